Context: an optimization exercise on an open-source flow, tuned for small area and a short achievable clock period. The choices shown serve that exercise and are no tape-out recipe.
RTL that was checked went through simulation tests only; none was proved equivalent to the original.
Order is by start time. A run may have started before the one above it ended, and the first run may already hold edits.
The series may have gaps, and a smaller design here may also do less where the tests do not look.
Function not checked in runs 1 to 12, 14 to 19, 21, 24, 26 and 29 to 31: the RTL went through the layout flow alone.
Power is estimated from default activity; no workload was simulated.

--- flow/run.sh ---
#!/bin/bash
# synth_recipe.tcl (not shown) runs the flow's synth.tcl, then flattens the netlist and writes it again
# the make line also repeats each setting of config.mk as NAME=value (left out here)
make -C /OpenROAD-flow-scripts/flow DESIGN_CONFIG=/design/flow/config.mk WORK_HOME=/design/flow/orfs CLKGATE_MAP_FILE= SYNTH_SCRIPT=/design/flow/synth_recipe.tcl finish
--- flow/config.mk ---
export PLATFORM = sky130hd
export DESIGN_NAME = dsp_27x27u
export DESIGN_NICKNAME = dsp_27x27u
export VERILOG_FILES = /design/flow/design.v
export SDC_FILE = /design/flow/constraint.sdc
export NUM_CORES = 4
export LEC_CHECK = 0
export CAP_MARGIN = 20
export CORE_MARGIN = 2
export CORE_UTILIZATION = 40
export SLEW_MARGIN = 20
--- flow/constraint.sdc ---
create_clock -name core_clock -period 8.5 [get_ports {clock}]
set_input_delay 1.7000 -clock core_clock [delete_from_list [all_inputs] [get_ports {clock}]]
set_output_delay 1.7000 -clock core_clock [all_outputs]
set_load 0.01 [all_outputs]
--- flow/design.v ---
module dsp_27x27u #(
    parameter LATENCY = 2,
    parameter AX_WIDTH = 27,
    parameter AY_WIDTH = 27,
    parameter RESULT_A_WIDTH = 54
) (
    input   clock,
    input   resetn,
    input   ivalid,
    input   iready,
    output  ovalid,
    output  oready,
    input [AX_WIDTH-1:0] ax,
    input [AY_WIDTH-1:0] ay,
    output [RESULT_A_WIDTH-1:0] resulta
);
    reg [RESULT_A_WIDTH-1:0] resulta_r[0:LATENCY-1];
    integer i;
    always @(posedge clock) begin
        resulta_r[0] <= ax * ay;
        for (i = 1; i < LATENCY; i=i+1) begin
            resulta_r[i] <= resulta_r[i-1];
        end
    end
    assign resulta = resulta_r[LATENCY-1];
    assign  ovalid = 1'b1;
    assign  oready = 1'b1;
endmodule
==> reports/qor.csv, run 1 <==
stage;metric;value;unit
run_status;status;complete, no violations;
synthesis;FFs w/ async S/R, synth;0;%
clock_network;Longest Clk Path Bufs;2;
route;post-DR vias/cell;4.77;
cells_and_area;FF+latch area;2160;um2
route;iteration count of the initial detailed-routing pass;7;
cells_and_area;fillcell total;6267;
timing;Final period util;97.0;%
place;Final GP Congestion;0.907;
synthesis;top-count cell post-synth;inv_1;
place;HPWL after DPL;58000;um
floorplan;num ports;114;
timing;max-slew violations;0;
cells_and_area;share of cells above drive strength 1;9.82;%
cells_and_area;area of the multi-input gates;20600;um2
synthesis;post-synthesis simple-gate area fraction;15.5;%
cells_and_area;Most flops, register;resulta_r;
timing;post-layout min period;8.25;ns
synthesis;Gate Count Post-Synth;2921;
route;antenna viol nets, final;0;
synthesis;post-synthesis compound-gate area fraction;4.22;%
timing;worst-margin pin slew;0.519;ns
critical_path;critical path's slowest cell;fa_1;
floorplan;Initial Utilization;40.5;%
grt;routing usage on met2;38.0;%
place;Port Buf Inserts;108;
synthesis;Adder-Cell Fraction of Synth Area;57.1;%
run;Max-Cap Viols;0;
synthesis;most frequent cells after synthesis;742 x inv_1, 624 x fa_1, 506 x nand2_1;
route;Routed WL;64900;um
floorplan;Die ar.;67300;um2
clock_network;Clock Pin Slew Worst Setup and Hold Paths;0.07;ns
clock_network;clock root buffer;clkbuf_16;
synthesis;Synth Register Bits;108;
place;pre-CTS setup slack;-0.387;ns
synthesis;Synth area leader;fa_1;
clock_network;Worst-Skew Late Latency;0.36;ns
synthesis;Synth top area share;47.9;%
cells_and_area;number of flip-flops in the largest register;108;
cells_and_area;largest registers;resulta_r: 108 flops;
synthesis;Netlist cell types;49;
critical_path;CP Max Fanout;9;
critical_path;Worst Setup Start Kind;input pin;
timing;Fmax achieved;0.121;GHz
synthesis;sequential share of the synthesized area;8.29;%
critical_path;CP required;8.79;ns
floorplan;Placeable Area;64500;um2
synthesis;number of synthesized flops with an enable pin;0;
grt;first-pass GRT wire length;106000;um
route;routed via count;19100;
cells_and_area;number of diodes;0;
timing;final setup margin;0.252;ns
synthesis;number of synthesis warnings;2;
clock_network;clock buffer count from CTS;9;
critical_path;Bufs and invs on worst path;11;
synthesis;Post-Synthesis Cell Area;26100;um2
grt;All-Layer GR Usage;20.3;%
timing;Final Hold Vio Count;0;
route;DR DRC count;0;
min_path;Hold Startpoint;resulta_r[0][16]$_DFF_P_;
cells_and_area;Nets;4016;
synthesis;XOR/XNOR Fraction of Synth Area;1.68;%
min_path;Hold WC Path Type;reg2reg;
cells_and_area;area grow syn2layout;16.5;%
grt;total grt overflow;0;
synthesis;post-synthesis mux area share;0;%
synthesis;synthesized area per cell;8.93;um2
grt;grt peak-use layer;met2;
grt;largest net degree at the start of global routing;28;
critical_path;CP dominant cell by count;fa_1;
floorplan;# rows;93;
synthesis;dominant cells by area after synthesis;fa_1 48%, inv_1 11%, ha_1 9.3%, dfxtp_1 8.3%, nand2_1 7.3%;
timing;Slew HR;65.1;%
critical_path;worst setup path startpoint;ay[3];
grt;number of global-route vias before repair;20500;
floorplan;DIE WIDTH;259;um
timing;hold_ws;0.327;ns
timing;Worst Clk Skew;0.00447;ns
critical_path;CP Class;in2reg;
route;per-cell routed wire length;16.2;um
synthesis;largest family of logic cells by synthesized area;adder cells;
clock_network;CTS tree;yes;
grt;met3 Use GR;2.27;%
critical_path;crit end category;register;
clock_network;clock sink count;108;
grt;met1 global-route usage;24.0;%
synthesis;dominant synthesized flop cell;dfxtp_1;
critical_path;slowest stage delay, CP;0.56;ns
critical_path;Data arrival, critical path;8.53;ns
clock_network;# H-tree levels;3;
critical_path;reg2reg start;resulta_r[0][11]$_DFF_P_;
timing;Final Setup Violations;0;
grt;initial antenna violation count;1;
clock_network;hold-fix buffers at CTS;0;
floorplan;die height;259;um
route;First DRT Iteration DRCs;855;
critical_path;Crit path max-delay family;adder cells;
[worst paths after layout]
check,end,slack (ns),cells past startpoint
hold / removal,resulta_r[1][16]$_DFF_P_,0.33,0
setup / recovery,resulta_r[0][49]$_DFF_P_,0.25,27
hold reg to reg,resulta_r[1][16]$_DFF_P_,0.33,0
setup reg to reg,resulta_r[1][11]$_DFF_P_,8.09,0
[timing repair]
item / in CTS / in global routing
endpoints found under the setup margin: 1 / 18
gates resized for setup: 1 / 30
pin swaps: 1 / 7
buffers inserted: 0 / 0
[cell usage in the layout, fill, tap and decap left out, types with 3 or more instances in the layout]
cell             Yosys  routed
ha_4                 0       3
nand3_1             12      12
fa_1               624     623
clkbuf_8             0       3
a21o_1              37      37
nand4_1             18      18
and2_1             273     273
nor2b_1              4       4
inv_1              742     742
a21oi_1             63      60
nor3_1               6       6
o21ai_1              1       7
nand2b_1             5       5
o21ai_0             25      18
a31oi_1              7       7
xor2_1              19      19
o211ai_1             3       3
xnor2_1             31      31
nor2_1              28      25
nand2_1            506     505
buf_4                2     236
o21bai_1            16      16
nor2_2               0       3
ha_1               193     189
buf_6                0       4
a21oi_2              0       3
dfxtp_1            108     108
buf_12               0      29
clkdlybuf4s50_1      0     108
clkbuf_16            0       9
[per-stage QoR]
| stage | setup TNS, ns | utilization, % | area (um2) | std cells |
|---|---|---|---|---|
| CTS | 0 | 47.0 | 30300 | 4001 |
| floorplan | 0 | - | 26100 | 2922 |
| global placement | -3.13 | 46.5 | 30000 | 3985 |
| detailed placement | -3.34 | 46.5 | 30000 | 3985 |
| global route | -0.0489 | 47.2 | 30400 | 4001 |
| finish | 0 | 47.2 | 30400 | 4001 |
[layer usage]
layer,vias up,routed length (um),part of all wire [%]
met2,368,35300,54
met4,2,2510,3.9
met3,110,1960,3.0
met1,9820,25100,39
met5,-,13,0.020
li1,8789,-,-
[layout make-up]
| cell class | count | share of cell area [%] |
|---|---|---|
| multi-input combinational | 1903 | 67.7 |
| tap | 855 | 3.52 |
| inverter | 742 | 9.16 |
| clock inverter | 4 | 0.173 |
| timing repair buffer | 377 | 11.4 |
| clock buffer | 12 | 0.877 |
| sequential | 108 | 7.11 |
[logic make-up (layout without fill, tap and decap cells)]
kind of cell / count (synthesis) / in the layout
XOR/XNOR: 50 / 50
AO/OA/AOI/OAI: 173 / 173
adder cells (fa/ha/maj): 817 / 817
AND/OR/NAND/NOR: 861 / 861
buffers and inverters: 911 / 1135
flip-flops: 108 / 108
other: 1 / 2
Power of run 1 is left out: the tool's default activity adds up to more than one toggle a clock period on the data nets, which glitch-free logic cannot reach.
==> run 2, diff against run 1 <==
==> flow/design.v (replaced) <==
module dsp_27x27u #(
    parameter LATENCY = 2,
    parameter AX_WIDTH = 27,
    parameter AY_WIDTH = 27,
    parameter RESULT_A_WIDTH = 54
) (
    input   clock,
    input   resetn,
    input   ivalid,
    input   iready,
    output  ovalid,
    output  oready,
    input [AX_WIDTH-1:0] ax,
    input [AY_WIDTH-1:0] ay,
    output [RESULT_A_WIDTH-1:0] resulta
);
    reg [26:0] xr;
    reg [13:0] negr;
    reg [13:0] oner;
    reg [13:0] twor;
    reg cs0_0;
    reg cs0_1;
    reg cs1_0;
    reg cs2_0;
    reg cs2_1;
    reg cs3_0;
    reg cs3_1;
    reg cs4_0;
    reg cs4_1;
    reg cs5_0;
    reg cs5_1;
    reg cs6_0;
    reg cs6_1;
    reg cs7_0;
    reg cs7_1;
    reg cs8_0;
    reg cs8_1;
    reg cs9_0;
    reg cs9_1;
    reg cs10_0;
    reg cs10_1;
    reg cs11_0;
    reg cs11_1;
    reg cs12_0;
    reg cs12_1;
    reg cs13_0;
    reg cs13_1;
    reg cs14_0;
    reg cs14_1;
    reg cs15_0;
    reg cs15_1;
    reg cs16_0;
    reg cs16_1;
    reg cs17_0;
    reg cs17_1;
    reg cs18_0;
    reg cs18_1;
    reg cs19_0;
    reg cs19_1;
    reg cs20_0;
    reg cs20_1;
    reg cs21_0;
    reg cs21_1;
    reg cs22_0;
    reg cs22_1;
    reg cs23_0;
    reg cs23_1;
    reg cs24_0;
    reg cs24_1;
    reg cs25_0;
    reg cs25_1;
    reg cs26_0;
    reg cs26_1;
    reg cs27_0;
    reg cs27_1;
    reg cs28_0;
    reg cs28_1;
    reg cs29_0;
    reg cs29_1;
    reg cs30_0;
    reg cs30_1;
    reg cs31_0;
    reg cs31_1;
    reg cs32_0;
    reg cs32_1;
    reg cs33_0;
    reg cs33_1;
    reg cs34_0;
    reg cs34_1;
    reg cs35_0;
    reg cs35_1;
    reg cs36_0;
    reg cs36_1;
    reg cs37_0;
    reg cs37_1;
    reg cs38_0;
    reg cs38_1;
    reg cs39_0;
    reg cs39_1;
    reg cs40_0;
    reg cs40_1;
    reg cs41_0;
    reg cs41_1;
    reg cs42_0;
    reg cs42_1;
    reg cs43_0;
    reg cs43_1;
    reg cs44_0;
    reg cs44_1;
    reg cs45_0;
    reg cs45_1;
    reg cs46_0;
    reg cs46_1;
    reg cs47_0;
    reg cs47_1;
    reg cs48_0;
    reg cs48_1;
    reg cs49_0;
    reg cs49_1;
    reg cs50_0;
    reg cs50_1;
    reg cs51_0;
    reg cs51_1;
    reg cs52_0;
    reg cs52_1;
    reg cs53_0;
    reg cs53_1;
    wire pp1;
    wire pp2;
    wire pp3;
    wire pp4;
    wire pp5;
    wire pp6;
    wire pp7;
    wire pp8;
    wire pp9;
    wire pp10;
    wire pp11;
    wire pp12;
    wire pp13;
    wire pp14;
    wire pp15;
    wire pp16;
    wire pp17;
    wire pp18;
    wire pp19;
    wire pp20;
    wire pp21;
    wire pp22;
    wire pp23;
    wire pp24;
    wire pp25;
    wire pp26;
    wire pp27;
    wire pp28;
    wire pp29;
    wire pp30;
    wire pp31;
    wire pp32;
    wire pp33;
    wire pp34;
    wire pp35;
    wire pp36;
    wire pp37;
    wire pp38;
    wire pp39;
    wire pp40;
    wire pp41;
    wire pp42;
    wire pp43;
    wire pp44;
    wire pp45;
    wire pp46;
    wire pp47;
    wire pp48;
    wire pp49;
    wire pp50;
    wire pp51;
    wire pp52;
    wire pp53;
    wire pp54;
    wire pp55;
    wire pp56;
    wire pp57;
    wire pp58;
    wire pp59;
    wire pp60;
    wire pp61;
    wire pp62;
    wire pp63;
    wire pp64;
    wire pp65;
    wire pp66;
    wire pp67;
    wire pp68;
    wire pp69;
    wire pp70;
    wire pp71;
    wire pp72;
    wire pp73;
    wire pp74;
    wire pp75;
    wire pp76;
    wire pp77;
    wire pp78;
    wire pp79;
    wire pp80;
    wire pp81;
    wire pp82;
    wire pp83;
    wire pp84;
    wire pp85;
    wire pp86;
    wire pp87;
    wire pp88;
    wire pp89;
    wire pp90;
    wire pp91;
    wire pp92;
    wire pp93;
    wire pp94;
    wire pp95;
    wire pp96;
    wire pp97;
    wire pp98;
    wire pp99;
    wire pp100;
    wire pp101;
    wire pp102;
    wire pp103;
    wire pp104;
    wire pp105;
    wire pp106;
    wire pp107;
    wire pp108;
    wire pp109;
    wire pp110;
    wire pp111;
    wire pp112;
    wire pp113;
    wire pp114;
    wire pp115;
    wire pp116;
    wire pp117;
    wire pp118;
    wire pp119;
    wire pp120;
    wire pp121;
    wire pp122;
    wire pp123;
    wire pp124;
    wire pp125;
    wire pp126;
    wire pp127;
    wire pp128;
    wire pp129;
    wire pp130;
    wire pp131;
    wire pp132;
    wire pp133;
    wire pp134;
    wire pp135;
    wire pp136;
    wire pp137;
    wire pp138;
    wire pp139;
    wire pp140;
    wire pp141;
    wire pp142;
    wire pp143;
    wire pp144;
    wire pp145;
    wire pp146;
    wire pp147;
    wire pp148;
    wire pp149;
    wire pp150;
    wire pp151;
    wire pp152;
    wire pp153;
    wire pp154;
    wire pp155;
    wire pp156;
    wire pp157;
    wire pp158;
    wire pp159;
    wire pp160;
    wire pp161;
    wire pp162;
    wire pp163;
    wire pp164;
    wire pp165;
    wire pp166;
    wire pp167;
    wire pp168;
    wire pp169;
    wire pp170;
    wire pp171;
    wire pp172;
    wire pp173;
    wire pp174;
    wire pp175;
    wire pp176;
    wire pp177;
    wire pp178;
    wire pp179;
    wire pp180;
    wire pp181;
    wire pp182;
    wire pp183;
    wire pp184;
    wire pp185;
    wire pp186;
    wire pp187;
    wire pp188;
    wire pp189;
    wire pp190;
    wire pp191;
    wire pp192;
    wire pp193;
    wire pp194;
    wire pp195;
    wire pp196;
    wire pp197;
    wire pp198;
    wire pp199;
    wire pp200;
    wire pp201;
    wire pp202;
    wire pp203;
    wire pp204;
    wire pp205;
    wire pp206;
    wire pp207;
    wire pp208;
    wire pp209;
    wire pp210;
    wire pp211;
    wire pp212;
    wire pp213;
    wire pp214;
    wire pp215;
    wire pp216;
    wire pp217;
    wire pp218;
    wire pp219;
    wire pp220;
    wire pp221;
    wire pp222;
    wire pp223;
    wire pp224;
    wire pp225;
    wire pp226;
    wire pp227;
    wire pp228;
    wire pp229;
    wire pp230;
    wire pp231;
    wire pp232;
    wire pp233;
    wire pp234;
    wire pp235;
    wire pp236;
    wire pp237;
    wire pp238;
    wire pp239;
    wire pp240;
    wire pp241;
    wire pp242;
    wire pp243;
    wire pp244;
    wire pp245;
    wire pp246;
    wire pp247;
    wire pp248;
    wire pp249;
    wire pp250;
    wire pp251;
    wire pp252;
    wire pp253;
    wire pp254;
    wire pp255;
    wire pp256;
    wire pp257;
    wire pp258;
    wire pp259;
    wire pp260;
    wire pp261;
    wire pp262;
    wire pp263;
    wire pp264;
    wire pp265;
    wire pp266;
    wire pp267;
    wire pp268;
    wire pp269;
    wire pp270;
    wire pp271;
    wire pp272;
    wire pp273;
    wire pp274;
    wire pp275;
    wire pp276;
    wire pp277;
    wire pp278;
    wire pp279;
    wire pp280;
    wire pp281;
    wire pp282;
    wire pp283;
    wire pp284;
    wire pp285;
    wire pp286;
    wire pp287;
    wire pp288;
    wire pp289;
    wire pp290;
    wire pp291;
    wire pp292;
    wire pp293;
    wire pp294;
    wire pp295;
    wire pp296;
    wire pp297;
    wire pp298;
    wire pp299;
    wire pp300;
    wire pp301;
    wire pp302;
    wire pp303;
    wire pp304;
    wire pp305;
    wire pp306;
    wire pp307;
    wire pp308;
    wire pp309;
    wire pp310;
    wire pp311;
    wire pp312;
    wire pp313;
    wire pp314;
    wire pp315;
    wire pp316;
    wire pp317;
    wire pp318;
    wire pp319;
    wire pp320;
    wire pp321;
    wire pp322;
    wire pp323;
    wire pp324;
    wire pp325;
    wire pp326;
    wire pp327;
    wire pp328;
    wire pp329;
    wire pp330;
    wire pp331;
    wire pp332;
    wire pp333;
    wire pp334;
    wire pp335;
    wire pp336;
    wire pp337;
    wire pp338;
    wire pp339;
    wire pp340;
    wire pp341;
    wire pp342;
    wire pp343;
    wire pp344;
    wire pp345;
    wire pp346;
    wire pp347;
    wire pp348;
    wire pp349;
    wire pp350;
    wire pp351;
    wire pp352;
    wire pp353;
    wire pp354;
    wire pp355;
    wire pp356;
    wire pp357;
    wire pp358;
    wire pp359;
    wire pp360;
    wire pp361;
    wire pp362;
    wire pp363;
    wire pp364;
    wire pp365;
    wire pp366;
    wire pp367;
    wire pp368;
    wire pp369;
    wire pp370;
    wire pp371;
    wire pp372;
    wire pp373;
    wire pp374;
    wire pp375;
    wire pp376;
    wire pp377;
    wire pp378;
    wire pp379;
    wire pp380;
    wire pp381;
    wire pp382;
    wire pp383;
    wire pp384;
    wire pp385;
    wire pp386;
    wire pp387;
    wire pp388;
    wire pp389;
    wire pp390;
    wire pp391;
    wire pp392;
    wire s393;
    wire c394;
    wire s395;
    wire c396;
    wire s397;
    wire c398;
    wire s399;
    wire c400;
    wire s401;
    wire c402;
    wire s403;
    wire c404;
    wire s405;
    wire c406;
    wire s407;
    wire c408;
    wire s409;
    wire c410;
    wire s411;
    wire c412;
    wire s413;
    wire c414;
    wire s415;
    wire c416;
    wire s417;
    wire c418;
    wire s419;
    wire c420;
    wire s421;
    wire c422;
    wire s423;
    wire c424;
    wire s425;
    wire c426;
    wire s427;
    wire c428;
    wire s429;
    wire c430;
    wire s431;
    wire c432;
    wire s433;
    wire c434;
    wire s435;
    wire c436;
    wire s437;
    wire c438;
    wire s439;
    wire c440;
    wire s441;
    wire c442;
    wire s443;
    wire c444;
    wire s445;
    wire c446;
    wire s447;
    wire c448;
    wire s449;
    wire c450;
    wire s451;
    wire c452;
    wire s453;
    wire c454;
    wire s455;
    wire c456;
    wire s457;
    wire c458;
    wire s459;
    wire c460;
    wire s461;
    wire c462;
    wire s463;
    wire c464;
    wire s465;
    wire c466;
    wire s467;
    wire c468;
    wire s469;
    wire c470;
    wire s471;
    wire c472;
    wire s473;
    wire c474;
    wire s475;
    wire c476;
    wire s477;
    wire c478;
    wire s479;
    wire c480;
    wire s481;
    wire c482;
    wire s483;
    wire c484;
    wire s485;
    wire c486;
    wire s487;
    wire c488;
    wire s489;
    wire c490;
    wire s491;
    wire c492;
    wire s493;
    wire c494;
    wire s495;
    wire c496;
    wire s497;
    wire c498;
    wire s499;
    wire c500;
    wire s501;
    wire c502;
    wire s503;
    wire c504;
    wire s505;
    wire c506;
    wire s507;
    wire c508;
    wire s509;
    wire c510;
    wire s511;
    wire c512;
    wire s513;
    wire c514;
    wire s515;
    wire c516;
    wire s517;
    wire c518;
    wire s519;
    wire c520;
    wire s521;
    wire c522;
    wire s523;
    wire c524;
    wire s525;
    wire c526;
    wire s527;
    wire c528;
    wire s529;
    wire c530;
    wire s531;
    wire c532;
    wire s533;
    wire c534;
    wire s535;
    wire c536;
    wire s537;
    wire c538;
    wire s539;
    wire c540;
    wire s541;
    wire c542;
    wire s543;
    wire c544;
    wire s545;
    wire c546;
    wire s547;
    wire c548;
    wire s549;
    wire c550;
    wire s551;
    wire c552;
    wire s553;
    wire c554;
    wire s555;
    wire c556;
    wire s557;
    wire c558;
    wire s559;
    wire c560;
    wire s561;
    wire c562;
    wire s563;
    wire c564;
    wire s565;
    wire c566;
    wire s567;
    wire c568;
    wire s569;
    wire c570;
    wire s571;
    wire c572;
    wire s573;
    wire c574;
    wire s575;
    wire c576;
    wire s577;
    wire c578;
    wire s579;
    wire c580;
    wire s581;
    wire c582;
    wire s583;
    wire c584;
    wire s585;
    wire c586;
    wire s587;
    wire c588;
    wire s589;
    wire c590;
    wire s591;
    wire c592;
    wire s593;
    wire c594;
    wire s595;
    wire c596;
    wire s597;
    wire c598;
    wire s599;
    wire c600;
    wire s601;
    wire c602;
    wire s603;
    wire c604;
    wire s605;
    wire c606;
    wire s607;
    wire c608;
    wire s609;
    wire c610;
    wire s611;
    wire c612;
    wire s613;
    wire c614;
    wire s615;
    wire c616;
    wire s617;
    wire c618;
    wire s619;
    wire c620;
    wire s621;
    wire c622;
    wire s623;
    wire c624;
    wire s625;
    wire c626;
    wire s627;
    wire c628;
    wire s629;
    wire c630;
    wire s631;
    wire c632;
    wire s633;
    wire c634;
    wire s635;
    wire c636;
    wire s637;
    wire c638;
    wire s639;
    wire c640;
    wire s641;
    wire c642;
    wire s643;
    wire c644;
    wire s645;
    wire c646;
    wire s647;
    wire c648;
    wire s649;
    wire c650;
    wire s651;
    wire c652;
    wire s653;
    wire c654;
    wire s655;
    wire c656;
    wire s657;
    wire c658;
    wire s659;
    wire c660;
    wire s661;
    wire c662;
    wire s663;
    wire c664;
    wire s665;
    wire c666;
    wire s667;
    wire c668;
    wire s669;
    wire c670;
    wire s671;
    wire c672;
    wire s673;
    wire c674;
    wire s675;
    wire c676;
    wire s677;
    wire c678;
    wire s679;
    wire c680;
    wire s681;
    wire c682;
    wire s683;
    wire c684;
    wire s685;
    wire c686;
    wire s687;
    wire c688;
    wire s689;
    wire c690;
    wire s691;
    wire c692;
    wire s693;
    wire c694;
    wire s695;
    wire c696;
    wire s697;
    wire c698;
    wire s699;
    wire c700;
    wire s701;
    wire c702;
    wire s703;
    wire c704;
    wire s705;
    wire c706;
    wire s707;
    wire c708;
    wire s709;
    wire c710;
    wire s711;
    wire c712;
    wire s713;
    wire c714;
    wire s715;
    wire c716;
    wire s717;
    wire c718;
    wire s719;
    wire c720;
    wire s721;
    wire c722;
    wire s723;
    wire c724;
    wire s725;
    wire c726;
    wire s727;
    wire c728;
    wire s729;
    wire c730;
    wire s731;
    wire c732;
    wire s733;
    wire c734;
    wire s735;
    wire c736;
    wire s737;
    wire c738;
    wire s739;
    wire c740;
    wire s741;
    wire c742;
    wire s743;
    wire c744;
    wire s745;
    wire c746;
    wire s747;
    wire c748;
    wire s749;
    wire c750;
    wire s751;
    wire c752;
    wire s753;
    wire c754;
    wire s755;
    wire c756;
    wire s757;
    wire c758;
    wire s759;
    wire c760;
    wire s761;
    wire c762;
    wire s763;
    wire c764;
    wire s765;
    wire c766;
    wire s767;
    wire c768;
    wire s769;
    wire c770;
    wire s771;
    wire c772;
    wire s773;
    wire c774;
    wire s775;
    wire c776;
    wire s777;
    wire c778;
    wire s779;
    wire c780;
    wire s781;
    wire c782;
    wire s783;
    wire c784;
    wire s785;
    wire c786;
    wire s787;
    wire c788;
    wire s789;
    wire c790;
    wire s791;
    wire c792;
    wire s793;
    wire c794;
    wire s795;
    wire c796;
    wire s797;
    wire c798;
    wire s799;
    wire c800;
    wire s801;
    wire c802;
    wire s803;
    wire c804;
    wire s805;
    wire c806;
    wire s807;
    wire c808;
    wire s809;
    wire c810;
    wire s811;
    wire c812;
    wire s813;
    wire c814;
    wire s815;
    wire c816;
    wire s817;
    wire c818;
    wire s819;
    wire c820;
    wire s821;
    wire c822;
    wire s823;
    wire c824;
    wire s825;
    wire c826;
    wire s827;
    wire c828;
    wire s829;
    wire c830;
    wire s831;
    wire c832;
    wire s833;
    wire c834;
    wire s835;
    wire c836;
    wire s837;
    wire c838;
    wire s839;
    wire c840;
    wire s841;
    wire c842;
    wire s843;
    wire c844;
    wire s845;
    wire c846;
    wire s847;
    wire c848;
    wire s849;
    wire c850;
    wire s851;
    wire c852;
    wire s853;
    wire c854;
    wire s855;
    wire c856;
    wire s857;
    wire c858;
    wire s859;
    wire c860;
    wire s861;
    wire c862;
    wire s863;
    wire c864;
    wire s865;
    wire c866;
    wire s867;
    wire c868;
    wire s869;
    wire c870;
    wire s871;
    wire c872;
    wire s873;
    wire c874;
    wire s875;
    wire c876;
    wire s877;
    wire c878;
    wire s879;
    wire c880;
    wire s881;
    wire c882;
    wire s883;
    wire c884;
    wire s885;
    wire c886;
    wire s887;
    wire c888;
    wire s889;
    wire c890;
    wire s891;
    wire c892;
    wire s893;
    wire c894;
    wire s895;
    wire c896;
    wire s897;
    wire c898;
    wire s899;
    wire c900;
    wire s901;
    wire c902;
    wire s903;
    wire c904;
    wire s905;
    wire c906;
    wire s907;
    wire c908;
    wire s909;
    wire c910;
    wire s911;
    wire c912;
    wire s913;
    wire c914;
    wire s915;
    wire c916;
    wire s917;
    wire c918;
    wire s919;
    wire c920;
    wire s921;
    wire c922;
    wire s923;
    wire c924;
    wire s925;
    wire c926;
    wire s927;
    wire c928;
    wire s929;
    wire c930;
    wire s931;
    wire c932;
    wire s933;
    wire c934;
    wire s935;
    wire c936;
    wire s937;
    wire c938;
    wire s939;
    wire c940;
    wire s941;
    wire c942;
    wire s943;
    wire c944;
    wire s945;
    wire c946;
    wire s947;
    wire c948;
    wire s949;
    wire c950;
    wire s951;
    wire c952;
    wire s953;
    wire c954;
    wire s955;
    wire c956;
    wire s957;
    wire c958;
    wire s959;
    wire c960;
    wire s961;
    wire c962;
    wire s963;
    wire c964;
    wire s965;
    wire c966;
    wire s967;
    wire c968;
    wire s969;
    wire c970;
    wire s971;
    wire c972;
    wire s973;
    wire c974;
    wire s975;
    wire c976;
    wire s977;
    wire c978;
    wire s979;
    wire c980;
    wire s981;
    wire c982;
    wire s983;
    wire c984;
    wire s985;
    wire c986;
    wire s987;
    wire c988;
    wire s989;
    wire c990;
    wire s991;
    wire c992;
    wire s993;
    wire c994;
    wire s995;
    wire c996;
    wire s997;
    wire c998;
    wire s999;
    wire c1000;
    wire s1001;
    wire c1002;
    wire s1003;
    wire c1004;
    wire s1005;
    wire c1006;
    wire s1007;
    wire c1008;
    wire s1009;
    wire c1010;
    wire s1011;
    wire c1012;
    wire s1013;
    wire c1014;
    wire s1015;
    wire c1016;
    wire s1017;
    wire c1018;
    wire s1019;
    wire c1020;
    wire s1021;
    wire c1022;
    wire s1023;
    wire c1024;
    wire s1025;
    wire c1026;
    wire s1027;
    wire c1028;
    wire s1029;
    wire c1030;
    wire s1031;
    wire c1032;
    wire s1033;
    wire c1034;
    wire s1035;
    wire c1036;
    wire s1037;
    wire c1038;
    wire s1039;
    wire c1040;
    wire s1041;
    wire c1042;
    wire s1043;
    wire c1044;
    wire s1045;
    wire c1046;
    wire s1047;
    wire c1048;
    wire s1049;
    wire c1050;
    wire s1051;
    wire c1052;
    wire s1053;
    wire c1054;
    wire s1055;
    wire c1056;
    wire s1057;
    wire c1058;
    wire s1059;
    wire c1060;
    wire s1061;
    wire c1062;
    wire s1063;
    wire c1064;
    wire s1065;
    wire c1066;
    wire s1067;
    wire c1068;
    wire s1069;
    wire c1070;
    wire s1071;
    wire c1072;
    wire s1073;
    wire c1074;
    wire s1075;
    wire c1076;
    wire s1077;
    wire c1078;
    wire s1079;
    wire c1080;
    wire s1081;
    wire c1082;
    wire s1083;
    wire c1084;
    wire s1085;
    wire c1086;
    wire s1087;
    wire c1088;
    wire s1089;
    wire c1090;
    wire s1091;
    wire c1092;
    wire s1093;
    wire c1094;
    wire s1095;
    wire c1096;
    wire s1097;
    wire c1098;
    wire s1099;
    wire c1100;
    wire s1101;
    wire c1102;
    wire s1103;
    wire c1104;
    wire s1105;
    wire c1106;
    wire s1107;
    wire c1108;
    wire s1109;
    wire c1110;
    wire s1111;
    wire c1112;
    wire s1113;
    wire c1114;
    wire s1115;
    wire c1116;
    wire [28:0] yz = {1'b0, ay, 1'b0};
    wire [13:0] neg_d, one_d, two_d;
    genvar gj;
    generate for (gj = 0; gj < 14; gj = gj + 1) begin : enc
        wire b0 = yz[2*gj], b1 = yz[2*gj+1], b2 = yz[2*gj+2];
        assign neg_d[gj] = b2;
        assign one_d[gj] = b1 ^ b0;
        assign two_d[gj] = (b2 & ~b1 & ~b0) | (~b2 & b1 & b0);
    end endgenerate
    assign pp1 = ((oner[0] & xr[0])) ^ negr[0];
    assign pp2 = ((oner[0] & xr[1]) | (twor[0] & xr[0])) ^ negr[0];
    assign pp3 = ((oner[0] & xr[2]) | (twor[0] & xr[1])) ^ negr[0];
    assign pp4 = ((oner[0] & xr[3]) | (twor[0] & xr[2])) ^ negr[0];
    assign pp5 = ((oner[0] & xr[4]) | (twor[0] & xr[3])) ^ negr[0];
    assign pp6 = ((oner[0] & xr[5]) | (twor[0] & xr[4])) ^ negr[0];
    assign pp7 = ((oner[0] & xr[6]) | (twor[0] & xr[5])) ^ negr[0];
    assign pp8 = ((oner[0] & xr[7]) | (twor[0] & xr[6])) ^ negr[0];
    assign pp9 = ((oner[0] & xr[8]) | (twor[0] & xr[7])) ^ negr[0];
    assign pp10 = ((oner[0] & xr[9]) | (twor[0] & xr[8])) ^ negr[0];
    assign pp11 = ((oner[0] & xr[10]) | (twor[0] & xr[9])) ^ negr[0];
    assign pp12 = ((oner[0] & xr[11]) | (twor[0] & xr[10])) ^ negr[0];
    assign pp13 = ((oner[0] & xr[12]) | (twor[0] & xr[11])) ^ negr[0];
    assign pp14 = ((oner[0] & xr[13]) | (twor[0] & xr[12])) ^ negr[0];
    assign pp15 = ((oner[0] & xr[14]) | (twor[0] & xr[13])) ^ negr[0];
    assign pp16 = ((oner[0] & xr[15]) | (twor[0] & xr[14])) ^ negr[0];
    assign pp17 = ((oner[0] & xr[16]) | (twor[0] & xr[15])) ^ negr[0];
    assign pp18 = ((oner[0] & xr[17]) | (twor[0] & xr[16])) ^ negr[0];
    assign pp19 = ((oner[0] & xr[18]) | (twor[0] & xr[17])) ^ negr[0];
    assign pp20 = ((oner[0] & xr[19]) | (twor[0] & xr[18])) ^ negr[0];
    assign pp21 = ((oner[0] & xr[20]) | (twor[0] & xr[19])) ^ negr[0];
    assign pp22 = ((oner[0] & xr[21]) | (twor[0] & xr[20])) ^ negr[0];
    assign pp23 = ((oner[0] & xr[22]) | (twor[0] & xr[21])) ^ negr[0];
    assign pp24 = ((oner[0] & xr[23]) | (twor[0] & xr[22])) ^ negr[0];
    assign pp25 = ((oner[0] & xr[24]) | (twor[0] & xr[23])) ^ negr[0];
    assign pp26 = ((oner[0] & xr[25]) | (twor[0] & xr[24])) ^ negr[0];
    assign pp27 = ((oner[0] & xr[26]) | (twor[0] & xr[25])) ^ negr[0];
    assign pp28 = ((twor[0] & xr[26])) ^ negr[0];
    assign pp29 = ((oner[1] & xr[0])) ^ negr[1];
    assign pp30 = ((oner[1] & xr[1]) | (twor[1] & xr[0])) ^ negr[1];
    assign pp31 = ((oner[1] & xr[2]) | (twor[1] & xr[1])) ^ negr[1];
    assign pp32 = ((oner[1] & xr[3]) | (twor[1] & xr[2])) ^ negr[1];
    assign pp33 = ((oner[1] & xr[4]) | (twor[1] & xr[3])) ^ negr[1];
    assign pp34 = ((oner[1] & xr[5]) | (twor[1] & xr[4])) ^ negr[1];
    assign pp35 = ((oner[1] & xr[6]) | (twor[1] & xr[5])) ^ negr[1];
    assign pp36 = ((oner[1] & xr[7]) | (twor[1] & xr[6])) ^ negr[1];
    assign pp37 = ((oner[1] & xr[8]) | (twor[1] & xr[7])) ^ negr[1];
    assign pp38 = ((oner[1] & xr[9]) | (twor[1] & xr[8])) ^ negr[1];
    assign pp39 = ((oner[1] & xr[10]) | (twor[1] & xr[9])) ^ negr[1];
    assign pp40 = ((oner[1] & xr[11]) | (twor[1] & xr[10])) ^ negr[1];
    assign pp41 = ((oner[1] & xr[12]) | (twor[1] & xr[11])) ^ negr[1];
    assign pp42 = ((oner[1] & xr[13]) | (twor[1] & xr[12])) ^ negr[1];
    assign pp43 = ((oner[1] & xr[14]) | (twor[1] & xr[13])) ^ negr[1];
    assign pp44 = ((oner[1] & xr[15]) | (twor[1] & xr[14])) ^ negr[1];
    assign pp45 = ((oner[1] & xr[16]) | (twor[1] & xr[15])) ^ negr[1];
    assign pp46 = ((oner[1] & xr[17]) | (twor[1] & xr[16])) ^ negr[1];
    assign pp47 = ((oner[1] & xr[18]) | (twor[1] & xr[17])) ^ negr[1];
    assign pp48 = ((oner[1] & xr[19]) | (twor[1] & xr[18])) ^ negr[1];
    assign pp49 = ((oner[1] & xr[20]) | (twor[1] & xr[19])) ^ negr[1];
    assign pp50 = ((oner[1] & xr[21]) | (twor[1] & xr[20])) ^ negr[1];
    assign pp51 = ((oner[1] & xr[22]) | (twor[1] & xr[21])) ^ negr[1];
    assign pp52 = ((oner[1] & xr[23]) | (twor[1] & xr[22])) ^ negr[1];
    assign pp53 = ((oner[1] & xr[24]) | (twor[1] & xr[23])) ^ negr[1];
    assign pp54 = ((oner[1] & xr[25]) | (twor[1] & xr[24])) ^ negr[1];
    assign pp55 = ((oner[1] & xr[26]) | (twor[1] & xr[25])) ^ negr[1];
    assign pp56 = ((twor[1] & xr[26])) ^ negr[1];
    assign pp57 = ((oner[2] & xr[0])) ^ negr[2];
    assign pp58 = ((oner[2] & xr[1]) | (twor[2] & xr[0])) ^ negr[2];
    assign pp59 = ((oner[2] & xr[2]) | (twor[2] & xr[1])) ^ negr[2];
    assign pp60 = ((oner[2] & xr[3]) | (twor[2] & xr[2])) ^ negr[2];
    assign pp61 = ((oner[2] & xr[4]) | (twor[2] & xr[3])) ^ negr[2];
    assign pp62 = ((oner[2] & xr[5]) | (twor[2] & xr[4])) ^ negr[2];
    assign pp63 = ((oner[2] & xr[6]) | (twor[2] & xr[5])) ^ negr[2];
    assign pp64 = ((oner[2] & xr[7]) | (twor[2] & xr[6])) ^ negr[2];
    assign pp65 = ((oner[2] & xr[8]) | (twor[2] & xr[7])) ^ negr[2];
    assign pp66 = ((oner[2] & xr[9]) | (twor[2] & xr[8])) ^ negr[2];
    assign pp67 = ((oner[2] & xr[10]) | (twor[2] & xr[9])) ^ negr[2];
    assign pp68 = ((oner[2] & xr[11]) | (twor[2] & xr[10])) ^ negr[2];
    assign pp69 = ((oner[2] & xr[12]) | (twor[2] & xr[11])) ^ negr[2];
    assign pp70 = ((oner[2] & xr[13]) | (twor[2] & xr[12])) ^ negr[2];
    assign pp71 = ((oner[2] & xr[14]) | (twor[2] & xr[13])) ^ negr[2];
    assign pp72 = ((oner[2] & xr[15]) | (twor[2] & xr[14])) ^ negr[2];
    assign pp73 = ((oner[2] & xr[16]) | (twor[2] & xr[15])) ^ negr[2];
    assign pp74 = ((oner[2] & xr[17]) | (twor[2] & xr[16])) ^ negr[2];
    assign pp75 = ((oner[2] & xr[18]) | (twor[2] & xr[17])) ^ negr[2];
    assign pp76 = ((oner[2] & xr[19]) | (twor[2] & xr[18])) ^ negr[2];
    assign pp77 = ((oner[2] & xr[20]) | (twor[2] & xr[19])) ^ negr[2];
    assign pp78 = ((oner[2] & xr[21]) | (twor[2] & xr[20])) ^ negr[2];
    assign pp79 = ((oner[2] & xr[22]) | (twor[2] & xr[21])) ^ negr[2];
    assign pp80 = ((oner[2] & xr[23]) | (twor[2] & xr[22])) ^ negr[2];
    assign pp81 = ((oner[2] & xr[24]) | (twor[2] & xr[23])) ^ negr[2];
    assign pp82 = ((oner[2] & xr[25]) | (twor[2] & xr[24])) ^ negr[2];
    assign pp83 = ((oner[2] & xr[26]) | (twor[2] & xr[25])) ^ negr[2];
    assign pp84 = ((twor[2] & xr[26])) ^ negr[2];
    assign pp85 = ((oner[3] & xr[0])) ^ negr[3];
    assign pp86 = ((oner[3] & xr[1]) | (twor[3] & xr[0])) ^ negr[3];
    assign pp87 = ((oner[3] & xr[2]) | (twor[3] & xr[1])) ^ negr[3];
    assign pp88 = ((oner[3] & xr[3]) | (twor[3] & xr[2])) ^ negr[3];
    assign pp89 = ((oner[3] & xr[4]) | (twor[3] & xr[3])) ^ negr[3];
    assign pp90 = ((oner[3] & xr[5]) | (twor[3] & xr[4])) ^ negr[3];
    assign pp91 = ((oner[3] & xr[6]) | (twor[3] & xr[5])) ^ negr[3];
    assign pp92 = ((oner[3] & xr[7]) | (twor[3] & xr[6])) ^ negr[3];
    assign pp93 = ((oner[3] & xr[8]) | (twor[3] & xr[7])) ^ negr[3];
    assign pp94 = ((oner[3] & xr[9]) | (twor[3] & xr[8])) ^ negr[3];
    assign pp95 = ((oner[3] & xr[10]) | (twor[3] & xr[9])) ^ negr[3];
    assign pp96 = ((oner[3] & xr[11]) | (twor[3] & xr[10])) ^ negr[3];
    assign pp97 = ((oner[3] & xr[12]) | (twor[3] & xr[11])) ^ negr[3];
    assign pp98 = ((oner[3] & xr[13]) | (twor[3] & xr[12])) ^ negr[3];
    assign pp99 = ((oner[3] & xr[14]) | (twor[3] & xr[13])) ^ negr[3];
    assign pp100 = ((oner[3] & xr[15]) | (twor[3] & xr[14])) ^ negr[3];
    assign pp101 = ((oner[3] & xr[16]) | (twor[3] & xr[15])) ^ negr[3];
    assign pp102 = ((oner[3] & xr[17]) | (twor[3] & xr[16])) ^ negr[3];
    assign pp103 = ((oner[3] & xr[18]) | (twor[3] & xr[17])) ^ negr[3];
    assign pp104 = ((oner[3] & xr[19]) | (twor[3] & xr[18])) ^ negr[3];
    assign pp105 = ((oner[3] & xr[20]) | (twor[3] & xr[19])) ^ negr[3];
    assign pp106 = ((oner[3] & xr[21]) | (twor[3] & xr[20])) ^ negr[3];
    assign pp107 = ((oner[3] & xr[22]) | (twor[3] & xr[21])) ^ negr[3];
    assign pp108 = ((oner[3] & xr[23]) | (twor[3] & xr[22])) ^ negr[3];
    assign pp109 = ((oner[3] & xr[24]) | (twor[3] & xr[23])) ^ negr[3];
    assign pp110 = ((oner[3] & xr[25]) | (twor[3] & xr[24])) ^ negr[3];
    assign pp111 = ((oner[3] & xr[26]) | (twor[3] & xr[25])) ^ negr[3];
    assign pp112 = ((twor[3] & xr[26])) ^ negr[3];
    assign pp113 = ((oner[4] & xr[0])) ^ negr[4];
    assign pp114 = ((oner[4] & xr[1]) | (twor[4] & xr[0])) ^ negr[4];
    assign pp115 = ((oner[4] & xr[2]) | (twor[4] & xr[1])) ^ negr[4];
    assign pp116 = ((oner[4] & xr[3]) | (twor[4] & xr[2])) ^ negr[4];
    assign pp117 = ((oner[4] & xr[4]) | (twor[4] & xr[3])) ^ negr[4];
    assign pp118 = ((oner[4] & xr[5]) | (twor[4] & xr[4])) ^ negr[4];
    assign pp119 = ((oner[4] & xr[6]) | (twor[4] & xr[5])) ^ negr[4];
    assign pp120 = ((oner[4] & xr[7]) | (twor[4] & xr[6])) ^ negr[4];
    assign pp121 = ((oner[4] & xr[8]) | (twor[4] & xr[7])) ^ negr[4];
    assign pp122 = ((oner[4] & xr[9]) | (twor[4] & xr[8])) ^ negr[4];
    assign pp123 = ((oner[4] & xr[10]) | (twor[4] & xr[9])) ^ negr[4];
    assign pp124 = ((oner[4] & xr[11]) | (twor[4] & xr[10])) ^ negr[4];
    assign pp125 = ((oner[4] & xr[12]) | (twor[4] & xr[11])) ^ negr[4];
    assign pp126 = ((oner[4] & xr[13]) | (twor[4] & xr[12])) ^ negr[4];
    assign pp127 = ((oner[4] & xr[14]) | (twor[4] & xr[13])) ^ negr[4];
    assign pp128 = ((oner[4] & xr[15]) | (twor[4] & xr[14])) ^ negr[4];
    assign pp129 = ((oner[4] & xr[16]) | (twor[4] & xr[15])) ^ negr[4];
    assign pp130 = ((oner[4] & xr[17]) | (twor[4] & xr[16])) ^ negr[4];
    assign pp131 = ((oner[4] & xr[18]) | (twor[4] & xr[17])) ^ negr[4];
    assign pp132 = ((oner[4] & xr[19]) | (twor[4] & xr[18])) ^ negr[4];
    assign pp133 = ((oner[4] & xr[20]) | (twor[4] & xr[19])) ^ negr[4];
    assign pp134 = ((oner[4] & xr[21]) | (twor[4] & xr[20])) ^ negr[4];
    assign pp135 = ((oner[4] & xr[22]) | (twor[4] & xr[21])) ^ negr[4];
    assign pp136 = ((oner[4] & xr[23]) | (twor[4] & xr[22])) ^ negr[4];
    assign pp137 = ((oner[4] & xr[24]) | (twor[4] & xr[23])) ^ negr[4];
    assign pp138 = ((oner[4] & xr[25]) | (twor[4] & xr[24])) ^ negr[4];
    assign pp139 = ((oner[4] & xr[26]) | (twor[4] & xr[25])) ^ negr[4];
    assign pp140 = ((twor[4] & xr[26])) ^ negr[4];
    assign pp141 = ((oner[5] & xr[0])) ^ negr[5];
    assign pp142 = ((oner[5] & xr[1]) | (twor[5] & xr[0])) ^ negr[5];
    assign pp143 = ((oner[5] & xr[2]) | (twor[5] & xr[1])) ^ negr[5];
    assign pp144 = ((oner[5] & xr[3]) | (twor[5] & xr[2])) ^ negr[5];
    assign pp145 = ((oner[5] & xr[4]) | (twor[5] & xr[3])) ^ negr[5];
    assign pp146 = ((oner[5] & xr[5]) | (twor[5] & xr[4])) ^ negr[5];
    assign pp147 = ((oner[5] & xr[6]) | (twor[5] & xr[5])) ^ negr[5];
    assign pp148 = ((oner[5] & xr[7]) | (twor[5] & xr[6])) ^ negr[5];
    assign pp149 = ((oner[5] & xr[8]) | (twor[5] & xr[7])) ^ negr[5];
    assign pp150 = ((oner[5] & xr[9]) | (twor[5] & xr[8])) ^ negr[5];
    assign pp151 = ((oner[5] & xr[10]) | (twor[5] & xr[9])) ^ negr[5];
    assign pp152 = ((oner[5] & xr[11]) | (twor[5] & xr[10])) ^ negr[5];
    assign pp153 = ((oner[5] & xr[12]) | (twor[5] & xr[11])) ^ negr[5];
    assign pp154 = ((oner[5] & xr[13]) | (twor[5] & xr[12])) ^ negr[5];
    assign pp155 = ((oner[5] & xr[14]) | (twor[5] & xr[13])) ^ negr[5];
    assign pp156 = ((oner[5] & xr[15]) | (twor[5] & xr[14])) ^ negr[5];
    assign pp157 = ((oner[5] & xr[16]) | (twor[5] & xr[15])) ^ negr[5];
    assign pp158 = ((oner[5] & xr[17]) | (twor[5] & xr[16])) ^ negr[5];
    assign pp159 = ((oner[5] & xr[18]) | (twor[5] & xr[17])) ^ negr[5];
    assign pp160 = ((oner[5] & xr[19]) | (twor[5] & xr[18])) ^ negr[5];
    assign pp161 = ((oner[5] & xr[20]) | (twor[5] & xr[19])) ^ negr[5];
    assign pp162 = ((oner[5] & xr[21]) | (twor[5] & xr[20])) ^ negr[5];
    assign pp163 = ((oner[5] & xr[22]) | (twor[5] & xr[21])) ^ negr[5];
    assign pp164 = ((oner[5] & xr[23]) | (twor[5] & xr[22])) ^ negr[5];
    assign pp165 = ((oner[5] & xr[24]) | (twor[5] & xr[23])) ^ negr[5];
    assign pp166 = ((oner[5] & xr[25]) | (twor[5] & xr[24])) ^ negr[5];
    assign pp167 = ((oner[5] & xr[26]) | (twor[5] & xr[25])) ^ negr[5];
    assign pp168 = ((twor[5] & xr[26])) ^ negr[5];
    assign pp169 = ((oner[6] & xr[0])) ^ negr[6];
    assign pp170 = ((oner[6] & xr[1]) | (twor[6] & xr[0])) ^ negr[6];
    assign pp171 = ((oner[6] & xr[2]) | (twor[6] & xr[1])) ^ negr[6];
    assign pp172 = ((oner[6] & xr[3]) | (twor[6] & xr[2])) ^ negr[6];
    assign pp173 = ((oner[6] & xr[4]) | (twor[6] & xr[3])) ^ negr[6];
    assign pp174 = ((oner[6] & xr[5]) | (twor[6] & xr[4])) ^ negr[6];
    assign pp175 = ((oner[6] & xr[6]) | (twor[6] & xr[5])) ^ negr[6];
    assign pp176 = ((oner[6] & xr[7]) | (twor[6] & xr[6])) ^ negr[6];
    assign pp177 = ((oner[6] & xr[8]) | (twor[6] & xr[7])) ^ negr[6];
    assign pp178 = ((oner[6] & xr[9]) | (twor[6] & xr[8])) ^ negr[6];
    assign pp179 = ((oner[6] & xr[10]) | (twor[6] & xr[9])) ^ negr[6];
    assign pp180 = ((oner[6] & xr[11]) | (twor[6] & xr[10])) ^ negr[6];
    assign pp181 = ((oner[6] & xr[12]) | (twor[6] & xr[11])) ^ negr[6];
    assign pp182 = ((oner[6] & xr[13]) | (twor[6] & xr[12])) ^ negr[6];
    assign pp183 = ((oner[6] & xr[14]) | (twor[6] & xr[13])) ^ negr[6];
    assign pp184 = ((oner[6] & xr[15]) | (twor[6] & xr[14])) ^ negr[6];
    assign pp185 = ((oner[6] & xr[16]) | (twor[6] & xr[15])) ^ negr[6];
    assign pp186 = ((oner[6] & xr[17]) | (twor[6] & xr[16])) ^ negr[6];
    assign pp187 = ((oner[6] & xr[18]) | (twor[6] & xr[17])) ^ negr[6];
    assign pp188 = ((oner[6] & xr[19]) | (twor[6] & xr[18])) ^ negr[6];
    assign pp189 = ((oner[6] & xr[20]) | (twor[6] & xr[19])) ^ negr[6];
    assign pp190 = ((oner[6] & xr[21]) | (twor[6] & xr[20])) ^ negr[6];
    assign pp191 = ((oner[6] & xr[22]) | (twor[6] & xr[21])) ^ negr[6];
    assign pp192 = ((oner[6] & xr[23]) | (twor[6] & xr[22])) ^ negr[6];
    assign pp193 = ((oner[6] & xr[24]) | (twor[6] & xr[23])) ^ negr[6];
    assign pp194 = ((oner[6] & xr[25]) | (twor[6] & xr[24])) ^ negr[6];
    assign pp195 = ((oner[6] & xr[26]) | (twor[6] & xr[25])) ^ negr[6];
    assign pp196 = ((twor[6] & xr[26])) ^ negr[6];
    assign pp197 = ((oner[7] & xr[0])) ^ negr[7];
    assign pp198 = ((oner[7] & xr[1]) | (twor[7] & xr[0])) ^ negr[7];
    assign pp199 = ((oner[7] & xr[2]) | (twor[7] & xr[1])) ^ negr[7];
    assign pp200 = ((oner[7] & xr[3]) | (twor[7] & xr[2])) ^ negr[7];
    assign pp201 = ((oner[7] & xr[4]) | (twor[7] & xr[3])) ^ negr[7];
    assign pp202 = ((oner[7] & xr[5]) | (twor[7] & xr[4])) ^ negr[7];
    assign pp203 = ((oner[7] & xr[6]) | (twor[7] & xr[5])) ^ negr[7];
    assign pp204 = ((oner[7] & xr[7]) | (twor[7] & xr[6])) ^ negr[7];
    assign pp205 = ((oner[7] & xr[8]) | (twor[7] & xr[7])) ^ negr[7];
    assign pp206 = ((oner[7] & xr[9]) | (twor[7] & xr[8])) ^ negr[7];
    assign pp207 = ((oner[7] & xr[10]) | (twor[7] & xr[9])) ^ negr[7];
    assign pp208 = ((oner[7] & xr[11]) | (twor[7] & xr[10])) ^ negr[7];
    assign pp209 = ((oner[7] & xr[12]) | (twor[7] & xr[11])) ^ negr[7];
    assign pp210 = ((oner[7] & xr[13]) | (twor[7] & xr[12])) ^ negr[7];
    assign pp211 = ((oner[7] & xr[14]) | (twor[7] & xr[13])) ^ negr[7];
    assign pp212 = ((oner[7] & xr[15]) | (twor[7] & xr[14])) ^ negr[7];
    assign pp213 = ((oner[7] & xr[16]) | (twor[7] & xr[15])) ^ negr[7];
    assign pp214 = ((oner[7] & xr[17]) | (twor[7] & xr[16])) ^ negr[7];
    assign pp215 = ((oner[7] & xr[18]) | (twor[7] & xr[17])) ^ negr[7];
    assign pp216 = ((oner[7] & xr[19]) | (twor[7] & xr[18])) ^ negr[7];
    assign pp217 = ((oner[7] & xr[20]) | (twor[7] & xr[19])) ^ negr[7];
    assign pp218 = ((oner[7] & xr[21]) | (twor[7] & xr[20])) ^ negr[7];
    assign pp219 = ((oner[7] & xr[22]) | (twor[7] & xr[21])) ^ negr[7];
    assign pp220 = ((oner[7] & xr[23]) | (twor[7] & xr[22])) ^ negr[7];
    assign pp221 = ((oner[7] & xr[24]) | (twor[7] & xr[23])) ^ negr[7];
    assign pp222 = ((oner[7] & xr[25]) | (twor[7] & xr[24])) ^ negr[7];
    assign pp223 = ((oner[7] & xr[26]) | (twor[7] & xr[25])) ^ negr[7];
    assign pp224 = ((twor[7] & xr[26])) ^ negr[7];
    assign pp225 = ((oner[8] & xr[0])) ^ negr[8];
    assign pp226 = ((oner[8] & xr[1]) | (twor[8] & xr[0])) ^ negr[8];
    assign pp227 = ((oner[8] & xr[2]) | (twor[8] & xr[1])) ^ negr[8];
    assign pp228 = ((oner[8] & xr[3]) | (twor[8] & xr[2])) ^ negr[8];
    assign pp229 = ((oner[8] & xr[4]) | (twor[8] & xr[3])) ^ negr[8];
    assign pp230 = ((oner[8] & xr[5]) | (twor[8] & xr[4])) ^ negr[8];
    assign pp231 = ((oner[8] & xr[6]) | (twor[8] & xr[5])) ^ negr[8];
    assign pp232 = ((oner[8] & xr[7]) | (twor[8] & xr[6])) ^ negr[8];
    assign pp233 = ((oner[8] & xr[8]) | (twor[8] & xr[7])) ^ negr[8];
    assign pp234 = ((oner[8] & xr[9]) | (twor[8] & xr[8])) ^ negr[8];
    assign pp235 = ((oner[8] & xr[10]) | (twor[8] & xr[9])) ^ negr[8];
    assign pp236 = ((oner[8] & xr[11]) | (twor[8] & xr[10])) ^ negr[8];
    assign pp237 = ((oner[8] & xr[12]) | (twor[8] & xr[11])) ^ negr[8];
    assign pp238 = ((oner[8] & xr[13]) | (twor[8] & xr[12])) ^ negr[8];
    assign pp239 = ((oner[8] & xr[14]) | (twor[8] & xr[13])) ^ negr[8];
    assign pp240 = ((oner[8] & xr[15]) | (twor[8] & xr[14])) ^ negr[8];
    assign pp241 = ((oner[8] & xr[16]) | (twor[8] & xr[15])) ^ negr[8];
    assign pp242 = ((oner[8] & xr[17]) | (twor[8] & xr[16])) ^ negr[8];
    assign pp243 = ((oner[8] & xr[18]) | (twor[8] & xr[17])) ^ negr[8];
    assign pp244 = ((oner[8] & xr[19]) | (twor[8] & xr[18])) ^ negr[8];
    assign pp245 = ((oner[8] & xr[20]) | (twor[8] & xr[19])) ^ negr[8];
    assign pp246 = ((oner[8] & xr[21]) | (twor[8] & xr[20])) ^ negr[8];
    assign pp247 = ((oner[8] & xr[22]) | (twor[8] & xr[21])) ^ negr[8];
    assign pp248 = ((oner[8] & xr[23]) | (twor[8] & xr[22])) ^ negr[8];
    assign pp249 = ((oner[8] & xr[24]) | (twor[8] & xr[23])) ^ negr[8];
    assign pp250 = ((oner[8] & xr[25]) | (twor[8] & xr[24])) ^ negr[8];
    assign pp251 = ((oner[8] & xr[26]) | (twor[8] & xr[25])) ^ negr[8];
    assign pp252 = ((twor[8] & xr[26])) ^ negr[8];
    assign pp253 = ((oner[9] & xr[0])) ^ negr[9];
    assign pp254 = ((oner[9] & xr[1]) | (twor[9] & xr[0])) ^ negr[9];
    assign pp255 = ((oner[9] & xr[2]) | (twor[9] & xr[1])) ^ negr[9];
    assign pp256 = ((oner[9] & xr[3]) | (twor[9] & xr[2])) ^ negr[9];
    assign pp257 = ((oner[9] & xr[4]) | (twor[9] & xr[3])) ^ negr[9];
    assign pp258 = ((oner[9] & xr[5]) | (twor[9] & xr[4])) ^ negr[9];
    assign pp259 = ((oner[9] & xr[6]) | (twor[9] & xr[5])) ^ negr[9];
    assign pp260 = ((oner[9] & xr[7]) | (twor[9] & xr[6])) ^ negr[9];
    assign pp261 = ((oner[9] & xr[8]) | (twor[9] & xr[7])) ^ negr[9];
    assign pp262 = ((oner[9] & xr[9]) | (twor[9] & xr[8])) ^ negr[9];
    assign pp263 = ((oner[9] & xr[10]) | (twor[9] & xr[9])) ^ negr[9];
    assign pp264 = ((oner[9] & xr[11]) | (twor[9] & xr[10])) ^ negr[9];
    assign pp265 = ((oner[9] & xr[12]) | (twor[9] & xr[11])) ^ negr[9];
    assign pp266 = ((oner[9] & xr[13]) | (twor[9] & xr[12])) ^ negr[9];
    assign pp267 = ((oner[9] & xr[14]) | (twor[9] & xr[13])) ^ negr[9];
    assign pp268 = ((oner[9] & xr[15]) | (twor[9] & xr[14])) ^ negr[9];
    assign pp269 = ((oner[9] & xr[16]) | (twor[9] & xr[15])) ^ negr[9];
    assign pp270 = ((oner[9] & xr[17]) | (twor[9] & xr[16])) ^ negr[9];
    assign pp271 = ((oner[9] & xr[18]) | (twor[9] & xr[17])) ^ negr[9];
    assign pp272 = ((oner[9] & xr[19]) | (twor[9] & xr[18])) ^ negr[9];
    assign pp273 = ((oner[9] & xr[20]) | (twor[9] & xr[19])) ^ negr[9];
    assign pp274 = ((oner[9] & xr[21]) | (twor[9] & xr[20])) ^ negr[9];
    assign pp275 = ((oner[9] & xr[22]) | (twor[9] & xr[21])) ^ negr[9];
    assign pp276 = ((oner[9] & xr[23]) | (twor[9] & xr[22])) ^ negr[9];
    assign pp277 = ((oner[9] & xr[24]) | (twor[9] & xr[23])) ^ negr[9];
    assign pp278 = ((oner[9] & xr[25]) | (twor[9] & xr[24])) ^ negr[9];
    assign pp279 = ((oner[9] & xr[26]) | (twor[9] & xr[25])) ^ negr[9];
    assign pp280 = ((twor[9] & xr[26])) ^ negr[9];
    assign pp281 = ((oner[10] & xr[0])) ^ negr[10];
    assign pp282 = ((oner[10] & xr[1]) | (twor[10] & xr[0])) ^ negr[10];
    assign pp283 = ((oner[10] & xr[2]) | (twor[10] & xr[1])) ^ negr[10];
    assign pp284 = ((oner[10] & xr[3]) | (twor[10] & xr[2])) ^ negr[10];
    assign pp285 = ((oner[10] & xr[4]) | (twor[10] & xr[3])) ^ negr[10];
    assign pp286 = ((oner[10] & xr[5]) | (twor[10] & xr[4])) ^ negr[10];
    assign pp287 = ((oner[10] & xr[6]) | (twor[10] & xr[5])) ^ negr[10];
    assign pp288 = ((oner[10] & xr[7]) | (twor[10] & xr[6])) ^ negr[10];
    assign pp289 = ((oner[10] & xr[8]) | (twor[10] & xr[7])) ^ negr[10];
    assign pp290 = ((oner[10] & xr[9]) | (twor[10] & xr[8])) ^ negr[10];
    assign pp291 = ((oner[10] & xr[10]) | (twor[10] & xr[9])) ^ negr[10];
    assign pp292 = ((oner[10] & xr[11]) | (twor[10] & xr[10])) ^ negr[10];
    assign pp293 = ((oner[10] & xr[12]) | (twor[10] & xr[11])) ^ negr[10];
    assign pp294 = ((oner[10] & xr[13]) | (twor[10] & xr[12])) ^ negr[10];
    assign pp295 = ((oner[10] & xr[14]) | (twor[10] & xr[13])) ^ negr[10];
    assign pp296 = ((oner[10] & xr[15]) | (twor[10] & xr[14])) ^ negr[10];
    assign pp297 = ((oner[10] & xr[16]) | (twor[10] & xr[15])) ^ negr[10];
    assign pp298 = ((oner[10] & xr[17]) | (twor[10] & xr[16])) ^ negr[10];
    assign pp299 = ((oner[10] & xr[18]) | (twor[10] & xr[17])) ^ negr[10];
    assign pp300 = ((oner[10] & xr[19]) | (twor[10] & xr[18])) ^ negr[10];
    assign pp301 = ((oner[10] & xr[20]) | (twor[10] & xr[19])) ^ negr[10];
    assign pp302 = ((oner[10] & xr[21]) | (twor[10] & xr[20])) ^ negr[10];
    assign pp303 = ((oner[10] & xr[22]) | (twor[10] & xr[21])) ^ negr[10];
    assign pp304 = ((oner[10] & xr[23]) | (twor[10] & xr[22])) ^ negr[10];
    assign pp305 = ((oner[10] & xr[24]) | (twor[10] & xr[23])) ^ negr[10];
    assign pp306 = ((oner[10] & xr[25]) | (twor[10] & xr[24])) ^ negr[10];
    assign pp307 = ((oner[10] & xr[26]) | (twor[10] & xr[25])) ^ negr[10];
    assign pp308 = ((twor[10] & xr[26])) ^ negr[10];
    assign pp309 = ((oner[11] & xr[0])) ^ negr[11];
    assign pp310 = ((oner[11] & xr[1]) | (twor[11] & xr[0])) ^ negr[11];
    assign pp311 = ((oner[11] & xr[2]) | (twor[11] & xr[1])) ^ negr[11];
    assign pp312 = ((oner[11] & xr[3]) | (twor[11] & xr[2])) ^ negr[11];
    assign pp313 = ((oner[11] & xr[4]) | (twor[11] & xr[3])) ^ negr[11];
    assign pp314 = ((oner[11] & xr[5]) | (twor[11] & xr[4])) ^ negr[11];
    assign pp315 = ((oner[11] & xr[6]) | (twor[11] & xr[5])) ^ negr[11];
    assign pp316 = ((oner[11] & xr[7]) | (twor[11] & xr[6])) ^ negr[11];
    assign pp317 = ((oner[11] & xr[8]) | (twor[11] & xr[7])) ^ negr[11];
    assign pp318 = ((oner[11] & xr[9]) | (twor[11] & xr[8])) ^ negr[11];
    assign pp319 = ((oner[11] & xr[10]) | (twor[11] & xr[9])) ^ negr[11];
    assign pp320 = ((oner[11] & xr[11]) | (twor[11] & xr[10])) ^ negr[11];
    assign pp321 = ((oner[11] & xr[12]) | (twor[11] & xr[11])) ^ negr[11];
    assign pp322 = ((oner[11] & xr[13]) | (twor[11] & xr[12])) ^ negr[11];
    assign pp323 = ((oner[11] & xr[14]) | (twor[11] & xr[13])) ^ negr[11];
    assign pp324 = ((oner[11] & xr[15]) | (twor[11] & xr[14])) ^ negr[11];
    assign pp325 = ((oner[11] & xr[16]) | (twor[11] & xr[15])) ^ negr[11];
    assign pp326 = ((oner[11] & xr[17]) | (twor[11] & xr[16])) ^ negr[11];
    assign pp327 = ((oner[11] & xr[18]) | (twor[11] & xr[17])) ^ negr[11];
    assign pp328 = ((oner[11] & xr[19]) | (twor[11] & xr[18])) ^ negr[11];
    assign pp329 = ((oner[11] & xr[20]) | (twor[11] & xr[19])) ^ negr[11];
    assign pp330 = ((oner[11] & xr[21]) | (twor[11] & xr[20])) ^ negr[11];
    assign pp331 = ((oner[11] & xr[22]) | (twor[11] & xr[21])) ^ negr[11];
    assign pp332 = ((oner[11] & xr[23]) | (twor[11] & xr[22])) ^ negr[11];
    assign pp333 = ((oner[11] & xr[24]) | (twor[11] & xr[23])) ^ negr[11];
    assign pp334 = ((oner[11] & xr[25]) | (twor[11] & xr[24])) ^ negr[11];
    assign pp335 = ((oner[11] & xr[26]) | (twor[11] & xr[25])) ^ negr[11];
    assign pp336 = ((twor[11] & xr[26])) ^ negr[11];
    assign pp337 = ((oner[12] & xr[0])) ^ negr[12];
    assign pp338 = ((oner[12] & xr[1]) | (twor[12] & xr[0])) ^ negr[12];
    assign pp339 = ((oner[12] & xr[2]) | (twor[12] & xr[1])) ^ negr[12];
    assign pp340 = ((oner[12] & xr[3]) | (twor[12] & xr[2])) ^ negr[12];
    assign pp341 = ((oner[12] & xr[4]) | (twor[12] & xr[3])) ^ negr[12];
    assign pp342 = ((oner[12] & xr[5]) | (twor[12] & xr[4])) ^ negr[12];
    assign pp343 = ((oner[12] & xr[6]) | (twor[12] & xr[5])) ^ negr[12];
    assign pp344 = ((oner[12] & xr[7]) | (twor[12] & xr[6])) ^ negr[12];
    assign pp345 = ((oner[12] & xr[8]) | (twor[12] & xr[7])) ^ negr[12];
    assign pp346 = ((oner[12] & xr[9]) | (twor[12] & xr[8])) ^ negr[12];
    assign pp347 = ((oner[12] & xr[10]) | (twor[12] & xr[9])) ^ negr[12];
    assign pp348 = ((oner[12] & xr[11]) | (twor[12] & xr[10])) ^ negr[12];
    assign pp349 = ((oner[12] & xr[12]) | (twor[12] & xr[11])) ^ negr[12];
    assign pp350 = ((oner[12] & xr[13]) | (twor[12] & xr[12])) ^ negr[12];
    assign pp351 = ((oner[12] & xr[14]) | (twor[12] & xr[13])) ^ negr[12];
    assign pp352 = ((oner[12] & xr[15]) | (twor[12] & xr[14])) ^ negr[12];
    assign pp353 = ((oner[12] & xr[16]) | (twor[12] & xr[15])) ^ negr[12];
    assign pp354 = ((oner[12] & xr[17]) | (twor[12] & xr[16])) ^ negr[12];
    assign pp355 = ((oner[12] & xr[18]) | (twor[12] & xr[17])) ^ negr[12];
    assign pp356 = ((oner[12] & xr[19]) | (twor[12] & xr[18])) ^ negr[12];
    assign pp357 = ((oner[12] & xr[20]) | (twor[12] & xr[19])) ^ negr[12];
    assign pp358 = ((oner[12] & xr[21]) | (twor[12] & xr[20])) ^ negr[12];
    assign pp359 = ((oner[12] & xr[22]) | (twor[12] & xr[21])) ^ negr[12];
    assign pp360 = ((oner[12] & xr[23]) | (twor[12] & xr[22])) ^ negr[12];
    assign pp361 = ((oner[12] & xr[24]) | (twor[12] & xr[23])) ^ negr[12];
    assign pp362 = ((oner[12] & xr[25]) | (twor[12] & xr[24])) ^ negr[12];
    assign pp363 = ((oner[12] & xr[26]) | (twor[12] & xr[25])) ^ negr[12];
    assign pp364 = ((twor[12] & xr[26])) ^ negr[12];
    assign pp365 = (oner[13] & xr[0]);
    assign pp366 = (oner[13] & xr[1]) | (twor[13] & xr[0]);
    assign pp367 = (oner[13] & xr[2]) | (twor[13] & xr[1]);
    assign pp368 = (oner[13] & xr[3]) | (twor[13] & xr[2]);
    assign pp369 = (oner[13] & xr[4]) | (twor[13] & xr[3]);
    assign pp370 = (oner[13] & xr[5]) | (twor[13] & xr[4]);
    assign pp371 = (oner[13] & xr[6]) | (twor[13] & xr[5]);
    assign pp372 = (oner[13] & xr[7]) | (twor[13] & xr[6]);
    assign pp373 = (oner[13] & xr[8]) | (twor[13] & xr[7]);
    assign pp374 = (oner[13] & xr[9]) | (twor[13] & xr[8]);
    assign pp375 = (oner[13] & xr[10]) | (twor[13] & xr[9]);
    assign pp376 = (oner[13] & xr[11]) | (twor[13] & xr[10]);
    assign pp377 = (oner[13] & xr[12]) | (twor[13] & xr[11]);
    assign pp378 = (oner[13] & xr[13]) | (twor[13] & xr[12]);
    assign pp379 = (oner[13] & xr[14]) | (twor[13] & xr[13]);
    assign pp380 = (oner[13] & xr[15]) | (twor[13] & xr[14]);
    assign pp381 = (oner[13] & xr[16]) | (twor[13] & xr[15]);
    assign pp382 = (oner[13] & xr[17]) | (twor[13] & xr[16]);
    assign pp383 = (oner[13] & xr[18]) | (twor[13] & xr[17]);
    assign pp384 = (oner[13] & xr[19]) | (twor[13] & xr[18]);
    assign pp385 = (oner[13] & xr[20]) | (twor[13] & xr[19]);
    assign pp386 = (oner[13] & xr[21]) | (twor[13] & xr[20]);
    assign pp387 = (oner[13] & xr[22]) | (twor[13] & xr[21]);
    assign pp388 = (oner[13] & xr[23]) | (twor[13] & xr[22]);
    assign pp389 = (oner[13] & xr[24]) | (twor[13] & xr[23]);
    assign pp390 = (oner[13] & xr[25]) | (twor[13] & xr[24]);
    assign pp391 = (oner[13] & xr[26]) | (twor[13] & xr[25]);
    assign pp392 = (twor[13] & xr[26]);
    assign s393 = pp25 ^ pp51;
    assign c394 = pp25 & pp51;
    assign s395 = pp26 ^ pp52;
    assign c396 = pp26 & pp52;
    mul_fa u_s397 (.a(pp27), .b(pp53), .c(pp79), .s(s397), .co(c398));
    mul_fa u_s399 (.a(pp28), .b(pp54), .c(pp80), .s(s399), .co(c400));
    mul_fa u_s401 (.a(pp55), .b(pp81), .c(pp107), .s(s401), .co(c402));
    assign s403 = pp133 ^ pp159;
    assign c404 = pp133 & pp159;
    mul_fa u_s405 (.a(pp56), .b(pp82), .c(pp108), .s(s405), .co(c406));
    assign s407 = pp134 ^ pp160;
    assign c408 = pp134 & pp160;
    mul_fa u_s409 (.a(pp83), .b(pp109), .c(pp135), .s(s409), .co(c410));
    assign s411 = pp84 ^ pp110;
    assign c412 = pp84 & pp110;
    assign s413 = pp17 ^ pp43;
    assign c414 = pp17 & pp43;
    assign s415 = pp18 ^ pp44;
    assign c416 = pp18 & pp44;
    mul_fa u_s417 (.a(pp19), .b(pp45), .c(pp71), .s(s417), .co(c418));
    assign s419 = pp97 ^ pp123;
    assign c420 = pp97 & pp123;
    mul_fa u_s421 (.a(pp20), .b(pp46), .c(pp72), .s(s421), .co(c422));
    assign s423 = pp98 ^ pp124;
    assign c424 = pp98 & pp124;
    mul_fa u_s425 (.a(pp21), .b(pp47), .c(pp73), .s(s425), .co(c426));
    mul_fa u_s427 (.a(pp99), .b(pp125), .c(pp151), .s(s427), .co(c428));
    assign s429 = pp177 ^ pp203;
    assign c430 = pp177 & pp203;
    mul_fa u_s431 (.a(pp22), .b(pp48), .c(pp74), .s(s431), .co(c432));
    mul_fa u_s433 (.a(pp100), .b(pp126), .c(pp152), .s(s433), .co(c434));
    assign s435 = pp178 ^ pp204;
    assign c436 = pp178 & pp204;
    mul_fa u_s437 (.a(pp23), .b(pp49), .c(pp75), .s(s437), .co(c438));
    mul_fa u_s439 (.a(pp101), .b(pp127), .c(pp153), .s(s439), .co(c440));
    mul_fa u_s441 (.a(pp179), .b(pp205), .c(pp231), .s(s441), .co(c442));
    assign s443 = pp257 ^ pp283;
    assign c444 = pp257 & pp283;
    mul_fa u_s445 (.a(pp24), .b(pp50), .c(pp76), .s(s445), .co(c446));
    mul_fa u_s447 (.a(pp102), .b(pp128), .c(pp154), .s(s447), .co(c448));
    mul_fa u_s449 (.a(pp180), .b(pp206), .c(pp232), .s(s449), .co(c450));
    assign s451 = pp258 ^ pp284;
    assign c452 = pp258 & pp284;
    mul_fa u_s453 (.a(s393), .b(pp77), .c(pp103), .s(s453), .co(c454));
    mul_fa u_s455 (.a(pp129), .b(pp155), .c(pp181), .s(s455), .co(c456));
    mul_fa u_s457 (.a(pp207), .b(pp233), .c(pp259), .s(s457), .co(c458));
    mul_fa u_s459 (.a(pp285), .b(pp311), .c(pp337), .s(s459), .co(c460));
    mul_fa u_s461 (.a(c394), .b(s395), .c(pp78), .s(s461), .co(c462));
    mul_fa u_s463 (.a(pp104), .b(pp130), .c(pp156), .s(s463), .co(c464));
    mul_fa u_s465 (.a(pp182), .b(pp208), .c(pp234), .s(s465), .co(c466));
    mul_fa u_s467 (.a(pp260), .b(pp286), .c(pp312), .s(s467), .co(c468));
    mul_fa u_s469 (.a(c396), .b(s397), .c(pp105), .s(s469), .co(c470));
    mul_fa u_s471 (.a(pp131), .b(pp157), .c(pp183), .s(s471), .co(c472));
    mul_fa u_s473 (.a(pp209), .b(pp235), .c(pp261), .s(s473), .co(c474));
    mul_fa u_s475 (.a(pp287), .b(pp313), .c(pp339), .s(s475), .co(c476));
    mul_fa u_s477 (.a(c398), .b(s399), .c(pp106), .s(s477), .co(c478));
    mul_fa u_s479 (.a(pp132), .b(pp158), .c(pp184), .s(s479), .co(c480));
    mul_fa u_s481 (.a(pp210), .b(pp236), .c(pp262), .s(s481), .co(c482));
    mul_fa u_s483 (.a(pp288), .b(pp314), .c(pp340), .s(s483), .co(c484));
    mul_fa u_s485 (.a(c400), .b(s401), .c(s403), .s(s485), .co(c486));
    mul_fa u_s487 (.a(pp185), .b(pp211), .c(pp237), .s(s487), .co(c488));
    mul_fa u_s489 (.a(pp263), .b(pp289), .c(pp315), .s(s489), .co(c490));
    mul_fa u_s491 (.a(pp341), .b(pp367), .c(~negr[0]), .s(s491), .co(c492));
    mul_fa u_s493 (.a(c402), .b(c404), .c(s405), .s(s493), .co(c494));
    mul_fa u_s495 (.a(s407), .b(pp186), .c(pp212), .s(s495), .co(c496));
    mul_fa u_s497 (.a(pp238), .b(pp264), .c(pp290), .s(s497), .co(c498));
    mul_fa u_s499 (.a(pp316), .b(pp342), .c(pp368), .s(s499), .co(c500));
    mul_fa u_s501 (.a(c406), .b(c408), .c(s409), .s(s501), .co(c502));
    mul_fa u_s503 (.a(pp161), .b(pp187), .c(pp213), .s(s503), .co(c504));
    mul_fa u_s505 (.a(pp239), .b(pp265), .c(pp291), .s(s505), .co(c506));
    mul_fa u_s507 (.a(pp317), .b(pp343), .c(pp369), .s(s507), .co(c508));
    mul_fa u_s509 (.a(c410), .b(s411), .c(pp136), .s(s509), .co(c510));
    mul_fa u_s511 (.a(pp162), .b(pp188), .c(pp214), .s(s511), .co(c512));
    mul_fa u_s513 (.a(pp240), .b(pp266), .c(pp292), .s(s513), .co(c514));
    mul_fa u_s515 (.a(pp318), .b(pp344), .c(pp370), .s(s515), .co(c516));
    mul_fa u_s517 (.a(c412), .b(pp111), .c(pp137), .s(s517), .co(c518));
    mul_fa u_s519 (.a(pp163), .b(pp189), .c(pp215), .s(s519), .co(c520));
    mul_fa u_s521 (.a(pp241), .b(pp267), .c(pp293), .s(s521), .co(c522));
    mul_fa u_s523 (.a(pp319), .b(pp345), .c(pp371), .s(s523), .co(c524));
    mul_fa u_s525 (.a(pp112), .b(pp138), .c(pp164), .s(s525), .co(c526));
    mul_fa u_s527 (.a(pp190), .b(pp216), .c(pp242), .s(s527), .co(c528));
    mul_fa u_s529 (.a(pp268), .b(pp294), .c(pp320), .s(s529), .co(c530));
    assign s531 = pp346 ^ pp372;
    assign c532 = pp346 & pp372;
    mul_fa u_s533 (.a(pp139), .b(pp165), .c(pp191), .s(s533), .co(c534));
    mul_fa u_s535 (.a(pp217), .b(pp243), .c(pp269), .s(s535), .co(c536));
    mul_fa u_s537 (.a(pp295), .b(pp321), .c(pp347), .s(s537), .co(c538));
    mul_fa u_s539 (.a(pp140), .b(pp166), .c(pp192), .s(s539), .co(c540));
    mul_fa u_s541 (.a(pp218), .b(pp244), .c(pp270), .s(s541), .co(c542));
    assign s543 = pp296 ^ pp322;
    assign c544 = pp296 & pp322;
    mul_fa u_s545 (.a(pp167), .b(pp193), .c(pp219), .s(s545), .co(c546));
    mul_fa u_s547 (.a(pp245), .b(pp271), .c(pp297), .s(s547), .co(c548));
    mul_fa u_s549 (.a(pp168), .b(pp194), .c(pp220), .s(s549), .co(c550));
    assign s551 = pp246 ^ pp272;
    assign c552 = pp246 & pp272;
    mul_fa u_s553 (.a(pp195), .b(pp221), .c(pp247), .s(s553), .co(c554));
    assign s555 = pp196 ^ pp222;
    assign c556 = pp196 & pp222;
    assign s557 = pp11 ^ pp37;
    assign c558 = pp11 & pp37;
    assign s559 = pp12 ^ pp38;
    assign c560 = pp12 & pp38;
    mul_fa u_s561 (.a(pp13), .b(pp39), .c(pp65), .s(s561), .co(c562));
    assign s563 = pp91 ^ pp117;
    assign c564 = pp91 & pp117;
    mul_fa u_s565 (.a(pp14), .b(pp40), .c(pp66), .s(s565), .co(c566));
    assign s567 = pp92 ^ pp118;
    assign c568 = pp92 & pp118;
    mul_fa u_s569 (.a(pp15), .b(pp41), .c(pp67), .s(s569), .co(c570));
    mul_fa u_s571 (.a(pp93), .b(pp119), .c(pp145), .s(s571), .co(c572));
    assign s573 = pp171 ^ pp197;
    assign c574 = pp171 & pp197;
    mul_fa u_s575 (.a(pp16), .b(pp42), .c(pp68), .s(s575), .co(c576));
    mul_fa u_s577 (.a(pp94), .b(pp120), .c(pp146), .s(s577), .co(c578));
    assign s579 = pp172 ^ pp198;
    assign c580 = pp172 & pp198;
    mul_fa u_s581 (.a(s413), .b(pp69), .c(pp95), .s(s581), .co(c582));
    mul_fa u_s583 (.a(pp121), .b(pp147), .c(pp173), .s(s583), .co(c584));
    mul_fa u_s585 (.a(pp199), .b(pp225), .c(negr[8]), .s(s585), .co(c586));
    mul_fa u_s587 (.a(c414), .b(s415), .c(pp70), .s(s587), .co(c588));
    mul_fa u_s589 (.a(pp96), .b(pp122), .c(pp148), .s(s589), .co(c590));
    mul_fa u_s591 (.a(pp174), .b(pp200), .c(pp226), .s(s591), .co(c592));
    mul_fa u_s593 (.a(c416), .b(s417), .c(s419), .s(s593), .co(c594));
    mul_fa u_s595 (.a(pp149), .b(pp175), .c(pp201), .s(s595), .co(c596));
    mul_fa u_s597 (.a(pp227), .b(pp253), .c(negr[9]), .s(s597), .co(c598));
    mul_fa u_s599 (.a(c418), .b(c420), .c(s421), .s(s599), .co(c600));
    mul_fa u_s601 (.a(s423), .b(pp150), .c(pp176), .s(s601), .co(c602));
    mul_fa u_s603 (.a(pp202), .b(pp228), .c(pp254), .s(s603), .co(c604));
    mul_fa u_s605 (.a(c422), .b(c424), .c(s425), .s(s605), .co(c606));
    mul_fa u_s607 (.a(s427), .b(s429), .c(pp229), .s(s607), .co(c608));
    mul_fa u_s609 (.a(pp255), .b(pp281), .c(negr[10]), .s(s609), .co(c610));
    mul_fa u_s611 (.a(c426), .b(c428), .c(c430), .s(s611), .co(c612));
    mul_fa u_s613 (.a(s431), .b(s433), .c(s435), .s(s613), .co(c614));
    mul_fa u_s615 (.a(pp230), .b(pp256), .c(pp282), .s(s615), .co(c616));
    mul_fa u_s617 (.a(c432), .b(c434), .c(c436), .s(s617), .co(c618));
    mul_fa u_s619 (.a(s437), .b(s439), .c(s441), .s(s619), .co(c620));
    mul_fa u_s621 (.a(s443), .b(pp309), .c(negr[11]), .s(s621), .co(c622));
    mul_fa u_s623 (.a(c438), .b(c440), .c(c442), .s(s623), .co(c624));
    mul_fa u_s625 (.a(c444), .b(s445), .c(s447), .s(s625), .co(c626));
    mul_fa u_s627 (.a(s449), .b(s451), .c(pp310), .s(s627), .co(c628));
    mul_fa u_s629 (.a(c446), .b(c448), .c(c450), .s(s629), .co(c630));
    mul_fa u_s631 (.a(c452), .b(s453), .c(s455), .s(s631), .co(c632));
    mul_fa u_s633 (.a(s457), .b(s459), .c(negr[12]), .s(s633), .co(c634));
    mul_fa u_s635 (.a(c454), .b(c456), .c(c458), .s(s635), .co(c636));
    mul_fa u_s637 (.a(c460), .b(s461), .c(s463), .s(s637), .co(c638));
    mul_fa u_s639 (.a(s465), .b(s467), .c(pp338), .s(s639), .co(c640));
    mul_fa u_s641 (.a(c462), .b(c464), .c(c466), .s(s641), .co(c642));
    mul_fa u_s643 (.a(c468), .b(s469), .c(s471), .s(s643), .co(c644));
    mul_fa u_s645 (.a(s473), .b(s475), .c(pp365), .s(s645), .co(c646));
    mul_fa u_s647 (.a(c470), .b(c472), .c(c474), .s(s647), .co(c648));
    mul_fa u_s649 (.a(c476), .b(s477), .c(s479), .s(s649), .co(c650));
    mul_fa u_s651 (.a(s481), .b(s483), .c(pp366), .s(s651), .co(c652));
    mul_fa u_s653 (.a(c478), .b(c480), .c(c482), .s(s653), .co(c654));
    mul_fa u_s655 (.a(c484), .b(s485), .c(s487), .s(s655), .co(c656));
    assign s657 = ~(s489 ^ s491);
    assign c658 = s489 | s491;
    mul_fa u_s659 (.a(c486), .b(c488), .c(c490), .s(s659), .co(c660));
    mul_fa u_s661 (.a(c492), .b(s493), .c(s495), .s(s661), .co(c662));
    assign s663 = ~(s497 ^ s499);
    assign c664 = s497 | s499;
    mul_fa u_s665 (.a(c494), .b(c496), .c(c498), .s(s665), .co(c666));
    mul_fa u_s667 (.a(c500), .b(s501), .c(s503), .s(s667), .co(c668));
    mul_fa u_s669 (.a(s505), .b(s507), .c(~negr[1]), .s(s669), .co(c670));
    mul_fa u_s671 (.a(c502), .b(c504), .c(c506), .s(s671), .co(c672));
    mul_fa u_s673 (.a(c508), .b(s509), .c(s511), .s(s673), .co(c674));
    assign s675 = ~(s513 ^ s515);
    assign c676 = s513 | s515;
    mul_fa u_s677 (.a(c510), .b(c512), .c(c514), .s(s677), .co(c678));
    mul_fa u_s679 (.a(c516), .b(s517), .c(s519), .s(s679), .co(c680));
    mul_fa u_s681 (.a(s521), .b(s523), .c(~negr[2]), .s(s681), .co(c682));
    mul_fa u_s683 (.a(c518), .b(c520), .c(c522), .s(s683), .co(c684));
    mul_fa u_s685 (.a(c524), .b(s525), .c(s527), .s(s685), .co(c686));
    assign s687 = ~(s529 ^ s531);
    assign c688 = s529 | s531;
    mul_fa u_s689 (.a(c526), .b(c528), .c(c530), .s(s689), .co(c690));
    mul_fa u_s691 (.a(c532), .b(s533), .c(s535), .s(s691), .co(c692));
    mul_fa u_s693 (.a(s537), .b(pp373), .c(~negr[3]), .s(s693), .co(c694));
    mul_fa u_s695 (.a(c534), .b(c536), .c(c538), .s(s695), .co(c696));
    mul_fa u_s697 (.a(s539), .b(s541), .c(s543), .s(s697), .co(c698));
    assign s699 = ~(pp348 ^ pp374);
    assign c700 = pp348 | pp374;
    mul_fa u_s701 (.a(c540), .b(c542), .c(c544), .s(s701), .co(c702));
    mul_fa u_s703 (.a(s545), .b(s547), .c(pp323), .s(s703), .co(c704));
    mul_fa u_s705 (.a(pp349), .b(pp375), .c(~negr[4]), .s(s705), .co(c706));
    mul_fa u_s707 (.a(c546), .b(c548), .c(s549), .s(s707), .co(c708));
    mul_fa u_s709 (.a(s551), .b(pp298), .c(pp324), .s(s709), .co(c710));
    assign s711 = ~(pp350 ^ pp376);
    assign c712 = pp350 | pp376;
    mul_fa u_s713 (.a(c550), .b(c552), .c(s553), .s(s713), .co(c714));
    mul_fa u_s715 (.a(pp273), .b(pp299), .c(pp325), .s(s715), .co(c716));
    mul_fa u_s717 (.a(pp351), .b(pp377), .c(~negr[5]), .s(s717), .co(c718));
    mul_fa u_s719 (.a(c554), .b(s555), .c(pp248), .s(s719), .co(c720));
    mul_fa u_s721 (.a(pp274), .b(pp300), .c(pp326), .s(s721), .co(c722));
    assign s723 = ~(pp352 ^ pp378);
    assign c724 = pp352 | pp378;
    mul_fa u_s725 (.a(c556), .b(pp223), .c(pp249), .s(s725), .co(c726));
    mul_fa u_s727 (.a(pp275), .b(pp301), .c(pp327), .s(s727), .co(c728));
    mul_fa u_s729 (.a(pp353), .b(pp379), .c(~negr[6]), .s(s729), .co(c730));
    mul_fa u_s731 (.a(pp224), .b(pp250), .c(pp276), .s(s731), .co(c732));
    mul_fa u_s733 (.a(pp302), .b(pp328), .c(pp354), .s(s733), .co(c734));
    mul_fa u_s737 (.a(pp251), .b(pp277), .c(pp303), .s(s737), .co(c738));
    mul_fa u_s739 (.a(pp329), .b(pp355), .c(pp381), .s(s739), .co(c740));
    mul_fa u_s741 (.a(pp252), .b(pp278), .c(pp304), .s(s741), .co(c742));
    assign s743 = pp330 ^ pp356;
    assign c744 = pp330 & pp356;
    mul_fa u_s745 (.a(pp279), .b(pp305), .c(pp331), .s(s745), .co(c746));
    assign s747 = pp280 ^ pp306;
    assign c748 = pp280 & pp306;
    assign s749 = pp7 ^ pp33;
    assign c750 = pp7 & pp33;
    assign s751 = pp8 ^ pp34;
    assign c752 = pp8 & pp34;
    mul_fa u_s753 (.a(pp9), .b(pp35), .c(pp61), .s(s753), .co(c754));
    assign s755 = pp87 ^ pp113;
    assign c756 = pp87 & pp113;
    mul_fa u_s757 (.a(pp10), .b(pp36), .c(pp62), .s(s757), .co(c758));
    assign s759 = pp88 ^ pp114;
    assign c760 = pp88 & pp114;
    mul_fa u_s761 (.a(s557), .b(pp63), .c(pp89), .s(s761), .co(c762));
    mul_fa u_s763 (.a(pp115), .b(pp141), .c(negr[5]), .s(s763), .co(c764));
    mul_fa u_s765 (.a(c558), .b(s559), .c(pp64), .s(s765), .co(c766));
    mul_fa u_s767 (.a(pp90), .b(pp116), .c(pp142), .s(s767), .co(c768));
    mul_fa u_s769 (.a(c560), .b(s561), .c(s563), .s(s769), .co(c770));
    mul_fa u_s771 (.a(pp143), .b(pp169), .c(negr[6]), .s(s771), .co(c772));
    mul_fa u_s773 (.a(c562), .b(c564), .c(s565), .s(s773), .co(c774));
    mul_fa u_s775 (.a(s567), .b(pp144), .c(pp170), .s(s775), .co(c776));
    mul_fa u_s777 (.a(c566), .b(c568), .c(s569), .s(s777), .co(c778));
    mul_fa u_s779 (.a(s571), .b(s573), .c(negr[7]), .s(s779), .co(c780));
    mul_fa u_s781 (.a(c570), .b(c572), .c(c574), .s(s781), .co(c782));
    mul_fa u_s783 (.a(s575), .b(s577), .c(s579), .s(s783), .co(c784));
    mul_fa u_s785 (.a(c576), .b(c578), .c(c580), .s(s785), .co(c786));
    mul_fa u_s787 (.a(s581), .b(s583), .c(s585), .s(s787), .co(c788));
    mul_fa u_s789 (.a(c582), .b(c584), .c(c586), .s(s789), .co(c790));
    mul_fa u_s791 (.a(s587), .b(s589), .c(s591), .s(s791), .co(c792));
    mul_fa u_s793 (.a(c588), .b(c590), .c(c592), .s(s793), .co(c794));
    mul_fa u_s795 (.a(s593), .b(s595), .c(s597), .s(s795), .co(c796));
    mul_fa u_s797 (.a(c594), .b(c596), .c(c598), .s(s797), .co(c798));
    mul_fa u_s799 (.a(s599), .b(s601), .c(s603), .s(s799), .co(c800));
    mul_fa u_s801 (.a(c600), .b(c602), .c(c604), .s(s801), .co(c802));
    mul_fa u_s803 (.a(s605), .b(s607), .c(s609), .s(s803), .co(c804));
    mul_fa u_s805 (.a(c606), .b(c608), .c(c610), .s(s805), .co(c806));
    mul_fa u_s807 (.a(s611), .b(s613), .c(s615), .s(s807), .co(c808));
    mul_fa u_s809 (.a(c612), .b(c614), .c(c616), .s(s809), .co(c810));
    mul_fa u_s811 (.a(s617), .b(s619), .c(s621), .s(s811), .co(c812));
    mul_fa u_s813 (.a(c618), .b(c620), .c(c622), .s(s813), .co(c814));
    mul_fa u_s815 (.a(s623), .b(s625), .c(s627), .s(s815), .co(c816));
    mul_fa u_s817 (.a(c624), .b(c626), .c(c628), .s(s817), .co(c818));
    mul_fa u_s819 (.a(s629), .b(s631), .c(s633), .s(s819), .co(c820));
    mul_fa u_s821 (.a(c630), .b(c632), .c(c634), .s(s821), .co(c822));
    mul_fa u_s823 (.a(s635), .b(s637), .c(s639), .s(s823), .co(c824));
    mul_fa u_s825 (.a(c636), .b(c638), .c(c640), .s(s825), .co(c826));
    mul_fa u_s827 (.a(s641), .b(s643), .c(s645), .s(s827), .co(c828));
    mul_fa u_s829 (.a(c642), .b(c644), .c(c646), .s(s829), .co(c830));
    mul_fa u_s831 (.a(s647), .b(s649), .c(s651), .s(s831), .co(c832));
    mul_fa u_s833 (.a(c648), .b(c650), .c(c652), .s(s833), .co(c834));
    mul_fa u_s835 (.a(s653), .b(s655), .c(s657), .s(s835), .co(c836));
    mul_fa u_s837 (.a(c654), .b(c656), .c(c658), .s(s837), .co(c838));
    mul_fa u_s839 (.a(s659), .b(s661), .c(s663), .s(s839), .co(c840));
    mul_fa u_s841 (.a(c660), .b(c662), .c(c664), .s(s841), .co(c842));
    mul_fa u_s843 (.a(s665), .b(s667), .c(s669), .s(s843), .co(c844));
    mul_fa u_s845 (.a(c666), .b(c668), .c(c670), .s(s845), .co(c846));
    mul_fa u_s847 (.a(s671), .b(s673), .c(s675), .s(s847), .co(c848));
    mul_fa u_s849 (.a(c672), .b(c674), .c(c676), .s(s849), .co(c850));
    mul_fa u_s851 (.a(s677), .b(s679), .c(s681), .s(s851), .co(c852));
    mul_fa u_s853 (.a(c678), .b(c680), .c(c682), .s(s853), .co(c854));
    mul_fa u_s855 (.a(s683), .b(s685), .c(s687), .s(s855), .co(c856));
    mul_fa u_s857 (.a(c684), .b(c686), .c(c688), .s(s857), .co(c858));
    mul_fa u_s859 (.a(s689), .b(s691), .c(s693), .s(s859), .co(c860));
    mul_fa u_s861 (.a(c690), .b(c692), .c(c694), .s(s861), .co(c862));
    mul_fa u_s863 (.a(s695), .b(s697), .c(s699), .s(s863), .co(c864));
    mul_fa u_s865 (.a(c696), .b(c698), .c(c700), .s(s865), .co(c866));
    mul_fa u_s867 (.a(s701), .b(s703), .c(s705), .s(s867), .co(c868));
    mul_fa u_s869 (.a(c702), .b(c704), .c(c706), .s(s869), .co(c870));
    mul_fa u_s871 (.a(s707), .b(s709), .c(s711), .s(s871), .co(c872));
    mul_fa u_s873 (.a(c708), .b(c710), .c(c712), .s(s873), .co(c874));
    mul_fa u_s875 (.a(s713), .b(s715), .c(s717), .s(s875), .co(c876));
    mul_fa u_s877 (.a(c714), .b(c716), .c(c718), .s(s877), .co(c878));
    mul_fa u_s879 (.a(s719), .b(s721), .c(s723), .s(s879), .co(c880));
    mul_fa u_s881 (.a(c720), .b(c722), .c(c724), .s(s881), .co(c882));
    mul_fa u_s883 (.a(s725), .b(s727), .c(s729), .s(s883), .co(c884));
    mul_fa u_s885 (.a(c726), .b(c728), .c(c730), .s(s885), .co(c886));
    mul_fa u_s887 (.a(s731), .b(s733), .c(~pp380), .s(s887), .co(c888));
    mul_fa u_s889 (.a(c732), .b(c734), .c(pp380), .s(s889), .co(c890));
    mul_fa u_s891 (.a(s737), .b(s739), .c(~negr[7]), .s(s891), .co(c892));
    mul_fa u_s893 (.a(c738), .b(c740), .c(s741), .s(s893), .co(c894));
    assign s895 = ~(s743 ^ pp382);
    assign c896 = s743 | pp382;
    mul_fa u_s897 (.a(c742), .b(c744), .c(s745), .s(s897), .co(c898));
    mul_fa u_s899 (.a(pp357), .b(pp383), .c(~negr[8]), .s(s899), .co(c900));
    mul_fa u_s901 (.a(c746), .b(s747), .c(pp332), .s(s901), .co(c902));
    assign s903 = ~(pp358 ^ pp384);
    assign c904 = pp358 | pp384;
    mul_fa u_s905 (.a(c748), .b(pp307), .c(pp333), .s(s905), .co(c906));
    mul_fa u_s907 (.a(pp359), .b(pp385), .c(~negr[9]), .s(s907), .co(c908));
    mul_fa u_s909 (.a(pp308), .b(pp334), .c(pp360), .s(s909), .co(c910));
    mul_fa u_s913 (.a(pp335), .b(pp361), .c(pp387), .s(s913), .co(c914));
    assign s915 = pp336 ^ pp362;
    assign c916 = pp336 & pp362;
    assign s917 = pp5 ^ pp31;
    assign c918 = pp5 & pp31;
    assign s919 = pp6 ^ pp32;
    assign c920 = pp6 & pp32;
    mul_fa u_s921 (.a(s749), .b(pp59), .c(pp85), .s(s921), .co(c922));
    mul_fa u_s923 (.a(c750), .b(s751), .c(pp60), .s(s923), .co(c924));
    mul_fa u_s925 (.a(c752), .b(s753), .c(s755), .s(s925), .co(c926));
    mul_fa u_s927 (.a(c754), .b(c756), .c(s757), .s(s927), .co(c928));
    mul_fa u_s929 (.a(c758), .b(c760), .c(s761), .s(s929), .co(c930));
    mul_fa u_s931 (.a(c762), .b(c764), .c(s765), .s(s931), .co(c932));
    mul_fa u_s933 (.a(c766), .b(c768), .c(s769), .s(s933), .co(c934));
    mul_fa u_s935 (.a(c770), .b(c772), .c(s773), .s(s935), .co(c936));
    mul_fa u_s937 (.a(c774), .b(c776), .c(s777), .s(s937), .co(c938));
    mul_fa u_s939 (.a(c778), .b(c780), .c(s781), .s(s939), .co(c940));
    mul_fa u_s941 (.a(c782), .b(c784), .c(s785), .s(s941), .co(c942));
    mul_fa u_s943 (.a(c786), .b(c788), .c(s789), .s(s943), .co(c944));
    mul_fa u_s945 (.a(c790), .b(c792), .c(s793), .s(s945), .co(c946));
    mul_fa u_s947 (.a(c794), .b(c796), .c(s797), .s(s947), .co(c948));
    mul_fa u_s949 (.a(c798), .b(c800), .c(s801), .s(s949), .co(c950));
    mul_fa u_s951 (.a(c802), .b(c804), .c(s805), .s(s951), .co(c952));
    mul_fa u_s953 (.a(c806), .b(c808), .c(s809), .s(s953), .co(c954));
    mul_fa u_s955 (.a(c810), .b(c812), .c(s813), .s(s955), .co(c956));
    mul_fa u_s957 (.a(c814), .b(c816), .c(s817), .s(s957), .co(c958));
    mul_fa u_s959 (.a(c818), .b(c820), .c(s821), .s(s959), .co(c960));
    mul_fa u_s961 (.a(c822), .b(c824), .c(s825), .s(s961), .co(c962));
    mul_fa u_s963 (.a(c826), .b(c828), .c(s829), .s(s963), .co(c964));
    mul_fa u_s965 (.a(c830), .b(c832), .c(s833), .s(s965), .co(c966));
    mul_fa u_s967 (.a(c834), .b(c836), .c(s837), .s(s967), .co(c968));
    mul_fa u_s969 (.a(c838), .b(c840), .c(s841), .s(s969), .co(c970));
    mul_fa u_s971 (.a(c842), .b(c844), .c(s845), .s(s971), .co(c972));
    mul_fa u_s973 (.a(c846), .b(c848), .c(s849), .s(s973), .co(c974));
    mul_fa u_s975 (.a(c850), .b(c852), .c(s853), .s(s975), .co(c976));
    mul_fa u_s977 (.a(c854), .b(c856), .c(s857), .s(s977), .co(c978));
    mul_fa u_s979 (.a(c858), .b(c860), .c(s861), .s(s979), .co(c980));
    mul_fa u_s981 (.a(c862), .b(c864), .c(s865), .s(s981), .co(c982));
    mul_fa u_s983 (.a(c866), .b(c868), .c(s869), .s(s983), .co(c984));
    mul_fa u_s985 (.a(c870), .b(c872), .c(s873), .s(s985), .co(c986));
    mul_fa u_s987 (.a(c874), .b(c876), .c(s877), .s(s987), .co(c988));
    mul_fa u_s989 (.a(c878), .b(c880), .c(s881), .s(s989), .co(c990));
    mul_fa u_s991 (.a(c882), .b(c884), .c(s885), .s(s991), .co(c992));
    mul_fa u_s993 (.a(c886), .b(c888), .c(s889), .s(s993), .co(c994));
    mul_fa u_s995 (.a(c890), .b(c892), .c(s893), .s(s995), .co(c996));
    mul_fa u_s997 (.a(c894), .b(c896), .c(s897), .s(s997), .co(c998));
    mul_fa u_s999 (.a(c898), .b(c900), .c(s901), .s(s999), .co(c1000));
    mul_fa u_s1001 (.a(c902), .b(c904), .c(s905), .s(s1001), .co(c1002));
    mul_fa u_s1003 (.a(c906), .b(c908), .c(s909), .s(s1003), .co(c1004));
    mul_fa u_s1005 (.a(c910), .b(pp386), .c(s913), .s(s1005), .co(c1006));
    mul_fa u_s1007 (.a(c914), .b(s915), .c(pp388), .s(s1007), .co(c1008));
    mul_fa u_s1009 (.a(c916), .b(pp363), .c(pp389), .s(s1009), .co(c1010));
    assign s1011 = pp364 ^ pp390;
    assign c1012 = pp364 & pp390;
    assign s1013 = pp3 ^ pp29;
    assign c1014 = pp3 & pp29;
    assign s1015 = pp4 ^ pp30;
    assign c1016 = pp4 & pp30;
    mul_fa u_s1017 (.a(s917), .b(pp57), .c(negr[2]), .s(s1017), .co(c1018));
    mul_fa u_s1019 (.a(c918), .b(s919), .c(pp58), .s(s1019), .co(c1020));
    mul_fa u_s1021 (.a(c920), .b(s921), .c(negr[3]), .s(s1021), .co(c1022));
    mul_fa u_s1023 (.a(c922), .b(s923), .c(pp86), .s(s1023), .co(c1024));
    mul_fa u_s1025 (.a(c924), .b(s925), .c(negr[4]), .s(s1025), .co(c1026));
    mul_fa u_s1027 (.a(c926), .b(s927), .c(s759), .s(s1027), .co(c1028));
    mul_fa u_s1029 (.a(c928), .b(s929), .c(s763), .s(s1029), .co(c1030));
    mul_fa u_s1031 (.a(c930), .b(s931), .c(s767), .s(s1031), .co(c1032));
    mul_fa u_s1033 (.a(c932), .b(s933), .c(s771), .s(s1033), .co(c1034));
    mul_fa u_s1035 (.a(c934), .b(s935), .c(s775), .s(s1035), .co(c1036));
    mul_fa u_s1037 (.a(c936), .b(s937), .c(s779), .s(s1037), .co(c1038));
    mul_fa u_s1039 (.a(c938), .b(s939), .c(s783), .s(s1039), .co(c1040));
    mul_fa u_s1041 (.a(c940), .b(s941), .c(s787), .s(s1041), .co(c1042));
    mul_fa u_s1043 (.a(c942), .b(s943), .c(s791), .s(s1043), .co(c1044));
    mul_fa u_s1045 (.a(c944), .b(s945), .c(s795), .s(s1045), .co(c1046));
    mul_fa u_s1047 (.a(c946), .b(s947), .c(s799), .s(s1047), .co(c1048));
    mul_fa u_s1049 (.a(c948), .b(s949), .c(s803), .s(s1049), .co(c1050));
    mul_fa u_s1051 (.a(c950), .b(s951), .c(s807), .s(s1051), .co(c1052));
    mul_fa u_s1053 (.a(c952), .b(s953), .c(s811), .s(s1053), .co(c1054));
    mul_fa u_s1055 (.a(c954), .b(s955), .c(s815), .s(s1055), .co(c1056));
    mul_fa u_s1057 (.a(c956), .b(s957), .c(s819), .s(s1057), .co(c1058));
    mul_fa u_s1059 (.a(c958), .b(s959), .c(s823), .s(s1059), .co(c1060));
    mul_fa u_s1061 (.a(c960), .b(s961), .c(s827), .s(s1061), .co(c1062));
    mul_fa u_s1063 (.a(c962), .b(s963), .c(s831), .s(s1063), .co(c1064));
    mul_fa u_s1065 (.a(c964), .b(s965), .c(s835), .s(s1065), .co(c1066));
    mul_fa u_s1067 (.a(c966), .b(s967), .c(s839), .s(s1067), .co(c1068));
    mul_fa u_s1069 (.a(c968), .b(s969), .c(s843), .s(s1069), .co(c1070));
    mul_fa u_s1071 (.a(c970), .b(s971), .c(s847), .s(s1071), .co(c1072));
    mul_fa u_s1073 (.a(c972), .b(s973), .c(s851), .s(s1073), .co(c1074));
    mul_fa u_s1075 (.a(c974), .b(s975), .c(s855), .s(s1075), .co(c1076));
    mul_fa u_s1077 (.a(c976), .b(s977), .c(s859), .s(s1077), .co(c1078));
    mul_fa u_s1079 (.a(c978), .b(s979), .c(s863), .s(s1079), .co(c1080));
    mul_fa u_s1081 (.a(c980), .b(s981), .c(s867), .s(s1081), .co(c1082));
    mul_fa u_s1083 (.a(c982), .b(s983), .c(s871), .s(s1083), .co(c1084));
    mul_fa u_s1085 (.a(c984), .b(s985), .c(s875), .s(s1085), .co(c1086));
    mul_fa u_s1087 (.a(c986), .b(s987), .c(s879), .s(s1087), .co(c1088));
    mul_fa u_s1089 (.a(c988), .b(s989), .c(s883), .s(s1089), .co(c1090));
    mul_fa u_s1091 (.a(c990), .b(s991), .c(s887), .s(s1091), .co(c1092));
    mul_fa u_s1093 (.a(c992), .b(s993), .c(s891), .s(s1093), .co(c1094));
    mul_fa u_s1095 (.a(c994), .b(s995), .c(s895), .s(s1095), .co(c1096));
    mul_fa u_s1097 (.a(c996), .b(s997), .c(s899), .s(s1097), .co(c1098));
    mul_fa u_s1099 (.a(c998), .b(s999), .c(s903), .s(s1099), .co(c1100));
    mul_fa u_s1101 (.a(c1000), .b(s1001), .c(s907), .s(s1101), .co(c1102));
    mul_fa u_s1103 (.a(c1002), .b(s1003), .c(~pp386), .s(s1103), .co(c1104));
    mul_fa u_s1105 (.a(c1004), .b(s1005), .c(~negr[10]), .s(s1105), .co(c1106));
    assign s1107 = ~(c1006 ^ s1007);
    assign c1108 = c1006 | s1007;
    mul_fa u_s1109 (.a(c1008), .b(s1009), .c(~negr[11]), .s(s1109), .co(c1110));
    assign s1111 = ~(c1010 ^ s1011);
    assign c1112 = c1010 | s1011;
    mul_fa u_s1113 (.a(c1012), .b(pp391), .c(~negr[12]), .s(s1113), .co(c1114));
    wire [53:0] hi = {cs53_0, cs52_0, cs51_0, cs50_0, cs49_0, cs48_0, cs47_0, cs46_0, cs45_0, cs44_0, cs43_0, cs42_0, cs41_0, cs40_0, cs39_0, cs38_0, cs37_0, cs36_0, cs35_0, cs34_0, cs33_0, cs32_0, cs31_0, cs30_0, cs29_0, cs28_0, cs27_0, cs26_0, cs25_0, cs24_0, cs23_0, cs22_0, cs21_0, cs20_0, cs19_0, cs18_0, cs17_0, cs16_0, cs15_0, cs14_0, cs13_0, cs12_0, cs11_0, cs10_0, cs9_0, cs8_0, cs7_0, cs6_0, cs5_0, cs4_0, cs3_0, cs2_0, cs1_0, cs0_0} + {cs53_1, cs52_1, cs51_1, cs50_1, cs49_1, cs48_1, cs47_1, cs46_1, cs45_1, cs44_1, cs43_1, cs42_1, cs41_1, cs40_1, cs39_1, cs38_1, cs37_1, cs36_1, cs35_1, cs34_1, cs33_1, cs32_1, cs31_1, cs30_1, cs29_1, cs28_1, cs27_1, cs26_1, cs25_1, cs24_1, cs23_1, cs22_1, cs21_1, cs20_1, cs19_1, cs18_1, cs17_1, cs16_1, cs15_1, cs14_1, cs13_1, cs12_1, cs11_1, cs10_1, cs9_1, cs8_1, cs7_1, cs6_1, cs5_1, cs4_1, cs3_1, cs2_1, 1'b0, cs0_1};
    assign resulta = hi;
    always @(posedge clock) begin
        xr <= ax;
        negr <= neg_d;
        oner <= one_d;
        twor <= two_d;
        cs0_0 <= pp1;
        cs0_1 <= negr[0];
        cs1_0 <= pp2;
        cs2_0 <= s1013;
        cs2_1 <= negr[1];
        cs3_0 <= c1014;
        cs3_1 <= s1015;
        cs4_0 <= c1016;
        cs4_1 <= s1017;
        cs5_0 <= c1018;
        cs5_1 <= s1019;
        cs6_0 <= c1020;
        cs6_1 <= s1021;
        cs7_0 <= c1022;
        cs7_1 <= s1023;
        cs8_0 <= c1024;
        cs8_1 <= s1025;
        cs9_0 <= c1026;
        cs9_1 <= s1027;
        cs10_0 <= c1028;
        cs10_1 <= s1029;
        cs11_0 <= c1030;
        cs11_1 <= s1031;
        cs12_0 <= c1032;
        cs12_1 <= s1033;
        cs13_0 <= c1034;
        cs13_1 <= s1035;
        cs14_0 <= c1036;
        cs14_1 <= s1037;
        cs15_0 <= c1038;
        cs15_1 <= s1039;
        cs16_0 <= c1040;
        cs16_1 <= s1041;
        cs17_0 <= c1042;
        cs17_1 <= s1043;
        cs18_0 <= c1044;
        cs18_1 <= s1045;
        cs19_0 <= c1046;
        cs19_1 <= s1047;
        cs20_0 <= c1048;
        cs20_1 <= s1049;
        cs21_0 <= c1050;
        cs21_1 <= s1051;
        cs22_0 <= c1052;
        cs22_1 <= s1053;
        cs23_0 <= c1054;
        cs23_1 <= s1055;
        cs24_0 <= c1056;
        cs24_1 <= s1057;
        cs25_0 <= c1058;
        cs25_1 <= s1059;
        cs26_0 <= c1060;
        cs26_1 <= s1061;
        cs27_0 <= c1062;
        cs27_1 <= s1063;
        cs28_0 <= c1064;
        cs28_1 <= s1065;
        cs29_0 <= c1066;
        cs29_1 <= s1067;
        cs30_0 <= c1068;
        cs30_1 <= s1069;
        cs31_0 <= c1070;
        cs31_1 <= s1071;
        cs32_0 <= c1072;
        cs32_1 <= s1073;
        cs33_0 <= c1074;
        cs33_1 <= s1075;
        cs34_0 <= c1076;
        cs34_1 <= s1077;
        cs35_0 <= c1078;
        cs35_1 <= s1079;
        cs36_0 <= c1080;
        cs36_1 <= s1081;
        cs37_0 <= c1082;
        cs37_1 <= s1083;
        cs38_0 <= c1084;
        cs38_1 <= s1085;
        cs39_0 <= c1086;
        cs39_1 <= s1087;
        cs40_0 <= c1088;
        cs40_1 <= s1089;
        cs41_0 <= c1090;
        cs41_1 <= s1091;
        cs42_0 <= c1092;
        cs42_1 <= s1093;
        cs43_0 <= c1094;
        cs43_1 <= s1095;
        cs44_0 <= c1096;
        cs44_1 <= s1097;
        cs45_0 <= c1098;
        cs45_1 <= s1099;
        cs46_0 <= c1100;
        cs46_1 <= s1101;
        cs47_0 <= c1102;
        cs47_1 <= s1103;
        cs48_0 <= c1104;
        cs48_1 <= s1105;
        cs49_0 <= c1106;
        cs49_1 <= s1107;
        cs50_0 <= c1108;
        cs50_1 <= s1109;
        cs51_0 <= c1110;
        cs51_1 <= s1111;
        cs52_0 <= c1112;
        cs52_1 <= s1113;
        cs53_0 <= c1114;
        cs53_1 <= ~pp392;
    end
    assign  ovalid = 1'b1;
    assign  oready = 1'b1;
endmodule
module mul_fa (
    input a,
    input b,
    input c,
    output s,
    output co
);
    assign s = a ^ b ^ c;
    assign co = (a & b) | (a & c) | (b & c);
endmodule
--- a/flow/config.mk
+++ b/flow/config.mk
@@ -11 +11,3 @@
 export SLEW_MARGIN = 20
+export SYNTH_HIERARCHICAL = 1
+export SYNTH_MINIMUM_KEEP_SIZE = 0
==> reports/qor.csv, run 2 <==
stage;metric;value;unit
run_status;status;complete, no violations;
timing;Slew HR;25.6;%
cells_and_area;share of cells above drive strength 1;5.51;%
critical_path;crit end category;output port;
route;antenna viol nets, final;0;
synthesis;Post-Synthesis Cell Area;20900;um2
place;Final GP Congestion;0.905;
clock_network;Worst-Skew Late Latency;0.48;ns
synthesis;sequential share of the synthesized area;16.8;%
critical_path;Data arrival, critical path;4.57;ns
critical_path;Crit path max-delay family;compound AO/OA/AOI/OAI gates;
route;DR DRC count;0;
clock_network;# H-tree levels;4;
floorplan;Die ar.;54000;um2
route;Routed WL;67900;um
cells_and_area;FF+latch area;3510;um2
cells_and_area;fillcell total;4862;
cells_and_area;Post-Layout Cell Count;2732;
timing;post-layout min period;6.27;ns
synthesis;most frequent cells after synthesis;398 x xnor2_1, 344 x a22oi_1, 313 x fa_1;
critical_path;critical path's slowest cell;nor4_1;
synthesis;number of synthesized flops with an enable pin;0;
clock_network;CTS tree;yes;
floorplan;Placeable Area;51400;um2
synthesis;Synth Register Bits;175;
synthesis;number of synthesis warnings;7;
place;pre-CTS setup slack;2.87;ns
critical_path;Worst Setup Start Kind;register;
synthesis;Synth top area share;30.0;%
clock_network;clock buffer count from CTS;17;
critical_path;ordered cell list for the critical path;ha_1 > ha_1 > a21oi_1 > nor2_1 > nor4_1 > nor4_1 > buf_4 > o21a_1 > o211ai_1 > a21oi_1 > a311oi_1 > clkdlybuf4s50_1;
grt;All-Layer GR Usage;25.3;%
cells_and_area;design area;23100;um2
place;Port Buf Inserts;108;
grt;largest net degree at the start of global routing;31;
clock_network;hold-fix buffers at CTS;0;
cells_and_area;Nets;2510;
timing;Final period util;73.8;%
timing;Worst Clk Skew;0.0174;ns
critical_path;Bufs and invs on worst path;2;
cells_and_area;area of the multi-input gates;16300;um2
critical_path;slowest stage delay, CP;0.93;ns
clock_network;Longest Clk Path Bufs;2;
route;post-DR vias/cell;6.07;
timing;setup TNS;0;ns
grt;number of global-route vias before repair;17300;
floorplan;num ports;114;
floorplan;die height;232;um
min_path;Hold WC Path Type;reg2reg;
cells_and_area;most common cell after layout, fill and taps aside;xnor2_1;
clock_network;Setup Buffers After CTS;0;
floorplan;# rows;83;
synthesis;FFs w/ async S/R, synth;0;%
clock_network;CTS resizes;0;
critical_path;CP Max Fanout;5;
timing;Fmax achieved;0.159;GHz
cells_and_area;commonest non-fill, non-tap cells in the layout;398 x xnor2_1, 344 x a22oi_1, 313 x fa_1, 172 x dfxtp_1, 108 x clkdlybuf4s50_1;
synthesis;top-count cell post-synth;xnor2_1;
place;placed inst area;22500;um2
route;per-cell routed wire length;24.9;um
synthesis;Gate Count Post-Synth;2062;
place;HPWL after DPL;44900;um
timing;RSZ-0062 raised after global routing;no;
timing;Final Setup Violations;0;
timing;worst-margin pin slew;1.11;ns
clock_network;clock sink count;175;
route;First DRT Iteration DRCs;1826;
synthesis;synthesized area per cell;10.1;um2
run;Max-Cap Viols;0;
clock_network;clock root buffer;clkbuf_16;
cells_and_area;number of flip-flops in the largest register;27;
synthesis;Synth area leader;fa_1;
grt;total grt overflow;0;
cells_and_area;number of diodes;0;
synthesis;Netlist cell types;56;
floorplan;Initial Utilization;40.6;%
synthesis;dominant cells by area after synthesis;fa_1 30%, dfxtp_1 17%, xnor2_1 17%, a22oi_1 12%, ha_1 6.0%;
synthesis;dominant synthesized flop cell;dfxtp_1;
floorplan;DIE WIDTH;232;um
cells_and_area;Most flops, register;xr;
clock_network;Clock Pin Slew Worst Setup and Hold Paths;0.07;ns
route;iteration count of the initial detailed-routing pass;6;
cells_and_area;largest registers;xr: 27 flops, oner: 14 flops, twor: 14 flops;
timing;Final Hold Vio Count;0;
route;routed via count;16600;
critical_path;CP Class;reg2out;
critical_path;CP required;6.80;ns
grt;first-pass GRT wire length;103000;um
timing;max-slew violations;0;
place;dpl cells;2700;
grt;initial antenna violation count;0;
cells_and_area;area grow syn2layout;10.7;%
timing;final setup margin;2.23;ns
## run 2: changes by cell type after synthesis, sizes merged, moves of 266 or more
cell   change
inv      -686
nand2    -435
xnor2    +367
a22oi    +344
fa       -311
and2     -266
## run 2: cell type report
class	count	share of cell area [%]
inverter	57	0.927
clock inverter	15	0.813
clock buffer	17	1.84
timing repair buffer	174	6.83
sequential	175	15.2
tap	680	3.69
multi-input combinational	1614	70.7
## run 2: stage by stage
| step | hold WS [ns] | utilization, % |
|---|---|---|
| floorplan | 0.347 | - |
| global placement | 0.667 | 43.7 |
| detailed placement | 0.674 | 43.7 |
| CTS | 0.693 | 44.9 |
| global route | 0.719 | 44.9 |
| finish | 0.703 | 44.9 |
## run 2: worst paths after layout
path             startpoint              to  slack (ns)  cells past startpoint
max reg2reg  xr[17]$_DFF_P_  cs29_1$_DFF_P_        4.14                      8
min reg2reg  xr[26]$_DFF_P_  cs53_1$_DFF_P_        0.70                      2
max           cs0_0$_DFF_P_     resulta[46]        2.23                     12
min          xr[26]$_DFF_P_  cs53_1$_DFF_P_        0.70                      2
## run 2: kinds of logic after synthesis
kind of cell | Yosys count | share of synthesized area (%)
XOR/XNOR | 428 | 18.0
flip-flops | 175 | 16.8
other | 1 | 0.0180
adder cells (fa/ha/maj) | 413 | 36.0
AO/OA/AOI/OAI | 559 | 19.2
buffers and inverters | 274 | 4.98
AND/OR/NAND/NOR | 212 | 5.03
## run 2: per-layer routing
| metal | track usage (%) | wire [um] |
|---|---|---|
| met5 | 0 | 0 |
| met4 | 9.84 | 2200 |
| met3 | 8.53 | 8240 |
| met2 | 38.8 | 30500 |
| met1 | 32.8 | 27000 |
## run 2: tightest hold or removal path: stages, from the launching register on
cell and delay (ns):
dfxtp_1 0.30, buf_4 0.24, nand2_1 0.10
## run 2: modules after synthesis (local to each module, per instance)
| module | cells inside | cell area (um2) | flops+latches |
|---|---|---|---|
| mul_fa | 1 | 20.0 | 0 |
| dsp_27x27u | 1749 | 14600 | 175 |
Power of run 2 is not shown: the default activity estimate is doubtful for this run.
==> run 3, diff against run 2 <==
--- a/flow/config.mk
+++ b/flow/config.mk
@@ -7,2 +7,3 @@
 export LEC_CHECK = 0
+export ABC_CLOCK_PERIOD_IN_PS = 4000
 export CAP_MARGIN = 20
@@ -10,2 +11,3 @@
 export CORE_UTILIZATION = 40
+export SETUP_SLACK_MARGIN = 5
 export SLEW_MARGIN = 20
==> reports/qor.csv, run 3 <==
stage;metric;value;unit
run_status;status;complete, no violations;
place;Port Buf Inserts;108;
timing;final setup margin;3.59;ns
route;First DRT Iteration DRCs;2004;
timing;Final Setup Violations;0;
clock_network;hold-fix buffers at CTS;0;
grt;number of global-route vias before repair;18500;
synthesis;Synth Register Bits;175;
min_path;Hold WC Path Type;reg2reg;
timing;post-layout min period;4.91;ns
synthesis;number of synthesis warnings;7;
clock_network;CTS tree;yes;
cells_and_area;number of diodes;0;
floorplan;die height;232;um
clock_network;clock root buffer;clkbuf_16;
cells_and_area;fillcell total;4328;
cells_and_area;commonest non-fill, non-tap cells in the layout;357 x xnor2_1, 282 x a22oi_1, 172 x fa_1, 141 x fa_2, 134 x dfxtp_1;
critical_path;critical path's slowest cell;o41a_1;
synthesis;Gate Count Post-Synth;2062;
route;post-DR vias/cell;6.15;
timing;Slew HR;66.5;%
synthesis;Post-Synthesis Cell Area;20900;um2
cells_and_area;area of the multi-input gates;18200;um2
grt;largest net degree at the start of global routing;31;
cells_and_area;largest registers;xr: 27 flops, oner: 14 flops, twor: 14 flops;
clock_network;Worst-Skew Late Latency;0.48;ns
critical_path;slowest stage delay, CP;0.40;ns
place;Final GP Congestion;0.864;
clock_network;Clock Pin Slew Worst Setup and Hold Paths;0.07;ns
synthesis;top-count cell post-synth;xnor2_1;
critical_path;Reg2Reg Depth;10;
cells_and_area;area grow syn2layout;31.5;%
critical_path;CP Class;reg2out;
clock_network;clock buffer count from CTS;17;
critical_path;Worst Setup Start Kind;register;
grt;first-pass GRT wire length;114000;um
timing;Fmax achieved;0.204;GHz
timing;max-slew violations;0;
grt;All-Layer GR Usage;28.1;%
run;Max-Cap Viols;0;
floorplan;Initial Utilization;40.6;%
critical_path;reg2reg start;xr[24]$_DFF_P_;
synthesis;synthesized area per cell;10.1;um2
route;iteration count of the initial detailed-routing pass;6;
clock_network;Longest Clk Path Bufs;2;
timing;hold_ws;0.634;ns
timing;Final Hold Vio Count;0;
place;HPWL after DPL;44500;um
synthesis;sequential share of the synthesized area;16.8;%
cells_and_area;share of cells above drive strength 1;32.3;%
route;antenna viol nets, final;0;
cells_and_area;Nets;2668;
floorplan;Die ar.;54000;um2
synthesis;dominant synthesized flop cell;dfxtp_1;
cells_and_area;FF+latch area;3610;um2
min_path;Hold Startpoint;negr[1]$_DFF_P_;
timing;Worst Clk Skew;0.0149;ns
critical_path;crit end category;output port;
grt;routing usage on met2;43.7;%
grt;met1 global-route usage;36.2;%
floorplan;# rows;83;
synthesis;FFs w/ async S/R, synth;0;%
clock_network;# H-tree levels;4;
synthesis;number of synthesized flops with an enable pin;0;
route;routed via count;17800;
grt;initial antenna violation count;0;
grt;met3 Use GR;8.21;%
critical_path;Data arrival, critical path;3.21;ns
grt;grt peak-use layer;met2;
cells_and_area;most common cell after layout, fill and taps aside;xnor2_1;
critical_path;ordered cell list for the critical path;ha_4 > or3_4 > o221a_4 > a311oi_4 > buf_6 > a21oi_4 > o21ai_4 > o211ai_1 > o41a_1 > xor2_2 > buf_2;
clock_network;clock sink count;175;
synthesis;Synth area leader;fa_1;
synthesis;dominant cells by area after synthesis;fa_1 30%, dfxtp_1 17%, xnor2_1 17%, a22oi_1 12%, ha_1 6.0%;
timing;RSZ-0062 raised after global routing;yes;
min_path;hold path cells;1;
route;per-cell routed wire length;26.5;um
grt;total grt overflow;0;
floorplan;num ports;114;
timing;Final period util;57.7;%
place;pre-CTS setup slack;3.02;ns
critical_path;R2R Setup Slk;4.52;ns
route;Routed WL;76600;um
timing;worst-margin pin slew;0.503;ns
route;DR DRC count;0;
critical_path;CP required;6.80;ns
timing;setup TNS;0;ns
critical_path;FF-to-FF End;cs29_1$_DFF_P_;
floorplan;Placeable Area;51400;um2
cells_and_area;Most flops, register;xr;
floorplan;DIE WIDTH;232;um
cells_and_area;number of flip-flops in the largest register;27;
synthesis;most frequent cells after synthesis;398 x xnor2_1, 344 x a22oi_1, 313 x fa_1;
min_path;Hold EP;cs2_1$_DFF_P_;
critical_path;CP Max Fanout;3;
synthesis;Netlist cell types;56;
synthesis;Synth top area share;30.0;%
[run 3: per-layer routing]
layer	part of all wire (%)	vias up	wire, um
met5	0	-	0
met1	39	8953	30000
met2	46	1167	35000
met4	4.3	0	3300
li1	-	7399	-
met3	11	253	8270
[run 3: worst max path at each step]
stage	cells past startpoint	slack, ns	startpoint	end
6_report	11	3.59	cs3_0$_DFF_P_	resulta[51]
5_1_grt	11	3.52	cs3_0$_DFF_P_	resulta[51]
4_1_cts	11	3.42	cs3_0$_DFF_P_	resulta[51]
3_5_place_dp	10	3.02	cs6_0$_DFF_P_	resulta[41]
3_3_place_gp	10	3.02	cs6_0$_DFF_P_	resulta[41]
2_1_floorplan	9	4.49	cs4_0$_DFF_P_	resulta[51]
[run 3: worst max-delay path, delay by kind of cell, from the launching register on]
family	cells	cell delay, ns
AOI/OAI and AO/OA	6	1.38
buffers and inverters	2	0.32
adders and majority gates	1	0.15
and+or+nand+nor	1	0.38
xor gates and xnor gates	1	0.15
DFF	1	0.33
[run 3: area by class of cell]
| cell class | count | area share (%) |
|---|---|---|
| multi-input combinational | 1614 | 66.1 |
| tap | 680 | 3.10 |
| clock inverter | 14 | 0.688 |
| sequential | 175 | 13.2 |
| timing repair buffer | 332 | 14.5 |
| clock buffer | 18 | 1.60 |
| inverter | 57 | 0.780 |
[run 3: cells by family (layout without fill, tap and decap cells)]
group / Yosys count / after routing / share of synthesized area [%]
compound gates: 559 / 559 / 19.2
xor+xnor: 428 / 428 / 18.0
fa+ha+maj: 413 / 413 / 36.0
buf+inv: 274 / 421 / 4.98
simple gates: 212 / 212 / 5.03
flops: 175 / 175 / 16.8
other cells: 1 / 2 / 0.0180
[run 3: Yosys stat by module (local to each module, per instance)]
module | area (um2) | cells inside | copies in the design
dsp_27x27u | 14600 | 1749 | 1
mul_fa | 20.0 | 1 | 313
[run 3: what timing repair did]
action,in CTS,in global routing
pin swaps,202,114
gates resized for setup,622,151
gates cloned,21,2
setup endpoints to repair,115,103
setup buffers,79,59
endpoints found under the hold margin,0,0
[run 3: through the flow]
stage	instance area, um2	utilization [%]	cells
4_1_cts	26300	51.2	2829
6_report	27400	53.4	2890
5_1_grt	27400	53.4	2890
3_5_place_dp	22900	44.6	2697
3_3_place_gp	22900	44.6	2697
2_1_floorplan	21700	-	2063
Power of run 3 is not shown: the default activity estimate is doubtful for this run.
==> run 4, diff against run 3 <==
--- a/flow/config.mk
+++ b/flow/config.mk
@@ -11,3 +11,3 @@
 export CORE_UTILIZATION = 40
-export SETUP_SLACK_MARGIN = 5
+export SETUP_SLACK_MARGIN = 4
 export SLEW_MARGIN = 20
==> reports/qor.csv, run 4 <==
stage;metric;value;unit
synthesis;number of synthesized flops with an enable pin;0;
cells_and_area;area of the multi-input gates;17100;um2
clock_network;clock sink count;175;
synthesis;Synth area leader;fa_1;
synthesis;Netlist cell types;56;
timing;RSZ-0062 raised after global routing;yes;
grt;first-pass GRT wire length;106000;um
timing;post-layout min period;4.98;ns
grt;number of global-route vias before repair;17800;
clock_network;CTS tree;yes;
timing;Final Hold Vio Count;0;
timing;Slew HR;36.7;%
floorplan;num ports;114;
floorplan;Placeable Area;51400;um2
place;Port Buf Inserts;108;
timing;worst-margin pin slew;0.949;ns
cells_and_area;area grow syn2layout;15.7;%
route;First DRT Iteration DRCs;1879;
floorplan;# rows;83;
critical_path;reg2reg start;xr[17]$_DFF_P_;
synthesis;synthesized area per cell;10.1;um2
timing;Final period util;58.6;%
timing;hold_ws;0.706;ns
critical_path;Worst Setup Start Kind;register;
cells_and_area;most common cell after layout, fill and taps aside;xnor2_1;
floorplan;Initial Utilization;40.6;%
route;iteration count of the initial detailed-routing pass;8;
synthesis;Synth top area share;30.0;%
synthesis;sequential share of the synthesized area;16.8;%
critical_path;Data arrival, critical path;3.28;ns
route;antenna viol nets, final;0;
timing;Fmax achieved;0.201;GHz
place;HPWL after DPL;44900;um
clock_network;hold-fix buffers at CTS;0;
grt;total grt overflow;0;
cells_and_area;Nets;2560;
clock_network;# H-tree levels;4;
cells_and_area;commonest non-fill, non-tap cells in the layout;388 x xnor2_1, 343 x a22oi_1, 313 x fa_1, 161 x dfxtp_1, 99 x buf_4;
min_path;Hold EP;cs53_1$_DFF_P_;
timing;setup TNS;0;ns
synthesis;number of synthesis warnings;7;
floorplan;die height;232;um
timing;Worst Clk Skew;0.0187;ns
synthesis;Post-Synthesis Cell Area;20900;um2
synthesis;Synth Register Bits;175;
grt;All-Layer GR Usage;25.7;%
timing;max-slew violations;0;
min_path;Hold Startpoint;xr[26]$_DFF_P_;
route;Routed WL;69300;um
min_path;hold path cells;2;
clock_network;Worst-Skew Late Latency;0.48;ns
run;Max-Cap Viols;0;
synthesis;most frequent cells after synthesis;398 x xnor2_1, 344 x a22oi_1, 313 x fa_1;
clock_network;clock buffer count from CTS;17;
grt;initial antenna violation count;0;
floorplan;Die ar.;54000;um2
synthesis;dominant synthesized flop cell;dfxtp_1;
place;Final GP Congestion;0.905;
route;post-DR vias/cell;6.06;
cells_and_area;share of cells above drive strength 1;14.6;%
timing;Final Setup Violations;0;
cells_and_area;fillcell total;4784;
critical_path;CP Class;reg2out;
floorplan;DIE WIDTH;232;um
route;DR DRC count;0;
critical_path;CP Max Fanout;3;
cells_and_area;number of diodes;0;
route;per-cell routed wire length;24.9;um
synthesis;Gate Count Post-Synth;2062;
route;routed via count;16900;
clock_network;clock root buffer;clkbuf_16;
critical_path;crit end category;output port;
grt;largest net degree at the start of global routing;31;
critical_path;CP required;6.80;ns
synthesis;top-count cell post-synth;xnor2_1;
synthesis;FFs w/ async S/R, synth;0;%
clock_network;Clock Pin Slew Worst Setup and Hold Paths;0.08;ns
critical_path;R2R Setup Slk;4.14;ns
min_path;Hold WC Path Type;reg2reg;
cells_and_area;Most flops, register;xr;
critical_path;FF-to-FF End;cs29_1$_DFF_P_;
clock_network;Longest Clk Path Bufs;2;
cells_and_area;largest registers;xr: 27 flops, oner: 14 flops, twor: 14 flops;
run_status;status;complete, no violations;
critical_path;Reg2Reg Depth;8;
synthesis;dominant cells by area after synthesis;fa_1 30%, dfxtp_1 17%, xnor2_1 17%, a22oi_1 12%, ha_1 6.0%;
cells_and_area;number of flip-flops in the largest register;27;
cells_and_area;FF+latch area;3520;um2
-- run 4: cell counts after synthesis --
Identical to the previous run, type by type.
-- run 4: cell type report --
type                            count  share of cell area (%)
Multi-Input combinational cell   1614                    70.9
Clock inverter                     15                   0.777
Tap cell                          680                    3.52
Inverter                           57                   0.886
Timing Repair Buffer              224                    7.59
Sequential cell                   175                    14.6
Clock buffer                       17                    1.76
-- run 4: worst max-delay path, cell delays in order (launching register included) --
cell,delay [ns]
dfxtp_2,0.34
ha_4,0.24
a21o_1,0.23
nor4_4,0.30
buf_6,0.16
nor4_2,0.05
buf_4,0.17
o21a_4,0.20
o211ai_1,0.28
buf_4,0.17
buf_4,0.09
a21oi_1,0.08
a311oi_2,0.31
buf_2,0.19
-- run 4: what timing repair did --
item / in CTS / in global routing
setup buffers: 33 / 17
endpoints found under the setup margin: 46 / 40
gates cloned: 0 / 0
pin swaps: 62 / 40
gates resized for setup: 266 / 68
-- run 4: metrics by stage --
stage / instance area [um2] / util (%) / std cells / worst slack (ns)
finish: 24100 / 47.0 / 2782 / 3.52
global route: 24100 / 47.0 / 2782 / 3.42
CTS: 23800 / 46.3 / 2765 / 3.40
detailed placement: 22500 / 43.7 / 2700 / 2.87
global placement: 22500 / 43.7 / 2700 / 2.88
floorplan: 20900 / - / 2063 / 4.34
-- run 4: worst max-delay path by stage --
stage | to | from | cells after the start | slack [ns]
floorplan | cs30_1$_DFF_P_ | negr[4]$_DFF_P_ | 9 | 4.34
global placement | resulta[46] | cs0_0$_DFF_P_ | 12 | 2.88
detailed placement | resulta[46] | cs0_0$_DFF_P_ | 12 | 2.87
CTS | resulta[51] | cs3_1$_DFF_P_ | 11 | 3.40
global route | resulta[53] | cs39_0$_DFF_P_ | 10 | 3.42
finish | resulta[46] | cs9_1$_DFF_P_ | 13 | 3.52
-- run 4: modules after synthesis, one instance, submodules excluded --
module,area (um2),cells inside,flops+latches,copies in the design
dsp_27x27u,14600,1749,175,1
mul_fa,20.0,1,0,313
-- run 4: cell families (layout without fill, tap and decap cells) --
logic type,Yosys count,in the layout,synth area share (%)
AOI/OAI and AO/OA,559,559,19.2
xor gates and xnor gates,428,428,18.0
adders and majority gates,413,413,36.0
buffers and inverters,274,313,4.98
DFF,175,175,16.8
other,1,2,0.0180
and+or+nand+nor,212,212,5.03
-- run 4: per-layer routing --
| layer | global-route usage (%) | up-vias | part of all wire [%] | routed length [um] |
|---|---|---|---|---|
| li1 | - | 7148 | - | - |
| met3 | 8.44 | 199 | 12 | 8160 |
| met1 | 32.9 | 8445 | 39 | 27300 |
| met2 | 40.1 | 1080 | 46 | 31600 |
| met5 | 0 | - | 0 | 0 |
| met4 | 10.0 | 0 | 3.3 | 2260 |
Power of run 4 is not shown: the default activity estimate is doubtful for this run.
--- run 5: outline of the changes from run 4 ---
flow/design.v: 2177 -> 2114 lines; modules unchanged: 1
  dsp_27x27u: edited, 2167 -> 2104 lines, shown in part
==> module dsp_27x27u as of run 5, first 63 of 2104 lines <==
module dsp_27x27u #(
    parameter LATENCY = 2,
    parameter AX_WIDTH = 27,
    parameter AY_WIDTH = 27,
    parameter RESULT_A_WIDTH = 54
) (
    input   clock,
    input   resetn,
    input   ivalid,
    input   iready,
    output  ovalid,
    output  oready,
    input [AX_WIDTH-1:0] ax,
    input [AY_WIDTH-1:0] ay,
    output [RESULT_A_WIDTH-1:0] resulta
);
    reg [26:0] xr;
    reg [13:0] negr;
    reg [13:0] oner;
    reg [13:0] twor;
    reg [18:0] lowr;
    reg cs18_0;
    reg cs18_1;
    reg cs19_0;
    reg cs19_1;
    reg cs20_0;
    reg cs20_1;
    reg cs21_0;
    reg cs21_1;
    reg cs22_0;
    reg cs22_1;
    reg cs23_0;
    reg cs23_1;
    reg cs24_0;
    reg cs24_1;
    reg cs25_0;
    reg cs25_1;
    reg cs26_0;
    reg cs26_1;
    reg cs27_0;
    reg cs27_1;
    reg cs28_0;
    reg cs28_1;
    reg cs29_0;
    reg cs29_1;
    reg cs30_0;
    reg cs30_1;
    reg cs31_0;
    reg cs31_1;
    reg cs32_0;
    reg cs32_1;
    reg cs33_0;
    reg cs33_1;
    reg cs34_0;
    reg cs34_1;
    reg cs35_0;
    reg cs35_1;
    reg cs36_0;
    reg cs36_1;
    reg cs37_0;
    reg cs37_1;
    reg cs38_0;
    reg cs38_1;
--- a/flow/config.mk
+++ b/flow/config.mk
@@ -7,3 +7,3 @@
 export LEC_CHECK = 0
-export ABC_CLOCK_PERIOD_IN_PS = 4000
+export ABC_CLOCK_PERIOD_IN_PS = 1200
 export CAP_MARGIN = 20
==> reports/qor.csv, run 5 <==
stage;metric;value;unit
run_status;status;complete, no violations;
clock_network;hold-fix buffers at CTS;0;
critical_path;Bufs and invs on worst path;4;
cells_and_area;area grow syn2layout;15.8;%
critical_path;CP required;6.80;ns
floorplan;num ports;114;
critical_path;CP Class;reg2out;
route;First DRT Iteration DRCs;1599;
critical_path;CP Max Fanout;3;
floorplan;die height;228;um
synthesis;number of synthesized flops with an enable pin;0;
floorplan;# rows;82;
run;Max-Cap Viols;0;
clock_network;clock sink count;159;
synthesis;FFs w/ async S/R, synth;0;%
route;post-DR vias/cell;6.01;
floorplan;Initial Utilization;40.3;%
grt;first-pass GRT wire length;97700;um
clock_network;Clock Pin Slew Worst Setup and Hold Paths;0.07;ns
timing;Worst Clk Skew;0.0180;ns
grt;initial antenna violation count;0;
floorplan;Placeable Area;49800;um2
timing;worst-margin pin slew;0.765;ns
clock_network;CTS tree;yes;
cells_and_area;Nets;2415;
cells_and_area;Post-Route Utilization;46.6;%
synthesis;Synth area leader;fa_1;
cells_and_area;commonest non-fill, non-tap cells in the layout;389 x xnor2_1, 327 x a22oi_1, 310 x fa_1, 141 x dfxtp_1, 95 x ha_1;
route;routed via count;15800;
synthesis;most frequent cells after synthesis;393 x xnor2_1, 338 x a22oi_1, 313 x fa_1;
synthesis;Netlist cell types;50;
critical_path;Crit path max-delay family;compound AO/OA/AOI/OAI gates;
critical_path;critical path's slowest cell;fa_2;
route;DR DRC count;0;
cells_and_area;Most flops, register;xr;
synthesis;Gate Count Post-Synth;1931;
route;iteration count of the initial detailed-routing pass;6;
synthesis;Post-Synthesis Cell Area;20000;um2
synthesis;Synth top area share;31.3;%
timing;max-slew violations;0;
timing;hold_ws;0.660;ns
synthesis;dominant cells by area after synthesis;fa_1 31%, xnor2_1 17%, dfxtp_1 16%, a22oi_1 13%, ha_1 6.5%;
route;Routed WL;64800;um
route;antenna viol nets, final;0;
clock_network;Longest Clk Path Bufs;2;
route;per-cell routed wire length;24.7;um
floorplan;Die ar.;51900;um2
critical_path;Worst Setup Start Kind;register;
cells_and_area;fillcell total;4587;
clock_network;Worst-Skew Late Latency;0.49;ns
timing;Final period util;59.5;%
timing;Final Hold Vio Count;0;
timing;setup TNS;0;ns
cells_and_area;number of diodes;0;
grt;largest net degree at the start of global routing;31;
synthesis;sequential share of the synthesized area;15.9;%
cells_and_area;share of cells above drive strength 1;12.7;%
place;pre-CTS setup slack;3.12;ns
grt;All-Layer GR Usage;24.5;%
critical_path;slowest stage delay, CP;0.39;ns
min_path;Hold WC Path Type;reg2reg;
floorplan;DIE WIDTH;228;um
timing;Slew HR;48.5;%
clock_network;# H-tree levels;4;
synthesis;dominant synthesized flop cell;dfxtp_1;
place;Final GP Congestion;0.856;
synthesis;Synth Register Bits;159;
cells_and_area;largest registers;xr: 27 flops, lowr: 19 flops;
grt;number of global-route vias before repair;16700;
clock_network;clock buffer count from CTS;17;
timing;Fmax achieved;0.198;GHz
timing;final setup margin;3.44;ns
synthesis;number of synthesis warnings;7;
place;Port Buf Inserts;108;
cells_and_area;most common cell after layout, fill and taps aside;xnor2_1;
critical_path;crit end category;output port;
grt;total grt overflow;0;
synthesis;top-count cell post-synth;xnor2_1;
critical_path;ordered cell list for the critical path;inv_2 > fa_2 > inv_2 > fa_2 > a21oi_2 > o211ai_1 > a31oi_4 > o21ai_4 > buf_12 > nor3_2 > o21ai_2 > nand4_1 > a31oi_1 > xor2_1 > buf_2;
clock_network;clock root buffer;clkbuf_16;
timing;post-layout min period;5.06;ns
timing;Final Setup Violations;0;
place;HPWL after DPL;39600;um
cells_and_area;number of flip-flops in the largest register;27;
critical_path;Data arrival, critical path;3.36;ns
synthesis;synthesized area per cell;10.4;um2
timing;RSZ-0062 raised after global routing;yes;
==> run 5: cell types whose count changed after synthesis, sizes merged, moves of 7 or more <==
cell,before,now
o21a,12,4
dfxtp,175,159
a21oi,61,45
inv,56,49
clkbuf,118,132
nand2,71,54
nor2,36,17
and3,11,3
==> run 5: kinds of logic (layout without fill, tap and decap cells) <==
group	Yosys count	in the layout	share of synthesized area [%]
other	1	2	0.0187
AND/OR/NAND/NOR	146	146	3.68
flip-flops	159	159	15.9
AO/OA/AOI/OAI	509	509	18.5
adder cells (fa/ha/maj)	417	417	37.8
XOR/XNOR	424	424	18.5
buffers and inverters	275	296	5.62
==> run 5: through the flow <==
step,instances,cell area [um2]
after detailed placement,2554,21500
final,2625,23200
after global routing,2625,23200
after global placement,2554,21500
after floorplan,1932,20100
after CTS,2611,22600
==> run 5: modules after synthesis (local to each module, per instance) <==
module	times used	area (um2)	flops+latches
dsp_27x27u	1	13800	159
mul_fa	311	20.0	0
==> run 5: repair_timing <==
item | CTS | global route
resized for setup | 214 | 79
setup endpoints to repair | 36 | 33
cloned | 3 | 7
pin swaps | 37 | 28
buffers inserted | 22 | 7
==> run 5: cell type report <==
type                            count  area (um2)  area share, %
Sequential cell                   159        3230           13.9
Tap cell                          672         841           3.63
Clock buffer                       20         457           1.97
Inverter                           49         184          0.793
Clock inverter                     12         100          0.432
Timing Repair Buffer              215        2320           10.0
Multi-Input combinational cell   1498       16100           69.2
==> run 5: layer usage <==
layer,vias up,track usage (%),routed length (um)
li1,6632,-,-
met1,7965,30.7,25400
met2,951,39.1,29700
met3,227,6.69,6690
met4,4,11.5,2930
met5,-,0,117
==> run 5: final timing paths <==
| path | from | end | slack [ns] | cells after the start |
|---|---|---|---|---|
| worst max-delay path | lowr[18]$_DFF_P_ | resulta[50] | 3.44 | 15 |
| worst min-delay path | xr[26]$_DFF_P_ | cs53_1$_DFF_P_ | 0.66 | 2 |
| worst max register to register | xr[5]$_DFF_P_ | lowr[17]$_DFF_P_ | 4.12 | 17 |
| worst min register to register | xr[26]$_DFF_P_ | cs53_1$_DFF_P_ | 0.66 | 2 |
==> run 5: worst register-to-register path: cells and delay by family, from the launching register on <==
| kind | cells | cell delay (ns) |
|---|---|---|
| AND/OR/NAND/NOR | 4 | 0.61 |
| AO/OA/AOI/OAI | 5 | 0.76 |
| XOR/XNOR | 2 | 0.32 |
| adder cells (fa/ha/maj) | 5 | 2.09 |
| flip-flops | 1 | 0.38 |
| buffers and inverters | 1 | 0.16 |
Power of run 5 is not shown: the default activity estimate is doubtful for this run.
==> run 6, diff against run 5 <==
==> flow/design.v: back to that of run 2 <==
==> reports/qor.csv, run 6 <==
stage;metric;value;unit
synthesis;Netlist cell types;56;
timing;worst-margin pin slew;0.949;ns
timing;Worst Clk Skew;0.0187;ns
floorplan;die height;232;um
timing;max-slew violations;0;
critical_path;Worst Setup Start Kind;register;
timing;Final period util;58.6;%
floorplan;Initial Utilization;40.6;%
floorplan;num ports;114;
min_path;Hold WC Path Type;reg2reg;
cells_and_area;share of cells above drive strength 1;14.6;%
route;post-DR vias/cell;6.06;
timing;Final Setup Violations;0;
run_status;status;complete, no violations;
synthesis;Synth Register Bits;175;
synthesis;most frequent cells after synthesis;398 x xnor2_1, 344 x a22oi_1, 313 x fa_1;
timing;Slew HR;36.7;%
synthesis;dominant synthesized flop cell;dfxtp_1;
route;Routed WL;69300;um
grt;total grt overflow;0;
critical_path;R2R Setup Slk;4.14;ns
route;per-cell routed wire length;24.9;um
clock_network;CTS tree;yes;
cells_and_area;Most flops, register;xr;
cells_and_area;area grow syn2layout;15.7;%
grt;largest net degree at the start of global routing;31;
floorplan;# rows;83;
clock_network;clock buffer count from CTS;17;
critical_path;Data arrival, critical path;3.28;ns
synthesis;Post-Synthesis Cell Area;20900;um2
synthesis;top-count cell post-synth;xnor2_1;
cells_and_area;most common cell after layout, fill and taps aside;xnor2_1;
timing;Final Hold Vio Count;0;
route;First DRT Iteration DRCs;1879;
place;Final GP Congestion;0.905;
clock_network;hold-fix buffers at CTS;0;
grt;number of global-route vias before repair;17800;
clock_network;# H-tree levels;4;
place;Port Buf Inserts;108;
route;antenna viol nets, final;0;
cells_and_area;number of flip-flops in the largest register;27;
timing;post-layout min period;4.98;ns
synthesis;Synth area leader;fa_1;
clock_network;clock root buffer;clkbuf_16;
clock_network;Clock Pin Slew Worst Setup and Hold Paths;0.08;ns
clock_network;Worst-Skew Late Latency;0.48;ns
floorplan;Die ar.;54000;um2
synthesis;number of synthesis warnings;7;
timing;setup TNS;0;ns
place;HPWL after DPL;44900;um
grt;first-pass GRT wire length;106000;um
cells_and_area;Post-Layout Cell Count;2782;
synthesis;synthesized area per cell;10.1;um2
critical_path;CP Class;reg2out;
cells_and_area;largest registers;xr: 27 flops, oner: 14 flops, twor: 14 flops;
route;iteration count of the initial detailed-routing pass;8;
cells_and_area;Nets;2560;
cells_and_area;number of diodes;0;
synthesis;Gate Count Post-Synth;2062;
timing;RSZ-0062 raised after global routing;yes;
clock_network;clock sink count;175;
synthesis;sequential share of the synthesized area;16.8;%
synthesis;FFs w/ async S/R, synth;0;%
cells_and_area;fillcell total;4784;
cells_and_area;commonest non-fill, non-tap cells in the layout;388 x xnor2_1, 343 x a22oi_1, 313 x fa_1, 161 x dfxtp_1, 99 x buf_4;
synthesis;dominant cells by area after synthesis;fa_1 30%, dfxtp_1 17%, xnor2_1 17%, a22oi_1 12%, ha_1 6.0%;
synthesis;Synth top area share;30.0;%
critical_path;CP Max Fanout;3;
clock_network;Longest Clk Path Bufs;2;
synthesis;number of synthesized flops with an enable pin;0;
grt;initial antenna violation count;0;
critical_path;CP required;6.80;ns
floorplan;DIE WIDTH;232;um
floorplan;Placeable Area;51400;um2
place;dpl cells;2700;
run;Max-Cap Viols;0;
route;routed via count;16900;
critical_path;crit end category;output port;
timing;Fmax achieved;0.201;GHz
route;DR DRC count;0;
grt;All-Layer GR Usage;25.7;%
-- run 6: timing repair --
item,in CTS,in global routing
resized for setup,266,68
gates cloned,0,0
endpoints found under the setup margin,46,40
pin swaps,62,40
buffers inserted,33,17
-- run 6: critical path: stages, from the launching register on --
cell	delay, ns
dfxtp_2	0.34
ha_4	0.24
a21o_1	0.23
nor4_4	0.30
buf_6	0.16
nor4_2	0.05
buf_4	0.17
o21a_4	0.20
o211ai_1	0.28
buf_4	0.17
buf_4	0.09
a21oi_1	0.08
a311oi_2	0.31
buf_2	0.19
-- run 6: cells by family after synthesis --
family | synth area share (%)
adders and majority gates | 36.0
other | 0.0180
buffers and inverters | 4.98
DFF | 16.8
AOI/OAI and AO/OA | 19.2
xor gates and xnor gates | 18.0
and+or+nand+nor | 5.03
-- run 6: cell type report --
cell class,count,area (um2),area share [%]
repair buffers,224,1830,7.59
multi-input cells,1614,17100,70.9
clock buffers,17,425,1.76
inverters,57,214,0.886
well taps,680,851,3.52
flip-flops and latches,175,3520,14.6
clock inverters,15,188,0.777
-- run 6: worst paths after layout --
check | cells after the start | from | endpoint
setup / recovery | 13 | cs9_1$_DFF_P_ | resulta[46]
setup reg to reg | 8 | xr[17]$_DFF_P_ | cs29_1$_DFF_P_
hold reg to reg | 2 | xr[26]$_DFF_P_ | cs53_1$_DFF_P_
hold / removal | 2 | xr[26]$_DFF_P_ | cs53_1$_DFF_P_
-- run 6: through the flow --
step                      util (%)  hold slack, ns  cell area [um2]  setup WS [ns]
after global routing          47.0           0.718            24100           3.42
final                         47.0           0.706            24100           3.52
after floorplan                  -           0.347            20900           4.34
after detailed placement      43.7           0.674            22500           2.87
after global placement        43.7           0.667            22500           2.88
after CTS                     46.3           0.693            23800           3.40
-- run 6: layer usage --
layer  wire length, um  track usage [%]  up-vias  share of wire [%]
met4              2260             10.0        0                3.3
met5                 0                0        -                  0
met2             31600             40.1     1080                 46
li1                  -                -     7148                  -
met1             27300             32.9     8445                 39
met3              8160             8.44      199                 12
-- run 6: modules after synthesis (local to each module, per instance) --
module	times used	area, um2	cells
mul_fa	313	20.0	1
dsp_27x27u	1	14600	1749
Power of run 6 is not shown: the default activity estimate is doubtful for this run.
==> run 7: too many edits to list; what changed since run 6 <==
flow/design.v: 2177 -> 2683 lines; modules unchanged: 1
  dsp_27x27u: edited, 2167 -> 2673 lines, shown in part
==> module dsp_27x27u, changes in run 7, first 60 of 1610 lines <==
@@ -20,37 +20,3 @@
     reg [13:0] twor;
-    reg cs0_0;
-    reg cs0_1;
-    reg cs1_0;
-    reg cs2_0;
-    reg cs2_1;
-    reg cs3_0;
-    reg cs3_1;
-    reg cs4_0;
-    reg cs4_1;
-    reg cs5_0;
-    reg cs5_1;
-    reg cs6_0;
-    reg cs6_1;
-    reg cs7_0;
-    reg cs7_1;
-    reg cs8_0;
-    reg cs8_1;
-    reg cs9_0;
-    reg cs9_1;
-    reg cs10_0;
-    reg cs10_1;
-    reg cs11_0;
-    reg cs11_1;
-    reg cs12_0;
-    reg cs12_1;
-    reg cs13_0;
-    reg cs13_1;
-    reg cs14_0;
-    reg cs14_1;
-    reg cs15_0;
-    reg cs15_1;
-    reg cs16_0;
-    reg cs16_1;
-    reg cs17_0;
-    reg cs17_1;
+    reg [18:0] lowr;
     reg cs18_0;
@@ -1241,4 +1207,284 @@
     wire c1114;
-    wire s1115;
-    wire c1116;
+    wire pg1115;
+    wire pg1116;
+    wire pp1117;
+    wire pg1118;
+    wire pp1119;
+    wire pg1120;
+    wire pp1121;
+    wire pg1122;
+    wire pp1123;
+    wire pg1124;
+    wire pp1125;
+    wire pg1126;
+    wire pp1127;
+    wire pg1128;
+    wire pp1129;
+    wire pg1130;
+    wire pp1131;
--- a/flow/config.mk
+++ b/flow/config.mk
@@ -7,3 +7,2 @@
 export LEC_CHECK = 0
-export ABC_CLOCK_PERIOD_IN_PS = 1200
 export CAP_MARGIN = 20
@@ -11,3 +10,3 @@
 export CORE_UTILIZATION = 40
-export SETUP_SLACK_MARGIN = 4
+export SETUP_SLACK_MARGIN = 4.5
 export SLEW_MARGIN = 20
==> reports/qor.csv, run 7 <==
stage;metric;value;unit
cells_and_area;most common cell after layout, fill and taps aside;xnor2_1;
timing;setup TNS;0;ns
critical_path;Worst Setup Start Kind;register;
critical_path;slowest stage delay, CP;0.41;ns
critical_path;FF-to-FF End;lowr[18]$_DFF_P_;
cells_and_area;fillcell total;4372;
route;DR DRC count;0;
min_path;hold path cells;2;
timing;Final Setup Violations;0;
grt;All-Layer GR Usage;26.2;%
cells_and_area;area grow syn2layout;25.1;%
route;antenna viol nets, final;0;
cells_and_area;commonest non-fill, non-tap cells in the layout;378 x xnor2_1, 301 x a22oi_1, 267 x fa_1, 127 x dfxtp_1, 79 x ha_1;
cells_and_area;Nets;2511;
route;First DRT Iteration DRCs;1769;
synthesis;largest family of logic cells by synthesized area;adder cells;
route;DRT met1 WL;26400;um
critical_path;ordered cell list for the critical path;inv_2 > fa_2 > nor2b_4 > o31a_1 > o2111ai_2 > o211ai_4 > buf_4 > a21boi_4 > o311ai_4 > buf_12 > a31oi_1 > xnor2_1 > buf_2;
synthesis;most frequent cells after synthesis;396 x xnor2_1, 338 x a22oi_1, 312 x fa_1;
synthesis;Synth Register Bits;159;
timing;Fmax achieved;0.206;GHz
synthesis;post-synthesis compound-gate area fraction;19.5;%
synthesis;post-synthesis mux area share;0.0558;%
floorplan;die height;229;um
cells_and_area;largest registers;xr: 27 flops, lowr: 19 flops;
synthesis;Post-Synthesis Cell Area;20200;um2
min_path;Hold EP;cs53_1$_DFF_P_;
route;iteration count of the initial detailed-routing pass;7;
grt;total grt overflow;0;
route;per-cell routed wire length;25.4;um
cells_and_area;area of the multi-input gates;17100;um2
floorplan;Placeable Area;50000;um2
synthesis;top-count cell post-synth;xnor2_1;
floorplan;Initial Utilization;40.4;%
synthesis;dominant synthesized flop cell;dfxtp_1;
synthesis;Gate Count Post-Synth;1951;
synthesis;Adder-Cell Fraction of Synth Area;37.4;%
critical_path;CP required;6.80;ns
route;post-DR vias/cell;6.13;
critical_path;R2R Setup Slk;4.20;ns
timing;RSZ-0062 raised after global routing;yes;
route;Routed WL;69100;um
grt;first-pass GRT wire length;105000;um
floorplan;DIE WIDTH;229;um
min_path;Hold Startpoint;xr[26]$_DFF_P_;
synthesis;post-synthesis simple-gate area fraction;3.86;%
synthesis;dominant cells by area after synthesis;fa_1 31%, xnor2_1 17%, dfxtp_1 16%, a22oi_1 13%, ha_1 6.4%;
critical_path;CP Class;reg2out;
timing;Slew HR;63.5;%
critical_path;reg2reg start;xr[9]$_DFF_P_;
place;HPWL after DPL;41200;um
synthesis;synthesized area per cell;10.3;um2
synthesis;XOR/XNOR Fraction of Synth Area;18.4;%
critical_path;Data arrival, critical path;3.15;ns
floorplan;Die ar.;52300;um2
route;DR WL met3;7520;um
synthesis;Synth top area share;30.9;%
run_status;status;complete, no violations;
synthesis;Netlist cell types;66;
grt;largest net degree at the start of global routing;29;
place;Port Buf Inserts;108;
floorplan;num ports;114;
clock_network;Worst-Skew Late Latency;0.48;ns
route;routed via count;16700;
synthesis;sequential share of the synthesized area;15.8;%
min_path;Hold WC Path Type;reg2reg;
timing;post-layout min period;4.85;ns
timing;Worst Clk Skew;0.0108;ns
route;Highest Signal Layer;met4;
grt;number of global-route vias before repair;17500;
place;Final GP Congestion;0.928;
clock_network;# H-tree levels;4;
critical_path;Bufs and invs on worst path;4;
run;Max-Cap Viols;0;
clock_network;clock root buffer;clkbuf_16;
critical_path;critical path's slowest cell;fa_2;
clock_network;Longest Clk Path Bufs;2;
cells_and_area;share of cells above drive strength 1;22.7;%
floorplan;# rows;82;
critical_path;Crit path max-delay family;compound AO/OA/AOI/OAI gates;
synthesis;Synth area leader;fa_1;
clock_network;CTS tree;yes;
grt;initial antenna violation count;0;
clock_network;Clock Pin Slew Worst Setup and Hold Paths;0.07;ns
cells_and_area;FF+latch area;3260;um2
clock_network;hold-fix buffers at CTS;0;
critical_path;CP Max Fanout;4;
timing;max-slew violations;0;
cells_and_area;Most flops, register;xr;
cells_and_area;number of flip-flops in the largest register;27;
synthesis;FFs w/ async S/R, synth;0;%
critical_path;crit end category;output port;
cells_and_area;number of diodes;0;
clock_network;clock buffer count from CTS;17;
critical_path;worst setup path startpoint;lowr[18]$_DFF_P_;
timing;Final period util;57.1;%
clock_network;clock sink count;159;
synthesis;number of synthesis warnings;7;
route;met2 wire len;31700;um
timing;Final Hold Vio Count;0;
critical_path;Reg2Reg Depth;14;
synthesis;number of synthesized flops with an enable pin;0;
timing;worst-margin pin slew;0.541;ns
run 7: worst max path at each step:
stage	cells after the start	end	slack, ns
floorplan	14	lowr[17]$_DFF_P_	4.42
global placement	11	resulta[47]	3.45
detailed placement	11	resulta[47]	3.46
CTS	13	resulta[53]	3.61
global route	15	resulta[50]	3.52
finish	13	resulta[47]	3.65
run 7: cell type report:
cell class,instances,area share (%)
multi-input combinational,1524,67.7
sequential,159,12.9
timing repair buffer,282,13.0
clock inverter,14,0.590
tap,672,3.33
inverter,53,0.788
clock buffer,18,1.74
run 7: per-layer routing:
metal | global-route usage, % | vias to the layer above
li1 | - | 6920
met1 | 32.7 | 8444
met2 | 41.8 | 1057
met3 | 7.57 | 258
met4 | 12.3 | 0
met5 | 0 | -
run 7: worst reg2reg max path, cell delays in order (launching register included):
cell and delay, ns:
dfxtp_4 0.39, buf_12 0.16, a22oi_2 0.19, xnor2_1 0.16
fa_1 0.49, fa_1 0.53, fa_1 0.47, ha_4 0.28
ha_4 0.17, or3_4 0.38, o2111ai_4 0.09, a21oi_2 0.10
o21a_2 0.25, o41ai_4 0.34, o21ai_2 0.16
run 7: kinds of logic (layout without fill, tap and decap cells):
kind of cell,count (synthesis),after routing
compound gates,527,527
xor+xnor,423,423
fa+ha+maj,416,416
buf+inv,269,367
flops,159,159
simple gates,155,155
other cells,1,2
mux,1,1
run 7: what timing repair did:
| item | in CTS | in global routing |
|---|---|---|
| resized for setup | 377 | 174 |
| setup endpoints to repair | 80 | 54 |
| gates cloned | 13 | 0 |
| pin swaps | 102 | 80 |
| buffers inserted | 69 | 24 |
run 7: Yosys stat by module (local to each module, per instance):
module	flops+latches	copies in the design	cell area, um2
mul_fa	0	311	20.0
dsp_27x27u	159	1	14000
run 7: per-stage QoR:
stage / utilization [%] / setup WS (ns) / hold slack [ns] / area [um2] / std cells
finish: 50.5 / 3.65 / 0.587 / 25200 / 2722
global placement: 43.7 / 3.45 / 0.628 / 21900 / 2584
floorplan: - / 4.42 / 0.628 / 20500 / 1952
global route: 50.5 / 3.52 / 0.632 / 25200 / 2722
CTS: 48.8 / 3.61 / 0.649 / 24400 / 2698
detailed placement: 43.7 / 3.46 / 0.630 / 21900 / 2584
Power of run 7 is not shown: the default activity estimate is doubtful for this run.
==> run 8: too many edits to list; what changed since run 7 <==
flow/design.v: 2683 -> 2181 lines; modules unchanged: 1
  dsp_27x27u: edited, 2673 -> 2171 lines, shown in part
==> module dsp_27x27u, changes in run 8, first 75 of 3252 lines <==
@@ -17,5 +17,9 @@
     reg [26:0] xr;
-    reg [13:0] negr;
-    reg [13:0] oner;
-    reg [13:0] twor;
+    reg [28:0] x3r;
+    reg [8:0] negr;
+    reg [8:0] oner;
+    reg [8:0] twor;
+    reg [8:0] thrr;
+    reg [8:0] fourr;
+    reg ytop;
     reg [18:0] lowr;
@@ -381,106 +385,106 @@
     wire pp288;
-    wire pp289;
-    wire pp290;
-    wire pp291;
-    wire pp292;
-    wire pp293;
-    wire pp294;
-    wire pp295;
-    wire pp296;
-    wire pp297;
-    wire pp298;
-    wire pp299;
-    wire pp300;
-    wire pp301;
-    wire pp302;
-    wire pp303;
-    wire pp304;
-    wire pp305;
-    wire pp306;
-    wire pp307;
-    wire pp308;
-    wire pp309;
-    wire pp310;
-    wire pp311;
-    wire pp312;
-    wire pp313;
-    wire pp314;
-    wire pp315;
-    wire pp316;
-    wire pp317;
-    wire pp318;
-    wire pp319;
-    wire pp320;
-    wire pp321;
-    wire pp322;
-    wire pp323;
-    wire pp324;
-    wire pp325;
-    wire pp326;
-    wire pp327;
-    wire pp328;
-    wire pp329;
-    wire pp330;
-    wire pp331;
-    wire pp332;
-    wire pp333;
-    wire pp334;
-    wire pp335;
-    wire pp336;
-    wire pp337;
-    wire pp338;
-    wire pp339;
-    wire pp340;
-    wire pp341;
-    wire pp342;
-    wire pp343;
-    wire pp344;
-    wire pp345;
-    wire pp346;
-    wire pp347;
-    wire pp348;
==> reports/qor.csv, run 8 <==
stage;metric;value;unit
synthesis;Gate Count Post-Synth;2222;
timing;Fmax achieved;0.213;GHz
synthesis;most frequent cells after synthesis;309 x xnor2_1, 224 x a221oi_1, 224 x a22o_1;
clock_network;CTS tree;yes;
route;post-DR vias/cell;6.39;
critical_path;Data arrival, critical path;2.99;ns
synthesis;number of synthesis warnings;8;
synthesis;dominant synthesized flop cell;dfxtp_1;
grt;largest net degree at the start of global routing;57;
floorplan;Initial Utilization;40.5;%
critical_path;CP Class;reg2out;
timing;Final Setup Violations;0;
cells_and_area;commonest non-fill, non-tap cells in the layout;302 x xnor2_1, 224 x a22o_1, 206 x a221oi_1, 198 x fa_1, 156 x dfxtp_1;
power;Leak Pwr;9.66;nW
place;placed inst area;22700;um2
timing;post-layout min period;4.69;ns
critical_path;crit end category;output port;
cells_and_area;number of diodes;0;
floorplan;die height;235;um
timing;Slew HR;47.9;%
min_path;Hold WC Path Type;reg2reg;
timing;hold_ws;0.802;ns
grt;initial antenna violation count;0;
clock_network;clock root buffer;clkbuf_16;
place;dpl cells;2809;
critical_path;CP Max Fanout;4;
synthesis;synthesized area per cell;9.60;um2
place;Final GP Congestion;0.905;
grt;total grt overflow;0;
route;per-cell routed wire length;24.3;um
place;pre-CTS setup slack;3.53;ns
timing;RSZ-0062 raised after global routing;yes;
critical_path;Worst Setup Start Kind;register;
power;IR drop worst, VDD;346;uV
clock_network;Longest Clk Path Bufs;2;
clock_network;hold-fix buffers at CTS;0;
grt;first-pass GRT wire length;108000;um
synthesis;dominant cells by area after synthesis;fa_1 19%, dfxtp_1 18%, xnor2_1 13%, ha_1 10%, a221oi_1 9.2%;
floorplan;DIE WIDTH;235;um
grt;number of global-route vias before repair;18400;
timing;Worst Clk Skew;0.00944;ns
power;Power Density;410;nW/um2
cells_and_area;area grow syn2layout;15.1;%
run_status;status;complete, no violations;
timing;worst-margin pin slew;0.782;ns
synthesis;Post-Synthesis Cell Area;21300;um2
route;antenna viol nets, final;0;
clock_network;Worst-Skew Late Latency;0.47;ns
timing;Final period util;55.2;%
synthesis;Netlist cell types;62;
cells_and_area;design area;24600;um2
cells_and_area;number of flip-flops in the largest register;29;
floorplan;num ports;114;
critical_path;CP required;6.80;ns
floorplan;# rows;84;
synthesis;Synth Register Bits;191;
place;Port Buf Inserts;108;
floorplan;Die ar.;55200;um2
route;DR DRC count;0;
clock_network;clock sink count;191;
synthesis;Synth area leader;fa_1;
synthesis;top-count cell post-synth;xnor2_1;
synthesis;FFs w/ async S/R, synth;0;%
route;iteration count of the initial detailed-routing pass;10;
run;Max-Cap Viols;0;
cells_and_area;Most flops, register;x3r;
synthesis;Synth top area share;18.9;%
route;First DRT Iteration DRCs;1940;
clock_network;# H-tree levels;4;
clock_network;Clock Pin Slew Worst Setup and Hold Paths;0.07;ns
floorplan;Placeable Area;52700;um2
grt;All-Layer GR Usage;24.5;%
cells_and_area;Nets;2618;
route;routed via count;18500;
timing;max-slew violations;0;
synthesis;sequential share of the synthesized area;17.9;%
cells_and_area;Post-Layout Cell Count;2889;
cells_and_area;largest registers;x3r: 29 flops, xr: 26 flops, lowr: 19 flops;
clock_network;clock buffer count from CTS;17;
cells_and_area;most common cell after layout, fill and taps aside;xnor2_1;
cells_and_area;share of cells above drive strength 1;15.9;%
timing;Final Hold Vio Count;0;
timing;final setup margin;3.81;ns
timing;setup TNS;0;ns
route;Routed WL;70200;um
place;HPWL after DPL;45900;um
synthesis;number of synthesized flops with an enable pin;0;
[run 8: what timing repair did]
action                     in CTS  in global routing
setup endpoints to repair      56                 44
hold endpoints to repair        0                  0
pin swaps                      44                 51
setup buffers                  27                 20
cloned                          0                  1
gates resized for setup       252                111
[run 8: layer usage]
| metal | global-route usage (%) | wire length (um) | vias to the layer above | share of wire [%] |
|---|---|---|---|---|
| met3 | 6.36 | 7730 | 236 | 11 |
| met1 | 32.9 | 29100 | 8972 | 41 |
| li1 | - | - | 8078 | - |
| met4 | 11.3 | 2980 | 0 | 4.2 |
| met5 | 0 | 0 | - | 0 |
| met2 | 36.8 | 30400 | 1170 | 43 |
[run 8: power breakdown]
part	internal [W]	switching [W]	leakage, nW
combinational	0.00368	0.00402	7.77
sequential	0.00131	0.000281	1.61
clock	0.000418	0.000356	0.277
total	0.00540	0.00466	9.66
[run 8: Yosys stat by module, one instance, submodules excluded]
module      cells inside  times used
dsp_27x27u          2023           1
mul_fa                 1         199
[run 8: cell type report]
class	count	area, um2
timing repair buffer	217	1940
clock inverter	12	124
sequential	191	3900
inverter	97	367
tap	688	861
multi-input combinational	1664	16900
clock buffer	20	447
fill	4888	28100
[run 8: worst max-delay path, cell delays in order, from the launching register on]
cell,delay [ns]
dfxtp_2,0.33
ha_4,0.24
nor2b_4,0.13
o211ai_1,0.28
a31oi_2,0.18
a21o_4,0.27
o311ai_4,0.31
a21oi_4,0.10
buf_6,0.13
or3b_1,0.35
nand3_2,0.09
buf_6,0.10
[run 8: cells by family (layout without fill, tap and decap cells)]
group	count (synthesis)	in the layout	synth area share, %
XOR/XNOR	328	328	13.5
multiplexers	13	13	0.663
buffers and inverters	368	346	6.62
AO/OA/AOI/OAI	709	709	26.8
adder cells (fa/ha/maj)	372	372	28.9
flip-flops	191	191	17.9
AND/OR/NAND/NOR	240	240	5.57
other	1	2	0.0176
[run 8: final timing paths]
| check | depth (start not counted) | slack [ns] | from | endpoint |
|---|---|---|---|---|
| max | 11 | 3.81 | cs19_1$_DFF_P_ | resulta[53] |
| max reg2reg | 9 | 4.59 | x3r[27]$_DFF_P_ | cs32_1$_DFF_P_ |
| min reg2reg | 1 | 0.80 | negr[0]$_DFF_P_ | lowr[0]$_DFF_P_ |
| min | 1 | 0.80 | negr[0]$_DFF_P_ | lowr[0]$_DFF_P_ |
[run 8: metrics by stage]
stage                     total power [W]  util (%)
final                              0.0101      46.6
after global routing               0.0111      46.6
after CTS                         0.00970      45.4
after detailed placement          0.00861      43.1
after global placement            0.00846      43.1
after floorplan                   0.00626         -
## Run 9: large edit since run 8, in outline
flow/design.v: 2181 -> 2729 lines; modules unchanged: 1
  dsp_27x27u: edited, 2171 -> 2673 lines, shown in part
  mul_g0001: new, 8 lines, not shown
  mul_g0010: new, 8 lines
  mul_g1100: new, 8 lines
  mul_g1110: new, 8 lines, not shown
  mul_p001: new, 7 lines
  mul_p110: new, 7 lines
==> module dsp_27x27u as of run 9, first 23 of 2673 lines <==
module dsp_27x27u #(
    parameter LATENCY = 2,
    parameter AX_WIDTH = 27,
    parameter AY_WIDTH = 27,
    parameter RESULT_A_WIDTH = 54
) (
    input   clock,
    input   resetn,
    input   ivalid,
    input   iready,
    output  ovalid,
    output  oready,
    input [AX_WIDTH-1:0] ax,
    input [AY_WIDTH-1:0] ay,
    output [RESULT_A_WIDTH-1:0] resulta
);
    reg [26:0] xr;
    reg [13:0] negr;
    reg [13:0] oner;
    reg [13:0] twor;
    reg [18:0] lowr;
    reg cs18_0;
    reg cs18_1;
==> module mul_g0010 as of run 9 <==
module mul_g0010 (
    input gh,
    input ph,
    input gl,
    output go
);
    assign go = gh | (ph & ~gl);
endmodule
==> module mul_g1100 as of run 9 <==
module mul_g1100 (
    input gh,
    input ph,
    input gl,
    output go
);
    assign go = ~gh | (~ph & gl);
endmodule
==> module mul_p001 as of run 9 <==
module mul_p001 (
    input ph,
    input pl,
    output po
);
    assign po = ~(ph & pl);
endmodule
==> module mul_p110 as of run 9 <==
module mul_p110 (
    input ph,
    input pl,
    output po
);
    assign po = ~ph & ~pl;
endmodule
--- a/flow/config.mk
+++ b/flow/config.mk
@@ -10,3 +10,3 @@
 export CORE_UTILIZATION = 40
-export SETUP_SLACK_MARGIN = 4.5
+export SETUP_SLACK_MARGIN = 4
 export SLEW_MARGIN = 20
==> reports/qor.csv, run 9 <==
stage;metric;value;unit
cells_and_area;share of cells above drive strength 1;15.0;%
critical_path;Worst Setup Start Kind;register;
route;DRT met1 WL;27800;um
cells_and_area;Most flops, register;xr;
synthesis;dominant cells by area after synthesis;fa_1 30%, xnor2_1 17%, dfxtp_1 15%, a22oi_1 12%, ha_1 6.4%;
place;Port Buf Inserts;108;
synthesis;dominant synthesized flop cell;dfxtp_1;
route;iteration count of the initial detailed-routing pass;6;
synthesis;number of synthesis warnings;7;
synthesis;Post-Synthesis Cell Area;20600;um2
route;antenna viol nets, final;0;
grt;largest net degree at the start of global routing;33;
clock_network;clock sink count;159;
floorplan;Die ar.;53400;um2
timing;Worst Clk Skew;0.0216;ns
cells_and_area;most common cell after layout, fill and taps aside;xnor2_1;
critical_path;R2R Setup Slk;4.03;ns
place;Final GP Congestion;0.936;
floorplan;Initial Utilization;40.3;%
critical_path;critical path's slowest cell;fa_1;
critical_path;worst setup path startpoint;twor[4]$_DFF_P_;
critical_path;CP required;8.91;ns
clock_network;clock buffer count from CTS;17;
timing;Final period util;52.6;%
clock_network;Longest Clk Path Bufs;2;
run_status;status;complete, no violations;
floorplan;DIE WIDTH;231;um
synthesis;number of synthesized flops with an enable pin;0;
floorplan;die height;231;um
floorplan;# rows;83;
grt;All-Layer GR Usage;25.4;%
synthesis;synthesized area per cell;10.1;um2
timing;hold_ws;0.709;ns
grt;initial antenna violation count;0;
timing;post-layout min period;4.47;ns
synthesis;Netlist cell types;47;
critical_path;CP Class;reg2reg;
grt;total grt overflow;0;
cells_and_area;Nets;2515;
cells_and_area;number of diodes;0;
synthesis;Gate Count Post-Synth;2036;
synthesis;FFs w/ async S/R, synth;0;%
cells_and_area;largest registers;xr: 27 flops, lowr: 19 flops;
route;met2 wire len;31000;um
critical_path;CP endpoint;lowr[17]$_DFF_P_;
grt;number of global-route vias before repair;17300;
timing;RSZ-0062 raised after global routing;yes;
critical_path;crit end category;register;
clock_network;CTS tree;yes;
timing;setup TNS;0;ns
critical_path;slowest stage delay, CP;0.53;ns
cells_and_area;number of flip-flops in the largest register;27;
route;DR DRC count;0;
critical_path;Data arrival, critical path;4.88;ns
clock_network;Worst-Skew Late Latency;0.48;ns
critical_path;FF-to-FF End;lowr[17]$_DFF_P_;
synthesis;Synth area leader;fa_1;
floorplan;Placeable Area;51100;um2
grt;first-pass GRT wire length;103000;um
route;post-DR vias/cell;6.06;
route;Routed WL;69700;um
critical_path;ordered cell list for the critical path;clkbuf_8 > a22oi_1 > xnor2_1 > fa_1 > fa_1 > fa_1 > fa_1 > ha_1 > ha_4 > nand2_1 > a2111o_1 > a2111o_1 > nand3_1;
timing;Slew HR;44.4;%
cells_and_area;commonest non-fill, non-tap cells in the layout;394 x xnor2_1, 336 x a22oi_1, 310 x fa_1, 146 x dfxtp_1, 96 x clkdlybuf4s50_1;
floorplan;num ports;114;
clock_network;Clock Pin Slew Worst Setup and Hold Paths;0.07;ns
timing;max-slew violations;0;
run;Max-Cap Viols;0;
cells_and_area;area grow syn2layout;15.8;%
synthesis;sequential share of the synthesized area;15.4;%
synthesis;most frequent cells after synthesis;394 x xnor2_1, 338 x a22oi_1, 311 x fa_1;
critical_path;CP dominant cell by count;fa_1;
critical_path;CP Max Fanout;27;
place;HPWL after DPL;43800;um
critical_path;reg2reg start;twor[4]$_DFF_P_;
synthesis;top-count cell post-synth;xnor2_1;
synthesis;Synth Register Bits;159;
route;Highest Signal Layer;met4;
timing;Fmax achieved;0.224;GHz
timing;worst-margin pin slew;0.834;ns
min_path;Hold WC Path Type;reg2reg;
clock_network;clock root buffer;clkbuf_16;
route;First DRT Iteration DRCs;1747;
clock_network;hold-fix buffers at CTS;0;
synthesis;Synth top area share;30.2;%
route;DR WL met3;8110;um
timing;Final Setup Violations;0;
route;routed via count;16600;
timing;Final Hold Vio Count;0;
critical_path;Reg2Reg Depth;13;
clock_network;# H-tree levels;4;
route;per-cell routed wire length;25.5;um
[run 9: worst min-delay path by stage]
| stage | cells past startpoint | slack (ns) | from | endpoint |
|---|---|---|---|---|
| 6_report | 2 | 0.71 | xr[26]$_DFF_P_ | cs53_1$_DFF_P_ |
| 5_1_grt | 2 | 0.75 | xr[26]$_DFF_P_ | cs53_1$_DFF_P_ |
| 4_1_cts | 2 | 0.70 | twor[13]$_DFF_P_ | cs53_1$_DFF_P_ |
| 3_5_place_dp | 2 | 0.68 | twor[13]$_DFF_P_ | cs53_1$_DFF_P_ |
| 3_3_place_gp | 2 | 0.68 | twor[13]$_DFF_P_ | cs53_1$_DFF_P_ |
| 2_1_floorplan | 2 | 0.61 | negr[0]$_DFF_P_ | lowr[0]$_DFF_P_ |
[run 9: per-stage QoR]
step	utilization (%)	setup WS, ns	cell area, um2	std cells
6_report	46.7	4.03	23900	2734
4_1_cts	45.4	3.80	23200	2720
3_5_place_dp	43.5	3.24	22200	2682
3_3_place_gp	43.5	3.27	22200	2682
5_1_grt	46.7	3.92	23900	2734
2_1_floorplan	-	3.99	20600	2037
[run 9: final cells by class]
type,count,area (um2)
multi-input cells,1612,16800
repair buffers,191,2130
clock inverters,14,204
fillers,4791,27200
inverters,60,225
clock buffers,18,429
well taps,680,851
flip-flops and latches,159,3220
[run 9: Yosys stat by module (local to each module, per instance)]
module / cells inside / flops+latches / times used / cell area, um2
dsp_27x27u: 1441 / 159 / 1 / 12800
mul_fa: 1 / 0 / 311 / 20.0
mul_g1100: 2 / 0 / 8 / 12.5
mul_g0010: 2 / 0 / 5 / 11.3
mul_g0001: 1 / 0 / 82 / 8.76
mul_g1110: 1 / 0 / 58 / 5.00
mul_p001: 1 / 0 / 66 / 3.75
mul_p110: 1 / 0 / 52 / 3.75
[run 9: kinds of logic after synthesis]
kind of cell    count (synthesis)  share of synthesized area [%]
xor+xnor                      428                           18.2
other cells                     1                         0.0182
buf+inv                       266                           4.97
flops                         159                           15.4
simple gates                  200                           4.24
mux                             1                          0.109
fa+ha+maj                     416                           36.6
compound gates                565                           20.5
[run 9: timing repair]
action,in CTS,in global routing
endpoints found under the setup margin,31,21
cloned,0,6
hold endpoints to repair,0,0
setup buffers,6,8
gates resized for setup,90,125
pin swaps,11,13
[run 9: layer usage]
metal	up-vias	global-route usage (%)
met3	192	5.87
li1	7000	-
met2	1111	39.2
met4	0	11.1
met1	8269	34.1
met5	-	0
[run 9: worst max-delay path: cells and delay by family, from the launching register on]
| family | cells | cell delay (ns) |
|---|---|---|
| XOR/XNOR | 1 | 0.16 |
| AND/OR/NAND/NOR | 2 | 0.13 |
| adder cells (fa/ha/maj) | 6 | 2.42 |
| flip-flops | 1 | 0.33 |
| buffers and inverters | 1 | 0.31 |
| AO/OA/AOI/OAI | 3 | 1.03 |
Power of run 9 is not shown: the default activity estimate is doubtful for this run.
--- run 10: outline of the changes from run 9 ---
flow/design.v: 2729 -> 2686 lines; modules unchanged: 7
  dsp_27x27u: edited, 2673 -> 2600 lines, not shown
  mul_g0100: new, 8 lines
  mul_g1000: new, 8 lines
  mul_p010: new, 7 lines
  mul_p100: new, 7 lines
==> module mul_g0100 as of run 10 <==
module mul_g0100 (
    input gh,
    input ph,
    input gl,
    output go
);
    assign go = gh | (~ph & gl);
endmodule
==> module mul_g1000 as of run 10 <==
module mul_g1000 (
    input gh,
    input ph,
    input gl,
    output go
);
    assign go = ~gh | (ph & gl);
endmodule
==> module mul_p010 as of run 10 <==
module mul_p010 (
    input ph,
    input pl,
    output po
);
    assign po = ph & ~pl;
endmodule
==> module mul_p100 as of run 10 <==
module mul_p100 (
    input ph,
    input pl,
    output po
);
    assign po = ~ph & pl;
endmodule
--- a/flow/config.mk
+++ b/flow/config.mk
@@ -9,4 +9,4 @@
 export CORE_MARGIN = 2
-export CORE_UTILIZATION = 40
-export SETUP_SLACK_MARGIN = 4
+export CORE_UTILIZATION = 55
+export SETUP_SLACK_MARGIN = 4.7
 export SLEW_MARGIN = 20
==> reports/qor.csv, run 10 <==
stage;metric;value;unit
synthesis;most frequent cells after synthesis;297 x xnor2_1, 225 x a221oi_1, 225 x a22o_1;
route;met2 wire len;33700;um
critical_path;Worst Setup Start Kind;register;
route;per-cell routed wire length;27.8;um
cells_and_area;most common cell after layout, fill and taps aside;xnor2_1;
synthesis;dominant cells by area after synthesis;fa_1 18%, dfxtp_1 17%, xnor2_1 12%, ha_1 9.7%, a221oi_1 9.0%;
floorplan;Placeable Area;39600;um2
critical_path;CP required;8.89;ns
synthesis;FFs w/ async S/R, synth;0;%
grt;All-Layer GR Usage;37.8;%
cells_and_area;number of diodes;0;
timing;Final Setup Violations;0;
synthesis;Synth Register Bits;190;
grt;largest net degree at the start of global routing;57;
critical_path;slowest stage delay, CP;0.63;ns
critical_path;Data arrival, critical path;4.57;ns
route;routed via count;20100;
synthesis;synthesized area per cell;9.43;um2
place;Final GP Congestion;0.939;
grt;total grt overflow;0;
grt;initial antenna violation count;0;
clock_network;# H-tree levels;4;
clock_network;Clock Pin Slew Worst Setup and Hold Paths;0.08;ns
clock_network;Longest Clk Path Bufs;2;
timing;worst-margin pin slew;0.677;ns
route;Highest Signal Layer;met5;
critical_path;CP Max Fanout;6;
timing;Final period util;49.1;%
min_path;Hold WC Path Type;reg2reg;
critical_path;crit end category;register;
timing;post-layout min period;4.18;ns
cells_and_area;share of cells above drive strength 1;32.5;%
floorplan;DIE WIDTH;204;um
run;Max-Cap Viols;0;
cells_and_area;commonest non-fill, non-tap cells in the layout;289 x xnor2_1, 225 x a22o_1, 140 x ha_1, 129 x fa_1, 127 x a221oi_1;
synthesis;dominant synthesized flop cell;dfxtp_1;
critical_path;critical path depth in cells;15;
route;First DRT Iteration DRCs;2466;
synthesis;top-count cell post-synth;xnor2_1;
timing;Worst Clk Skew;0.0105;ns
synthesis;number of synthesized flops with an enable pin;0;
critical_path;CP Class;reg2reg;
synthesis;Post-Synthesis Cell Area;22000;um2
critical_path;ordered cell list for the critical path;buf_12 > a22o_1 > a221oi_2 > xnor2_2 > fa_1 > fa_2 > fa_1 > ha_4 > ha_4 > nand2_4 > nor2_4 > nand2_2 > nor2_2 > a21oi_2 > xnor2_1;
cells_and_area;Most flops, register;x3r;
synthesis;Netlist cell types;57;
critical_path;Bufs and invs on worst path;1;
timing;Final Hold Vio Count;0;
critical_path;Crit path max-delay family;adder cells;
cells_and_area;Nets;2792;
run_status;status;complete, no violations;
synthesis;Synth top area share;18.2;%
floorplan;num ports;114;
clock_network;CTS tree;yes;
grt;first-pass GRT wire length;120000;um
floorplan;die height;204;um
synthesis;Synth area leader;fa_1;
timing;Slew HR;54.9;%
place;Port Buf Inserts;108;
floorplan;# rows;73;
timing;max-slew violations;0;
critical_path;Reg2Reg Depth;15;
clock_network;clock buffer count from CTS;17;
critical_path;critical path's slowest cell;fa_1;
synthesis;number of synthesis warnings;8;
clock_network;clock root buffer;clkbuf_16;
timing;RSZ-0062 raised after global routing;yes;
route;antenna viol nets, final;0;
route;DR DRC count;0;
timing;setup TNS;0;ns
floorplan;Die ar.;41600;um2
route;Routed WL;80700;um
cells_and_area;area grow syn2layout;24.0;%
synthesis;Gate Count Post-Synth;2333;
critical_path;R2R Setup Slk;4.32;ns
cells_and_area;number of flip-flops in the largest register;29;
place;HPWL after DPL;50600;um
floorplan;Initial Utilization;55.5;%
min_path;hold path cells;1;
route;post-DR vias/cell;6.92;
timing;Fmax achieved;0.239;GHz
grt;number of global-route vias before repair;20200;
route;DR WL met3;11300;um
clock_network;clock sink count;190;
synthesis;sequential share of the synthesized area;17.3;%
cells_and_area;largest registers;x3r: 29 flops, xr: 26 flops, lowr: 19 flops;
route;DRT met1 WL;31300;um
clock_network;hold-fix buffers at CTS;0;
route;iteration count of the initial detailed-routing pass;8;
clock_network;Worst-Skew Late Latency;0.47;ns
-- run 10: changes by cell type after synthesis, sizes merged, moves of 30 or more --
cell / delta
a21oi: +54
a221oi: +225
a22o: +200
a22oi: -330
dfxtp: +31
fa: -111
ha: +66
inv: +43
nand2: +30
o21ai: +32
xnor2: -97
-- run 10: modules after synthesis, one instance, submodules excluded, excerpt --
module | copies in the design | cells inside
mul_fa | 199 | 1
mul_g1110 | 74 | 1
mul_p001 | 90 | 1
mul_g0001 | 110 | 1
mul_p100 | 1 | 1
mul_g0010 | 7 | 2
mul_g1000 | 1 | 1
mul_g0100 | 1 | 2
mul_g1100 | 14 | 2
dsp_27x27u | 1 | 1748
-- run 10: layout make-up --
class                           count  area [um2]
Sequential cell                   190        3970
Inverter                          103         387
Clock inverter                     13         166
Timing Repair Buffer              267        2810
Fill cell                        3132       12400
Clock buffer                       19         453
Tap cell                          525         657
Multi-Input combinational cell   1784       18800
-- run 10: kinds of logic after synthesis --
family | count (synthesis) | share of synthesized area (%)
AOI/OAI and AO/OA | 788 | 29.1
adders and majority gates | 371 | 27.9
buffers and inverters | 360 | 6.25
xor gates and xnor gates | 334 | 13.3
and+or+nand+nor | 280 | 5.65
DFF | 190 | 17.3
muxes | 9 | 0.455
other | 1 | 0.0170
-- run 10: worst paths after layout --
kind / startpoint / endpoint
worst min register to register: negr[0]$_DFF_P_ / lowr[0]$_DFF_P_
worst max-delay path: fourr[1]$_DFF_P_ / lowr[17]$_DFF_P_
worst min-delay path: negr[0]$_DFF_P_ / lowr[0]$_DFF_P_
worst max register to register: fourr[1]$_DFF_P_ / lowr[17]$_DFF_P_
-- run 10: per-layer routing --
layer / track usage (%) / up-vias
met5: 0.714 / -
met2: 56.6 / 1455
li1: - / 8554
met3: 14.1 / 393
met1: 48.5 / 9682
met4: 17.4 / 4
-- run 10: per-stage QoR --
| step | hold slack (ns) | utilization (%) | worst slack [ns] | cell area (um2) | std cells |
|---|---|---|---|---|---|
| floorplan | 0.616 | - | 4.69 | 22400 | 2334 |
| global placement | 0.846 | 59.4 | 3.96 | 23500 | 2780 |
| detailed placement | 0.876 | 59.4 | 3.93 | 23500 | 2780 |
| CTS | 0.782 | 66.0 | 4.47 | 26200 | 2864 |
| global route | 0.803 | 68.8 | 4.21 | 27300 | 2901 |
| finish | 0.791 | 68.8 | 4.32 | 27300 | 2901 |
-- run 10: repair_timing --
item | 4_1_cts | 5_1_grt
gates cloned | 6 | 4
endpoints found under the setup margin | 94 | 84
pin swaps | 105 | 146
gates resized for setup | 459 | 198
buffers inserted | 46 | 33
Power of run 10 is not shown: the default activity estimate is doubtful for this run.
--- run 11: outline of the changes from run 10 ---
flow/design.v: 2686 -> 2638 lines; modules unchanged: 9
  dsp_27x27u: edited, 2600 -> 2568 lines, shown in part
  removed: mul_g0100, mul_g1000
==> module dsp_27x27u as of run 11, first 81 of 2568 lines <==
module dsp_27x27u #(
    parameter LATENCY = 2,
    parameter AX_WIDTH = 27,
    parameter AY_WIDTH = 27,
    parameter RESULT_A_WIDTH = 54
) (
    input   clock,
    input   resetn,
    input   ivalid,
    input   iready,
    output  ovalid,
    output  oready,
    input [AX_WIDTH-1:0] ax,
    input [AY_WIDTH-1:0] ay,
    output [RESULT_A_WIDTH-1:0] resulta
);
    reg [26:0] xr;
    reg [28:0] x3r;
    reg [8:0] negr;
    reg [8:0] oner;
    reg [8:0] twor;
    reg [8:0] thrr;
    reg [8:0] fourr;
    reg ytop;
    reg [18:0] lowr;
    reg pr18;
    reg gr18;
    reg pr19;
    reg gr19;
    reg pr20;
    reg gr20;
    reg pr21;
    reg gr21;
    reg pr22;
    reg gr22;
    reg pr23;
    reg gr23;
    reg pr24;
    reg gr24;
    reg pr25;
    reg gr25;
    reg pr26;
    reg gr26;
    reg pr27;
    reg gr27;
    reg pr28;
    reg gr28;
    reg pr29;
    reg gr29;
    reg pr30;
    reg gr30;
    reg pr31;
    reg gr31;
    reg pr32;
    reg gr32;
    reg pr33;
    reg gr33;
    reg pr34;
    reg gr34;
    reg pr35;
    reg gr35;
    reg pr36;
    reg gr36;
    reg pr37;
    reg gr37;
    reg pr38;
    reg gr38;
    reg pr39;
    reg gr39;
    reg pr40;
    reg gr40;
    reg pr41;
    reg gr41;
    reg pr42;
    reg gr42;
    reg pr43;
    reg gr43;
    reg pr44;
    reg gr44;
    reg pr45;
    reg gr45;
==> reports/qor.csv, run 11 <==
stage;metric;value;unit
min_path;Hold EP;lowr[0]$_DFF_P_;
timing;Fmax achieved;0.236;GHz
grt;number of global-route vias before repair;18200;
critical_path;slowest stage delay, CP;0.67;ns
critical_path;Reg2Reg Depth;11;
grt;largest net degree at the start of global routing;57;
route;post-DR vias/cell;6.71;
cells_and_area;Most flops, register;x3r;
synthesis;most frequent cells after synthesis;295 x xnor2_1, 224 x a221oi_1, 224 x a22o_1;
clock_network;CTS tree;yes;
synthesis;number of synthesis warnings;8;
clock_network;# H-tree levels;4;
clock_network;Worst-Skew Late Latency;0.48;ns
power;Power Density;455;nW/um2
power;IR drop worst, VDD;458;uV
floorplan;DIE WIDTH;201;um
timing;Slew HR;47.6;%
clock_network;clock sink count;190;
critical_path;CP Max Fanout;14;
critical_path;ordered cell list for the critical path;buf_12 > a222oi_1 > xnor2_1 > ha_1 > inv_1 > fa_1 > fa_2 > fa_2 > fa_2 > fa_1 > ha_2;
route;antenna viol nets, final;0;
timing;RSZ-0062 raised after global routing;yes;
critical_path;CP required;8.87;ns
synthesis;sequential share of the synthesized area;17.9;%
critical_path;R2R Setup Slk;4.26;ns
route;First DRT Iteration DRCs;2203;
min_path;Hold Startpoint;negr[0]$_DFF_P_;
floorplan;num ports;114;
synthesis;Synth Register Bits;190;
route;per-cell routed wire length;26.1;um
synthesis;Gate Count Post-Synth;2135;
synthesis;Synth top area share;18.8;%
cells_and_area;number of diodes;0;
grt;total grt overflow;0;
place;Port Buf Inserts;108;
floorplan;die height;201;um
cells_and_area;area grow syn2layout;22.4;%
route;routed via count;18100;
run_status;status;complete, no violations;
run;Max-Cap Viols;0;
critical_path;crit end category;register;
synthesis;Post-Synthesis Cell Area;21200;um2
synthesis;synthesized area per cell;9.95;um2
place;HPWL after DPL;43100;um
cells_and_area;commonest non-fill, non-tap cells in the layout;284 x xnor2_1, 224 x a22o_1, 154 x a221oi_1, 129 x ha_1, 125 x dfxtp_1;
clock_network;clock root buffer;clkbuf_16;
timing;Final Hold Vio Count;0;
floorplan;Placeable Area;37800;um2
clock_network;Longest Clk Path Bufs;2;
cells_and_area;number of flip-flops in the largest register;29;
cells_and_area;largest registers;x3r: 29 flops, xr: 26 flops, lowr: 19 flops;
floorplan;Die ar.;40200;um2
synthesis;Synth area leader;fa_1;
timing;final setup margin;4.26;ns
timing;Worst Clk Skew;0.0170;ns
route;iteration count of the initial detailed-routing pass;9;
place;Final GP Congestion;0.923;
clock_network;Clock Pin Slew Worst Setup and Hold Paths;0.08;ns
timing;Final period util;49.9;%
grt;first-pass GRT wire length;108000;um
synthesis;dominant cells by area after synthesis;fa_1 19%, dfxtp_1 18%, xnor2_1 12%, ha_1 10%, a221oi_1 9.2%;
synthesis;Netlist cell types;32;
clock_network;clock buffer count from CTS;17;
floorplan;# rows;71;
timing;worst-margin pin slew;0.786;ns
route;Routed WL;70200;um
timing;max-slew violations;0;
critical_path;FF-to-FF End;pr32$_DFF_P_;
critical_path;Worst Setup Start Kind;register;
place;pre-CTS setup slack;3.78;ns
cells_and_area;share of cells above drive strength 1;31.9;%
timing;Final Setup Violations;0;
timing;post-layout min period;4.24;ns
min_path;Hold WC Path Type;reg2reg;
synthesis;FFs w/ async S/R, synth;0;%
timing;setup TNS;0;ns
critical_path;CP Class;reg2reg;
critical_path;reg2reg start;xr[25]$_DFF_P_;
grt;All-Layer GR Usage;34.2;%
cells_and_area;most common cell after layout, fill and taps aside;xnor2_1;
grt;initial antenna violation count;0;
critical_path;CP dominant cell by count;fa_2;
power;Leak Pwr;10.3;nW
critical_path;critical path's slowest cell;a222oi_1;
cells_and_area;Nets;2595;
min_path;hold path cells;1;
synthesis;top-count cell post-synth;xnor2_1;
critical_path;Data arrival, critical path;4.61;ns
clock_network;hold-fix buffers at CTS;0;
synthesis;dominant synthesized flop cell;dfxtp_1;
synthesis;number of synthesized flops with an enable pin;0;
floorplan;Initial Utilization;56.1;%
route;DR DRC count;0;
[run 11: changes by cell type in the layout (fill, tap and decap cells not counted), sizes merged, moves of 29 or more]
| cell | delta |
|---|---|
| nor2 | -58 |
| nand2 | -56 |
| a21oi | -55 |
| o21ai | -50 |
| a21o | +29 |
| inv | +29 |
[run 11: worst max-delay path, delay by kind of cell (launching register included)]
family                     cells  cell delay, ns
AOI/OAI and AO/OA              1            0.67
DFF                            1            0.36
buffers and inverters          2            0.22
xor gates and xnor gates       1            0.17
adders and majority gates      7            2.69
[run 11: power breakdown]
part           total (W)  internal [W]  switching, W
combinational    0.00927       0.00479       0.00449
clock           0.000844      0.000409      0.000434
sequential       0.00172       0.00135      0.000368
total             0.0118       0.00655       0.00529
[run 11: repair_timing]
action | in CTS | in global routing
setup buffers | 52 | 31
pin swaps | 130 | 119
gates cloned | 7 | 2
gates resized for setup | 435 | 154
setup endpoints to repair | 102 | 82
[run 11: how the worst max path moves through the flow]
| stage | start | to | slack, ns | depth (start not counted) |
|---|---|---|---|---|
| floorplan | fourr[5]$_DFF_P_ | pr27$_DFF_P_ | 4.64 | 11 |
| global placement | pr18$_DFF_P_ | resulta[52] | 3.83 | 9 |
| detailed placement | pr18$_DFF_P_ | resulta[51] | 3.78 | 8 |
| CTS | lowr[18]$_DFF_P_ | resulta[53] | 4.38 | 10 |
| global route | xr[26]$_DFF_P_ | pr32$_DFF_P_ | 4.18 | 11 |
| finish | xr[25]$_DFF_P_ | pr32$_DFF_P_ | 4.26 | 11 |
[run 11: layout make-up]
type,instances,area [um2]
inverter,132,495
timing repair buffer,263,2830
tap,511,639
multi-input combinational,1565,17500
sequential,190,3940
clock inverter,14,176
clock buffer,18,439
fill,2956,11800
[run 11: routing by layer]
| layer | GRT usage (%) | routed length (um) | up-vias |
|---|---|---|---|
| li1 | - | - | 7751 |
| met1 | 45.5 | 28200 | 8852 |
| met3 | 12.6 | 8810 | 259 |
| met4 | 13.7 | 3230 | 2 |
| met5 | 0 | 98 | - |
| met2 | 50.3 | 29800 | 1217 |
[run 11: cells by family (layout without fill, tap and decap cells)]
group / after synthesis / in the layout / synth area share, %
flops: 190 / 190 / 17.9
other cells: 1 / 2 / 0.0176
xor+xnor: 340 / 340 / 14.0
simple gates: 167 / 167 / 4.93
buf+inv: 381 / 427 / 6.91
mux: 8 / 8 / 0.424
fa+ha+maj: 368 / 368 / 28.7
compound gates: 680 / 680 / 27.1
[run 11: stage by stage]
step	instances	util (%)	hold slack, ns	total power, W	cell area [um2]
finish	2693	68.7	0.788	0.0118	26000
detailed placement	2569	59.8	0.884	0.00871	22600
global route	2693	68.7	0.833	0.0132	26000
global placement	2569	59.8	0.902	0.00850	22600
CTS	2660	66.1	0.786	0.0106	25000
floorplan	2136	-	0.618	0.00660	21500
[run 11: modules after synthesis, one instance, submodules excluded]
module	times used	area, um2	cells inside
mul_p100	6	13.8	1
mul_g0010	41	11.3	2
mul_p001	54	3.75	1
mul_g1100	21	12.5	2
mul_g0001	89	8.76	1
dsp_27x27u	1	14900	1582
mul_p110	22	3.75	1
mul_fa	199	20.0	1
mul_p010	26	13.8	1
mul_g1110	33	5.00	1
==> run 12: too many edits to list; what changed since run 11 <==
flow/design.v: 2638 -> 2771 lines; modules unchanged: 9
  dsp_27x27u: edited, 2568 -> 2685 lines, shown in part
  mul_x3: new, 8 lines
  mul_mj: new, 8 lines
==> module dsp_27x27u, changes in run 12, first 48 of 1460 lines <==
@@ -24,3 +24,15 @@
     reg ytop;
-    reg [18:0] lowr;
+    reg [12:0] lowr;
+    reg pr12;
+    reg gr12;
+    reg pr13;
+    reg gr13;
+    reg pr14;
+    reg gr14;
+    reg pr15;
+    reg gr15;
+    reg pr16;
+    reg gr16;
+    reg pr17;
+    reg gr17;
     reg pr18;
@@ -1074,14 +1086,14 @@
     wire lg977;
-    wire lp978;
-    wire lg979;
-    wire lp980;
-    wire lg981;
-    wire lp982;
-    wire lg983;
-    wire lp984;
-    wire lg985;
-    wire lp986;
-    wire lg987;
-    wire lp988;
-    wire lg989;
+    wire pp978;
+    wire pg979;
+    wire pp980;
+    wire pg981;
+    wire pp982;
+    wire pg983;
+    wire pp984;
+    wire pg985;
+    wire pp986;
+    wire pg987;
+    wire pg988;
+    wire pg989;
     wire pp990;
@@ -1094,5 +1106,5 @@
     wire pg997;
-    wire pp998;
+    wire pg998;
==> module mul_x3 as of run 12 <==
module mul_x3 (
    input a,
    input b,
    input c,
    output s
);
    assign s = a ^ b ^ c;
endmodule
==> module mul_mj as of run 12 <==
module mul_mj (
    input a,
    input b,
    input c,
    output co
);
    assign co = (a & b) | (a & c) | (b & c);
endmodule
--- a/flow/config.mk
+++ b/flow/config.mk
@@ -9,4 +9,4 @@
 export CORE_MARGIN = 2
-export CORE_UTILIZATION = 55
-export SETUP_SLACK_MARGIN = 4.7
+export CORE_UTILIZATION = 45
+export SETUP_SLACK_MARGIN = 4.6
 export SLEW_MARGIN = 20
==> reports/qor.csv, run 12 <==
stage;metric;value;unit
run_status;status;complete, no violations;
clock_network;Clock Pin Slew Worst Setup and Hold Paths;0.07;ns
grt;All-Layer GR Usage;26.0;%
route;iteration count of the initial detailed-routing pass;10;
cells_and_area;share of cells above drive strength 1;22.0;%
place;HPWL after DPL;45200;um
clock_network;clock buffer count from CTS;17;
grt;total grt overflow;0;
clock_network;CTS tree;yes;
timing;hold_ws;0.764;ns
floorplan;Die ar.;52200;um2
clock_network;Worst-Skew Late Latency;0.50;ns
place;placed inst area;24200;um2
cells_and_area;Nets;2554;
critical_path;CP required;6.80;ns
cells_and_area;largest registers;x3r: 29 flops, xr: 26 flops, lowr: 13 flops;
run;Max-Cap Viols;0;
route;DR DRC count;0;
cells_and_area;most common cell after layout, fill and taps aside;xnor2_1;
route;antenna viol nets, final;0;
cells_and_area;design area;25500;um2
timing;setup TNS;0;ns
min_path;Hold EP;lowr[0]$_DFF_P_;
floorplan;Placeable Area;50000;um2
floorplan;# rows;82;
route;routed via count;18400;
cells_and_area;number of flip-flops in the largest register;29;
synthesis;most frequent cells after synthesis;294 x xnor2_1, 224 x a221oi_1, 224 x a22o_1;
synthesis;FFs w/ async S/R, synth;0;%
place;Final GP Congestion;0.880;
grt;initial antenna violation count;0;
cells_and_area;commonest non-fill, non-tap cells in the layout;289 x xnor2_1, 224 x a22o_1, 219 x a221oi_1, 169 x ha_1, 169 x dfxtp_1;
timing;post-layout min period;4.16;ns
timing;Slew HR;45.5;%
clock_network;# H-tree levels;4;
grt;largest net degree at the start of global routing;39;
power;Leak Pwr;10.8;nW
route;First DRT Iteration DRCs;2222;
clock_network;hold-fix buffers at CTS;0;
critical_path;Worst Setup Start Kind;register;
synthesis;top-count cell post-synth;xnor2_1;
clock_network;clock root buffer;clkbuf_16;
critical_path;CP Class;reg2out;
min_path;Hold Startpoint;negr[0]$_DFF_P_;
timing;worst-margin pin slew;0.816;ns
route;Routed WL;69000;um
synthesis;dominant synthesized flop cell;dfxtp_1;
timing;RSZ-0062 raised after global routing;yes;
timing;Worst Clk Skew;0.0123;ns
critical_path;critical path's slowest cell;dfxtp_2;
clock_network;Longest Clk Path Bufs;2;
critical_path;reg2reg start;x3r[23]$_DFF_P_;
grt;number of global-route vias before repair;18300;
timing;Fmax achieved;0.240;GHz
synthesis;Synth top area share;17.3;%
route;post-DR vias/cell;6.34;
synthesis;Netlist cell types;34;
critical_path;R2R Setup Slk;4.63;ns
critical_path;Reg2Reg Depth;9;
critical_path;slowest stage delay, CP;0.34;ns
cells_and_area;area grow syn2layout;12.3;%
critical_path;Data arrival, critical path;2.46;ns
synthesis;Gate Count Post-Synth;2232;
critical_path;FF-to-FF End;pr33$_DFF_P_;
power;Power Density;438;nW/um2
timing;Final period util;48.9;%
floorplan;die height;229;um
min_path;hold path cells;1;
route;per-cell routed wire length;23.8;um
synthesis;sequential share of the synthesized area;17.3;%
critical_path;ordered cell list for the critical path;a21oi_4 > o21ai_4 > a21oi_4 > o21ai_4 > buf_12 > buf_4 > buf_4 > buf_6 > a21oi_2 > xnor2_1 > buf_2;
critical_path;crit end category;output port;
floorplan;DIE WIDTH;229;um
synthesis;Post-Synthesis Cell Area;22700;um2
floorplan;num ports;114;
clock_network;clock sink count;196;
power;IR drop worst, VDD;310;uV
timing;Final Hold Vio Count;0;
cells_and_area;number of diodes;0;
synthesis;synthesized area per cell;10.2;um2
synthesis;Synth area leader;dfxtp_1;
grt;first-pass GRT wire length;107000;um
timing;max-slew violations;0;
synthesis;Synth Register Bits;196;
cells_and_area;Most flops, register;x3r;
critical_path;CP Max Fanout;4;
cells_and_area;Post-Route Utilization;51.0;%
floorplan;Initial Utilization;45.4;%
synthesis;number of synthesized flops with an enable pin;0;
min_path;Hold WC Path Type;reg2reg;
timing;Final Setup Violations;0;
synthesis;dominant cells by area after synthesis;dfxtp_1 17%, xnor2_1 11%, fa_1 9.9%, ha_1 9.3%, xor3_1 9.1%;
synthesis;number of synthesis warnings;8;
place;Port Buf Inserts;108;
[run 12: cell families after synthesis]
family | count (synthesis) | synth area share (%)
flops | 196 | 17.3
xor+xnor | 427 | 22.2
other cells | 1 | 0.0165
fa+ha+maj | 368 | 23.5
buf+inv | 381 | 6.47
mux | 8 | 0.397
simple gates | 169 | 4.65
compound gates | 682 | 25.4
[run 12: cell type report]
type / instances / area, um2
inverters: 132 / 498
clock buffers: 18 / 429
well taps: 672 / 841
multi-input cells: 1656 / 17700
repair buffers: 212 / 1930
clock inverters: 13 / 155
fillers: 4521 / 24500
flip-flops and latches: 196 / 3980
[run 12: worst max path at each step]
stage	start	to	slack, ns	depth (start not counted)
floorplan	pr12$_DFF_P_	resulta[46]	4.65	8
global route	pr12$_DFF_P_	resulta[44]	4.23	11
finish	pr12$_DFF_P_	resulta[31]	4.34	11
global placement	pr12$_DFF_P_	resulta[53]	3.62	10
CTS	lowr[12]$_DFF_P_	resulta[49]	4.30	11
detailed placement	pr12$_DFF_P_	resulta[49]	3.54	10
[run 12: worst max-delay path, delay by kind of cell (launching register included)]
family / cells / cell delay, ns
AOI/OAI and AO/OA: 5 / 0.78
buffers and inverters: 5 / 0.69
DFF: 1 / 0.34
xor gates and xnor gates: 1 / 0.14
[run 12: what timing repair did]
item,4_1_cts,5_1_grt
setup buffers,26,8
pin swaps,32,22
resized for setup,206,69
setup endpoints to repair,78,57
cloned,1,2
[run 12: stage by stage]
stage          instances  setup WS, ns  total power (W)
2_1_floorplan       2233          4.65          0.00807
3_3_place_gp        2831          3.62           0.0101
3_5_place_dp        2831          3.54           0.0102
4_1_cts             2889          4.30           0.0112
5_1_grt             2899          4.23           0.0123
6_report            2899          4.34           0.0112
[run 12: report_power, final]
group / switching (W) / internal, W
logic: 0.00374 / 0.00485
clock network: 0.000398 / 0.000417
registers: 0.000372 / 0.00138
total: 0.00451 / 0.00664
[run 12: routing by layer]
metal	GRT usage [%]	share of wire (%)
met1	34.3	42
met2	39.5	43
met3	9.03	11
met4	9.29	3.1
met5	0	0
[run 12: modules after synthesis, one instance, submodules excluded, excerpt]
module / cell area (um2) / times used / cells
mul_g1110: 5.00 / 35 / 1
mul_p110: 3.75 / 23 / 1
mul_g0010: 11.3 / 43 / 2
mul_p010: 13.8 / 26 / 1
mul_mj: 11.3 / 87 / 1
mul_p001: 3.75 / 55 / 1
mul_x3: 23.8 / 87 / 1
dsp_27x27u: 15000 / 1 / 1587
==> run 13: too many edits to list; what changed since run 12 <==
flow/design.v: 2771 -> 2227 lines; modules unchanged: 7
  dsp_27x27u: edited, 2685 -> 2171 lines, shown in part
  removed: mul_p010, mul_p100, mul_x3, mul_mj
==> module dsp_27x27u, changes in run 13, first 72 of 3614 lines <==
@@ -24,87 +24,75 @@
     reg ytop;
-    reg [12:0] lowr;
-    reg pr12;
-    reg gr12;
-    reg pr13;
-    reg gr13;
-    reg pr14;
-    reg gr14;
-    reg pr15;
-    reg gr15;
-    reg pr16;
-    reg gr16;
-    reg pr17;
-    reg gr17;
-    reg pr18;
-    reg gr18;
-    reg pr19;
-    reg gr19;
-    reg pr20;
-    reg gr20;
-    reg pr21;
-    reg gr21;
-    reg pr22;
-    reg gr22;
-    reg pr23;
-    reg gr23;
-    reg pr24;
-    reg gr24;
-    reg pr25;
-    reg gr25;
-    reg pr26;
-    reg gr26;
-    reg pr27;
-    reg gr27;
-    reg pr28;
-    reg gr28;
-    reg pr29;
-    reg gr29;
-    reg pr30;
-    reg gr30;
-    reg pr31;
-    reg gr31;
-    reg pr32;
-    reg gr32;
-    reg pr33;
-    reg gr33;
-    reg pr34;
-    reg gr34;
-    reg pr35;
-    reg gr35;
-    reg pr36;
-    reg gr36;
-    reg pr37;
-    reg gr37;
-    reg pr38;
-    reg gr38;
-    reg pr39;
-    reg gr39;
-    reg pr40;
-    reg gr40;
-    reg pr41;
-    reg gr41;
-    reg pr42;
-    reg gr42;
-    reg pr43;
-    reg gr43;
-    reg pr44;
-    reg gr44;
-    reg pr45;
-    reg gr45;
-    reg pr46;
--- a/flow/config.mk
+++ b/flow/config.mk
@@ -9,4 +9,4 @@
 export CORE_MARGIN = 2
-export CORE_UTILIZATION = 45
-export SETUP_SLACK_MARGIN = 4.6
+export CORE_UTILIZATION = 40
+export SETUP_SLACK_MARGIN = 4.5
 export SLEW_MARGIN = 20
==> reports/qor.csv, run 13 <==
stage;metric;value;unit
run;Max-Cap Viols;0;
grt;routing usage on met2;41.1;%
clock_network;clock sink count;191;
critical_path;CP endpoint;resulta[53];
cells_and_area;number of diodes;0;
synthesis;Gate Count Post-Synth;2284;
place;pre-CTS setup slack;3.85;ns
cells_and_area;most common cell after layout, fill and taps aside;xnor2_1;
grt;grt peak-use layer;met2;
timing;Fmax achieved;0.246;GHz
critical_path;critical path's slowest cell;dfxtp_2;
timing;Worst Clk Skew;0.0106;ns
floorplan;Die ar.;56200;um2
synthesis;number of synthesis warnings;8;
route;post-DR vias/cell;6.44;
synthesis;Synth Register Bits;191;
critical_path;CP Max Fanout;4;
grt;met1 global-route usage;35.9;%
route;Routed WL;78800;um
place;Final GP Congestion;0.933;
run_status;status;complete, no violations;
clock_network;CTS tree;yes;
route;DR DRC count;0;
cells_and_area;fillcell total;4859;
grt;first-pass GRT wire length;117000;um
min_path;Hold WC Path Type;reg2reg;
clock_network;Longest Clk Path Bufs;2;
synthesis;Synth area leader;fa_1;
cells_and_area;area grow syn2layout;21.6;%
place;HPWL after DPL;50300;um
timing;max-slew violations;0;
clock_network;clock root buffer;clkbuf_16;
critical_path;Worst Setup Start Kind;register;
critical_path;R2R Setup Slk;4.55;ns
cells_and_area;Nets;2739;
critical_path;CP Class;reg2out;
grt;initial antenna violation count;0;
cells_and_area;Most flops, register;x3r;
clock_network;hold-fix buffers at CTS;0;
grt;All-Layer GR Usage;27.1;%
synthesis;top-count cell post-synth;xnor2_1;
synthesis;Synth top area share;18.4;%
floorplan;# rows;85;
grt;met3 Use GR;7.30;%
timing;Slew HR;49.1;%
critical_path;slowest stage delay, CP;0.34;ns
critical_path;CP dominant cell by count;o21ai_4;
route;First DRT Iteration DRCs;2275;
timing;worst-margin pin slew;0.763;ns
grt;number of global-route vias before repair;19500;
synthesis;FFs w/ async S/R, synth;0;%
synthesis;Post-Synthesis Cell Area;21700;um2
timing;post-layout min period;4.06;ns
critical_path;CP required;6.80;ns
synthesis;Netlist cell types;54;
floorplan;DIE WIDTH;237;um
cells_and_area;commonest non-fill, non-tap cells in the layout;297 x xnor2_1, 224 x a22o_1, 202 x a221oi_1, 195 x fa_1, 146 x dfxtp_1;
timing;final setup margin;4.44;ns
floorplan;num ports;114;
clock_network;Clock Pin Slew Worst Setup and Hold Paths;0.07;ns
synthesis;number of synthesized flops with an enable pin;0;
critical_path;worst setup path startpoint;cs34_1$_DFF_P_;
synthesis;synthesized area per cell;9.51;um2
grt;largest net degree at the start of global routing;57;
timing;Final period util;47.8;%
clock_network;clock buffer count from CTS;17;
cells_and_area;number of flip-flops in the largest register;29;
synthesis;dominant synthesized flop cell;dfxtp_1;
timing;Final Setup Violations;0;
floorplan;die height;237;um
critical_path;Crit path max-delay family;compound AO/OA/AOI/OAI gates;
place;Port Buf Inserts;108;
grt;total grt overflow;0;
clock_network;Worst-Skew Late Latency;0.47;ns
cells_and_area;largest registers;x3r: 29 flops, xr: 26 flops, lowr: 19 flops;
synthesis;dominant cells by area after synthesis;fa_1 18%, dfxtp_1 18%, xnor2_1 12%, ha_1 9.9%, a221oi_1 9.2%;
route;antenna viol nets, final;0;
critical_path;FF-to-FF End;lowr[18]$_DFF_P_;
critical_path;ordered cell list for the critical path;ha_4 > a21oi_4 > o21ai_4 > a21oi_4 > o21ai_4 > a21oi_2 > o21ai_4 > xnor2_2 > xnor2_1 > buf_2;
synthesis;most frequent cells after synthesis;300 x xnor2_1, 227 x a221oi_1, 224 x a22o_1;
cells_and_area;share of cells above drive strength 1;24.7;%
timing;Final Hold Vio Count;0;
synthesis;sequential share of the synthesized area;17.6;%
timing;setup TNS;0;ns
critical_path;reg2reg start;fourr[0]$_DFF_P_;
floorplan;Placeable Area;53700;um2
floorplan;Initial Utilization;40.4;%
clock_network;# H-tree levels;4;
critical_path;crit end category;output port;
timing;RSZ-0062 raised after global routing;yes;
route;routed via count;19500;
critical_path;critical path depth in cells;10;
critical_path;Reg2Reg Depth;14;
route;iteration count of the initial detailed-routing pass;9;
critical_path;Bufs and invs on worst path;1;
route;per-cell routed wire length;26.1;um
critical_path;Data arrival, critical path;2.36;ns
run 13: modules after synthesis (local to each module, per instance):
module      area [um2]  cells  flops+latches  times used
dsp_27x27u       16100   1801            191           1
mul_fa            20.0      1              0         199
mul_g0001         8.76      1              0          82
mul_g0010         11.3      2              0           5
mul_g1100         12.5      2              0           8
mul_g1110         5.00      1              0          58
mul_p001          3.75      1              0          66
mul_p110          3.75      1              0          52
run 13: metal layers:
metal | wire [um] | vias to the layer above
met4 | 3530 | 2
met3 | 8740 | 262
met5 | 58 | -
met2 | 34400 | 1279
li1 | - | 8396
met1 | 32100 | 9517
run 13: worst min-delay path by stage:
stage	startpoint	endpoint	slack [ns]	cells past startpoint
global placement	x3r[0]$_DFF_P_	lowr[0]$_DFF_P_	0.91	4
floorplan	negr[0]$_DFF_P_	lowr[0]$_DFF_P_	0.58	2
global route	negr[0]$_DFF_P_	lowr[0]$_DFF_P_	0.82	1
finish	negr[0]$_DFF_P_	lowr[0]$_DFF_P_	0.77	1
detailed placement	x3r[0]$_DFF_P_	lowr[0]$_DFF_P_	0.90	4
CTS	negr[0]$_DFF_P_	lowr[0]$_DFF_P_	0.77	1
run 13: cells by family after synthesis:
group	synth area share [%]
compound gates	28.4
xor+xnor	13.6
fa+ha+maj	28.3
buf+inv	6.13
flops	17.6
mux	0.415
other cells	0.0173
simple gates	5.52
run 13: through the flow:
step / util [%] / hold WS [ns] / instance area (um2) / std cells
after floorplan: - / 0.577 / 21700 / 2285
after global placement: 43.3 / 0.906 / 23200 / 2907
after global routing: 49.2 / 0.821 / 26400 / 3019
after CTS: 47.4 / 0.773 / 25400 / 2975
final: 49.2 / 0.770 / 26400 / 3019
after detailed placement: 43.3 / 0.896 / 23200 / 2907
run 13: what timing repair did:
| item | 4_1_cts | 5_1_grt |
|---|---|---|
| buffers inserted | 36 | 40 |
| gates cloned | 0 | 4 |
| gates resized for setup | 370 | 163 |
| pin swaps | 82 | 88 |
| endpoints found under the setup margin | 61 | 44 |
run 13: layout make-up:
class | instances | area (um2) | share of cell area [%]
timing repair buffer | 259 | 2330 | 8.82
sequential | 191 | 3890 | 14.7
multi-input combinational | 1746 | 18300 | 69.4
inverter | 95 | 357 | 1.35
clock inverter | 14 | 194 | 0.734
clock buffer | 18 | 429 | 1.63
tap | 696 | 871 | 3.30
run 13: worst register-to-register path, stage by stage (launching register included):
cell      delay, ns
dfxtp_4        0.35
buf_12         0.13
a22o_1         0.23
a221oi_2       0.24
xnor2_2        0.18
fa_1           0.47
fa_1           0.49
fa_1           0.57
ha_4           0.22
ha_4           0.26
a21o_1         0.19
a21oi_2        0.10
o21ai_1        0.08
a21oi_2        0.18
o41ai_4        0.11
Power of run 13 is not shown: the default activity estimate is doubtful for this run.
## Run 14: large edit since run 13, in outline
flow/design.v: 2227 -> 3185 lines; modules unchanged: 7
  dsp_27x27u: edited, 2171 -> 3083 lines, not shown
  mul_g0100: new, 8 lines
  mul_g1000: new, 8 lines, not shown
  mul_p010: new, 7 lines
  mul_p100: new, 7 lines
  mul_x3: new, 8 lines
  mul_mj: new, 8 lines, not shown
==> module mul_g0100 as of run 14 <==
module mul_g0100 (
    input gh,
    input ph,
    input gl,
    output go
);
    assign go = gh | (~ph & gl);
endmodule
==> module mul_p010 as of run 14 <==
module mul_p010 (
    input ph,
    input pl,
    output po
);
    assign po = ph & ~pl;
endmodule
==> module mul_p100 as of run 14 <==
module mul_p100 (
    input ph,
    input pl,
    output po
);
    assign po = ~ph & pl;
endmodule
==> module mul_x3 as of run 14 <==
module mul_x3 (
    input a,
    input b,
    input c,
    output s
);
    assign s = a ^ b ^ c;
endmodule
--- a/flow/config.mk
+++ b/flow/config.mk
@@ -9,4 +9,4 @@
 export CORE_MARGIN = 2
-export CORE_UTILIZATION = 40
-export SETUP_SLACK_MARGIN = 4.5
+export CORE_UTILIZATION = 45
+export SETUP_SLACK_MARGIN = 4.7
 export SLEW_MARGIN = 20
==> reports/qor.csv, run 14 <==
stage;metric;value;unit
synthesis;XOR/XNOR Fraction of Synth Area;21.5;%
clock_network;hold-fix buffers at CTS;0;
critical_path;CP Max Fanout;4;
timing;RSZ-0062 raised after global routing;yes;
synthesis;dominant synthesized flop cell;dfxtp_1;
synthesis;number of synthesized flops with an enable pin;0;
synthesis;largest family of logic cells by synthesized area;compound AO/OA/AOI/OAI gates;
power;switching power;0.00558;W
cells_and_area;area grow syn2layout;18.8;%
synthesis;Post-Synthesis Cell Area;23500;um2
route;Routed WL;80600;um
critical_path;R2R Setup Slk;4.71;ns
power;IR drop worst, VDD;395;uV
route;per-cell routed wire length;25.8;um
synthesis;dominant cells by area after synthesis;dfxtp_1 17%, xnor2_1 11%, fa_1 9.5%, ha_1 9.0%, xor3_1 8.8%;
clock_network;clock sink count;196;
synthesis;synthesized area per cell;9.76;um2
place;Port Buf Inserts;108;
synthesis;post-synthesis simple-gate area fraction;5.25;%
clock_network;Clock Pin Slew Worst Setup and Hold Paths;0.07;ns
floorplan;Placeable Area;51500;um2
floorplan;Initial Utilization;45.6;%
clock_network;CTS tree;yes;
synthesis;most frequent cells after synthesis;293 x xnor2_1, 224 x a221oi_1, 224 x a22o_1;
clock_network;Worst-Skew Late Latency;0.47;ns
floorplan;Die ar.;54100;um2
route;post-DR vias/cell;6.39;
cells_and_area;Most flops, register;x3r;
synthesis;Synth Register Bits;196;
power;Internal;0.00724;W
timing;Final period util;45.4;%
run_status;status;complete, no violations;
place;Final GP Congestion;0.940;
timing;worst-margin pin slew;0.691;ns
cells_and_area;share of cells above drive strength 1;31.9;%
place;placed inst area;24900;um2
grt;total grt overflow;0;
cells_and_area;FF+latch area;4120;um2
synthesis;post-synthesis mux area share;0.383;%
clock_network;Longest Clk Path Bufs;2;
synthesis;post-synthesis compound-gate area fraction;27.3;%
cells_and_area;largest registers;x3r: 29 flops, xr: 26 flops, lowr: 13 flops;
floorplan;DIE WIDTH;232;um
critical_path;Worst Setup Start Kind;register;
grt;largest net degree at the start of global routing;57;
critical_path;worst setup path startpoint;pr15$_DFF_P_;
route;First DRT Iteration DRCs;2205;
critical_path;CP Class;reg2out;
critical_path;crit end category;output port;
timing;Slew HR;53.9;%
grt;number of global-route vias before repair;20000;
route;DR DRC count;0;
synthesis;Netlist cell types;34;
synthesis;Adder-Cell Fraction of Synth Area;22.7;%
critical_path;FF-to-FF End;pr31$_DFF_P_;
cells_and_area;fillcell total;4561;
place;HPWL after DPL;54800;um
floorplan;die height;232;um
cells_and_area;number of flip-flops in the largest register;29;
cells_and_area;area of the multi-input gates;19600;um2
synthesis;FFs w/ async S/R, synth;0;%
grt;initial antenna violation count;0;
synthesis;Synth area leader;dfxtp_1;
critical_path;CP required;6.80;ns
cells_and_area;design area;27900;um2
power;Sw Ratio;43.5;%
cells_and_area;number of diodes;0;
synthesis;Synth top area share;16.7;%
power;Flop pwr share;15.1;%
grt;All-Layer GR Usage;29.7;%
synthesis;Gate Count Post-Synth;2406;
clock_network;clock root buffer;clkbuf_16;
cells_and_area;most common cell after layout, fill and taps aside;xnor2_1;
synthesis;top-count cell post-synth;xnor2_1;
floorplan;# rows;83;
timing;Final Hold Vio Count;0;
route;routed via count;19900;
critical_path;Reg2Reg Depth;9;
timing;Worst Clk Skew;0.0173;ns
synthesis;number of synthesis warnings;8;
floorplan;num ports;114;
timing;setup TNS;0;ns
timing;Final Setup Violations;0;
timing;post-layout min period;3.86;ns
critical_path;Data arrival, critical path;2.16;ns
power;Leak Pwr;11.2;nW
synthesis;sequential share of the synthesized area;16.7;%
critical_path;CP endpoint;resulta[44];
cells_and_area;commonest non-fill, non-tap cells in the layout;290 x xnor2_1, 224 x a22o_1, 191 x a221oi_1, 169 x ha_1, 121 x dfxtp_1;
route;iteration count of the initial detailed-routing pass;6;
critical_path;reg2reg start;x3r[16]$_DFF_P_;
route;antenna viol nets, final;0;
run;Max-Cap Viols;0;
grt;first-pass GRT wire length;123000;um
cells_and_area;Nets;2769;
min_path;Hold WC Path Type;reg2reg;
power;clock power share;7.1;%
clock_network;# H-tree levels;4;
clock_network;clock buffer count from CTS;17;
power;Gate power share;77.8;%
timing;Fmax achieved;0.259;GHz
power;Power Density;459;nW/um2
timing;max-slew violations;0;
[run 14: cell count changes in the layout (fill, tap and decap cells not counted), sizes merged, moves of 8 or more]
cell	previous run	this run
fa	200	112
maj3	0	87
xor3	0	87
a21oi	115	146
nand2	107	132
o21ai	98	122
inv	102	116
nor2b	11	23
nand3	10	0
o21a	10	0
xor2	37	47
a31oi	8	0
[run 14: worst min path at each step]
stage | startpoint | to | slack, ns | cells past startpoint
after floorplan | negr[0]$_DFF_P_ | lowr[2]$_DFF_P_ | 0.63 | 2
after global routing | negr[0]$_DFF_P_ | lowr[0]$_DFF_P_ | 0.91 | 2
final | negr[0]$_DFF_P_ | lowr[0]$_DFF_P_ | 0.85 | 2
after detailed placement | negr[0]$_DFF_P_ | lowr[0]$_DFF_P_ | 0.86 | 2
after global placement | negr[0]$_DFF_P_ | lowr[0]$_DFF_P_ | 0.86 | 2
after CTS | negr[0]$_DFF_P_ | lowr[0]$_DFF_P_ | 0.87 | 2
[run 14: Yosys stat by module (local to each module, per instance), a selection]
module	cells	flip-flops and latches	times used
mul_fa	1	0	112
mul_g0001	1	0	146
mul_g1000	1	0	1
mul_g1110	1	0	88
mul_p010	1	0	10
mul_p100	1	0	3
[run 14: critical path, cell delays in order (launching register included)]
cell,delay [ns]
dfxtp_4,0.38
a21oi_4,0.22
o21ai_4,0.11
a21oi_2,0.17
buf_4,0.14
o21ai_4,0.06
a21oi_2,0.18
o21ai_4,0.10
xor2_1,0.17
buf_2,0.15
[run 14: layer usage]
metal	wire length [um]	vias up	part of all wire, %	global-route usage [%]
met5	0	-	0	0
met4	3140	0	3.9	12.2
met3	9680	240	12	9.39
met2	33900	1213	42	43.4
met1	33900	9642	42	40.2
li1	-	8833	-	-
[run 14: power groups by stage]
stage	registers [W]	logic [W]	clock network (W)
after floorplan	0.00157	0.00675	0
after global placement	0.00178	0.00903	0
after detailed placement	0.00178	0.00912	0
after CTS	0.00189	0.00974	0.000933
after global routing	0.00196	0.0109	0.000969
final	0.00194	0.00997	0.000911
[run 14: logic make-up (layout without fill, tap and decap cells)]
| family | Yosys count | count (layout) |
|---|---|---|
| and+or+nand+nor | 266 | 266 |
| AOI/OAI and AO/OA | 776 | 776 |
| muxes | 8 | 8 |
| buffers and inverters | 364 | 397 |
| other | 1 | 2 |
| DFF | 196 | 196 |
| xor gates and xnor gates | 427 | 427 |
| adders and majority gates | 368 | 368 |
[run 14: metrics by stage]
| stage | instances | worst slack (ns) | util, % | total power [W] | hold slack, ns |
|---|---|---|---|---|---|
| finish | 3120 | 4.64 | 54.2 | 0.0128 | 0.848 |
| global route | 3120 | 4.51 | 54.2 | 0.0139 | 0.906 |
| CTS | 3097 | 4.57 | 52.7 | 0.0126 | 0.874 |
| detailed placement | 3012 | 3.89 | 48.4 | 0.0109 | 0.855 |
| global placement | 3012 | 3.93 | 48.4 | 0.0108 | 0.857 |
| floorplan | 2407 | 4.89 | - | 0.00833 | 0.631 |
[run 14: layout make-up]
type / instances / share of cell area, %
multi-input combinational: 1847 / 70.3
tap: 680 / 3.05
sequential: 196 / 14.8
inverter: 115 / 1.55
timing repair buffer: 253 / 7.97
clock buffer: 21 / 1.69
clock inverter: 8 / 0.708
[run 14: repair_timing]
action,CTS,global route
buffers inserted,56,23
resized for setup,457,166
pin swaps,100,86
setup endpoints to repair,95,60
## Run 15: large edit since run 14, in outline
flow/design.v: 3185 -> 3297 lines; modules unchanged: 13
  dsp_27x27u: edited, 3083 -> 3195 lines, shown in part
==> module dsp_27x27u, changes in run 15, first 23 of 705 lines <==
@@ -2063,21 +2063,28 @@
     assign c449 = pp6 & pp32;
-    mul_fa u_s450 (.a(negr[2]), .b(pp7), .c(pp33), .s(s450), .co(c451));
+    mul_x3 ux_s450 (.a(negr[2]), .b(pp7), .c(pp33), .s(s450));
+    mul_mj um_s450 (.a(negr[2]), .b(pp7), .c(pp33), .co(c451));
     assign s452 = pp59 ^ c449;
     assign c453 = pp59 & c449;
-    mul_fa u_s454 (.a(pp8), .b(pp34), .c(pp60), .s(s454), .co(c455));
-    assign s456 = c451 ^ c453;
-    assign c457 = c451 & c453;
-    mul_fa u_s458 (.a(pp9), .b(pp35), .c(pp61), .s(s458), .co(c459));
+    mul_x3 ux_s454 (.a(pp8), .b(pp34), .c(pp60), .s(s454));
+    mul_mj um_s454 (.a(pp8), .b(pp34), .c(pp60), .co(c455));
+    assign s456 = c451 ^ s454;
+    assign c457 = c451 & s454;
+    mul_x3 ux_s458 (.a(pp9), .b(pp35), .c(pp61), .s(s458));
+    mul_mj um_s458 (.a(pp9), .b(pp35), .c(pp61), .co(c459));
     assign s460 = c455 ^ s458;
     assign c461 = c455 & s458;
-    mul_fa u_s462 (.a(negr[3]), .b(pp10), .c(pp36), .s(s462), .co(c463));
-    mul_fa u_s464 (.a(pp62), .b(pp88), .c(c459), .s(s464), .co(c465));
-    assign s466 = s462 ^ c461;
-    assign c467 = s462 & c461;
--- a/flow/config.mk
+++ b/flow/config.mk
@@ -10,3 +10,3 @@
 export CORE_UTILIZATION = 45
-export SETUP_SLACK_MARGIN = 4.7
+export SETUP_SLACK_MARGIN = 4.8
 export SLEW_MARGIN = 20
==> reports/qor.csv, run 15 <==
stage;metric;value;unit
run_status;status;complete, no violations;
grt;number of global-route vias before repair;21700;
synthesis;number of synthesized flops with an enable pin;0;
critical_path;CP Max Fanout;4;
synthesis;top-count cell post-synth;xnor2_1;
critical_path;slowest stage delay, CP;0.38;ns
clock_network;Longest Clk Path Bufs;2;
cells_and_area;commonest non-fill, non-tap cells in the layout;288 x xnor2_1, 224 x a22o_1, 208 x a221oi_1, 198 x maj3_2, 196 x xor3_1;
power;Sw Ratio;44.8;%
synthesis;dominant cells by area after synthesis;xor3_1 19%, dfxtp_1 16%, xnor2_1 10%, maj3_2 8.9%, ha_1 8.4%;
grt;All-Layer GR Usage;32.7;%
critical_path;critical path's slowest cell;dfxtp_4;
power;switching power;0.00616;W
clock_network;clock root buffer;clkbuf_16;
power;Gate power share;79.5;%
route;post-DR vias/cell;6.63;
critical_path;CP required;6.80;ns
power;IR drop worst, VDD;429;uV
route;iteration count of the initial detailed-routing pass;9;
critical_path;crit end category;output port;
cells_and_area;Nets;2775;
synthesis;synthesized area per cell;9.99;um2
floorplan;DIE WIDTH;240;um
critical_path;Worst Setup Start Kind;register;
cells_and_area;most common cell after layout, fill and taps aside;xnor2_1;
critical_path;Bufs and invs on worst path;2;
place;Final GP Congestion;0.938;
floorplan;die height;240;um
synthesis;most frequent cells after synthesis;293 x xnor2_1, 224 x a221oi_1, 224 x a22o_1;
timing;Fmax achieved;0.256;GHz
power;Leak Pwr;12.4;nW
power;Flop pwr share;14.5;%
cells_and_area;share of cells above drive strength 1;34.9;%
grt;largest net degree at the start of global routing;58;
floorplan;Initial Utilization;45.5;%
grt;initial antenna violation count;2;
critical_path;Data arrival, critical path;2.21;ns
route;per-cell routed wire length;29.2;um
clock_network;clock buffer count from CTS;17;
timing;Final Hold Vio Count;0;
floorplan;Placeable Area;55200;um2
critical_path;Crit path max-delay family;compound AO/OA/AOI/OAI gates;
synthesis;FFs w/ async S/R, synth;0;%
timing;Final period util;46.0;%
timing;worst-margin pin slew;0.802;ns
cells_and_area;largest registers;x3r: 29 flops, xr: 26 flops, lowr: 13 flops;
min_path;Hold WC Path Type;reg2reg;
grt;first-pass GRT wire length;139000;um
timing;max-slew violations;0;
floorplan;num ports;114;
power;Power Density;463;nW/um2
timing;post-layout min period;3.91;ns
run;Max-Cap Viols;0;
grt;total grt overflow;0;
cells_and_area;area grow syn2layout;17.9;%
cells_and_area;Most flops, register;x3r;
synthesis;Synth area leader;xor3_1;
synthesis;Netlist cell types;33;
clock_network;hold-fix buffers at CTS;0;
power;clock power share;5.9;%
synthesis;number of synthesis warnings;8;
critical_path;CP dominant cell by count;a21oi_4;
route;First DRT Iteration DRCs;2469;
synthesis;Gate Count Post-Synth;2517;
place;HPWL after DPL;60800;um
synthesis;Synth Register Bits;196;
synthesis;dominant synthesized flop cell;dfxtp_1;
critical_path;ordered cell list for the critical path;a21oi_4 > o21ai_4 > buf_6 > a21oi_4 > o21ai_2 > a21oi_2 > xnor2_1 > buf_2;
clock_network;clock sink count;196;
route;DR DRC count;0;
timing;Worst Clk Skew;0.0138;ns
timing;RSZ-0062 raised after global routing;yes;
timing;Final Setup Violations;0;
floorplan;Die ar.;57800;um2
clock_network;Worst-Skew Late Latency;0.49;ns
floorplan;# rows;86;
place;placed inst area;26700;um2
cells_and_area;number of flip-flops in the largest register;29;
synthesis;Synth top area share;18.8;%
synthesis;Post-Synthesis Cell Area;25100;um2
critical_path;CP Class;reg2out;
route;routed via count;22000;
cells_and_area;design area;29700;um2
clock_network;Clock Pin Slew Worst Setup and Hold Paths;0.08;ns
clock_network;# H-tree levels;4;
power;Final Power;0.0137;W
place;Port Buf Inserts;108;
route;antenna viol nets, final;0;
power;Internal;0.00758;W
timing;setup TNS;0;ns
timing;Slew HR;46.5;%
synthesis;sequential share of the synthesized area;15.6;%
route;Routed WL;96700;um
clock_network;CTS tree;yes;
## run 15: cell types whose count changed after synthesis, sizes merged
cell,delta
clkbuf,+27
maj3,+111
buf,-27
fa,-112
xor3,+112
## run 15: what timing repair did
action                                  in CTS  in global routing
setup buffers                               51                 37
endpoints found under the setup margin      84                 64
pin swaps                                  104                 73
endpoints found under the hold margin        0                  0
cloned                                       0                  1
gates resized for setup                    486                118
## run 15: layout make-up
type	count	area, um2
fillers	4944	25500
multi-input cells	1958	21100
flip-flops and latches	196	4160
repair buffers	260	2380
well taps	748	936
inverters	115	432
clock buffers	17	425
clock inverters	15	185
diodes	1	2.50
## run 15: Yosys stat by module (local to each module, per instance)
module	flops+latches	times used	area (um2)	cells
dsp_27x27u	196	1	15000	1591
mul_g1000	0	1	10.0	1
mul_p110	0	77	3.75	1
mul_g0001	0	146	8.76	1
mul_p100	0	3	13.8	1
mul_p001	0	114	3.75	1
mul_g1100	0	24	12.5	2
mul_g0100	0	1	11.3	2
mul_g0010	0	20	11.3	2
mul_p010	0	10	13.8	1
mul_x3	0	199	23.8	1
mul_g1110	0	88	5.00	1
mul_mj	0	198	11.3	1
## run 15: worst paths after layout
check                   from              end  slack [ns]  cells past startpoint
max             pr17$_DFF_P_      resulta[42]        4.59                      8
min          negr[0]$_DFF_P_  lowr[0]$_DFF_P_        0.93                      2
max reg2reg   x3r[4]$_DFF_P_     pr27$_DFF_P_        4.82                      9
min reg2reg  negr[0]$_DFF_P_  lowr[0]$_DFF_P_        0.93                      2
## run 15: layer usage
layer	routed length, um	track usage [%]	vias up	part of all wire (%)
met2	42000	50.3	1343	43
met1	37800	40.0	10800	39
met3	10900	10.7	369	11
met4	5970	18.6	2	6.2
li1	-	-	9432	-
met5	57	0	-	0.059
## run 15: kinds of logic (layout without fill, tap and decap cells)
logic type | count (synthesis) | count (layout) | synth area share [%]
muxes | 8 | 8 | 0.358
adders and majority gates | 367 | 367 | 17.3
xor gates and xnor gates | 539 | 539 | 30.7
other | 1 | 3 | 0.0149
and+or+nand+nor | 266 | 266 | 4.91
buffers and inverters | 364 | 407 | 5.66
DFF | 196 | 196 | 15.6
AOI/OAI and AO/OA | 776 | 776 | 25.5
## run 15: worst min-delay path: cells and delay by family (launching register included)
family / cells / cell delay, ns
flip-flops: 1 / 0.31
buffers and inverters: 1 / 0.32
XOR/XNOR: 1 / 0.22
## run 15: per-stage QoR
stage / hold WS, ns / instances / util (%) / setup slack [ns]
floorplan: 0.631 / 2518 / - / 4.93
global placement: 0.889 / 3188 / 48.3 / 3.97
detailed placement: 0.892 / 3188 / 48.3 / 3.92
CTS: 0.916 / 3271 / 52.0 / 4.62
global route: 0.951 / 3309 / 53.7 / 4.50
finish: 0.933 / 3310 / 53.7 / 4.59
## run 15: power groups by stage
stage / logic [W] / clock network (W) / registers (W)
after global routing: 0.0117 / 0.000873 / 0.00200
after global placement: 0.00986 / 0 / 0.00184
after detailed placement: 0.00997 / 0 / 0.00184
after floorplan: 0.00709 / 0 / 0.00157
final: 0.0109 / 0.000818 / 0.00200
after CTS: 0.0103 / 0.000843 / 0.00195
==> run 16: too many edits to list; what changed since run 15 <==
flow/design.v: 3297 -> 2821 lines; modules unchanged: 13
  dsp_27x27u: edited, 3195 -> 2719 lines, shown in part
==> module dsp_27x27u, changes in run 16, first 65 of 2318 lines <==
@@ -1086,57 +1086,57 @@
     wire lg977;
-    wire pg978;
-    wire pp979;
+    wire pp978;
+    wire pg979;
     wire pp980;
-    wire pp981;
-    wire pg982;
-    wire pp983;
-    wire pg984;
-    wire pp985;
-    wire pg986;
-    wire pp987;
-    wire pg988;
-    wire pp989;
-    wire pg990;
-    wire pp991;
-    wire pg992;
-    wire pp993;
-    wire pg994;
-    wire pp995;
+    wire pg981;
+    wire pp982;
+    wire pg983;
+    wire pp984;
+    wire pg985;
+    wire pp986;
+    wire pg987;
+    wire pp988;
+    wire pg989;
+    wire pp990;
+    wire pg991;
+    wire pp992;
+    wire pg993;
+    wire pp994;
+    wire pg995;
     wire pg996;
-    wire pp997;
-    wire pg998;
+    wire pg997;
+    wire pp998;
     wire pg999;
     wire pp1000;
-    wire pp1001;
+    wire pg1001;
     wire pg1002;
-    wire pp1003;
+    wire pg1003;
     wire pg1004;
-    wire pp1005;
+    wire pg1005;
     wire pg1006;
-    wire pp1007;
+    wire pg1007;
     wire pg1008;
-    wire pp1009;
-    wire pg1010;
-    wire pp1011;
-    wire pg1012;
-    wire pp1013;
-    wire pg1014;
-    wire pp1015;
-    wire pg1016;
-    wire pg1017;
--- a/flow/config.mk
+++ b/flow/config.mk
@@ -10,3 +10,3 @@
 export CORE_UTILIZATION = 45
-export SETUP_SLACK_MARGIN = 4.8
+export SETUP_SLACK_MARGIN = 4.6
 export SLEW_MARGIN = 20
==> reports/qor.csv, run 16 <==
stage;metric;value;unit
synthesis;sequential share of the synthesized area;17.4;%
floorplan;die height;228;um
cells_and_area;Nets;2574;
synthesis;Synth Register Bits;196;
clock_network;Worst-Skew Late Latency;0.48;ns
timing;setup TNS;0;ns
grt;first-pass GRT wire length;111000;um
min_path;Hold WC Path Type;reg2reg;
timing;worst-margin pin slew;0.857;ns
cells_and_area;share of cells above drive strength 1;26.2;%
power;Leak Pwr;10.7;nW
timing;Slew HR;42.8;%
cells_and_area;number of diodes;0;
timing;max-slew violations;0;
clock_network;# H-tree levels;4;
cells_and_area;number of flip-flops in the largest register;29;
synthesis;Gate Count Post-Synth;2236;
grt;largest net degree at the start of global routing;57;
timing;Final Setup Violations;0;
power;switching power;0.00495;W
cells_and_area;area grow syn2layout;15.1;%
critical_path;CP Class;reg2out;
critical_path;CP Max Fanout;3;
cells_and_area;largest registers;x3r: 29 flops, xr: 26 flops, lowr: 13 flops;
cells_and_area;Post-Route Utilization;52.1;%
place;dpl cells;2830;
synthesis;FFs w/ async S/R, synth;0;%
power;clock power share;7.1;%
synthesis;top-count cell post-synth;xnor2_1;
critical_path;Worst Setup Start Kind;register;
timing;post-layout min period;4.06;ns
cells_and_area;area of the multi-input gates;18000;um2
route;antenna viol nets, final;0;
power;Internal;0.00679;W
synthesis;number of synthesized flops with an enable pin;0;
clock_network;clock buffer count from CTS;17;
cells_and_area;fillcell total;4484;
synthesis;dominant synthesized flop cell;dfxtp_1;
route;iteration count of the initial detailed-routing pass;6;
synthesis;most frequent cells after synthesis;300 x xnor2_1, 224 x a221oi_1, 224 x a22o_1;
critical_path;CP required;6.80;ns
cells_and_area;most common cell after layout, fill and taps aside;xnor2_1;
power;Flop pwr share;15.5;%
route;routed via count;18400;
critical_path;ordered cell list for the critical path;a21oi_4 > o21ai_4 > a21oi_4 > o21ai_2 > a21oi_2 > o21ai_4 > buf_4 > a21oi_2 > xnor2_1 > clkdlybuf4s15_1;
critical_path;slowest stage delay, CP;0.38;ns
synthesis;Post-Synthesis Cell Area;22500;um2
clock_network;Clock Pin Slew Worst Setup and Hold Paths;0.08;ns
run;Max-Cap Viols;0;
synthesis;Netlist cell types;34;
grt;number of global-route vias before repair;18300;
timing;Final Hold Vio Count;0;
clock_network;Longest Clk Path Bufs;2;
synthesis;dominant cells by area after synthesis;dfxtp_1 17%, xnor2_1 12%, fa_1 10%, ha_1 9.4%, xor3_1 9.2%;
critical_path;crit end category;output port;
cells_and_area;FF+latch area;4040;um2
floorplan;Placeable Area;49800;um2
floorplan;# rows;82;
floorplan;num ports;114;
grt;initial antenna violation count;0;
timing;Final period util;47.8;%
power;Power Density;453;nW/um2
timing;Fmax achieved;0.246;GHz
power;Sw Ratio;42.2;%
place;Final GP Congestion;0.906;
synthesis;number of synthesis warnings;8;
floorplan;Initial Utilization;45.3;%
cells_and_area;commonest non-fill, non-tap cells in the layout;298 x xnor2_1, 224 x a22o_1, 213 x a221oi_1, 168 x ha_1, 133 x dfxtp_1;
route;DR DRC count;0;
route;Routed WL;74600;um
run_status;status;complete, no violations;
grt;All-Layer GR Usage;27.6;%
route;post-DR vias/cell;6.32;
critical_path;Data arrival, critical path;2.36;ns
synthesis;Synth top area share;17.4;%
floorplan;Die ar.;51900;um2
grt;total grt overflow;0;
cells_and_area;Most flops, register;x3r;
power;IR drop worst, VDD;269;uV
route;First DRT Iteration DRCs;1889;
clock_network;clock sink count;196;
power;Gate power share;77.4;%
route;per-cell routed wire length;25.5;um
timing;Worst Clk Skew;0.0157;ns
floorplan;DIE WIDTH;228;um
synthesis;synthesized area per cell;10.1;um2
synthesis;Synth area leader;dfxtp_1;
critical_path;critical path's slowest cell;dfxtp_4;
clock_network;clock root buffer;clkbuf_16;
timing;RSZ-0062 raised after global routing;yes;
cells_and_area;Post-Layout Cell Count;2920;
place;HPWL after DPL;48900;um
clock_network;CTS tree;yes;
place;Port Buf Inserts;108;
run 16: per-module statistics from Yosys (local to each module, per instance), excerpt:
module | times used | cell area, um2
dsp_27x27u | 1 | 15000
mul_fa | 112 | 20.0
mul_g0001 | 104 | 8.76
mul_g0010 | 26 | 11.3
mul_g1000 | 1 | 10.0
mul_g1110 | 48 | 5.00
mul_p001 | 66 | 3.75
mul_p010 | 10 | 13.8
mul_p100 | 2 | 13.8
mul_p110 | 42 | 3.75
mul_x3 | 87 | 23.8
run 16: kinds of logic (layout without fill, tap and decap cells):
group	after synthesis	after routing	share of synthesized area [%]
compound gates	692	692	25.8
flops	196	196	17.4
mux	8	8	0.400
simple gates	181	181	4.00
buf+inv	363	374	6.25
fa+ha+maj	368	368	23.7
xor+xnor	427	427	22.4
other cells	1	2	0.0166
run 16: routing by layer:
| metal | GRT usage, % | vias up | part of all wire, % |
|---|---|---|---|
| met2 | 41.0 | 1141 | 42 |
| met5 | 0 | - | 0 |
| met1 | 37.3 | 8901 | 42 |
| met4 | 12.4 | 0 | 4.1 |
| li1 | - | 8170 | - |
| met3 | 7.58 | 229 | 11 |
run 16: area by class of cell:
type / instances / share of cell area, %
Multi-Input combinational cell: 1678 / 69.3
Sequential cell: 196 / 15.6
Timing Repair Buffer: 228 / 7.78
Tap cell: 672 / 3.24
Clock buffer: 18 / 1.69
Inverter: 114 / 1.66
Clock inverter: 14 / 0.752
run 16: final timing paths:
kind / cells after the start / from / to / slack, ns
worst min-delay path: 2 / negr[0]$_DFF_P_ / lowr[0]$_DFF_P_ / 0.89
worst max register to register: 9 / x3r[11]$_DFF_P_ / pr28$_DFF_P_ / 4.62
worst max-delay path: 10 / pr22$_DFF_P_ / resulta[52] / 4.44
worst min register to register: 2 / negr[0]$_DFF_P_ / lowr[0]$_DFF_P_ / 0.89
run 16: power groups by stage:
stage               clock (W)  sequential, W  combinational [W]
global route         0.000896        0.00183             0.0100
floorplan                   0        0.00154            0.00647
detailed placement          0        0.00173            0.00852
finish               0.000835        0.00181            0.00909
global placement            0        0.00172            0.00852
CTS                  0.000861        0.00175            0.00887
run 16: worst max-delay path: cells and delay by family (launching register included):
family	cells	cell delay [ns]
xor gates and xnor gates	1	0.12
DFF	1	0.38
AOI/OAI and AO/OA	7	1.00
buffers and inverters	2	0.39
run 16: timing repair:
action,4_1_cts,5_1_grt
gates resized for setup,246,166
pin swaps,37,80
setup endpoints to repair,75,59
hold buffers,0,0
gates cloned,0,2
buffers inserted,25,31
run 16: through the flow:
stage | hold slack, ns | total power, W | setup WS (ns) | area, um2
global placement | 0.896 | 0.0102 | 3.48 | 23900
finish | 0.892 | 0.0117 | 4.44 | 25900
CTS | 0.916 | 0.0115 | 4.35 | 25200
global route | 0.937 | 0.0127 | 4.32 | 25900
detailed placement | 0.904 | 0.0102 | 3.48 | 23900
floorplan | 0.614 | 0.00801 | 4.86 | 22500
==> run 17, diff against run 16 <==
--- a/flow/config.mk
+++ b/flow/config.mk
@@ -10,3 +10,3 @@
 export CORE_UTILIZATION = 45
-export SETUP_SLACK_MARGIN = 4.6
+export SETUP_SLACK_MARGIN = 4.2
 export SLEW_MARGIN = 20
==> reports/qor.csv, run 17 <==
stage;metric;value;unit
run_status;status;complete, no violations;
grt;number of global-route vias before repair;18200;
power;Flop pwr share;15.4;%
clock_network;clock buffer count from CTS;17;
synthesis;dominant synthesized flop cell;dfxtp_1;
timing;Final period util;51.1;%
power;switching power;0.00480;W
synthesis;Gate Count Post-Synth;2236;
timing;Slew HR;29.7;%
synthesis;FFs w/ async S/R, synth;0;%
clock_network;Clock Pin Slew Worst Setup and Hold Paths;0.08;ns
floorplan;# rows;82;
critical_path;critical path depth in cells;9;
route;Routed WL;73100;um
critical_path;CP endpoint;resulta[52];
floorplan;Initial Utilization;45.3;%
grt;total grt overflow;0;
clock_network;Worst-Skew Late Latency;0.48;ns
clock_network;hold-fix buffers at CTS;0;
cells_and_area;fillcell total;4520;
cells_and_area;largest registers;x3r: 29 flops, xr: 26 flops, lowr: 13 flops;
run;Max-Cap Viols;0;
timing;Worst Clk Skew;0.0159;ns
critical_path;R2R Setup Slk;4.37;ns
critical_path;slowest stage delay, CP;0.55;ns
cells_and_area;area grow syn2layout;12.1;%
clock_network;CTS tree;yes;
synthesis;most frequent cells after synthesis;300 x xnor2_1, 224 x a221oi_1, 224 x a22o_1;
route;routed via count;18200;
clock_network;clock root buffer;clkbuf_16;
synthesis;Synth top area share;17.4;%
place;Final GP Congestion;0.906;
critical_path;Worst Setup Start Kind;register;
cells_and_area;number of flip-flops in the largest register;29;
grt;largest net degree at the start of global routing;57;
critical_path;crit end category;output port;
synthesis;dominant cells by area after synthesis;dfxtp_1 17%, xnor2_1 12%, fa_1 10%, ha_1 9.4%, xor3_1 9.2%;
floorplan;Die ar.;51900;um2
timing;RSZ-0062 raised after global routing;yes;
timing;worst-margin pin slew;1.05;ns
critical_path;ordered cell list for the critical path;a21oi_4 > o21ai_4 > a21oi_4 > buf_4 > buf_6 > o21ai_4 > a21oi_2 > xnor2_1 > clkdlybuf4s50_1;
grt;initial antenna violation count;0;
critical_path;FF-to-FF End;pr27$_DFF_P_;
power;Sw Ratio;41.8;%
critical_path;Crit path max-delay family;compound AO/OA/AOI/OAI gates;
synthesis;number of synthesized flops with an enable pin;0;
route;DR DRC count;0;
place;HPWL after DPL;48900;um
synthesis;synthesized area per cell;10.1;um2
route;antenna viol nets, final;0;
power;Power Density;455;nW/um2
route;per-cell routed wire length;25.4;um
clock_network;clock sink count;196;
cells_and_area;share of cells above drive strength 1;20.8;%
timing;Final Hold Vio Count;0;
timing;post-layout min period;4.34;ns
place;Port Buf Inserts;108;
cells_and_area;number of diodes;0;
synthesis;Post-Synthesis Cell Area;22500;um2
route;iteration count of the initial detailed-routing pass;9;
timing;Final Setup Violations;0;
cells_and_area;Nets;2533;
timing;hold_ws;0.892;ns
critical_path;CP required;6.80;ns
min_path;Hold WC Path Type;reg2reg;
synthesis;Synth area leader;dfxtp_1;
critical_path;CP Class;reg2out;
power;Leak Pwr;10.4;nW
grt;All-Layer GR Usage;27.5;%
critical_path;worst setup path startpoint;pr14$_DFF_P_;
route;post-DR vias/cell;6.32;
cells_and_area;most common cell after layout, fill and taps aside;xnor2_1;
route;First DRT Iteration DRCs;1822;
grt;first-pass GRT wire length;111000;um
clock_network;Longest Clk Path Bufs;2;
floorplan;Placeable Area;49800;um2
critical_path;Reg2Reg Depth;8;
critical_path;Data arrival, critical path;2.64;ns
power;IR drop worst, VDD;260;uV
synthesis;Netlist cell types;34;
critical_path;Bufs and invs on worst path;3;
cells_and_area;commonest non-fill, non-tap cells in the layout;300 x xnor2_1, 224 x a22o_1, 224 x a221oi_1, 169 x ha_1, 154 x dfxtp_1;
critical_path;reg2reg start;oner[0]$_DFF_P_;
timing;max-slew violations;0;
min_path;hold path cells;2;
floorplan;die height;228;um
clock_network;# H-tree levels;4;
critical_path;CP Max Fanout;4;
cells_and_area;Most flops, register;x3r;
power;Internal;0.00669;W
floorplan;num ports;114;
synthesis;number of synthesis warnings;8;
synthesis;Synth Register Bits;196;
timing;Fmax achieved;0.230;GHz
timing;setup TNS;0;ns
synthesis;sequential share of the synthesized area;17.4;%
power;clock power share;7.3;%
critical_path;critical path's slowest cell;clkdlybuf4s50_1;
floorplan;DIE WIDTH;228;um
power;Gate power share;77.3;%
synthesis;top-count cell post-synth;xnor2_1;
[run 17: metal layers]
layer / vias to the layer above / global-route usage [%] / routed length (um)
li1: 8077 / - / -
met1: 8820 / 37.2 / 31300
met2: 1107 / 41.0 / 30800
met3: 201 / 7.59 / 8100
met4: 0 / 12.1 / 2840
met5: - / 0 / 0
[run 17: area by class of cell]
class | instances | area [um2] | area share, %
tap | 672 | 841 | 3.33
inverter | 114 | 428 | 1.69
clock inverter | 14 | 195 | 0.773
clock buffer | 18 | 439 | 1.74
timing repair buffer | 187 | 1710 | 6.76
multi-input combinational | 1678 | 17700 | 70.0
sequential | 196 | 3980 | 15.7
[run 17: power by group through the flow]
| stage | registers [W] | clock network [W] | logic [W] |
|---|---|---|---|
| 6_report | 0.00177 | 0.000836 | 0.00888 |
| 5_1_grt | 0.00179 | 0.000897 | 0.00979 |
| 4_1_cts | 0.00172 | 0.000861 | 0.00886 |
| 3_5_place_dp | 0.00173 | 0 | 0.00852 |
| 3_3_place_gp | 0.00172 | 0 | 0.00852 |
| 2_1_floorplan | 0.00154 | 0 | 0.00647 |
[run 17: metrics by stage]
| step | std cells | utilization (%) | power (W) | area [um2] | setup slack, ns |
|---|---|---|---|---|---|
| 2_1_floorplan | 2237 | - | 0.00801 | 22500 | 4.86 |
| 3_3_place_gp | 2830 | 48.1 | 0.0102 | 23900 | 3.48 |
| 3_5_place_dp | 2830 | 48.1 | 0.0102 | 23900 | 3.48 |
| 4_1_cts | 2874 | 50.0 | 0.0114 | 24900 | 3.98 |
| 5_1_grt | 2879 | 50.8 | 0.0125 | 25300 | 4.04 |
| 6_report | 2879 | 50.8 | 0.0115 | 25300 | 4.16 |
[run 17: logic make-up (layout without fill, tap and decap cells)]
group	after synthesis	after routing	synth area share, %
AOI/OAI and AO/OA	692	692	25.8
xor gates and xnor gates	427	427	22.4
adders and majority gates	368	368	23.7
buffers and inverters	363	333	6.25
DFF	196	196	17.4
muxes	8	8	0.400
other	1	2	0.0166
and+or+nand+nor	181	181	4.00
[run 17: timing repair]
action	CTS	global route
gates resized for setup	61	112
endpoints found under the setup margin	38	30
pin swaps	8	16
buffers inserted	12	5
[run 17: worst register-to-register path, stage by stage, from the launching register on]
cell,delay (ns)
dfxtp_1,1.02
a221oi_1,0.24
xnor2_1,0.21
fa_1,0.57
fa_1,0.51
xor3_1,0.43
xor3_1,0.27
xor3_1,0.44
ha_1,0.32
[run 17: how the worst min path moves through the flow]
stage / start / slack, ns / endpoint
detailed placement: negr[0]$_DFF_P_ / 0.90 / lowr[0]$_DFF_P_
global route: negr[0]$_DFF_P_ / 0.94 / lowr[0]$_DFF_P_
CTS: negr[0]$_DFF_P_ / 0.92 / lowr[0]$_DFF_P_
finish: negr[0]$_DFF_P_ / 0.89 / lowr[0]$_DFF_P_
floorplan: negr[0]$_DFF_P_ / 0.61 / lowr[2]$_DFF_P_
global placement: negr[0]$_DFF_P_ / 0.90 / lowr[0]$_DFF_P_
[run 17: Yosys stat by module (local to each module, per instance), excerpt]
| module | copies in the design | area [um2] | cells |
|---|---|---|---|
| mul_p100 | 2 | 13.8 | 1 |
| mul_mj | 87 | 11.3 | 1 |
| mul_g1000 | 1 | 10.0 | 1 |
| mul_g1110 | 48 | 5.00 | 1 |
| mul_p110 | 42 | 3.75 | 1 |
| mul_g0001 | 104 | 8.76 | 1 |
| mul_p001 | 66 | 3.75 | 1 |
| mul_fa | 112 | 20.0 | 1 |
| mul_p010 | 10 | 13.8 | 1 |
==> run 18, diff against run 17 <==
--- a/flow/design.v
+++ b/flow/design.v
@@ -1895,29 +1895,24 @@
     mul_fa u_s468 (.a(pp11), .b(pp37), .c(pp63), .s(s468), .co(c469));
-    mul_x3 ux_s470 (.a(pp89), .b(c463), .c(s468), .s(s470));
-    mul_mj um_s470 (.a(pp89), .b(c463), .c(s468), .co(c471));
-    assign s472 = s470 ^ c465;
-    assign c473 = s470 & c465;
+    mul_fa u_s470 (.a(pp89), .b(c463), .c(s468), .s(s470), .co(c471));
+    assign s472 = c465 ^ c467;
+    assign c473 = c465 & c467;
     mul_fa u_s474 (.a(pp12), .b(pp38), .c(pp64), .s(s474), .co(c475));
-    mul_x3 ux_s476 (.a(pp90), .b(c469), .c(s474), .s(s476));
-    mul_mj um_s476 (.a(pp90), .b(c469), .c(s474), .co(c477));
-    assign s478 = s476 ^ c471;
-    assign c479 = s476 & c471;
+    mul_fa u_s476 (.a(pp90), .b(c469), .c(s474), .s(s476), .co(c477));
+    assign s478 = c471 ^ s476;
+    assign c479 = c471 & s476;
     mul_fa u_s480 (.a(negr[4]), .b(pp13), .c(pp39), .s(s480), .co(c481));
     mul_fa u_s482 (.a(pp65), .b(pp91), .c(pp117), .s(s482), .co(c483));
-    mul_x3 ux_s484 (.a(c475), .b(s480), .c(s482), .s(s484));
-    mul_mj um_s484 (.a(c475), .b(s480), .c(s482), .co(c485));
-    assign s486 = s484 ^ c477;
-    assign c487 = s484 & c477;
+    mul_fa u_s484 (.a(c475), .b(s480), .c(s482), .s(s484), .co(c485));
+    assign s486 = c477 ^ s484;
+    assign c487 = c477 & s484;
     mul_fa u_s488 (.a(pp14), .b(pp40), .c(pp66), .s(s488), .co(c489));
     mul_fa u_s490 (.a(pp92), .b(pp118), .c(c481), .s(s490), .co(c491));
-    mul_x3 ux_s492 (.a(c483), .b(s488), .c(s490), .s(s492));
-    mul_mj um_s492 (.a(c483), .b(s488), .c(s490), .co(c493));
-    assign s494 = c485 ^ s492;
-    assign c495 = c485 & s492;
+    mul_fa u_s492 (.a(c483), .b(s488), .c(s490), .s(s492), .co(c493));
+    assign s494 = c485 ^ c487;
+    assign c495 = c485 & c487;
     mul_fa u_s496 (.a(pp15), .b(pp41), .c(pp67), .s(s496), .co(c497));
     mul_fa u_s498 (.a(pp93), .b(pp119), .c(c489), .s(s498), .co(c499));
-    mul_x3 ux_s500 (.a(s496), .b(c491), .c(s498), .s(s500));
-    mul_mj um_s500 (.a(s496), .b(c491), .c(s498), .co(c501));
-    assign s502 = s500 ^ c493;
-    assign c503 = s500 & c493;
+    mul_fa u_s500 (.a(s496), .b(c491), .c(s498), .s(s500), .co(c501));
+    assign s502 = c493 ^ s500;
+    assign c503 = c493 & s500;
     mul_fa u_s504 (.a(negr[5]), .b(pp16), .c(pp42), .s(s504), .co(c505));
@@ -1925,3 +1920,3 @@
     mul_fa u_s508 (.a(pp146), .b(c497), .c(s504), .s(s508), .co(c509));
-    mul_x3 ux_s510 (.a(s506), .b(c499), .c(s508), .s(s510));
+    mul_x3 ux_s510 (.a(c499), .b(s506), .c(s508), .s(s510));
     mul_mj um_s510 (.a(s506), .b(c499), .c(s508), .co(c511));
@@ -1931,6 +1926,5 @@
     mul_fa u_s516 (.a(pp95), .b(pp121), .c(pp147), .s(s516), .co(c517));
-    mul_x3 ux_s518 (.a(c505), .b(c507), .c(s514), .s(s518));
-    mul_mj um_s518 (.a(c505), .b(c507), .c(s514), .co(c519));
-    mul_x3 ux_s520 (.a(s516), .b(s518), .c(c509), .s(s520));
-    mul_mj um_s520 (.a(s516), .b(s518), .c(c509), .co(c521));
+    mul_fa u_s518 (.a(c505), .b(c507), .c(s514), .s(s518), .co(c519));
+    mul_x3 ux_s520 (.a(c509), .b(s516), .c(s518), .s(s520));
+    mul_mj um_s520 (.a(s516), .b(c509), .c(s518), .co(c521));
     assign s522 = s520 ^ c511;
@@ -1939,6 +1933,5 @@
     mul_fa u_s526 (.a(pp96), .b(pp122), .c(pp148), .s(s526), .co(c527));
-    mul_x3 ux_s528 (.a(c515), .b(c517), .c(s524), .s(s528));
-    mul_mj um_s528 (.a(c515), .b(c517), .c(s524), .co(c529));
-    mul_x3 ux_s530 (.a(s526), .b(s528), .c(c519), .s(s530));
-    mul_mj um_s530 (.a(s526), .b(s528), .c(c519), .co(c531));
+    mul_fa u_s528 (.a(c515), .b(c517), .c(s524), .s(s528), .co(c529));
+    mul_x3 ux_s530 (.a(c519), .b(s526), .c(s528), .s(s530));
+    mul_mj um_s530 (.a(s526), .b(c519), .c(s528), .co(c531));
     assign s532 = s530 ^ c521;
@@ -1948,8 +1941,7 @@
     mul_fa u_s538 (.a(pp149), .b(pp175), .c(c525), .s(s538), .co(c539));
-    mul_x3 ux_s540 (.a(c527), .b(s534), .c(s536), .s(s540));
-    mul_mj um_s540 (.a(c527), .b(s534), .c(s536), .co(c541));
-    mul_x3 ux_s542 (.a(s540), .b(s538), .c(c529), .s(s542));
-    mul_mj um_s542 (.a(s540), .b(s538), .c(c529), .co(c543));
-    assign s544 = s542 ^ c531;
-    assign c545 = s542 & c531;
+    mul_fa u_s540 (.a(c527), .b(s534), .c(s536), .s(s540), .co(c541));
+    mul_x3 ux_s542 (.a(c529), .b(s538), .c(s540), .s(s542));
+    mul_mj um_s542 (.a(s538), .b(c529), .c(s540), .co(c543));
+    assign s544 = c531 ^ s542;
+    assign c545 = c531 & s542;
     mul_fa u_s546 (.a(pp20), .b(pp46), .c(pp72), .s(s546), .co(c547));
@@ -1957,8 +1949,7 @@
     mul_fa u_s550 (.a(pp176), .b(c535), .c(c537), .s(s550), .co(c551));
-    mul_x3 ux_s552 (.a(s546), .b(s548), .c(c539), .s(s552));
-    mul_mj um_s552 (.a(s546), .b(s548), .c(c539), .co(c553));
-    mul_x3 ux_s554 (.a(c541), .b(s550), .c(s552), .s(s554));
+    mul_fa u_s552 (.a(s546), .b(s548), .c(c539), .s(s552), .co(c553));
+    mul_x3 ux_s554 (.a(s550), .b(c541), .c(s552), .s(s554));
     mul_mj um_s554 (.a(c541), .b(s550), .c(s552), .co(c555));
-    assign s556 = c543 ^ s554;
-    assign c557 = c543 & s554;
+    assign s556 = c543 ^ c545;
+    assign c557 = c543 & c545;
     mul_fa u_s558 (.a(pp21), .b(pp47), .c(pp73), .s(s558), .co(c559));
@@ -1966,8 +1957,7 @@
     mul_fa u_s562 (.a(pp177), .b(c547), .c(c549), .s(s562), .co(c563));
-    mul_x3 ux_s564 (.a(s558), .b(s560), .c(c551), .s(s564));
-    mul_mj um_s564 (.a(s558), .b(s560), .c(c551), .co(c565));
-    mul_x3 ux_s566 (.a(s562), .b(s564), .c(c553), .s(s566));
-    mul_mj um_s566 (.a(s562), .b(s564), .c(c553), .co(c567));
-    assign s568 = c555 ^ s566;
-    assign c569 = c555 & s566;
+    mul_fa u_s564 (.a(s558), .b(s560), .c(c551), .s(s564), .co(c565));
+    mul_x3 ux_s566 (.a(c553), .b(s562), .c(s564), .s(s566));
+    mul_mj um_s566 (.a(s562), .b(c553), .c(s564), .co(c567));
+    assign s568 = s566 ^ c555;
+    assign c569 = s566 & c555;
     mul_fa u_s570 (.a(negr[7]), .b(pp22), .c(pp48), .s(s570), .co(c571));
@@ -1976,6 +1966,5 @@
     mul_fa u_s576 (.a(c559), .b(c561), .c(s570), .s(s576), .co(c577));
-    mul_x3 ux_s578 (.a(s572), .b(s574), .c(c563), .s(s578));
-    mul_mj um_s578 (.a(s572), .b(s574), .c(c563), .co(c579));
-    mul_x3 ux_s580 (.a(s576), .b(s578), .c(c565), .s(s580));
-    mul_mj um_s580 (.a(s576), .b(s578), .c(c565), .co(c581));
+    mul_fa u_s578 (.a(s572), .b(s574), .c(c563), .s(s578), .co(c579));
+    mul_x3 ux_s580 (.a(c565), .b(s576), .c(s578), .s(s580));
+    mul_mj um_s580 (.a(s576), .b(c565), .c(s578), .co(c581));
     assign s582 = s580 ^ c567;
@@ -1985,10 +1974,8 @@
     mul_fa u_s588 (.a(pp179), .b(pp205), .c(c571), .s(s588), .co(c589));
-    mul_x3 ux_s590 (.a(c573), .b(c575), .c(s584), .s(s590));
-    mul_mj um_s590 (.a(c573), .b(c575), .c(s584), .co(c591));
-    mul_x3 ux_s592 (.a(s586), .b(s590), .c(s588), .s(s592));
-    mul_mj um_s592 (.a(s586), .b(s590), .c(s588), .co(c593));
-    mul_x3 ux_s594 (.a(c577), .b(s592), .c(c579), .s(s594));
-    mul_mj um_s594 (.a(c577), .b(s592), .c(c579), .co(c595));
-    assign s596 = c581 ^ s594;
-    assign c597 = c581 & s594;
+    mul_fa u_s590 (.a(c573), .b(c575), .c(s584), .s(s590), .co(c591));
+    mul_fa u_s592 (.a(s586), .b(s588), .c(c577), .s(s592), .co(c593));
+    mul_x3 ux_s594 (.a(c579), .b(s590), .c(s592), .s(s594));
+    mul_mj um_s594 (.a(s590), .b(c579), .c(s592), .co(c595));
+    assign s596 = s594 ^ c581;
+    assign c597 = s594 & c581;
     mul_fa u_s598 (.a(pp24), .b(pp50), .c(pp76), .s(s598), .co(c599));
@@ -1996,10 +1983,8 @@
     mul_fa u_s602 (.a(pp180), .b(pp206), .c(c585), .s(s602), .co(c603));
-    mul_x3 ux_s604 (.a(c587), .b(s598), .c(s600), .s(s604));
-    mul_mj um_s604 (.a(c587), .b(s598), .c(s600), .co(c605));
-    mul_x3 ux_s606 (.a(c589), .b(s602), .c(c591), .s(s606));
-    mul_mj um_s606 (.a(c589), .b(s602), .c(c591), .co(c607));
-    mul_x3 ux_s608 (.a(s604), .b(c593), .c(s606), .s(s608));
+    mul_fa u_s604 (.a(c587), .b(s598), .c(s600), .s(s604), .co(c605));
+    mul_fa u_s606 (.a(c589), .b(s602), .c(c591), .s(s606), .co(c607));
+    mul_x3 ux_s608 (.a(c593), .b(s604), .c(s606), .s(s608));
     mul_mj um_s608 (.a(s604), .b(c593), .c(s606), .co(c609));
-    assign s610 = c595 ^ s608;
-    assign c611 = c595 & s608;
+    assign s610 = s608 ^ c595;
+    assign c611 = s608 & c595;
     mul_fa u_s612 (.a(negr[8]), .b(pp25), .c(pp51), .s(s612), .co(c613));
@@ -2008,10 +1993,9 @@
     mul_fa u_s618 (.a(pp233), .b(c599), .c(c601), .s(s618), .co(c619));
-    mul_x3 ux_s620 (.a(s612), .b(s614), .c(s616), .s(s620));
-    mul_mj um_s620 (.a(s612), .b(s614), .c(s616), .co(c621));
-    mul_x3 ux_s622 (.a(c603), .b(c605), .c(s620), .s(s622));
-    mul_mj um_s622 (.a(c603), .b(c605), .c(s620), .co(c623));
-    mul_x3 ux_s624 (.a(s618), .b(c607), .c(s622), .s(s624));
-    mul_mj um_s624 (.a(s618), .b(c607), .c(s622), .co(c625));
-    assign s626 = c609 ^ s624;
-    assign c627 = c609 & s624;
+    mul_fa u_s620 (.a(s612), .b(s614), .c(s616), .s(s620), .co(c621));
+    mul_x3 ux_s622 (.a(s618), .b(c603), .c(c605), .s(s622));
+    mul_mj um_s622 (.a(c603), .b(s618), .c(c605), .co(c623));
+    mul_x3 ux_s624 (.a(s622), .b(s620), .c(c607), .s(s624));
+    mul_mj um_s624 (.a(s620), .b(s622), .c(c607), .co(c625));
+    assign s626 = s624 ^ c609;
+    assign c627 = s624 & c609;
     mul_fa u_s628 (.a(pp26), .b(pp52), .c(pp78), .s(s628), .co(c629));
@@ -2020,10 +2004,9 @@
     mul_fa u_s634 (.a(c613), .b(c615), .c(c617), .s(s634), .co(c635));
-    mul_x3 ux_s636 (.a(s628), .b(s630), .c(s632), .s(s636));
-    mul_mj um_s636 (.a(s628), .b(s630), .c(s632), .co(c637));
-    mul_x3 ux_s638 (.a(c619), .b(c621), .c(s636), .s(s638));
-    mul_mj um_s638 (.a(c619), .b(c621), .c(s636), .co(c639));
-    mul_x3 ux_s640 (.a(s634), .b(c623), .c(s638), .s(s640));
-    mul_mj um_s640 (.a(s634), .b(c623), .c(s638), .co(c641));
-    assign s642 = c625 ^ s640;
-    assign c643 = c625 & s640;
+    mul_fa u_s636 (.a(s628), .b(s630), .c(s632), .s(s636), .co(c637));
+    mul_x3 ux_s638 (.a(c621), .b(c619), .c(s634), .s(s638));
+    mul_mj um_s638 (.a(c619), .b(c621), .c(s634), .co(c639));
+    mul_x3 ux_s640 (.a(c623), .b(s636), .c(s638), .s(s640));
+    mul_mj um_s640 (.a(s636), .b(c623), .c(s638), .co(c641));
+    assign s642 = s640 ^ c625;
+    assign c643 = s640 & c625;
     mul_fa u_s644 (.a(pp27), .b(pp53), .c(pp79), .s(s644), .co(c645));
@@ -2032,8 +2015,7 @@
     mul_fa u_s650 (.a(c629), .b(c631), .c(c633), .s(s650), .co(c651));
-    mul_x3 ux_s652 (.a(s644), .b(s646), .c(s648), .s(s652));
-    mul_mj um_s652 (.a(s644), .b(s646), .c(s648), .co(c653));
-    mul_x3 ux_s654 (.a(c635), .b(c637), .c(s652), .s(s654));
-    mul_mj um_s654 (.a(c635), .b(c637), .c(s652), .co(c655));
-    mul_x3 ux_s656 (.a(s650), .b(s654), .c(c639), .s(s656));
-    mul_mj um_s656 (.a(s650), .b(s654), .c(c639), .co(c657));
+    mul_fa u_s652 (.a(s644), .b(s646), .c(s648), .s(s652), .co(c653));
+    mul_x3 ux_s654 (.a(c637), .b(c635), .c(s650), .s(s654));
+    mul_mj um_s654 (.a(c635), .b(c637), .c(s650), .co(c655));
+    mul_x3 ux_s656 (.a(c639), .b(s652), .c(s654), .s(s656));
+    mul_mj um_s656 (.a(s652), .b(c639), .c(s654), .co(c657));
     assign s658 = c641 ^ s656;
@@ -2044,9 +2026,8 @@
     mul_fa u_s666 (.a(pp236), .b(c645), .c(c647), .s(s666), .co(c667));
-    mul_x3 ux_s668 (.a(c649), .b(s660), .c(s662), .s(s668));
-    mul_mj um_s668 (.a(c649), .b(s660), .c(s662), .co(c669));
-    mul_x3 ux_s670 (.a(s664), .b(c651), .c(s668), .s(s670));
-    mul_mj um_s670 (.a(s664), .b(c651), .c(s668), .co(c671));
-    mul_x3 ux_s672 (.a(c653), .b(s666), .c(s670), .s(s672));
-    mul_mj um_s672 (.a(c653), .b(s666), .c(s670), .co(c673));
-    mul_x3 ux_s674 (.a(c655), .b(s672), .c(c657), .s(s674));
+    mul_fa u_s668 (.a(c649), .b(s660), .c(s662), .s(s668), .co(c669));
+    mul_x3 ux_s670 (.a(c651), .b(s664), .c(s666), .s(s670));
+    mul_mj um_s670 (.a(s664), .b(c651), .c(s666), .co(c671));
+    mul_x3 ux_s672 (.a(s668), .b(c653), .c(s670), .s(s672));
+    mul_mj um_s672 (.a(c653), .b(s668), .c(s670), .co(c673));
+    mul_x3 ux_s674 (.a(s672), .b(c655), .c(c657), .s(s674));
     mul_mj um_s674 (.a(c655), .b(s672), .c(c657), .co(c675));
@@ -2056,9 +2037,8 @@
     mul_fa u_s682 (.a(pp237), .b(c661), .c(c663), .s(s682), .co(c683));
-    mul_x3 ux_s684 (.a(c665), .b(s676), .c(s678), .s(s684));
-    mul_mj um_s684 (.a(c665), .b(s676), .c(s678), .co(c685));
-    mul_x3 ux_s686 (.a(s680), .b(c667), .c(s684), .s(s686));
-    mul_mj um_s686 (.a(s680), .b(c667), .c(s684), .co(c687));
-    mul_x3 ux_s688 (.a(c669), .b(s682), .c(s686), .s(s688));
-    mul_mj um_s688 (.a(c669), .b(s682), .c(s686), .co(c689));
-    mul_x3 ux_s690 (.a(c671), .b(s688), .c(c673), .s(s690));
+    mul_fa u_s684 (.a(c665), .b(s676), .c(s678), .s(s684), .co(c685));
+    mul_x3 ux_s686 (.a(c667), .b(s680), .c(c669), .s(s686));
+    mul_mj um_s686 (.a(s680), .b(c667), .c(c669), .co(c687));
+    mul_x3 ux_s688 (.a(s684), .b(s682), .c(s686), .s(s688));
+    mul_mj um_s688 (.a(s682), .b(s684), .c(s686), .co(c689));
+    mul_x3 ux_s690 (.a(s688), .b(c671), .c(c673), .s(s690));
     mul_mj um_s690 (.a(c671), .b(s688), .c(c673), .co(c691));
@@ -2070,8 +2050,7 @@
     mul_fa u_s700 (.a(c677), .b(c679), .c(c681), .s(s700), .co(c701));
-    mul_x3 ux_s702 (.a(s694), .b(s696), .c(s698), .s(s702));
-    mul_mj um_s702 (.a(s694), .b(s696), .c(s698), .co(c703));
-    mul_x3 ux_s704 (.a(c683), .b(c685), .c(s702), .s(s704));
-    mul_mj um_s704 (.a(c683), .b(c685), .c(s702), .co(c705));
-    mul_x3 ux_s706 (.a(s700), .b(c687), .c(s704), .s(s706));
-    mul_mj um_s706 (.a(s700), .b(c687), .c(s704), .co(c707));
+    mul_fa u_s702 (.a(s694), .b(s696), .c(s698), .s(s702), .co(c703));
+    mul_x3 ux_s704 (.a(c685), .b(c683), .c(s700), .s(s704));
+    mul_mj um_s704 (.a(c683), .b(c685), .c(s700), .co(c705));
+    mul_x3 ux_s706 (.a(c687), .b(s702), .c(s704), .s(s706));
+    mul_mj um_s706 (.a(s702), .b(c687), .c(s704), .co(c707));
     assign s708 = c689 ^ s706;
@@ -2084,8 +2063,7 @@
     mul_fa u_s718 (.a(c695), .b(c697), .c(c699), .s(s718), .co(c719));
-    mul_x3 ux_s720 (.a(s712), .b(s714), .c(s716), .s(s720));
-    mul_mj um_s720 (.a(s712), .b(s714), .c(s716), .co(c721));
-    mul_x3 ux_s722 (.a(c701), .b(c703), .c(s720), .s(s722));
-    mul_mj um_s722 (.a(c701), .b(c703), .c(s720), .co(c723));
-    mul_x3 ux_s724 (.a(s718), .b(s722), .c(c705), .s(s724));
-    mul_mj um_s724 (.a(s718), .b(s722), .c(c705), .co(c725));
+    mul_fa u_s720 (.a(s712), .b(s714), .c(s716), .s(s720), .co(c721));
+    mul_x3 ux_s722 (.a(c703), .b(c701), .c(s718), .s(s722));
+    mul_mj um_s722 (.a(c701), .b(c703), .c(s718), .co(c723));
+    mul_x3 ux_s724 (.a(c705), .b(s720), .c(s722), .s(s724));
+    mul_mj um_s724 (.a(s720), .b(c705), .c(s722), .co(c725));
     assign s726 = c707 ^ s724;
@@ -2097,12 +2075,10 @@
     mul_fa u_s734 (.a(pp240), .b(c711), .c(s728), .s(s734), .co(c735));
-    mul_x3 ux_s736 (.a(c713), .b(c715), .c(s730), .s(s736));
-    mul_mj um_s736 (.a(c713), .b(c715), .c(s730), .co(c737));
-    mul_x3 ux_s738 (.a(s732), .b(c717), .c(s734), .s(s738));
-    mul_mj um_s738 (.a(s732), .b(c717), .c(s734), .co(c739));
-    mul_x3 ux_s740 (.a(s736), .b(c719), .c(s738), .s(s740));
-    mul_mj um_s740 (.a(s736), .b(c719), .c(s738), .co(c741));
-    mul_x3 ux_s742 (.a(c721), .b(s740), .c(c723), .s(s742));
-    mul_mj um_s742 (.a(c721), .b(s740), .c(c723), .co(c743));
-    assign s744 = s742 ^ c725;
-    assign c745 = s742 & c725;
+    mul_fa u_s736 (.a(c713), .b(c715), .c(s730), .s(s736), .co(c737));
+    mul_fa u_s738 (.a(s732), .b(c717), .c(s734), .s(s738), .co(c739));
+    mul_x3 ux_s740 (.a(s736), .b(c719), .c(c721), .s(s740));
+    mul_mj um_s740 (.a(c719), .b(s736), .c(c721), .co(c741));
+    mul_x3 ux_s742 (.a(c723), .b(s738), .c(s740), .s(s742));
+    mul_mj um_s742 (.a(s738), .b(c723), .c(s740), .co(c743));
+    assign s744 = c725 ^ s742;
+    assign c745 = c725 & s742;
     mul_fa u_s746 (.a(pp267), .b(~negr[1]), .c(pp85), .s(s746), .co(c747));
@@ -2111,9 +2087,8 @@
     mul_fa u_s752 (.a(c729), .b(c731), .c(c733), .s(s752), .co(c753));
-    mul_x3 ux_s754 (.a(s746), .b(s748), .c(s750), .s(s754));
-    mul_mj um_s754 (.a(s746), .b(s748), .c(s750), .co(c755));
-    mul_x3 ux_s756 (.a(c735), .b(c737), .c(s754), .s(s756));
-    mul_mj um_s756 (.a(c735), .b(c737), .c(s754), .co(c757));
-    mul_x3 ux_s758 (.a(s752), .b(c739), .c(s756), .s(s758));
-    mul_mj um_s758 (.a(s752), .b(c739), .c(s756), .co(c759));
-    mul_x3 ux_s760 (.a(c741), .b(s758), .c(c743), .s(s760));
+    mul_fa u_s754 (.a(s746), .b(s748), .c(s750), .s(s754), .co(c755));
+    mul_x3 ux_s756 (.a(c737), .b(c735), .c(s752), .s(s756));
+    mul_mj um_s756 (.a(c735), .b(c737), .c(s752), .co(c757));
+    mul_x3 ux_s758 (.a(c739), .b(s754), .c(s756), .s(s758));
+    mul_mj um_s758 (.a(s754), .b(c739), .c(s756), .co(c759));
+    mul_x3 ux_s760 (.a(s758), .b(c741), .c(c743), .s(s760));
     mul_mj um_s760 (.a(c741), .b(s758), .c(c743), .co(c761));
@@ -2124,10 +2099,9 @@
     mul_fa u_s768 (.a(s762), .b(c747), .c(c749), .s(s768), .co(c769));
-    mul_x3 ux_s770 (.a(c751), .b(s764), .c(s766), .s(s770));
-    mul_mj um_s770 (.a(c751), .b(s764), .c(s766), .co(c771));
-    mul_x3 ux_s772 (.a(c753), .b(s768), .c(c755), .s(s772));
+    mul_fa u_s770 (.a(c751), .b(s764), .c(s766), .s(s770), .co(c771));
+    mul_x3 ux_s772 (.a(s768), .b(c753), .c(c755), .s(s772));
     mul_mj um_s772 (.a(c753), .b(s768), .c(c755), .co(c773));
-    mul_x3 ux_s774 (.a(s770), .b(s772), .c(c757), .s(s774));
-    mul_mj um_s774 (.a(s770), .b(s772), .c(c757), .co(c775));
-    assign s776 = s774 ^ c759;
-    assign c777 = s774 & c759;
+    mul_x3 ux_s774 (.a(c757), .b(s770), .c(s772), .s(s774));
+    mul_mj um_s774 (.a(s770), .b(c757), .c(s772), .co(c775));
+    assign s776 = c759 ^ s774;
+    assign c777 = c759 & s774;
     assign s778 = ~(pp269 ^ pp87);
@@ -2137,10 +2111,9 @@
     mul_fa u_s784 (.a(c763), .b(s778), .c(c765), .s(s784), .co(c785));
-    mul_x3 ux_s786 (.a(c767), .b(s780), .c(s782), .s(s786));
-    mul_mj um_s786 (.a(c767), .b(s780), .c(s782), .co(c787));
-    mul_x3 ux_s788 (.a(c769), .b(s784), .c(c771), .s(s788));
+    mul_fa u_s786 (.a(c767), .b(s780), .c(s782), .s(s786), .co(c787));
+    mul_x3 ux_s788 (.a(s784), .b(c769), .c(c771), .s(s788));
     mul_mj um_s788 (.a(c769), .b(s784), .c(c771), .co(c789));
-    mul_x3 ux_s790 (.a(s786), .b(s788), .c(c773), .s(s790));
+    mul_x3 ux_s790 (.a(s788), .b(s786), .c(c773), .s(s790));
     mul_mj um_s790 (.a(s786), .b(s788), .c(c773), .co(c791));
-    assign s792 = s790 ^ c775;
-    assign c793 = s790 & c775;
+    assign s792 = c775 ^ s790;
+    assign c793 = c775 & s790;
     mul_fa u_s794 (.a(pp270), .b(~negr[2]), .c(pp114), .s(s794), .co(c795));
@@ -2149,8 +2122,7 @@
     mul_fa u_s800 (.a(c781), .b(c783), .c(s794), .s(s800), .co(c801));
-    mul_x3 ux_s802 (.a(s796), .b(s798), .c(c785), .s(s802));
-    mul_mj um_s802 (.a(s796), .b(s798), .c(c785), .co(c803));
-    mul_x3 ux_s804 (.a(c787), .b(s800), .c(s802), .s(s804));
-    mul_mj um_s804 (.a(c787), .b(s800), .c(s802), .co(c805));
-    mul_x3 ux_s806 (.a(c789), .b(s804), .c(c791), .s(s806));
-    mul_mj um_s806 (.a(c789), .b(s804), .c(c791), .co(c807));
+    mul_fa u_s802 (.a(s796), .b(s798), .c(c785), .s(s802), .co(c803));
+    mul_x3 ux_s804 (.a(s800), .b(c787), .c(c789), .s(s804));
+    mul_mj um_s804 (.a(c787), .b(s800), .c(c789), .co(c805));
+    mul_x3 ux_s806 (.a(s804), .b(s802), .c(c791), .s(s806));
+    mul_mj um_s806 (.a(s802), .b(s804), .c(c791), .co(c807));
     assign s808 = ~(pp271 ^ pp115);
@@ -2159,8 +2131,6 @@
     mul_fa u_s812 (.a(pp219), .b(pp245), .c(s808), .s(s812), .co(c813));
-    mul_x3 ux_s814 (.a(c795), .b(c797), .c(s810), .s(s814));
-    mul_mj um_s814 (.a(c795), .b(c797), .c(s810), .co(c815));
-    mul_x3 ux_s816 (.a(c799), .b(s812), .c(s814), .s(s816));
-    mul_mj um_s816 (.a(c799), .b(s812), .c(s814), .co(c817));
-    mul_x3 ux_s818 (.a(c801), .b(s816), .c(c803), .s(s818));
-    mul_mj um_s818 (.a(c801), .b(s816), .c(c803), .co(c819));
+    mul_fa u_s814 (.a(c795), .b(c797), .c(s810), .s(s814), .co(c815));
+    mul_fa u_s816 (.a(c799), .b(s812), .c(c801), .s(s816), .co(c817));
+    mul_x3 ux_s818 (.a(c803), .b(s814), .c(s816), .s(s818));
+    mul_mj um_s818 (.a(s814), .b(c803), .c(s816), .co(c819));
     assign s820 = c805 ^ s818;
@@ -2171,8 +2141,6 @@
     mul_fa u_s826 (.a(pp220), .b(pp246), .c(c809), .s(s826), .co(c827));
-    mul_x3 ux_s828 (.a(s822), .b(c811), .c(s824), .s(s828));
-    mul_mj um_s828 (.a(s822), .b(c811), .c(s824), .co(c829));
-    mul_x3 ux_s830 (.a(c813), .b(s826), .c(s828), .s(s830));
-    mul_mj um_s830 (.a(c813), .b(s826), .c(s828), .co(c831));
-    mul_x3 ux_s832 (.a(c815), .b(s830), .c(c817), .s(s832));
-    mul_mj um_s832 (.a(c815), .b(s830), .c(c817), .co(c833));
+    mul_fa u_s828 (.a(s822), .b(c811), .c(s824), .s(s828), .co(c829));
+    mul_fa u_s830 (.a(c813), .b(s826), .c(c815), .s(s830), .co(c831));
+    mul_x3 ux_s832 (.a(c817), .b(s828), .c(s830), .s(s832));
+    mul_mj um_s832 (.a(s828), .b(c817), .c(s830), .co(c833));
     assign s834 = s832 ^ c819;
@@ -2182,8 +2150,7 @@
     mul_fa u_s840 (.a(pp247), .b(c823), .c(c825), .s(s840), .co(c841));
-    mul_x3 ux_s842 (.a(s836), .b(s838), .c(c827), .s(s842));
-    mul_mj um_s842 (.a(s836), .b(s838), .c(c827), .co(c843));
-    mul_x3 ux_s844 (.a(s840), .b(c829), .c(s842), .s(s844));
+    mul_fa u_s842 (.a(s836), .b(s838), .c(c827), .s(s842), .co(c843));
+    mul_x3 ux_s844 (.a(c829), .b(s840), .c(s842), .s(s844));
     mul_mj um_s844 (.a(s840), .b(c829), .c(s842), .co(c845));
     mul_x3 ux_s846 (.a(c831), .b(s844), .c(c833), .s(s846));
-    mul_mj um_s846 (.a(c831), .b(s844), .c(c833), .co(c847));
+    mul_mj um_s846 (.a(s844), .b(c831), .c(c833), .co(c847));
     assign s848 = ~(pp274 ^ pp144);
@@ -2192,5 +2159,4 @@
     mul_fa u_s852 (.a(pp248), .b(s848), .c(c837), .s(s852), .co(c853));
-    mul_x3 ux_s854 (.a(c839), .b(s850), .c(c841), .s(s854));
-    mul_mj um_s854 (.a(c839), .b(s850), .c(c841), .co(c855));
-    mul_x3 ux_s856 (.a(s852), .b(c843), .c(s854), .s(s856));
+    mul_fa u_s854 (.a(c839), .b(s850), .c(c841), .s(s854), .co(c855));
+    mul_x3 ux_s856 (.a(c843), .b(s852), .c(s854), .s(s856));
     mul_mj um_s856 (.a(s852), .b(c843), .c(s854), .co(c857));
@@ -2202,8 +2168,7 @@
     mul_fa u_s864 (.a(pp249), .b(c849), .c(s860), .s(s864), .co(c865));
-    mul_x3 ux_s866 (.a(c851), .b(s862), .c(s864), .s(s866));
-    mul_mj um_s866 (.a(c851), .b(s862), .c(s864), .co(c867));
-    mul_x3 ux_s868 (.a(c853), .b(s866), .c(c855), .s(s868));
+    mul_fa u_s866 (.a(c851), .b(s862), .c(s864), .s(s866), .co(c867));
+    mul_x3 ux_s868 (.a(s866), .b(c853), .c(c855), .s(s868));
     mul_mj um_s868 (.a(c853), .b(s866), .c(c855), .co(c869));
-    assign s870 = c857 ^ s868;
-    assign c871 = c857 & s868;
+    assign s870 = s868 ^ c857;
+    assign c871 = s868 & c857;
     mul_fa u_s872 (.a(pp276), .b(~negr[4]), .c(pp172), .s(s872), .co(c873));
@@ -2211,5 +2176,5 @@
     mul_fa u_s876 (.a(c861), .b(c863), .c(s872), .s(s876), .co(c877));
-    mul_x3 ux_s878 (.a(s874), .b(c865), .c(s876), .s(s878));
+    mul_x3 ux_s878 (.a(c865), .b(s874), .c(s876), .s(s878));
     mul_mj um_s878 (.a(s874), .b(c865), .c(s876), .co(c879));
-    mul_x3 ux_s880 (.a(c867), .b(s878), .c(c869), .s(s880));
+    mul_x3 ux_s880 (.a(s878), .b(c867), .c(c869), .s(s880));
     mul_mj um_s880 (.a(c867), .b(s878), .c(c869), .co(c881));
@@ -2219,6 +2184,5 @@
     mul_fa u_s886 (.a(s882), .b(c873), .c(c875), .s(s886), .co(c887));
-    mul_x3 ux_s888 (.a(s884), .b(c877), .c(s886), .s(s888));
-    mul_mj um_s888 (.a(s884), .b(c877), .c(s886), .co(c889));
-    assign s890 = s888 ^ c879;
-    assign c891 = s888 & c879;
+    mul_fa u_s888 (.a(s884), .b(c877), .c(s886), .s(s888), .co(c889));
+    assign s890 = c879 ^ s888;
+    assign c891 = c879 & s888;
     assign s892 = ~(pp278 ^ pp174);
@@ -2227,11 +2191,9 @@
     mul_fa u_s896 (.a(c883), .b(s892), .c(c885), .s(s896), .co(c897));
-    mul_x3 ux_s898 (.a(s894), .b(c887), .c(s896), .s(s898));
-    mul_mj um_s898 (.a(s894), .b(c887), .c(s896), .co(c899));
-    assign s900 = s898 ^ c889;
-    assign c901 = s898 & c889;
+    mul_fa u_s898 (.a(s894), .b(c887), .c(s896), .s(s898), .co(c899));
+    assign s900 = c889 ^ s898;
+    assign c901 = c889 & s898;
     mul_fa u_s902 (.a(pp279), .b(~negr[5]), .c(pp201), .s(s902), .co(c903));
     mul_fa u_s904 (.a(pp227), .b(pp253), .c(c893), .s(s904), .co(c905));
-    mul_x3 ux_s906 (.a(c895), .b(s902), .c(s904), .s(s906));
-    mul_mj um_s906 (.a(c895), .b(s902), .c(s904), .co(c907));
-    mul_x3 ux_s908 (.a(c897), .b(s906), .c(c899), .s(s908));
+    mul_fa u_s906 (.a(c895), .b(s902), .c(s904), .s(s906), .co(c907));
+    mul_x3 ux_s908 (.a(s906), .b(c897), .c(c899), .s(s908));
     mul_mj um_s908 (.a(c897), .b(s906), .c(c899), .co(c909));
@@ -2240,6 +2202,5 @@
     mul_fa u_s912 (.a(pp228), .b(pp254), .c(s910), .s(s912), .co(c913));
-    mul_x3 ux_s914 (.a(c903), .b(c905), .c(s912), .s(s914));
-    mul_mj um_s914 (.a(c903), .b(c905), .c(s912), .co(c915));
-    assign s916 = s914 ^ c907;
-    assign c917 = s914 & c907;
+    mul_fa u_s914 (.a(c903), .b(c905), .c(s912), .s(s914), .co(c915));
+    assign s916 = c907 ^ s914;
+    assign c917 = c907 & s914;
     assign s918 = ~(pp281 ^ pp203);
@@ -2247,9 +2208,8 @@
     mul_fa u_s920 (.a(pp229), .b(pp255), .c(c911), .s(s920), .co(c921));
-    mul_x3 ux_s922 (.a(s918), .b(c913), .c(s920), .s(s922));
-    mul_mj um_s922 (.a(s918), .b(c913), .c(s920), .co(c923));
-    assign s924 = s922 ^ c915;
-    assign c925 = s922 & c915;
+    mul_fa u_s922 (.a(s918), .b(c913), .c(s920), .s(s922), .co(c923));
+    assign s924 = c915 ^ s922;
+    assign c925 = c915 & s922;
     mul_fa u_s926 (.a(pp282), .b(~negr[6]), .c(pp230), .s(s926), .co(c927));
     mul_fa u_s928 (.a(pp256), .b(c919), .c(s926), .s(s928), .co(c929));
-    mul_x3 ux_s930 (.a(c921), .b(s928), .c(c923), .s(s930));
+    mul_x3 ux_s930 (.a(s928), .b(c921), .c(c923), .s(s930));
     mul_mj um_s930 (.a(c921), .b(s928), .c(c923), .co(c931));
@@ -2266,4 +2226,3 @@
     mul_fa u_s944 (.a(pp285), .b(~negr[7]), .c(pp259), .s(s944), .co(c945));
-    mul_x3 ux_s946 (.a(c939), .b(s944), .c(c941), .s(s946));
-    mul_mj um_s946 (.a(c939), .b(s944), .c(c941), .co(c947));
+    mul_fa u_s946 (.a(c939), .b(s944), .c(c941), .s(s946), .co(c947));
     assign s948 = ~(pp286 ^ pp260);
@@ -2293,4 +2252,4 @@
     assign lg973 = s464 & s466;
-    assign lp974 = c467 ^ s472;
-    assign lg975 = c467 & s472;
+    assign lp974 = s470 ^ s472;
+    assign lg975 = s470 & s472;
     assign lp976 = c473 ^ s478;
@@ -2344,4 +2303,4 @@
     assign cg1010 = c479 & s486;
-    assign cp1011 = c487 ^ s494;
-    assign cg1012 = c487 & s494;
+    assign cp1011 = s492 ^ s494;
+    assign cg1012 = s492 & s494;
     assign cp1013 = c495 ^ s502;
@@ -2356,4 +2315,4 @@
     assign cg1022 = c533 & s544;
-    assign cp1023 = c545 ^ s556;
-    assign cg1024 = c545 & s556;
+    assign cp1023 = s554 ^ s556;
+    assign cg1024 = s554 & s556;
     assign cp1025 = c557 ^ s568;
--- a/flow/config.mk
+++ b/flow/config.mk
@@ -10,3 +10,3 @@
 export CORE_UTILIZATION = 45
-export SETUP_SLACK_MARGIN = 4.2
+export SETUP_SLACK_MARGIN = 4.8
 export SLEW_MARGIN = 20
==> reports/qor.csv, run 18 <==
stage;metric;value;unit
critical_path;Reg2Reg Depth;10;
critical_path;ordered cell list for the critical path;a21oi_4 > buf_6 > inv_2 > a21o_4 > inv_4 > o21ai_4 > a21oi_4 > inv_1 > a21o_1 > xor2_1 > buf_2;
cells_and_area;Most flops, register;x3r;
place;Port Buf Inserts;108;
grt;number of global-route vias before repair;18200;
timing;max-slew violations;0;
timing;RSZ-0062 raised after global routing;yes;
cells_and_area;commonest non-fill, non-tap cells in the layout;289 x xnor2_1, 224 x a22o_1, 165 x ha_1, 146 x a221oi_1, 112 x dfxtp_1;
critical_path;CP required;6.80;ns
run;Max-Cap Viols;0;
min_path;Hold WC Path Type;reg2reg;
power;Final Power;0.0114;W
critical_path;critical path's slowest cell;dfxtp_2;
synthesis;Synth area leader;dfxtp_1;
synthesis;number of synthesized flops with an enable pin;0;
critical_path;slowest stage delay, CP;0.34;ns
timing;Final period util;47.6;%
clock_network;hold-fix buffers at CTS;0;
synthesis;Synth top area share;17.9;%
timing;Slew HR;55.5;%
route;routed via count;18400;
route;per-cell routed wire length;26.3;um
cells_and_area;most common cell after layout, fill and taps aside;xnor2_1;
floorplan;Die ar.;50500;um2
critical_path;Data arrival, critical path;2.35;ns
critical_path;Crit path max-delay family;compound AO/OA/AOI/OAI gates;
run_status;status;complete, no violations;
synthesis;top-count cell post-synth;xnor2_1;
critical_path;CP Class;reg2out;
grt;largest net degree at the start of global routing;57;
clock_network;clock root buffer;clkbuf_16;
critical_path;Bufs and invs on worst path;5;
min_path;hold path cells;1;
cells_and_area;area grow syn2layout;21.7;%
timing;Final Hold Vio Count;0;
cells_and_area;number of diodes;0;
clock_network;Clock Pin Slew Worst Setup and Hold Paths;0.08;ns
critical_path;CP Max Fanout;3;
timing;post-layout min period;4.05;ns
floorplan;# rows;80;
floorplan;num ports;114;
critical_path;Worst Setup Start Kind;register;
synthesis;Post-Synthesis Cell Area;21900;um2
clock_network;clock buffer count from CTS;17;
timing;Final Setup Violations;0;
synthesis;FFs w/ async S/R, synth;0;%
cells_and_area;largest registers;x3r: 29 flops, xr: 26 flops, lowr: 13 flops;
route;Routed WL;75100;um
route;First DRT Iteration DRCs;2209;
cells_and_area;Nets;2612;
critical_path;CP dominant cell by count;a21oi_4;
grt;total grt overflow;0;
power;Leak Pwr;10.7;nW
place;Final GP Congestion;0.914;
critical_path;worst setup path startpoint;pr12$_DFF_P_;
timing;setup TNS;0;ns
synthesis;number of synthesis warnings;8;
grt;first-pass GRT wire length;112000;um
synthesis;sequential share of the synthesized area;17.9;%
grt;All-Layer GR Usage;29.1;%
synthesis;most frequent cells after synthesis;300 x xnor2_1, 224 x a221oi_1, 224 x a22o_1;
cells_and_area;share of cells above drive strength 1;33.2;%
synthesis;Netlist cell types;34;
grt;initial antenna violation count;0;
clock_network;CTS tree;yes;
route;DR DRC count;0;
clock_network;Worst-Skew Late Latency;0.48;ns
clock_network;Longest Clk Path Bufs;2;
place;dpl cells;2738;
floorplan;Placeable Area;47900;um2
floorplan;DIE WIDTH;225;um
critical_path;critical path depth in cells;11;
floorplan;Initial Utilization;45.7;%
clock_network;clock sink count;196;
synthesis;Gate Count Post-Synth;2195;
critical_path;crit end category;output port;
timing;Fmax achieved;0.247;GHz
route;post-DR vias/cell;6.45;
timing;hold_ws;0.788;ns
power;Power Density;428;nW/um2
route;iteration count of the initial detailed-routing pass;10;
min_path;Hold Startpoint;negr[0]$_DFF_P_;
cells_and_area;Post-Layout Cell Count;2860;
synthesis;dominant cells by area after synthesis;dfxtp_1 18%, fa_1 14%, xnor2_1 12%, ha_1 9.6%, a221oi_1 9.0%;
critical_path;reg2reg start;xr[10]$_DFF_P_;
timing;worst-margin pin slew;0.667;ns
cells_and_area;Post-Route Utilization;55.6;%
floorplan;die height;225;um
power;IR drop worst, VDD;262;uV
synthesis;synthesized area per cell;9.99;um2
clock_network;# H-tree levels;4;
place;HPWL after DPL;47700;um
cells_and_area;number of flip-flops in the largest register;29;
synthesis;dominant synthesized flop cell;dfxtp_1;
timing;Worst Clk Skew;0.0149;ns
route;antenna viol nets, final;0;
synthesis;Synth Register Bits;196;
[run 18: cell types whose count changed in the layout (fill, tap and decap cells not counted), sizes merged, moves of 15 or more]
| cell | change |
|---|---|
| xor3 | -41 |
| buf | +107 |
| clkdlybuf4s50 | -17 |
| maj3 | -41 |
| fa | +41 |
| dlymetal6s2s | -15 |
[run 18: layout make-up]
class,count,area [um2]
clock buffer,18,429
fill,4217,21300
clock inverter,14,188
sequential,196,4080
multi-input combinational,1637,18000
tap,615,769
inverter,114,443
timing repair buffer,266,2740
[run 18: what timing repair did]
action | CTS | global route
pin swaps | 95 | 110
gates resized for setup | 418 | 257
endpoints found under the setup margin | 99 | 90
gates cloned | 3 | 5
setup buffers | 54 | 28
[run 18: worst paths after layout]
kind / end / slack (ns)
setup / recovery: resulta[42] / 4.45
hold / removal: lowr[0]$_DFF_P_ / 0.79
setup reg to reg: pr26$_DFF_P_ / 4.82
hold reg to reg: lowr[0]$_DFF_P_ / 0.79
[run 18: logic make-up after synthesis]
logic type	after synthesis	share of synthesized area (%)
AOI/OAI and AO/OA	692	26.6
xor gates and xnor gates	386	18.6
adders and majority gates	368	26.0
buffers and inverters	363	6.44
DFF	196	17.9
and+or+nand+nor	181	4.12
muxes	8	0.411
other	1	0.0171
[run 18: power breakdown]
part | internal [W] | switching, W | total (W) | leakage, nW
sequential | 0.00140 | 0.000415 | 0.00181 | 1.65
clock | 0.000424 | 0.000403 | 0.000827 | 0.295
combinational | 0.00468 | 0.00409 | 0.00878 | 8.77
total | 0.00650 | 0.00491 | 0.0114 | 10.7
[run 18: routing by layer]
metal	track usage (%)	wire [um]
met1	39.0	30700
met2	42.5	31600
met3	10.2	9660
met4	12.0	3100
met5	0	0
[run 18: metrics by stage]
step | instance area [um2] | setup slack [ns]
4_1_cts | 25200 | 4.40
5_1_grt | 26700 | 4.34
3_3_place_gp | 23300 | 3.86
6_report | 26700 | 4.45
2_1_floorplan | 21900 | 4.84
3_5_place_dp | 23300 | 3.88
[run 18: modules after synthesis, one instance, submodules excluded, a selection]
| module | cell area (um2) | cells inside | copies in the design |
|---|---|---|---|
| mul_g1100 | 12.5 | 2 | 16 |
| mul_p001 | 3.75 | 1 | 66 |
| mul_fa | 20.0 | 1 | 153 |
| mul_g0010 | 11.3 | 2 | 26 |
| mul_g1110 | 5.00 | 1 | 48 |
| mul_g0100 | 11.3 | 2 | 1 |
| mul_g1000 | 10.0 | 1 | 1 |
| mul_p010 | 13.8 | 1 | 10 |
| mul_g0001 | 8.76 | 1 | 104 |
| dsp_27x27u | 15000 | 1591 | 1 |
| mul_x3 | 23.8 | 1 | 46 |
==> run 19, diff against run 18 <==
==> flow/design.v: back to that of run 16 <==
--- a/flow/config.mk
+++ b/flow/config.mk
@@ -10,3 +10,3 @@
 export CORE_UTILIZATION = 45
-export SETUP_SLACK_MARGIN = 4.8
+export SETUP_SLACK_MARGIN = 5.0
 export SLEW_MARGIN = 20
==> reports/qor.csv, run 19 <==
stage;metric;value;unit
clock_network;clock sink count;196;
timing;setup TNS;0;ns
run;Max-Cap Viols;0;
grt;initial antenna violation count;0;
synthesis;dominant cells by area after synthesis;dfxtp_1 17%, xnor2_1 12%, fa_1 10%, ha_1 9.4%, xor3_1 9.2%;
place;pre-CTS setup slack;3.73;ns
power;Power Density;472;nW/um2
synthesis;number of synthesis warnings;8;
grt;total grt overflow;0;
critical_path;Data arrival, critical path;2.34;ns
floorplan;Placeable Area;49800;um2
synthesis;Netlist cell types;34;
route;Routed WL;83500;um
route;per-cell routed wire length;27.1;um
synthesis;Synth area leader;dfxtp_1;
synthesis;Synth Register Bits;196;
timing;Final Hold Vio Count;0;
critical_path;crit end category;output port;
timing;Fmax achieved;0.248;GHz
floorplan;# rows;82;
floorplan;Die ar.;51900;um2
timing;RSZ-0062 raised after global routing;yes;
critical_path;CP Class;reg2out;
timing;final setup margin;4.46;ns
cells_and_area;area grow syn2layout;31.6;%
cells_and_area;fillcell total;4093;
cells_and_area;largest registers;x3r: 29 flops, xr: 26 flops, lowr: 13 flops;
power;Final Power;0.0140;W
grt;All-Layer GR Usage;30.3;%
cells_and_area;commonest non-fill, non-tap cells in the layout;286 x xnor2_1, 224 x a22o_1, 155 x buf_4, 126 x ha_1, 119 x a221oi_1;
clock_network;Clock Pin Slew Worst Setup and Hold Paths;0.08;ns
floorplan;num ports;114;
grt;first-pass GRT wire length;121000;um
cells_and_area;Post-Route Utilization;59.6;%
clock_network;Worst-Skew Late Latency;0.48;ns
synthesis;FFs w/ async S/R, synth;0;%
clock_network;# H-tree levels;4;
route;routed via count;19800;
cells_and_area;number of flip-flops in the largest register;29;
min_path;Hold WC Path Type;reg2reg;
cells_and_area;most common cell after layout, fill and taps aside;xnor2_1;
cells_and_area;number of diodes;0;
floorplan;die height;228;um
grt;largest net degree at the start of global routing;34;
cells_and_area;Most flops, register;x3r;
clock_network;Longest Clk Path Bufs;2;
synthesis;top-count cell post-synth;xnor2_1;
power;Leak Pwr;12.1;nW
critical_path;CP Max Fanout;4;
timing;Final period util;47.5;%
cells_and_area;FF+latch area;4150;um2
synthesis;synthesized area per cell;10.1;um2
timing;Final Setup Violations;0;
route;First DRT Iteration DRCs;2107;
synthesis;Post-Synthesis Cell Area;22500;um2
cells_and_area;share of cells above drive strength 1;42.2;%
run_status;status;complete, no violations;
route;iteration count of the initial detailed-routing pass;10;
synthesis;sequential share of the synthesized area;17.4;%
clock_network;clock root buffer;clkbuf_16;
place;Port Buf Inserts;108;
cells_and_area;area of the multi-input gates;19300;um2
synthesis;Gate Count Post-Synth;2236;
place;Final GP Congestion;0.921;
clock_network;CTS tree;yes;
synthesis;number of synthesized flops with an enable pin;0;
timing;Worst Clk Skew;0.0175;ns
timing;Slew HR;57.0;%
timing;worst-margin pin slew;0.645;ns
floorplan;Initial Utilization;45.3;%
route;post-DR vias/cell;6.43;
timing;max-slew violations;0;
timing;hold_ws;0.793;ns
critical_path;Worst Setup Start Kind;register;
cells_and_area;Nets;2735;
route;DR DRC count;0;
power;IR drop worst, VDD;320;uV
critical_path;CP required;6.80;ns
route;antenna viol nets, final;0;
clock_network;clock buffer count from CTS;17;
synthesis;Synth top area share;17.4;%
place;HPWL after DPL;49100;um
synthesis;most frequent cells after synthesis;300 x xnor2_1, 224 x a221oi_1, 224 x a22o_1;
floorplan;DIE WIDTH;228;um
timing;post-layout min period;4.04;ns
synthesis;dominant synthesized flop cell;dfxtp_1;
grt;number of global-route vias before repair;19300;
-- run 19: changes by cell type in the layout (fill, tap and decap cells not counted), moves of 30 or more --
cell,change
buf_4,+85
maj3_2,+41
fa_1,-39
ha_1,-39
xor3_1,+33
ha_4,+30
-- run 19: per-stage QoR --
step                      instance area, um2  cells
after CTS                              28100   3016
final                                  29700   3081
after detailed placement               24100   2831
after floorplan                        22800   2237
after global placement                 24100   2831
after global routing                   29700   3081
-- run 19: path summary, 6_finish.rpt --
path | slack (ns) | startpoint | end | cells past startpoint
setup / recovery | 4.46 | pr14$_DFF_P_ | resulta[38] | 10
hold / removal | 0.79 | negr[0]$_DFF_P_ | lowr[0]$_DFF_P_ | 1
setup reg to reg | 4.73 | xr[26]$_DFF_P_ | pr32$_DFF_P_ | 13
hold reg to reg | 0.79 | negr[0]$_DFF_P_ | lowr[0]$_DFF_P_ | 1
-- run 19: what timing repair did --
item                       in CTS  in global routing
resized for setup             613                226
setup endpoints to repair     111                113
pin swaps                     237                180
cloned                         21                  6
setup buffers                 132                 59
hold buffers                    0                  0
-- run 19: worst max-delay path: stages (launching register included) --
cell and delay, ns:
dfxtp_4 0.36, a21oi_4 0.27, o21ai_4 0.12, a21oi_4 0.18, buf_6 0.12, o21ai_4 0.08
a21oi_2 0.16, inv_1 0.05, a21o_1 0.16, xor2_1 0.19, buf_2 0.17
-- run 19: where the power goes --
| part | internal [W] | total (W) | switching, W |
|---|---|---|---|
| sequential | 0.00140 | 0.00183 | 0.000422 |
| combinational | 0.00635 | 0.0114 | 0.00502 |
| clock | 0.000399 | 0.000815 | 0.000416 |
| total | 0.00815 | 0.0140 | 0.00586 |
-- run 19: kinds of logic after synthesis --
logic type,count (synthesis),share of synthesized area [%]
AO/OA/AOI/OAI,692,25.8
XOR/XNOR,427,22.4
adder cells (fa/ha/maj),368,23.7
buffers and inverters,363,6.25
flip-flops,196,17.4
multiplexers,8,0.400
other,1,0.0166
AND/OR/NAND/NOR,181,4.00
-- run 19: area by class of cell --
class	instances	share of cell area (%)
flip-flops and latches	196	14.0
well taps	672	2.84
clock buffers	18	1.45
repair buffers	388	14.5
inverters	114	1.47
multi-input cells	1679	65.1
clock inverters	14	0.612
-- run 19: Yosys stat by module (local to each module, per instance), excerpt --
module | area (um2) | flip-flops and latches | cells
mul_fa | 20.0 | 0 | 1
mul_g0010 | 11.3 | 0 | 2
mul_g1000 | 10.0 | 0 | 1
mul_g1110 | 5.00 | 0 | 1
mul_mj | 11.3 | 0 | 1
mul_p010 | 13.8 | 0 | 1
mul_x3 | 23.8 | 0 | 1
-- run 19: per-layer routing --
layer  part of all wire (%)  global-route usage (%)  vias to the layer above
met1                     39                    38.9                     9602
li1                       -                       -                     8544
met3                     12                    9.51                      345
met2                     43                    45.1                     1321
met4                    6.2                    17.0                        0
met5                      0                       0                        -
==> run 20: too many edits to list; what changed since run 19 <==
flow/design.v: 2821 -> 2863 lines; modules unchanged: 7
  dsp_27x27u: edited, 2719 -> 2799 lines, shown in part
  mul_g1010: new, 8 lines
  removed: mul_g0010, mul_g0100, mul_g1000, mul_g1100, mul_p010, mul_p100
==> module dsp_27x27u, changes in run 20, first 57 of 3456 lines <==
@@ -475,4 +475,4 @@
     wire pp366;
-    wire pg367;
-    wire pp368;
+    wire pi367;
+    wire pi368;
     wire pg369;
@@ -481,4 +481,4 @@
     wire pp372;
-    wire pg373;
-    wire pp374;
+    wire pi373;
+    wire pi374;
     wire pg375;
@@ -487,4 +487,4 @@
     wire pp378;
-    wire pg379;
-    wire pp380;
+    wire pi379;
+    wire pi380;
     wire pg381;
@@ -493,4 +493,4 @@
     wire pp384;
-    wire pg385;
-    wire pp386;
+    wire pi385;
+    wire pi386;
     wire pg387;
@@ -499,10 +499,10 @@
     wire pp390;
-    wire pg391;
-    wire pg392;
+    wire pi391;
+    wire pi392;
     wire pg393;
-    wire pg394;
+    wire pp394;
     wire pg395;
     wire pp396;
-    wire pg397;
-    wire pp398;
+    wire pi397;
+    wire pi398;
     wire pg399;
@@ -511,30 +511,30 @@
     wire pp402;
-    wire pg403;
-    wire pp404;
+    wire pi403;
+    wire pg404;
     wire pg405;
-    wire pp406;
+    wire pg406;
     wire pg407;
-    wire pp408;
-    wire pg409;
-    wire pp410;
==> module mul_g1010 as of run 20 <==
module mul_g1010 (
    input gh,
    input ph,
    input gl,
    output go
);
    assign go = ~gh | (ph & ~gl);
endmodule
--- a/flow/config.mk
+++ b/flow/config.mk
@@ -10,3 +10,3 @@
 export CORE_UTILIZATION = 45
-export SETUP_SLACK_MARGIN = 5.0
+export SETUP_SLACK_MARGIN = 4.55
 export SLEW_MARGIN = 20
==> reports/qor.csv, run 20 <==
stage;metric;value;unit
cells_and_area;share of cells above drive strength 1;25.0;%
synthesis;Gate Count Post-Synth;2231;
critical_path;R2R Setup Slk;4.63;ns
synthesis;number of synthesized flops with an enable pin;0;
timing;Worst Clk Skew;0.0175;ns
critical_path;reg2reg start;xr[20]$_DFF_P_;
place;pre-CTS setup slack;3.86;ns
synthesis;dominant synthesized flop cell;dfxtp_1;
floorplan;Initial Utilization;45.7;%
synthesis;Synth top area share;17.5;%
cells_and_area;largest registers;x3r: 29 flops, xr: 26 flops, lowr: 13 flops;
run;Max-Cap Viols;0;
cells_and_area;fillcell total;4398;
clock_network;Worst-Skew Late Latency;0.48;ns
place;Port Buf Inserts;108;
critical_path;crit end category;output port;
timing;Fmax achieved;0.248;GHz
grt;largest net degree at the start of global routing;34;
synthesis;post-synthesis compound-gate area fraction;25.8;%
timing;RSZ-0062 raised after global routing;yes;
synthesis;most frequent cells after synthesis;312 x xnor2_1, 224 x a221oi_1, 224 x a22o_1;
critical_path;Worst Setup Start Kind;register;
power;Sw Ratio;42.8;%
synthesis;number of synthesis warnings;8;
critical_path;Reg2Reg Depth;10;
power;Internal;0.00672;W
run_status;status;complete, no violations;
power;Leak Pwr;10.3;nW
route;antenna viol nets, final;0;
critical_path;FF-to-FF End;pr25$_DFF_P_;
route;iteration count of the initial detailed-routing pass;6;
power;Flop pwr share;15.5;%
clock_network;Clock Pin Slew Worst Setup and Hold Paths;0.08;ns
clock_network;clock root buffer;clkbuf_16;
cells_and_area;Nets;2562;
timing;final setup margin;4.47;ns
synthesis;synthesized area per cell;10.0;um2
timing;Final Setup Violations;0;
timing;worst-margin pin slew;0.847;ns
floorplan;Die ar.;51500;um2
timing;Final period util;47.4;%
clock_network;# H-tree levels;4;
place;Final GP Congestion;0.937;
grt;All-Layer GR Usage;28.9;%
grt;initial antenna violation count;0;
power;Power Density;460;nW/um2
timing;hold_ws;0.771;ns
cells_and_area;most common cell after layout, fill and taps aside;xnor2_1;
timing;post-layout min period;4.03;ns
floorplan;num ports;114;
synthesis;dominant cells by area after synthesis;dfxtp_1 18%, xnor2_1 12%, fa_1 9.8%, xor3_1 9.5%, ha_1 9.5%;
synthesis;Post-Synthesis Cell Area;22400;um2
cells_and_area;number of flip-flops in the largest register;29;
synthesis;XOR/XNOR Fraction of Synth Area;22.8;%
timing;Final Hold Vio Count;0;
critical_path;slowest stage delay, CP;0.37;ns
route;Routed WL;74400;um
timing;Slew HR;43.5;%
clock_network;Longest Clk Path Bufs;2;
grt;total grt overflow;0;
min_path;Hold EP;lowr[0]$_DFF_P_;
synthesis;largest family of logic cells by synthesized area;compound AO/OA/AOI/OAI gates;
power;switching power;0.00504;W
min_path;hold path cells;1;
synthesis;post-synthesis simple-gate area fraction;3.46;%
route;per-cell routed wire length;25.6;um
synthesis;Synth area leader;dfxtp_1;
min_path;Hold Startpoint;negr[0]$_DFF_P_;
power;clock power share;7.0;%
synthesis;Synth Register Bits;196;
floorplan;die height;227;um
critical_path;ordered cell list for the critical path;a21oi_4 > o21ai_4 > a21oi_2 > buf_4 > o21ai_4 > a21oi_2 > o21ai_4 > buf_6 > a21oi_2 > xnor2_1 > buf_2;
route;DR DRC count;0;
power;IR drop worst, VDD;254;uV
synthesis;Adder-Cell Fraction of Synth Area;23.8;%
place;HPWL after DPL;48800;um
critical_path;critical path's slowest cell;dfxtp_4;
floorplan;Placeable Area;49000;um2
synthesis;FFs w/ async S/R, synth;0;%
critical_path;CP required;6.80;ns
route;routed via count;18600;
min_path;Hold WC Path Type;reg2reg;
grt;first-pass GRT wire length;112000;um
clock_network;clock buffer count from CTS;17;
critical_path;Data arrival, critical path;2.33;ns
critical_path;CP Class;reg2out;
floorplan;DIE WIDTH;227;um
cells_and_area;number of diodes;0;
cells_and_area;Most flops, register;x3r;
cells_and_area;commonest non-fill, non-tap cells in the layout;311 x xnor2_1, 224 x a22o_1, 222 x a221oi_1, 169 x ha_1, 138 x dfxtp_1;
clock_network;clock sink count;196;
synthesis;sequential share of the synthesized area;17.5;%
cells_and_area;area grow syn2layout;14.2;%
power;Gate power share;77.5;%
synthesis;post-synthesis mux area share;0.403;%
grt;number of global-route vias before repair;18400;
clock_network;CTS tree;yes;
critical_path;CP Max Fanout;3;
synthesis;Netlist cell types;32;
timing;max-slew violations;0;
route;First DRT Iteration DRCs;2022;
timing;setup TNS;0;ns
synthesis;top-count cell post-synth;xnor2_1;
route;post-DR vias/cell;6.40;
floorplan;# rows;81;
[run 20: worst max path at each step]
stage,endpoint,cells after the start,from,slack (ns)
final,resulta[46],11,pr16$_DFF_P_,4.47
after CTS,resulta[46],10,pr30$_DFF_P_,4.38
after global routing,resulta[53],10,pr22$_DFF_P_,4.36
after detailed placement,x3r[20]$_DFF_P_,9,ax[8],3.86
after global placement,x3r[20]$_DFF_P_,9,ax[6],3.85
after floorplan,pr28$_DFF_P_,11,xr[23]$_DFF_P_,4.89
[run 20: per-layer routing]
layer / up-vias / part of all wire (%) / track usage [%]
met2: 1132 / 42 / 42.3
li1: 8160 / - / -
met1: 9024 / 42 / 38.3
met3: 258 / 12 / 9.20
met5: - / 0 / 0
met4: 0 / 4.6 / 14.3
[run 20: worst max-delay path, delay by kind of cell, from the launching register on]
kind | cells | cell delay (ns)
XOR/XNOR | 1 | 0.14
AO/OA/AOI/OAI | 7 | 0.93
buffers and inverters | 3 | 0.43
flip-flops | 1 | 0.37
[run 20: power groups by stage]
stage | registers, W | logic (W) | clock network, W
6_report | 0.00183 | 0.00912 | 0.000818
5_1_grt | 0.00184 | 0.0101 | 0.000873
4_1_cts | 0.00178 | 0.00906 | 0.000840
3_5_place_dp | 0.00174 | 0.00858 | 0
3_3_place_gp | 0.00174 | 0.00855 | 0
2_1_floorplan | 0.00155 | 0.00647 | 0
[run 20: through the flow]
stage / total power [W] / cells / cell area [um2] / utilization (%)
6_report: 0.0118 / 2902 / 25500 / 52.2
5_1_grt: 0.0128 / 2902 / 25500 / 52.2
4_1_cts: 0.0117 / 2888 / 25300 / 51.6
3_5_place_dp: 0.0103 / 2817 / 23800 / 48.6
3_3_place_gp: 0.0103 / 2817 / 23800 / 48.6
2_1_floorplan: 0.00802 / 2232 / 22400 / -
[run 20: Yosys stat by module, one instance, submodules excluded]
module      cells inside  flip-flops and latches
mul_p001               1                       0
mul_p110               1                       0
mul_mj                 1                       0
dsp_27x27u          1626                     196
mul_fa                 1                       0
mul_g0001              1                       0
mul_g1110              1                       0
mul_g1010              2                       0
mul_x3                 1                       0
[run 20: cell type report]
cell class	count	area [um2]	area share [%]
repair buffers	223	1900	7.43
flip-flops and latches	196	4030	15.8
clock buffers	18	439	1.72
multi-input cells	1679	17800	69.5
clock inverters	14	175	0.686
inverters	108	413	1.62
well taps	664	831	3.25
[run 20: cell families (layout without fill, tap and decap cells)]
group,Yosys count,after routing
buffers and inverters,357,363
muxes,8,8
adders and majority gates,368,368
AOI/OAI and AO/OA,693,693
other,1,2
DFF,196,196
xor gates and xnor gates,429,429
and+or+nand+nor,179,179
[run 20: what timing repair did]
action                     4_1_cts  5_1_grt
pin swaps                       49       40
hold buffers                     0        0
setup endpoints to repair       80       43
buffers inserted                39       14
gates resized for setup        283       75
==> run 21: too many edits to list; what changed since run 20 <==
flow/design.v: 2863 -> 2903 lines; modules unchanged: 8
  dsp_27x27u: edited, 2799 -> 2839 lines, not shown
--- a/flow/config.mk
+++ b/flow/config.mk
@@ -10,3 +10,3 @@
 export CORE_UTILIZATION = 45
-export SETUP_SLACK_MARGIN = 4.55
+export SETUP_SLACK_MARGIN = 4.65
 export SLEW_MARGIN = 20
==> reports/qor.csv, run 21 <==
stage;metric;value;unit
clock_network;clock buffer count from CTS;24;
cells_and_area;Post-Layout Cell Count;2944;
critical_path;CP Max Fanout;3;
place;Final GP Congestion;0.913;
synthesis;Gate Count Post-Synth;2251;
timing;Final Setup Violations;0;
run_status;status;complete, no violations;
critical_path;CP required;6.80;ns
place;HPWL after DPL;48700;um
floorplan;Die ar.;52400;um2
clock_network;Longest Clk Path Bufs;3;
cells_and_area;Nets;2591;
timing;post-layout min period;4.00;ns
cells_and_area;largest registers;x3r: 29 flops, xr: 26 flops, lowr: 13 flops;
critical_path;R2R Setup Slk;4.70;ns
synthesis;Netlist cell types;32;
cells_and_area;most common cell after layout, fill and taps aside;xnor2_1;
clock_network;Clock Pin Slew Worst Setup and Hold Paths;0.06;ns
timing;Final period util;47.0;%
critical_path;Worst Setup Start Kind;register;
cells_and_area;Most flops, register;x3r;
timing;Final Hold Vio Count;0;
timing;max-slew violations;0;
synthesis;Synth top area share;19.0;%
synthesis;dominant synthesized flop cell;dfxtp_1;
place;Port Buf Inserts;108;
grt;All-Layer GR Usage;27.5;%
timing;worst-margin pin slew;0.774;ns
cells_and_area;commonest non-fill, non-tap cells in the layout;308 x xnor2_1, 224 x a22o_1, 179 x a221oi_1, 162 x ha_1, 151 x dfxtp_1;
route;routed via count;18800;
cells_and_area;area grow syn2layout;17.3;%
timing;setup TNS;0;ns
floorplan;num ports;114;
run;Max-Cap Viols;0;
synthesis;number of synthesized flops with an enable pin;0;
timing;Slew HR;48.4;%
grt;largest net degree at the start of global routing;57;
min_path;Hold WC Path Type;reg2reg;
floorplan;DIE WIDTH;229;um
cells_and_area;share of cells above drive strength 1;27.9;%
timing;Fmax achieved;0.250;GHz
synthesis;Synth area leader;dfxtp_1;
floorplan;Placeable Area;50100;um2
floorplan;# rows;82;
synthesis;FFs w/ async S/R, synth;0;%
synthesis;dominant cells by area after synthesis;dfxtp_1 19%, xnor2_1 12%, fa_1 9.7%, xor3_1 9.3%, ha_1 9.3%;
cells_and_area;number of flip-flops in the largest register;29;
route;DR DRC count;0;
critical_path;CP Class;reg2out;
grt;number of global-route vias before repair;18700;
synthesis;synthesized area per cell;10.1;um2
route;antenna viol nets, final;0;
route;iteration count of the initial detailed-routing pass;7;
synthesis;top-count cell post-synth;xnor2_1;
synthesis;most frequent cells after synthesis;312 x xnor2_1, 224 x a221oi_1, 224 x a22o_1;
route;Routed WL;75100;um
clock_network;CTS tree;yes;
clock_network;clock sink count;216;
grt;total grt overflow;0;
critical_path;crit end category;output port;
place;dpl cells;2840;
floorplan;Initial Utilization;45.5;%
route;post-DR vias/cell;6.40;
clock_network;# H-tree levels;1;
cells_and_area;fillcell total;4462;
timing;Worst Clk Skew;0.0192;ns
synthesis;Synth Register Bits;216;
floorplan;die height;229;um
synthesis;number of synthesis warnings;8;
route;First DRT Iteration DRCs;1897;
clock_network;clock root buffer;clkbuf_16;
timing;RSZ-0062 raised after global routing;yes;
route;per-cell routed wire length;25.5;um
synthesis;sequential share of the synthesized area;19.0;%
clock_network;Worst-Skew Late Latency;0.56;ns
synthesis;Post-Synthesis Cell Area;22800;um2
grt;first-pass GRT wire length;113000;um
critical_path;Data arrival, critical path;2.30;ns
grt;initial antenna violation count;0;
-- run 21: cell count changes after synthesis, sizes merged --
cell    before  now
dfxtp      196  216
buf         85   91
clkbuf     164  158
-- run 21: cells by family (layout without fill, tap and decap cells) --
family	after synthesis	count (layout)	synth area share (%)
simple gates	179	179	3.40
mux	8	8	0.396
other cells	1	3	0.0165
flops	216	216	19.0
compound gates	693	693	25.4
buf+inv	357	376	6.06
xor+xnor	429	429	22.4
fa+ha+maj	368	368	23.4
-- run 21: timing repair --
item | 4_1_cts | 5_1_grt
hold buffers | 0 | 0
pin swaps | 44 | 63
hold endpoints to repair | 0 | 0
setup buffers | 27 | 31
endpoints found under the setup margin | 109 | 68
gates cloned | 0 | 2
resized for setup | 289 | 189
-- run 21: final timing paths --
check                        from              end  depth (start not counted)
setup / recovery    gpr18$_DFF_P_      resulta[46]                          9
hold / removal    negr[0]$_DFF_P_  lowr[0]$_DFF_P_                          1
setup reg to reg   xr[26]$_DFF_P_    gpr34$_DFF_P_                         12
hold reg to reg   negr[0]$_DFF_P_  lowr[0]$_DFF_P_                          1
-- run 21: area by class of cell --
type | count | area, um2 | area share [%]
flip-flops and latches | 216 | 4480 | 16.8
multi-input cells | 1679 | 18100 | 67.7
diodes | 1 | 2.50 | 0.00937
clock buffers | 32 | 681 | 2.55
clock inverters | 11 | 88.8 | 0.333
well taps | 672 | 841 | 3.15
inverters | 108 | 409 | 1.53
repair buffers | 225 | 2120 | 7.94
-- run 21: worst max-delay path, cell delays in order (launching register included) --
cell and delay, ns:
dfxtp_4 0.36, nor2_4 0.25, nand2_4 0.11, nor2_4 0.14
nand2_1 0.10, o21ai_4 0.22, buf_4 0.15, a21oi_2 0.04
xnor2_1 0.19, buf_2 0.16
-- run 21: stage by stage --
step	setup slack, ns	util (%)	cell area (um2)	hold WS, ns
6_report	4.50	53.3	26700	0.777
5_1_grt	4.40	53.3	26700	0.820
4_1_cts	4.44	51.3	25700	0.800
3_5_place_dp	3.80	48.2	24100	0.885
3_3_place_gp	3.90	48.2	24100	0.882
2_1_floorplan	4.78	-	22800	0.614
-- run 21: per-module statistics from Yosys, one instance, submodules excluded, a selection --
| module | cells | cell area (um2) |
|---|---|---|
| mul_x3 | 1 | 23.8 |
| mul_fa | 1 | 20.0 |
| mul_mj | 1 | 11.3 |
| mul_g1110 | 1 | 5.00 |
| mul_p001 | 1 | 3.75 |
| mul_p110 | 1 | 3.75 |
-- run 21: per-layer routing --
metal	global-route usage, %	vias up	part of all wire, %	wire length, um
met5	0	-	0	0
met2	41.3	1176	43	32500
met4	12.0	0	4.3	3210
met1	36.7	9156	41	30600
met3	7.88	245	12	8880
li1	-	8260	-	-
Power of run 21 is not shown: the default activity estimate is doubtful for this run.
==> run 22, diff against run 21 <==
==> flow/design.v: back to that of run 20 <==
--- a/flow/config.mk
+++ b/flow/config.mk
@@ -10,3 +10,3 @@
 export CORE_UTILIZATION = 45
-export SETUP_SLACK_MARGIN = 4.65
+export SETUP_SLACK_MARGIN = 4.8
 export SLEW_MARGIN = 20
@@ -14 +14,2 @@
 export SYNTH_MINIMUM_KEEP_SIZE = 0
+export TNS_END_PERCENT = 10
==> reports/qor.csv, run 22 <==
stage;metric;value;unit
run_status;status;complete, no violations;
cells_and_area;commonest non-fill, non-tap cells in the layout;309 x xnor2_1, 224 x a22o_1, 219 x a221oi_1, 169 x ha_1, 135 x dfxtp_1;
route;antenna viol nets, final;0;
synthesis;top-count cell post-synth;xnor2_1;
clock_network;Clock Pin Slew Worst Setup and Hold Paths;0.08;ns
timing;Final Hold Vio Count;0;
synthesis;number of synthesized flops with an enable pin;0;
synthesis;Synth area leader;dfxtp_1;
power;Flop pwr share;15.5;%
power;Gate power share;77.5;%
synthesis;most frequent cells after synthesis;312 x xnor2_1, 224 x a221oi_1, 224 x a22o_1;
timing;Final Setup Violations;0;
floorplan;Die ar.;51500;um2
cells_and_area;Most flops, register;x3r;
place;pre-CTS setup slack;3.86;ns
cells_and_area;Nets;2554;
grt;first-pass GRT wire length;112000;um
cells_and_area;area of the multi-input gates;17700;um2
floorplan;DIE WIDTH;227;um
clock_network;clock sink count;196;
cells_and_area;area grow syn2layout;13.8;%
route;First DRT Iteration DRCs;2132;
power;switching power;0.00499;W
floorplan;Placeable Area;49000;um2
cells_and_area;Post-Route Utilization;52.0;%
cells_and_area;FF+latch area;4030;um2
synthesis;dominant synthesized flop cell;dfxtp_1;
grt;initial antenna violation count;0;
synthesis;synthesized area per cell;10.0;um2
clock_network;clock buffer count from CTS;17;
clock_network;CTS tree;yes;
critical_path;Worst Setup Start Kind;register;
grt;total grt overflow;0;
cells_and_area;most common cell after layout, fill and taps aside;xnor2_1;
floorplan;# rows;81;
synthesis;Synth Register Bits;196;
synthesis;FFs w/ async S/R, synth;0;%
critical_path;CP Max Fanout;2;
synthesis;dominant cells by area after synthesis;dfxtp_1 18%, xnor2_1 12%, fa_1 9.8%, xor3_1 9.5%, ha_1 9.5%;
cells_and_area;number of flip-flops in the largest register;29;
timing;setup TNS;0;ns
power;Sw Ratio;42.7;%
cells_and_area;share of cells above drive strength 1;24.3;%
route;routed via count;18400;
place;Port Buf Inserts;108;
route;Routed WL;74000;um
critical_path;crit end category;output port;
timing;Fmax achieved;0.249;GHz
grt;largest net degree at the start of global routing;34;
run;Max-Cap Viols;0;
clock_network;clock root buffer;clkbuf_16;
clock_network;hold-fix buffers at CTS;0;
grt;number of global-route vias before repair;18400;
floorplan;Initial Utilization;45.7;%
route;iteration count of the initial detailed-routing pass;6;
timing;worst-margin pin slew;0.846;ns
place;dpl cells;2817;
clock_network;Longest Clk Path Bufs;2;
synthesis;Gate Count Post-Synth;2231;
timing;post-layout min period;4.01;ns
critical_path;CP Class;reg2out;
power;Internal;0.00669;W
critical_path;Data arrival, critical path;2.31;ns
route;per-cell routed wire length;25.6;um
timing;Worst Clk Skew;0.0169;ns
power;Power Density;459;nW/um2
power;clock power share;7.0;%
timing;RSZ-0062 raised after global routing;yes;
power;Leak Pwr;10.2;nW
min_path;Hold WC Path Type;reg2reg;
floorplan;die height;227;um
power;IR drop worst, VDD;253;uV
timing;max-slew violations;0;
cells_and_area;Post-Layout Cell Count;2894;
floorplan;num ports;114;
synthesis;Post-Synthesis Cell Area;22400;um2
cells_and_area;fillcell total;4391;
timing;Slew HR;43.5;%
grt;All-Layer GR Usage;28.9;%
synthesis;sequential share of the synthesized area;17.5;%
place;HPWL after DPL;48800;um
synthesis;number of synthesis warnings;8;
route;post-DR vias/cell;6.37;
cells_and_area;number of diodes;0;
cells_and_area;largest registers;x3r: 29 flops, xr: 26 flops, lowr: 13 flops;
timing;Final period util;47.2;%
timing;final setup margin;4.49;ns
clock_network;# H-tree levels;4;
critical_path;CP required;6.80;ns
route;DR DRC count;0;
clock_network;Worst-Skew Late Latency;0.48;ns
synthesis;Synth top area share;17.5;%
place;Final GP Congestion;0.937;
synthesis;Netlist cell types;32;
[run 22: area by class of cell]
cell class | count | share of cell area, %
Clock buffer | 18 | 1.73
Timing Repair Buffer | 215 | 7.35
Tap cell | 664 | 3.26
Clock inverter | 14 | 0.688
Sequential cell | 196 | 15.8
Multi-Input combinational cell | 1679 | 69.5
Inverter | 108 | 1.64
[run 22: what timing repair did]
item,CTS,global route
endpoints found under the setup margin,91,92
hold endpoints to repair,0,0
buffers inserted,41,4
resized for setup,272,47
pin swaps,54,20
[run 22: final timing paths]
check | start | endpoint | slack, ns | cells after the start
max | gr15$_DFF_P_ | resulta[29] | 4.49 | 7
min | negr[0]$_DFF_P_ | lowr[0]$_DFF_P_ | 0.77 | 1
max reg2reg | xr[22]$_DFF_P_ | pr25$_DFF_P_ | 4.60 | 10
min reg2reg | negr[0]$_DFF_P_ | lowr[0]$_DFF_P_ | 0.77 | 1
[run 22: metrics by stage]
step / instance area (um2) / power (W) / hold WS, ns
3_3_place_gp: 23800 / 0.0103 / 0.892
3_5_place_dp: 23800 / 0.0103 / 0.893
4_1_cts: 25300 / 0.0117 / 0.917
5_1_grt: 25400 / 0.0127 / 0.822
2_1_floorplan: 22400 / 0.00802 / 0.614
6_report: 25400 / 0.0117 / 0.773
[run 22: Yosys stat by module, one instance, submodules excluded]
module	area [um2]	flops+latches	cells inside	copies in the design
dsp_27x27u	15100	196	1626	1
mul_x3	23.8	0	1	89
mul_fa	20.0	0	1	110
mul_g1010	12.5	0	2	1
mul_mj	11.3	0	1	89
mul_g0001	8.76	0	1	123
mul_g1110	5.00	0	1	72
mul_p001	3.75	0	1	73
mul_p110	3.75	0	1	47
[run 22: logic make-up after synthesis]
logic type	count (synthesis)	share of synthesized area [%]
AO/OA/AOI/OAI	693	25.8
XOR/XNOR	429	22.8
adder cells (fa/ha/maj)	368	23.8
buffers and inverters	357	6.18
flip-flops	196	17.5
multiplexers	8	0.403
other	1	0.0168
AND/OR/NAND/NOR	179	3.46
[run 22: power groups by stage]
stage / logic, W / clock network, W / registers [W]
final: 0.00906 / 0.000817 / 0.00181
after global routing: 0.0100 / 0.000873 / 0.00183
after CTS: 0.00908 / 0.000840 / 0.00178
after detailed placement: 0.00858 / 0 / 0.00174
after global placement: 0.00855 / 0 / 0.00174
after floorplan: 0.00647 / 0 / 0.00155
[run 22: metal layers]
layer / GRT usage (%) / share of wire, %
met1: 38.6 / 42
met2: 42.2 / 42
met3: 8.97 / 11
met4: 14.0 / 4.6
met5: 0 / 0
[run 22: critical path, cell delays in order (launching register included)]
cell and delay [ns]:
dfxtp_2 0.34, a21oi_4 0.22, o21ai_4 0.12, a21oi_4 0.21, o21ai_2 0.09, a21oi_2 0.15
xnor2_1 0.16, clkdlybuf4s50_1 0.57
==> run 23, diff against run 22 <==
--- a/flow/config.mk
+++ b/flow/config.mk
@@ -10,3 +10,3 @@
 export CORE_UTILIZATION = 45
-export SETUP_SLACK_MARGIN = 4.8
+export SETUP_SLACK_MARGIN = 5.0
 export SLEW_MARGIN = 20
@@ -14,2 +14,2 @@
 export SYNTH_MINIMUM_KEEP_SIZE = 0
-export TNS_END_PERCENT = 10
+export TNS_END_PERCENT = 5
==> reports/qor.csv, run 23 <==
stage;metric;value;unit
run_status;status;complete, no violations;
route;post-DR vias/cell;6.40;
timing;Fmax achieved;0.248;GHz
clock_network;clock sink count;196;
synthesis;Netlist cell types;32;
grt;number of global-route vias before repair;18300;
floorplan;Initial Utilization;45.7;%
grt;initial antenna violation count;0;
clock_network;clock buffer count from CTS;17;
critical_path;reg2reg start;xr[21]$_DFF_P_;
timing;final setup margin;4.46;ns
critical_path;Reg2Reg Depth;10;
clock_network;Longest Clk Path Bufs;2;
synthesis;Synth area leader;dfxtp_1;
timing;setup TNS;0;ns
min_path;hold path cells;4;
power;Power Density;463;nW/um2
clock_network;CTS tree;yes;
route;per-cell routed wire length;25.6;um
timing;Final Hold Vio Count;0;
synthesis;most frequent cells after synthesis;312 x xnor2_1, 224 x a221oi_1, 224 x a22o_1;
critical_path;FF-to-FF End;pr24$_DFF_P_;
power;IR drop worst, VDD;255;uV
grt;total grt overflow;0;
timing;worst-margin pin slew;1.00;ns
grt;largest net degree at the start of global routing;57;
cells_and_area;number of flip-flops in the largest register;29;
synthesis;sequential share of the synthesized area;17.5;%
critical_path;R2R Setup Slk;4.51;ns
cells_and_area;area grow syn2layout;13.4;%
run;Max-Cap Viols;0;
synthesis;top-count cell post-synth;xnor2_1;
place;pre-CTS setup slack;3.93;ns
critical_path;CP Max Fanout;3;
timing;RSZ-0062 raised after global routing;yes;
floorplan;Die ar.;51500;um2
place;Final GP Congestion;0.927;
cells_and_area;Most flops, register;x3r;
critical_path;Data arrival, critical path;2.34;ns
synthesis;number of synthesis warnings;8;
timing;Worst Clk Skew;0.0193;ns
place;Port Buf Inserts;108;
floorplan;die height;227;um
timing;hold_ws;0.892;ns
synthesis;dominant synthesized flop cell;dfxtp_1;
place;dpl cells;2819;
timing;Final period util;47.5;%
floorplan;DIE WIDTH;227;um
synthesis;FFs w/ async S/R, synth;0;%
critical_path;Worst Setup Start Kind;register;
critical_path;CP required;6.80;ns
cells_and_area;Post-Layout Cell Count;2891;
synthesis;number of synthesized flops with an enable pin;0;
clock_network;# H-tree levels;4;
cells_and_area;most common cell after layout, fill and taps aside;xnor2_1;
min_path;Hold Startpoint;x3r[0]$_DFF_P_;
clock_network;clock root buffer;clkbuf_16;
timing;Final Setup Violations;0;
route;iteration count of the initial detailed-routing pass;8;
min_path;Hold WC Path Type;reg2reg;
min_path;Hold EP;lowr[0]$_DFF_P_;
power;Leak Pwr;10.2;nW
route;Routed WL;74000;um
cells_and_area;share of cells above drive strength 1;23.4;%
synthesis;Post-Synthesis Cell Area;22400;um2
clock_network;Worst-Skew Late Latency;0.48;ns
critical_path;slowest stage delay, CP;0.37;ns
critical_path;crit end category;output port;
cells_and_area;Post-Route Utilization;51.8;%
synthesis;dominant cells by area after synthesis;dfxtp_1 18%, xnor2_1 12%, fa_1 9.8%, xor3_1 9.5%, ha_1 9.5%;
cells_and_area;fillcell total;4418;
place;HPWL after DPL;48800;um
synthesis;Synth top area share;17.5;%
route;routed via count;18500;
cells_and_area;largest registers;x3r: 29 flops, xr: 26 flops, lowr: 13 flops;
critical_path;CP Class;reg2out;
floorplan;num ports;114;
route;DR DRC count;0;
route;First DRT Iteration DRCs;2089;
cells_and_area;commonest non-fill, non-tap cells in the layout;311 x xnor2_1, 224 x a22o_1, 221 x a221oi_1, 169 x ha_1, 145 x dfxtp_1;
timing;Slew HR;33.1;%
critical_path;critical path's slowest cell;dfxtp_4;
floorplan;Placeable Area;49000;um2
synthesis;Gate Count Post-Synth;2231;
cells_and_area;Nets;2550;
timing;max-slew violations;0;
route;antenna viol nets, final;0;
floorplan;# rows;81;
clock_network;Clock Pin Slew Worst Setup and Hold Paths;0.08;ns
grt;All-Layer GR Usage;28.7;%
timing;post-layout min period;4.04;ns
grt;first-pass GRT wire length;112000;um
synthesis;synthesized area per cell;10.0;um2
synthesis;Synth Register Bits;196;
critical_path;ordered cell list for the critical path;a21oi_4 > o21ai_4 > a21oi_4 > o21ai_2 > a21oi_2 > o21ai_4 > buf_4 > xor2_1 > dlygate4sd2_1;
-- run 23: changes by cell type in the layout (fill, tap and decap cells not counted), sizes merged --
cell | before | now
clkdlybuf4s15 | 3 | 4
diode | 0 | 1
clkinvlp | 2 | 3
buf | 121 | 114
dlymetal6s2s | 0 | 1
-- run 23: worst max-delay path by stage --
stage / endpoint / from / slack [ns] / depth (start not counted)
5_1_grt: resulta[40] / pr24$_DFF_P_ / 4.37 / 10
2_1_floorplan: pr33$_DFF_P_ / fourr[5]$_DFF_P_ / 4.95 / 11
4_1_cts: resulta[42] / lowr[12]$_DFF_P_ / 4.45 / 11
3_5_place_dp: resulta[42] / lowr[12]$_DFF_P_ / 3.93 / 9
3_3_place_gp: resulta[42] / lowr[12]$_DFF_P_ / 3.92 / 9
6_report: resulta[51] / pr22$_DFF_P_ / 4.46 / 9
-- run 23: layout make-up --
cell class	instances	area, um2	area share (%)
multi-input cells	1679	17700	69.7
flip-flops and latches	196	4000	15.8
repair buffers	211	1830	7.21
well taps	664	831	3.28
clock buffers	17	425	1.68
inverters	108	414	1.63
clock inverters	15	196	0.775
diodes	1	2.50	0.00987
-- run 23: routing by layer --
layer	part of all wire (%)	global-route usage, %
met2	42	42.0
met4	4.3	12.5
met1	41	38.8
met5	0	0
met3	12	9.19
-- run 23: through the flow --
step	instance area (um2)	total power, W
after detailed placement	23800	0.0104
after global routing	25300	0.0127
after global placement	23800	0.0103
final	25300	0.0117
after floorplan	22400	0.00802
after CTS	25300	0.0117
-- run 23: kinds of logic after synthesis --
| kind of cell | share of synthesized area (%) |
|---|---|
| XOR/XNOR | 22.8 |
| other | 0.0168 |
| AO/OA/AOI/OAI | 25.8 |
| AND/OR/NAND/NOR | 3.46 |
| multiplexers | 0.403 |
| flip-flops | 17.5 |
| buffers and inverters | 6.18 |
| adder cells (fa/ha/maj) | 23.8 |
-- run 23: report_power, final --
group          leakage, nW  switching, W  internal, W
Clock                0.293      0.000420     0.000403
Combinational         8.23       0.00422      0.00489
Sequential            1.65      0.000401      0.00139
Total                 10.2       0.00504      0.00669
-- run 23: repair_timing --
item,in CTS,in global routing
buffers inserted,39,0
setup endpoints to repair,107,108
pin swaps,49,16
resized for setup,255,18
hold buffers,0,0
-- run 23: worst max-delay path, delay by kind of cell (launching register included) --
kind            cells  cell delay [ns]
buf+inv             2             0.42
xor+xnor            1             0.14
flops               1             0.37
compound gates      6             0.94
-- run 23: per-module statistics from Yosys, one instance, submodules excluded, a selection --
module      cell area, um2  times used
mul_mj                11.3          89
mul_x3                23.8          89
mul_p110              3.75          47
dsp_27x27u           15100           1
mul_g0001             8.76         123
mul_g1110             5.00          72
==> run 24: too many edits to list; what changed since run 23 <==
flow/design.v: 2863 -> 2839 lines; modules unchanged: 8
  dsp_27x27u: edited, 2799 -> 2775 lines, shown in part
==> module dsp_27x27u, changes in run 24, first 59 of 2294 lines <==
@@ -475,4 +475,4 @@
     wire pp366;
-    wire pi367;
-    wire pi368;
+    wire pg367;
+    wire pp368;
     wire pg369;
@@ -481,4 +481,4 @@
     wire pp372;
-    wire pi373;
-    wire pi374;
+    wire pg373;
+    wire pp374;
     wire pg375;
@@ -487,4 +487,4 @@
     wire pp378;
-    wire pi379;
-    wire pi380;
+    wire pg379;
+    wire pp380;
     wire pg381;
@@ -493,4 +493,4 @@
     wire pp384;
-    wire pi385;
-    wire pi386;
+    wire pg385;
+    wire pp386;
     wire pg387;
@@ -500,3 +500,3 @@
     wire pi391;
-    wire pi392;
+    wire pg392;
     wire pg393;
@@ -505,4 +505,4 @@
     wire pp396;
-    wire pi397;
-    wire pi398;
+    wire pg397;
+    wire pp398;
     wire pg399;
@@ -511,33 +511,33 @@
     wire pp402;
-    wire pi403;
-    wire pg404;
+    wire pg403;
+    wire pp404;
     wire pg405;
-    wire pg406;
+    wire pp406;
     wire pg407;
-    wire pg408;
-    wire pp409;
-    wire pi410;
-    wire pi411;
-    wire pg412;
-    wire pp413;
-    wire pg414;
-    wire pp415;
+    wire pp408;
--- a/flow/config.mk
+++ b/flow/config.mk
@@ -10,3 +10,3 @@
 export CORE_UTILIZATION = 45
-export SETUP_SLACK_MARGIN = 5.0
+export SETUP_SLACK_MARGIN = 4.8
 export SLEW_MARGIN = 20
@@ -14,2 +14,2 @@
 export SYNTH_MINIMUM_KEEP_SIZE = 0
-export TNS_END_PERCENT = 5
+export TNS_END_PERCENT = 10
==> reports/qor.csv, run 24 <==
stage;metric;value;unit
run_status;status;complete, no violations;
place;Final GP Congestion;0.911;
power;Leak Pwr;10.1;nW
timing;RSZ-0062 raised after global routing;yes;
timing;max-slew violations;0;
cells_and_area;commonest non-fill, non-tap cells in the layout;316 x xnor2_1, 224 x a22o_1, 224 x a221oi_1, 170 x ha_1, 153 x dfxtp_1;
place;HPWL after DPL;49600;um
synthesis;Synth top area share;17.6;%
power;Internal;0.00666;W
floorplan;die height;227;um
power;Power Density;461;nW/um2
critical_path;CP Class;reg2out;
critical_path;slowest stage delay, CP;0.36;ns
floorplan;Initial Utilization;45.6;%
synthesis;Post-Synthesis Cell Area;22300;um2
route;First DRT Iteration DRCs;1965;
grt;total grt overflow;0;
clock_network;Worst-Skew Late Latency;0.47;ns
power;Final Power;0.0116;W
critical_path;ordered cell list for the critical path;a21oi_4 > o21ai_2 > a21oi_2 > o21ai_2 > a21oi_2 > o21ai_4 > buf_4 > xor2_1 > dlygate4sd2_1;
floorplan;Placeable Area;49000;um2
power;Gate power share;77.7;%
timing;Final Setup Violations;0;
critical_path;CP required;6.80;ns
critical_path;Worst Setup Start Kind;register;
route;routed via count;18500;
cells_and_area;share of cells above drive strength 1;23.4;%
critical_path;CP Max Fanout;3;
timing;Final period util;47.6;%
min_path;Hold WC Path Type;reg2reg;
floorplan;Die ar.;51400;um2
clock_network;CTS tree;yes;
clock_network;Clock Pin Slew Worst Setup and Hold Paths;0.07;ns
synthesis;Synth Register Bits;196;
synthesis;dominant synthesized flop cell;dfxtp_1;
clock_network;# H-tree levels;4;
floorplan;DIE WIDTH;227;um
timing;worst-margin pin slew;0.981;ns
synthesis;top-count cell post-synth;xnor2_1;
grt;first-pass GRT wire length;115000;um
critical_path;Bufs and invs on worst path;2;
timing;setup TNS;0;ns
critical_path;Crit path max-delay family;compound AO/OA/AOI/OAI gates;
route;antenna viol nets, final;0;
synthesis;number of synthesis warnings;8;
critical_path;crit end category;output port;
timing;Slew HR;34.5;%
power;clock power share;7.1;%
power;Flop pwr share;15.2;%
synthesis;Synth area leader;dfxtp_1;
floorplan;num ports;114;
timing;Final Hold Vio Count;0;
synthesis;synthesized area per cell;10.1;um2
clock_network;Longest Clk Path Bufs;2;
clock_network;clock root buffer;clkbuf_16;
power;IR drop worst, VDD;276;uV
synthesis;dominant cells by area after synthesis;dfxtp_1 18%, xnor2_1 12%, fa_1 9.9%, ha_1 9.5%, xor3_1 9.5%;
cells_and_area;area grow syn2layout;13.2;%
route;post-DR vias/cell;6.43;
floorplan;# rows;81;
cells_and_area;number of flip-flops in the largest register;29;
synthesis;Netlist cell types;32;
place;placed inst area;23800;um2
power;Sw Ratio;42.8;%
synthesis;Gate Count Post-Synth;2216;
cells_and_area;design area;25200;um2
synthesis;most frequent cells after synthesis;318 x xnor2_1, 224 x a221oi_1, 224 x a22o_1;
clock_network;clock buffer count from CTS;17;
cells_and_area;largest registers;x3r: 29 flops, xr: 26 flops, lowr: 13 flops;
grt;All-Layer GR Usage;29.8;%
grt;number of global-route vias before repair;18900;
synthesis;FFs w/ async S/R, synth;0;%
cells_and_area;fillcell total;4392;
route;iteration count of the initial detailed-routing pass;8;
power;switching power;0.00498;W
timing;Fmax achieved;0.247;GHz
run;Max-Cap Viols;0;
clock_network;clock sink count;196;
timing;Worst Clk Skew;0.0156;ns
grt;largest net degree at the start of global routing;38;
place;Port Buf Inserts;108;
critical_path;critical path's slowest cell;dfxtp_2;
cells_and_area;Nets;2544;
route;Routed WL;76600;um
cells_and_area;Most flops, register;x3r;
route;per-cell routed wire length;26.6;um
critical_path;R2R Setup Slk;4.51;ns
timing;post-layout min period;4.05;ns
synthesis;sequential share of the synthesized area;17.6;%
synthesis;number of synthesized flops with an enable pin;0;
critical_path;Data arrival, critical path;2.35;ns
route;DR DRC count;0;
cells_and_area;most common cell after layout, fill and taps aside;xnor2_1;
grt;initial antenna violation count;0;
-- run 24: cell types whose count changed in the layout (fill, tap and decap cells not counted), moves of 4 or more --
cell     change
xor2_1       -7
nor2_2       +5
dfxtp_4      +4
xnor2_1      +5
a21oi_2      +4
dfxtp_2     -12
inv_1       -12
dfxtp_1      +8
buf_2        +4
buf_4        +8
o21ai_2      -6
-- run 24: layer usage --
metal	up-vias	global-route usage (%)	wire length (um)
met1	9003	38.7	31300
met5	-	0	0
met3	244	10.4	9450
li1	8108	-	-
met2	1186	44.0	32400
met4	0	14.3	3390
-- run 24: final cells by class --
type / instances / area (um2) / area share, %
clock buffers: 18 / 439 / 1.74
repair buffers: 219 / 1850 / 7.34
multi-input cells: 1676 / 17600 / 69.7
diodes: 1 / 2.50 / 0.00991
well taps: 664 / 831 / 3.29
clock inverters: 14 / 168 / 0.664
flip-flops and latches: 196 / 4000 / 15.8
inverters: 96 / 363 / 1.44
-- run 24: what timing repair did --
| item | CTS | global route |
|---|---|---|
| setup endpoints to repair | 80 | 80 |
| hold buffers | 0 | 0 |
| setup buffers | 36 | 2 |
| gates resized for setup | 235 | 34 |
| pin swaps | 43 | 29 |
-- run 24: worst paths after layout --
kind,startpoint,end,cells after the start
worst min register to register,negr[0]$_DFF_P_,lowr[0]$_DFF_P_,2
worst max-delay path,pr20$_DFF_P_,resulta[51],9
worst min-delay path,negr[0]$_DFF_P_,lowr[0]$_DFF_P_,2
worst max register to register,x3r[25]$_DFF_P_,pr26$_DFF_P_,9
-- run 24: power groups by stage --
stage	Sequential (W)	Combinational (W)	Clock, W
after floorplan	0.00155	0.00647	0
after detailed placement	0.00171	0.00862	0
after global routing	0.00179	0.00999	0.000877
after global placement	0.00170	0.00863	0
final	0.00177	0.00905	0.000821
after CTS	0.00174	0.00905	0.000842
-- run 24: tightest hold or removal path, cell delays in order (launching register included) --
cell	delay (ns)
dfxtp_2	0.31
buf_4	0.31
xnor2_1	0.22
-- run 24: Yosys stat by module, one instance, submodules excluded --
module | cell area, um2 | times used | cells inside
dsp_27x27u | 15100 | 1 | 1612
mul_x3 | 23.8 | 89 | 1
mul_fa | 20.0 | 110 | 1
mul_g1010 | 12.5 | 1 | 2
mul_mj | 11.3 | 89 | 1
mul_g0001 | 8.76 | 126 | 1
mul_g1110 | 5.00 | 68 | 1
mul_p001 | 3.75 | 69 | 1
mul_p110 | 3.75 | 51 | 1
-- run 24: logic make-up after synthesis --
group	synth area share (%)
AOI/OAI and AO/OA	25.9
xor gates and xnor gates	22.8
other	0.0168
adders and majority gates	23.9
and+or+nand+nor	3.42
muxes	0.404
DFF	17.6
buffers and inverters	5.98
-- run 24: stage by stage --
stage               setup slack [ns]  hold slack (ns)  std cells  util (%)
floorplan                       4.89            0.614       2217         -
global placement                3.92            0.870       2813      48.6
detailed placement              3.93            0.884       2813      48.6
CTS                             4.40            0.899       2881      51.4
global route                    4.36            0.921       2883      51.6
finish                          4.45            0.902       2884      51.6
==> run 25, diff against run 24 <==
==> flow/design.v: back to that of run 20 <==
--- a/flow/config.mk
+++ b/flow/config.mk
@@ -9,3 +9,3 @@
 export CORE_MARGIN = 2
-export CORE_UTILIZATION = 45
+export CORE_UTILIZATION = 60
 export SETUP_SLACK_MARGIN = 4.8
==> reports/qor.csv, run 25 <==
stage;metric;value;unit
timing;Worst Clk Skew;0.0240;ns
power;switching power;0.00505;W
timing;Final period util;47.6;%
route;First DRT Iteration DRCs;2313;
timing;post-layout min period;4.05;ns
cells_and_area;area of the multi-input gates;17700;um2
clock_network;clock buffer count from CTS;17;
grt;number of global-route vias before repair;18700;
critical_path;Data arrival, critical path;2.35;ns
critical_path;R2R Setup Slk;4.56;ns
clock_network;Worst-Skew Late Latency;0.46;ns
route;routed via count;18800;
critical_path;ordered cell list for the critical path;a21oi_4 > o21ai_4 > a21oi_2 > buf_4 > o21ai_4 > buf_4 > a21oi_4 > inv_2 > a21oi_2 > xnor2_2 > buf_2;
place;Final GP Congestion;0.940;
synthesis;number of synthesized flops with an enable pin;0;
clock_network;clock sink count;196;
grt;largest net degree at the start of global routing;57;
clock_network;Longest Clk Path Bufs;2;
cells_and_area;design area;25200;um2
floorplan;DIE WIDTH;197;um
cells_and_area;commonest non-fill, non-tap cells in the layout;311 x xnor2_1, 224 x a22o_1, 224 x a221oi_1, 169 x ha_1, 142 x dfxtp_1;
cells_and_area;FF+latch area;4020;um2
grt;initial antenna violation count;0;
cells_and_area;fillcell total;2832;
run;Max-Cap Viols;0;
critical_path;reg2reg start;xr[21]$_DFF_P_;
route;iteration count of the initial detailed-routing pass;8;
critical_path;critical path's slowest cell;dfxtp_4;
min_path;Hold Startpoint;x3r[0]$_DFF_P_;
critical_path;CP Class;reg2out;
min_path;Hold WC Path Type;reg2reg;
synthesis;Netlist cell types;32;
synthesis;synthesized area per cell;10.0;um2
grt;All-Layer GR Usage;36.5;%
synthesis;Post-Synthesis Cell Area;22400;um2
cells_and_area;Post-Layout Cell Count;2704;
critical_path;Worst Setup Start Kind;register;
timing;RSZ-0062 raised after global routing;yes;
power;Leak Pwr;10.3;nW
power;IR drop worst, VDD;384;uV
floorplan;# rows;70;
place;pre-CTS setup slack;3.84;ns
timing;Fmax achieved;0.247;GHz
route;DR DRC count;0;
place;placed inst area;23500;um2
power;Flop pwr share;15.5;%
critical_path;slowest stage delay, CP;0.38;ns
timing;setup TNS;0;ns
critical_path;CP required;6.80;ns
cells_and_area;Nets;2560;
timing;Slew HR;30.9;%
timing;final setup margin;4.45;ns
critical_path;crit end category;output port;
cells_and_area;largest registers;x3r: 29 flops, xr: 26 flops, lowr: 13 flops;
cells_and_area;share of cells above drive strength 1;23.8;%
critical_path;Reg2Reg Depth;10;
timing;Final Setup Violations;0;
clock_network;hold-fix buffers at CTS;0;
place;Port Buf Inserts;108;
power;Gate power share;77.6;%
clock_network;Clock Pin Slew Worst Setup and Hold Paths;0.07;ns
power;Power Density;467;nW/um2
cells_and_area;area grow syn2layout;12.5;%
power;Internal;0.00671;W
synthesis;sequential share of the synthesized area;17.5;%
clock_network;clock root buffer;clkbuf_16;
synthesis;number of synthesis warnings;8;
floorplan;Initial Utilization;60.9;%
synthesis;dominant cells by area after synthesis;dfxtp_1 18%, xnor2_1 12%, fa_1 9.8%, xor3_1 9.5%, ha_1 9.5%;
floorplan;die height;197;um
critical_path;FF-to-FF End;pr24$_DFF_P_;
timing;Final Hold Vio Count;0;
power;Final Power;0.0118;W
grt;total grt overflow;0;
power;Sw Ratio;43.0;%
timing;max-slew violations;0;
cells_and_area;most common cell after layout, fill and taps aside;xnor2_1;
power;clock power share;6.9;%
synthesis;top-count cell post-synth;xnor2_1;
floorplan;num ports;114;
cells_and_area;number of diodes;0;
run_status;status;complete, no violations;
synthesis;FFs w/ async S/R, synth;0;%
grt;first-pass GRT wire length;108000;um
clock_network;CTS tree;yes;
floorplan;Placeable Area;36700;um2
synthesis;most frequent cells after synthesis;312 x xnor2_1, 224 x a221oi_1, 224 x a22o_1;
route;Routed WL;71600;um
synthesis;Gate Count Post-Synth;2231;
clock_network;# H-tree levels;4;
place;dpl cells;2619;
synthesis;dominant synthesized flop cell;dfxtp_1;
synthesis;Synth area leader;dfxtp_1;
place;HPWL after DPL;47100;um
min_path;Hold EP;lowr[0]$_DFF_P_;
synthesis;Synth Register Bits;196;
critical_path;CP Max Fanout;3;
route;post-DR vias/cell;6.97;
route;per-cell routed wire length;26.5;um
timing;worst-margin pin slew;1.04;ns
min_path;hold path cells;4;
cells_and_area;number of flip-flops in the largest register;29;
cells_and_area;Most flops, register;x3r;
floorplan;Die ar.;38800;um2
synthesis;Synth top area share;17.5;%
route;antenna viol nets, final;0;
-- run 25: final cells by class --
| class | count | share of cell area, % |
|---|---|---|
| clock buffers | 18 | 1.75 |
| clock inverters | 14 | 0.696 |
| inverters | 108 | 1.61 |
| multi-input cells | 1679 | 70.3 |
| flip-flops and latches | 196 | 16.0 |
| well taps | 468 | 2.33 |
| repair buffers | 221 | 7.39 |
-- run 25: power by group through the flow --
stage	Combinational [W]	Clock, W	Sequential, W
5_1_grt	0.00994	0.000873	0.00183
4_1_cts	0.00904	0.000836	0.00178
6_report	0.00912	0.000815	0.00182
3_5_place_dp	0.00859	0	0.00174
3_3_place_gp	0.00851	0	0.00173
2_1_floorplan	0.00647	0	0.00155
-- run 25: kinds of logic after synthesis --
kind of cell | synth area share, %
buffers and inverters | 6.18
adder cells (fa/ha/maj) | 23.8
multiplexers | 0.403
AND/OR/NAND/NOR | 3.46
XOR/XNOR | 22.8
AO/OA/AOI/OAI | 25.8
other | 0.0168
flip-flops | 17.5
-- run 25: metal layers --
layer | global-route usage (%) | wire, um
met2 | 54.7 | 30500
met3 | 11.6 | 9490
met5 | 0 | 0
met4 | 17.9 | 3460
met1 | 47.6 | 28200
-- run 25: how the worst max path moves through the flow --
stage	startpoint	end	cells after the start	slack [ns]
2_1_floorplan	xr[23]$_DFF_P_	pr28$_DFF_P_	11	4.89
3_3_place_gp	lowr[12]$_DFF_P_	resulta[44]	9	3.85
3_5_place_dp	lowr[12]$_DFF_P_	resulta[44]	9	3.84
4_1_cts	gr17$_DFF_P_	resulta[48]	10	4.49
5_1_grt	pr16$_DFF_P_	resulta[38]	11	4.38
6_report	pr20$_DFF_P_	resulta[38]	11	4.45
-- run 25: through the flow --
stage,util (%),hold WS (ns)
floorplan,-,0.614
global placement,64.1,0.889
detailed placement,64.1,0.906
CTS,68.3,0.934
global route,68.6,0.972
finish,68.6,0.923
-- run 25: modules after synthesis (local to each module, per instance) --
| module | times used | flip-flops and latches |
|---|---|---|
| mul_p110 | 47 | 0 |
| mul_mj | 89 | 0 |
| mul_g1010 | 1 | 0 |
| mul_p001 | 73 | 0 |
| mul_x3 | 89 | 0 |
| dsp_27x27u | 1 | 196 |
| mul_g1110 | 72 | 0 |
| mul_fa | 110 | 0 |
| mul_g0001 | 123 | 0 |
-- run 25: repair_timing --
item,CTS,global route
setup endpoints to repair,93,83
buffers inserted,46,7
pin swaps,58,25
gates resized for setup,273,25
endpoints found under the hold margin,0,0
-- run 25: critical path, delay by kind of cell, from the launching register on --
| kind | cells | cell delay [ns] |
|---|---|---|
| compound gates | 6 | 0.89 |
| flops | 1 | 0.38 |
| xor+xnor | 1 | 0.12 |
| buf+inv | 4 | 0.50 |
==> run 26, diff against run 25 <==
--- a/flow/design.v
+++ b/flow/design.v
@@ -1955,15 +1955,12 @@
     mul_fa u_s489 (.a(pp11), .b(pp37), .c(pp63), .s(s489), .co(c490));
-    mul_x3 ux_s491 (.a(c484), .b(pp89), .c(s489), .s(s491));
-    mul_mj um_s491 (.a(pp89), .b(c484), .c(s489), .co(c492));
-    assign s493 = s491 ^ c486;
-    assign c494 = s491 & c486;
+    mul_fa u_s491 (.a(pp89), .b(c484), .c(s489), .s(s491), .co(c492));
+    assign s493 = c486 ^ c488;
+    assign c494 = c486 & c488;
     mul_fa u_s495 (.a(pp12), .b(pp38), .c(pp64), .s(s495), .co(c496));
-    mul_x3 ux_s497 (.a(c490), .b(pp90), .c(s495), .s(s497));
-    mul_mj um_s497 (.a(pp90), .b(c490), .c(s495), .co(c498));
-    assign s499 = s497 ^ c492;
-    assign c500 = s497 & c492;
+    mul_fa u_s497 (.a(pp90), .b(c490), .c(s495), .s(s497), .co(c498));
+    assign s499 = c492 ^ s497;
+    assign c500 = c492 & s497;
     mul_fa u_s501 (.a(negr[4]), .b(pp13), .c(pp39), .s(s501), .co(c502));
     mul_fa u_s503 (.a(pp65), .b(pp91), .c(pp117), .s(s503), .co(c504));
-    mul_x3 ux_s505 (.a(s501), .b(c496), .c(s503), .s(s505));
-    mul_mj um_s505 (.a(c496), .b(s501), .c(s503), .co(c506));
+    mul_fa u_s505 (.a(c496), .b(s501), .c(s503), .s(s505), .co(c506));
     assign s507 = c498 ^ s505;
@@ -1972,10 +1969,8 @@
     mul_fa u_s511 (.a(pp92), .b(pp118), .c(c502), .s(s511), .co(c512));
-    mul_x3 ux_s513 (.a(s509), .b(c504), .c(c506), .s(s513));
-    mul_mj um_s513 (.a(c504), .b(s509), .c(c506), .co(c514));
-    assign s515 = s511 ^ c508;
-    assign c516 = s511 & c508;
+    mul_fa u_s513 (.a(c504), .b(s509), .c(s511), .s(s513), .co(c514));
+    assign s515 = c506 ^ c508;
+    assign c516 = c506 & c508;
     mul_fa u_s517 (.a(pp15), .b(pp41), .c(pp67), .s(s517), .co(c518));
     mul_fa u_s519 (.a(pp93), .b(pp119), .c(c510), .s(s519), .co(c520));
-    mul_x3 ux_s521 (.a(c512), .b(s517), .c(s519), .s(s521));
-    mul_mj um_s521 (.a(s517), .b(c512), .c(s519), .co(c522));
+    mul_fa u_s521 (.a(s517), .b(c512), .c(s519), .s(s521), .co(c522));
     assign s523 = c514 ^ s521;
@@ -1984,14 +1979,10 @@
     mul_fa u_s527 (.a(pp68), .b(pp94), .c(pp120), .s(s527), .co(c528));
-    mul_x3 ux_s529 (.a(c518), .b(pp146), .c(s525), .s(s529));
-    mul_mj um_s529 (.a(pp146), .b(c518), .c(s525), .co(c530));
-    mul_x3 ux_s531 (.a(s529), .b(s527), .c(c520), .s(s531));
-    mul_mj um_s531 (.a(s527), .b(s529), .c(c520), .co(c532));
-    assign s533 = s531 ^ c522;
-    assign c534 = s531 & c522;
+    mul_fa u_s529 (.a(pp146), .b(c518), .c(s525), .s(s529), .co(c530));
+    mul_fa u_s531 (.a(s527), .b(c520), .c(s529), .s(s531), .co(c532));
+    assign s533 = c522 ^ s531;
+    assign c534 = c522 & s531;
     mul_fa u_s535 (.a(pp17), .b(pp43), .c(pp69), .s(s535), .co(c536));
     mul_fa u_s537 (.a(pp95), .b(pp121), .c(pp147), .s(s537), .co(c538));
-    mul_x3 ux_s539 (.a(c528), .b(c526), .c(s535), .s(s539));
-    mul_mj um_s539 (.a(c526), .b(c528), .c(s535), .co(c540));
-    mul_x3 ux_s541 (.a(c530), .b(s537), .c(s539), .s(s541));
-    mul_mj um_s541 (.a(s537), .b(c530), .c(s539), .co(c542));
+    mul_fa u_s539 (.a(c526), .b(c528), .c(s535), .s(s539), .co(c540));
+    mul_fa u_s541 (.a(s537), .b(c530), .c(s539), .s(s541), .co(c542));
     assign s543 = c532 ^ s541;
@@ -2000,6 +1991,4 @@
     mul_fa u_s547 (.a(pp96), .b(pp122), .c(pp148), .s(s547), .co(c548));
-    mul_x3 ux_s549 (.a(c538), .b(c536), .c(s545), .s(s549));
-    mul_mj um_s549 (.a(c536), .b(c538), .c(s545), .co(c550));
-    mul_x3 ux_s551 (.a(c540), .b(s547), .c(s549), .s(s551));
-    mul_mj um_s551 (.a(s547), .b(c540), .c(s549), .co(c552));
+    mul_fa u_s549 (.a(c536), .b(c538), .c(s545), .s(s549), .co(c550));
+    mul_fa u_s551 (.a(s547), .b(c540), .c(s549), .s(s551), .co(c552));
     assign s553 = c542 ^ s551;
@@ -2009,6 +1998,4 @@
     mul_fa u_s559 (.a(pp149), .b(pp175), .c(c546), .s(s559), .co(c560));
-    mul_x3 ux_s561 (.a(s555), .b(c548), .c(s557), .s(s561));
-    mul_mj um_s561 (.a(c548), .b(s555), .c(s557), .co(c562));
-    mul_x3 ux_s563 (.a(s561), .b(c550), .c(s559), .s(s563));
-    mul_mj um_s563 (.a(c550), .b(s561), .c(s559), .co(c564));
+    mul_fa u_s561 (.a(c548), .b(s555), .c(s557), .s(s561), .co(c562));
+    mul_fa u_s563 (.a(s559), .b(c550), .c(s561), .s(s563), .co(c564));
     assign s565 = c552 ^ s563;
@@ -2018,8 +2005,6 @@
     mul_fa u_s571 (.a(pp176), .b(c556), .c(c558), .s(s571), .co(c572));
-    mul_x3 ux_s573 (.a(s569), .b(s567), .c(c562), .s(s573));
-    mul_mj um_s573 (.a(s567), .b(s569), .c(c562), .co(c574));
-    mul_x3 ux_s575 (.a(s571), .b(c560), .c(s573), .s(s575));
-    mul_mj um_s575 (.a(c560), .b(s571), .c(s573), .co(c576));
-    assign s577 = c564 ^ s575;
-    assign c578 = c564 & s575;
+    mul_fa u_s573 (.a(s567), .b(s569), .c(c560), .s(s573), .co(c574));
+    mul_fa u_s575 (.a(c562), .b(s571), .c(s573), .s(s575), .co(c576));
+    assign s577 = c564 ^ c566;
+    assign c578 = c564 & c566;
     mul_fa u_s579 (.a(pp21), .b(pp47), .c(pp73), .s(s579), .co(c580));
@@ -2027,6 +2012,4 @@
     mul_fa u_s583 (.a(pp177), .b(c568), .c(c570), .s(s583), .co(c584));
-    mul_x3 ux_s585 (.a(s581), .b(s579), .c(c572), .s(s585));
-    mul_mj um_s585 (.a(s579), .b(s581), .c(c572), .co(c586));
-    mul_x3 ux_s587 (.a(s585), .b(s583), .c(c574), .s(s587));
-    mul_mj um_s587 (.a(s583), .b(s585), .c(c574), .co(c588));
+    mul_fa u_s585 (.a(s579), .b(s581), .c(c572), .s(s585), .co(c586));
+    mul_fa u_s587 (.a(s583), .b(c574), .c(s585), .s(s587), .co(c588));
     assign s589 = c576 ^ s587;
@@ -2036,10 +2019,7 @@
     mul_fa u_s595 (.a(pp152), .b(pp178), .c(pp204), .s(s595), .co(c596));
-    mul_x3 ux_s597 (.a(c582), .b(c580), .c(s591), .s(s597));
-    mul_mj um_s597 (.a(c580), .b(c582), .c(s591), .co(c598));
-    mul_x3 ux_s599 (.a(s595), .b(s593), .c(s597), .s(s599));
-    mul_mj um_s599 (.a(s593), .b(s595), .c(s597), .co(c600));
-    mul_x3 ux_s601 (.a(s599), .b(c584), .c(c586), .s(s601));
-    mul_mj um_s601 (.a(c584), .b(s599), .c(c586), .co(c602));
-    assign s603 = s601 ^ c588;
-    assign c604 = s601 & c588;
+    mul_fa u_s597 (.a(c580), .b(c582), .c(s591), .s(s597), .co(c598));
+    mul_fa u_s599 (.a(s593), .b(s595), .c(c584), .s(s599), .co(c600));
+    mul_fa u_s601 (.a(s597), .b(c586), .c(s599), .s(s601), .co(c602));
+    assign s603 = c588 ^ s601;
+    assign c604 = c588 & s601;
     mul_fa u_s605 (.a(pp23), .b(pp49), .c(pp75), .s(s605), .co(c606));
@@ -2047,8 +2027,5 @@
     mul_fa u_s609 (.a(pp179), .b(pp205), .c(c592), .s(s609), .co(c610));
-    mul_x3 ux_s611 (.a(c596), .b(c594), .c(s605), .s(s611));
-    mul_mj um_s611 (.a(c594), .b(c596), .c(s605), .co(c612));
-    mul_x3 ux_s613 (.a(c598), .b(s607), .c(s611), .s(s613));
-    mul_mj um_s613 (.a(s607), .b(c598), .c(s611), .co(c614));
-    mul_x3 ux_s615 (.a(c600), .b(s609), .c(s613), .s(s615));
-    mul_mj um_s615 (.a(s609), .b(c600), .c(s613), .co(c616));
+    mul_fa u_s611 (.a(c594), .b(c596), .c(s605), .s(s611), .co(c612));
+    mul_fa u_s613 (.a(s607), .b(s609), .c(c598), .s(s613), .co(c614));
+    mul_fa u_s615 (.a(s611), .b(c600), .c(s613), .s(s615), .co(c616));
     assign s617 = c602 ^ s615;
@@ -2058,8 +2035,5 @@
     mul_fa u_s623 (.a(pp180), .b(pp206), .c(c606), .s(s623), .co(c624));
-    mul_x3 ux_s625 (.a(s619), .b(c608), .c(s621), .s(s625));
-    mul_mj um_s625 (.a(c608), .b(s619), .c(s621), .co(c626));
-    mul_x3 ux_s627 (.a(c610), .b(c612), .c(s625), .s(s627));
-    mul_mj um_s627 (.a(c612), .b(c610), .c(s625), .co(c628));
-    mul_x3 ux_s629 (.a(c614), .b(s623), .c(s627), .s(s629));
-    mul_mj um_s629 (.a(s623), .b(c614), .c(s627), .co(c630));
+    mul_fa u_s625 (.a(c608), .b(s619), .c(s621), .s(s625), .co(c626));
+    mul_fa u_s627 (.a(c610), .b(s623), .c(c612), .s(s627), .co(c628));
+    mul_fa u_s629 (.a(s625), .b(c614), .c(s627), .s(s629), .co(c630));
     assign s631 = c616 ^ s629;
@@ -2070,8 +2044,5 @@
     mul_fa u_s639 (.a(pp233), .b(c620), .c(c622), .s(s639), .co(c640));
-    mul_x3 ux_s641 (.a(s635), .b(s633), .c(s637), .s(s641));
-    mul_mj um_s641 (.a(s633), .b(s635), .c(s637), .co(c642));
-    mul_x3 ux_s643 (.a(c624), .b(c626), .c(s641), .s(s643));
-    mul_mj um_s643 (.a(c626), .b(c624), .c(s641), .co(c644));
-    mul_x3 ux_s645 (.a(c628), .b(s639), .c(s643), .s(s645));
-    mul_mj um_s645 (.a(s639), .b(c628), .c(s643), .co(c646));
+    mul_fa u_s641 (.a(s633), .b(s635), .c(s637), .s(s641), .co(c642));
+    mul_fa u_s643 (.a(c624), .b(s639), .c(c626), .s(s643), .co(c644));
+    mul_fa u_s645 (.a(s641), .b(c628), .c(s643), .s(s645), .co(c646));
     assign s647 = c630 ^ s645;
@@ -2082,8 +2053,5 @@
     mul_fa u_s655 (.a(c634), .b(c636), .c(c638), .s(s655), .co(c656));
-    mul_x3 ux_s657 (.a(s651), .b(s649), .c(s653), .s(s657));
-    mul_mj um_s657 (.a(s649), .b(s651), .c(s653), .co(c658));
-    mul_x3 ux_s659 (.a(c640), .b(c642), .c(s657), .s(s659));
-    mul_mj um_s659 (.a(c642), .b(c640), .c(s657), .co(c660));
-    mul_x3 ux_s661 (.a(c644), .b(s655), .c(s659), .s(s661));
-    mul_mj um_s661 (.a(s655), .b(c644), .c(s659), .co(c662));
+    mul_fa u_s657 (.a(s649), .b(s651), .c(s653), .s(s657), .co(c658));
+    mul_fa u_s659 (.a(c640), .b(c642), .c(s655), .s(s659), .co(c660));
+    mul_fa u_s661 (.a(s657), .b(c644), .c(s659), .s(s661), .co(c662));
     assign s663 = c646 ^ s661;
@@ -2094,8 +2062,5 @@
     mul_fa u_s671 (.a(c650), .b(c652), .c(c654), .s(s671), .co(c672));
-    mul_x3 ux_s673 (.a(s667), .b(s665), .c(s669), .s(s673));
-    mul_mj um_s673 (.a(s665), .b(s667), .c(s669), .co(c674));
-    mul_x3 ux_s675 (.a(c656), .b(c658), .c(s673), .s(s675));
-    mul_mj um_s675 (.a(c658), .b(c656), .c(s673), .co(c676));
-    mul_x3 ux_s677 (.a(c660), .b(s671), .c(s675), .s(s677));
-    mul_mj um_s677 (.a(s671), .b(c660), .c(s675), .co(c678));
+    mul_fa u_s673 (.a(s665), .b(s667), .c(s669), .s(s673), .co(c674));
+    mul_fa u_s675 (.a(c656), .b(c658), .c(s671), .s(s675), .co(c676));
+    mul_fa u_s677 (.a(s673), .b(c660), .c(s675), .s(s677), .co(c678));
     assign s679 = c662 ^ s677;
@@ -2106,10 +2071,6 @@
     mul_fa u_s687 (.a(pp236), .b(c666), .c(c668), .s(s687), .co(c688));
-    mul_x3 ux_s689 (.a(s681), .b(c670), .c(s683), .s(s689));
-    mul_mj um_s689 (.a(c670), .b(s681), .c(s683), .co(c690));
-    mul_x3 ux_s691 (.a(c674), .b(s685), .c(s689), .s(s691));
-    mul_mj um_s691 (.a(s685), .b(c674), .c(s689), .co(c692));
-    mul_x3 ux_s693 (.a(s687), .b(c672), .c(s691), .s(s693));
-    mul_mj um_s693 (.a(c672), .b(s687), .c(s691), .co(c694));
-    mul_x3 ux_s695 (.a(s693), .b(c676), .c(c678), .s(s695));
-    mul_mj um_s695 (.a(c676), .b(s693), .c(c678), .co(c696));
+    mul_fa u_s689 (.a(c670), .b(s681), .c(s683), .s(s689), .co(c690));
+    mul_fa u_s691 (.a(s685), .b(c672), .c(s687), .s(s691), .co(c692));
+    mul_fa u_s693 (.a(c674), .b(s689), .c(c676), .s(s693), .co(c694));
+    mul_fa u_s695 (.a(s691), .b(s693), .c(c678), .s(s695), .co(c696));
     mul_fa u_s697 (.a(pp263), .b(pp29), .c(pp55), .s(s697), .co(c698));
@@ -2118,10 +2079,6 @@
     mul_fa u_s703 (.a(pp237), .b(c682), .c(c684), .s(s703), .co(c704));
-    mul_x3 ux_s705 (.a(s697), .b(c686), .c(s699), .s(s705));
-    mul_mj um_s705 (.a(c686), .b(s697), .c(s699), .co(c706));
-    mul_x3 ux_s707 (.a(c690), .b(s701), .c(s705), .s(s707));
-    mul_mj um_s707 (.a(s701), .b(c690), .c(s705), .co(c708));
-    mul_x3 ux_s709 (.a(s703), .b(c688), .c(c692), .s(s709));
-    mul_mj um_s709 (.a(c688), .b(s703), .c(c692), .co(c710));
-    mul_x3 ux_s711 (.a(s709), .b(s707), .c(c694), .s(s711));
-    mul_mj um_s711 (.a(s707), .b(s709), .c(c694), .co(c712));
+    mul_fa u_s705 (.a(c686), .b(s697), .c(s699), .s(s705), .co(c706));
+    mul_fa u_s707 (.a(s701), .b(c688), .c(c690), .s(s707), .co(c708));
+    mul_fa u_s709 (.a(s703), .b(s705), .c(c692), .s(s709), .co(c710));
+    mul_fa u_s711 (.a(s707), .b(c694), .c(s709), .s(s711), .co(c712));
     assign s713 = ~(pp264 ^ ~negr[0]);
@@ -2132,8 +2089,5 @@
     mul_fa u_s721 (.a(c698), .b(c700), .c(c702), .s(s721), .co(c722));
-    mul_x3 ux_s723 (.a(s717), .b(s715), .c(s719), .s(s723));
-    mul_mj um_s723 (.a(s715), .b(s717), .c(s719), .co(c724));
-    mul_x3 ux_s725 (.a(c704), .b(c706), .c(s723), .s(s725));
-    mul_mj um_s725 (.a(c706), .b(c704), .c(s723), .co(c726));
-    mul_x3 ux_s727 (.a(c708), .b(s721), .c(s725), .s(s727));
-    mul_mj um_s727 (.a(s721), .b(c708), .c(s725), .co(c728));
+    mul_fa u_s723 (.a(s715), .b(s717), .c(s719), .s(s723), .co(c724));
+    mul_fa u_s725 (.a(c704), .b(c706), .c(s721), .s(s725), .co(c726));
+    mul_fa u_s727 (.a(s723), .b(c708), .c(s725), .s(s727), .co(c728));
     assign s729 = c710 ^ s727;
@@ -2146,8 +2100,5 @@
     mul_fa u_s739 (.a(c716), .b(c718), .c(c720), .s(s739), .co(c740));
-    mul_x3 ux_s741 (.a(s735), .b(s733), .c(s737), .s(s741));
-    mul_mj um_s741 (.a(s733), .b(s735), .c(s737), .co(c742));
-    mul_x3 ux_s743 (.a(c722), .b(c724), .c(s741), .s(s743));
-    mul_mj um_s743 (.a(c724), .b(c722), .c(s741), .co(c744));
-    mul_x3 ux_s745 (.a(c726), .b(s739), .c(s743), .s(s745));
-    mul_mj um_s745 (.a(s739), .b(c726), .c(s743), .co(c746));
+    mul_fa u_s741 (.a(s733), .b(s735), .c(s737), .s(s741), .co(c742));
+    mul_fa u_s743 (.a(c722), .b(c724), .c(s739), .s(s743), .co(c744));
+    mul_fa u_s745 (.a(s741), .b(c726), .c(s743), .s(s745), .co(c746));
     assign s747 = c728 ^ s745;
@@ -2159,10 +2110,6 @@
     mul_fa u_s755 (.a(pp240), .b(c732), .c(s749), .s(s755), .co(c756));
-    mul_x3 ux_s757 (.a(c736), .b(c734), .c(s751), .s(s757));
-    mul_mj um_s757 (.a(c734), .b(c736), .c(s751), .co(c758));
-    mul_x3 ux_s759 (.a(c738), .b(s753), .c(s755), .s(s759));
-    mul_mj um_s759 (.a(s753), .b(c738), .c(s755), .co(c760));
-    mul_x3 ux_s761 (.a(c740), .b(s757), .c(s759), .s(s761));
-    mul_mj um_s761 (.a(s757), .b(c740), .c(s759), .co(c762));
-    mul_x3 ux_s763 (.a(c744), .b(c742), .c(s761), .s(s763));
-    mul_mj um_s763 (.a(c742), .b(c744), .c(s761), .co(c764));
+    mul_fa u_s757 (.a(c734), .b(c736), .c(s751), .s(s757), .co(c758));
+    mul_fa u_s759 (.a(s753), .b(c738), .c(s755), .s(s759), .co(c760));
+    mul_fa u_s761 (.a(c740), .b(s757), .c(c742), .s(s761), .co(c762));
+    mul_fa u_s763 (.a(s759), .b(c744), .c(s761), .s(s763), .co(c764));
     assign s765 = c746 ^ s763;
@@ -2173,10 +2120,6 @@
     mul_fa u_s773 (.a(c750), .b(c752), .c(c754), .s(s773), .co(c774));
-    mul_x3 ux_s775 (.a(s769), .b(s767), .c(s771), .s(s775));
-    mul_mj um_s775 (.a(s767), .b(s769), .c(s771), .co(c776));
-    mul_x3 ux_s777 (.a(c758), .b(c756), .c(s775), .s(s777));
-    mul_mj um_s777 (.a(c756), .b(c758), .c(s775), .co(c778));
-    mul_x3 ux_s779 (.a(c760), .b(s773), .c(s777), .s(s779));
-    mul_mj um_s779 (.a(s773), .b(c760), .c(s777), .co(c780));
-    mul_x3 ux_s781 (.a(s779), .b(c762), .c(c764), .s(s781));
-    mul_mj um_s781 (.a(c762), .b(s779), .c(c764), .co(c782));
+    mul_fa u_s775 (.a(s767), .b(s769), .c(s771), .s(s775), .co(c776));
+    mul_fa u_s777 (.a(c756), .b(c758), .c(s773), .s(s777), .co(c778));
+    mul_fa u_s779 (.a(s775), .b(c760), .c(s777), .s(s779), .co(c780));
+    mul_fa u_s781 (.a(c762), .b(s779), .c(c764), .s(s781), .co(c782));
     assign s783 = ~(pp268 ^ pp86);
@@ -2186,8 +2129,5 @@
     mul_fa u_s789 (.a(s783), .b(c768), .c(c770), .s(s789), .co(c790));
-    mul_x3 ux_s791 (.a(s785), .b(c772), .c(s787), .s(s791));
-    mul_mj um_s791 (.a(c772), .b(s785), .c(s787), .co(c792));
-    mul_x3 ux_s793 (.a(c774), .b(c776), .c(s791), .s(s793));
-    mul_mj um_s793 (.a(c776), .b(c774), .c(s791), .co(c794));
-    mul_x3 ux_s795 (.a(c778), .b(s789), .c(s793), .s(s795));
-    mul_mj um_s795 (.a(s789), .b(c778), .c(s793), .co(c796));
+    mul_fa u_s791 (.a(c772), .b(s785), .c(s787), .s(s791), .co(c792));
+    mul_fa u_s793 (.a(c774), .b(s789), .c(c776), .s(s793), .co(c794));
+    mul_fa u_s795 (.a(s791), .b(c778), .c(s793), .s(s795), .co(c796));
     assign s797 = c780 ^ s795;
@@ -2199,8 +2139,5 @@
     mul_fa u_s805 (.a(c784), .b(s799), .c(c786), .s(s805), .co(c806));
-    mul_x3 ux_s807 (.a(s801), .b(c788), .c(s803), .s(s807));
-    mul_mj um_s807 (.a(c788), .b(s801), .c(s803), .co(c808));
-    mul_x3 ux_s809 (.a(c790), .b(c792), .c(s807), .s(s809));
-    mul_mj um_s809 (.a(c792), .b(c790), .c(s807), .co(c810));
-    mul_x3 ux_s811 (.a(c794), .b(s805), .c(s809), .s(s811));
-    mul_mj um_s811 (.a(s805), .b(c794), .c(s809), .co(c812));
+    mul_fa u_s807 (.a(c788), .b(s801), .c(s803), .s(s807), .co(c808));
+    mul_fa u_s809 (.a(c790), .b(s805), .c(c792), .s(s809), .co(c810));
+    mul_fa u_s811 (.a(s807), .b(c794), .c(s809), .s(s811), .co(c812));
     assign s813 = c796 ^ s811;
@@ -2211,8 +2148,5 @@
     mul_fa u_s821 (.a(c802), .b(c804), .c(s815), .s(s821), .co(c822));
-    mul_x3 ux_s823 (.a(s819), .b(s817), .c(c808), .s(s823));
-    mul_mj um_s823 (.a(s817), .b(s819), .c(c808), .co(c824));
-    mul_x3 ux_s825 (.a(s821), .b(c806), .c(s823), .s(s825));
-    mul_mj um_s825 (.a(c806), .b(s821), .c(s823), .co(c826));
-    mul_x3 ux_s827 (.a(s825), .b(c810), .c(c812), .s(s827));
-    mul_mj um_s827 (.a(c810), .b(s825), .c(c812), .co(c828));
+    mul_fa u_s823 (.a(s817), .b(s819), .c(c806), .s(s823), .co(c824));
+    mul_fa u_s825 (.a(c808), .b(s821), .c(s823), .s(s825), .co(c826));
+    mul_fa u_s827 (.a(c810), .b(s825), .c(c812), .s(s827), .co(c828));
     assign s829 = ~(pp271 ^ pp115);
@@ -2221,8 +2155,5 @@
     mul_fa u_s833 (.a(pp219), .b(pp245), .c(s829), .s(s833), .co(c834));
-    mul_x3 ux_s835 (.a(c818), .b(c816), .c(s831), .s(s835));
-    mul_mj um_s835 (.a(c816), .b(c818), .c(s831), .co(c836));
-    mul_x3 ux_s837 (.a(s833), .b(c820), .c(s835), .s(s837));
-    mul_mj um_s837 (.a(c820), .b(s833), .c(s835), .co(c838));
-    mul_x3 ux_s839 (.a(s837), .b(c822), .c(c824), .s(s839));
-    mul_mj um_s839 (.a(c822), .b(s837), .c(c824), .co(c840));
+    mul_fa u_s835 (.a(c816), .b(c818), .c(s831), .s(s835), .co(c836));
+    mul_fa u_s837 (.a(c820), .b(s833), .c(c822), .s(s837), .co(c838));
+    mul_fa u_s839 (.a(s835), .b(c824), .c(s837), .s(s839), .co(c840));
     assign s841 = c826 ^ s839;
@@ -2233,10 +2164,7 @@
     mul_fa u_s847 (.a(pp220), .b(pp246), .c(c830), .s(s847), .co(c848));
-    mul_x3 ux_s849 (.a(c832), .b(s843), .c(s845), .s(s849));
-    mul_mj um_s849 (.a(s843), .b(c832), .c(s845), .co(c850));
-    mul_x3 ux_s851 (.a(s847), .b(c834), .c(s849), .s(s851));
-    mul_mj um_s851 (.a(c834), .b(s847), .c(s849), .co(c852));
-    mul_x3 ux_s853 (.a(s851), .b(c836), .c(c838), .s(s853));
-    mul_mj um_s853 (.a(c836), .b(s851), .c(c838), .co(c854));
-    assign s855 = s853 ^ c840;
-    assign c856 = s853 & c840;
+    mul_fa u_s849 (.a(s843), .b(c832), .c(s845), .s(s849), .co(c850));
+    mul_fa u_s851 (.a(c834), .b(s847), .c(c836), .s(s851), .co(c852));
+    mul_fa u_s853 (.a(s849), .b(c838), .c(s851), .s(s853), .co(c854));
+    assign s855 = c840 ^ s853;
+    assign c856 = c840 & s853;
     mul_fa u_s857 (.a(pp273), .b(~negr[3]), .c(pp143), .s(s857), .co(c858));
@@ -2244,8 +2172,5 @@
     mul_fa u_s861 (.a(pp247), .b(c844), .c(c846), .s(s861), .co(c862));
-    mul_x3 ux_s863 (.a(s859), .b(s857), .c(c848), .s(s863));
-    mul_mj um_s863 (.a(s857), .b(s859), .c(c848), .co(c864));
-    mul_x3 ux_s865 (.a(s863), .b(c850), .c(s861), .s(s865));
-    mul_mj um_s865 (.a(c850), .b(s863), .c(s861), .co(c866));
-    mul_x3 ux_s867 (.a(s865), .b(c852), .c(c854), .s(s867));
-    mul_mj um_s867 (.a(c852), .b(s865), .c(c854), .co(c868));
+    mul_fa u_s863 (.a(s857), .b(s859), .c(c848), .s(s863), .co(c864));
+    mul_fa u_s865 (.a(s861), .b(c850), .c(s863), .s(s865), .co(c866));
+    mul_fa u_s867 (.a(c852), .b(s865), .c(c854), .s(s867), .co(c868));
     assign s869 = ~(pp274 ^ pp144);
@@ -2254,6 +2179,4 @@
     mul_fa u_s873 (.a(pp248), .b(s869), .c(c858), .s(s873), .co(c874));
-    mul_x3 ux_s875 (.a(s871), .b(c860), .c(c862), .s(s875));
-    mul_mj um_s875 (.a(c860), .b(s871), .c(c862), .co(c876));
-    mul_x3 ux_s877 (.a(c864), .b(s873), .c(s875), .s(s877));
-    mul_mj um_s877 (.a(s873), .b(c864), .c(s875), .co(c878));
+    mul_fa u_s875 (.a(c860), .b(s871), .c(c862), .s(s875), .co(c876));
+    mul_fa u_s877 (.a(s873), .b(c864), .c(s875), .s(s877), .co(c878));
     assign s879 = c866 ^ s877;
@@ -2264,8 +2187,6 @@
     mul_fa u_s885 (.a(pp249), .b(c870), .c(s881), .s(s885), .co(c886));
-    mul_x3 ux_s887 (.a(s883), .b(c872), .c(s885), .s(s887));
-    mul_mj um_s887 (.a(c872), .b(s883), .c(s885), .co(c888));
-    mul_x3 ux_s889 (.a(s887), .b(c874), .c(c876), .s(s889));
-    mul_mj um_s889 (.a(c874), .b(s887), .c(c876), .co(c890));
-    assign s891 = c878 ^ s889;
-    assign c892 = c878 & s889;
+    mul_fa u_s887 (.a(c872), .b(s883), .c(s885), .s(s887), .co(c888));
+    mul_fa u_s889 (.a(c874), .b(s887), .c(c876), .s(s889), .co(c890));
+    assign s891 = s889 ^ c878;
+    assign c892 = s889 & c878;
     mul_fa u_s893 (.a(pp276), .b(~negr[4]), .c(pp172), .s(s893), .co(c894));
@@ -2273,6 +2194,4 @@
     mul_fa u_s897 (.a(c882), .b(c884), .c(s893), .s(s897), .co(c898));
-    mul_x3 ux_s899 (.a(c886), .b(s895), .c(s897), .s(s899));
-    mul_mj um_s899 (.a(s895), .b(c886), .c(s897), .co(c900));
-    mul_x3 ux_s901 (.a(s899), .b(c888), .c(c890), .s(s901));
-    mul_mj um_s901 (.a(c888), .b(s899), .c(c890), .co(c902));
+    mul_fa u_s899 (.a(s895), .b(c886), .c(s897), .s(s899), .co(c900));
+    mul_fa u_s901 (.a(c888), .b(s899), .c(c890), .s(s901), .co(c902));
     assign s903 = ~(pp277 ^ pp173);
@@ -2281,6 +2200,5 @@
     mul_fa u_s907 (.a(s903), .b(c894), .c(c896), .s(s907), .co(c908));
-    mul_x3 ux_s909 (.a(c898), .b(s905), .c(s907), .s(s909));
-    mul_mj um_s909 (.a(s905), .b(c898), .c(s907), .co(c910));
-    assign s911 = s909 ^ c900;
-    assign c912 = s909 & c900;
+    mul_fa u_s909 (.a(s905), .b(c898), .c(s907), .s(s909), .co(c910));
+    assign s911 = c900 ^ s909;
+    assign c912 = c900 & s909;
     assign s913 = ~(pp278 ^ pp174);
@@ -2289,12 +2207,9 @@
     mul_fa u_s917 (.a(c904), .b(s913), .c(c906), .s(s917), .co(c918));
-    mul_x3 ux_s919 (.a(c908), .b(s915), .c(s917), .s(s919));
-    mul_mj um_s919 (.a(s915), .b(c908), .c(s917), .co(c920));
-    assign s921 = s919 ^ c910;
-    assign c922 = s919 & c910;
+    mul_fa u_s919 (.a(s915), .b(c908), .c(s917), .s(s919), .co(c920));
+    assign s921 = c910 ^ s919;
+    assign c922 = c910 & s919;
     mul_fa u_s923 (.a(pp279), .b(~negr[5]), .c(pp201), .s(s923), .co(c924));
     mul_fa u_s925 (.a(pp227), .b(pp253), .c(c914), .s(s925), .co(c926));
-    mul_x3 ux_s927 (.a(s923), .b(c916), .c(s925), .s(s927));
-    mul_mj um_s927 (.a(c916), .b(s923), .c(s925), .co(c928));
-    mul_x3 ux_s929 (.a(s927), .b(c918), .c(c920), .s(s929));
-    mul_mj um_s929 (.a(c918), .b(s927), .c(c920), .co(c930));
+    mul_fa u_s927 (.a(c916), .b(s923), .c(s925), .s(s927), .co(c928));
+    mul_fa u_s929 (.a(c918), .b(s927), .c(c920), .s(s929), .co(c930));
     assign s931 = ~(pp280 ^ pp202);
@@ -2302,6 +2217,5 @@
     mul_fa u_s933 (.a(pp228), .b(pp254), .c(s931), .s(s933), .co(c934));
-    mul_x3 ux_s935 (.a(c926), .b(c924), .c(s933), .s(s935));
-    mul_mj um_s935 (.a(c924), .b(c926), .c(s933), .co(c936));
-    assign s937 = s935 ^ c928;
-    assign c938 = s935 & c928;
+    mul_fa u_s935 (.a(c924), .b(c926), .c(s933), .s(s935), .co(c936));
+    assign s937 = c928 ^ s935;
+    assign c938 = c928 & s935;
     assign s939 = ~(pp281 ^ pp203);
@@ -2309,10 +2223,8 @@
     mul_fa u_s941 (.a(pp229), .b(pp255), .c(c932), .s(s941), .co(c942));
-    mul_x3 ux_s943 (.a(c934), .b(s939), .c(s941), .s(s943));
-    mul_mj um_s943 (.a(s939), .b(c934), .c(s941), .co(c944));
-    assign s945 = s943 ^ c936;
-    assign c946 = s943 & c936;
+    mul_fa u_s943 (.a(s939), .b(c934), .c(s941), .s(s943), .co(c944));
+    assign s945 = c936 ^ s943;
+    assign c946 = c936 & s943;
     mul_fa u_s947 (.a(pp282), .b(~negr[6]), .c(pp230), .s(s947), .co(c948));
     mul_fa u_s949 (.a(pp256), .b(c940), .c(s947), .s(s949), .co(c950));
-    mul_x3 ux_s951 (.a(s949), .b(c942), .c(c944), .s(s951));
-    mul_mj um_s951 (.a(c942), .b(s949), .c(c944), .co(c952));
+    mul_fa u_s951 (.a(c942), .b(s949), .c(c944), .s(s951), .co(c952));
     assign s953 = ~(pp283 ^ pp231);
@@ -2328,4 +2240,3 @@
     mul_fa u_s965 (.a(pp285), .b(~negr[7]), .c(pp259), .s(s965), .co(c966));
-    mul_x3 ux_s967 (.a(s965), .b(c960), .c(c962), .s(s967));
-    mul_mj um_s967 (.a(c960), .b(s965), .c(c962), .co(c968));
+    mul_fa u_s967 (.a(c960), .b(s965), .c(c962), .s(s967), .co(c968));
     assign s969 = ~(pp286 ^ pp260);
@@ -2355,4 +2266,4 @@
     assign lg994 = s485 & s487;
-    assign lp995 = c488 ^ s493;
-    assign lg996 = c488 & s493;
+    assign lp995 = s491 ^ s493;
+    assign lg996 = s491 & s493;
     assign lp997 = c494 ^ s499;
@@ -2423,4 +2334,4 @@
     assign cg1048 = c554 & s565;
-    assign cp1049 = c566 ^ s577;
-    assign cg1050 = c566 & s577;
+    assign cp1049 = s575 ^ s577;
+    assign cg1050 = s575 & s577;
     assign cp1051 = c578 ^ s589;
@@ -2847,17 +2758 @@
 endmodule
-module mul_x3 (
-    input a,
-    input b,
-    input c,
-    output s
-);
-    assign s = a ^ b ^ c;
-endmodule
-module mul_mj (
-    input a,
-    input b,
-    input c,
-    output co
-);
-    assign co = (a & b) | (a & c) | (b & c);
-endmodule
--- a/flow/config.mk
+++ b/flow/config.mk
@@ -9,3 +9,3 @@
 export CORE_MARGIN = 2
-export CORE_UTILIZATION = 60
+export CORE_UTILIZATION = 45
 export SETUP_SLACK_MARGIN = 4.8
==> reports/qor.csv, run 26 <==
stage;metric;value;unit
synthesis;sequential share of the synthesized area;18.7;%
place;dpl cells;2683;
critical_path;Bufs and invs on worst path;6;
critical_path;slowest stage delay, CP;0.34;ns
synthesis;Synth area leader;fa_1;
synthesis;synthesized area per cell;9.81;um2
route;post-DR vias/cell;6.47;
cells_and_area;FF+latch area;4050;um2
synthesis;Post-Synthesis Cell Area;21000;um2
cells_and_area;fillcell total;4088;
min_path;Hold WC Path Type;reg2reg;
synthesis;most frequent cells after synthesis;312 x xnor2_1, 224 x a221oi_1, 224 x a22o_1;
synthesis;number of synthesis warnings;8;
route;iteration count of the initial detailed-routing pass;6;
cells_and_area;number of diodes;0;
floorplan;Initial Utilization;45.3;%
power;Sw Ratio;46.7;%
grt;total grt overflow;0;
clock_network;hold-fix buffers at CTS;0;
place;pre-CTS setup slack;4.01;ns
power;Flop pwr share;18.1;%
route;routed via count;17900;
synthesis;Netlist cell types;30;
place;Final GP Congestion;0.960;
critical_path;Crit path max-delay family;buffers and inverters;
clock_network;clock root buffer;clkbuf_16;
critical_path;CP Max Fanout;4;
synthesis;top-count cell post-synth;xnor2_1;
power;clock power share;8.4;%
min_path;hold path cells;4;
cells_and_area;area grow syn2layout;19.3;%
timing;Fmax achieved;0.246;GHz
synthesis;dominant cells by area after synthesis;fa_1 19%, dfxtp_1 19%, xnor2_1 13%, ha_1 10%, a221oi_1 9.3%;
floorplan;Die ar.;48500;um2
synthesis;Synth top area share;19.0;%
power;Power Density;390;nW/um2
grt;largest net degree at the start of global routing;47;
cells_and_area;share of cells above drive strength 1;26.6;%
route;per-cell routed wire length;26.7;um
power;Internal;0.00521;W
run;Max-Cap Viols;0;
critical_path;critical path depth in cells;10;
cells_and_area;largest registers;x3r: 29 flops, xr: 26 flops, lowr: 13 flops;
route;Routed WL;74000;um
place;HPWL after DPL;47600;um
route;antenna viol nets, final;0;
floorplan;# rows;79;
floorplan;num ports;114;
timing;Worst Clk Skew;0.0145;ns
critical_path;CP required;6.80;ns
grt;first-pass GRT wire length;109000;um
critical_path;Worst Setup Start Kind;register;
route;DR DRC count;0;
power;switching power;0.00457;W
timing;RSZ-0062 raised after global routing;yes;
power;Leak Pwr;9.58;nW
timing;max-slew violations;0;
grt;number of global-route vias before repair;17800;
timing;Final Hold Vio Count;0;
cells_and_area;number of flip-flops in the largest register;29;
timing;post-layout min period;4.06;ns
synthesis;number of synthesized flops with an enable pin;0;
cells_and_area;area of the multi-input gates;16800;um2
timing;Final period util;47.8;%
timing;setup TNS;0;ns
power;Gate power share;73.5;%
synthesis;dominant synthesized flop cell;dfxtp_1;
run_status;status;complete, no violations;
floorplan;Placeable Area;46400;um2
power;IR drop worst, VDD;236;uV
critical_path;Reg2Reg Depth;11;
floorplan;die height;220;um
synthesis;Synth Register Bits;196;
clock_network;clock sink count;196;
critical_path;crit end category;output port;
synthesis;Gate Count Post-Synth;2142;
grt;initial antenna violation count;0;
clock_network;clock buffer count from CTS;17;
clock_network;# H-tree levels;4;
clock_network;CTS tree;yes;
cells_and_area;Most flops, register;x3r;
timing;Slew HR;56.5;%
critical_path;ordered cell list for the critical path;a21oi_4 > buf_6 > inv_4 > a21oi_4 > buf_6 > buf_4 > o21ai_4 > buf_4 > xor2_1 > dlygate4sd2_1;
synthesis;FFs w/ async S/R, synth;0;%
cells_and_area;Nets;2574;
timing;Final Setup Violations;0;
cells_and_area;Post-Layout Cell Count;2768;
timing;final setup margin;4.44;ns
power;Final Power;0.00978;W
route;First DRT Iteration DRCs;1976;
critical_path;Data arrival, critical path;2.36;ns
cells_and_area;most common cell after layout, fill and taps aside;xnor2_1;
place;Port Buf Inserts;108;
timing;worst-margin pin slew;0.652;ns
cells_and_area;commonest non-fill, non-tap cells in the layout;307 x xnor2_1, 224 x a22o_1, 167 x ha_1, 164 x fa_1, 161 x a221oi_1;
floorplan;DIE WIDTH;220;um
critical_path;CP Class;reg2out;
grt;All-Layer GR Usage;29.7;%
clock_network;Clock Pin Slew Worst Setup and Hold Paths;0.07;ns
clock_network;Longest Clk Path Bufs;2;
critical_path;critical path's slowest cell;dfxtp_2;
clock_network;Worst-Skew Late Latency;0.47;ns
[run 26: cells by family (layout without fill, tap and decap cells)]
| logic type | after synthesis | after routing | share of synthesized area, % |
|---|---|---|---|
| compound gates | 693 | 693 | 27.5 |
| xor+xnor | 340 | 340 | 14.2 |
| fa+ha+maj | 368 | 368 | 29.0 |
| buf+inv | 357 | 375 | 6.56 |
| flops | 196 | 196 | 18.7 |
| mux | 8 | 8 | 0.429 |
| other cells | 1 | 2 | 0.0178 |
| simple gates | 179 | 179 | 3.68 |
[run 26: worst min-delay path: cells and delay by family, from the launching register on]
family	cells	cell delay [ns]
compound gates	1	0.10
xor+xnor	1	0.06
fa+ha+maj	1	0.15
buf+inv	1	0.18
flops	1	0.31
[run 26: per-module statistics from Yosys (local to each module, per instance)]
module	cells inside	flip-flops and latches	copies in the design
mul_g0001	1	0	123
mul_p001	1	0	73
mul_fa	1	0	199
mul_g1110	1	0	72
dsp_27x27u	1626	196	1
mul_p110	1	0	47
mul_g1010	2	0	1
[run 26: per-stage QoR]
step                hold WS (ns)  util (%)  cell area [um2]
floorplan                  0.614         -            21400
global placement           0.861      48.8            22600
detailed placement         0.845      48.8            22600
CTS                        0.863      51.5            23900
global route               0.897      54.1            25100
finish                     0.850      54.1            25100
[run 26: worst paths after layout]
check / slack (ns) / end / start
setup / recovery: 4.44 / resulta[49] / pr12$_DFF_P_
hold / removal: 0.85 / lowr[0]$_DFF_P_ / x3r[0]$_DFF_P_
setup reg to reg: 4.53 / pr38$_DFF_P_ / fourr[4]$_DFF_P_
hold reg to reg: 0.85 / lowr[0]$_DFF_P_ / x3r[0]$_DFF_P_
[run 26: what timing repair did]
| item | in CTS | in global routing |
|---|---|---|
| setup buffers | 29 | 16 |
| cloned | 0 | 8 |
| setup endpoints to repair | 101 | 98 |
| pin swaps | 40 | 74 |
| gates resized for setup | 195 | 260 |
[run 26: layout make-up]
class,instances,area share [%]
tap,607,3.03
clock buffer,17,1.70
clock inverter,15,0.733
inverter,108,1.64
multi-input combinational,1590,66.9
timing repair buffer,235,9.90
sequential,196,16.1
[run 26: routing by layer]
layer / wire, um / share of wire, % / vias to the layer above / global-route usage (%)
met5: 0 / 0 / - / 0.303
met1: 30200 / 41 / 8719 / 40.4
li1: - / - / 7749 / -
met3: 9320 / 13 / 247 / 9.22
met4: 3240 / 4.4 / 0 / 12.0
met2: 31300 / 42 / 1204 / 43.9
[run 26: power groups by stage]
stage | logic [W] | clock network, W | registers [W]
6_report | 0.00719 | 0.000823 | 0.00177
5_1_grt | 0.00819 | 0.000887 | 0.00178
4_1_cts | 0.00689 | 0.000847 | 0.00171
3_5_place_dp | 0.00665 | 0 | 0.00170
3_3_place_gp | 0.00650 | 0 | 0.00169
2_1_floorplan | 0.00448 | 0 | 0.00153
==> run 27, diff against run 26 <==
==> flow/design.v: back to that of run 20 <==
==> flow/flow/run.sh (new file) <==
#!/bin/bash
# Standard layout, with each tool's output kept in a log here.
set -e
bash standard.sh > standard.log 2>&1
==> flow/standard.sh (new file) <==
#!/bin/bash
# synth_recipe.tcl (not shown) runs the flow's synth.tcl, then flattens the netlist and writes it again
# the make line also repeats each setting of config.mk as NAME=value (left out here)
make -C /OpenROAD-flow-scripts/flow DESIGN_CONFIG=/design/flow/config.mk WORK_HOME=/design/flow/orfs CLKGATE_MAP_FILE= SYNTH_SCRIPT=/design/flow/synth_recipe.tcl "${@:-finish}"
removed: flow/run.sh
==> reports/qor.csv, run 27 <==
stage;metric;value;unit
run_status;status;complete, no violations;
timing;Worst Clk Skew;0.0169;ns
route;post-DR vias/cell;6.37;
synthesis;most frequent cells after synthesis;312 x xnor2_1, 224 x a221oi_1, 224 x a22o_1;
synthesis;Netlist cell types;32;
synthesis;post-synthesis simple-gate area fraction;3.46;%
synthesis;dominant synthesized flop cell;dfxtp_1;
route;per-cell routed wire length;25.6;um
cells_and_area;area grow syn2layout;13.8;%
synthesis;number of synthesized flops with an enable pin;0;
synthesis;Post-Synthesis Cell Area;22400;um2
power;Power Density;459;nW/um2
critical_path;slowest stage delay, CP;0.57;ns
clock_network;# H-tree levels;4;
grt;largest net degree at the start of global routing;34;
timing;max-slew violations;0;
critical_path;Bufs and invs on worst path;1;
power;Flop pwr share;15.5;%
cells_and_area;commonest non-fill, non-tap cells in the layout;309 x xnor2_1, 224 x a22o_1, 219 x a221oi_1, 169 x ha_1, 135 x dfxtp_1;
synthesis;post-synthesis compound-gate area fraction;25.8;%
timing;final setup margin;4.49;ns
min_path;Hold WC Path Type;reg2reg;
place;pre-CTS setup slack;3.86;ns
power;Sw Ratio;42.7;%
synthesis;sequential share of the synthesized area;17.5;%
synthesis;Adder-Cell Fraction of Synth Area;23.8;%
critical_path;crit end category;output port;
clock_network;Longest Clk Path Bufs;2;
run;Max-Cap Viols;0;
timing;worst-margin pin slew;0.846;ns
place;Port Buf Inserts;108;
grt;total grt overflow;0;
cells_and_area;most common cell after layout, fill and taps aside;xnor2_1;
synthesis;dominant cells by area after synthesis;dfxtp_1 18%, xnor2_1 12%, fa_1 9.8%, xor3_1 9.5%, ha_1 9.5%;
power;Internal;0.00669;W
timing;post-layout min period;4.01;ns
floorplan;DIE WIDTH;227;um
critical_path;CP dominant cell by count;a21oi_4;
clock_network;clock root buffer;clkbuf_16;
critical_path;CP Max Fanout;2;
timing;Final Setup Violations;0;
power;Gate power share;77.5;%
synthesis;Gate Count Post-Synth;2231;
cells_and_area;design area;25400;um2
cells_and_area;number of flip-flops in the largest register;29;
power;Leak Pwr;10.2;nW
cells_and_area;Post-Route Utilization;52.0;%
clock_network;Clock Pin Slew Worst Setup and Hold Paths;0.08;ns
synthesis;Synth top area share;17.5;%
floorplan;Placeable Area;49000;um2
cells_and_area;share of cells above drive strength 1;24.3;%
power;clock power share;7.0;%
power;IR drop worst, VDD;253;uV
synthesis;Synth area leader;dfxtp_1;
route;Routed WL;74000;um
grt;All-Layer GR Usage;28.9;%
floorplan;Die ar.;51500;um2
synthesis;largest family of logic cells by synthesized area;compound AO/OA/AOI/OAI gates;
power;switching power;0.00499;W
power;Final Power;0.0117;W
grt;initial antenna violation count;0;
synthesis;FFs w/ async S/R, synth;0;%
floorplan;# rows;81;
timing;Final Hold Vio Count;0;
critical_path;Crit path max-delay family;compound AO/OA/AOI/OAI gates;
cells_and_area;Most flops, register;x3r;
timing;Fmax achieved;0.249;GHz
clock_network;Worst-Skew Late Latency;0.48;ns
cells_and_area;Nets;2554;
place;HPWL after DPL;48800;um
clock_network;clock sink count;196;
clock_network;clock buffer count from CTS;17;
route;antenna viol nets, final;0;
timing;setup TNS;0;ns
timing;RSZ-0062 raised after global routing;yes;
route;routed via count;18400;
synthesis;top-count cell post-synth;xnor2_1;
floorplan;die height;227;um
place;Final GP Congestion;0.937;
critical_path;CP required;6.80;ns
timing;Slew HR;43.5;%
floorplan;num ports;114;
synthesis;synthesized area per cell;10.0;um2
route;DR DRC count;0;
grt;number of global-route vias before repair;18400;
route;First DRT Iteration DRCs;2132;
grt;first-pass GRT wire length;112000;um
synthesis;number of synthesis warnings;8;
cells_and_area;largest registers;x3r: 29 flops, xr: 26 flops, lowr: 13 flops;
place;placed inst area;23800;um2
critical_path;Worst Setup Start Kind;register;
critical_path;Data arrival, critical path;2.31;ns
critical_path;CP Class;reg2out;
critical_path;ordered cell list for the critical path;a21oi_4 > o21ai_4 > a21oi_4 > o21ai_2 > a21oi_2 > xnor2_1 > clkdlybuf4s50_1;
clock_network;CTS tree;yes;
route;iteration count of the initial detailed-routing pass;6;
synthesis;post-synthesis mux area share;0.403;%
floorplan;Initial Utilization;45.7;%
synthesis;Synth Register Bits;196;
critical_path;critical path's slowest cell;clkdlybuf4s50_1;
cells_and_area;number of diodes;0;
synthesis;XOR/XNOR Fraction of Synth Area;22.8;%
timing;Final period util;47.2;%
[run 27: cell types whose count changed after synthesis, sizes merged]
cell,delta
buf,-3
clkbuf,+3
fa,-89
maj3,+89
xor3,+89
[run 27: power by group through the flow]
stage | Sequential (W) | Combinational, W | Clock, W
after floorplan | 0.00155 | 0.00647 | 0
after global placement | 0.00174 | 0.00855 | 0
after detailed placement | 0.00174 | 0.00858 | 0
after CTS | 0.00178 | 0.00908 | 0.000840
after global routing | 0.00183 | 0.0100 | 0.000873
final | 0.00181 | 0.00906 | 0.000817
[run 27: final timing paths]
path | from | end | slack, ns | depth (start not counted)
setup / recovery | gr15$_DFF_P_ | resulta[29] | 4.49 | 7
hold / removal | negr[0]$_DFF_P_ | lowr[0]$_DFF_P_ | 0.77 | 1
setup reg to reg | xr[22]$_DFF_P_ | pr25$_DFF_P_ | 4.60 | 10
hold reg to reg | negr[0]$_DFF_P_ | lowr[0]$_DFF_P_ | 0.77 | 1
[run 27: area by class of cell]
type                    count  area (um2)
clock buffers              18         439
clock inverters            14         175
fillers                  4391       23500
inverters                 108         418
multi-input cells        1679       17700
flip-flops and latches    196        4030
well taps                 664         831
repair buffers            215        1870
[run 27: kinds of logic after synthesis]
logic type | after synthesis
and+or+nand+nor | 179
buffers and inverters | 357
xor gates and xnor gates | 429
adders and majority gates | 368
DFF | 196
other | 1
muxes | 8
AOI/OAI and AO/OA | 693
[run 27: per-stage QoR]
step                      hold slack, ns  instances
after floorplan                    0.614       2232
after global placement             0.892       2817
after detailed placement           0.893       2817
after CTS                          0.917       2890
after global routing               0.822       2894
final                              0.773       2894
[run 27: modules after synthesis, one instance, submodules excluded, excerpt]
module	cell area (um2)	cells inside	times used
mul_fa	20.0	1	110
dsp_27x27u	15100	1626	1
mul_mj	11.3	1	89
mul_g1010	12.5	2	1
mul_g0001	8.76	1	123
mul_p110	3.75	1	47
[run 27: what timing repair did]
action                                  in CTS  in global routing
pin swaps                                   54                 20
buffers inserted                            41                  4
endpoints found under the hold margin        0                  0
gates resized for setup                    272                 47
hold buffers                                 0                  0
endpoints found under the setup margin      91                 92
cloned                                       0                  0
[run 27: metal layers]
metal / track usage [%] / share of wire (%) / vias up
met5: 0 / 0 / -
met4: 14.0 / 4.6 / 0
met3: 8.97 / 11 / 259
met2: 42.2 / 42 / 1125
met1: 38.6 / 42 / 8911
li1: - / - / 8138
==> run 28, diff against run 27 <==
==> flow/flow/run.sh (replaced) <==
#!/bin/bash
# The standard layout (standard.sh), except that the buffers on the ports are
# plain buffers (buf_2) rather than the delay cells the default picks.
# make's output goes to standard.log; each ORFS step keeps its own log under orfs/logs.
set -euo pipefail
bash standard.sh finish "BUFFER_PORTS_ARGS=-buffer_cell sky130_fd_sc_hd__buf_2" > standard.log 2>&1
==> reports/qor.csv, run 28 <==
stage;metric;value;unit
cells_and_area;most common cell after layout, fill and taps aside;xnor2_1;
critical_path;Crit path max-delay family;simple AND/OR/NAND/NOR gates;
timing;Final Setup Violations;0;
floorplan;# rows;81;
critical_path;Bufs and invs on worst path;1;
power;Internal;0.00647;W
power;Sw Ratio;43.6;%
synthesis;Synth top area share;17.5;%
critical_path;CP Max Fanout;3;
critical_path;Data arrival, critical path;2.28;ns
grt;largest net degree at the start of global routing;57;
run_status;status;complete, no violations;
synthesis;top-count cell post-synth;xnor2_1;
timing;worst-margin pin slew;1.05;ns
timing;Worst Clk Skew;0.0196;ns
route;routed via count;18400;
synthesis;synthesized area per cell;10.0;um2
power;switching power;0.00500;W
critical_path;FF-to-FF End;pr26$_DFF_P_;
grt;initial antenna violation count;0;
route;First DRT Iteration DRCs;2086;
grt;number of global-route vias before repair;18000;
power;Flop pwr share;15.6;%
clock_network;CTS tree;yes;
clock_network;hold-fix buffers at CTS;0;
route;Routed WL;74700;um
synthesis;Synth Register Bits;196;
critical_path;Reg2Reg Depth;7;
synthesis;number of synthesis warnings;8;
grt;first-pass GRT wire length;111000;um
timing;hold_ws;0.906;ns
floorplan;Placeable Area;49000;um2
cells_and_area;area grow syn2layout;10.3;%
power;IR drop worst, VDD;238;uV
route;per-cell routed wire length;26.0;um
run;Max-Cap Viols;0;
clock_network;clock buffer count from CTS;17;
critical_path;reg2reg start;negr[0]$_DFF_P_;
min_path;Hold EP;lowr[0]$_DFF_P_;
power;Power Density;465;nW/um2
cells_and_area;number of flip-flops in the largest register;29;
place;pre-CTS setup slack;4.14;ns
floorplan;Initial Utilization;45.7;%
synthesis;Gate Count Post-Synth;2231;
place;HPWL after DPL;49000;um
floorplan;DIE WIDTH;227;um
timing;Final period util;46.8;%
timing;RSZ-0062 raised after global routing;yes;
route;antenna viol nets, final;0;
min_path;Hold Startpoint;x3r[0]$_DFF_P_;
synthesis;Synth area leader;dfxtp_1;
critical_path;critical path's slowest cell;dfxtp_2;
min_path;hold path cells;4;
critical_path;CP required;6.80;ns
timing;Slew HR;29.8;%
synthesis;Netlist cell types;32;
clock_network;clock root buffer;clkbuf_16;
critical_path;Worst Setup Start Kind;register;
synthesis;dominant cells by area after synthesis;dfxtp_1 18%, xnor2_1 12%, fa_1 9.8%, xor3_1 9.5%, ha_1 9.5%;
grt;total grt overflow;0;
place;Port Buf Inserts;108;
cells_and_area;Nets;2531;
timing;Final Hold Vio Count;0;
timing;max-slew violations;0;
power;clock power share;7.1;%
timing;Fmax achieved;0.251;GHz
synthesis;most frequent cells after synthesis;312 x xnor2_1, 224 x a221oi_1, 224 x a22o_1;
route;iteration count of the initial detailed-routing pass;7;
critical_path;crit end category;output port;
grt;All-Layer GR Usage;28.6;%
floorplan;die height;227;um
synthesis;number of synthesized flops with an enable pin;0;
synthesis;sequential share of the synthesized area;17.5;%
min_path;Hold WC Path Type;reg2reg;
synthesis;dominant synthesized flop cell;dfxtp_1;
floorplan;num ports;114;
floorplan;Die ar.;51500;um2
power;Leak Pwr;10.0;nW
clock_network;Longest Clk Path Bufs;2;
synthesis;Post-Synthesis Cell Area;22400;um2
critical_path;ordered cell list for the critical path;nand2_2 > nor2_4 > nand2_1 > nor2_4 > nand2_1 > o21ai_4 > a21oi_2 > xnor2_1 > buf_2;
critical_path;R2R Setup Slk;4.53;ns
clock_network;Worst-Skew Late Latency;0.48;ns
place;Final GP Congestion;0.973;
synthesis;FFs w/ async S/R, synth;0;%
clock_network;clock sink count;196;
route;post-DR vias/cell;6.41;
cells_and_area;number of diodes;0;
cells_and_area;Most flops, register;x3r;
timing;setup TNS;0;ns
timing;post-layout min period;3.98;ns
route;DR DRC count;0;
cells_and_area;commonest non-fill, non-tap cells in the layout;312 x xnor2_1, 224 x a22o_1, 224 x a221oi_1, 169 x ha_1, 148 x dfxtp_1;
critical_path;CP Class;reg2out;
critical_path;slowest stage delay, CP;0.40;ns
cells_and_area;share of cells above drive strength 1;26.6;%
clock_network;# H-tree levels;4;
cells_and_area;largest registers;x3r: 29 flops, xr: 26 flops, lowr: 13 flops;
power;Gate power share;77.3;%
timing;final setup margin;4.52;ns
clock_network;Clock Pin Slew Worst Setup and Hold Paths;0.08;ns
run 28: kinds of logic after synthesis:
group                    synth area share [%]
other                                  0.0168
flip-flops                               17.5
AND/OR/NAND/NOR                          3.46
XOR/XNOR                                 22.8
AO/OA/AOI/OAI                            25.8
buffers and inverters                    6.18
adder cells (fa/ha/maj)                  23.8
multiplexers                            0.403
run 28: how the worst max path moves through the flow:
stage                     slack, ns      endpoint  depth (start not counted)              from
final                          4.52   resulta[46]                          9      pr32$_DFF_P_
after global routing           4.41   resulta[42]                         10  lowr[12]$_DFF_P_
after CTS                      4.42   resulta[42]                         10  lowr[12]$_DFF_P_
after detailed placement       4.14   resulta[44]                          9  lowr[12]$_DFF_P_
after global placement         4.15   resulta[44]                          9  lowr[12]$_DFF_P_
after floorplan                4.89  pr28$_DFF_P_                         11    xr[23]$_DFF_P_
run 28: area by class of cell:
cell class,count,area [um2]
Timing Repair Buffer,192,1190
Sequential cell,196,4000
Multi-Input combinational cell,1679,17600
Clock buffer,18,429
Tap cell,664,831
Fill cell,4495,24300
Inverter,108,412
Clock inverter,14,180
run 28: power by group through the flow:
stage                     clock (W)  sequential, W  combinational, W
after floorplan                   0        0.00155           0.00647
after global placement            0        0.00172           0.00831
after detailed placement          0        0.00173           0.00834
after CTS                  0.000832        0.00173           0.00881
after global routing       0.000864        0.00180           0.00986
final                      0.000812        0.00179           0.00887
run 28: modules after synthesis (local to each module, per instance):
module      cells  cell area (um2)  copies in the design
mul_g0001       1             8.76                   123
mul_mj          1             11.3                    89
mul_p110        1             3.75                    47
mul_g1010       2             12.5                     1
mul_g1110       1             5.00                    72
mul_x3          1             23.8                    89
mul_fa          1             20.0                   110
mul_p001        1             3.75                    73
dsp_27x27u   1626            15100                     1
run 28: worst register-to-register path: stages, from the launching register on:
cell	delay, ns
dfxtp_2	1.02
xnor2_1	0.24
fa_1	0.76
xor3_1	0.52
maj3_2	0.35
xor3_1	0.38
ha_1	0.29
ha_1	0.29
run 28: routing by layer:
layer / vias up / share of wire [%] / wire length [um] / track usage [%]
met1: 8964 / 42 / 31600 / 38.8
met3: 231 / 12 / 8740 / 9.25
li1: 8092 / - / - / -
met4: 0 / 3.9 / 2930 / 10.5
met2: 1126 / 42 / 31300 / 42.5
met5: - / 0 / 0 / 0
run 28: timing repair:
item | CTS | global route
resized for setup | 117 | 74
buffers inserted | 15 | 5
pin swaps | 22 | 29
setup endpoints to repair | 84 | 81
run 28: through the flow:
stage	power (W)	cells	util, %	instance area [um2]
after floorplan	0.00802	2232	-	22400
after global placement	0.0100	2819	47.5	23200
after detailed placement	0.0101	2819	47.5	23200
after CTS	0.0114	2866	49.7	24300
after global routing	0.0125	2871	50.4	24700
final	0.0115	2871	50.4	24700
==> run 29, diff against run 28 <==
==> flow/design.v: back to that of run 26 <==
==> reports/qor.csv, run 29 <==
stage;metric;value;unit
synthesis;Synth top area share;19.0;%
grt;All-Layer GR Usage;29.9;%
min_path;Hold Startpoint;x3r[0]$_DFF_P_;
critical_path;CP Class;reg2reg;
route;antenna viol nets, final;0;
floorplan;Initial Utilization;45.3;%
timing;post-layout min period;3.98;ns
cells_and_area;Most flops, register;x3r;
clock_network;CTS tree;yes;
synthesis;Post-Synthesis Cell Area;21000;um2
synthesis;Gate Count Post-Synth;2142;
cells_and_area;number of flip-flops in the largest register;29;
clock_network;Worst-Skew Late Latency;0.48;ns
min_path;Hold WC Path Type;reg2reg;
grt;initial antenna violation count;0;
place;HPWL after DPL;47500;um
min_path;Hold EP;lowr[0]$_DFF_P_;
synthesis;XOR/XNOR Fraction of Synth Area;14.2;%
cells_and_area;most common cell after layout, fill and taps aside;xnor2_1;
cells_and_area;commonest non-fill, non-tap cells in the layout;310 x xnor2_1, 224 x a22o_1, 169 x ha_1, 163 x a221oi_1, 163 x fa_1;
timing;Slew HR;54.8;%
grt;total grt overflow;0;
route;post-DR vias/cell;6.54;
route;First DRT Iteration DRCs;2381;
cells_and_area;largest registers;x3r: 29 flops, xr: 26 flops, lowr: 13 flops;
min_path;hold path cells;4;
clock_network;Longest Clk Path Bufs;2;
route;routed via count;18400;
synthesis;top-count cell post-synth;xnor2_1;
synthesis;Netlist cell types;30;
synthesis;synthesized area per cell;9.81;um2
run_status;status;complete, no violations;
timing;worst-margin pin slew;0.677;ns
clock_network;clock buffer count from CTS;17;
route;Routed WL;75800;um
synthesis;dominant cells by area after synthesis;fa_1 19%, dfxtp_1 19%, xnor2_1 13%, ha_1 10%, a221oi_1 9.3%;
clock_network;hold-fix buffers at CTS;0;
cells_and_area;Post-Route Utilization;54.2;%
synthesis;number of synthesis warnings;8;
route;per-cell routed wire length;27.0;um
critical_path;R2R Setup Slk;4.52;ns
route;DR DRC count;0;
critical_path;CP required;8.85;ns
timing;Worst Clk Skew;0.0177;ns
clock_network;clock sink count;196;
floorplan;DIE WIDTH;220;um
synthesis;post-synthesis mux area share;0.429;%
timing;max-slew violations;0;
synthesis;sequential share of the synthesized area;18.7;%
cells_and_area;area grow syn2layout;19.5;%
place;Final GP Congestion;0.972;
power;IR drop worst, VDD;264;uV
power;Leak Pwr;9.82;nW
timing;Fmax achieved;0.251;GHz
synthesis;number of synthesized flops with an enable pin;0;
cells_and_area;Nets;2612;
critical_path;reg2reg start;xr[18]$_DFF_P_;
clock_network;Clock Pin Slew Worst Setup and Hold Paths;0.08;ns
timing;Final Setup Violations;0;
floorplan;die height;220;um
critical_path;CP Max Fanout;28;
synthesis;largest family of logic cells by synthesized area;adder cells;
timing;Final Hold Vio Count;0;
floorplan;Die ar.;48500;um2
floorplan;num ports;114;
critical_path;Data arrival, critical path;4.33;ns
timing;hold_ws;0.841;ns
synthesis;FFs w/ async S/R, synth;0;%
timing;Final period util;46.8;%
critical_path;crit end category;register;
cells_and_area;share of cells above drive strength 1;32.2;%
timing;setup TNS;0;ns
place;Port Buf Inserts;108;
synthesis;most frequent cells after synthesis;312 x xnor2_1, 224 x a221oi_1, 224 x a22o_1;
cells_and_area;design area;25100;um2
floorplan;# rows;79;
synthesis;Adder-Cell Fraction of Synth Area;29.0;%
critical_path;FF-to-FF End;pr22$_DFF_P_;
power;Power Density;386;nW/um2
floorplan;Placeable Area;46400;um2
clock_network;# H-tree levels;4;
synthesis;post-synthesis compound-gate area fraction;27.5;%
timing;RSZ-0062 raised after global routing;yes;
synthesis;Synth Register Bits;196;
grt;number of global-route vias before repair;18200;
synthesis;dominant synthesized flop cell;dfxtp_1;
route;iteration count of the initial detailed-routing pass;10;
grt;largest net degree at the start of global routing;34;
critical_path;Worst Setup Start Kind;register;
synthesis;post-synthesis simple-gate area fraction;3.68;%
clock_network;clock root buffer;clkbuf_16;
grt;first-pass GRT wire length;109000;um
synthesis;Synth area leader;fa_1;
critical_path;Reg2Reg Depth;10;
run;Max-Cap Viols;0;
place;placed inst area;22100;um2
run 29: cell count changes in the layout (fill, tap and decap cells not counted), moves of 18 or more:
cell	before	now
xor3_1	89	0
fa_1	110	163
fa_2	0	36
buf_6	1	19
maj3_2	89	0
a221oi_1	224	163
dfxtp_2	42	64
buf_12	1	26
dfxtp_1	148	109
a221oi_2	0	61
run 29: stage by stage:
stage,setup WS (ns),std cells,total power (W)
after detailed placement,4.12,2684,0.00824
after CTS,4.47,2751,0.00948
after global routing,4.41,2806,0.0107
final,4.52,2807,0.00969
after floorplan,4.72,2143,0.00601
after global placement,4.18,2684,0.00802
run 29: Yosys stat by module (local to each module, per instance):
module	flip-flops and latches	cell area [um2]	copies in the design
mul_g1010	0	12.5	1
mul_p001	0	3.75	73
dsp_27x27u	196	15100	1
mul_g0001	0	8.76	123
mul_p110	0	3.75	47
mul_g1110	0	5.00	72
mul_fa	0	20.0	199
run 29: logic make-up after synthesis:
logic type	Yosys count
AOI/OAI and AO/OA	693
and+or+nand+nor	179
muxes	8
xor gates and xnor gates	340
other	1
DFF	196
buffers and inverters	357
adders and majority gates	368
run 29: area by class of cell:
type / instances / area [um2]
Tap cell: 607 / 759
Inverter: 108 / 408
Clock buffer: 18 / 429
Multi-Input combinational cell: 1590 / 16600
Fill cell: 4039 / 21200
Sequential cell: 196 / 4090
Timing Repair Buffer: 273 / 2620
Antenna cell: 1 / 2.50
Clock inverter: 14 / 183
run 29: worst max-delay path by stage:
stage / start / to / slack (ns) / depth (start not counted)
6_report: xr[18]$_DFF_P_ / pr22$_DFF_P_ / 4.52 / 10
5_1_grt: xr[18]$_DFF_P_ / pr22$_DFF_P_ / 4.41 / 10
4_1_cts: lowr[12]$_DFF_P_ / resulta[44] / 4.47 / 9
3_5_place_dp: oner[1]$_DFF_P_ / pr32$_DFF_P_ / 4.12 / 8
3_3_place_gp: oner[1]$_DFF_P_ / pr32$_DFF_P_ / 4.18 / 8
2_1_floorplan: fourr[1]$_DFF_P_ / pr32$_DFF_P_ / 4.72 / 12
run 29: what timing repair did:
item | in CTS | in global routing
endpoints found under the setup margin | 95 | 92
buffers inserted | 31 | 40
cloned | 4 | 15
pin swaps | 70 | 63
resized for setup | 241 | 155
run 29: report_power, final:
| part | internal [W] | leakage, nW | total [W] | switching [W] |
|---|---|---|---|---|
| clock | 0.000423 | 0.298 | 0.000822 | 0.000399 |
| sequential | 0.00139 | 1.65 | 0.00176 | 0.000378 |
| combinational | 0.00326 | 7.87 | 0.00710 | 0.00383 |
| total | 0.00507 | 9.82 | 0.00969 | 0.00461 |
run 29: per-layer routing:
layer / share of wire, % / GRT usage [%]
met1: 39 / 38.9
met2: 42 / 44.5
met3: 13 / 9.90
met4: 5.2 / 15.2
met5: 0 / 0
run 29: worst max-delay path, stage by stage (launching register included):
cell	delay [ns]
dfxtp_1	0.33
buf_12	0.17
a22o_1	0.24
a221oi_1	0.32
xnor2_1	0.16
fa_1	0.61
fa_1	0.50
fa_1	0.51
fa_1	0.41
ha_1	0.29
ha_1	0.29
==> run 30: too many edits to list; what changed since run 29 <==
flow/design.v: 2758 -> 2877 lines; modules unchanged: 6
  dsp_27x27u: edited, 2710 -> 2799 lines, shown in part
  mul_x2: new, 7 lines
  mul_a2: new, 7 lines
  mul_x3: new, 8 lines
  mul_mj: new, 8 lines
==> module dsp_27x27u, changes in run 30, first 18 of 764 lines <==
@@ -1935,62 +1935,73 @@
     assign x3_d[28] = pg464;
-    assign s465 = negr[1] ^ pp4;
-    assign c466 = negr[1] & pp4;
-    assign s467 = pp5 ^ pp31;
-    assign c468 = pp5 & pp31;
-    assign s469 = pp6 ^ pp32;
-    assign c470 = pp6 & pp32;
+    mul_x2 u_s465 (.a(negr[1]), .b(pp4), .y(s465));
+    mul_a2 u_c466 (.a(negr[1]), .b(pp4), .y(c466));
+    mul_x2 u_s467 (.a(pp5), .b(pp31), .y(s467));
+    mul_a2 u_c468 (.a(pp5), .b(pp31), .y(c468));
+    mul_x2 u_s469 (.a(pp6), .b(pp32), .y(s469));
+    mul_a2 u_c470 (.a(pp6), .b(pp32), .y(c470));
     mul_fa u_s471 (.a(negr[2]), .b(pp7), .c(pp33), .s(s471), .co(c472));
-    assign s473 = pp59 ^ c470;
-    assign c474 = pp59 & c470;
+    mul_x2 u_s473 (.a(pp59), .b(c470), .y(s473));
==> module mul_x2 as of run 30 <==
module mul_x2 (
    input a,
    input b,
    output y
);
    assign y = a ^ b;
endmodule
==> module mul_a2 as of run 30 <==
module mul_a2 (
    input a,
    input b,
    output y
);
    assign y = a & b;
endmodule
==> module mul_x3 as of run 30 <==
module mul_x3 (
    input a,
    input b,
    input c,
    output s
);
    assign s = a ^ b ^ c;
endmodule
==> module mul_mj as of run 30 <==
module mul_mj (
    input a,
    input b,
    input c,
    output co
);
    assign co = (a & b) | (a & c) | (b & c);
endmodule
==> reports/qor.csv, run 30 <==
stage;metric;value;unit
timing;post-layout min period;4.03;ns
cells_and_area;fillcell total;4686;
synthesis;dominant cells by area after synthesis;dfxtp_1 17%, xnor2_1 12%, fa_1 9.7%, xor3_1 9.4%, a221oi_1 8.7%;
cells_and_area;area grow syn2layout;9.82;%
synthesis;Synth area leader;dfxtp_1;
grt;largest net degree at the start of global routing;57;
synthesis;sequential share of the synthesized area;17.4;%
cells_and_area;design area;24800;um2
cells_and_area;most common cell after layout, fill and taps aside;xnor2_1;
critical_path;Worst Setup Start Kind;register;
clock_network;clock buffer count from CTS;17;
cells_and_area;largest registers;x3r: 29 flops, xr: 26 flops, lowr: 13 flops;
floorplan;Placeable Area;49900;um2
clock_network;# H-tree levels;4;
clock_network;clock root buffer;clkbuf_16;
critical_path;crit end category;output port;
place;Port Buf Inserts;108;
route;Routed WL;74600;um
synthesis;Synth Register Bits;196;
synthesis;most frequent cells after synthesis;312 x xnor2_1, 224 x a221oi_1, 224 x a22o_1;
route;antenna viol nets, final;0;
cells_and_area;commonest non-fill, non-tap cells in the layout;309 x xnor2_1, 224 x a22o_1, 224 x a221oi_1, 171 x dfxtp_1, 120 x xor2_1;
synthesis;post-synthesis mux area share;0.399;%
timing;hold_ws;0.936;ns
grt;All-Layer GR Usage;28.2;%
synthesis;synthesized area per cell;9.72;um2
synthesis;largest family of logic cells by synthesized area;XOR/XNOR gates;
critical_path;CP required;6.80;ns
synthesis;Netlist cell types;32;
floorplan;DIE WIDTH;228;um
clock_network;Longest Clk Path Bufs;2;
clock_network;Worst-Skew Late Latency;0.47;ns
synthesis;number of synthesis warnings;8;
clock_network;clock sink count;196;
critical_path;Data arrival, critical path;2.33;ns
run_status;status;complete, no violations;
clock_network;CTS tree;yes;
place;placed inst area;23500;um2
timing;Fmax achieved;0.248;GHz
floorplan;Die ar.;52000;um2
cells_and_area;share of cells above drive strength 1;24.2;%
timing;Final period util;47.4;%
timing;Final Hold Vio Count;0;
synthesis;number of synthesized flops with an enable pin;0;
timing;max-slew violations;0;
timing;Worst Clk Skew;0.0147;ns
timing;Final Setup Violations;0;
grt;number of global-route vias before repair;18700;
floorplan;Initial Utilization;45.3;%
route;post-DR vias/cell;6.34;
place;Final GP Congestion;0.955;
cells_and_area;Most flops, register;x3r;
timing;worst-margin pin slew;1.09;ns
synthesis;XOR/XNOR Fraction of Synth Area;26.1;%
cells_and_area;area of the multi-input gates;17800;um2
route;iteration count of the initial detailed-routing pass;12;
run;Max-Cap Viols;0;
grt;total grt overflow;0;
grt;initial antenna violation count;0;
clock_network;hold-fix buffers at CTS;0;
floorplan;die height;228;um
synthesis;post-synthesis simple-gate area fraction;5.98;%
timing;Slew HR;27.1;%
route;per-cell routed wire length;25.0;um
synthesis;top-count cell post-synth;xnor2_1;
synthesis;Synth top area share;17.4;%
synthesis;Gate Count Post-Synth;2323;
cells_and_area;number of flip-flops in the largest register;29;
critical_path;CP Max Fanout;3;
synthesis;post-synthesis compound-gate area fraction;25.6;%
critical_path;CP Class;reg2out;
cells_and_area;Post-Layout Cell Count;2983;
route;routed via count;18900;
route;DR DRC count;0;
synthesis;Post-Synthesis Cell Area;22600;um2
place;HPWL after DPL;49700;um
place;dpl cells;2925;
cells_and_area;FF+latch area;3960;um2
floorplan;num ports;114;
synthesis;FFs w/ async S/R, synth;0;%
cells_and_area;Nets;2543;
route;First DRT Iteration DRCs;2346;
clock_network;Clock Pin Slew Worst Setup and Hold Paths;0.07;ns
timing;RSZ-0062 raised after global routing;yes;
cells_and_area;number of diodes;0;
synthesis;dominant synthesized flop cell;dfxtp_1;
synthesis;Adder-Cell Fraction of Synth Area;18.5;%
grt;first-pass GRT wire length;114000;um
min_path;Hold WC Path Type;reg2reg;
timing;setup TNS;0;ns
floorplan;# rows;82;
## run 30: layer usage
metal | vias up | GRT usage [%] | part of all wire (%) | wire length (um)
met3 | 249 | 10.5 | 14 | 10100
met5 | - | 0 | 0 | 0
li1 | 8310 | - | - | -
met4 | 0 | 12.4 | 4.1 | 3060
met2 | 1194 | 40.0 | 41 | 30600
met1 | 9161 | 38.1 | 41 | 30800
## run 30: final cells by class
cell class,instances,share of cell area [%]
multi-input cells,1771,71.7
flip-flops and latches,196,16.0
repair buffers,204,5.12
well taps,672,3.39
clock buffers,19,1.75
inverters,108,1.64
clock inverters,13,0.494
## run 30: repair_timing
action,in CTS,in global routing
endpoints found under the setup margin,87,76
buffers inserted,18,8
pin swaps,31,31
gates resized for setup,89,50
## run 30: Yosys stat by module, one instance, submodules excluded, a selection
module     cells  cell area [um2]
mul_x2         1             8.76
mul_x3         1             23.8
mul_g1010      2             12.5
mul_mj         1             11.3
mul_p001       1             3.75
mul_g0001      1             8.76
mul_g1110      1             5.00
mul_a2         1             6.26
mul_p110       1             3.75
mul_fa         1             20.0
## run 30: cell families (layout without fill, tap and decap cells)
family	after synthesis	after routing
mux	8	8
buf+inv	357	344
flops	196	196
simple gates	271	271
other cells	1	2
fa+ha+maj	276	276
xor+xnor	521	521
compound gates	693	693
## run 30: metrics by stage
step,util (%),worst slack [ns]
final,49.7,4.47
after global routing,49.7,4.43
after CTS,49.3,4.50
after detailed placement,47.2,4.21
after global placement,47.2,4.29
after floorplan,-,4.95
## run 30: path summary, 6_finish.rpt
| kind | startpoint | endpoint | slack [ns] | cells after the start |
|---|---|---|---|---|
| worst max-delay path | pr32$_DFF_P_ | resulta[46] | 4.47 | 9 |
| worst min-delay path | x3r[0]$_DFF_P_ | lowr[0]$_DFF_P_ | 0.94 | 4 |
| worst max register to register | xr[7]$_DFF_P_ | lowr[11]$_DFF_P_ | 4.70 | 13 |
| worst min register to register | x3r[0]$_DFF_P_ | lowr[0]$_DFF_P_ | 0.94 | 4 |
## run 30: critical path, stage by stage (launching register included)
cell     delay [ns]
dfxtp_1        0.43
nand2_2        0.13
o21ai_1        0.30
a21oi_2        0.10
o21ai_1        0.27
a21oi_2        0.08
o21ai_4        0.11
a21oi_2        0.09
xnor2_1        0.19
buf_2          0.16
Power of run 30 is not shown: the default activity estimate is doubtful for this run.
==> run 31: too many edits to list; what changed since run 30 <==
flow/design.v: 2877 -> 3140 lines; modules unchanged: 8
  dsp_27x27u: edited, 2799 -> 3078 lines, shown in part
  removed: mul_x3, mul_mj
==> module dsp_27x27u, changes in run 31, first 73 of 2012 lines <==
@@ -1107,13 +1107,13 @@
     wire lg998;
-    wire pp999;
-    wire pg1000;
+    wire pg999;
+    wire pp1000;
     wire pp1001;
-    wire pg1002;
-    wire pp1003;
-    wire pg1004;
-    wire pp1005;
-    wire pg1006;
-    wire pp1007;
-    wire pg1008;
-    wire pi1009;
+    wire pp1002;
+    wire pg1003;
+    wire pp1004;
+    wire pg1005;
+    wire pp1006;
+    wire pg1007;
+    wire pp1008;
+    wire pg1009;
     wire pp1010;
@@ -1125,48 +1125,48 @@
     wire pp1016;
-    wire pi1017;
-    wire pg1018;
+    wire pg1017;
+    wire pp1018;
     wire pg1019;
-    wire pi1020;
-    wire pg1021;
-    wire pp1022;
-    wire pg1023;
-    wire pp1024;
-    wire pg1025;
-    wire pi1026;
-    wire pg1027;
+    wire pg1020;
+    wire pp1021;
+    wire pi1022;
+    wire pp1023;
+    wire pi1024;
+    wire pi1025;
+    wire pg1026;
+    wire pp1027;
     wire pg1028;
-    wire pg1029;
+    wire pp1029;
     wire pg1030;
-    wire pi1031;
+    wire pp1031;
     wire pg1032;
-    wire pg1033;
+    wire pp1033;
     wire pg1034;
-    wire cp1035;
-    wire cg1036;
-    wire cp1037;
-    wire cg1038;
-    wire cp1039;
-    wire cg1040;
-    wire cp1041;
-    wire cg1042;
-    wire cp1043;
-    wire cg1044;
-    wire cp1045;
-    wire cg1046;
-    wire cp1047;
-    wire cg1048;
-    wire cp1049;
-    wire cg1050;
==> reports/qor.csv, run 31 <==
stage;metric;value;unit
min_path;Hold Startpoint;x3r[0]$_DFF_P_;
floorplan;num ports;114;
cells_and_area;Nets;2749;
cells_and_area;share of cells above drive strength 1;31.3;%
synthesis;dominant synthesized flop cell;dfxtp_1;
place;Final GP Congestion;0.978;
synthesis;XOR/XNOR Fraction of Synth Area;17.1;%
synthesis;FFs w/ async S/R, synth;0;%
synthesis;number of synthesis warnings;8;
synthesis;post-synthesis simple-gate area fraction;7.57;%
clock_network;clock buffer count from CTS;17;
critical_path;Reg2Reg Depth;11;
power;Power Density;430;nW/um2
grt;initial antenna violation count;0;
floorplan;# rows;81;
clock_network;CTS tree;yes;
route;Routed WL;78900;um
clock_network;clock sink count;196;
timing;final setup margin;4.63;ns
timing;setup TNS;0;ns
timing;worst-margin pin slew;0.666;ns
cells_and_area;most common cell after layout, fill and taps aside;xnor2_1;
timing;post-layout min period;3.87;ns
synthesis;post-synthesis compound-gate area fraction;28.6;%
critical_path;Worst Setup Start Kind;register;
run_status;status;complete, no violations;
min_path;hold path cells;4;
cells_and_area;Most flops, register;x3r;
route;per-cell routed wire length;25.5;um
timing;Fmax achieved;0.259;GHz
route;routed via count;19600;
synthesis;Netlist cell types;30;
grt;first-pass GRT wire length;116000;um
run;Max-Cap Viols;0;
cells_and_area;Post-Layout Cell Count;3091;
synthesis;Adder-Cell Fraction of Synth Area;22.4;%
floorplan;Placeable Area;48700;um2
synthesis;dominant cells by area after synthesis;fa_1 18%, dfxtp_1 18%, xnor2_1 12%, a221oi_1 8.9%, a22o_1 8.9%;
synthesis;sequential share of the synthesized area;17.7;%
cells_and_area;number of diodes;0;
place;dpl cells;2998;
route;post-DR vias/cell;6.34;
timing;Slew HR;55.6;%
synthesis;Gate Count Post-Synth;2402;
synthesis;largest family of logic cells by synthesized area;compound AO/OA/AOI/OAI gates;
synthesis;most frequent cells after synthesis;300 x xnor2_1, 224 x a221oi_1, 224 x a22o_1;
power;Final Power;0.0113;W
cells_and_area;number of flip-flops in the largest register;29;
route;antenna viol nets, final;0;
synthesis;Synth Register Bits;196;
place;HPWL after DPL;51900;um
floorplan;die height;226;um
clock_network;Longest Clk Path Bufs;2;
synthesis;synthesized area per cell;9.21;um2
grt;largest net degree at the start of global routing;57;
synthesis;top-count cell post-synth;xnor2_1;
critical_path;CP required;8.89;ns
timing;Worst Clk Skew;0.0166;ns
cells_and_area;area grow syn2layout;18.3;%
floorplan;DIE WIDTH;226;um
timing;Final Setup Violations;0;
timing;RSZ-0062 raised after global routing;yes;
clock_network;Worst-Skew Late Latency;0.48;ns
cells_and_area;largest registers;x3r: 29 flops, xr: 26 flops, lowr: 13 flops;
place;pre-CTS setup slack;4.51;ns
critical_path;R2R Setup Slk;4.63;ns
route;iteration count of the initial detailed-routing pass;6;
synthesis;Synth area leader;fa_1;
route;First DRT Iteration DRCs;2125;
timing;max-slew violations;0;
place;Port Buf Inserts;108;
synthesis;number of synthesized flops with an enable pin;0;
clock_network;Clock Pin Slew Worst Setup and Hold Paths;0.07;ns
critical_path;CP Max Fanout;8;
grt;total grt overflow;0;
min_path;Hold EP;lowr[0]$_DFF_P_;
synthesis;Synth top area share;18.0;%
power;Leak Pwr;9.81;nW
clock_network;# H-tree levels;4;
grt;number of global-route vias before repair;19500;
clock_network;clock root buffer;clkbuf_16;
grt;All-Layer GR Usage;29.9;%
min_path;Hold WC Path Type;reg2reg;
timing;Final Hold Vio Count;0;
critical_path;reg2reg start;fourr[7]$_DFF_P_;
timing;Final period util;45.5;%
floorplan;Die ar.;51000;um2
critical_path;CP Class;reg2reg;
power;IR drop worst, VDD;268;uV
critical_path;Data arrival, critical path;4.25;ns
floorplan;Initial Utilization;45.4;%
route;DR DRC count;0;
critical_path;crit end category;register;
critical_path;FF-to-FF End;pr27$_DFF_P_;
synthesis;post-synthesis mux area share;0.407;%
cells_and_area;commonest non-fill, non-tap cells in the layout;296 x xnor2_1, 224 x a22o_1, 171 x a221oi_1, 163 x fa_1;
clock_network;hold-fix buffers at CTS;0;
synthesis;Post-Synthesis Cell Area;22100;um2
-- run 31: cell types whose count changed after synthesis, moves of 2 or more --
| cell | before | now |
|---|---|---|
| fa_1 | 110 | 199 |
| xor2_1 | 120 | 132 |
| o21ai_1 | 72 | 120 |
| nor2_1 | 48 | 84 |
| xnor2_1 | 312 | 300 |
| xor3_1 | 89 | 0 |
| buf_2 | 15 | 17 |
| nand2_1 | 91 | 140 |
| inv_1 | 108 | 106 |
| a21oi_2 | 123 | 159 |
| maj3_2 | 89 | 0 |
-- run 31: worst max-delay path: stages (launching register included) --
cell      delay, ns
dfxtp_4        0.35
buf_12         0.14
buf_4          0.19
a22o_1         0.26
a221oi_2       0.26
xnor2_1        0.20
fa_2           0.49
fa_1           0.39
fa_2           0.41
fa_2           0.39
fa_2           0.55
xor2_1         0.14
-- run 31: layout make-up --
type	instances	area (um2)
fillers	4399	22600
multi-input cells	1852	18100
flip-flops and latches	196	4130
repair buffers	242	2110
well taps	664	831
clock buffers	24	492
inverters	106	402
clock inverters	7	72.6
-- run 31: worst max-delay path by stage --
stage	start	endpoint	slack, ns	cells past startpoint
after CTS	fourr[2]$_DFF_P_	pr32$_DFF_P_	4.70	10
after global routing	xr[14]$_DFF_P_	pr32$_DFF_P_	4.57	10
final	fourr[7]$_DFF_P_	pr27$_DFF_P_	4.63	11
after detailed placement	thrr[7]$_DFF_P_	pr27$_DFF_P_	4.51	10
after floorplan	thrr[1]$_DFF_P_	pr32$_DFF_P_	4.78	12
after global placement	fourr[4]$_DFF_P_	pr27$_DFF_P_	4.14	9
-- run 31: logic make-up (layout without fill, tap and decap cells) --
kind of cell / count (synthesis) / count (layout)
multiplexers: 8 / 8
buffers and inverters: 355 / 379
adder cells (fa/ha/maj): 276 / 276
AND/OR/NAND/NOR: 357 / 357
XOR/XNOR: 432 / 432
AO/OA/AOI/OAI: 777 / 777
other: 1 / 2
flip-flops: 196 / 196
-- run 31: where the power goes --
group / switching [W] / internal [W] / leakage (nW)
Sequential: 0.000461 / 0.00141 / 1.66
Clock: 0.000347 / 0.000433 / 0.273
Combinational: 0.00467 / 0.00393 / 7.88
-- run 31: through the flow --
| stage | utilization, % | area, um2 | hold WS (ns) |
|---|---|---|---|
| final | 53.7 | 26200 | 0.841 |
| after detailed placement | 47.5 | 23200 | 0.884 |
| after global placement | 47.5 | 23200 | 0.869 |
| after floorplan | - | 22300 | 0.521 |
| after global routing | 53.7 | 26200 | 0.909 |
| after CTS | 51.8 | 25200 | 0.895 |
-- run 31: layer usage --
metal | vias up | wire length (um) | track usage, %
met2 | 1305 | 34400 | 45.0
met3 | 253 | 10100 | 9.97
met4 | 0 | 3360 | 14.2
li1 | 8576 | - | -
met5 | - | 0 | 0
met1 | 9464 | 31000 | 38.6
-- run 31: what timing repair did --
action	in CTS	in global routing
pin swaps	85	41
cloned	0	10
resized for setup	369	126
setup buffers	28	24
setup endpoints to repair	75	75
hold endpoints to repair	0	0
-- run 31: Yosys stat by module (local to each module, per instance) --
module,area (um2),flip-flops and latches,cells,times used
mul_g1110,5.00,0,1,120
mul_p110,3.75,0,1,83
mul_a2,6.26,0,1,92
mul_x2,8.76,0,1,93
mul_p001,3.75,0,1,121
mul_g1010,12.5,0,2,1
mul_fa,20.0,0,1,199
mul_g0001,8.76,0,1,159
dsp_27x27u,14000,196,1533,1
==> run 32: too many edits to list; what changed since run 31 <==
flow/design.v: 3140 -> 2772 lines; modules unchanged: 8
  dsp_27x27u: edited, 3078 -> 2710 lines, shown in part
==> module dsp_27x27u, changes in run 32, first 56 of 1581 lines <==
@@ -1107,13 +1107,13 @@
     wire lg998;
-    wire pg999;
-    wire pp1000;
+    wire pp999;
+    wire pg1000;
     wire pp1001;
-    wire pp1002;
-    wire pg1003;
-    wire pp1004;
-    wire pg1005;
-    wire pp1006;
-    wire pg1007;
-    wire pp1008;
-    wire pg1009;
+    wire pg1002;
+    wire pp1003;
+    wire pg1004;
+    wire pp1005;
+    wire pg1006;
+    wire pp1007;
+    wire pg1008;
+    wire pi1009;
     wire pp1010;
@@ -1125,48 +1125,48 @@
     wire pp1016;
-    wire pg1017;
-    wire pp1018;
+    wire pi1017;
+    wire pg1018;
     wire pg1019;
-    wire pg1020;
-    wire pp1021;
-    wire pi1022;
-    wire pp1023;
-    wire pi1024;
-    wire pi1025;
-    wire pg1026;
-    wire pp1027;
+    wire pi1020;
+    wire pg1021;
+    wire pp1022;
+    wire pg1023;
+    wire pp1024;
+    wire pg1025;
+    wire pi1026;
+    wire pg1027;
     wire pg1028;
-    wire pp1029;
+    wire pg1029;
     wire pg1030;
-    wire pp1031;
+    wire pi1031;
     wire pg1032;
-    wire pp1033;
+    wire pg1033;
--- a/flow/config.mk
+++ b/flow/config.mk
@@ -10,3 +10,3 @@
 export CORE_UTILIZATION = 45
-export SETUP_SLACK_MARGIN = 4.8
+export SETUP_SLACK_MARGIN = 4.9
 export SLEW_MARGIN = 20
@@ -14,2 +14,2 @@
 export SYNTH_MINIMUM_KEEP_SIZE = 0
-export TNS_END_PERCENT = 10
+export TNS_END_PERCENT = 20
==> reports/qor.csv, run 32 <==
stage;metric;value;unit
run_status;status;complete, no violations;
cells_and_area;most common cell after layout, fill and taps aside;xnor2_1;
synthesis;Netlist cell types;30;
route;routed via count;18200;
synthesis;post-synthesis simple-gate area fraction;6.35;%
timing;setup TNS;0;ns
place;Final GP Congestion;0.933;
power;Gate power share;76.5;%
cells_and_area;area grow syn2layout;17.5;%
floorplan;Initial Utilization;45.6;%
synthesis;Adder-Cell Fraction of Synth Area;23.3;%
power;Power Density;432;nW/um2
critical_path;Data arrival, critical path;2.24;ns
cells_and_area;largest registers;x3r: 29 flops, xr: 26 flops, lowr: 13 flops;
floorplan;DIE WIDTH;221;um
critical_path;crit end category;output port;
timing;Fmax achieved;0.254;GHz
run;Max-Cap Viols;0;
route;Routed WL;73000;um
route;per-cell routed wire length;25.5;um
synthesis;dominant synthesized flop cell;dfxtp_1;
power;clock power share;7.1;%
power;Flop pwr share;16.4;%
synthesis;Post-Synthesis Cell Area;21300;um2
grt;All-Layer GR Usage;29.5;%
synthesis;synthesized area per cell;9.51;um2
timing;Final Setup Violations;0;
cells_and_area;share of cells above drive strength 1;30.3;%
synthesis;number of synthesis warnings;8;
clock_network;hold-fix buffers at CTS;0;
floorplan;Placeable Area;46600;um2
place;Port Buf Inserts;108;
synthesis;sequential share of the synthesized area;18.5;%
power;Leak Pwr;9.55;nW
route;First DRT Iteration DRCs;1918;
synthesis;number of synthesized flops with an enable pin;0;
timing;worst-margin pin slew;0.756;ns
synthesis;dominant cells by area after synthesis;fa_1 19%, dfxtp_1 18%, xnor2_1 13%, a221oi_1 9.2%, a22o_1 9.2%;
grt;total grt overflow;0;
synthesis;FFs w/ async S/R, synth;0;%
timing;RSZ-0062 raised after global routing;yes;
clock_network;Longest Clk Path Bufs;2;
critical_path;CP required;6.80;ns
cells_and_area;number of diodes;0;
floorplan;die height;221;um
power;Sw Ratio;47.6;%
synthesis;post-synthesis mux area share;0.424;%
cells_and_area;fillcell total;4196;
clock_network;# H-tree levels;4;
synthesis;XOR/XNOR Fraction of Synth Area;17.8;%
grt;number of global-route vias before repair;18400;
synthesis;Synth Register Bits;196;
floorplan;# rows;79;
synthesis;Synth top area share;18.7;%
timing;Final Hold Vio Count;0;
cells_and_area;Nets;2571;
synthesis;Synth area leader;fa_1;
power;IR drop worst, VDD;317;uV
grt;initial antenna violation count;1;
clock_network;clock root buffer;clkbuf_16;
route;antenna viol nets, final;0;
synthesis;top-count cell post-synth;xnor2_1;
power;Final Power;0.0108;W
timing;Final period util;46.4;%
grt;first-pass GRT wire length;112000;um
grt;largest net degree at the start of global routing;57;
critical_path;Worst Setup Start Kind;register;
floorplan;Die ar.;49000;um2
clock_network;Worst-Skew Late Latency;0.48;ns
power;Internal;0.00565;W
critical_path;CP Max Fanout;3;
synthesis;most frequent cells after synthesis;312 x xnor2_1, 224 x a221oi_1, 224 x a22o_1;
place;HPWL after DPL;47700;um
clock_network;CTS tree;yes;
clock_network;Clock Pin Slew Worst Setup and Hold Paths;0.07;ns
timing;Slew HR;49.5;%
timing;max-slew violations;0;
synthesis;post-synthesis compound-gate area fraction;27.2;%
timing;Worst Clk Skew;0.0125;ns
cells_and_area;commonest non-fill, non-tap cells in the layout;306 x xnor2_1, 224 x a22o_1, 164 x a221oi_1, 153 x fa_1, 126 x dfxtp_1;
floorplan;num ports;114;
power;switching power;0.00513;W
clock_network;clock sink count;196;
synthesis;largest family of logic cells by synthesized area;compound AO/OA/AOI/OAI gates;
route;iteration count of the initial detailed-routing pass;7;
route;DR DRC count;0;
min_path;Hold WC Path Type;reg2reg;
cells_and_area;number of flip-flops in the largest register;29;
critical_path;CP Class;reg2out;
route;post-DR vias/cell;6.37;
synthesis;Gate Count Post-Synth;2234;
cells_and_area;Most flops, register;x3r;
timing;hold_ws;0.863;ns
timing;post-layout min period;3.94;ns
clock_network;clock buffer count from CTS;17;
## run 32: Yosys stat by module, one instance, submodules excluded
module | flops+latches | cells inside
dsp_27x27u | 196 | 1533
mul_fa | 0 | 1
mul_g1010 | 0 | 2
mul_g0001 | 0 | 1
mul_x2 | 0 | 1
mul_a2 | 0 | 1
mul_g1110 | 0 | 1
mul_p001 | 0 | 1
mul_p110 | 0 | 1
## run 32: power by group through the flow
| stage | combinational, W | sequential, W | clock (W) |
|---|---|---|---|
| floorplan | 0.00577 | 0.00153 | 0 |
| global placement | 0.00742 | 0.00167 | 0 |
| detailed placement | 0.00760 | 0.00168 | 0 |
| CTS | 0.00799 | 0.00171 | 0.000784 |
| global route | 0.00909 | 0.00178 | 0.000816 |
| finish | 0.00825 | 0.00177 | 0.000766 |
## run 32: final timing paths
| path | start | endpoint | slack, ns | depth (start not counted) |
|---|---|---|---|---|
| worst max-delay path | pr30$_DFF_P_ | resulta[46] | 4.56 | 9 |
| worst min-delay path | x3r[0]$_DFF_P_ | lowr[0]$_DFF_P_ | 0.86 | 4 |
| worst max register to register | fourr[3]$_DFF_P_ | gr32$_DFF_P_ | 4.64 | 10 |
| worst min register to register | x3r[0]$_DFF_P_ | lowr[0]$_DFF_P_ | 0.86 | 4 |
## run 32: metrics by stage
step	instance area (um2)	util, %	std cells	setup slack [ns]
floorplan	21600	-	2235	4.79
global placement	22300	47.9	2773	4.17
detailed placement	22300	47.9	2773	4.12
CTS	24400	52.5	2848	4.50
global route	25000	53.6	2857	4.46
finish	25000	53.6	2857	4.56
## run 32: cell type report
type,instances,area [um2],area share (%)
clock buffers,21,470,1.88
flip-flops and latches,196,4050,16.2
clock inverters,11,92.6,0.371
well taps,607,759,3.04
inverters,108,415,1.66
multi-input cells,1682,17200,68.9
repair buffers,232,1980,7.91
## run 32: repair_timing
action | CTS | global route
endpoints found under the setup margin | 89 | 98
endpoints found under the hold margin | 0 | 0
resized for setup | 304 | 110
pin swaps | 100 | 58
gates cloned | 8 | 0
setup buffers | 35 | 9
## run 32: kinds of logic after synthesis
logic type,count (synthesis)
flip-flops,196
buffers and inverters,357
multiplexers,8
other,1
adder cells (fa/ha/maj),276
XOR/XNOR,432
AO/OA/AOI/OAI,693
AND/OR/NAND/NOR,271
## run 32: metal layers
metal / vias to the layer above / track usage, % / part of all wire (%)
li1: 7952 / - / -
met1: 8876 / 38.3 / 40
met2: 1135 / 43.9 / 43
met3: 231 / 10.9 / 13
met4: 4 / 12.3 / 4.0
met5: - / 0.489 / 0.11
## run 32: critical path: stages (launching register included)
cell and delay (ns):
dfxtp_2 0.39, nand2_2 0.13, nor2_4 0.17, nand2_2 0.13
nor2_4 0.18, nand2_2 0.09, o21ai_4 0.23, a21oi_2 0.09
xnor2_1 0.19, buf_2 0.16
==> run 33, diff against run 32 <==
--- a/flow/config.mk
+++ b/flow/config.mk
@@ -10,3 +10,3 @@
 export CORE_UTILIZATION = 45
-export SETUP_SLACK_MARGIN = 4.9
+export SETUP_SLACK_MARGIN = 4.8
 export SLEW_MARGIN = 20
@@ -14,2 +14,2 @@
 export SYNTH_MINIMUM_KEEP_SIZE = 0
-export TNS_END_PERCENT = 20
+export TNS_END_PERCENT = 10
==> reports/qor.csv, run 33 <==
stage;metric;value;unit
run_status;status;complete, no violations;
cells_and_area;design area;24500;um2
clock_network;# H-tree levels;4;
grt;total grt overflow;0;
cells_and_area;commonest non-fill, non-tap cells in the layout;307 x xnor2_1, 224 x a22o_1, 185 x a221oi_1, 169 x fa_1, 145 x dfxtp_1;
timing;Final period util;46.9;%
place;placed inst area;22200;um2
timing;Fmax achieved;0.251;GHz
cells_and_area;Post-Layout Cell Count;2860;
floorplan;die height;221;um
cells_and_area;largest registers;x3r: 29 flops, xr: 26 flops, lowr: 13 flops;
grt;first-pass GRT wire length;111000;um
critical_path;FF-to-FF End;pr28$_DFF_P_;
timing;Slew HR;52.4;%
synthesis;Netlist cell types;30;
timing;worst-margin pin slew;0.714;ns
route;iteration count of the initial detailed-routing pass;6;
synthesis;sequential share of the synthesized area;18.5;%
cells_and_area;Most flops, register;x3r;
cells_and_area;most common cell after layout, fill and taps aside;xnor2_1;
floorplan;Die ar.;49000;um2
clock_network;clock sink count;196;
place;dpl cells;2773;
cells_and_area;number of diodes;0;
critical_path;Data arrival, critical path;2.29;ns
clock_network;Clock Pin Slew Worst Setup and Hold Paths;0.07;ns
critical_path;CP Class;reg2out;
timing;Final Setup Violations;0;
floorplan;Placeable Area;46600;um2
floorplan;num ports;114;
power;IR drop worst, VDD;283;uV
critical_path;Worst Setup Start Kind;register;
synthesis;number of synthesis warnings;8;
place;Final GP Congestion;0.942;
critical_path;R2R Setup Slk;4.62;ns
cells_and_area;share of cells above drive strength 1;27.0;%
clock_network;clock buffer count from CTS;17;
floorplan;# rows;79;
place;HPWL after DPL;47600;um
timing;setup TNS;0;ns
critical_path;CP endpoint;resulta[42];
synthesis;FFs w/ async S/R, synth;0;%
critical_path;Reg2Reg Depth;10;
clock_network;Worst-Skew Late Latency;0.47;ns
min_path;hold path cells;2;
synthesis;most frequent cells after synthesis;312 x xnor2_1, 224 x a221oi_1, 224 x a22o_1;
power;Power Density;432;nW/um2
place;Port Buf Inserts;108;
clock_network;Longest Clk Path Bufs;2;
critical_path;crit end category;output port;
route;Routed WL;73000;um
floorplan;DIE WIDTH;221;um
critical_path;CP required;6.80;ns
power;Final Power;0.0106;W
synthesis;Gate Count Post-Synth;2234;
critical_path;worst setup path startpoint;pr14$_DFF_P_;
clock_network;hold-fix buffers at CTS;0;
floorplan;Initial Utilization;45.6;%
cells_and_area;area grow syn2layout;15.5;%
route;per-cell routed wire length;25.5;um
timing;RSZ-0062 raised after global routing;yes;
timing;Worst Clk Skew;0.0144;ns
route;DR DRC count;0;
synthesis;synthesized area per cell;9.51;um2
route;First DRT Iteration DRCs;2506;
synthesis;dominant cells by area after synthesis;fa_1 19%, dfxtp_1 18%, xnor2_1 13%, a221oi_1 9.2%, a22o_1 9.2%;
grt;All-Layer GR Usage;29.4;%
cells_and_area;number of flip-flops in the largest register;29;
critical_path;reg2reg start;xr[24]$_DFF_P_;
synthesis;Synth top area share;18.7;%
grt;largest net degree at the start of global routing;57;
grt;initial antenna violation count;0;
synthesis;Synth Register Bits;196;
timing;Final Hold Vio Count;0;
cells_and_area;Nets;2574;
clock_network;clock root buffer;clkbuf_16;
run;Max-Cap Viols;0;
synthesis;dominant synthesized flop cell;dfxtp_1;
min_path;Hold WC Path Type;reg2reg;
timing;max-slew violations;0;
synthesis;Synth area leader;fa_1;
cells_and_area;fillcell total;4176;
timing;post-layout min period;3.99;ns
clock_network;CTS tree;yes;
route;post-DR vias/cell;6.37;
synthesis;number of synthesized flops with an enable pin;0;
route;routed via count;18200;
grt;number of global-route vias before repair;18300;
synthesis;top-count cell post-synth;xnor2_1;
critical_path;CP Max Fanout;4;
power;Leak Pwr;9.41;nW
synthesis;Post-Synthesis Cell Area;21300;um2
route;antenna viol nets, final;0;
[run 33: cells by family after synthesis]
kind of cell	synth area share, %
adder cells (fa/ha/maj)	23.3
AND/OR/NAND/NOR	6.35
other	0.0176
buffers and inverters	6.48
XOR/XNOR	17.8
flip-flops	18.5
AO/OA/AOI/OAI	27.2
multiplexers	0.424
[run 33: cell type report]
class	count	area, um2	share of cell area, %
Sequential cell	196	4010	16.3
Tap cell	607	759	3.09
Timing Repair Buffer	235	1990	8.10
Clock buffer	19	453	1.85
Clock inverter	13	121	0.494
Multi-Input combinational cell	1682	16800	68.5
Inverter	108	408	1.66
[run 33: worst min-delay path by stage]
stage	start	endpoint	slack, ns
after detailed placement	negr[0]$_DFF_P_	lowr[0]$_DFF_P_	0.90
after floorplan	negr[0]$_DFF_P_	lowr[0]$_DFF_P_	0.52
final	negr[0]$_DFF_P_	lowr[0]$_DFF_P_	0.89
after global routing	negr[0]$_DFF_P_	lowr[0]$_DFF_P_	0.92
after CTS	negr[0]$_DFF_P_	lowr[0]$_DFF_P_	0.91
after global placement	negr[0]$_DFF_P_	lowr[0]$_DFF_P_	0.86
[run 33: worst max-delay path, stage by stage, from the launching register on]
cell	delay, ns
dfxtp_2	0.35
a21oi_4	0.16
buf_4	0.15
o21ai_4	0.08
a21oi_4	0.25
o21ai_4	0.10
a21oi_4	0.20
inv_1	0.08
a21oi_2	0.17
xnor2_2	0.14
buf_2	0.16
[run 33: stage by stage]
stage          utilization, %  setup WS [ns]  hold WS [ns]
5_1_grt                  52.7           4.44         0.923
6_report                 52.7           4.51         0.888
2_1_floorplan               -           4.78         0.523
4_1_cts                  51.9           4.51         0.912
3_5_place_dp             47.7           4.12         0.899
3_3_place_gp             47.7           4.17         0.865
[run 33: modules after synthesis (local to each module, per instance), excerpt]
module,cells,cell area (um2),times used,flip-flops and latches
mul_x2,1,8.76,93,0
mul_g0001,1,8.76,123,0
mul_fa,1,20.0,199,0
mul_p110,1,3.75,47,0
mul_g1010,2,12.5,1,0
mul_a2,1,6.26,92,0
dsp_27x27u,1533,14000,1,196
mul_g1110,1,5.00,72,0
[run 33: layer usage]
| metal | up-vias | track usage [%] | share of wire [%] |
|---|---|---|---|
| li1 | 7942 | - | - |
| met1 | 8857 | 38.6 | 40 |
| met2 | 1184 | 44.3 | 43 |
| met3 | 246 | 9.44 | 13 |
| met4 | 2 | 12.8 | 4.4 |
| met5 | - | 0.587 | 0.053 |
[run 33: timing repair]
action / 4_1_cts / 5_1_grt
resized for setup: 237 / 72
setup buffers: 39 / 8
hold endpoints to repair: 0 / 0
gates cloned: 6 / 2
endpoints found under the setup margin: 87 / 87
pin swaps: 68 / 27
[run 33: report_power, final]
| group | internal, W | leakage, nW | switching (W) | total [W] |
|---|---|---|---|---|
| logic | 0.00377 | 7.49 | 0.00431 | 0.00808 |
| registers | 0.00137 | 1.65 | 0.000356 | 0.00173 |
| clock network | 0.000421 | 0.274 | 0.000363 | 0.000784 |
| total | 0.00556 | 9.41 | 0.00503 | 0.0106 |
==> run 34, diff against run 33 <==
--- a/flow/config.mk
+++ b/flow/config.mk
@@ -9,3 +9,3 @@
 export CORE_MARGIN = 2
-export CORE_UTILIZATION = 45
+export CORE_UTILIZATION = 55
 export SETUP_SLACK_MARGIN = 4.8
==> reports/qor.csv, run 34 <==
stage;metric;value;unit
run_status;status;complete, no violations;
synthesis;Gate Count Post-Synth;2234;
synthesis;FFs w/ async S/R, synth;0;%
route;DR DRC count;0;
floorplan;Die ar.;40200;um2
cells_and_area;Nets;2563;
cells_and_area;share of cells above drive strength 1;27.7;%
critical_path;CP required;6.80;ns
clock_network;Longest Clk Path Bufs;2;
clock_network;Worst-Skew Late Latency;0.47;ns
route;routed via count;18400;
grt;number of global-route vias before repair;17900;
synthesis;Synth Register Bits;196;
cells_and_area;Most flops, register;x3r;
synthesis;XOR/XNOR Fraction of Synth Area;17.8;%
synthesis;top-count cell post-synth;xnor2_1;
cells_and_area;most common cell after layout, fill and taps aside;xnor2_1;
timing;Final period util;46.2;%
synthesis;synthesized area per cell;9.51;um2
power;IR drop worst, VDD;264;uV
clock_network;hold-fix buffers at CTS;0;
grt;first-pass GRT wire length;108000;um
route;Routed WL;72400;um
clock_network;clock sink count;196;
timing;Final Hold Vio Count;0;
route;antenna viol nets, final;0;
power;Power Density;437;nW/um2
grt;initial antenna violation count;1;
synthesis;Netlist cell types;30;
clock_network;clock root buffer;clkbuf_16;
place;Final GP Congestion;0.959;
cells_and_area;commonest non-fill, non-tap cells in the layout;308 x xnor2_1, 224 x a22o_1, 170 x a221oi_1, 167 x fa_1, 139 x dfxtp_1;
power;clock power share;7.9;%
clock_network;CTS tree;yes;
critical_path;slowest stage delay, CP;0.34;ns
synthesis;sequential share of the synthesized area;18.5;%
cells_and_area;number of flip-flops in the largest register;29;
power;Flop pwr share;16.2;%
timing;setup TNS;0;ns
critical_path;CP Class;reg2out;
floorplan;num ports;114;
cells_and_area;Post-Layout Cell Count;2761;
timing;max-slew violations;0;
synthesis;largest family of logic cells by synthesized area;compound AO/OA/AOI/OAI gates;
critical_path;CP Max Fanout;5;
floorplan;Initial Utilization;55.4;%
synthesis;dominant synthesized flop cell;dfxtp_1;
synthesis;number of synthesized flops with an enable pin;0;
synthesis;dominant cells by area after synthesis;fa_1 19%, dfxtp_1 18%, xnor2_1 13%, a221oi_1 9.2%, a22o_1 9.2%;
place;dpl cells;2684;
synthesis;post-synthesis compound-gate area fraction;27.2;%
critical_path;Worst Setup Start Kind;register;
clock_network;clock buffer count from CTS;17;
cells_and_area;area grow syn2layout;15.4;%
min_path;Hold WC Path Type;reg2reg;
synthesis;Synth area leader;fa_1;
timing;worst-margin pin slew;0.681;ns
run;Max-Cap Viols;0;
synthesis;number of synthesis warnings;8;
place;Port Buf Inserts;108;
floorplan;die height;201;um
floorplan;Placeable Area;38400;um2
floorplan;# rows;72;
synthesis;Synth top area share;18.7;%
synthesis;post-synthesis mux area share;0.424;%
grt;total grt overflow;0;
route;iteration count of the initial detailed-routing pass;9;
clock_network;Clock Pin Slew Worst Setup and Hold Paths;0.07;ns
route;First DRT Iteration DRCs;2160;
power;switching power;0.00509;W
timing;RSZ-0062 raised after global routing;yes;
timing;Worst Clk Skew;0.0138;ns
place;HPWL after DPL;46700;um
grt;largest net degree at the start of global routing;57;
grt;All-Layer GR Usage;34.9;%
critical_path;Data arrival, critical path;2.23;ns
critical_path;ordered cell list for the critical path;a21oi_4 > o21ai_4 > a21oi_4 > inv_2 > a21oi_2 > inv_1 > a21oi_2 > xnor2_1 > buf_2;
timing;Final Setup Violations;0;
route;per-cell routed wire length;26.2;um
power;Leak Pwr;9.40;nW
floorplan;DIE WIDTH;201;um
power;Sw Ratio;47.5;%
synthesis;Post-Synthesis Cell Area;21300;um2
critical_path;crit end category;output port;
power;Internal;0.00563;W
clock_network;# H-tree levels;4;
critical_path;critical path's slowest cell;dfxtp_2;
synthesis;Adder-Cell Fraction of Synth Area;23.3;%
cells_and_area;largest registers;x3r: 29 flops, xr: 26 flops, lowr: 13 flops;
timing;post-layout min period;3.93;ns
route;post-DR vias/cell;6.65;
power;Gate power share;75.8;%
synthesis;most frequent cells after synthesis;312 x xnor2_1, 224 x a221oi_1, 224 x a22o_1;
timing;Slew HR;54.5;%
synthesis;post-synthesis simple-gate area fraction;6.35;%
timing;Fmax achieved;0.255;GHz
[run 34: changes by cell type in the layout (fill, tap and decap cells not counted), moves of 5 or more]
cell	before	now
dfxtp_2	42	47
bufbuf_16	6	0
a221oi_1	185	170
buf_4	73	61
buf_12	14	19
buf_6	28	19
a221oi_2	39	54
buf_8	4	10
dfxtp_1	145	139
clkbuf_16	19	24
[run 34: worst max-delay path, delay by kind of cell, from the launching register on]
family	cells	cell delay, ns
buf+inv	3	0.34
xor+xnor	1	0.16
compound gates	5	0.91
flops	1	0.34
[run 34: modules after synthesis (local to each module, per instance)]
module | flip-flops and latches | cells inside | copies in the design
dsp_27x27u | 196 | 1533 | 1
mul_p001 | 0 | 1 | 73
mul_g0001 | 0 | 1 | 123
mul_g1110 | 0 | 1 | 72
mul_x2 | 0 | 1 | 93
mul_fa | 0 | 1 | 199
mul_g1010 | 0 | 2 | 1
mul_a2 | 0 | 1 | 92
mul_p110 | 0 | 1 | 47
[run 34: path summary, 6_finish.rpt]
path	slack, ns	cells after the start	end	startpoint
setup / recovery	4.57	9	resulta[36]	pr12$_DFF_P_
hold / removal	0.87	4	lowr[0]$_DFF_P_	x3r[0]$_DFF_P_
setup reg to reg	4.65	10	pr38$_DFF_P_	xr[21]$_DFF_P_
hold reg to reg	0.87	4	lowr[0]$_DFF_P_	x3r[0]$_DFF_P_
[run 34: cells by family (layout without fill, tap and decap cells)]
| kind of cell | after synthesis | in the layout |
|---|---|---|
| buffers and inverters | 357 | 364 |
| AOI/OAI and AO/OA | 693 | 693 |
| xor gates and xnor gates | 432 | 432 |
| other | 1 | 3 |
| DFF | 196 | 196 |
| muxes | 8 | 8 |
| adders and majority gates | 276 | 276 |
| and+or+nand+nor | 271 | 271 |
[run 34: power by group through the flow]
stage	logic, W	registers [W]	clock network [W]
2_1_floorplan	0.00574	0.00153	0
3_3_place_gp	0.00742	0.00168	0
3_5_place_dp	0.00760	0.00168	0
4_1_cts	0.00784	0.00169	0.000872
5_1_grt	0.00898	0.00176	0.000905
6_report	0.00813	0.00174	0.000852
[run 34: per-stage QoR]
stage / total power (W) / hold WS [ns] / cell area [um2] / worst slack (ns) / util, %
after floorplan: 0.00727 / 0.523 / 21400 / 4.78 / -
after global placement: 0.00910 / 0.855 / 22100 / 4.09 / 57.6
after detailed placement: 0.00929 / 0.865 / 22100 / 4.44 / 57.6
after CTS: 0.0104 / 0.887 / 23300 / 4.55 / 60.7
after global routing: 0.0116 / 0.924 / 24500 / 4.48 / 63.9
final: 0.0107 / 0.870 / 24500 / 4.57 / 63.9
[run 34: final cells by class]
| type | count | area [um2] |
|---|---|---|
| timing repair buffer | 224 | 1920 |
| tap | 518 | 648 |
| clock inverter | 14 | 196 |
| antenna | 1 | 2.50 |
| fill | 3276 | 13800 |
| multi-input combinational | 1682 | 16900 |
| clock buffer | 18 | 429 |
| sequential | 196 | 4020 |
| inverter | 108 | 405 |
[run 34: repair_timing]
item	in CTS	in global routing
setup buffers	16	21
setup endpoints to repair	71	83
pin swaps	27	60
gates resized for setup	112	245
gates cloned	0	7
[run 34: metal layers]
metal	vias up	GRT usage [%]	wire, um
met1	8926	47.8	29700
met3	238	12.0	9950
met5	-	0	0
met2	1275	50.4	29800
met4	0	13.7	2930
li1	7924	-	-
==> run 35, diff against run 34 <==
--- a/flow/config.mk
+++ b/flow/config.mk
@@ -9,3 +9,3 @@
 export CORE_MARGIN = 2
-export CORE_UTILIZATION = 55
+export CORE_UTILIZATION = 65
 export SETUP_SLACK_MARGIN = 4.8
==> reports/qor.csv, run 35 <==
stage;metric;value;unit
clock_network;Longest Clk Path Bufs;2;
synthesis;Synth area leader;fa_1;
grt;All-Layer GR Usage;41.1;%
critical_path;worst setup path startpoint;x3r[23]$_DFF_P_;
critical_path;CP endpoint;pr35$_DFF_P_;
power;Power Density;445;nW/um2
clock_network;clock root buffer;clkbuf_16;
floorplan;Placeable Area;32400;um2
critical_path;CP Class;reg2reg;
route;iteration count of the initial detailed-routing pass;8;
synthesis;number of synthesized flops with an enable pin;0;
timing;Final period util;46.5;%
run_status;status;complete, no violations;
cells_and_area;most common cell after layout, fill and taps aside;xnor2_1;
grt;initial antenna violation count;2;
critical_path;R2R Setup Slk;4.55;ns
synthesis;dominant synthesized flop cell;dfxtp_1;
synthesis;post-synthesis mux area share;0.424;%
cells_and_area;area grow syn2layout;13.2;%
cells_and_area;number of flip-flops in the largest register;29;
synthesis;Adder-Cell Fraction of Synth Area;23.3;%
cells_and_area;fillcell total;2430;
floorplan;Initial Utilization;65.6;%
critical_path;crit end category;register;
synthesis;FFs w/ async S/R, synth;0;%
clock_network;Clock Pin Slew Worst Setup and Hold Paths;0.08;ns
synthesis;Netlist cell types;30;
timing;Slew HR;50.2;%
synthesis;Synth top area share;18.7;%
synthesis;Synth Register Bits;196;
grt;largest net degree at the start of global routing;57;
synthesis;Gate Count Post-Synth;2234;
timing;Worst Clk Skew;0.0116;ns
critical_path;FF-to-FF End;pr35$_DFF_P_;
timing;setup TNS;0;ns
synthesis;sequential share of the synthesized area;18.5;%
cells_and_area;Most flops, register;x3r;
timing;Final Hold Vio Count;0;
min_path;Hold WC Path Type;reg2reg;
synthesis;top-count cell post-synth;xnor2_1;
grt;first-pass GRT wire length;106000;um
timing;Final Setup Violations;0;
place;HPWL after DPL;44000;um
synthesis;most frequent cells after synthesis;312 x xnor2_1, 224 x a221oi_1, 224 x a22o_1;
critical_path;Data arrival, critical path;4.29;ns
timing;post-layout min period;3.95;ns
run;Max-Cap Viols;0;
floorplan;die height;185;um
grt;total grt overflow;0;
clock_network;clock sink count;196;
synthesis;XOR/XNOR Fraction of Synth Area;17.8;%
critical_path;reg2reg start;x3r[23]$_DFF_P_;
floorplan;Die ar.;34200;um2
floorplan;num ports;114;
synthesis;post-synthesis compound-gate area fraction;27.2;%
route;routed via count;18800;
critical_path;Worst Setup Start Kind;register;
route;per-cell routed wire length;26.3;um
timing;worst-margin pin slew;0.746;ns
critical_path;Reg2Reg Depth;9;
synthesis;dominant cells by area after synthesis;fa_1 19%, dfxtp_1 18%, xnor2_1 13%, a221oi_1 9.2%, a22o_1 9.2%;
power;IR drop worst, VDD;290;uV
critical_path;CP required;8.84;ns
timing;hold_ws;0.873;ns
synthesis;post-synthesis simple-gate area fraction;6.35;%
clock_network;# H-tree levels;4;
timing;RSZ-0062 raised after global routing;yes;
synthesis;number of synthesis warnings;8;
route;First DRT Iteration DRCs;2581;
synthesis;largest family of logic cells by synthesized area;compound AO/OA/AOI/OAI gates;
grt;number of global-route vias before repair;18200;
cells_and_area;number of diodes;0;
cells_and_area;share of cells above drive strength 1;25.0;%
critical_path;CP Max Fanout;9;
timing;Fmax achieved;0.253;GHz
power;Leak Pwr;9.27;nW
route;DR DRC count;0;
route;post-DR vias/cell;7.01;
cells_and_area;largest registers;x3r: 29 flops, xr: 26 flops, lowr: 13 flops;
timing;max-slew violations;0;
place;Final GP Congestion;1.04;
floorplan;# rows;66;
place;Port Buf Inserts;108;
cells_and_area;Nets;2555;
clock_network;Worst-Skew Late Latency;0.46;ns
route;antenna viol nets, final;0;
route;Routed WL;70500;um
cells_and_area;commonest non-fill, non-tap cells in the layout;310 x xnor2_1, 224 x a22o_1, 197 x a221oi_1, 179 x fa_1, 146 x dfxtp_1;
synthesis;Post-Synthesis Cell Area;21300;um2
clock_network;clock buffer count from CTS;17;
clock_network;CTS tree;yes;
floorplan;DIE WIDTH;185;um
synthesis;synthesized area per cell;9.51;um2
-- run 35: routing by layer --
metal	share of wire (%)	global-route usage, %	routed length (um)	vias up
met5	0.15	2.22	107	-
met1	38	53.0	26700	8952
met2	41	59.5	28900	1522
met3	16	18.0	11100	368
li1	-	-	-	7910
met4	5.3	18.1	3720	4
-- run 35: metrics by stage --
stage | setup slack, ns | area [um2] | total power [W] | std cells | util, %
after floorplan | 4.78 | 21400 | 0.00727 | 2235 | -
after global placement | 4.10 | 22000 | 0.00898 | 2606 | 67.9
after detailed placement | 4.22 | 22000 | 0.00925 | 2606 | 67.9
after CTS | 4.59 | 23800 | 0.0104 | 2672 | 73.6
after global routing | 4.47 | 24100 | 0.0116 | 2676 | 74.3
final | 4.55 | 24100 | 0.0107 | 2676 | 74.3
-- run 35: logic make-up (layout without fill, tap and decap cells) --
kind of cell	count (synthesis)	in the layout
other	1	2
AO/OA/AOI/OAI	693	693
adder cells (fa/ha/maj)	276	276
AND/OR/NAND/NOR	271	271
buffers and inverters	357	356
XOR/XNOR	432	432
flip-flops	196	196
multiplexers	8	8
-- run 35: worst min-delay path by stage --
stage	to	slack (ns)	startpoint	depth (start not counted)
after floorplan	lowr[0]$_DFF_P_	0.52	negr[0]$_DFF_P_	1
after global placement	lowr[0]$_DFF_P_	0.86	negr[0]$_DFF_P_	2
after detailed placement	lowr[0]$_DFF_P_	0.87	negr[0]$_DFF_P_	2
after CTS	lowr[0]$_DFF_P_	0.86	x3r[0]$_DFF_P_	4
after global routing	lowr[0]$_DFF_P_	0.93	negr[0]$_DFF_P_	2
final	lowr[0]$_DFF_P_	0.87	x3r[0]$_DFF_P_	4
-- run 35: timing repair --
item | CTS | global route
buffers inserted | 28 | 4
hold buffers | 0 | 0
pin swaps | 66 | 30
resized for setup | 220 | 52
gates cloned | 6 | 0
setup endpoints to repair | 81 | 87
-- run 35: modules after synthesis, one instance, submodules excluded, excerpt --
module,copies in the design,flip-flops and latches
mul_g0001,123,0
mul_x2,93,0
mul_g1010,1,0
mul_g1110,72,0
mul_fa,199,0
mul_a2,92,0
dsp_27x27u,1,196
-- run 35: worst max-delay path, cell delays in order (launching register included) --
cell,delay [ns]
dfxtp_1,0.80
a22o_1,0.23
a221oi_1,0.06
xnor2_1,0.18
fa_1,0.57
fa_1,0.49
fa_1,0.43
fa_1,0.41
fa_1,0.48
xor2_1,0.17
-- run 35: final cells by class --
type                    count  area [um2]  share of cell area (%)
well taps                 442         553                    2.30
clock inverters            15         191                   0.796
repair buffers            216        1760                    7.32
flip-flops and latches    196        4010                    16.7
inverters                 108         410                    1.71
multi-input cells        1682       16700                    69.4
clock buffers              17         425                    1.77
-- run 35: power breakdown --
group	internal, W	switching (W)	leakage [nW]
Combinational	0.00373	0.00440	7.33
Sequential	0.00137	0.000376	1.65
Clock	0.000447	0.000383	0.293
Total	0.00555	0.00515	9.27

## what the ideal ports hide
In the flow no input, the clock included, has a driving cell. The finished layouts below were timed again as built, in two steps. Step 1 (the two cells are an assumption about what drives the block):
set clk [get_ports {clock}]
set_driving_cell -lib_cell sky130_fd_sc_hd__clkbuf_16 $clk
set_driving_cell -lib_cell sky130_fd_sc_hd__buf_2 [delete_from_list [all_inputs] $clk]
Step 2, shift: input delay + t, output delay - t, t = (earliest + latest rising clock arrival at the registers) / 2. This alone moves slack from input paths to output paths. Three values: no drivers, after step 1, after step 2; two values: the first two.
run	t (ns)	slack for setup (ns)	worst setup path after step 2	pins driven straight from the clock port
run 1	0.407	0.252 / 0.271 / -0.136	input to register	1
run 2	0.528	2.230 / 2.172 / 2.700	register to output	1
run 3	0.544	3.591 / 3.522 / 4.066	register to output	1
run 4	0.531	3.523 / 3.462 / 3.993	register to output	1
run 5	0.537	3.443 / 3.386 / 3.923	register to output	1
run 6	0.531	3.523 / 3.462 / 3.993	register to output	1
run 7	0.530	3.648 / 3.592 / 4.123	register to output	1
run 8	0.520	3.807 / 3.751 / 4.136	input to register	1
run 9	0.529	4.027 / 3.975 / 4.027	register to register	1
run 10	0.526	4.323 / 4.323 / 4.323	register to register	1
run 11	0.526	4.259 / 4.259 / 4.259	register to register	1
run 12	0.557	4.340 / 4.279 / 4.337	input to register	1
run 13	0.520	4.439 / 4.383 / 4.158	input to register	1
run 14	0.520	4.641 / 4.585 / 4.334	input to register	1
run 15	0.548	4.591 / 4.529 / 4.411	input to register	1
run 16	0.535	4.436 / 4.376 / 4.357	input to register	1
run 17	0.534	4.160 / 4.100 / 3.979	input to register	1
run 18	0.520	4.453 / 4.401 / 4.494	input to register	1
run 19	0.525	4.463 / 4.409 / 4.541	input to register	1
run 20	0.524	4.471 / 4.416 / 4.299	input to register	1
run 21	0.607	4.503 / 4.449 / 4.368	input to register	1
run 22	0.522	4.488 / 4.433 / 4.155	input to register	1
run 23	0.521	4.463 / 4.408 / 4.168	input to register	1
run 24	0.516	4.450 / 4.396 / 4.410	input to register	1
run 25	0.514	4.450 / 4.390 / 4.131	input to register	1
run 26	0.524	4.438 / 4.381 / 4.257	input to register	1
run 27	0.522	4.488 / 4.433 / 4.155	input to register	1
run 28	0.524	4.521 / 4.464 / 4.254	input to register	1
run 29	0.521	4.518 / 4.472 / 4.518	register to register	1
run 30	0.522	4.473 / 4.415 / 4.185	input to register	1
run 31	0.520	4.633 / 4.633 / 4.555	input to register	1
run 32	0.526	4.560 / 4.506 / 4.626	input to register	1
run 33	0.525	4.512 / 4.454 / 4.559	input to register	1
run 34	0.526	4.571 / 4.511 / 4.493	input to register	1
run 35	0.509	4.546 / 4.512 / 4.546	register to register	1
With both steps, setup timing fails in run 1, where it was met with ideal ports. For run 1, which loses most, drivers alone change the setup slack by +0.019 ns; drivers and shift together by -0.388 ns.
